This design comes from an exercise in tuning for small area on the open sky130 flow, not from production work.
RTL that was checked went through simulation tests only; none was proved equivalent to the original.
The runs stand in the order in which they began. Some may have run side by side, so a run need not build on the results above it, and the first need not be the original design.
The series may have gaps, and a smaller design here may also do less where the tests do not look.
Function not checked in runs 2, 5, 6, 10, 11 and 15: the RTL went through the layout flow alone.
Power is estimated from default activity; no workload was simulated.

File: design/flow/run.sh
#!/bin/bash
# synth_recipe.tcl (not shown) runs the flow's synth.tcl, then flattens the netlist and writes it again
# the make line also repeats each setting of config.mk as NAME=value (left out here)
make -C /OpenROAD-flow-scripts/flow DESIGN_CONFIG=/design/flow/config.mk WORK_HOME=/design/flow/orfs CLKGATE_MAP_FILE= SYNTH_SCRIPT=/design/flow/synth_recipe.tcl finish
File: design/flow/config.mk
export PLATFORM = sky130hd
export DESIGN_NAME = systolic_array
export DESIGN_NICKNAME = systolic_array
export VERILOG_FILES = /design/flow/design.v
export SDC_FILE = /design/flow/constraint.sdc
export NUM_CORES = 4
export LEC_CHECK = 0
export CAP_MARGIN = 20
export CORE_MARGIN = 2
export CORE_UTILIZATION = 40
export SLEW_MARGIN = 20
File: design/flow/constraint.sdc
create_clock -name core_clock -period 6.5 [get_ports {clk}]
set_input_delay 1.3000 -clock core_clock [delete_from_list [all_inputs] [get_ports {clk}]]
set_output_delay 1.3000 -clock core_clock [all_outputs]
set_load 0.01 [all_outputs]
File: design/flow/design.v
module processing_element #(parameter DATA_WIDTH = 8) (
    input clk,
    input rst,
    input signed [DATA_WIDTH-1:0] a_in, b_in,
    input signed [2*DATA_WIDTH-1:0] accum_in,
    output reg signed [2*DATA_WIDTH-1:0] accum_out,
    output reg signed [DATA_WIDTH-1:0] a_out, b_out
);
always @(posedge clk or posedge rst) begin
    if (rst) begin
        accum_out <= 0;
        a_out <= 0;
        b_out <= 0;
    end else begin
        accum_out <= accum_in + a_in * b_in;
        a_out <= a_in;
        b_out <= b_in;
    end
end
endmodule
module systolic_array #(parameter DATA_WIDTH = 8, SIZE = 4) (
    input clk,
    input rst,
    input signed [DATA_WIDTH*SIZE*SIZE-1:0] a_in,   
    input signed [DATA_WIDTH*SIZE*SIZE-1:0] b_in,   
    output signed [2*DATA_WIDTH*SIZE*SIZE-1:0] result   
);
wire signed [DATA_WIDTH-1:0] a [0:SIZE-1][0:SIZE-1];
wire signed [DATA_WIDTH-1:0] b [0:SIZE-1][0:SIZE-1];
wire signed [2*DATA_WIDTH-1:0] accum [0:SIZE-1][0:SIZE-1];
generate
    genvar i, j;
    for (i = 0; i < SIZE; i = i + 1) begin
        for (j = 0; j < SIZE; j = j + 1) begin
            assign a[i][j] = a_in[(i * SIZE + j) * DATA_WIDTH +: DATA_WIDTH];
            assign b[i][j] = b_in[(i * SIZE + j) * DATA_WIDTH +: DATA_WIDTH];
        end
    end
endgenerate
generate
    for (i = 0; i < SIZE; i = i + 1) begin
        for (j = 0; j < SIZE; j = j + 1) begin
            if (i == 0) begin
                processing_element #(.DATA_WIDTH(DATA_WIDTH)) pe (
                    .clk(clk), .rst(rst),
                    .a_in(a[i][j]), .b_in(b[i][j]),
                    .accum_in(0),   
                    .accum_out(accum[i][j])
                );
            end else begin
                processing_element #(.DATA_WIDTH(DATA_WIDTH)) pe (
                    .clk(clk), .rst(rst),
                    .a_in(a[i][j]), .b_in(b[i][j]),
                    .accum_in(accum[i-1][j]),   
                    .accum_out(accum[i][j])
                );
            end
        end
    end
endgenerate
generate
    for (i = 0; i < SIZE; i = i + 1) begin
        for (j = 0; j < SIZE; j = j + 1) begin
            assign result[(i * SIZE + j) * 2 * DATA_WIDTH +: 2 * DATA_WIDTH] = accum[i][j];
        end
    end
endgenerate
endmodule
==> results of run 1 <==
## layer usage
layer | vias to the layer above | routed length, um | GRT usage [%]
met4 | 6 | 3964 | 6.117
met3 | 149 | 5277 | 2.701
met5 | - | 41 | 0
met1 | 17160 | 54220 | 26.79
met2 | 579 | 58180 | 32.51
li1 | 15870 | - | -
## worst max-delay path: stages
cell and delay [ns]:
clkdlybuf4s50_1 0.62, and2_1 0.45, fa_1 0.52, fa_1 0.49, fa_1 0.57, fa_1 0.42, ha_1 0.29, ha_1 0.34
a2111oi_0 0.44, o21ai_0 0.16, nand2_1 0.13, o21a_1 0.16, o21ai_0 0.12, xnor2_1 0.14
## metrics by stage
stage               util, %  cell area, sq um  hold slack [ns]
global placement      46.17             57830           0.4955
floorplan                 -             50290           0.5453
detailed placement    46.17             57830           0.5144
global route          47.31             59260           0.5415
CTS                   47.29             59230           0.5268
finish                47.32             59270           0.5212
## kinds of logic after synthesis
kind of cell / synth area share [%]
fa+ha+maj: 56.62
simple gates: 12.34
buf+inv: 8.503
xor+xnor: 5.348
flops: 12.74
compound gates: 4.452
## cell type report
cell class / instances / area (sq um)
Multi-Input combinational cell: 3483 / 39600
Clock inverter: 22 / 315.3
Inverter: 1132 / 4253
Tap cell: 1650 / 2064
Antenna cell: 14 / 35.03
Clock buffer: 49 / 1085
Sequential cell: 256 / 6406
Fill cell: 11900 / 65980
Timing Repair Buffer: 561 / 5508
## path summary, 6_finish.rpt
kind | startpoint | endpoint | cells after the start
min | genblk2[2].genblk1[1].genblk1.pe.accum_out[0]$_DFF_PP0_ | genblk2[3].genblk1[1].genblk1.pe.accum_out[0]$_DFF_PP0_ | 1
max in group asynchronous | rst | genblk2[0].genblk1[0].genblk1.pe.accum_out[12]$_DFF_PP0_ | 4
min in group asynchronous | rst | genblk2[2].genblk1[2].genblk1.pe.accum_out[12]$_DFF_PP0_ | 3
max | b_in[113] | genblk2[3].genblk1[2].genblk1.pe.accum_out[15]$_DFF_PP0_ | 14
min reg2reg | genblk2[2].genblk1[1].genblk1.pe.accum_out[0]$_DFF_PP0_ | genblk2[3].genblk1[1].genblk1.pe.accum_out[0]$_DFF_PP0_ | 1
max reg2reg | genblk2[1].genblk1[0].genblk1.pe.accum_out[4]$_DFF_PP0_ | genblk2[2].genblk1[0].genblk1.pe.accum_out[14]$_DFF_PP0_ | 17
## synth_stat cells, types with 25 or more instances
library cell and number:
nor3_1 25, ha_1 560, xnor2_1 267, a21oi_1 82, o21bai_1 26, nand2_1 381, o21a_1 28, inv_1 1121
a211oi_1 25, fa_1 1072, a21o_1 29, nand2b_1 38, nor2_1 177, and2_1 549, xor2_1 40, dfrtp_1 256
o21ai_0 55
==> impl_metrics.json, run 1 <==
{
  "grt_use_total_pct": 19.64,
  "dieArea_sq_mm": 0.1286,
  "cp_data_arrival_time_ns": 6.15,
  "drt_iter0_drc": 1379,
  "finalNetCount": 7363,
  "fin_crit_sh_pct": 87.56,
  "min_path_type": "flop to flop",
  "first_pass_iters": 7,
  "netlist_area_sq_mm": 0.05028,
  "grt_pass1_vias": 36580,
  "grt_pass1_wl_um": 197800,
  "hold_violations": 0,
  "cp_max_fo": 8,
  "cts_sinks": 256,
  "synth_top_area_share_pct": 42.68,
  "path_class": "input pin to flop",
  "postCtsSetupBuffers": 0,
  "syn_inst": 4878,
  "dp_hpwl_um": 108600,
  "clk_pin_slew_ns": 0.06,
  "clk_latency_ns": 0.59,
  "largest_reg_flops": 256,
  "io-pin-count": 514,
  "cts-resized-gates": 0,
  "tritoncts": "done",
  "slew_violations": 0,
  "yosysTopAreaCell": "fa_1",
  "start_util_pct": 40.15,
  "htreeDepth": 2,
  "syn_to_final_growth_pct": 17.87,
  "synth_top_flop_cell": "dfrtp_1",
  "synth_edf_count": 0,
  "tns_ns": 0,
  "routed_wl_um": 121700,
  "dpl_worst_slack_ns": 0.2057,
  "grt_max_degree": 98,
  "drive_above_1_share_pct": 2.689,
  "core_sq_mm": 0.1252,
  "gr-total-overflow": 0,
  "cts_buffers": 39,
  "relSlewSlack_pct": 39.91,
  "outcome": "timing/DRC/antenna clean",
  "die_y_um": 358.6,
  "die_w_um": 358.6,
  "start_kind": "input pin",
  "async_flop_share_pct": 100.0,
  "finClkSkew_ns": 0.02372,
  "drcViolationCount": 0,
  "top_regs": "genblk2.genblk1.genblk1.pe.accum_out x256",
  "fmax_mhz": 175.7,
  "ant_nets": 0,
  "cts_buffer_depth": 3,
  "worstMarginPinSlew_ns": 0.9013,
  "vias": 33760,
  "row_count": 130,
  "ys_types": 56,
  "cp.required_ns": 6.96,
  "regMostFlops": "genblk2.genblk1.genblk1.pe.accum_out",
  "finalSetupViolations": 0,
  "synth_seq_area_share_pct": 12.74,
  "yosysWarnings": 2,
  "routedWlPerCell_um": 16.98,
  "fin_crit_ns": 5.691,
  "synth_seq_cells": 256,
  "rsz0062_at_grt": "no",
  "final_common_cell": "inv_1",
  "globalplace.congestion": 0.8905,
  "final_cell_mix": "inv_1, fa_1, ha_1",
  "hold_buffers": 0,
  "fin_cells": 7167,
  "maxCapViolations": 0,
  "dp_cells": 7082,
  "fin_ws_ns": 0.8087,
  "port_buffers": 513,
  "synth_nets": 6768,
  "ff2ff_setup_slack_ns": 1.80,
  "ctsRootBufferMaster": "clkbuf_16",
  "yosys-top-cells-area": "fa_1, ha_1, dfrtp_1",
  "antenna_found_initial": 15,
  "drt-vias-per-instance": 4.710,
  "syn_area_per_cell_sq_um": 10.31,
  "worstSetupEndpointType": "flop"
}
Power of run 1 is not shown: the default activity estimate is doubtful for this run.
==> inputs of run 2 (changes only) <==
==> design/flow/design.v (replaced) <==
module pe_first (
    input clk,
    input rst,
    input [7:0] a_in,
    input [7:0] b_in,
    output reg [15:0] accum_out
);
  wire na1;
  wire nb3;
  wire na5;
  wire nb7;
  wire na9;
  wire nb11;
  wire na13;
  wire nb15;
  wire na17;
  wire nb19;
  wire na21;
  wire nb23;
  wire na25;
  wire nb27;
  wire pp0_0_29;
  wire pp0_1_31;
  wire pp0_2_33;
  wire pp0_3_35;
  wire pp0_4_37;
  wire pp0_5_39;
  wire pp0_6_41;
  wire pp0_7_43;
  wire pp1_0_45;
  wire pp1_1_47;
  wire pp1_2_49;
  wire pp1_3_51;
  wire pp1_4_53;
  wire pp1_5_55;
  wire pp1_6_57;
  wire pp1_7_59;
  wire pp2_0_61;
  wire pp2_1_63;
  wire pp2_2_65;
  wire pp2_3_67;
  wire pp2_4_69;
  wire pp2_5_71;
  wire pp2_6_73;
  wire pp2_7_75;
  wire pp3_0_77;
  wire pp3_1_79;
  wire pp3_2_81;
  wire pp3_3_83;
  wire pp3_4_85;
  wire pp3_5_87;
  wire pp3_6_89;
  wire pp3_7_91;
  wire pp4_0_93;
  wire pp4_1_95;
  wire pp4_2_97;
  wire pp4_3_99;
  wire pp4_4_101;
  wire pp4_5_103;
  wire pp4_6_105;
  wire pp4_7_107;
  wire pp5_0_109;
  wire pp5_1_111;
  wire pp5_2_113;
  wire pp5_3_115;
  wire pp5_4_117;
  wire pp5_5_119;
  wire pp5_6_121;
  wire pp5_7_123;
  wire pp6_0_125;
  wire pp6_1_127;
  wire pp6_2_129;
  wire pp6_3_131;
  wire pp6_4_133;
  wire pp6_5_135;
  wire pp6_6_137;
  wire pp6_7_139;
  wire pp7_0_141;
  wire pp7_1_143;
  wire pp7_2_145;
  wire pp7_3_147;
  wire pp7_4_149;
  wire pp7_5_151;
  wire pp7_6_153;
  wire pp7_7_155;
  wire s157;
  wire c158;
  wire s160;
  wire c161;
  wire s163;
  wire c164;
  wire s166;
  wire c167;
  wire s169;
  wire c170;
  wire s172;
  wire c173;
  wire s175;
  wire c176;
  wire s178;
  wire c179;
  wire s181;
  wire c182;
  wire s184;
  wire c185;
  wire s187;
  wire c188;
  wire s190;
  wire c191;
  wire s193;
  wire c194;
  wire s196;
  wire c197;
  wire s199;
  wire c200;
  wire s202;
  wire c203;
  wire s205;
  wire c206;
  wire s208;
  wire c209;
  wire s211;
  wire c212;
  wire s214;
  wire c215;
  wire s217;
  wire c218;
  wire s220;
  wire c221;
  wire s223;
  wire c224;
  wire s226;
  wire c227;
  wire s229;
  wire c230;
  wire s232;
  wire c233;
  wire s235;
  wire c236;
  wire s238;
  wire c239;
  wire s241;
  wire c242;
  wire s244;
  wire c245;
  wire s247;
  wire c248;
  wire s250;
  wire c251;
  wire s253;
  wire c254;
  wire s256;
  wire c257;
  wire s259;
  wire c260;
  wire s263;
  wire c264;
  wire s266;
  wire c267;
  wire s269;
  wire c270;
  wire s272;
  wire c273;
  wire s275;
  wire c276;
  wire s278;
  wire c279;
  wire s281;
  wire c282;
  wire s284;
  wire c285;
  wire s287;
  wire c288;
  wire s290;
  wire c291;
  wire s293;
  wire c294;
  wire s296;
  wire c297;
  wire s299;
  wire c300;
  wire s302;
  wire c303;
  wire s305;
  wire c306;
  wire s308;
  wire c309;
  wire s311;
  wire c312;
  wire s314;
  wire c315;
  wire s317;
  wire c318;
  wire s320;
  wire c321;
  wire s323;
  wire c324;
  wire x326;
  c_inv g2 (.a(a_in[0]), .y(na1));
  c_inv g4 (.a(b_in[0]), .y(nb3));
  c_inv g6 (.a(a_in[1]), .y(na5));
  c_inv g8 (.a(b_in[1]), .y(nb7));
  c_inv g10 (.a(a_in[2]), .y(na9));
  c_inv g12 (.a(b_in[2]), .y(nb11));
  c_inv g14 (.a(a_in[3]), .y(na13));
  c_inv g16 (.a(b_in[3]), .y(nb15));
  c_inv g18 (.a(a_in[4]), .y(na17));
  c_inv g20 (.a(b_in[4]), .y(nb19));
  c_inv g22 (.a(a_in[5]), .y(na21));
  c_inv g24 (.a(b_in[5]), .y(nb23));
  c_inv g26 (.a(a_in[6]), .y(na25));
  c_inv g28 (.a(b_in[6]), .y(nb27));
  c_nor2 g30 (.a(na1), .b(nb3), .y(pp0_0_29));
  c_nor2 g32 (.a(na1), .b(nb7), .y(pp0_1_31));
  c_nor2 g34 (.a(na1), .b(nb11), .y(pp0_2_33));
  c_nor2 g36 (.a(na1), .b(nb15), .y(pp0_3_35));
  c_nor2 g38 (.a(na1), .b(nb19), .y(pp0_4_37));
  c_nor2 g40 (.a(na1), .b(nb23), .y(pp0_5_39));
  c_nor2 g42 (.a(na1), .b(nb27), .y(pp0_6_41));
  c_nand2 g44 (.a(a_in[0]), .b(b_in[7]), .y(pp0_7_43));
  c_nor2 g46 (.a(na5), .b(nb3), .y(pp1_0_45));
  c_nor2 g48 (.a(na5), .b(nb7), .y(pp1_1_47));
  c_nor2 g50 (.a(na5), .b(nb11), .y(pp1_2_49));
  c_nor2 g52 (.a(na5), .b(nb15), .y(pp1_3_51));
  c_nor2 g54 (.a(na5), .b(nb19), .y(pp1_4_53));
  c_nor2 g56 (.a(na5), .b(nb23), .y(pp1_5_55));
  c_nor2 g58 (.a(na5), .b(nb27), .y(pp1_6_57));
  c_nand2 g60 (.a(a_in[1]), .b(b_in[7]), .y(pp1_7_59));
  c_nor2 g62 (.a(na9), .b(nb3), .y(pp2_0_61));
  c_nor2 g64 (.a(na9), .b(nb7), .y(pp2_1_63));
  c_nor2 g66 (.a(na9), .b(nb11), .y(pp2_2_65));
  c_nor2 g68 (.a(na9), .b(nb15), .y(pp2_3_67));
  c_nor2 g70 (.a(na9), .b(nb19), .y(pp2_4_69));
  c_nor2 g72 (.a(na9), .b(nb23), .y(pp2_5_71));
  c_nor2 g74 (.a(na9), .b(nb27), .y(pp2_6_73));
  c_nand2 g76 (.a(a_in[2]), .b(b_in[7]), .y(pp2_7_75));
  c_nor2 g78 (.a(na13), .b(nb3), .y(pp3_0_77));
  c_nor2 g80 (.a(na13), .b(nb7), .y(pp3_1_79));
  c_nor2 g82 (.a(na13), .b(nb11), .y(pp3_2_81));
  c_nor2 g84 (.a(na13), .b(nb15), .y(pp3_3_83));
  c_nor2 g86 (.a(na13), .b(nb19), .y(pp3_4_85));
  c_nor2 g88 (.a(na13), .b(nb23), .y(pp3_5_87));
  c_nor2 g90 (.a(na13), .b(nb27), .y(pp3_6_89));
  c_nand2 g92 (.a(a_in[3]), .b(b_in[7]), .y(pp3_7_91));
  c_nor2 g94 (.a(na17), .b(nb3), .y(pp4_0_93));
  c_nor2 g96 (.a(na17), .b(nb7), .y(pp4_1_95));
  c_nor2 g98 (.a(na17), .b(nb11), .y(pp4_2_97));
  c_nor2 g100 (.a(na17), .b(nb15), .y(pp4_3_99));
  c_nor2 g102 (.a(na17), .b(nb19), .y(pp4_4_101));
  c_nor2 g104 (.a(na17), .b(nb23), .y(pp4_5_103));
  c_nor2 g106 (.a(na17), .b(nb27), .y(pp4_6_105));
  c_nand2 g108 (.a(a_in[4]), .b(b_in[7]), .y(pp4_7_107));
  c_nor2 g110 (.a(na21), .b(nb3), .y(pp5_0_109));
  c_nor2 g112 (.a(na21), .b(nb7), .y(pp5_1_111));
  c_nor2 g114 (.a(na21), .b(nb11), .y(pp5_2_113));
  c_nor2 g116 (.a(na21), .b(nb15), .y(pp5_3_115));
  c_nor2 g118 (.a(na21), .b(nb19), .y(pp5_4_117));
  c_nor2 g120 (.a(na21), .b(nb23), .y(pp5_5_119));
  c_nor2 g122 (.a(na21), .b(nb27), .y(pp5_6_121));
  c_nand2 g124 (.a(a_in[5]), .b(b_in[7]), .y(pp5_7_123));
  c_nor2 g126 (.a(na25), .b(nb3), .y(pp6_0_125));
  c_nor2 g128 (.a(na25), .b(nb7), .y(pp6_1_127));
  c_nor2 g130 (.a(na25), .b(nb11), .y(pp6_2_129));
  c_nor2 g132 (.a(na25), .b(nb15), .y(pp6_3_131));
  c_nor2 g134 (.a(na25), .b(nb19), .y(pp6_4_133));
  c_nor2 g136 (.a(na25), .b(nb23), .y(pp6_5_135));
  c_nor2 g138 (.a(na25), .b(nb27), .y(pp6_6_137));
  c_nand2 g140 (.a(a_in[6]), .b(b_in[7]), .y(pp6_7_139));
  c_nand2 g142 (.a(a_in[7]), .b(b_in[0]), .y(pp7_0_141));
  c_nand2 g144 (.a(a_in[7]), .b(b_in[1]), .y(pp7_1_143));
  c_nand2 g146 (.a(a_in[7]), .b(b_in[2]), .y(pp7_2_145));
  c_nand2 g148 (.a(a_in[7]), .b(b_in[3]), .y(pp7_3_147));
  c_nand2 g150 (.a(a_in[7]), .b(b_in[4]), .y(pp7_4_149));
  c_nand2 g152 (.a(a_in[7]), .b(b_in[5]), .y(pp7_5_151));
  c_nand2 g154 (.a(a_in[7]), .b(b_in[6]), .y(pp7_6_153));
  c_and2 g156 (.a(a_in[7]), .b(b_in[7]), .y(pp7_7_155));
  c_ha g159 (.a(pp0_1_31), .b(pp1_0_45), .s(s157), .c(c158));
  c_fa g162 (.a(pp0_2_33), .b(pp1_1_47), .ci(pp2_0_61), .s(s160), .c(c161));
  c_ha g165 (.a(c158), .b(s160), .s(s163), .c(c164));
  c_fa g168 (.a(pp0_3_35), .b(pp1_2_49), .ci(pp2_1_63), .s(s166), .c(c167));
  c_fa g171 (.a(pp3_0_77), .b(c161), .ci(s166), .s(s169), .c(c170));
  c_ha g174 (.a(c164), .b(s169), .s(s172), .c(c173));
  c_fa g177 (.a(pp0_4_37), .b(pp1_3_51), .ci(pp2_2_65), .s(s175), .c(c176));
  c_fa g180 (.a(pp3_1_79), .b(pp4_0_93), .ci(c167), .s(s178), .c(c179));
  c_fa g183 (.a(s175), .b(c170), .ci(s178), .s(s181), .c(c182));
  c_ha g186 (.a(c173), .b(s181), .s(s184), .c(c185));
  c_fa g189 (.a(pp0_5_39), .b(pp1_4_53), .ci(pp2_3_67), .s(s187), .c(c188));
  c_fa g192 (.a(pp3_2_81), .b(pp4_1_95), .ci(pp5_0_109), .s(s190), .c(c191));
  c_fa g195 (.a(c176), .b(s187), .ci(s190), .s(s193), .c(c194));
  c_fa g198 (.a(c179), .b(s193), .ci(c182), .s(s196), .c(c197));
  c_ha g201 (.a(c185), .b(s196), .s(s199), .c(c200));
  c_fa g204 (.a(pp0_6_41), .b(pp1_5_55), .ci(pp2_4_69), .s(s202), .c(c203));
  c_fa g207 (.a(pp3_3_83), .b(pp4_2_97), .ci(pp5_1_111), .s(s205), .c(c206));
  c_fa g210 (.a(pp6_0_125), .b(c188), .ci(c191), .s(s208), .c(c209));
  c_fa g213 (.a(s202), .b(s205), .ci(c194), .s(s211), .c(c212));
  c_fa g216 (.a(s208), .b(s211), .ci(c197), .s(s214), .c(c215));
  c_ha g219 (.a(c200), .b(s214), .s(s217), .c(c218));
  c_fa g222 (.a(pp0_7_43), .b(pp7_0_141), .ci(pp1_6_57), .s(s220), .c(c221));
  c_fa g225 (.a(pp2_5_71), .b(pp3_4_85), .ci(pp4_3_99), .s(s223), .c(c224));
  c_fa g228 (.a(pp5_2_113), .b(pp6_1_127), .ci(c203), .s(s226), .c(c227));
  c_fa g231 (.a(c206), .b(s220), .ci(s223), .s(s229), .c(c230));
  c_fa g234 (.a(c209), .b(s226), .ci(s229), .s(s232), .c(c233));
  c_fa g237 (.a(c212), .b(s232), .ci(c215), .s(s235), .c(c236));
  c_ha g240 (.a(c218), .b(s235), .s(s238), .c(c239));
  c_fa g243 (.a(pp1_7_59), .b(pp7_1_143), .ci(pp2_6_73), .s(s241), .c(c242));
  c_fa g246 (.a(pp3_5_87), .b(pp4_4_101), .ci(pp5_3_115), .s(s244), .c(c245));
  c_fa g249 (.a(pp6_2_129), .b(c221), .ci(c224), .s(s247), .c(c248));
  c_fa g252 (.a(s241), .b(s244), .ci(c227), .s(s250), .c(c251));
  c_fa g255 (.a(c230), .b(s247), .ci(s250), .s(s253), .c(c254));
  c_fa g258 (.a(c233), .b(s253), .ci(c236), .s(s256), .c(c257));
  c_xnor2 g261 (.a(c239), .b(s256), .y(s259));
  c_or2 g262 (.a(c239), .b(s256), .y(c260));
  c_fa g265 (.a(pp2_7_75), .b(pp7_2_145), .ci(pp3_6_89), .s(s263), .c(c264));
  c_fa g268 (.a(pp4_5_103), .b(pp5_4_117), .ci(pp6_3_131), .s(s266), .c(c267));
  c_fa g271 (.a(c242), .b(c245), .ci(s263), .s(s269), .c(c270));
  c_fa g274 (.a(s266), .b(c248), .ci(s269), .s(s272), .c(c273));
  c_fa g277 (.a(c251), .b(s272), .ci(c254), .s(s275), .c(c276));
  c_fa g280 (.a(s275), .b(c257), .ci(c260), .s(s278), .c(c279));
  c_fa g283 (.a(pp3_7_91), .b(pp7_3_147), .ci(pp4_6_105), .s(s281), .c(c282));
  c_fa g286 (.a(pp5_5_119), .b(pp6_4_133), .ci(c264), .s(s284), .c(c285));
  c_fa g289 (.a(c267), .b(s281), .ci(c270), .s(s287), .c(c288));
  c_fa g292 (.a(s284), .b(c273), .ci(s287), .s(s290), .c(c291));
  c_fa g295 (.a(s290), .b(c276), .ci(c279), .s(s293), .c(c294));
  c_fa g298 (.a(pp4_7_107), .b(pp7_4_149), .ci(pp5_6_121), .s(s296), .c(c297));
  c_fa g301 (.a(pp6_5_135), .b(c282), .ci(s296), .s(s299), .c(c300));
  c_fa g304 (.a(c285), .b(s299), .ci(c288), .s(s302), .c(c303));
  c_fa g307 (.a(c291), .b(s302), .ci(c294), .s(s305), .c(c306));
  c_fa g310 (.a(pp5_7_123), .b(pp7_5_151), .ci(pp6_6_137), .s(s308), .c(c309));
  c_fa g313 (.a(c297), .b(s308), .ci(c300), .s(s311), .c(c312));
  c_fa g316 (.a(s311), .b(c303), .ci(c306), .s(s314), .c(c315));
  c_fa g319 (.a(pp6_7_139), .b(pp7_6_153), .ci(c309), .s(s317), .c(c318));
  c_fa g322 (.a(s317), .b(c312), .ci(c315), .s(s320), .c(c321));
  c_fa g325 (.a(pp7_7_155), .b(c318), .ci(c321), .s(s323), .c(c324));
  c_inv g327 (.a(c324), .y(x326));
  wire [15:0] sum = {x326, s323, s320, s314, s305, s293, s278, s259, s238, s217, s199, s184, s172, s163, s157, pp0_0_29};
  always @(posedge clk or posedge rst) begin
    if (rst)
      accum_out <= 16'd0;
    else
      accum_out <= sum;
  end
endmodule
module pe_acc (
    input clk,
    input rst,
    input [7:0] a_in,
    input [7:0] b_in,
    input [15:0] accum_in,
    output reg [15:0] accum_out
);
  wire na1;
  wire nb3;
  wire na5;
  wire nb7;
  wire na9;
  wire nb11;
  wire na13;
  wire nb15;
  wire na17;
  wire nb19;
  wire na21;
  wire nb23;
  wire na25;
  wire nb27;
  wire pp0_0_29;
  wire pp0_1_31;
  wire pp0_2_33;
  wire pp0_3_35;
  wire pp0_4_37;
  wire pp0_5_39;
  wire pp0_6_41;
  wire pp0_7_43;
  wire pp1_0_45;
  wire pp1_1_47;
  wire pp1_2_49;
  wire pp1_3_51;
  wire pp1_4_53;
  wire pp1_5_55;
  wire pp1_6_57;
  wire pp1_7_59;
  wire pp2_0_61;
  wire pp2_1_63;
  wire pp2_2_65;
  wire pp2_3_67;
  wire pp2_4_69;
  wire pp2_5_71;
  wire pp2_6_73;
  wire pp2_7_75;
  wire pp3_0_77;
  wire pp3_1_79;
  wire pp3_2_81;
  wire pp3_3_83;
  wire pp3_4_85;
  wire pp3_5_87;
  wire pp3_6_89;
  wire pp3_7_91;
  wire pp4_0_93;
  wire pp4_1_95;
  wire pp4_2_97;
  wire pp4_3_99;
  wire pp4_4_101;
  wire pp4_5_103;
  wire pp4_6_105;
  wire pp4_7_107;
  wire pp5_0_109;
  wire pp5_1_111;
  wire pp5_2_113;
  wire pp5_3_115;
  wire pp5_4_117;
  wire pp5_5_119;
  wire pp5_6_121;
  wire pp5_7_123;
  wire pp6_0_125;
  wire pp6_1_127;
  wire pp6_2_129;
  wire pp6_3_131;
  wire pp6_4_133;
  wire pp6_5_135;
  wire pp6_6_137;
  wire pp6_7_139;
  wire pp7_0_141;
  wire pp7_1_143;
  wire pp7_2_145;
  wire pp7_3_147;
  wire pp7_4_149;
  wire pp7_5_151;
  wire pp7_6_153;
  wire pp7_7_155;
  wire s157;
  wire c158;
  wire s160;
  wire c161;
  wire s163;
  wire c164;
  wire s166;
  wire c167;
  wire s169;
  wire c170;
  wire s172;
  wire c173;
  wire s175;
  wire c176;
  wire s178;
  wire c179;
  wire s181;
  wire c182;
  wire s184;
  wire c185;
  wire s187;
  wire c188;
  wire s190;
  wire c191;
  wire s193;
  wire c194;
  wire s196;
  wire c197;
  wire s199;
  wire c200;
  wire s202;
  wire c203;
  wire s205;
  wire c206;
  wire s208;
  wire c209;
  wire s211;
  wire c212;
  wire s214;
  wire c215;
  wire s217;
  wire c218;
  wire s220;
  wire c221;
  wire s223;
  wire c224;
  wire s226;
  wire c227;
  wire s229;
  wire c230;
  wire s232;
  wire c233;
  wire s235;
  wire c236;
  wire s238;
  wire c239;
  wire s241;
  wire c242;
  wire s244;
  wire c245;
  wire s247;
  wire c248;
  wire s250;
  wire c251;
  wire s253;
  wire c254;
  wire s256;
  wire c257;
  wire s259;
  wire c260;
  wire s262;
  wire c263;
  wire s265;
  wire c266;
  wire s268;
  wire c269;
  wire s271;
  wire c272;
  wire s274;
  wire c275;
  wire s277;
  wire c278;
  wire s280;
  wire c281;
  wire s283;
  wire c284;
  wire s286;
  wire c287;
  wire s290;
  wire c291;
  wire s293;
  wire c294;
  wire s296;
  wire c297;
  wire s299;
  wire c300;
  wire s302;
  wire c303;
  wire s305;
  wire c306;
  wire s308;
  wire c309;
  wire s311;
  wire c312;
  wire s314;
  wire c315;
  wire s317;
  wire c318;
  wire s320;
  wire c321;
  wire s323;
  wire c324;
  wire s326;
  wire c327;
  wire s329;
  wire c330;
  wire s332;
  wire c333;
  wire s335;
  wire c336;
  wire s338;
  wire c339;
  wire s341;
  wire c342;
  wire s344;
  wire c345;
  wire s347;
  wire c348;
  wire s350;
  wire c351;
  wire s353;
  wire c354;
  wire s356;
  wire c357;
  wire s359;
  wire c360;
  wire s362;
  wire c363;
  wire s365;
  wire c366;
  wire s368;
  wire c369;
  wire x371;
  wire x373;
  c_inv g2 (.a(a_in[0]), .y(na1));
  c_inv g4 (.a(b_in[0]), .y(nb3));
  c_inv g6 (.a(a_in[1]), .y(na5));
  c_inv g8 (.a(b_in[1]), .y(nb7));
  c_inv g10 (.a(a_in[2]), .y(na9));
  c_inv g12 (.a(b_in[2]), .y(nb11));
  c_inv g14 (.a(a_in[3]), .y(na13));
  c_inv g16 (.a(b_in[3]), .y(nb15));
  c_inv g18 (.a(a_in[4]), .y(na17));
  c_inv g20 (.a(b_in[4]), .y(nb19));
  c_inv g22 (.a(a_in[5]), .y(na21));
  c_inv g24 (.a(b_in[5]), .y(nb23));
  c_inv g26 (.a(a_in[6]), .y(na25));
  c_inv g28 (.a(b_in[6]), .y(nb27));
  c_nor2 g30 (.a(na1), .b(nb3), .y(pp0_0_29));
  c_nor2 g32 (.a(na1), .b(nb7), .y(pp0_1_31));
  c_nor2 g34 (.a(na1), .b(nb11), .y(pp0_2_33));
  c_nor2 g36 (.a(na1), .b(nb15), .y(pp0_3_35));
  c_nor2 g38 (.a(na1), .b(nb19), .y(pp0_4_37));
  c_nor2 g40 (.a(na1), .b(nb23), .y(pp0_5_39));
  c_nor2 g42 (.a(na1), .b(nb27), .y(pp0_6_41));
  c_nand2 g44 (.a(a_in[0]), .b(b_in[7]), .y(pp0_7_43));
  c_nor2 g46 (.a(na5), .b(nb3), .y(pp1_0_45));
  c_nor2 g48 (.a(na5), .b(nb7), .y(pp1_1_47));
  c_nor2 g50 (.a(na5), .b(nb11), .y(pp1_2_49));
  c_nor2 g52 (.a(na5), .b(nb15), .y(pp1_3_51));
  c_nor2 g54 (.a(na5), .b(nb19), .y(pp1_4_53));
  c_nor2 g56 (.a(na5), .b(nb23), .y(pp1_5_55));
  c_nor2 g58 (.a(na5), .b(nb27), .y(pp1_6_57));
  c_nand2 g60 (.a(a_in[1]), .b(b_in[7]), .y(pp1_7_59));
  c_nor2 g62 (.a(na9), .b(nb3), .y(pp2_0_61));
  c_nor2 g64 (.a(na9), .b(nb7), .y(pp2_1_63));
  c_nor2 g66 (.a(na9), .b(nb11), .y(pp2_2_65));
  c_nor2 g68 (.a(na9), .b(nb15), .y(pp2_3_67));
  c_nor2 g70 (.a(na9), .b(nb19), .y(pp2_4_69));
  c_nor2 g72 (.a(na9), .b(nb23), .y(pp2_5_71));
  c_nor2 g74 (.a(na9), .b(nb27), .y(pp2_6_73));
  c_nand2 g76 (.a(a_in[2]), .b(b_in[7]), .y(pp2_7_75));
  c_nor2 g78 (.a(na13), .b(nb3), .y(pp3_0_77));
  c_nor2 g80 (.a(na13), .b(nb7), .y(pp3_1_79));
  c_nor2 g82 (.a(na13), .b(nb11), .y(pp3_2_81));
  c_nor2 g84 (.a(na13), .b(nb15), .y(pp3_3_83));
  c_nor2 g86 (.a(na13), .b(nb19), .y(pp3_4_85));
  c_nor2 g88 (.a(na13), .b(nb23), .y(pp3_5_87));
  c_nor2 g90 (.a(na13), .b(nb27), .y(pp3_6_89));
  c_nand2 g92 (.a(a_in[3]), .b(b_in[7]), .y(pp3_7_91));
  c_nor2 g94 (.a(na17), .b(nb3), .y(pp4_0_93));
  c_nor2 g96 (.a(na17), .b(nb7), .y(pp4_1_95));
  c_nor2 g98 (.a(na17), .b(nb11), .y(pp4_2_97));
  c_nor2 g100 (.a(na17), .b(nb15), .y(pp4_3_99));
  c_nor2 g102 (.a(na17), .b(nb19), .y(pp4_4_101));
  c_nor2 g104 (.a(na17), .b(nb23), .y(pp4_5_103));
  c_nor2 g106 (.a(na17), .b(nb27), .y(pp4_6_105));
  c_nand2 g108 (.a(a_in[4]), .b(b_in[7]), .y(pp4_7_107));
  c_nor2 g110 (.a(na21), .b(nb3), .y(pp5_0_109));
  c_nor2 g112 (.a(na21), .b(nb7), .y(pp5_1_111));
  c_nor2 g114 (.a(na21), .b(nb11), .y(pp5_2_113));
  c_nor2 g116 (.a(na21), .b(nb15), .y(pp5_3_115));
  c_nor2 g118 (.a(na21), .b(nb19), .y(pp5_4_117));
  c_nor2 g120 (.a(na21), .b(nb23), .y(pp5_5_119));
  c_nor2 g122 (.a(na21), .b(nb27), .y(pp5_6_121));
  c_nand2 g124 (.a(a_in[5]), .b(b_in[7]), .y(pp5_7_123));
  c_nor2 g126 (.a(na25), .b(nb3), .y(pp6_0_125));
  c_nor2 g128 (.a(na25), .b(nb7), .y(pp6_1_127));
  c_nor2 g130 (.a(na25), .b(nb11), .y(pp6_2_129));
  c_nor2 g132 (.a(na25), .b(nb15), .y(pp6_3_131));
  c_nor2 g134 (.a(na25), .b(nb19), .y(pp6_4_133));
  c_nor2 g136 (.a(na25), .b(nb23), .y(pp6_5_135));
  c_nor2 g138 (.a(na25), .b(nb27), .y(pp6_6_137));
  c_nand2 g140 (.a(a_in[6]), .b(b_in[7]), .y(pp6_7_139));
  c_nand2 g142 (.a(a_in[7]), .b(b_in[0]), .y(pp7_0_141));
  c_nand2 g144 (.a(a_in[7]), .b(b_in[1]), .y(pp7_1_143));
  c_nand2 g146 (.a(a_in[7]), .b(b_in[2]), .y(pp7_2_145));
  c_nand2 g148 (.a(a_in[7]), .b(b_in[3]), .y(pp7_3_147));
  c_nand2 g150 (.a(a_in[7]), .b(b_in[4]), .y(pp7_4_149));
  c_nand2 g152 (.a(a_in[7]), .b(b_in[5]), .y(pp7_5_151));
  c_nand2 g154 (.a(a_in[7]), .b(b_in[6]), .y(pp7_6_153));
  c_and2 g156 (.a(a_in[7]), .b(b_in[7]), .y(pp7_7_155));
  c_ha g159 (.a(accum_in[0]), .b(pp0_0_29), .s(s157), .c(c158));
  c_fa g162 (.a(accum_in[1]), .b(pp0_1_31), .ci(pp1_0_45), .s(s160), .c(c161));
  c_ha g165 (.a(c158), .b(s160), .s(s163), .c(c164));
  c_fa g168 (.a(accum_in[2]), .b(pp0_2_33), .ci(pp1_1_47), .s(s166), .c(c167));
  c_fa g171 (.a(pp2_0_61), .b(c161), .ci(s166), .s(s169), .c(c170));
  c_ha g174 (.a(c164), .b(s169), .s(s172), .c(c173));
  c_fa g177 (.a(accum_in[3]), .b(pp0_3_35), .ci(pp1_2_49), .s(s175), .c(c176));
  c_fa g180 (.a(pp2_1_63), .b(pp3_0_77), .ci(c167), .s(s178), .c(c179));
  c_fa g183 (.a(s175), .b(c170), .ci(s178), .s(s181), .c(c182));
  c_ha g186 (.a(c173), .b(s181), .s(s184), .c(c185));
  c_fa g189 (.a(accum_in[4]), .b(pp0_4_37), .ci(pp1_3_51), .s(s187), .c(c188));
  c_fa g192 (.a(pp2_2_65), .b(pp3_1_79), .ci(pp4_0_93), .s(s190), .c(c191));
  c_fa g195 (.a(c176), .b(s187), .ci(s190), .s(s193), .c(c194));
  c_fa g198 (.a(c179), .b(s193), .ci(c182), .s(s196), .c(c197));
  c_ha g201 (.a(c185), .b(s196), .s(s199), .c(c200));
  c_fa g204 (.a(accum_in[5]), .b(pp0_5_39), .ci(pp1_4_53), .s(s202), .c(c203));
  c_fa g207 (.a(pp2_3_67), .b(pp3_2_81), .ci(pp4_1_95), .s(s205), .c(c206));
  c_fa g210 (.a(pp5_0_109), .b(c188), .ci(c191), .s(s208), .c(c209));
  c_fa g213 (.a(s202), .b(s205), .ci(c194), .s(s211), .c(c212));
  c_fa g216 (.a(s208), .b(s211), .ci(c197), .s(s214), .c(c215));
  c_ha g219 (.a(c200), .b(s214), .s(s217), .c(c218));
  c_fa g222 (.a(accum_in[6]), .b(pp0_6_41), .ci(pp1_5_55), .s(s220), .c(c221));
  c_fa g225 (.a(pp2_4_69), .b(pp3_3_83), .ci(pp4_2_97), .s(s223), .c(c224));
  c_fa g228 (.a(pp5_1_111), .b(pp6_0_125), .ci(c203), .s(s226), .c(c227));
  c_fa g231 (.a(c206), .b(s220), .ci(s223), .s(s229), .c(c230));
  c_fa g234 (.a(c209), .b(s226), .ci(s229), .s(s232), .c(c233));
  c_fa g237 (.a(c212), .b(s232), .ci(c215), .s(s235), .c(c236));
  c_ha g240 (.a(c218), .b(s235), .s(s238), .c(c239));
  c_fa g243 (.a(accum_in[7]), .b(pp0_7_43), .ci(pp7_0_141), .s(s241), .c(c242));
  c_fa g246 (.a(pp1_6_57), .b(pp2_5_71), .ci(pp3_4_85), .s(s244), .c(c245));
  c_fa g249 (.a(pp4_3_99), .b(pp5_2_113), .ci(pp6_1_127), .s(s247), .c(c248));
  c_fa g252 (.a(s241), .b(c221), .ci(c224), .s(s250), .c(c251));
  c_fa g255 (.a(s244), .b(s247), .ci(c227), .s(s253), .c(c254));
  c_fa g258 (.a(c230), .b(s250), .ci(s253), .s(s256), .c(c257));
  c_fa g261 (.a(c233), .b(s256), .ci(c236), .s(s259), .c(c260));
  c_ha g264 (.a(c239), .b(s259), .s(s262), .c(c263));
  c_fa g267 (.a(accum_in[8]), .b(pp1_7_59), .ci(pp7_1_143), .s(s265), .c(c266));
  c_fa g270 (.a(pp2_6_73), .b(pp3_5_87), .ci(pp4_4_101), .s(s268), .c(c269));
  c_fa g273 (.a(pp5_3_115), .b(pp6_2_129), .ci(c242), .s(s271), .c(c272));
  c_fa g276 (.a(s265), .b(c245), .ci(c248), .s(s274), .c(c275));
  c_fa g279 (.a(s268), .b(s271), .ci(c251), .s(s277), .c(c278));
  c_fa g282 (.a(s274), .b(c254), .ci(s277), .s(s280), .c(c281));
  c_fa g285 (.a(c257), .b(s280), .ci(c260), .s(s283), .c(c284));
  c_xnor2 g288 (.a(c263), .b(s283), .y(s286));
  c_or2 g289 (.a(c263), .b(s283), .y(c287));
  c_fa g292 (.a(accum_in[9]), .b(pp2_7_75), .ci(pp7_2_145), .s(s290), .c(c291));
  c_fa g295 (.a(pp3_6_89), .b(pp4_5_103), .ci(pp5_4_117), .s(s293), .c(c294));
  c_fa g298 (.a(pp6_3_131), .b(c266), .ci(s290), .s(s296), .c(c297));
  c_fa g301 (.a(c269), .b(s293), .ci(c272), .s(s299), .c(c300));
  c_fa g304 (.a(c275), .b(s296), .ci(s299), .s(s302), .c(c303));
  c_fa g307 (.a(c278), .b(s302), .ci(c281), .s(s305), .c(c306));
  c_fa g310 (.a(s305), .b(c284), .ci(c287), .s(s308), .c(c309));
  c_fa g313 (.a(accum_in[10]), .b(pp3_7_91), .ci(pp7_3_147), .s(s311), .c(c312));
  c_fa g316 (.a(pp4_6_105), .b(pp5_5_119), .ci(pp6_4_133), .s(s314), .c(c315));
  c_fa g319 (.a(c291), .b(s311), .ci(c294), .s(s317), .c(c318));
  c_fa g322 (.a(s314), .b(c297), .ci(s317), .s(s320), .c(c321));
  c_fa g325 (.a(c300), .b(s320), .ci(c303), .s(s323), .c(c324));
  c_fa g328 (.a(s323), .b(c306), .ci(c309), .s(s326), .c(c327));
  c_fa g331 (.a(accum_in[11]), .b(pp4_7_107), .ci(pp7_4_149), .s(s329), .c(c330));
  c_fa g334 (.a(pp5_6_121), .b(pp6_5_135), .ci(c312), .s(s332), .c(c333));
  c_fa g337 (.a(s329), .b(c315), .ci(s332), .s(s335), .c(c336));
  c_fa g340 (.a(c318), .b(s335), .ci(c321), .s(s338), .c(c339));
  c_fa g343 (.a(s338), .b(c324), .ci(c327), .s(s341), .c(c342));
  c_fa g346 (.a(accum_in[12]), .b(pp5_7_123), .ci(pp7_5_151), .s(s344), .c(c345));
  c_fa g349 (.a(pp6_6_137), .b(c330), .ci(s344), .s(s347), .c(c348));
  c_fa g352 (.a(c333), .b(s347), .ci(c336), .s(s350), .c(c351));
  c_fa g355 (.a(s350), .b(c339), .ci(c342), .s(s353), .c(c354));
  c_fa g358 (.a(accum_in[13]), .b(pp6_7_139), .ci(pp7_6_153), .s(s356), .c(c357));
  c_fa g361 (.a(c345), .b(s356), .ci(c348), .s(s359), .c(c360));
  c_fa g364 (.a(s359), .b(c351), .ci(c354), .s(s362), .c(c363));
  c_fa g367 (.a(accum_in[14]), .b(pp7_7_155), .ci(c357), .s(s365), .c(c366));
  c_fa g370 (.a(s365), .b(c360), .ci(c363), .s(s368), .c(c369));
  c_xnor2 g372 (.a(accum_in[15]), .b(c366), .y(x371));
  c_xor2 g374 (.a(x371), .b(c369), .y(x373));
  wire [15:0] sum = {x373, s368, s362, s353, s341, s326, s308, s286, s262, s238, s217, s199, s184, s172, s163, s157};
  always @(posedge clk or posedge rst) begin
    if (rst)
      accum_out <= 16'd0;
    else
      accum_out <= sum;
  end
endmodule
module c_inv (input a, output y);
  assign y = ~a;
endmodule
module c_and2 (input a, input b, output y);
  assign y = a & b;
endmodule
module c_nand2 (input a, input b, output y);
  assign y = ~(a & b);
endmodule
module c_nor2 (input a, input b, output y);
  assign y = ~(a | b);
endmodule
module c_or2 (input a, input b, output y);
  assign y = a | b;
endmodule
module c_xor2 (input a, input b, output y);
  assign y = a ^ b;
endmodule
module c_xnor2 (input a, input b, output y);
  assign y = ~(a ^ b);
endmodule
module c_ha (input a, input b, output s, output c);
  assign s = a ^ b;
  assign c = a & b;
endmodule
module c_fa (input a, input b, input ci, output s, output c);
  assign s = a ^ b ^ ci;
  assign c = (a & b) | (a & ci) | (b & ci);
endmodule
module systolic_array #(parameter DATA_WIDTH = 8, SIZE = 4) (
    input clk,
    input rst,
    input [DATA_WIDTH*SIZE*SIZE-1:0] a_in,
    input [DATA_WIDTH*SIZE*SIZE-1:0] b_in,
    output [2*DATA_WIDTH*SIZE*SIZE-1:0] result
);
wire [2*DATA_WIDTH-1:0] accum [0:SIZE-1][0:SIZE-1];
generate
    genvar i, j;
    for (i = 0; i < SIZE; i = i + 1) begin : row
        for (j = 0; j < SIZE; j = j + 1) begin : col
            if (i == 0) begin : first
                pe_first pe (
                    .clk(clk), .rst(rst),
                    .a_in(a_in[(i * SIZE + j) * DATA_WIDTH +: DATA_WIDTH]),
                    .b_in(b_in[(i * SIZE + j) * DATA_WIDTH +: DATA_WIDTH]),
                    .accum_out(accum[i][j])
                );
            end else begin : rest
                pe_acc pe (
                    .clk(clk), .rst(rst),
                    .a_in(a_in[(i * SIZE + j) * DATA_WIDTH +: DATA_WIDTH]),
                    .b_in(b_in[(i * SIZE + j) * DATA_WIDTH +: DATA_WIDTH]),
                    .accum_in(accum[i-1][j]),
                    .accum_out(accum[i][j])
                );
            end
            assign result[(i * SIZE + j) * 2 * DATA_WIDTH +: 2 * DATA_WIDTH] = accum[i][j];
        end
    end
endgenerate
endmodule
--- a/design/flow/config.mk
+++ b/design/flow/config.mk
@@ -9,3 +9,4 @@
 export CORE_MARGIN = 2
 export CORE_UTILIZATION = 40
 export SLEW_MARGIN = 20
+export SYNTH_HIERARCHICAL = 1
==> run 2 against run 1 <==
Now fails the layout checks on negative setup slack. Synthesized area down 36%. Register-to-register slack got worse by 1.6 ns. Core utilization grew 9.6 points. Fmax shrank 16%. Count of clock-buffer cells in the layout is 4 lower. Via count down 32%. Cell count shrank 34%. Worst setup slack got worse by 1.1 ns. Critical path type unchanged. First-iteration DRC count down 14%. Die area is 36% lower. Sequential share of layout area up 3.4 points.
==> impl_metrics.json, run 2 <==
{
  "p_sw_share_pct": 42.61,
  "dp_hpwl_um": 87500,
  "tritoncts": "done",
  "async_flop_share_pct": 100.0,
  "cts_sinks": 256,
  "path_class": "input pin to flop",
  "io-pin-count": 514,
  "ant_nets": 0,
  "fin_crit_sh_pct": 103.9,
  "synth_top_flop_cell": "dfrtp_1",
  "slew_violations": 0,
  "cp_max_fo": 2,
  "die_w_um": 286.6,
  "globalplace.congestion": 0.9655,
  "maxCapViolations": 0,
  "antenna_found_initial": 27,
  "final_common_cell": "fa_1",
  "regMostFlops": "row.col.rest.pe.accum_out",
  "ctsRootBufferMaster": "clkbuf_16",
  "finalNetCount": 4998,
  "dieArea_sq_mm": 0.08214,
  "grt_max_degree": 17,
  "synth_seq_cells": 256,
  "combPwrFrac_pct": 75.4,
  "p_per_area_mw_per_mm2": 528.1,
  "fmax_mhz": 148.1,
  "dpl_worst_slack_ns": -1.470,
  "syn_to_final_growth_pct": 40.83,
  "final_area_sq_mm": 0.04499,
  "fin_ws_ns": -0.2526,
  "cp_data_arrival_time_ns": 7.17,
  "violations": "negative setup slack",
  "dpl_cell_area_sq_mm": 0.04239,
  "top_regs": "row.col.rest.pe.accum_out x192, row.col.first.pe.accum_out x64",
  "hold_buffers": 0,
  "rsz0062_at_grt": "yes",
  "start_kind": "input pin",
  "htreeDepth": 2,
  "clk_latency_ns": 0.56,
  "yosys-top-cells-area": "fa_1, dfrtp_1, nor2_1",
  "routed_wl_um": 98190,
  "cts_buffer_depth": 3,
  "drt-vias-per-instance": 4.783,
  "syn_area_per_cell_sq_um": 12.10,
  "ys_types": 10,
  "gr-total-overflow": 0,
  "power_mw": 23.76,
  "vias": 22790,
  "netlist_area_sq_mm": 0.03195,
  "first_pass_iters": 5,
  "sequentialPowerShare_pct": 15.6,
  "intPower_mw": 13.63,
  "switchingPower_mw": 10.12,
  "synth_common_cells": "fa_1, nor2_1, dfrtp_1, inv_1, nand2_1",
  "largest_reg_flops": 192,
  "clk_pin_slew_ns": 0.06,
  "start_util_pct": 40.44,
  "cts_buffers": 36,
  "worstMarginPinSlew_ns": 0.7506,
  "min_path_type": "flop to flop",
  "final_cell_mix": "fa_1, nor2_1, buf_4",
  "hold_violations": 0,
  "drt_iter0_drc": 1185,
  "yosysWarnings": 9,
  "cp.required_ns": 6.92,
  "grt_pass1_wl_um": 153100,
  "core_sq_mm": 0.07900,
  "synth_seq_area_share_pct": 20.05,
  "syn_inst": 2640,
  "finalSetupViolations": 25,
  "peakVddDrop_mv": 0.3622,
  "grt_use_total_pct": 24.56,
  "worstSetupEndpointType": "flop",
  "row_count": 103,
  "drive_above_1_share_pct": 32.49,
  "cellLeakagePower_nw": 20.00,
  "synth.most_common_cell": "fa_1",
  "synth_top_area_share_pct": 58.66,
  "yosysTopAreaCell": "fa_1",
  "outcome": "failed layout checks",
  "relSlewSlack_pct": 49.91,
  "fin_crit_ns": 6.753,
  "port_buffers": 513,
  "synth_nets": 3958,
  "drcViolationCount": 0,
  "clock_power_share_pct": 9.0,
  "finClkSkew_ns": 0.01955,
  "die_y_um": 286.6,
  "routedWlPerCell_um": 20.61,
  "synth_edf_count": 0,
  "grt_pass1_vias": 26900
}
[run 2: worst paths after layout]
| path | endpoint | depth (start not counted) | from | slack (ns) |
|---|---|---|---|---|
| max reg2reg | row[1].col[3].rest.pe.accum_out[15]$_DFF_PP0_ | 16 | row[0].col[3].first.pe.accum_out[2]$_DFF_PP0_ | 0.25 |
| min reg2reg | row[1].col[1].rest.pe.accum_out[0]$_DFF_PP0_ | 1 | row[0].col[1].first.pe.accum_out[0]$_DFF_PP0_ | 0.54 |
| max | row[3].col[0].rest.pe.accum_out[15]$_DFF_PP0_ | 19 | a_in[96] | -0.25 |
| min | row[1].col[1].rest.pe.accum_out[0]$_DFF_PP0_ | 1 | row[0].col[1].first.pe.accum_out[0]$_DFF_PP0_ | 0.54 |
| min in group asynchronous | row[2].col[1].rest.pe.accum_out[12]$_DFF_PP0_ | 3 | rst | 1.43 |
| max in group asynchronous | row[3].col[1].rest.pe.accum_out[2]$_DFF_PP0_ | 3 | rst | 4.49 |
[run 2: kinds of logic (layout without fill, tap and decap cells)]
kind of cell,Yosys count,after routing,synth area share (%)
adder cells (fa/ha/maj),1060,1060,63.51
flip-flops,256,256,20.05
other,0,12,0
XOR/XNOR,40,40,1.097
AND/OR/NAND/NOR,1040,1040,12.47
buffers and inverters,244,1307,2.867
[run 2: cell type report]
type                    count  area, sq um
clock inverters            16        256.5
diodes                     12        30.03
repair buffers           1002         8897
inverters                 244         1136
clock buffers              45         1026
well taps                1050         1314
fillers                  6628        34010
multi-input cells        2140        25920
flip-flops and latches    256         6406
[run 2: power groups by stage]
| stage | Clock [mW] | Combinational (mW) | Sequential [mW] |
|---|---|---|---|
| 2_1_floorplan | 0 | 10.7 | 3.76 |
| 4_1_cts | 2.22 | 18.4 | 3.73 |
| 5_1_grt | 2.28 | 20.5 | 3.80 |
| 6_report | 2.14 | 17.9 | 3.71 |
| 3_3_place_gp | 0 | 17.4 | 3.74 |
| 3_5_place_dp | 0 | 18.0 | 3.75 |
[run 2: what timing repair did]
action	in CTS	in global routing
setup buffers	38	19
cloned	0	0
pin swaps	152	86
gates resized for setup	719	170
setup endpoints to repair	54	34
[run 2: metrics by stage]
stage	hold WS (ns)	utilization, %	TNS (ns)	instances
finish	0.5438	56.95	-4.511	4765
global route	0.5697	56.95	-7.456	4765
CTS	0.5364	56.43	-4.604	4734
detailed placement	0.5233	53.65	-64.20	4635
global placement	0.5165	53.65	-60.49	4635
floorplan	0.5453	-	-16.88	2640
[run 2: critical path, cell delays in order]
cell        delay, ns
buf_8            0.08
clkinvlp_4       0.09
nor2_4           0.12
fa_2             0.47
fa_2             0.36
fa_2             0.35
fa_2             0.35
fa_2             0.36
fa_2             0.37
fa_2             0.35
fa_1             0.46
or2_1            0.25
fa_2             0.34
fa_2             0.37
fa_2             0.36
fa_2             0.35
fa_2             0.34
fa_2             0.34
xor2_1           0.16
[run 2: per-module statistics from Yosys (local to each module, per instance), excerpt]
module    copies in the design  flip-flops and latches
c_and2                      16                       0
c_or2                       16                       0
c_nand2                    224                       0
pe_acc                      12                      16
c_xor2                      12                       0
pe_first                     4                      16
c_ha                       124                       0
c_xnor2                     28                       0
c_inv                      228                       0
c_nor2                     784                       0
c_fa                       936                       0
[run 2: routing by layer]
| metal | vias to the layer above | share of wire, % | GRT usage [%] |
|---|---|---|---|
| met5 | - | 0.11 | 0 |
| met4 | 18 | 3.1 | 7.120 |
| met3 | 157 | 5.2 | 4.141 |
| met2 | 689 | 51 | 41.94 |
| met1 | 11970 | 41 | 32.36 |
| li1 | 9959 | - | - |
==> inputs of run 3 (changes only) <==
--- a/design/flow/design.v
+++ b/design/flow/design.v
@@ -174,28 +174,37 @@
   wire s290;
   wire c291;
   wire s293;
-  wire c294;
-  wire s296;
-  wire c297;
-  wire s299;
-  wire c300;
-  wire s302;
-  wire c303;
-  wire s305;
-  wire c306;
-  wire s308;
-  wire c309;
-  wire s311;
-  wire c312;
-  wire s314;
-  wire c315;
+  wire k294;
+  wire p295;
+  wire g296;
+  wire s300;
+  wire c301;
+  wire s303;
+  wire c304;
+  wire s306;
+  wire c307;
+  wire s309;
+  wire k310;
+  wire pn311;
+  wire gn312;
   wire s317;
   wire c318;
   wire s320;
   wire c321;
   wire s323;
-  wire c324;
-  wire x326;
+  wire k324;
+  wire p325;
+  wire g326;
+  wire s330;
+  wire c331;
+  wire s333;
+  wire k334;
+  wire pn335;
+  wire gn336;
+  wire s341;
+  wire k342;
+  wire p343;
+  wire g344;
   c_inv g2 (.a(a_in[0]), .y(na1));
   c_inv g4 (.a(b_in[0]), .y(nb3));
   c_inv g6 (.a(a_in[1]), .y(na5));
@@ -320,19 +329,30 @@
   c_fa g286 (.a(pp5_5_119), .b(pp6_4_133), .ci(c264), .s(s284), .c(c285));
   c_fa g289 (.a(c267), .b(s281), .ci(c270), .s(s287), .c(c288));
   c_fa g292 (.a(s284), .b(c273), .ci(s287), .s(s290), .c(c291));
-  c_fa g295 (.a(s290), .b(c276), .ci(c279), .s(s293), .c(c294));
-  c_fa g298 (.a(pp4_7_107), .b(pp7_4_149), .ci(pp5_6_121), .s(s296), .c(c297));
-  c_fa g301 (.a(pp6_5_135), .b(c282), .ci(s296), .s(s299), .c(c300));
-  c_fa g304 (.a(c285), .b(s299), .ci(c288), .s(s302), .c(c303));
-  c_fa g307 (.a(c291), .b(s302), .ci(c294), .s(s305), .c(c306));
-  c_fa g310 (.a(pp5_7_123), .b(pp7_5_151), .ci(pp6_6_137), .s(s308), .c(c309));
-  c_fa g313 (.a(c297), .b(s308), .ci(c300), .s(s311), .c(c312));
-  c_fa g316 (.a(s311), .b(c303), .ci(c306), .s(s314), .c(c315));
-  c_fa g319 (.a(pp6_7_139), .b(pp7_6_153), .ci(c309), .s(s317), .c(c318));
-  c_fa g322 (.a(s317), .b(c312), .ci(c315), .s(s320), .c(c321));
-  c_fa g325 (.a(pp7_7_155), .b(c318), .ci(c321), .s(s323), .c(c324));
-  c_inv g327 (.a(c324), .y(x326));
-  wire [15:0] sum = {x326, s323, s320, s314, s305, s293, s278, s259, s238, s217, s199, s184, s172, s163, s157, pp0_0_29};
+  c_ha g297 (.a(s290), .b(c276), .s(p295), .c(g296));
+  c_xor2 g298 (.a(p295), .b(c279), .y(s293));
+  c_a21oi g299 (.a1(p295), .a2(c279), .b1(g296), .y(k294));
+  c_fa g302 (.a(pp4_7_107), .b(pp7_4_149), .ci(pp5_6_121), .s(s300), .c(c301));
+  c_fa g305 (.a(pp6_5_135), .b(c282), .ci(s300), .s(s303), .c(c304));
+  c_fa g308 (.a(c285), .b(s303), .ci(c288), .s(s306), .c(c307));
+  c_xnor2 g313 (.a(c291), .b(s306), .y(pn311));
+  c_nand2 g314 (.a(c291), .b(s306), .y(gn312));
+  c_xor2 g315 (.a(pn311), .b(k294), .y(s309));
+  c_o21ai g316 (.a1(pn311), .a2(k294), .b1(gn312), .y(k310));
+  c_fa g319 (.a(pp5_7_123), .b(pp7_5_151), .ci(pp6_6_137), .s(s317), .c(c318));
+  c_fa g322 (.a(c301), .b(s317), .ci(c304), .s(s320), .c(c321));
+  c_ha g327 (.a(s320), .b(c307), .s(p325), .c(g326));
+  c_xor2 g328 (.a(p325), .b(k310), .y(s323));
+  c_a21oi g329 (.a1(p325), .a2(k310), .b1(g326), .y(k324));
+  c_fa g332 (.a(pp6_7_139), .b(pp7_6_153), .ci(c318), .s(s330), .c(c331));
+  c_xnor2 g337 (.a(s330), .b(c321), .y(pn335));
+  c_nand2 g338 (.a(s330), .b(c321), .y(gn336));
+  c_xor2 g339 (.a(pn335), .b(k324), .y(s333));
+  c_o21ai g340 (.a1(pn335), .a2(k324), .b1(gn336), .y(k334));
+  c_ha g345 (.a(pp7_7_155), .b(c331), .s(p343), .c(g344));
+  c_xor2 g346 (.a(p343), .b(k334), .y(s341));
+  c_a21oi g347 (.a1(p343), .a2(k334), .b1(g344), .y(k342));
+  wire [15:0] sum = {k342, s341, s333, s323, s309, s293, s278, s259, s238, s217, s199, s184, s172, s163, s157, pp0_0_29};
   always @(posedge clk or posedge rst) begin
     if (rst)
       accum_out <= 16'd0;
@@ -512,28 +532,26 @@
   wire c281;
   wire s283;
   wire c284;
-  wire s286;
-  wire c287;
-  wire s290;
-  wire c291;
-  wire s293;
-  wire c294;
-  wire s296;
-  wire c297;
-  wire s299;
-  wire c300;
-  wire s302;
-  wire c303;
-  wire s305;
-  wire c306;
-  wire s308;
-  wire c309;
-  wire s311;
-  wire c312;
-  wire s314;
-  wire c315;
-  wire s317;
-  wire c318;
+  wire s287;
+  wire k288;
+  wire p289;
+  wire g290;
+  wire s294;
+  wire c295;
+  wire s297;
+  wire c298;
+  wire s300;
+  wire c301;
+  wire s303;
+  wire c304;
+  wire s306;
+  wire c307;
+  wire s309;
+  wire c310;
+  wire s312;
+  wire k313;
+  wire pn314;
+  wire gn315;
   wire s320;
   wire c321;
   wire s323;
@@ -545,31 +563,47 @@
   wire s332;
   wire c333;
   wire s335;
-  wire c336;
-  wire s338;
-  wire c339;
-  wire s341;
-  wire c342;
-  wire s344;
-  wire c345;
-  wire s347;
-  wire c348;
-  wire s350;
-  wire c351;
-  wire s353;
-  wire c354;
-  wire s356;
-  wire c357;
-  wire s359;
-  wire c360;
+  wire k336;
+  wire p337;
+  wire g338;
+  wire s342;
+  wire c343;
+  wire s345;
+  wire c346;
+  wire s348;
+  wire c349;
+  wire s351;
+  wire c352;
+  wire s354;
+  wire k355;
+  wire pn356;
+  wire gn357;
   wire s362;
   wire c363;
   wire s365;
   wire c366;
   wire s368;
   wire c369;
-  wire x371;
-  wire x373;
+  wire s371;
+  wire k372;
+  wire p373;
+  wire g374;
+  wire s378;
+  wire c379;
+  wire s381;
+  wire c382;
+  wire s384;
+  wire k385;
+  wire pn386;
+  wire gn387;
+  wire s392;
+  wire c393;
+  wire s395;
+  wire k396;
+  wire p397;
+  wire g398;
+  wire x402;
+  wire x404;
   c_inv g2 (.a(a_in[0]), .y(na1));
   c_inv g4 (.a(b_in[0]), .y(nb3));
   c_inv g6 (.a(a_in[1]), .y(na5));
@@ -690,39 +724,56 @@
   c_fa g276 (.a(s265), .b(c245), .ci(c248), .s(s274), .c(c275));
   c_fa g279 (.a(s268), .b(s271), .ci(c251), .s(s277), .c(c278));
   c_fa g282 (.a(s274), .b(c254), .ci(s277), .s(s280), .c(c281));
-  c_fa g285 (.a(c257), .b(s280), .ci(c260), .s(s283), .c(c284));
-  c_xnor2 g288 (.a(c263), .b(s283), .y(s286));
-  c_or2 g289 (.a(c263), .b(s283), .y(c287));
-  c_fa g292 (.a(accum_in[9]), .b(pp2_7_75), .ci(pp7_2_145), .s(s290), .c(c291));
-  c_fa g295 (.a(pp3_6_89), .b(pp4_5_103), .ci(pp5_4_117), .s(s293), .c(c294));
-  c_fa g298 (.a(pp6_3_131), .b(c266), .ci(s290), .s(s296), .c(c297));
-  c_fa g301 (.a(c269), .b(s293), .ci(c272), .s(s299), .c(c300));
-  c_fa g304 (.a(c275), .b(s296), .ci(s299), .s(s302), .c(c303));
-  c_fa g307 (.a(c278), .b(s302), .ci(c281), .s(s305), .c(c306));
-  c_fa g310 (.a(s305), .b(c284), .ci(c287), .s(s308), .c(c309));
-  c_fa g313 (.a(accum_in[10]), .b(pp3_7_91), .ci(pp7_3_147), .s(s311), .c(c312));
-  c_fa g316 (.a(pp4_6_105), .b(pp5_5_119), .ci(pp6_4_133), .s(s314), .c(c315));
-  c_fa g319 (.a(c291), .b(s311), .ci(c294), .s(s317), .c(c318));
-  c_fa g322 (.a(s314), .b(c297), .ci(s317), .s(s320), .c(c321));
-  c_fa g325 (.a(c300), .b(s320), .ci(c303), .s(s323), .c(c324));
-  c_fa g328 (.a(s323), .b(c306), .ci(c309), .s(s326), .c(c327));
-  c_fa g331 (.a(accum_in[11]), .b(pp4_7_107), .ci(pp7_4_149), .s(s329), .c(c330));
-  c_fa g334 (.a(pp5_6_121), .b(pp6_5_135), .ci(c312), .s(s332), .c(c333));
-  c_fa g337 (.a(s329), .b(c315), .ci(s332), .s(s335), .c(c336));
-  c_fa g340 (.a(c318), .b(s335), .ci(c321), .s(s338), .c(c339));
-  c_fa g343 (.a(s338), .b(c324), .ci(c327), .s(s341), .c(c342));
-  c_fa g346 (.a(accum_in[12]), .b(pp5_7_123), .ci(pp7_5_151), .s(s344), .c(c345));
-  c_fa g349 (.a(pp6_6_137), .b(c330), .ci(s344), .s(s347), .c(c348));
-  c_fa g352 (.a(c333), .b(s347), .ci(c336), .s(s350), .c(c351));
-  c_fa g355 (.a(s350), .b(c339), .ci(c342), .s(s353), .c(c354));
-  c_fa g358 (.a(accum_in[13]), .b(pp6_7_139), .ci(pp7_6_153), .s(s356), .c(c357));
-  c_fa g361 (.a(c345), .b(s356), .ci(c348), .s(s359), .c(c360));
-  c_fa g364 (.a(s359), .b(c351), .ci(c354), .s(s362), .c(c363));
-  c_fa g367 (.a(accum_in[14]), .b(pp7_7_155), .ci(c357), .s(s365), .c(c366));
-  c_fa g370 (.a(s365), .b(c360), .ci(c363), .s(s368), .c(c369));
-  c_xnor2 g372 (.a(accum_in[15]), .b(c366), .y(x371));
-  c_xor2 g374 (.a(x371), .b(c369), .y(x373));
-  wire [15:0] sum = {x373, s368, s362, s353, s341, s326, s308, s286, s262, s238, s217, s199, s184, s172, s163, s157};
+  c_xnor2 g285 (.a(c257), .b(s280), .y(s283));
+  c_or2 g286 (.a(c257), .b(s280), .y(c284));
+  c_ha g291 (.a(s283), .b(c260), .s(p289), .c(g290));
+  c_xor2 g292 (.a(p289), .b(c263), .y(s287));
+  c_a21oi g293 (.a1(p289), .a2(c263), .b1(g290), .y(k288));
+  c_fa g296 (.a(accum_in[9]), .b(pp2_7_75), .ci(pp7_2_145), .s(s294), .c(c295));
+  c_fa g299 (.a(pp3_6_89), .b(pp4_5_103), .ci(pp5_4_117), .s(s297), .c(c298));
+  c_fa g302 (.a(pp6_3_131), .b(c266), .ci(s294), .s(s300), .c(c301));
+  c_fa g305 (.a(c269), .b(s297), .ci(c272), .s(s303), .c(c304));
+  c_fa g308 (.a(c275), .b(s300), .ci(s303), .s(s306), .c(c307));
+  c_fa g311 (.a(c278), .b(s306), .ci(c281), .s(s309), .c(c310));
+  c_xnor2 g316 (.a(c284), .b(s309), .y(pn314));
+  c_nand2 g317 (.a(c284), .b(s309), .y(gn315));
+  c_xor2 g318 (.a(pn314), .b(k288), .y(s312));
+  c_o21ai g319 (.a1(pn314), .a2(k288), .b1(gn315), .y(k313));
+  c_fa g322 (.a(accum_in[10]), .b(pp3_7_91), .ci(pp7_3_147), .s(s320), .c(c321));
+  c_fa g325 (.a(pp4_6_105), .b(pp5_5_119), .ci(pp6_4_133), .s(s323), .c(c324));
+  c_fa g328 (.a(c295), .b(s320), .ci(c298), .s(s326), .c(c327));
+  c_fa g331 (.a(s323), .b(c301), .ci(s326), .s(s329), .c(c330));
+  c_fa g334 (.a(c304), .b(s329), .ci(c307), .s(s332), .c(c333));
+  c_ha g339 (.a(s332), .b(c310), .s(p337), .c(g338));
+  c_xor2 g340 (.a(p337), .b(k313), .y(s335));
+  c_a21oi g341 (.a1(p337), .a2(k313), .b1(g338), .y(k336));
+  c_fa g344 (.a(accum_in[11]), .b(pp4_7_107), .ci(pp7_4_149), .s(s342), .c(c343));
+  c_fa g347 (.a(pp5_6_121), .b(pp6_5_135), .ci(c321), .s(s345), .c(c346));
+  c_fa g350 (.a(s342), .b(c324), .ci(s345), .s(s348), .c(c349));
+  c_fa g353 (.a(c327), .b(s348), .ci(c330), .s(s351), .c(c352));
+  c_xnor2 g358 (.a(s351), .b(c333), .y(pn356));
+  c_nand2 g359 (.a(s351), .b(c333), .y(gn357));
+  c_xor2 g360 (.a(pn356), .b(k336), .y(s354));
+  c_o21ai g361 (.a1(pn356), .a2(k336), .b1(gn357), .y(k355));
+  c_fa g364 (.a(accum_in[12]), .b(pp5_7_123), .ci(pp7_5_151), .s(s362), .c(c363));
+  c_fa g367 (.a(pp6_6_137), .b(c343), .ci(s362), .s(s365), .c(c366));
+  c_fa g370 (.a(c346), .b(s365), .ci(c349), .s(s368), .c(c369));
+  c_ha g375 (.a(s368), .b(c352), .s(p373), .c(g374));
+  c_xor2 g376 (.a(p373), .b(k355), .y(s371));
+  c_a21oi g377 (.a1(p373), .a2(k355), .b1(g374), .y(k372));
+  c_fa g380 (.a(accum_in[13]), .b(pp6_7_139), .ci(pp7_6_153), .s(s378), .c(c379));
+  c_fa g383 (.a(c363), .b(s378), .ci(c366), .s(s381), .c(c382));
+  c_xnor2 g388 (.a(s381), .b(c369), .y(pn386));
+  c_nand2 g389 (.a(s381), .b(c369), .y(gn387));
+  c_xor2 g390 (.a(pn386), .b(k372), .y(s384));
+  c_o21ai g391 (.a1(pn386), .a2(k372), .b1(gn387), .y(k385));
+  c_fa g394 (.a(accum_in[14]), .b(pp7_7_155), .ci(c379), .s(s392), .c(c393));
+  c_ha g399 (.a(s392), .b(c382), .s(p397), .c(g398));
+  c_xor2 g400 (.a(p397), .b(k385), .y(s395));
+  c_a21oi g401 (.a1(p397), .a2(k385), .b1(g398), .y(k396));
+  c_xor2 g403 (.a(accum_in[15]), .b(c393), .y(x402));
+  c_xor2 g405 (.a(x402), .b(k396), .y(x404));
+  wire [15:0] sum = {x404, s395, s384, s371, s354, s335, s312, s287, s262, s238, s217, s199, s184, s172, s163, s157};
   always @(posedge clk or posedge rst) begin
     if (rst)
       accum_out <= 16'd0;
@@ -751,6 +802,12 @@
 module c_xnor2 (input a, input b, output y);
   assign y = ~(a ^ b);
 endmodule
+module c_a21oi (input a1, input a2, input b1, output y);
+  assign y = ~((a1 & a2) | b1);
+endmodule
+module c_o21ai (input a1, input a2, input b1, output y);
+  assign y = ~((a1 | a2) & b1);
+endmodule
 module c_ha (input a, input b, output s, output c);
   assign s = a ^ b;
   assign c = a & b;
==> design/flow/flow/run.sh (new file) <==
#!/bin/bash
# Layout flow: the standard ORFS flow (standard.sh), with
#  - the port buffers made from the smallest buffer cell (buf_1) instead of
#    the default delay buffer, and
#  - clock tree synthesis using small clock buffers and no dummy loads.
# Each tool's full output is in the ORFS logs under orfs/logs/; the make output
# is in standard.log.
set -euo pipefail
export BUFFER_PORTS_ARGS="-buffer_cell sky130_fd_sc_hd__buf_1"
export CTS_ARGS="-sink_clustering_enable -repair_clock_nets -dont_use_dummy_load -buf_list {sky130_fd_sc_hd__clkbuf_4 sky130_fd_sc_hd__clkbuf_8}"
bash standard.sh > standard.log 2>&1
==> design/flow/standard.sh (new file) <==
#!/bin/bash
# synth_recipe.tcl (not shown) runs the flow's synth.tcl, then flattens the netlist and writes it again
# the make line also repeats each setting of config.mk as NAME=value (left out here)
make -C /OpenROAD-flow-scripts/flow DESIGN_CONFIG=/design/flow/config.mk WORK_HOME=/design/flow/orfs CLKGATE_MAP_FILE= SYNTH_SCRIPT=/design/flow/synth_recipe.tcl "${@:-finish}"
removed: design/flow/run.sh
==> run 3 against run 2 <==
The run now finishes clean. Critical endpoint is now row[3].col[1].rest.pe.accum_out[15]$_DFF_PP0_. Clock skew grew 0.044 ns. First-iteration DRC count is 13% lower. Count of clock-buffer cells in the layout increased by 8.
==> impl_metrics.json, run 3 <==
{
  "yosys-top-cells-area": "fa_1, dfrtp_1, nor2_1",
  "synth_edf_count": 0,
  "netlist_area_sq_mm": 0.03281,
  "hold_buffers": 0,
  "worstSetupEndpointType": "flop",
  "routed_wl_um": 88780,
  "syn_area_per_cell_sq_um": 11.36,
  "antenna_found_initial": 22,
  "fmax_mhz": 174.3,
  "start_util_pct": 40.21,
  "cts-resized-gates": 0,
  "htreeDepth": 2,
  "yosysWarnings": 9,
  "cts_sinks": 256,
  "cp_max_fo": 7,
  "synth_seq_area_share_pct": 19.53,
  "grt_use_total_pct": 21.66,
  "synth_seq_cells": 256,
  "core_sq_mm": 0.08158,
  "cp_data_arrival_time_ns": 6.23,
  "fin_crit_ns": 5.738,
  "regMostFlops": "row.col.rest.pe.accum_out",
  "vias": 22530,
  "nFillCells": 7738,
  "postCtsSetupBuffers": 0,
  "cp.required_ns": 6.99,
  "relSlewSlack_pct": 40.36,
  "grt_pass1_wl_um": 141800,
  "final_cell_mix": "fa_1, nor2_1, buf_1",
  "die_y_um": 290.4,
  "port_buffers": 513,
  "ant_nets": 0,
  "synth_common_cells": "fa_1, nor2_1, nand2_1, dfrtp_1, inv_1",
  "worstMarginPinSlew_ns": 0.8946,
  "drcViolationCount": 0,
  "fin_crit_sh_pct": 88.28,
  "largest_reg_flops": 192,
  "finalSetupViolations": 0,
  "cts_buffer_depth": 3,
  "finalNetCount": 4809,
  "synth.most_common_cell": "fa_1",
  "finClkSkew_ns": 0.06374,
  "yosysTopAreaCell": "fa_1",
  "min_path_type": "flop to flop",
  "cts_buffers": 53,
  "synth_top_area_share_pct": 50.77,
  "ctsRootBufferMaster": "clkbuf_8",
  "drt-vias-per-instance": 4.881,
  "drt_iter0_drc": 1030,
  "row_count": 105,
  "path_class": "input pin to flop",
  "dpl_worst_slack_ns": 0.1125,
  "fin_ws_ns": 0.7617,
  "outcome": "timing/DRC/antenna clean",
  "final_core_util_pct": 45.88,
  "dieArea_sq_mm": 0.08432,
  "final_common_cell": "fa_1",
  "ys_types": 12,
  "start_kind": "input pin",
  "routedWlPerCell_um": 19.23,
  "top_regs": "row.col.rest.pe.accum_out x192, row.col.first.pe.accum_out x64",
  "syn_inst": 2888,
  "dp_hpwl_um": 78080,
  "rsz0062_at_grt": "no",
  "maxCapViolations": 0,
  "tritoncts": "done",
  "grt_pass1_vias": 25240,
  "gr-total-overflow": 0,
  "async_flop_share_pct": 100.0,
  "slew_violations": 0,
  "clk_pin_slew_ns": 0.06,
  "hold_violations": 0,
  "grt_max_degree": 17,
  "tns_ns": 0,
  "syn_to_final_growth_pct": 14.08,
  "first_pass_iters": 5,
  "synth_top_flop_cell": "dfrtp_1",
  "drive_above_1_share_pct": 5.463,
  "synth_nets": 4162,
  "clk_latency_ns": 0.64,
  "globalplace.congestion": 0.9364,
  "io-pin-count": 514,
  "die_w_um": 290.4
}
## run 3: cell count changes after synthesis
cell     change
o21ai_1     +44
ha_1        +60
a21oi_2     +60
nand2_1     +44
xor2_1     +116
inv_1        -4
fa_1       -104
xnor2_1     +32
## run 3: metal layers
metal | vias to the layer above | track usage, % | wire, um
met3 | 165 | 4.206 | 5457
li1 | 10050 | - | -
met1 | 11580 | 29.66 | 38610
met4 | 18 | 8.067 | 3286
met5 | - | 0 | 126
met2 | 727 | 34.42 | 41300
## run 3: path summary, 6_finish.rpt
| kind | startpoint | endpoint | slack (ns) | cells past startpoint |
|---|---|---|---|---|
| min in group asynchronous | rst | row[1].col[1].rest.pe.accum_out[14]$_DFF_PP0_ | 1.37 | 2 |
| worst min register to register | row[0].col[2].first.pe.accum_out[0]$_DFF_PP0_ | row[1].col[2].rest.pe.accum_out[0]$_DFF_PP0_ | 0.52 | 1 |
| worst min-delay path | row[0].col[2].first.pe.accum_out[0]$_DFF_PP0_ | row[1].col[2].rest.pe.accum_out[0]$_DFF_PP0_ | 0.52 | 1 |
| max in group asynchronous | rst | row[3].col[3].rest.pe.accum_out[1]$_DFF_PP0_ | 4.51 | 2 |
| worst max register to register | row[2].col[1].rest.pe.accum_out[2]$_DFF_PP0_ | row[3].col[1].rest.pe.accum_out[15]$_DFF_PP0_ | 1.34 | 16 |
| worst max-delay path | a_in[104] | row[3].col[1].rest.pe.accum_out[15]$_DFF_PP0_ | 0.76 | 19 |
## run 3: logic make-up (layout without fill, tap and decap cells)
family | count (synthesis) | count (layout) | share of synthesized area [%]
AOI/OAI and AO/OA | 104 | 104 | 2.273
xor gates and xnor gates | 188 | 188 | 5.019
adders and majority gates | 1016 | 1016 | 57.79
buffers and inverters | 240 | 885 | 2.746
DFF | 256 | 256 | 19.53
other | 0 | 13 | 0
and+or+nand+nor | 1084 | 1084 | 12.65
## run 3: worst max-delay path, cell delays in order
cell and delay (ns):
buf_1 0.11, inv_1 0.12, nor2_1 0.15, fa_1 0.45, fa_1 0.40, fa_1 0.44
fa_1 0.40, fa_1 0.39, fa_1 0.39, fa_1 0.37, ha_1 0.33, a21oi_2 0.08
o21ai_1 0.26, a21oi_2 0.11, o21ai_1 0.27, a21oi_2 0.11, o21ai_1 0.27, a21oi_2 0.09
xor2_1 0.16
## run 3: final cells by class
cell class	count	area (sq um)	area share, %
inverter	240	900.9	2.407
sequential	256	6406	17.12
tap	1070	1339	3.577
clock buffer	53	729.5	1.949
antenna	13	32.53	0.08692
timing repair buffer	592	2520	6.733
multi-input combinational	2392	25500	68.13
## run 3: metrics by stage
stage               std cells  instance area (sq um)  hold slack, ns
floorplan                2888                  32810          0.5453
global placement         4550                  36670          0.4924
detailed placement       4550                  36670          0.5171
CTS                      4603                  37390          0.5355
global route             4616                  37430          0.5466
finish                   4616                  37430          0.5184
## run 3: modules after synthesis (local to each module, per instance), a selection
module | copies in the design | area [sq um] | flip-flops and latches
pe_acc | 12 | 404.1 | 16
pe_first | 4 | 404.1 | 16
c_fa | 832 | 20.02 | 0
c_ha | 184 | 12.51 | 0
c_xnor2 | 60 | 8.758 | 0
c_and2 | 16 | 6.256 | 0
c_o21ai | 44 | 5.005 | 0
c_nor2 | 784 | 3.754 | 0
c_nand2 | 268 | 3.754 | 0
c_inv | 224 | 3.754 | 0
Power of run 3 is not shown: the default activity estimate is doubtful for this run.
==> inputs of run 4 (changes only) <==
--- a/design/flow/config.mk
+++ b/design/flow/config.mk
@@ -8,5 +8,6 @@
 export CAP_MARGIN = 20
 export CORE_MARGIN = 2
 export CORE_UTILIZATION = 40
+export GPL_TIMING_DRIVEN = 0
 export SLEW_MARGIN = 20
 export SYNTH_HIERARCHICAL = 1
==> run 4 against run 3 <==
Die area unchanged. Fmax decreased by 3.0%. Global-route usage decreased by 0.46 points. Via count decreased by 0.97%. Wire length decreased by 2.5%. Final area decreased by 1.6%. Critical path depth unchanged. Sequential share of layout area increased by 0.27 points. Register-to-register slack got worse by 0.08 ns. Synthesized cell count unchanged. Synthesized area unchanged. Critical path type unchanged. Highest routed layer unchanged.
==> impl_metrics.json, run 4 <==
{
  "synth_top_flop_cell": "dfrtp_1",
  "final_cell_mix": "fa_1, nor2_1, buf_1",
  "slew_violations": 0,
  "drcViolationCount": 0,
  "fin_crit_sh_pct": 90.98,
  "hold_buffers": 0,
  "tns_ns": 0,
  "clk_pin_slew_ns": 0.05,
  "drive_above_1_share_pct": 3.273,
  "synth.most_common_cell": "fa_1",
  "antenna_found_initial": 25,
  "cts-resized-gates": 0,
  "relSlewSlack_pct": 52.83,
  "dpl_cell_area_sq_mm": 0.03610,
  "fmax_mhz": 169.1,
  "grt_max_degree": 17,
  "synth_edf_count": 0,
  "globalplace.congestion": 0.9310,
  "min_path_type": "flop to flop",
  "cp_data_arrival_time_ns": 6.39,
  "routedWlPerCell_um": 19.08,
  "grt_pass1_wl_um": 140500,
  "largest_reg_flops": 192,
  "row_count": 105,
  "path_buf_inv": 2,
  "fin_cells": 4538,
  "worstMarginPinSlew_ns": 0.7067,
  "synth_compound_gate_area_share_pct": 2.273,
  "first_pass_iters": 6,
  "synth_seq_area_share_pct": 19.53,
  "clk_latency_ns": 0.62,
  "netlist_area_sq_mm": 0.03281,
  "hold_violations": 0,
  "yosysTopAreaCell": "fa_1",
  "port_buffers": 513,
  "cts_buffers": 51,
  "postCtsSetupBuffers": 0,
  "ant_nets": 0,
  "hold_ws_ns": 0.5543,
  "drt-vias-per-instance": 4.917,
  "final_common_cell": "fa_1",
  "finalSetupViolations": 0,
  "synthMuxAreaShare_pct": 0,
  "dieArea_sq_mm": 0.08432,
  "drt_iter0_drc": 1003,
  "ys_types": 12,
  "synth_common_cells": "fa_1, nor2_1, nand2_1, dfrtp_1, inv_1",
  "final_area_sq_mm": 0.03684,
  "grt_use_total_pct": 21.20,
  "io-pin-count": 514,
  "die_w_um": 290.4,
  "finClkSkew_ns": 0.04337,
  "htreeDepth": 2,
  "yosysWarnings": 9,
  "grt_pass1_vias": 25420,
  "syn_to_final_growth_pct": 12.29,
  "synth-simple-area-share_pct": 12.65,
  "yosys-top-cells-area": "fa_1, dfrtp_1, nor2_1",
  "synthXorXnorAreaFrac_pct": 5.019,
  "cp_slowest_cell": "fa_1",
  "regMostFlops": "row.col.rest.pe.accum_out",
  "start_kind": "input pin",
  "outcome": "timing/DRC/antenna clean",
  "gr-total-overflow": 0,
  "routed_wl_um": 86580,
  "syn_area_per_cell_sq_um": 11.36,
  "cpPeakStageDelay_ns": 0.45,
  "core_sq_mm": 0.08158,
  "path_class": "input pin to flop",
  "rsz0062_at_grt": "no",
  "synth_nets": 4162,
  "async_flop_share_pct": 100.0,
  "synth_top_family_by_area": "adder cells",
  "syn_inst": 2888,
  "synth_fa_ha_area_share_pct": 57.79,
  "crit_top_cell": "fa_1",
  "dp_hpwl_um": 76130,
  "cts_sinks": 256,
  "cp.required_ns": 6.98,
  "dp_cells": 4472,
  "ctsRootBufferMaster": "clkbuf_8",
  "cts_buffer_depth": 3,
  "worstSetupEndpointType": "flop",
  "synth_seq_cells": 256,
  "crit_chain": "buf_1 > inv_1 > nor2_1 > fa_1 > fa_1 > fa_1 > fa_1 > fa_1 > fa_1 > fa_1 > ha_1 > a21oi_2 > o21ai_1 > a21oi_2 > o21ai_1 > a21oi_2 > o21ai_1 > a21oi_2 > xor2_1",
  "vias": 22310,
  "fin_crit_ns": 5.913,
  "tritoncts": "done",
  "cp_max_fo": 7,
  "synth_top_area_share_pct": 50.77,
  "nFillCells": 7721,
  "finalNetCount": 4729,
  "die_y_um": 290.4,
  "maxCapViolations": 0,
  "start_util_pct": 40.21,
  "path_delay_family": "adder cells",
  "top_regs": "row.col.rest.pe.accum_out x192, row.col.first.pe.accum_out x64"
}
[run 4: cell counts after synthesis]
Identical to the previous run, type by type.
[run 4: layer usage]
| layer | share of wire, % | up-vias | GRT usage, % |
|---|---|---|---|
| met3 | 5.7 | 175 | 3.969 |
| met1 | 43 | 11540 | 29.03 |
| met5 | 0.17 | - | 0 |
| li1 | - | 9883 | - |
| met4 | 3.8 | 20 | 7.851 |
| met2 | 47 | 699 | 33.83 |
[run 4: cell type report]
cell class              count  area (sq um)  share of cell area (%)
flip-flops and latches    256          6406                   17.39
multi-input cells        2392         25500                   69.22
clock buffers              51         701.9                   1.905
diodes                     15         37.54                  0.1019
repair buffers            514          1954                   5.305
inverters                 240         900.9                   2.445
well taps                1070          1339                   3.634
[run 4: worst paths after layout]
kind,from,endpoint,slack [ns],cells after the start
min in group asynchronous,rst,row[1].col[1].rest.pe.accum_out[12]$_DFF_PP0_,0.92,2
worst min-delay path,row[0].col[2].first.pe.accum_out[0]$_DFF_PP0_,row[1].col[2].rest.pe.accum_out[0]$_DFF_PP0_,0.55,1
worst max register to register,row[1].col[1].rest.pe.accum_out[2]$_DFF_PP0_,row[2].col[1].rest.pe.accum_out[15]$_DFF_PP0_,1.26,16
worst max-delay path,b_in[81],row[2].col[2].rest.pe.accum_out[15]$_DFF_PP0_,0.59,19
max in group asynchronous,rst,row[3].col[3].rest.pe.accum_out[2]$_DFF_PP0_,4.87,3
worst min register to register,row[0].col[2].first.pe.accum_out[0]$_DFF_PP0_,row[1].col[2].rest.pe.accum_out[0]$_DFF_PP0_,0.55,1
[run 4: kinds of logic after synthesis]
family / after synthesis
buf+inv: 240
compound gates: 104
simple gates: 1084
xor+xnor: 188
fa+ha+maj: 1016
flops: 256
[run 4: metrics by stage]
stage	setup WS, ns	utilization, %
after global routing	0.3392	45.15
final	0.5865	45.15
after CTS	0.6290	45.11
after detailed placement	-0.01730	44.25
after floorplan	0.6128	-
after global placement	0.004518	44.21
[run 4: modules after synthesis, one instance, submodules excluded, a selection]
module,flip-flops and latches,cells inside,area [sq um],copies in the design
c_xor2,0,1,8.758,128
c_or2,0,1,6.256,16
c_fa,0,1,20.02,832
pe_first,16,17,404.1,4
c_nor2,0,1,3.754,784
pe_acc,16,17,404.1,12
c_xnor2,0,1,8.758,60
c_nand2,0,1,3.754,268
c_inv,0,1,3.754,224
c_and2,0,1,6.256,16
c_a21oi,0,1,8.758,60
Power of run 4 is not shown: the default activity estimate is doubtful for this run.
==> inputs of run 5 (changes only) <==
==> design/flow/design.v (replaced) <==
module systolic_array #(parameter DATA_WIDTH = 8, SIZE = 4) (
    input clk,
    input rst,
    input [DATA_WIDTH*SIZE*SIZE-1:0] a_in,
    input [DATA_WIDTH*SIZE*SIZE-1:0] b_in,
    output [2*DATA_WIDTH*SIZE*SIZE-1:0] result
);
wire [2*DATA_WIDTH-1:0] accum [0:SIZE-1][0:SIZE-1];
generate
    genvar i, j;
    for (i = 0; i < SIZE; i = i + 1) begin : row
        for (j = 0; j < SIZE; j = j + 1) begin : col
            if (i == 0) begin : first
                pe_first pe (
                    .clk(clk), .rst(rst),
                    .a_in(a_in[(i * SIZE + j) * DATA_WIDTH +: DATA_WIDTH]),
                    .b_in(b_in[(i * SIZE + j) * DATA_WIDTH +: DATA_WIDTH]),
                    .accum_out(accum[i][j])
                );
            end else begin : rest
                pe_acc pe (
                    .clk(clk), .rst(rst),
                    .a_in(a_in[(i * SIZE + j) * DATA_WIDTH +: DATA_WIDTH]),
                    .b_in(b_in[(i * SIZE + j) * DATA_WIDTH +: DATA_WIDTH]),
                    .accum_in(accum[i-1][j]),
                    .accum_out(accum[i][j])
                );
            end
            assign result[(i * SIZE + j) * 2 * DATA_WIDTH +: 2 * DATA_WIDTH] = accum[i][j];
        end
    end
endgenerate
endmodule
==> design/flow/flow/run.sh (replaced) <==
#!/bin/bash
# Layout flow: the standard ORFS flow (standard.sh), with
#  - the AOI21 gates that synthesis sized to drive strength 2 set back to
#    drive strength 1 (same function; timing repair may upsize them again),
#  - the port buffers made from the smallest buffer cell (buf_1) instead of
#    the default delay buffer, and
#  - clock tree synthesis with smaller clusters of clkbuf_8 and no dummy loads.
# Each tool's full output is in the ORFS logs under orfs/logs/; the make
# output is in synth.log and standard.log.
set -euo pipefail
export BUFFER_PORTS_ARGS="-buffer_cell sky130_fd_sc_hd__buf_1"
export CTS_ARGS="-sink_clustering_enable -repair_clock_nets -dont_use_dummy_load -sink_clustering_size 14 -sink_clustering_max_diameter 80 -buf_list {sky130_fd_sc_hd__clkbuf_4 sky130_fd_sc_hd__clkbuf_8}"
RES=orfs/results/sky130hd/systolic_array/base
bash standard.sh synth > synth.log 2>&1
sed -i 's/sky130_fd_sc_hd__a21oi_2 /sky130_fd_sc_hd__a21oi_1 /' $RES/1_2_yosys.v
rm -f $RES/1_synth.odb $RES/1_synth.sdc
bash standard.sh > standard.log 2>&1
==> run 5 against run 4 <==
The flow now stops in Yosys front end (1_1_yosys_canonicalize).
==> impl_metrics.json, run 5 <==
{
  "outcome": "aborted with a tool error",
  "stop_stage": "Yosys front end (1_1_yosys_canonicalize)",
  "error_line": "ERROR: Module `\\pe_acc' referenced in module `\\systolic_array' in cell `\\row[3].col[3].rest.pe' is not part of the design.",
  "yosysWarnings": 0
}
==> inputs of run 6 (changes only) <==
--- a/design/flow/design.v
+++ b/design/flow/design.v
@@ -1,3 +1,823 @@
+module pe_first (
+    input clk,
+    input rst,
+    input [7:0] a_in,
+    input [7:0] b_in,
+    output reg [15:0] accum_out
+);
+  wire na1;
+  wire nb3;
+  wire na5;
+  wire nb7;
+  wire na9;
+  wire nb11;
+  wire na13;
+  wire nb15;
+  wire na17;
+  wire nb19;
+  wire na21;
+  wire nb23;
+  wire na25;
+  wire nb27;
+  wire pp0_0_29;
+  wire pp0_1_31;
+  wire pp0_2_33;
+  wire pp0_3_35;
+  wire pp0_4_37;
+  wire pp0_5_39;
+  wire pp0_6_41;
+  wire pp0_7_43;
+  wire pp1_0_45;
+  wire pp1_1_47;
+  wire pp1_2_49;
+  wire pp1_3_51;
+  wire pp1_4_53;
+  wire pp1_5_55;
+  wire pp1_6_57;
+  wire pp1_7_59;
+  wire pp2_0_61;
+  wire pp2_1_63;
+  wire pp2_2_65;
+  wire pp2_3_67;
+  wire pp2_4_69;
+  wire pp2_5_71;
+  wire pp2_6_73;
+  wire pp2_7_75;
+  wire pp3_0_77;
+  wire pp3_1_79;
+  wire pp3_2_81;
+  wire pp3_3_83;
+  wire pp3_4_85;
+  wire pp3_5_87;
+  wire pp3_6_89;
+  wire pp3_7_91;
+  wire pp4_0_93;
+  wire pp4_1_95;
+  wire pp4_2_97;
+  wire pp4_3_99;
+  wire pp4_4_101;
+  wire pp4_5_103;
+  wire pp4_6_105;
+  wire pp4_7_107;
+  wire pp5_0_109;
+  wire pp5_1_111;
+  wire pp5_2_113;
+  wire pp5_3_115;
+  wire pp5_4_117;
+  wire pp5_5_119;
+  wire pp5_6_121;
+  wire pp5_7_123;
+  wire pp6_0_125;
+  wire pp6_1_127;
+  wire pp6_2_129;
+  wire pp6_3_131;
+  wire pp6_4_133;
+  wire pp6_5_135;
+  wire pp6_6_137;
+  wire pp6_7_139;
+  wire pp7_0_141;
+  wire pp7_1_143;
+  wire pp7_2_145;
+  wire pp7_3_147;
+  wire pp7_4_149;
+  wire pp7_5_151;
+  wire pp7_6_153;
+  wire pp7_7_155;
+  wire s157;
+  wire c158;
+  wire s160;
+  wire c161;
+  wire s163;
+  wire c164;
+  wire s166;
+  wire c167;
+  wire s169;
+  wire c170;
+  wire s172;
+  wire c173;
+  wire s175;
+  wire c176;
+  wire s178;
+  wire c179;
+  wire s181;
+  wire c182;
+  wire s184;
+  wire c185;
+  wire s187;
+  wire c188;
+  wire s190;
+  wire c191;
+  wire s193;
+  wire c194;
+  wire s196;
+  wire c197;
+  wire s199;
+  wire c200;
+  wire s202;
+  wire c203;
+  wire s205;
+  wire c206;
+  wire s208;
+  wire c209;
+  wire s211;
+  wire c212;
+  wire s214;
+  wire c215;
+  wire s217;
+  wire c218;
+  wire s220;
+  wire c221;
+  wire s223;
+  wire c224;
+  wire s226;
+  wire c227;
+  wire s229;
+  wire c230;
+  wire s232;
+  wire c233;
+  wire s235;
+  wire c236;
+  wire s238;
+  wire c239;
+  wire s241;
+  wire c242;
+  wire s244;
+  wire c245;
+  wire s247;
+  wire c248;
+  wire s250;
+  wire c251;
+  wire s253;
+  wire c254;
+  wire s256;
+  wire c257;
+  wire s259;
+  wire c260;
+  wire s263;
+  wire c264;
+  wire s266;
+  wire c267;
+  wire s269;
+  wire c270;
+  wire s272;
+  wire c273;
+  wire s275;
+  wire c276;
+  wire s278;
+  wire c279;
+  wire s281;
+  wire c282;
+  wire s284;
+  wire c285;
+  wire s287;
+  wire c288;
+  wire s290;
+  wire c291;
+  wire s293;
+  wire k294;
+  wire p295;
+  wire g296;
+  wire s300;
+  wire c301;
+  wire s303;
+  wire c304;
+  wire s306;
+  wire c307;
+  wire s309;
+  wire k310;
+  wire pn311;
+  wire gn312;
+  wire s317;
+  wire c318;
+  wire s320;
+  wire c321;
+  wire s323;
+  wire k324;
+  wire p325;
+  wire g326;
+  wire s330;
+  wire c331;
+  wire s333;
+  wire k334;
+  wire pn335;
+  wire gn336;
+  wire s341;
+  wire k342;
+  wire p343;
+  wire g344;
+  c_inv g2 (.a(a_in[0]), .y(na1));
+  c_inv g4 (.a(b_in[0]), .y(nb3));
+  c_inv g6 (.a(a_in[1]), .y(na5));
+  c_inv g8 (.a(b_in[1]), .y(nb7));
+  c_inv g10 (.a(a_in[2]), .y(na9));
+  c_inv g12 (.a(b_in[2]), .y(nb11));
+  c_inv g14 (.a(a_in[3]), .y(na13));
+  c_inv g16 (.a(b_in[3]), .y(nb15));
+  c_inv g18 (.a(a_in[4]), .y(na17));
+  c_inv g20 (.a(b_in[4]), .y(nb19));
+  c_inv g22 (.a(a_in[5]), .y(na21));
+  c_inv g24 (.a(b_in[5]), .y(nb23));
+  c_inv g26 (.a(a_in[6]), .y(na25));
+  c_inv g28 (.a(b_in[6]), .y(nb27));
+  c_nor2 g30 (.a(na1), .b(nb3), .y(pp0_0_29));
+  c_nor2 g32 (.a(na1), .b(nb7), .y(pp0_1_31));
+  c_nor2 g34 (.a(na1), .b(nb11), .y(pp0_2_33));
+  c_nor2 g36 (.a(na1), .b(nb15), .y(pp0_3_35));
+  c_nor2 g38 (.a(na1), .b(nb19), .y(pp0_4_37));
+  c_nor2 g40 (.a(na1), .b(nb23), .y(pp0_5_39));
+  c_nor2 g42 (.a(na1), .b(nb27), .y(pp0_6_41));
+  c_nand2 g44 (.a(a_in[0]), .b(b_in[7]), .y(pp0_7_43));
+  c_nor2 g46 (.a(na5), .b(nb3), .y(pp1_0_45));
+  c_nor2 g48 (.a(na5), .b(nb7), .y(pp1_1_47));
+  c_nor2 g50 (.a(na5), .b(nb11), .y(pp1_2_49));
+  c_nor2 g52 (.a(na5), .b(nb15), .y(pp1_3_51));
+  c_nor2 g54 (.a(na5), .b(nb19), .y(pp1_4_53));
+  c_nor2 g56 (.a(na5), .b(nb23), .y(pp1_5_55));
+  c_nor2 g58 (.a(na5), .b(nb27), .y(pp1_6_57));
+  c_nand2 g60 (.a(a_in[1]), .b(b_in[7]), .y(pp1_7_59));
+  c_nor2 g62 (.a(na9), .b(nb3), .y(pp2_0_61));
+  c_nor2 g64 (.a(na9), .b(nb7), .y(pp2_1_63));
+  c_nor2 g66 (.a(na9), .b(nb11), .y(pp2_2_65));
+  c_nor2 g68 (.a(na9), .b(nb15), .y(pp2_3_67));
+  c_nor2 g70 (.a(na9), .b(nb19), .y(pp2_4_69));
+  c_nor2 g72 (.a(na9), .b(nb23), .y(pp2_5_71));
+  c_nor2 g74 (.a(na9), .b(nb27), .y(pp2_6_73));
+  c_nand2 g76 (.a(a_in[2]), .b(b_in[7]), .y(pp2_7_75));
+  c_nor2 g78 (.a(na13), .b(nb3), .y(pp3_0_77));
+  c_nor2 g80 (.a(na13), .b(nb7), .y(pp3_1_79));
+  c_nor2 g82 (.a(na13), .b(nb11), .y(pp3_2_81));
+  c_nor2 g84 (.a(na13), .b(nb15), .y(pp3_3_83));
+  c_nor2 g86 (.a(na13), .b(nb19), .y(pp3_4_85));
+  c_nor2 g88 (.a(na13), .b(nb23), .y(pp3_5_87));
+  c_nor2 g90 (.a(na13), .b(nb27), .y(pp3_6_89));
+  c_nand2 g92 (.a(a_in[3]), .b(b_in[7]), .y(pp3_7_91));
+  c_nor2 g94 (.a(na17), .b(nb3), .y(pp4_0_93));
+  c_nor2 g96 (.a(na17), .b(nb7), .y(pp4_1_95));
+  c_nor2 g98 (.a(na17), .b(nb11), .y(pp4_2_97));
+  c_nor2 g100 (.a(na17), .b(nb15), .y(pp4_3_99));
+  c_nor2 g102 (.a(na17), .b(nb19), .y(pp4_4_101));
+  c_nor2 g104 (.a(na17), .b(nb23), .y(pp4_5_103));
+  c_nor2 g106 (.a(na17), .b(nb27), .y(pp4_6_105));
+  c_nand2 g108 (.a(a_in[4]), .b(b_in[7]), .y(pp4_7_107));
+  c_nor2 g110 (.a(na21), .b(nb3), .y(pp5_0_109));
+  c_nor2 g112 (.a(na21), .b(nb7), .y(pp5_1_111));
+  c_nor2 g114 (.a(na21), .b(nb11), .y(pp5_2_113));
+  c_nor2 g116 (.a(na21), .b(nb15), .y(pp5_3_115));
+  c_nor2 g118 (.a(na21), .b(nb19), .y(pp5_4_117));
+  c_nor2 g120 (.a(na21), .b(nb23), .y(pp5_5_119));
+  c_nor2 g122 (.a(na21), .b(nb27), .y(pp5_6_121));
+  c_nand2 g124 (.a(a_in[5]), .b(b_in[7]), .y(pp5_7_123));
+  c_nor2 g126 (.a(na25), .b(nb3), .y(pp6_0_125));
+  c_nor2 g128 (.a(na25), .b(nb7), .y(pp6_1_127));
+  c_nor2 g130 (.a(na25), .b(nb11), .y(pp6_2_129));
+  c_nor2 g132 (.a(na25), .b(nb15), .y(pp6_3_131));
+  c_nor2 g134 (.a(na25), .b(nb19), .y(pp6_4_133));
+  c_nor2 g136 (.a(na25), .b(nb23), .y(pp6_5_135));
+  c_nor2 g138 (.a(na25), .b(nb27), .y(pp6_6_137));
+  c_nand2 g140 (.a(a_in[6]), .b(b_in[7]), .y(pp6_7_139));
+  c_nand2 g142 (.a(a_in[7]), .b(b_in[0]), .y(pp7_0_141));
+  c_nand2 g144 (.a(a_in[7]), .b(b_in[1]), .y(pp7_1_143));
+  c_nand2 g146 (.a(a_in[7]), .b(b_in[2]), .y(pp7_2_145));
+  c_nand2 g148 (.a(a_in[7]), .b(b_in[3]), .y(pp7_3_147));
+  c_nand2 g150 (.a(a_in[7]), .b(b_in[4]), .y(pp7_4_149));
+  c_nand2 g152 (.a(a_in[7]), .b(b_in[5]), .y(pp7_5_151));
+  c_nand2 g154 (.a(a_in[7]), .b(b_in[6]), .y(pp7_6_153));
+  c_and2 g156 (.a(a_in[7]), .b(b_in[7]), .y(pp7_7_155));
+  c_ha g159 (.a(pp0_1_31), .b(pp1_0_45), .s(s157), .c(c158));
+  c_fa g162 (.a(pp0_2_33), .b(pp1_1_47), .ci(pp2_0_61), .s(s160), .c(c161));
+  c_ha g165 (.a(c158), .b(s160), .s(s163), .c(c164));
+  c_fa g168 (.a(pp0_3_35), .b(pp1_2_49), .ci(pp2_1_63), .s(s166), .c(c167));
+  c_fa g171 (.a(pp3_0_77), .b(c161), .ci(s166), .s(s169), .c(c170));
+  c_ha g174 (.a(c164), .b(s169), .s(s172), .c(c173));
+  c_fa g177 (.a(pp0_4_37), .b(pp1_3_51), .ci(pp2_2_65), .s(s175), .c(c176));
+  c_fa g180 (.a(pp3_1_79), .b(pp4_0_93), .ci(c167), .s(s178), .c(c179));
+  c_fa g183 (.a(s175), .b(c170), .ci(s178), .s(s181), .c(c182));
+  c_ha g186 (.a(c173), .b(s181), .s(s184), .c(c185));
+  c_fa g189 (.a(pp0_5_39), .b(pp1_4_53), .ci(pp2_3_67), .s(s187), .c(c188));
+  c_fa g192 (.a(pp3_2_81), .b(pp4_1_95), .ci(pp5_0_109), .s(s190), .c(c191));
+  c_fa g195 (.a(c176), .b(s187), .ci(s190), .s(s193), .c(c194));
+  c_fa g198 (.a(c179), .b(s193), .ci(c182), .s(s196), .c(c197));
+  c_ha g201 (.a(c185), .b(s196), .s(s199), .c(c200));
+  c_fa g204 (.a(pp0_6_41), .b(pp1_5_55), .ci(pp2_4_69), .s(s202), .c(c203));
+  c_fa g207 (.a(pp3_3_83), .b(pp4_2_97), .ci(pp5_1_111), .s(s205), .c(c206));
+  c_fa g210 (.a(pp6_0_125), .b(c188), .ci(c191), .s(s208), .c(c209));
+  c_fa g213 (.a(s202), .b(s205), .ci(c194), .s(s211), .c(c212));
+  c_fa g216 (.a(s208), .b(s211), .ci(c197), .s(s214), .c(c215));
+  c_ha g219 (.a(c200), .b(s214), .s(s217), .c(c218));
+  c_fa g222 (.a(pp0_7_43), .b(pp7_0_141), .ci(pp1_6_57), .s(s220), .c(c221));
+  c_fa g225 (.a(pp2_5_71), .b(pp3_4_85), .ci(pp4_3_99), .s(s223), .c(c224));
+  c_fa g228 (.a(pp5_2_113), .b(pp6_1_127), .ci(c203), .s(s226), .c(c227));
+  c_fa g231 (.a(c206), .b(s220), .ci(s223), .s(s229), .c(c230));
+  c_fa g234 (.a(c209), .b(s226), .ci(s229), .s(s232), .c(c233));
+  c_fa g237 (.a(c212), .b(s232), .ci(c215), .s(s235), .c(c236));
+  c_ha g240 (.a(c218), .b(s235), .s(s238), .c(c239));
+  c_fa g243 (.a(pp1_7_59), .b(pp7_1_143), .ci(pp2_6_73), .s(s241), .c(c242));
+  c_fa g246 (.a(pp3_5_87), .b(pp4_4_101), .ci(pp5_3_115), .s(s244), .c(c245));
+  c_fa g249 (.a(pp6_2_129), .b(c221), .ci(c224), .s(s247), .c(c248));
+  c_fa g252 (.a(s241), .b(s244), .ci(c227), .s(s250), .c(c251));
+  c_fa g255 (.a(c230), .b(s247), .ci(s250), .s(s253), .c(c254));
+  c_fa g258 (.a(c233), .b(s253), .ci(c236), .s(s256), .c(c257));
+  c_xnor2 g261 (.a(c239), .b(s256), .y(s259));
+  c_or2 g262 (.a(c239), .b(s256), .y(c260));
+  c_fa g265 (.a(pp2_7_75), .b(pp7_2_145), .ci(pp3_6_89), .s(s263), .c(c264));
+  c_fa g268 (.a(pp4_5_103), .b(pp5_4_117), .ci(pp6_3_131), .s(s266), .c(c267));
+  c_fa g271 (.a(c242), .b(c245), .ci(s263), .s(s269), .c(c270));
+  c_fa g274 (.a(s266), .b(c248), .ci(s269), .s(s272), .c(c273));
+  c_fa g277 (.a(c251), .b(s272), .ci(c254), .s(s275), .c(c276));
+  c_fa g280 (.a(s275), .b(c257), .ci(c260), .s(s278), .c(c279));
+  c_fa g283 (.a(pp3_7_91), .b(pp7_3_147), .ci(pp4_6_105), .s(s281), .c(c282));
+  c_fa g286 (.a(pp5_5_119), .b(pp6_4_133), .ci(c264), .s(s284), .c(c285));
+  c_fa g289 (.a(c267), .b(s281), .ci(c270), .s(s287), .c(c288));
+  c_fa g292 (.a(s284), .b(c273), .ci(s287), .s(s290), .c(c291));
+  c_ha g297 (.a(s290), .b(c276), .s(p295), .c(g296));
+  c_xor2 g298 (.a(p295), .b(c279), .y(s293));
+  c_a21oi g299 (.a1(p295), .a2(c279), .b1(g296), .y(k294));
+  c_fa g302 (.a(pp4_7_107), .b(pp7_4_149), .ci(pp5_6_121), .s(s300), .c(c301));
+  c_fa g305 (.a(pp6_5_135), .b(c282), .ci(s300), .s(s303), .c(c304));
+  c_fa g308 (.a(c285), .b(s303), .ci(c288), .s(s306), .c(c307));
+  c_xnor2 g313 (.a(c291), .b(s306), .y(pn311));
+  c_nand2 g314 (.a(c291), .b(s306), .y(gn312));
+  c_xor2 g315 (.a(pn311), .b(k294), .y(s309));
+  c_o21ai g316 (.a1(pn311), .a2(k294), .b1(gn312), .y(k310));
+  c_fa g319 (.a(pp5_7_123), .b(pp7_5_151), .ci(pp6_6_137), .s(s317), .c(c318));
+  c_fa g322 (.a(c301), .b(s317), .ci(c304), .s(s320), .c(c321));
+  c_ha g327 (.a(s320), .b(c307), .s(p325), .c(g326));
+  c_xor2 g328 (.a(p325), .b(k310), .y(s323));
+  c_a21oi g329 (.a1(p325), .a2(k310), .b1(g326), .y(k324));
+  c_fa g332 (.a(pp6_7_139), .b(pp7_6_153), .ci(c318), .s(s330), .c(c331));
+  c_xnor2 g337 (.a(s330), .b(c321), .y(pn335));
+  c_nand2 g338 (.a(s330), .b(c321), .y(gn336));
+  c_xor2 g339 (.a(pn335), .b(k324), .y(s333));
+  c_o21ai g340 (.a1(pn335), .a2(k324), .b1(gn336), .y(k334));
+  c_ha g345 (.a(pp7_7_155), .b(c331), .s(p343), .c(g344));
+  c_xor2 g346 (.a(p343), .b(k334), .y(s341));
+  c_a21oi g347 (.a1(p343), .a2(k334), .b1(g344), .y(k342));
+  wire [15:0] sum = {k342, s341, s333, s323, s309, s293, s278, s259, s238, s217, s199, s184, s172, s163, s157, pp0_0_29};
+  always @(posedge clk or posedge rst) begin
+    if (rst)
+      accum_out <= 16'd0;
+    else
+      accum_out <= sum;
+  end
+endmodule
+module pe_acc (
+    input clk,
+    input rst,
+    input [7:0] a_in,
+    input [7:0] b_in,
+    input [15:0] accum_in,
+    output reg [15:0] accum_out
+);
+  wire na1;
+  wire nb3;
+  wire na5;
+  wire nb7;
+  wire na9;
+  wire nb11;
+  wire na13;
+  wire nb15;
+  wire na17;
+  wire nb19;
+  wire na21;
+  wire nb23;
+  wire na25;
+  wire nb27;
+  wire pp0_0_29;
+  wire pp0_1_31;
+  wire pp0_2_33;
+  wire pp0_3_35;
+  wire pp0_4_37;
+  wire pp0_5_39;
+  wire pp0_6_41;
+  wire pp0_7_43;
+  wire pp1_0_45;
+  wire pp1_1_47;
+  wire pp1_2_49;
+  wire pp1_3_51;
+  wire pp1_4_53;
+  wire pp1_5_55;
+  wire pp1_6_57;
+  wire pp1_7_59;
+  wire pp2_0_61;
+  wire pp2_1_63;
+  wire pp2_2_65;
+  wire pp2_3_67;
+  wire pp2_4_69;
+  wire pp2_5_71;
+  wire pp2_6_73;
+  wire pp2_7_75;
+  wire pp3_0_77;
+  wire pp3_1_79;
+  wire pp3_2_81;
+  wire pp3_3_83;
+  wire pp3_4_85;
+  wire pp3_5_87;
+  wire pp3_6_89;
+  wire pp3_7_91;
+  wire pp4_0_93;
+  wire pp4_1_95;
+  wire pp4_2_97;
+  wire pp4_3_99;
+  wire pp4_4_101;
+  wire pp4_5_103;
+  wire pp4_6_105;
+  wire pp4_7_107;
+  wire pp5_0_109;
+  wire pp5_1_111;
+  wire pp5_2_113;
+  wire pp5_3_115;
+  wire pp5_4_117;
+  wire pp5_5_119;
+  wire pp5_6_121;
+  wire pp5_7_123;
+  wire pp6_0_125;
+  wire pp6_1_127;
+  wire pp6_2_129;
+  wire pp6_3_131;
+  wire pp6_4_133;
+  wire pp6_5_135;
+  wire pp6_6_137;
+  wire pp6_7_139;
+  wire pp7_0_141;
+  wire pp7_1_143;
+  wire pp7_2_145;
+  wire pp7_3_147;
+  wire pp7_4_149;
+  wire pp7_5_151;
+  wire pp7_6_153;
+  wire pp7_7_155;
+  wire s157;
+  wire c158;
+  wire s160;
+  wire c161;
+  wire s163;
+  wire c164;
+  wire s166;
+  wire c167;
+  wire s169;
+  wire c170;
+  wire s172;
+  wire c173;
+  wire s175;
+  wire c176;
+  wire s178;
+  wire c179;
+  wire s181;
+  wire c182;
+  wire s184;
+  wire c185;
+  wire s187;
+  wire c188;
+  wire s190;
+  wire c191;
+  wire s193;
+  wire c194;
+  wire s196;
+  wire c197;
+  wire s199;
+  wire c200;
+  wire s202;
+  wire c203;
+  wire s205;
+  wire c206;
+  wire s208;
+  wire c209;
+  wire s211;
+  wire c212;
+  wire s214;
+  wire c215;
+  wire s217;
+  wire c218;
+  wire s220;
+  wire c221;
+  wire s223;
+  wire c224;
+  wire s226;
+  wire c227;
+  wire s229;
+  wire c230;
+  wire s232;
+  wire c233;
+  wire s235;
+  wire c236;
+  wire s238;
+  wire c239;
+  wire s241;
+  wire c242;
+  wire s244;
+  wire c245;
+  wire s247;
+  wire c248;
+  wire s250;
+  wire c251;
+  wire s253;
+  wire c254;
+  wire s256;
+  wire c257;
+  wire s259;
+  wire c260;
+  wire s262;
+  wire k263;
+  wire s266;
+  wire c267;
+  wire s269;
+  wire c270;
+  wire s272;
+  wire c273;
+  wire s275;
+  wire c276;
+  wire s278;
+  wire c279;
+  wire s281;
+  wire c282;
+  wire s284;
+  wire c285;
+  wire s288;
+  wire k289;
+  wire pn290;
+  wire gn291;
+  wire s296;
+  wire c297;
+  wire s299;
+  wire c300;
+  wire s302;
+  wire c303;
+  wire s305;
+  wire c306;
+  wire s308;
+  wire c309;
+  wire s311;
+  wire c312;
+  wire s314;
+  wire k315;
+  wire p316;
+  wire g317;
+  wire s321;
+  wire c322;
+  wire s324;
+  wire c325;
+  wire s327;
+  wire c328;
+  wire s330;
+  wire c331;
+  wire s333;
+  wire c334;
+  wire s336;
+  wire k337;
+  wire pn338;
+  wire gn339;
+  wire s344;
+  wire c345;
+  wire s347;
+  wire c348;
+  wire s350;
+  wire c351;
+  wire s353;
+  wire c354;
+  wire s356;
+  wire k357;
+  wire p358;
+  wire g359;
+  wire s363;
+  wire c364;
+  wire s366;
+  wire c367;
+  wire s369;
+  wire c370;
+  wire s372;
+  wire k373;
+  wire pn374;
+  wire gn375;
+  wire s380;
+  wire c381;
+  wire s383;
+  wire c384;
+  wire s386;
+  wire k387;
+  wire p388;
+  wire g389;
+  wire s393;
+  wire c394;
+  wire s396;
+  wire k397;
+  wire pn398;
+  wire gn399;
+  wire x404;
+  wire x406;
+  c_inv g2 (.a(a_in[0]), .y(na1));
+  c_inv g4 (.a(b_in[0]), .y(nb3));
+  c_inv g6 (.a(a_in[1]), .y(na5));
+  c_inv g8 (.a(b_in[1]), .y(nb7));
+  c_inv g10 (.a(a_in[2]), .y(na9));
+  c_inv g12 (.a(b_in[2]), .y(nb11));
+  c_inv g14 (.a(a_in[3]), .y(na13));
+  c_inv g16 (.a(b_in[3]), .y(nb15));
+  c_inv g18 (.a(a_in[4]), .y(na17));
+  c_inv g20 (.a(b_in[4]), .y(nb19));
+  c_inv g22 (.a(a_in[5]), .y(na21));
+  c_inv g24 (.a(b_in[5]), .y(nb23));
+  c_inv g26 (.a(a_in[6]), .y(na25));
+  c_inv g28 (.a(b_in[6]), .y(nb27));
+  c_nor2 g30 (.a(na1), .b(nb3), .y(pp0_0_29));
+  c_nor2 g32 (.a(na1), .b(nb7), .y(pp0_1_31));
+  c_nor2 g34 (.a(na1), .b(nb11), .y(pp0_2_33));
+  c_nor2 g36 (.a(na1), .b(nb15), .y(pp0_3_35));
+  c_nor2 g38 (.a(na1), .b(nb19), .y(pp0_4_37));
+  c_nor2 g40 (.a(na1), .b(nb23), .y(pp0_5_39));
+  c_nor2 g42 (.a(na1), .b(nb27), .y(pp0_6_41));
+  c_nand2 g44 (.a(a_in[0]), .b(b_in[7]), .y(pp0_7_43));
+  c_nor2 g46 (.a(na5), .b(nb3), .y(pp1_0_45));
+  c_nor2 g48 (.a(na5), .b(nb7), .y(pp1_1_47));
+  c_nor2 g50 (.a(na5), .b(nb11), .y(pp1_2_49));
+  c_nor2 g52 (.a(na5), .b(nb15), .y(pp1_3_51));
+  c_nor2 g54 (.a(na5), .b(nb19), .y(pp1_4_53));
+  c_nor2 g56 (.a(na5), .b(nb23), .y(pp1_5_55));
+  c_nor2 g58 (.a(na5), .b(nb27), .y(pp1_6_57));
+  c_nand2 g60 (.a(a_in[1]), .b(b_in[7]), .y(pp1_7_59));
+  c_nor2 g62 (.a(na9), .b(nb3), .y(pp2_0_61));
+  c_nor2 g64 (.a(na9), .b(nb7), .y(pp2_1_63));
+  c_nor2 g66 (.a(na9), .b(nb11), .y(pp2_2_65));
+  c_nor2 g68 (.a(na9), .b(nb15), .y(pp2_3_67));
+  c_nor2 g70 (.a(na9), .b(nb19), .y(pp2_4_69));
+  c_nor2 g72 (.a(na9), .b(nb23), .y(pp2_5_71));
+  c_nor2 g74 (.a(na9), .b(nb27), .y(pp2_6_73));
+  c_nand2 g76 (.a(a_in[2]), .b(b_in[7]), .y(pp2_7_75));
+  c_nor2 g78 (.a(na13), .b(nb3), .y(pp3_0_77));
+  c_nor2 g80 (.a(na13), .b(nb7), .y(pp3_1_79));
+  c_nor2 g82 (.a(na13), .b(nb11), .y(pp3_2_81));
+  c_nor2 g84 (.a(na13), .b(nb15), .y(pp3_3_83));
+  c_nor2 g86 (.a(na13), .b(nb19), .y(pp3_4_85));
+  c_nor2 g88 (.a(na13), .b(nb23), .y(pp3_5_87));
+  c_nor2 g90 (.a(na13), .b(nb27), .y(pp3_6_89));
+  c_nand2 g92 (.a(a_in[3]), .b(b_in[7]), .y(pp3_7_91));
+  c_nor2 g94 (.a(na17), .b(nb3), .y(pp4_0_93));
+  c_nor2 g96 (.a(na17), .b(nb7), .y(pp4_1_95));
+  c_nor2 g98 (.a(na17), .b(nb11), .y(pp4_2_97));
+  c_nor2 g100 (.a(na17), .b(nb15), .y(pp4_3_99));
+  c_nor2 g102 (.a(na17), .b(nb19), .y(pp4_4_101));
+  c_nor2 g104 (.a(na17), .b(nb23), .y(pp4_5_103));
+  c_nor2 g106 (.a(na17), .b(nb27), .y(pp4_6_105));
+  c_nand2 g108 (.a(a_in[4]), .b(b_in[7]), .y(pp4_7_107));
+  c_nor2 g110 (.a(na21), .b(nb3), .y(pp5_0_109));
+  c_nor2 g112 (.a(na21), .b(nb7), .y(pp5_1_111));
+  c_nor2 g114 (.a(na21), .b(nb11), .y(pp5_2_113));
+  c_nor2 g116 (.a(na21), .b(nb15), .y(pp5_3_115));
+  c_nor2 g118 (.a(na21), .b(nb19), .y(pp5_4_117));
+  c_nor2 g120 (.a(na21), .b(nb23), .y(pp5_5_119));
+  c_nor2 g122 (.a(na21), .b(nb27), .y(pp5_6_121));
+  c_nand2 g124 (.a(a_in[5]), .b(b_in[7]), .y(pp5_7_123));
+  c_nor2 g126 (.a(na25), .b(nb3), .y(pp6_0_125));
+  c_nor2 g128 (.a(na25), .b(nb7), .y(pp6_1_127));
+  c_nor2 g130 (.a(na25), .b(nb11), .y(pp6_2_129));
+  c_nor2 g132 (.a(na25), .b(nb15), .y(pp6_3_131));
+  c_nor2 g134 (.a(na25), .b(nb19), .y(pp6_4_133));
+  c_nor2 g136 (.a(na25), .b(nb23), .y(pp6_5_135));
+  c_nor2 g138 (.a(na25), .b(nb27), .y(pp6_6_137));
+  c_nand2 g140 (.a(a_in[6]), .b(b_in[7]), .y(pp6_7_139));
+  c_nand2 g142 (.a(a_in[7]), .b(b_in[0]), .y(pp7_0_141));
+  c_nand2 g144 (.a(a_in[7]), .b(b_in[1]), .y(pp7_1_143));
+  c_nand2 g146 (.a(a_in[7]), .b(b_in[2]), .y(pp7_2_145));
+  c_nand2 g148 (.a(a_in[7]), .b(b_in[3]), .y(pp7_3_147));
+  c_nand2 g150 (.a(a_in[7]), .b(b_in[4]), .y(pp7_4_149));
+  c_nand2 g152 (.a(a_in[7]), .b(b_in[5]), .y(pp7_5_151));
+  c_nand2 g154 (.a(a_in[7]), .b(b_in[6]), .y(pp7_6_153));
+  c_and2 g156 (.a(a_in[7]), .b(b_in[7]), .y(pp7_7_155));
+  c_ha g159 (.a(accum_in[0]), .b(pp0_0_29), .s(s157), .c(c158));
+  c_fa g162 (.a(accum_in[1]), .b(pp0_1_31), .ci(pp1_0_45), .s(s160), .c(c161));
+  c_ha g165 (.a(c158), .b(s160), .s(s163), .c(c164));
+  c_fa g168 (.a(accum_in[2]), .b(pp0_2_33), .ci(pp1_1_47), .s(s166), .c(c167));
+  c_fa g171 (.a(pp2_0_61), .b(c161), .ci(s166), .s(s169), .c(c170));
+  c_ha g174 (.a(c164), .b(s169), .s(s172), .c(c173));
+  c_fa g177 (.a(accum_in[3]), .b(pp0_3_35), .ci(pp1_2_49), .s(s175), .c(c176));
+  c_fa g180 (.a(pp2_1_63), .b(pp3_0_77), .ci(c167), .s(s178), .c(c179));
+  c_fa g183 (.a(s175), .b(c170), .ci(s178), .s(s181), .c(c182));
+  c_ha g186 (.a(c173), .b(s181), .s(s184), .c(c185));
+  c_fa g189 (.a(accum_in[4]), .b(pp0_4_37), .ci(pp1_3_51), .s(s187), .c(c188));
+  c_fa g192 (.a(pp2_2_65), .b(pp3_1_79), .ci(pp4_0_93), .s(s190), .c(c191));
+  c_fa g195 (.a(c176), .b(s187), .ci(s190), .s(s193), .c(c194));
+  c_fa g198 (.a(c179), .b(s193), .ci(c182), .s(s196), .c(c197));
+  c_ha g201 (.a(c185), .b(s196), .s(s199), .c(c200));
+  c_fa g204 (.a(accum_in[5]), .b(pp0_5_39), .ci(pp1_4_53), .s(s202), .c(c203));
+  c_fa g207 (.a(pp2_3_67), .b(pp3_2_81), .ci(pp4_1_95), .s(s205), .c(c206));
+  c_fa g210 (.a(pp5_0_109), .b(c188), .ci(c191), .s(s208), .c(c209));
+  c_fa g213 (.a(s202), .b(s205), .ci(c194), .s(s211), .c(c212));
+  c_fa g216 (.a(s208), .b(s211), .ci(c197), .s(s214), .c(c215));
+  c_ha g219 (.a(c200), .b(s214), .s(s217), .c(c218));
+  c_fa g222 (.a(accum_in[6]), .b(pp0_6_41), .ci(pp1_5_55), .s(s220), .c(c221));
+  c_fa g225 (.a(pp2_4_69), .b(pp3_3_83), .ci(pp4_2_97), .s(s223), .c(c224));
+  c_fa g228 (.a(pp5_1_111), .b(pp6_0_125), .ci(c203), .s(s226), .c(c227));
+  c_fa g231 (.a(c206), .b(s220), .ci(s223), .s(s229), .c(c230));
+  c_fa g234 (.a(c209), .b(s226), .ci(s229), .s(s232), .c(c233));
+  c_fa g237 (.a(c212), .b(s232), .ci(c215), .s(s235), .c(c236));
+  c_ha g240 (.a(c218), .b(s235), .s(s238), .c(c239));
+  c_fa g243 (.a(accum_in[7]), .b(pp0_7_43), .ci(pp7_0_141), .s(s241), .c(c242));
+  c_fa g246 (.a(pp1_6_57), .b(pp2_5_71), .ci(pp3_4_85), .s(s244), .c(c245));
+  c_fa g249 (.a(pp4_3_99), .b(pp5_2_113), .ci(pp6_1_127), .s(s247), .c(c248));
+  c_fa g252 (.a(s241), .b(c221), .ci(c224), .s(s250), .c(c251));
+  c_fa g255 (.a(s244), .b(s247), .ci(c227), .s(s253), .c(c254));
+  c_fa g258 (.a(c230), .b(s250), .ci(s253), .s(s256), .c(c257));
+  c_fa g261 (.a(c233), .b(s256), .ci(c236), .s(s259), .c(c260));
+  c_xor2 g264 (.a(s259), .b(c239), .y(s262));
+  c_nand2 g265 (.a(s259), .b(c239), .y(k263));
+  c_fa g268 (.a(accum_in[8]), .b(pp1_7_59), .ci(pp7_1_143), .s(s266), .c(c267));
+  c_fa g271 (.a(pp2_6_73), .b(pp3_5_87), .ci(pp4_4_101), .s(s269), .c(c270));
+  c_fa g274 (.a(pp5_3_115), .b(pp6_2_129), .ci(c242), .s(s272), .c(c273));
+  c_fa g277 (.a(s266), .b(c245), .ci(c248), .s(s275), .c(c276));
+  c_fa g280 (.a(s269), .b(s272), .ci(c251), .s(s278), .c(c279));
+  c_fa g283 (.a(s275), .b(c254), .ci(s278), .s(s281), .c(c282));
+  c_xnor2 g286 (.a(c257), .b(s281), .y(s284));
+  c_or2 g287 (.a(c257), .b(s281), .y(c285));
+  c_xnor2 g292 (.a(s284), .b(c260), .y(pn290));
+  c_nand2 g293 (.a(s284), .b(c260), .y(gn291));
+  c_xor2 g294 (.a(pn290), .b(k263), .y(s288));
+  c_o21ai g295 (.a1(pn290), .a2(k263), .b1(gn291), .y(k289));
+  c_fa g298 (.a(accum_in[9]), .b(pp2_7_75), .ci(pp7_2_145), .s(s296), .c(c297));
+  c_fa g301 (.a(pp3_6_89), .b(pp4_5_103), .ci(pp5_4_117), .s(s299), .c(c300));
+  c_fa g304 (.a(pp6_3_131), .b(c267), .ci(s296), .s(s302), .c(c303));
+  c_fa g307 (.a(c270), .b(s299), .ci(c273), .s(s305), .c(c306));
+  c_fa g310 (.a(c276), .b(s302), .ci(s305), .s(s308), .c(c309));
+  c_fa g313 (.a(c279), .b(s308), .ci(c282), .s(s311), .c(c312));
+  c_ha g318 (.a(c285), .b(s311), .s(p316), .c(g317));
+  c_xor2 g319 (.a(p316), .b(k289), .y(s314));
+  c_a21oi g320 (.a1(p316), .a2(k289), .b1(g317), .y(k315));
+  c_fa g323 (.a(accum_in[10]), .b(pp3_7_91), .ci(pp7_3_147), .s(s321), .c(c322));
+  c_fa g326 (.a(pp4_6_105), .b(pp5_5_119), .ci(pp6_4_133), .s(s324), .c(c325));
+  c_fa g329 (.a(c297), .b(s321), .ci(c300), .s(s327), .c(c328));
+  c_fa g332 (.a(s324), .b(c303), .ci(s327), .s(s330), .c(c331));
+  c_fa g335 (.a(c306), .b(s330), .ci(c309), .s(s333), .c(c334));
+  c_xnor2 g340 (.a(s333), .b(c312), .y(pn338));
+  c_nand2 g341 (.a(s333), .b(c312), .y(gn339));
+  c_xor2 g342 (.a(pn338), .b(k315), .y(s336));
+  c_o21ai g343 (.a1(pn338), .a2(k315), .b1(gn339), .y(k337));
+  c_fa g346 (.a(accum_in[11]), .b(pp4_7_107), .ci(pp7_4_149), .s(s344), .c(c345));
+  c_fa g349 (.a(pp5_6_121), .b(pp6_5_135), .ci(c322), .s(s347), .c(c348));
+  c_fa g352 (.a(s344), .b(c325), .ci(s347), .s(s350), .c(c351));
+  c_fa g355 (.a(c328), .b(s350), .ci(c331), .s(s353), .c(c354));
+  c_ha g360 (.a(s353), .b(c334), .s(p358), .c(g359));
+  c_xor2 g361 (.a(p358), .b(k337), .y(s356));
+  c_a21oi g362 (.a1(p358), .a2(k337), .b1(g359), .y(k357));
+  c_fa g365 (.a(accum_in[12]), .b(pp5_7_123), .ci(pp7_5_151), .s(s363), .c(c364));
+  c_fa g368 (.a(pp6_6_137), .b(c345), .ci(s363), .s(s366), .c(c367));
+  c_fa g371 (.a(c348), .b(s366), .ci(c351), .s(s369), .c(c370));
+  c_xnor2 g376 (.a(s369), .b(c354), .y(pn374));
+  c_nand2 g377 (.a(s369), .b(c354), .y(gn375));
+  c_xor2 g378 (.a(pn374), .b(k357), .y(s372));
+  c_o21ai g379 (.a1(pn374), .a2(k357), .b1(gn375), .y(k373));
+  c_fa g382 (.a(accum_in[13]), .b(pp6_7_139), .ci(pp7_6_153), .s(s380), .c(c381));
+  c_fa g385 (.a(c364), .b(s380), .ci(c367), .s(s383), .c(c384));
+  c_ha g390 (.a(s383), .b(c370), .s(p388), .c(g389));
+  c_xor2 g391 (.a(p388), .b(k373), .y(s386));
+  c_a21oi g392 (.a1(p388), .a2(k373), .b1(g389), .y(k387));
+  c_fa g395 (.a(accum_in[14]), .b(pp7_7_155), .ci(c381), .s(s393), .c(c394));
+  c_xnor2 g400 (.a(s393), .b(c384), .y(pn398));
+  c_nand2 g401 (.a(s393), .b(c384), .y(gn399));
+  c_xor2 g402 (.a(pn398), .b(k387), .y(s396));
+  c_o21ai g403 (.a1(pn398), .a2(k387), .b1(gn399), .y(k397));
+  c_xnor2 g405 (.a(accum_in[15]), .b(c394), .y(x404));
+  c_xor2 g407 (.a(x404), .b(k397), .y(x406));
+  wire [15:0] sum = {x406, s396, s386, s372, s356, s336, s314, s288, s262, s238, s217, s199, s184, s172, s163, s157};
+  always @(posedge clk or posedge rst) begin
+    if (rst)
+      accum_out <= 16'd0;
+    else
+      accum_out <= sum;
+  end
+endmodule
+module c_inv (input a, output y);
+  assign y = ~a;
+endmodule
+module c_and2 (input a, input b, output y);
+  assign y = a & b;
+endmodule
+module c_nand2 (input a, input b, output y);
+  assign y = ~(a & b);
+endmodule
+module c_nor2 (input a, input b, output y);
+  assign y = ~(a | b);
+endmodule
+module c_or2 (input a, input b, output y);
+  assign y = a | b;
+endmodule
+module c_xor2 (input a, input b, output y);
+  assign y = a ^ b;
+endmodule
+module c_xnor2 (input a, input b, output y);
+  assign y = ~(a ^ b);
+endmodule
+module c_a21oi (input a1, input a2, input b1, output y);
+  assign y = ~((a1 & a2) | b1);
+endmodule
+module c_o21ai (input a1, input a2, input b1, output y);
+  assign y = ~((a1 | a2) & b1);
+endmodule
+module c_ha (input a, input b, output s, output c);
+  assign s = a ^ b;
+  assign c = a & b;
+endmodule
+module c_fa (input a, input b, input ci, output s, output c);
+  assign s = a ^ b ^ ci;
+  assign c = (a & b) | (a & ci) | (b & ci);
+endmodule
 module systolic_array #(parameter DATA_WIDTH = 8, SIZE = 4) (
     input clk,
     input rst,
==> run 6 against run 5 <==
The run now finishes clean.
==> impl_metrics.json, run 6 <==
{
  "r2r_start": "row[2].col[2].rest.pe.accum_out[2]$_DFF_PP0_",
  "yosysWarnings": 9,
  "clk_latency_ns": 0.67,
  "synth_nets": 4162,
  "drt_iter0_drc": 1222,
  "fmax_mhz": 168.6,
  "first_pass_iters": 5,
  "syn_to_final_growth_pct": 11.34,
  "ys_types": 12,
  "worstMarginPinSlew_ns": 0.7413,
  "regMostFlops": "row.col.rest.pe.accum_out",
  "routedWlPerCell_um": 19.03,
  "netlist_area_sq_mm": 0.03258,
  "drive_above_1_share_pct": 0.8973,
  "dp_hpwl_um": 76060,
  "finalNetCount": 4707,
  "synth_top_area_share_pct": 50.84,
  "rsz0062_at_grt": "no",
  "cp_max_fo": 7,
  "largest_reg_flops": 192,
  "top_regs": "row.col.rest.pe.accum_out x192, row.col.first.pe.accum_out x64",
  "drcViolationCount": 0,
  "async_flop_share_pct": 100.0,
  "outcome": "timing/DRC/antenna clean",
  "postCtsSetupBuffers": 0,
  "die_w_um": 289.4,
  "drt-vias-per-instance": 4.928,
  "synth_edf_count": 0,
  "hold_violations": 0,
  "htreeDepth": 1,
  "port_buffers": 513,
  "cts_buffer_depth": 3,
  "hp-start": "row[0].col[1].first.pe.accum_out[0]$_DFF_PP0_",
  "critPathLaunch": "b_in[73]",
  "min_path_type": "flop to flop",
  "grt_max_degree": 17,
  "tritoncts": "done",
  "cts_sinks": 256,
  "synth-simple-area-share_pct": 12.94,
  "ys_chip_area_sq_mm": 0.03276,
  "fin_crit_sh_pct": 91.25,
  "synth_seq_area_share_pct": 19.55,
  "start_kind": "input pin",
  "final_cell_mix": "fa_1, nor2_1, buf_1",
  "grt_use_total_pct": 20.68,
  "path_class": "input pin to flop",
  "antenna_found_initial": 18,
  "globalplace.congestion": 0.9067,
  "yosysTopAreaCell": "fa_1",
  "io-pin-count": 514,
  "cts_buffers": 29,
  "synthMuxAreaShare_pct": 0,
  "hold_buffers": 0,
  "slew_violations": 0,
  "routed_wl_um": 86050,
  "synthXorXnorAreaFrac_pct": 5.668,
  "relSlewSlack_pct": 50.52,
  "die_y_um": 289.4,
  "maxCapViolations": 0,
  "synth.most_common_cell": "fa_1",
  "gr-total-overflow": 0,
  "final_common_cell": "fa_1",
  "worstSetupEndpointType": "flop",
  "dieArea_sq_mm": 0.08375,
  "fin_crit_ns": 5.931,
  "row_count": 104,
  "start_util_pct": 40.45,
  "grt_pass1_wl_um": 135000,
  "synth_top_flop_cell": "dfrtp_1",
  "synth_compound_gate_area_share_pct": 2.139,
  "finClkSkew_ns": 0.07504,
  "yosys-top-cells-area": "fa_1, dfrtp_1, nor2_1",
  "ctsRootBufferMaster": "clkbuf_8",
  "grt_pass1_vias": 24440,
  "ant_nets": 0,
  "cp_data_arrival_time_ns": 6.44,
  "synth_seq_cells": 256,
  "synth_top_family_by_area": "adder cells",
  "clk_pin_slew_ns": 0.07,
  "syn_area_per_cell_sq_um": 11.19,
  "syn_inst": 2912,
  "core_sq_mm": 0.08055,
  "final_core_util_pct": 45.04,
  "finalSetupViolations": 0,
  "cts-resized-gates": 0,
  "synth_fa_ha_area_share_pct": 56.95,
  "cp.required_ns": 7.01,
  "synth_common_cells": "fa_1, nor2_1, nand2_1, dfrtp_1, inv_1",
  "vias": 22280
}
-- run 6: layout make-up --
class / count / area [sq um]
well taps: 1060 / 1326
flip-flops and latches: 256 / 6406
multi-input cells: 2416 / 25270
fillers: 7650 / 44270
diodes: 6 / 15.01
clock buffers: 29 / 399.1
inverters: 240 / 900.9
repair buffers: 514 / 1954
-- run 6: cells by family (layout without fill, tap and decap cells) --
family | Yosys count | count (layout)
AO/OA/AOI/OAI | 104 | 104
other | 0 | 6
adder cells (fa/ha/maj) | 992 | 992
flip-flops | 256 | 256
AND/OR/NAND/NOR | 1108 | 1108
XOR/XNOR | 212 | 212
buffers and inverters | 240 | 783
-- run 6: worst paths after layout --
check	cells after the start	slack, ns	end
max reg2reg	16	1.19	row[3].col[2].rest.pe.accum_out[15]$_DFF_PP0_
max in group asynchronous	3	4.90	row[3].col[2].rest.pe.accum_out[5]$_DFF_PP0_
min	1	0.52	row[1].col[1].rest.pe.accum_out[0]$_DFF_PP0_
min reg2reg	1	0.52	row[1].col[1].rest.pe.accum_out[0]$_DFF_PP0_
min in group asynchronous	2	0.89	row[0].col[2].first.pe.accum_out[3]$_DFF_PP0_
max	19	0.57	row[2].col[1].rest.pe.accum_out[15]$_DFF_PP0_
-- run 6: per-stage QoR --
| stage | hold slack [ns] | cells | setup TNS (ns) | setup WS [ns] | area, sq um |
|---|---|---|---|---|---|
| finish | 0.5161 | 4521 | 0 | 0.5689 | 36280 |
| global route | 0.5235 | 4519 | 0 | 0.1745 | 36270 |
| CTS | 0.5106 | 4515 | 0 | 0.5016 | 36260 |
| detailed placement | 0.5227 | 4486 | -0.3786 | -0.1680 | 35860 |
| global placement | 0.5100 | 4485 | -0.2659 | -0.1467 | 35830 |
| floorplan | 0.5453 | 2912 | 0 | 0.5623 | 32580 |
-- run 6: layer usage --
metal / part of all wire, % / wire (um) / GRT usage [%]
met2: 47 / 40260 / 32.88
met3: 6.1 / 5280 / 3.764
met5: 0.15 / 129 / 0
met1: 44 / 37840 / 28.94
met4: 2.9 / 2529 / 6.443
-- run 6: modules after synthesis (local to each module, per instance), a selection --
| module | cell area [sq um] | flip-flops and latches | cells | copies in the design |
|---|---|---|---|---|
| c_fa | 20.02 | 0 | 1 | 832 |
| c_and2 | 6.256 | 0 | 1 | 16 |
| c_xor2 | 8.758 | 0 | 1 | 128 |
| c_nor2 | 3.754 | 0 | 1 | 784 |
| pe_first | 404.1 | 16 | 17 | 4 |
| c_inv | 3.754 | 0 | 1 | 224 |
| c_a21oi | 8.758 | 0 | 1 | 48 |
| c_or2 | 6.256 | 0 | 1 | 16 |
| c_ha | 12.51 | 0 | 1 | 160 |
| pe_acc | 404.1 | 16 | 17 | 12 |
| c_o21ai | 5.005 | 0 | 1 | 56 |
| c_nand2 | 3.754 | 0 | 1 | 292 |
| c_xnor2 | 8.758 | 0 | 1 | 84 |
-- run 6: critical path, stage by stage --
cell     delay (ns)
buf_1          0.16
inv_1          0.16
nor2_1         0.16
fa_1           0.44
fa_1           0.40
fa_1           0.42
fa_1           0.40
fa_1           0.39
fa_1           0.39
fa_1           0.41
xnor2_1        0.27
o21ai_1        0.14
a21oi_1        0.26
o21ai_1        0.15
a21oi_1        0.24
o21ai_1        0.15
a21oi_1        0.22
o21ai_1        0.11
xor2_1         0.26
Power of run 6 is not shown: the default activity estimate is doubtful for this run.
==> inputs of run 7 (changes only) <==
==> design/flow/design.v (replaced) <==
module pe_first (
    input clk,
    input rst,
    input [7:0] a_in,
    input [7:0] b_in,
    output reg [15:0] accum_out
);
  wire two1;
  wire n2;
  wire m0_0_5;
  wire p0_0_7;
  wire m0_1_9;
  wire p0_1_11;
  wire m0_2_13;
  wire p0_2_15;
  wire m0_3_17;
  wire p0_3_19;
  wire m0_4_21;
  wire p0_4_23;
  wire m0_5_25;
  wire p0_5_27;
  wire m0_6_29;
  wire p0_6_31;
  wire m0_7_33;
  wire p0_7_35;
  wire m0_8_37;
  wire p0_8_39;
  wire one41;
  wire eq43;
  wire two45;
  wire m1_0_47;
  wire p1_0_49;
  wire m1_1_51;
  wire p1_1_53;
  wire m1_2_55;
  wire p1_2_57;
  wire m1_3_59;
  wire p1_3_61;
  wire m1_4_63;
  wire p1_4_65;
  wire m1_5_67;
  wire p1_5_69;
  wire m1_6_71;
  wire p1_6_73;
  wire m1_7_75;
  wire p1_7_77;
  wire m1_8_79;
  wire p1_8_81;
  wire one83;
  wire eq85;
  wire two87;
  wire m2_0_89;
  wire p2_0_91;
  wire m2_1_93;
  wire p2_1_95;
  wire m2_2_97;
  wire p2_2_99;
  wire m2_3_101;
  wire p2_3_103;
  wire m2_4_105;
  wire p2_4_107;
  wire m2_5_109;
  wire p2_5_111;
  wire m2_6_113;
  wire p2_6_115;
  wire m2_7_117;
  wire p2_7_119;
  wire m2_8_121;
  wire p2_8_123;
  wire one125;
  wire eq127;
  wire two129;
  wire m3_0_131;
  wire p3_0_133;
  wire m3_1_135;
  wire p3_1_137;
  wire m3_2_139;
  wire p3_2_141;
  wire m3_3_143;
  wire p3_3_145;
  wire m3_4_147;
  wire p3_4_149;
  wire m3_5_151;
  wire p3_5_153;
  wire m3_6_155;
  wire p3_6_157;
  wire m3_7_159;
  wire p3_7_161;
  wire m3_8_163;
  wire p3_8_165;
  wire s167;
  wire c168;
  wire s170;
  wire c171;
  wire s173;
  wire c174;
  wire s176;
  wire c177;
  wire s179;
  wire c180;
  wire s182;
  wire c183;
  wire s185;
  wire c186;
  wire s188;
  wire c189;
  wire s191;
  wire c192;
  wire s194;
  wire c195;
  wire s197;
  wire c198;
  wire s200;
  wire k201;
  wire s204;
  wire c205;
  wire s207;
  wire c208;
  wire s210;
  wire c211;
  wire s213;
  wire k214;
  wire pn215;
  wire gn216;
  wire s221;
  wire c222;
  wire s224;
  wire c225;
  wire s227;
  wire c228;
  wire s230;
  wire k231;
  wire s234;
  wire c235;
  wire s237;
  wire c238;
  wire s240;
  wire c241;
  wire s244;
  wire k245;
  wire pn246;
  wire gn247;
  wire s252;
  wire c253;
  wire s255;
  wire c256;
  wire s258;
  wire c259;
  wire s262;
  wire k263;
  wire s266;
  wire c267;
  wire s269;
  wire c270;
  wire s272;
  wire k273;
  wire pn274;
  wire gn275;
  wire s280;
  wire c281;
  wire s283;
  wire c284;
  wire s287;
  wire k288;
  wire s291;
  wire c292;
  wire s294;
  wire k295;
  wire pn296;
  wire gn297;
  wire s302;
  wire c303;
  wire s306;
  wire k307;
  wire s310;
  wire k311;
  wire pn312;
  wire gn313;
  wire x318;
  c_inv g3 (.a(b_in[1]), .y(n2));
  c_nor2 g4 (.a(b_in[0]), .b(n2), .y(two1));
  c_nand2 g6 (.a(b_in[0]), .b(a_in[0]), .y(m0_0_5));
  c_xnor2 g8 (.a(m0_0_5), .b(b_in[1]), .y(p0_0_7));
  c_a22oi g10 (.a1(b_in[0]), .a2(a_in[1]), .b1(two1), .b2(a_in[0]), .y(m0_1_9));
  c_xnor2 g12 (.a(m0_1_9), .b(b_in[1]), .y(p0_1_11));
  c_a22oi g14 (.a1(b_in[0]), .a2(a_in[2]), .b1(two1), .b2(a_in[1]), .y(m0_2_13));
  c_xnor2 g16 (.a(m0_2_13), .b(b_in[1]), .y(p0_2_15));
  c_a22oi g18 (.a1(b_in[0]), .a2(a_in[3]), .b1(two1), .b2(a_in[2]), .y(m0_3_17));
  c_xnor2 g20 (.a(m0_3_17), .b(b_in[1]), .y(p0_3_19));
  c_a22oi g22 (.a1(b_in[0]), .a2(a_in[4]), .b1(two1), .b2(a_in[3]), .y(m0_4_21));
  c_xnor2 g24 (.a(m0_4_21), .b(b_in[1]), .y(p0_4_23));
  c_a22oi g26 (.a1(b_in[0]), .a2(a_in[5]), .b1(two1), .b2(a_in[4]), .y(m0_5_25));
  c_xnor2 g28 (.a(m0_5_25), .b(b_in[1]), .y(p0_5_27));
  c_a22oi g30 (.a1(b_in[0]), .a2(a_in[6]), .b1(two1), .b2(a_in[5]), .y(m0_6_29));
  c_xnor2 g32 (.a(m0_6_29), .b(b_in[1]), .y(p0_6_31));
  c_a22oi g34 (.a1(b_in[0]), .a2(a_in[7]), .b1(two1), .b2(a_in[6]), .y(m0_7_33));
  c_xnor2 g36 (.a(m0_7_33), .b(b_in[1]), .y(p0_7_35));
  c_a22oi g38 (.a1(b_in[0]), .a2(a_in[7]), .b1(two1), .b2(a_in[7]), .y(m0_8_37));
  c_xor2 g40 (.a(m0_8_37), .b(b_in[1]), .y(p0_8_39));
  c_xor2 g42 (.a(b_in[2]), .b(b_in[1]), .y(one41));
  c_xnor2 g44 (.a(b_in[3]), .b(b_in[2]), .y(eq43));
  c_nor2 g46 (.a(one41), .b(eq43), .y(two45));
  c_nand2 g48 (.a(one41), .b(a_in[0]), .y(m1_0_47));
  c_xnor2 g50 (.a(m1_0_47), .b(b_in[3]), .y(p1_0_49));
  c_a22oi g52 (.a1(one41), .a2(a_in[1]), .b1(two45), .b2(a_in[0]), .y(m1_1_51));
  c_xnor2 g54 (.a(m1_1_51), .b(b_in[3]), .y(p1_1_53));
  c_a22oi g56 (.a1(one41), .a2(a_in[2]), .b1(two45), .b2(a_in[1]), .y(m1_2_55));
  c_xnor2 g58 (.a(m1_2_55), .b(b_in[3]), .y(p1_2_57));
  c_a22oi g60 (.a1(one41), .a2(a_in[3]), .b1(two45), .b2(a_in[2]), .y(m1_3_59));
  c_xnor2 g62 (.a(m1_3_59), .b(b_in[3]), .y(p1_3_61));
  c_a22oi g64 (.a1(one41), .a2(a_in[4]), .b1(two45), .b2(a_in[3]), .y(m1_4_63));
  c_xnor2 g66 (.a(m1_4_63), .b(b_in[3]), .y(p1_4_65));
  c_a22oi g68 (.a1(one41), .a2(a_in[5]), .b1(two45), .b2(a_in[4]), .y(m1_5_67));
  c_xnor2 g70 (.a(m1_5_67), .b(b_in[3]), .y(p1_5_69));
  c_a22oi g72 (.a1(one41), .a2(a_in[6]), .b1(two45), .b2(a_in[5]), .y(m1_6_71));
  c_xnor2 g74 (.a(m1_6_71), .b(b_in[3]), .y(p1_6_73));
  c_a22oi g76 (.a1(one41), .a2(a_in[7]), .b1(two45), .b2(a_in[6]), .y(m1_7_75));
  c_xnor2 g78 (.a(m1_7_75), .b(b_in[3]), .y(p1_7_77));
  c_a22oi g80 (.a1(one41), .a2(a_in[7]), .b1(two45), .b2(a_in[7]), .y(m1_8_79));
  c_xor2 g82 (.a(m1_8_79), .b(b_in[3]), .y(p1_8_81));
  c_xor2 g84 (.a(b_in[4]), .b(b_in[3]), .y(one83));
  c_xnor2 g86 (.a(b_in[5]), .b(b_in[4]), .y(eq85));
  c_nor2 g88 (.a(one83), .b(eq85), .y(two87));
  c_nand2 g90 (.a(one83), .b(a_in[0]), .y(m2_0_89));
  c_xnor2 g92 (.a(m2_0_89), .b(b_in[5]), .y(p2_0_91));
  c_a22oi g94 (.a1(one83), .a2(a_in[1]), .b1(two87), .b2(a_in[0]), .y(m2_1_93));
  c_xnor2 g96 (.a(m2_1_93), .b(b_in[5]), .y(p2_1_95));
  c_a22oi g98 (.a1(one83), .a2(a_in[2]), .b1(two87), .b2(a_in[1]), .y(m2_2_97));
  c_xnor2 g100 (.a(m2_2_97), .b(b_in[5]), .y(p2_2_99));
  c_a22oi g102 (.a1(one83), .a2(a_in[3]), .b1(two87), .b2(a_in[2]), .y(m2_3_101));
  c_xnor2 g104 (.a(m2_3_101), .b(b_in[5]), .y(p2_3_103));
  c_a22oi g106 (.a1(one83), .a2(a_in[4]), .b1(two87), .b2(a_in[3]), .y(m2_4_105));
  c_xnor2 g108 (.a(m2_4_105), .b(b_in[5]), .y(p2_4_107));
  c_a22oi g110 (.a1(one83), .a2(a_in[5]), .b1(two87), .b2(a_in[4]), .y(m2_5_109));
  c_xnor2 g112 (.a(m2_5_109), .b(b_in[5]), .y(p2_5_111));
  c_a22oi g114 (.a1(one83), .a2(a_in[6]), .b1(two87), .b2(a_in[5]), .y(m2_6_113));
  c_xnor2 g116 (.a(m2_6_113), .b(b_in[5]), .y(p2_6_115));
  c_a22oi g118 (.a1(one83), .a2(a_in[7]), .b1(two87), .b2(a_in[6]), .y(m2_7_117));
  c_xnor2 g120 (.a(m2_7_117), .b(b_in[5]), .y(p2_7_119));
  c_a22oi g122 (.a1(one83), .a2(a_in[7]), .b1(two87), .b2(a_in[7]), .y(m2_8_121));
  c_xor2 g124 (.a(m2_8_121), .b(b_in[5]), .y(p2_8_123));
  c_xor2 g126 (.a(b_in[6]), .b(b_in[5]), .y(one125));
  c_xnor2 g128 (.a(b_in[7]), .b(b_in[6]), .y(eq127));
  c_nor2 g130 (.a(one125), .b(eq127), .y(two129));
  c_nand2 g132 (.a(one125), .b(a_in[0]), .y(m3_0_131));
  c_xnor2 g134 (.a(m3_0_131), .b(b_in[7]), .y(p3_0_133));
  c_a22oi g136 (.a1(one125), .a2(a_in[1]), .b1(two129), .b2(a_in[0]), .y(m3_1_135));
  c_xnor2 g138 (.a(m3_1_135), .b(b_in[7]), .y(p3_1_137));
  c_a22oi g140 (.a1(one125), .a2(a_in[2]), .b1(two129), .b2(a_in[1]), .y(m3_2_139));
  c_xnor2 g142 (.a(m3_2_139), .b(b_in[7]), .y(p3_2_141));
  c_a22oi g144 (.a1(one125), .a2(a_in[3]), .b1(two129), .b2(a_in[2]), .y(m3_3_143));
  c_xnor2 g146 (.a(m3_3_143), .b(b_in[7]), .y(p3_3_145));
  c_a22oi g148 (.a1(one125), .a2(a_in[4]), .b1(two129), .b2(a_in[3]), .y(m3_4_147));
  c_xnor2 g150 (.a(m3_4_147), .b(b_in[7]), .y(p3_4_149));
  c_a22oi g152 (.a1(one125), .a2(a_in[5]), .b1(two129), .b2(a_in[4]), .y(m3_5_151));
  c_xnor2 g154 (.a(m3_5_151), .b(b_in[7]), .y(p3_5_153));
  c_a22oi g156 (.a1(one125), .a2(a_in[6]), .b1(two129), .b2(a_in[5]), .y(m3_6_155));
  c_xnor2 g158 (.a(m3_6_155), .b(b_in[7]), .y(p3_6_157));
  c_a22oi g160 (.a1(one125), .a2(a_in[7]), .b1(two129), .b2(a_in[6]), .y(m3_7_159));
  c_xnor2 g162 (.a(m3_7_159), .b(b_in[7]), .y(p3_7_161));
  c_a22oi g164 (.a1(one125), .a2(a_in[7]), .b1(two129), .b2(a_in[7]), .y(m3_8_163));
  c_xor2 g166 (.a(m3_8_163), .b(b_in[7]), .y(p3_8_165));
  c_ha g169 (.a(b_in[1]), .b(p0_0_7), .s(s167), .c(c168));
  c_ha g172 (.a(c168), .b(p0_1_11), .s(s170), .c(c171));
  c_fa g175 (.a(b_in[3]), .b(p1_0_49), .ci(p0_2_15), .s(s173), .c(c174));
  c_ha g178 (.a(c171), .b(s173), .s(s176), .c(c177));
  c_fa g181 (.a(p0_3_19), .b(p1_1_53), .ci(c174), .s(s179), .c(c180));
  c_ha g184 (.a(c177), .b(s179), .s(s182), .c(c183));
  c_fa g187 (.a(b_in[5]), .b(p2_0_91), .ci(p0_4_23), .s(s185), .c(c186));
  c_fa g190 (.a(p1_2_57), .b(s185), .ci(c180), .s(s188), .c(c189));
  c_ha g193 (.a(c183), .b(s188), .s(s191), .c(c192));
  c_fa g196 (.a(p0_5_27), .b(p1_3_61), .ci(p2_1_95), .s(s194), .c(c195));
  c_fa g199 (.a(c186), .b(s194), .ci(c189), .s(s197), .c(c198));
  c_xor2 g202 (.a(s197), .b(c192), .y(s200));
  c_nand2 g203 (.a(s197), .b(c192), .y(k201));
  c_ha g206 (.a(b_in[7]), .b(p3_0_133), .s(s204), .c(c205));
  c_fa g209 (.a(p0_6_31), .b(s204), .ci(p1_4_65), .s(s207), .c(c208));
  c_fa g212 (.a(p2_2_99), .b(c195), .ci(s207), .s(s210), .c(c211));
  c_xnor2 g217 (.a(s210), .b(c198), .y(pn215));
  c_nand2 g218 (.a(s210), .b(c198), .y(gn216));
  c_xor2 g219 (.a(pn215), .b(k201), .y(s213));
  c_o21ai g220 (.a1(pn215), .a2(k201), .b1(gn216), .y(k214));
  c_fa g223 (.a(c205), .b(p0_7_35), .ci(p1_5_69), .s(s221), .c(c222));
  c_fa g226 (.a(p2_3_103), .b(p3_1_137), .ci(c208), .s(s224), .c(c225));
  c_fa g229 (.a(s221), .b(c211), .ci(s224), .s(s227), .c(c228));
  c_xor2 g232 (.a(s227), .b(k214), .y(s230));
  c_nand2 g233 (.a(s227), .b(k214), .y(k231));
  c_fa g236 (.a(p0_8_39), .b(p1_6_73), .ci(p2_4_107), .s(s234), .c(c235));
  c_fa g239 (.a(p3_2_141), .b(c222), .ci(s234), .s(s237), .c(c238));
  c_xnor2 g242 (.a(c225), .b(s237), .y(s240));
  c_or2 g243 (.a(c225), .b(s237), .y(c241));
  c_xnor2 g248 (.a(s240), .b(c228), .y(pn246));
  c_nand2 g249 (.a(s240), .b(c228), .y(gn247));
  c_xor2 g250 (.a(pn246), .b(k231), .y(s244));
  c_o21ai g251 (.a1(pn246), .a2(k231), .b1(gn247), .y(k245));
  c_fa g254 (.a(p1_7_77), .b(p2_5_111), .ci(p3_3_145), .s(s252), .c(c253));
  c_fa g257 (.a(c235), .b(s252), .ci(c238), .s(s255), .c(c256));
  c_xnor2 g260 (.a(c241), .b(s255), .y(s258));
  c_or2 g261 (.a(c241), .b(s255), .y(c259));
  c_xor2 g264 (.a(s258), .b(k245), .y(s262));
  c_nand2 g265 (.a(s258), .b(k245), .y(k263));
  c_fa g268 (.a(p1_8_81), .b(p2_6_115), .ci(p3_4_149), .s(s266), .c(c267));
  c_fa g271 (.a(c253), .b(s266), .ci(c256), .s(s269), .c(c270));
  c_xnor2 g276 (.a(c259), .b(s269), .y(pn274));
  c_nand2 g277 (.a(c259), .b(s269), .y(gn275));
  c_xor2 g278 (.a(pn274), .b(k263), .y(s272));
  c_o21ai g279 (.a1(pn274), .a2(k263), .b1(gn275), .y(k273));
  c_fa g282 (.a(p2_7_119), .b(p3_5_153), .ci(c267), .s(s280), .c(c281));
  c_xnor2 g285 (.a(s280), .b(c270), .y(s283));
  c_or2 g286 (.a(s280), .b(c270), .y(c284));
  c_xor2 g289 (.a(s283), .b(k273), .y(s287));
  c_nand2 g290 (.a(s283), .b(k273), .y(k288));
  c_fa g293 (.a(p2_8_123), .b(p3_6_157), .ci(c281), .s(s291), .c(c292));
  c_xnor2 g298 (.a(s291), .b(c284), .y(pn296));
  c_nand2 g299 (.a(s291), .b(c284), .y(gn297));
  c_xor2 g300 (.a(pn296), .b(k288), .y(s294));
  c_o21ai g301 (.a1(pn296), .a2(k288), .b1(gn297), .y(k295));
  c_xnor2 g304 (.a(p3_7_161), .b(c292), .y(s302));
  c_or2 g305 (.a(p3_7_161), .b(c292), .y(c303));
  c_xor2 g308 (.a(s302), .b(k295), .y(s306));
  c_nand2 g309 (.a(s302), .b(k295), .y(k307));
  c_xnor2 g314 (.a(p3_8_165), .b(c303), .y(pn312));
  c_nand2 g315 (.a(p3_8_165), .b(c303), .y(gn313));
  c_xor2 g316 (.a(pn312), .b(k307), .y(s310));
  c_o21ai g317 (.a1(pn312), .a2(k307), .b1(gn313), .y(k311));
  c_inv g319 (.a(k311), .y(x318));
  wire [15:0] sum = {x318, s310, s306, s294, s287, s272, s262, s244, s230, s213, s200, s191, s182, s176, s170, s167};
  always @(posedge clk or posedge rst) begin
    if (rst)
      accum_out <= 16'd0;
    else
      accum_out <= sum;
  end
endmodule
module pe_acc (
    input clk,
    input rst,
    input [7:0] a_in,
    input [7:0] b_in,
    input [15:0] accum_in,
    output reg [15:0] accum_out
);
  wire two1;
  wire n2;
  wire m0_0_5;
  wire p0_0_7;
  wire m0_1_9;
  wire p0_1_11;
  wire m0_2_13;
  wire p0_2_15;
  wire m0_3_17;
  wire p0_3_19;
  wire m0_4_21;
  wire p0_4_23;
  wire m0_5_25;
  wire p0_5_27;
  wire m0_6_29;
  wire p0_6_31;
  wire m0_7_33;
  wire p0_7_35;
  wire m0_8_37;
  wire p0_8_39;
  wire one41;
  wire eq43;
  wire two45;
  wire m1_0_47;
  wire p1_0_49;
  wire m1_1_51;
  wire p1_1_53;
  wire m1_2_55;
  wire p1_2_57;
  wire m1_3_59;
  wire p1_3_61;
  wire m1_4_63;
  wire p1_4_65;
  wire m1_5_67;
  wire p1_5_69;
  wire m1_6_71;
  wire p1_6_73;
  wire m1_7_75;
  wire p1_7_77;
  wire m1_8_79;
  wire p1_8_81;
  wire one83;
  wire eq85;
  wire two87;
  wire m2_0_89;
  wire p2_0_91;
  wire m2_1_93;
  wire p2_1_95;
  wire m2_2_97;
  wire p2_2_99;
  wire m2_3_101;
  wire p2_3_103;
  wire m2_4_105;
  wire p2_4_107;
  wire m2_5_109;
  wire p2_5_111;
  wire m2_6_113;
  wire p2_6_115;
  wire m2_7_117;
  wire p2_7_119;
  wire m2_8_121;
  wire p2_8_123;
  wire one125;
  wire eq127;
  wire two129;
  wire m3_0_131;
  wire p3_0_133;
  wire m3_1_135;
  wire p3_1_137;
  wire m3_2_139;
  wire p3_2_141;
  wire m3_3_143;
  wire p3_3_145;
  wire m3_4_147;
  wire p3_4_149;
  wire m3_5_151;
  wire p3_5_153;
  wire m3_6_155;
  wire p3_6_157;
  wire m3_7_159;
  wire p3_7_161;
  wire m3_8_163;
  wire p3_8_165;
  wire s167;
  wire c168;
  wire s170;
  wire c171;
  wire s173;
  wire c174;
  wire s176;
  wire c177;
  wire s179;
  wire c180;
  wire s182;
  wire c183;
  wire s185;
  wire c186;
  wire s188;
  wire c189;
  wire s191;
  wire c192;
  wire s194;
  wire c195;
  wire s197;
  wire c198;
  wire s200;
  wire c201;
  wire s203;
  wire c204;
  wire s206;
  wire c207;
  wire s209;
  wire c210;
  wire s212;
  wire k213;
  wire p214;
  wire g215;
  wire s219;
  wire c220;
  wire s222;
  wire c223;
  wire s225;
  wire c226;
  wire s228;
  wire k229;
  wire pn230;
  wire gn231;
  wire s236;
  wire c237;
  wire s239;
  wire c240;
  wire s242;
  wire c243;
  wire s245;
  wire c246;
  wire s249;
  wire k250;
  wire s253;
  wire c254;
  wire s256;
  wire c257;
  wire s259;
  wire c260;
  wire s262;
  wire s264;
  wire k265;
  wire pn266;
  wire gn267;
  wire s272;
  wire c273;
  wire s275;
  wire c276;
  wire s278;
  wire c279;
  wire s281;
  wire k282;
  wire p283;
  wire g284;
  wire s288;
  wire c289;
  wire s291;
  wire c292;
  wire s294;
  wire s296;
  wire k297;
  wire pn298;
  wire gn299;
  wire s304;
  wire c305;
  wire s307;
  wire c308;
  wire s310;
  wire k311;
  wire p312;
  wire g313;
  wire s317;
  wire c318;
  wire s320;
  wire c321;
  wire s324;
  wire k325;
  wire nx327;
  wire s330;
  wire c331;
  wire s333;
  wire k334;
  wire p335;
  wire g336;
  wire x340;
  wire x342;
  c_inv g3 (.a(b_in[1]), .y(n2));
  c_nor2 g4 (.a(b_in[0]), .b(n2), .y(two1));
  c_nand2 g6 (.a(b_in[0]), .b(a_in[0]), .y(m0_0_5));
  c_xnor2 g8 (.a(m0_0_5), .b(b_in[1]), .y(p0_0_7));
  c_a22oi g10 (.a1(b_in[0]), .a2(a_in[1]), .b1(two1), .b2(a_in[0]), .y(m0_1_9));
  c_xnor2 g12 (.a(m0_1_9), .b(b_in[1]), .y(p0_1_11));
  c_a22oi g14 (.a1(b_in[0]), .a2(a_in[2]), .b1(two1), .b2(a_in[1]), .y(m0_2_13));
  c_xnor2 g16 (.a(m0_2_13), .b(b_in[1]), .y(p0_2_15));
  c_a22oi g18 (.a1(b_in[0]), .a2(a_in[3]), .b1(two1), .b2(a_in[2]), .y(m0_3_17));
  c_xnor2 g20 (.a(m0_3_17), .b(b_in[1]), .y(p0_3_19));
  c_a22oi g22 (.a1(b_in[0]), .a2(a_in[4]), .b1(two1), .b2(a_in[3]), .y(m0_4_21));
  c_xnor2 g24 (.a(m0_4_21), .b(b_in[1]), .y(p0_4_23));
  c_a22oi g26 (.a1(b_in[0]), .a2(a_in[5]), .b1(two1), .b2(a_in[4]), .y(m0_5_25));
  c_xnor2 g28 (.a(m0_5_25), .b(b_in[1]), .y(p0_5_27));
  c_a22oi g30 (.a1(b_in[0]), .a2(a_in[6]), .b1(two1), .b2(a_in[5]), .y(m0_6_29));
  c_xnor2 g32 (.a(m0_6_29), .b(b_in[1]), .y(p0_6_31));
  c_a22oi g34 (.a1(b_in[0]), .a2(a_in[7]), .b1(two1), .b2(a_in[6]), .y(m0_7_33));
  c_xnor2 g36 (.a(m0_7_33), .b(b_in[1]), .y(p0_7_35));
  c_a22oi g38 (.a1(b_in[0]), .a2(a_in[7]), .b1(two1), .b2(a_in[7]), .y(m0_8_37));
  c_xor2 g40 (.a(m0_8_37), .b(b_in[1]), .y(p0_8_39));
  c_xor2 g42 (.a(b_in[2]), .b(b_in[1]), .y(one41));
  c_xnor2 g44 (.a(b_in[3]), .b(b_in[2]), .y(eq43));
  c_nor2 g46 (.a(one41), .b(eq43), .y(two45));
  c_nand2 g48 (.a(one41), .b(a_in[0]), .y(m1_0_47));
  c_xnor2 g50 (.a(m1_0_47), .b(b_in[3]), .y(p1_0_49));
  c_a22oi g52 (.a1(one41), .a2(a_in[1]), .b1(two45), .b2(a_in[0]), .y(m1_1_51));
  c_xnor2 g54 (.a(m1_1_51), .b(b_in[3]), .y(p1_1_53));
  c_a22oi g56 (.a1(one41), .a2(a_in[2]), .b1(two45), .b2(a_in[1]), .y(m1_2_55));
  c_xnor2 g58 (.a(m1_2_55), .b(b_in[3]), .y(p1_2_57));
  c_a22oi g60 (.a1(one41), .a2(a_in[3]), .b1(two45), .b2(a_in[2]), .y(m1_3_59));
  c_xnor2 g62 (.a(m1_3_59), .b(b_in[3]), .y(p1_3_61));
  c_a22oi g64 (.a1(one41), .a2(a_in[4]), .b1(two45), .b2(a_in[3]), .y(m1_4_63));
  c_xnor2 g66 (.a(m1_4_63), .b(b_in[3]), .y(p1_4_65));
  c_a22oi g68 (.a1(one41), .a2(a_in[5]), .b1(two45), .b2(a_in[4]), .y(m1_5_67));
  c_xnor2 g70 (.a(m1_5_67), .b(b_in[3]), .y(p1_5_69));
  c_a22oi g72 (.a1(one41), .a2(a_in[6]), .b1(two45), .b2(a_in[5]), .y(m1_6_71));
  c_xnor2 g74 (.a(m1_6_71), .b(b_in[3]), .y(p1_6_73));
  c_a22oi g76 (.a1(one41), .a2(a_in[7]), .b1(two45), .b2(a_in[6]), .y(m1_7_75));
  c_xnor2 g78 (.a(m1_7_75), .b(b_in[3]), .y(p1_7_77));
  c_a22oi g80 (.a1(one41), .a2(a_in[7]), .b1(two45), .b2(a_in[7]), .y(m1_8_79));
  c_xor2 g82 (.a(m1_8_79), .b(b_in[3]), .y(p1_8_81));
  c_xor2 g84 (.a(b_in[4]), .b(b_in[3]), .y(one83));
  c_xnor2 g86 (.a(b_in[5]), .b(b_in[4]), .y(eq85));
  c_nor2 g88 (.a(one83), .b(eq85), .y(two87));
  c_nand2 g90 (.a(one83), .b(a_in[0]), .y(m2_0_89));
  c_xnor2 g92 (.a(m2_0_89), .b(b_in[5]), .y(p2_0_91));
  c_a22oi g94 (.a1(one83), .a2(a_in[1]), .b1(two87), .b2(a_in[0]), .y(m2_1_93));
  c_xnor2 g96 (.a(m2_1_93), .b(b_in[5]), .y(p2_1_95));
  c_a22oi g98 (.a1(one83), .a2(a_in[2]), .b1(two87), .b2(a_in[1]), .y(m2_2_97));
  c_xnor2 g100 (.a(m2_2_97), .b(b_in[5]), .y(p2_2_99));
  c_a22oi g102 (.a1(one83), .a2(a_in[3]), .b1(two87), .b2(a_in[2]), .y(m2_3_101));
  c_xnor2 g104 (.a(m2_3_101), .b(b_in[5]), .y(p2_3_103));
  c_a22oi g106 (.a1(one83), .a2(a_in[4]), .b1(two87), .b2(a_in[3]), .y(m2_4_105));
  c_xnor2 g108 (.a(m2_4_105), .b(b_in[5]), .y(p2_4_107));
  c_a22oi g110 (.a1(one83), .a2(a_in[5]), .b1(two87), .b2(a_in[4]), .y(m2_5_109));
  c_xnor2 g112 (.a(m2_5_109), .b(b_in[5]), .y(p2_5_111));
  c_a22oi g114 (.a1(one83), .a2(a_in[6]), .b1(two87), .b2(a_in[5]), .y(m2_6_113));
  c_xnor2 g116 (.a(m2_6_113), .b(b_in[5]), .y(p2_6_115));
  c_a22oi g118 (.a1(one83), .a2(a_in[7]), .b1(two87), .b2(a_in[6]), .y(m2_7_117));
  c_xnor2 g120 (.a(m2_7_117), .b(b_in[5]), .y(p2_7_119));
  c_a22oi g122 (.a1(one83), .a2(a_in[7]), .b1(two87), .b2(a_in[7]), .y(m2_8_121));
  c_xor2 g124 (.a(m2_8_121), .b(b_in[5]), .y(p2_8_123));
  c_xor2 g126 (.a(b_in[6]), .b(b_in[5]), .y(one125));
  c_xnor2 g128 (.a(b_in[7]), .b(b_in[6]), .y(eq127));
  c_nor2 g130 (.a(one125), .b(eq127), .y(two129));
  c_nand2 g132 (.a(one125), .b(a_in[0]), .y(m3_0_131));
  c_xnor2 g134 (.a(m3_0_131), .b(b_in[7]), .y(p3_0_133));
  c_a22oi g136 (.a1(one125), .a2(a_in[1]), .b1(two129), .b2(a_in[0]), .y(m3_1_135));
  c_xnor2 g138 (.a(m3_1_135), .b(b_in[7]), .y(p3_1_137));
  c_a22oi g140 (.a1(one125), .a2(a_in[2]), .b1(two129), .b2(a_in[1]), .y(m3_2_139));
  c_xnor2 g142 (.a(m3_2_139), .b(b_in[7]), .y(p3_2_141));
  c_a22oi g144 (.a1(one125), .a2(a_in[3]), .b1(two129), .b2(a_in[2]), .y(m3_3_143));
  c_xnor2 g146 (.a(m3_3_143), .b(b_in[7]), .y(p3_3_145));
  c_a22oi g148 (.a1(one125), .a2(a_in[4]), .b1(two129), .b2(a_in[3]), .y(m3_4_147));
  c_xnor2 g150 (.a(m3_4_147), .b(b_in[7]), .y(p3_4_149));
  c_a22oi g152 (.a1(one125), .a2(a_in[5]), .b1(two129), .b2(a_in[4]), .y(m3_5_151));
  c_xnor2 g154 (.a(m3_5_151), .b(b_in[7]), .y(p3_5_153));
  c_a22oi g156 (.a1(one125), .a2(a_in[6]), .b1(two129), .b2(a_in[5]), .y(m3_6_155));
  c_xnor2 g158 (.a(m3_6_155), .b(b_in[7]), .y(p3_6_157));
  c_a22oi g160 (.a1(one125), .a2(a_in[7]), .b1(two129), .b2(a_in[6]), .y(m3_7_159));
  c_xnor2 g162 (.a(m3_7_159), .b(b_in[7]), .y(p3_7_161));
  c_a22oi g164 (.a1(one125), .a2(a_in[7]), .b1(two129), .b2(a_in[7]), .y(m3_8_163));
  c_xor2 g166 (.a(m3_8_163), .b(b_in[7]), .y(p3_8_165));
  c_fa g169 (.a(accum_in[0]), .b(b_in[1]), .ci(p0_0_7), .s(s167), .c(c168));
  c_fa g172 (.a(accum_in[1]), .b(c168), .ci(p0_1_11), .s(s170), .c(c171));
  c_fa g175 (.a(accum_in[2]), .b(b_in[3]), .ci(p1_0_49), .s(s173), .c(c174));
  c_fa g178 (.a(p0_2_15), .b(s173), .ci(c171), .s(s176), .c(c177));
  c_fa g181 (.a(accum_in[3]), .b(p0_3_19), .ci(c174), .s(s179), .c(c180));
  c_fa g184 (.a(p1_1_53), .b(s179), .ci(c177), .s(s182), .c(c183));
  c_fa g187 (.a(accum_in[4]), .b(b_in[5]), .ci(p2_0_91), .s(s185), .c(c186));
  c_fa g190 (.a(p0_4_23), .b(s185), .ci(p1_2_57), .s(s188), .c(c189));
  c_fa g193 (.a(c180), .b(s188), .ci(c183), .s(s191), .c(c192));
  c_fa g196 (.a(accum_in[5]), .b(p0_5_27), .ci(c186), .s(s194), .c(c195));
  c_fa g199 (.a(p1_3_61), .b(p2_1_95), .ci(s194), .s(s197), .c(c198));
  c_fa g202 (.a(c189), .b(s197), .ci(c192), .s(s200), .c(c201));
  c_fa g205 (.a(accum_in[6]), .b(b_in[7]), .ci(p3_0_133), .s(s203), .c(c204));
  c_fa g208 (.a(p0_6_31), .b(s203), .ci(p1_4_65), .s(s206), .c(c207));
  c_fa g211 (.a(p2_2_99), .b(c195), .ci(s206), .s(s209), .c(c210));
  c_ha g216 (.a(c198), .b(s209), .s(p214), .c(g215));
  c_xor2 g217 (.a(p214), .b(c201), .y(s212));
  c_a21oi g218 (.a1(p214), .a2(c201), .b1(g215), .y(k213));
  c_fa g221 (.a(accum_in[7]), .b(p0_7_35), .ci(c204), .s(s219), .c(c220));
  c_fa g224 (.a(p1_5_69), .b(p2_3_103), .ci(p3_1_137), .s(s222), .c(c223));
  c_fa g227 (.a(s219), .b(c207), .ci(s222), .s(s225), .c(c226));
  c_xnor2 g232 (.a(c210), .b(s225), .y(pn230));
  c_nand2 g233 (.a(c210), .b(s225), .y(gn231));
  c_xor2 g234 (.a(pn230), .b(k213), .y(s228));
  c_o21ai g235 (.a1(pn230), .a2(k213), .b1(gn231), .y(k229));
  c_fa g238 (.a(accum_in[8]), .b(p0_8_39), .ci(p1_6_73), .s(s236), .c(c237));
  c_fa g241 (.a(p2_4_107), .b(p3_2_141), .ci(c220), .s(s239), .c(c240));
  c_fa g244 (.a(c223), .b(s236), .ci(s239), .s(s242), .c(c243));
  c_xnor2 g247 (.a(c226), .b(s242), .y(s245));
  c_or2 g248 (.a(c226), .b(s242), .y(c246));
  c_xor2 g251 (.a(s245), .b(k229), .y(s249));
  c_nand2 g252 (.a(s245), .b(k229), .y(k250));
  c_fa g255 (.a(accum_in[9]), .b(p1_7_77), .ci(p2_5_111), .s(s253), .c(c254));
  c_fa g258 (.a(p3_3_145), .b(c237), .ci(s253), .s(s256), .c(c257));
  c_fa g261 (.a(c240), .b(s256), .ci(c243), .s(s259), .c(c260));
  c_inv g263 (.a(s259), .y(s262));
  c_xnor2 g268 (.a(c246), .b(s262), .y(pn266));
  c_nand2 g269 (.a(c246), .b(s262), .y(gn267));
  c_xor2 g270 (.a(pn266), .b(k250), .y(s264));
  c_o21ai g271 (.a1(pn266), .a2(k250), .b1(gn267), .y(k265));
  c_fa g274 (.a(accum_in[10]), .b(p1_8_81), .ci(p2_6_115), .s(s272), .c(c273));
  c_fa g277 (.a(p3_4_149), .b(c254), .ci(s272), .s(s275), .c(c276));
  c_fa g280 (.a(c257), .b(s275), .ci(c260), .s(s278), .c(c279));
  c_ha g285 (.a(s259), .b(s278), .s(p283), .c(g284));
  c_xor2 g286 (.a(p283), .b(k265), .y(s281));
  c_a21oi g287 (.a1(p283), .a2(k265), .b1(g284), .y(k282));
  c_fa g290 (.a(accum_in[11]), .b(p2_7_119), .ci(p3_5_153), .s(s288), .c(c289));
  c_fa g293 (.a(c273), .b(s288), .ci(c276), .s(s291), .c(c292));
  c_inv g295 (.a(s291), .y(s294));
  c_xnor2 g300 (.a(s294), .b(c279), .y(pn298));
  c_nand2 g301 (.a(s294), .b(c279), .y(gn299));
  c_xor2 g302 (.a(pn298), .b(k282), .y(s296));
  c_o21ai g303 (.a1(pn298), .a2(k282), .b1(gn299), .y(k297));
  c_fa g306 (.a(accum_in[12]), .b(p2_8_123), .ci(p3_6_157), .s(s304), .c(c305));
  c_fa g309 (.a(c289), .b(s304), .ci(c292), .s(s307), .c(c308));
  c_ha g314 (.a(s291), .b(s307), .s(p312), .c(g313));
  c_xor2 g315 (.a(p312), .b(k297), .y(s310));
  c_a21oi g316 (.a1(p312), .a2(k297), .b1(g313), .y(k311));
  c_fa g319 (.a(accum_in[13]), .b(p3_7_161), .ci(c305), .s(s317), .c(c318));
  c_xnor2 g322 (.a(s317), .b(c308), .y(s320));
  c_or2 g323 (.a(s317), .b(c308), .y(c321));
  c_xnor2 g326 (.a(s320), .b(k311), .y(s324));
  c_inv g328 (.a(s320), .y(nx327));
  c_nor2 g329 (.a(nx327), .b(k311), .y(k325));
  c_fa g332 (.a(accum_in[14]), .b(p3_8_165), .ci(c318), .s(s330), .c(c331));
  c_ha g337 (.a(s330), .b(c321), .s(p335), .c(g336));
  c_xor2 g338 (.a(p335), .b(k325), .y(s333));
  c_a21oi g339 (.a1(p335), .a2(k325), .b1(g336), .y(k334));
  c_xor2 g341 (.a(accum_in[15]), .b(c331), .y(x340));
  c_xor2 g343 (.a(x340), .b(k334), .y(x342));
  wire [15:0] sum = {x342, s333, s324, s310, s296, s281, s264, s249, s228, s212, s200, s191, s182, s176, s170, s167};
  always @(posedge clk or posedge rst) begin
    if (rst)
      accum_out <= 16'd0;
    else
      accum_out <= sum;
  end
endmodule
module c_inv (input a, output y);
  assign y = ~a;
endmodule
module c_and2 (input a, input b, output y);
  assign y = a & b;
endmodule
module c_nand2 (input a, input b, output y);
  assign y = ~(a & b);
endmodule
module c_nor2 (input a, input b, output y);
  assign y = ~(a | b);
endmodule
module c_or2 (input a, input b, output y);
  assign y = a | b;
endmodule
module c_xor2 (input a, input b, output y);
  assign y = a ^ b;
endmodule
module c_xnor2 (input a, input b, output y);
  assign y = ~(a ^ b);
endmodule
module c_a21oi (input a1, input a2, input b1, output y);
  assign y = ~((a1 & a2) | b1);
endmodule
module c_o21ai (input a1, input a2, input b1, output y);
  assign y = ~((a1 | a2) & b1);
endmodule
module c_a22oi (input a1, input a2, input b1, input b2, output y);
  assign y = ~((a1 & a2) | (b1 & b2));
endmodule
module c_ha (input a, input b, output s, output c);
  assign s = a ^ b;
  assign c = a & b;
endmodule
module c_fa (input a, input b, input ci, output s, output c);
  assign s = a ^ b ^ ci;
  assign c = (a & b) | (a & ci) | (b & ci);
endmodule
module systolic_array #(parameter DATA_WIDTH = 8, SIZE = 4) (
    input clk,
    input rst,
    input [DATA_WIDTH*SIZE*SIZE-1:0] a_in,
    input [DATA_WIDTH*SIZE*SIZE-1:0] b_in,
    output [2*DATA_WIDTH*SIZE*SIZE-1:0] result
);
wire [2*DATA_WIDTH-1:0] accum [0:SIZE-1][0:SIZE-1];
generate
    genvar i, j;
    for (i = 0; i < SIZE; i = i + 1) begin : row
        for (j = 0; j < SIZE; j = j + 1) begin : col
            if (i == 0) begin : first
                pe_first pe (
                    .clk(clk), .rst(rst),
                    .a_in(a_in[(i * SIZE + j) * DATA_WIDTH +: DATA_WIDTH]),
                    .b_in(b_in[(i * SIZE + j) * DATA_WIDTH +: DATA_WIDTH]),
                    .accum_out(accum[i][j])
                );
            end else begin : rest
                pe_acc pe (
                    .clk(clk), .rst(rst),
                    .a_in(a_in[(i * SIZE + j) * DATA_WIDTH +: DATA_WIDTH]),
                    .b_in(b_in[(i * SIZE + j) * DATA_WIDTH +: DATA_WIDTH]),
                    .accum_in(accum[i-1][j]),
                    .accum_out(accum[i][j])
                );
            end
            assign result[(i * SIZE + j) * 2 * DATA_WIDTH +: 2 * DATA_WIDTH] = accum[i][j];
        end
    end
endgenerate
endmodule
--- a/design/flow/flow/run.sh
+++ b/design/flow/flow/run.sh
@@ -1,6 +1,6 @@
 #!/bin/bash
 # Layout flow: the standard ORFS flow (standard.sh), with
-#  - the AOI21 gates that synthesis sized to drive strength 2 set back to
+#  - the AOI21 and AOI22 gates that synthesis sized to drive strength 2 set back to
 #    drive strength 1 (same function; timing repair may upsize them again),
 #  - the port buffers made from the smallest buffer cell (buf_1) instead of
 #    the default delay buffer, and
@@ -12,6 +12,6 @@
 export CTS_ARGS="-sink_clustering_enable -repair_clock_nets -dont_use_dummy_load -sink_clustering_size 14 -sink_clustering_max_diameter 80 -buf_list {sky130_fd_sc_hd__clkbuf_4 sky130_fd_sc_hd__clkbuf_8}"
 RES=orfs/results/sky130hd/systolic_array/base
 bash standard.sh synth > synth.log 2>&1
-sed -i 's/sky130_fd_sc_hd__a21oi_2 /sky130_fd_sc_hd__a21oi_1 /' $RES/1_2_yosys.v
+sed -i -e "s/sky130_fd_sc_hd__a21oi_2 /sky130_fd_sc_hd__a21oi_1 /" -e "s/sky130_fd_sc_hd__a22oi_2 /sky130_fd_sc_hd__a22oi_1 /" $RES/1_2_yosys.v
 rm -f $RES/1_synth.odb $RES/1_synth.sdc
 bash standard.sh > standard.log 2>&1
==> run 7 against run 6 <==
Final area shrank 4.8%. Core utilization grew 0.41 points. Wire length shrank 6.4%. Non-clock buffer count is the same. Critical endpoint is now row[3].col[2].rest.pe.accum_out[15]$_DFF_PP0_.
==> impl_metrics.json, run 7 <==
{
  "syn_area_per_cell_sq_um": 11.40,
  "clk_latency_ns": 0.62,
  "dieArea_sq_mm": 0.07906,
  "outcome": "timing/DRC/antenna clean",
  "final_common_cell": "xnor2_1",
  "fin_crit_sh_pct": 96.69,
  "row_count": 101,
  "fin_ws_ns": 0.2151,
  "regMostFlops": "row.col.rest.pe.accum_out",
  "syn_to_final_growth_pct": 12.33,
  "min_path_type": "flop to flop",
  "yosysWarnings": 9,
  "dp_hpwl_um": 67140,
  "grt_max_degree": 17,
  "globalplace.congestion": 0.8892,
  "routedWlPerCell_um": 18.83,
  "worstMarginPinSlew_ns": 0.9396,
  "cts_buffers": 28,
  "r2r_start": "row[0].col[3].first.pe.accum_out[0]$_DFF_PP0_",
  "cp.required_ns": 7.05,
  "cpPeakStageDelay_ns": 0.72,
  "crit_chain": "buf_1 > xor2_1 > nand2_1 > xnor2_1 > fa_1 > fa_1 > fa_1 > fa_1 > fa_1 > a21oi_1 > o21ai_1 > nand2_1 > o21ai_1 > a21oi_1 > o21ai_1 > a21oi_1 > nor2_1 > a21oi_1 > xor2_1",
  "finalNetCount": 4042,
  "core_sq_mm": 0.07595,
  "finClkSkew_ns": 0.04282,
  "ant_nets": 0,
  "largest_reg_flops": 192,
  "crit_top_cell": "fa_1",
  "syn_inst": 2696,
  "critPathLaunch": "b_in[113]",
  "rsz0062_at_grt": "no",
  "routed_wl_um": 80580,
  "tritoncts": "done",
  "cts-resized-gates": 0,
  "dpl_worst_slack_ns": -0.4554,
  "hold_violations": 0,
  "netlist_area_sq_mm": 0.03073,
  "fmax_mhz": 159.1,
  "worstSetupEndpointType": "flop",
  "final_area_sq_mm": 0.03452,
  "clk_pin_slew_ns": 0.09,
  "cp_slowest_cell": "xor2_1",
  "antenna_found_initial": 11,
  "top_regs": "row.col.rest.pe.accum_out x192, row.col.first.pe.accum_out x64",
  "cp-endpoint": "row[3].col[2].rest.pe.accum_out[15]$_DFF_PP0_",
  "cp_max_fo": 12,
  "reg2reg_to": "row[1].col[3].rest.pe.accum_out[15]$_DFF_PP0_",
  "die_w_um": 281.2,
  "postCtsSetupBuffers": 0,
  "ff2ff_setup_slack_ns": 1.80,
  "io-pin-count": 514,
  "die_y_um": 281.2,
  "drive_above_1_share_pct": 1.297,
  "finalSetupViolations": 0,
  "cts_sinks": 256,
  "grt_pass1_vias": 21580,
  "fin_crit_ns": 6.285,
  "grt_use_total_pct": 19.94,
  "first_pass_iters": 6,
  "cts_buffer_depth": 3,
  "vias": 21900,
  "grt_pass1_wl_um": 123900,
  "gr-total-overflow": 0,
  "drt-vias-per-instance": 5.117,
  "maxCapViolations": 0,
  "path_class": "input pin to flop",
  "hold_buffers": 0,
  "cp_data_arrival_time_ns": 6.84,
  "final_core_util_pct": 45.45,
  "slew_violations": 0,
  "final_cell_mix": "xnor2_1, a22oi_1, buf_1",
  "drcViolationCount": 0,
  "start_kind": "input pin",
  "synth_nets": 3498,
  "drt_iter0_drc": 1316,
  "reg2reg_depth": 16,
  "ctsRootBufferMaster": "clkbuf_8",
  "start_util_pct": 40.46,
  "htreeDepth": 1,
  "port_buffers": 513,
  "tns_ns": 0,
  "relSlewSlack_pct": 37.36,
  "dpl_cell_area_sq_mm": 0.03397
}
run 7: cell count changes in the layout (fill, tap and decap cells not counted), moves of 12 or more:
cell,before,now
inv_1,240,72
xor2_2,0,12
xnor2_1,84,668
ha_1,160,72
or2_1,16,40
a22oi_1,0,512
and2_1,16,0
xor2_1,128,260
nor2_1,784,76
fa_1,832,472
nand2_1,292,152
run 7: metal layers:
metal  wire length, um  vias up  share of wire [%]  GRT usage [%]
met5                 0        -                  0              0
met4              2522        0                3.1          6.499
met3              4197      106                5.2          2.386
met1             36340    10800                 45          28.53
met2             37520      654                 47          31.45
li1                  -    10340                  -              -
run 7: how the worst min path moves through the flow:
| stage | from | to | slack [ns] | cells after the start |
|---|---|---|---|---|
| floorplan | row[0].col[0].first.pe.accum_out[0]$_DFF_PP0_ | row[1].col[0].rest.pe.accum_out[0]$_DFF_PP0_ | 0.60 | 1 |
| global placement | row[2].col[2].rest.pe.accum_out[0]$_DFF_PP0_ | row[3].col[2].rest.pe.accum_out[0]$_DFF_PP0_ | 0.55 | 1 |
| detailed placement | row[2].col[2].rest.pe.accum_out[0]$_DFF_PP0_ | row[3].col[2].rest.pe.accum_out[0]$_DFF_PP0_ | 0.57 | 1 |
| CTS | row[2].col[1].rest.pe.accum_out[0]$_DFF_PP0_ | row[3].col[1].rest.pe.accum_out[0]$_DFF_PP0_ | 0.58 | 1 |
| global route | row[1].col[3].rest.pe.accum_out[1]$_DFF_PP0_ | row[2].col[3].rest.pe.accum_out[1]$_DFF_PP0_ | 0.60 | 1 |
| finish | row[2].col[2].rest.pe.accum_out[0]$_DFF_PP0_ | row[3].col[2].rest.pe.accum_out[0]$_DFF_PP0_ | 0.58 | 1 |
run 7: per-stage QoR:
stage	instances	hold slack, ns
global route	4278	0.5951
global placement	4239	0.5549
detailed placement	4240	0.5654
finish	4279	0.5799
CTS	4268	0.5840
floorplan	2696	0.6037
run 7: cell type report:
class,instances,area (sq um)
Clock buffer,28,385.4
Sequential cell,256,6406
Tap cell,1030,1289
Multi-Input combinational cell,2368,24140
Fill cell,7398,41430
Inverter,72,270.3
Timing Repair Buffer,514,1998
Antenna cell,11,27.53
run 7: critical path: cells and delay by family:
kind / cells / cell delay (ns)
AOI/OAI and AO/OA: 7 / 1.25
xor gates and xnor gates: 3 / 1.13
adders and majority gates: 5 / 2.17
buffers and inverters: 1 / 0.60
and+or+nand+nor: 3 / 0.38
Power of run 7 is not shown: the default activity estimate is doubtful for this run.
==> inputs of run 8 (changes only) <==
--- a/design/flow/design.v
+++ b/design/flow/design.v
@@ -262,25 +262,25 @@
   c_xor2 g166 (.a(m3_8_163), .b(b_in[7]), .y(p3_8_165));
   c_ha g169 (.a(b_in[1]), .b(p0_0_7), .s(s167), .c(c168));
   c_ha g172 (.a(c168), .b(p0_1_11), .s(s170), .c(c171));
-  c_fa g175 (.a(b_in[3]), .b(p1_0_49), .ci(p0_2_15), .s(s173), .c(c174));
+  c_fa g175 (.a(b_in[3]), .b(p0_2_15), .ci(p1_0_49), .s(s173), .c(c174));
   c_ha g178 (.a(c171), .b(s173), .s(s176), .c(c177));
-  c_fa g181 (.a(p0_3_19), .b(p1_1_53), .ci(c174), .s(s179), .c(c180));
+  c_fa g181 (.a(p0_3_19), .b(c174), .ci(p1_1_53), .s(s179), .c(c180));
   c_ha g184 (.a(c177), .b(s179), .s(s182), .c(c183));
-  c_fa g187 (.a(b_in[5]), .b(p2_0_91), .ci(p0_4_23), .s(s185), .c(c186));
-  c_fa g190 (.a(p1_2_57), .b(s185), .ci(c180), .s(s188), .c(c189));
+  c_fa g187 (.a(b_in[5]), .b(p0_4_23), .ci(p2_0_91), .s(s185), .c(c186));
+  c_fa g190 (.a(s185), .b(p1_2_57), .ci(c180), .s(s188), .c(c189));
   c_ha g193 (.a(c183), .b(s188), .s(s191), .c(c192));
-  c_fa g196 (.a(p0_5_27), .b(p1_3_61), .ci(p2_1_95), .s(s194), .c(c195));
-  c_fa g199 (.a(c186), .b(s194), .ci(c189), .s(s197), .c(c198));
+  c_fa g196 (.a(p0_5_27), .b(c186), .ci(p1_3_61), .s(s194), .c(c195));
+  c_fa g199 (.a(p2_1_95), .b(s194), .ci(c189), .s(s197), .c(c198));
   c_xor2 g202 (.a(s197), .b(c192), .y(s200));
   c_nand2 g203 (.a(s197), .b(c192), .y(k201));
-  c_ha g206 (.a(b_in[7]), .b(p3_0_133), .s(s204), .c(c205));
-  c_fa g209 (.a(p0_6_31), .b(s204), .ci(p1_4_65), .s(s207), .c(c208));
+  c_ha g206 (.a(b_in[7]), .b(p0_6_31), .s(s204), .c(c205));
+  c_fa g209 (.a(p3_0_133), .b(s204), .ci(p1_4_65), .s(s207), .c(c208));
   c_fa g212 (.a(p2_2_99), .b(c195), .ci(s207), .s(s210), .c(c211));
   c_xnor2 g217 (.a(s210), .b(c198), .y(pn215));
   c_nand2 g218 (.a(s210), .b(c198), .y(gn216));
   c_xor2 g219 (.a(pn215), .b(k201), .y(s213));
   c_o21ai g220 (.a1(pn215), .a2(k201), .b1(gn216), .y(k214));
-  c_fa g223 (.a(c205), .b(p0_7_35), .ci(p1_5_69), .s(s221), .c(c222));
+  c_fa g223 (.a(p0_7_35), .b(c205), .ci(p1_5_69), .s(s221), .c(c222));
   c_fa g226 (.a(p2_3_103), .b(p3_1_137), .ci(c208), .s(s224), .c(c225));
   c_fa g229 (.a(s221), .b(c211), .ci(s224), .s(s227), .c(c228));
   c_xor2 g232 (.a(s227), .b(k214), .y(s230));
@@ -446,90 +446,90 @@
   wire s197;
   wire c198;
   wire s200;
-  wire c201;
-  wire s203;
-  wire c204;
-  wire s206;
-  wire c207;
-  wire s209;
-  wire c210;
-  wire s212;
-  wire k213;
-  wire p214;
-  wire g215;
-  wire s219;
-  wire c220;
-  wire s222;
-  wire c223;
-  wire s225;
-  wire c226;
-  wire s228;
-  wire k229;
-  wire pn230;
-  wire gn231;
-  wire s236;
-  wire c237;
-  wire s239;
-  wire c240;
-  wire s242;
-  wire c243;
-  wire s245;
-  wire c246;
+  wire k201;
+  wire p202;
+  wire g203;
+  wire s207;
+  wire c208;
+  wire s210;
+  wire c211;
+  wire s213;
+  wire c214;
+  wire s216;
+  wire k217;
+  wire pn218;
+  wire gn219;
+  wire s224;
+  wire c225;
+  wire s227;
+  wire c228;
+  wire s230;
+  wire c231;
+  wire s233;
+  wire k234;
+  wire p235;
+  wire g236;
+  wire s240;
+  wire c241;
+  wire s243;
+  wire c244;
+  wire s246;
+  wire c247;
   wire s249;
-  wire k250;
-  wire s253;
-  wire c254;
-  wire s256;
-  wire c257;
+  wire s251;
+  wire k252;
+  wire pn253;
+  wire gn254;
   wire s259;
   wire c260;
   wire s262;
-  wire s264;
-  wire k265;
-  wire pn266;
-  wire gn267;
+  wire c263;
+  wire s265;
+  wire c266;
+  wire s268;
+  wire c269;
   wire s272;
-  wire c273;
-  wire s275;
-  wire c276;
-  wire s278;
-  wire c279;
-  wire s281;
-  wire k282;
-  wire p283;
-  wire g284;
-  wire s288;
-  wire c289;
-  wire s291;
-  wire c292;
-  wire s294;
+  wire k273;
+  wire s276;
+  wire c277;
+  wire s279;
+  wire c280;
+  wire s282;
+  wire c283;
+  wire s285;
+  wire k286;
+  wire pn287;
+  wire gn288;
+  wire s293;
+  wire c294;
   wire s296;
-  wire k297;
-  wire pn298;
-  wire gn299;
-  wire s304;
-  wire c305;
+  wire c297;
+  wire s299;
+  wire c300;
+  wire s303;
+  wire k304;
   wire s307;
   wire c308;
   wire s310;
-  wire k311;
-  wire p312;
-  wire g313;
-  wire s317;
-  wire c318;
-  wire s320;
-  wire c321;
+  wire c311;
+  wire s313;
+  wire k314;
+  wire pn315;
+  wire gn316;
+  wire s321;
+  wire c322;
   wire s324;
-  wire k325;
-  wire nx327;
-  wire s330;
-  wire c331;
-  wire s333;
-  wire k334;
-  wire p335;
-  wire g336;
-  wire x340;
-  wire x342;
+  wire c325;
+  wire s328;
+  wire k329;
+  wire s332;
+  wire c333;
+  wire s335;
+  wire k336;
+  wire pn337;
+  wire gn338;
+  wire x343;
+  wire x345;
   c_inv g3 (.a(b_in[1]), .y(n2));
   c_nor2 g4 (.a(b_in[0]), .b(n2), .y(two1));
   c_nand2 g6 (.a(b_in[0]), .b(a_in[0]), .y(m0_0_5));
@@ -615,75 +615,78 @@
   c_xor2 g166 (.a(m3_8_163), .b(b_in[7]), .y(p3_8_165));
   c_fa g169 (.a(accum_in[0]), .b(b_in[1]), .ci(p0_0_7), .s(s167), .c(c168));
   c_fa g172 (.a(accum_in[1]), .b(c168), .ci(p0_1_11), .s(s170), .c(c171));
-  c_fa g175 (.a(accum_in[2]), .b(b_in[3]), .ci(p1_0_49), .s(s173), .c(c174));
-  c_fa g178 (.a(p0_2_15), .b(s173), .ci(c171), .s(s176), .c(c177));
+  c_fa g175 (.a(accum_in[2]), .b(b_in[3]), .ci(p0_2_15), .s(s173), .c(c174));
+  c_fa g178 (.a(p1_0_49), .b(c171), .ci(s173), .s(s176), .c(c177));
   c_fa g181 (.a(accum_in[3]), .b(p0_3_19), .ci(c174), .s(s179), .c(c180));
-  c_fa g184 (.a(p1_1_53), .b(s179), .ci(c177), .s(s182), .c(c183));
-  c_fa g187 (.a(accum_in[4]), .b(b_in[5]), .ci(p2_0_91), .s(s185), .c(c186));
-  c_fa g190 (.a(p0_4_23), .b(s185), .ci(p1_2_57), .s(s188), .c(c189));
+  c_fa g184 (.a(p1_1_53), .b(c177), .ci(s179), .s(s182), .c(c183));
+  c_fa g187 (.a(accum_in[4]), .b(b_in[5]), .ci(p0_4_23), .s(s185), .c(c186));
+  c_fa g190 (.a(p2_0_91), .b(s185), .ci(p1_2_57), .s(s188), .c(c189));
   c_fa g193 (.a(c180), .b(s188), .ci(c183), .s(s191), .c(c192));
   c_fa g196 (.a(accum_in[5]), .b(p0_5_27), .ci(c186), .s(s194), .c(c195));
   c_fa g199 (.a(p1_3_61), .b(p2_1_95), .ci(s194), .s(s197), .c(c198));
-  c_fa g202 (.a(c189), .b(s197), .ci(c192), .s(s200), .c(c201));
-  c_fa g205 (.a(accum_in[6]), .b(b_in[7]), .ci(p3_0_133), .s(s203), .c(c204));
-  c_fa g208 (.a(p0_6_31), .b(s203), .ci(p1_4_65), .s(s206), .c(c207));
-  c_fa g211 (.a(p2_2_99), .b(c195), .ci(s206), .s(s209), .c(c210));
-  c_ha g216 (.a(c198), .b(s209), .s(p214), .c(g215));
-  c_xor2 g217 (.a(p214), .b(c201), .y(s212));
-  c_a21oi g218 (.a1(p214), .a2(c201), .b1(g215), .y(k213));
-  c_fa g221 (.a(accum_in[7]), .b(p0_7_35), .ci(c204), .s(s219), .c(c220));
-  c_fa g224 (.a(p1_5_69), .b(p2_3_103), .ci(p3_1_137), .s(s222), .c(c223));
-  c_fa g227 (.a(s219), .b(c207), .ci(s222), .s(s225), .c(c226));
-  c_xnor2 g232 (.a(c210), .b(s225), .y(pn230));
-  c_nand2 g233 (.a(c210), .b(s225), .y(gn231));
-  c_xor2 g234 (.a(pn230), .b(k213), .y(s228));
-  c_o21ai g235 (.a1(pn230), .a2(k213), .b1(gn231), .y(k229));
-  c_fa g238 (.a(accum_in[8]), .b(p0_8_39), .ci(p1_6_73), .s(s236), .c(c237));
-  c_fa g241 (.a(p2_4_107), .b(p3_2_141), .ci(c220), .s(s239), .c(c240));
-  c_fa g244 (.a(c223), .b(s236), .ci(s239), .s(s242), .c(c243));
-  c_xnor2 g247 (.a(c226), .b(s242), .y(s245));
-  c_or2 g248 (.a(c226), .b(s242), .y(c246));
-  c_xor2 g251 (.a(s245), .b(k229), .y(s249));
-  c_nand2 g252 (.a(s245), .b(k229), .y(k250));
-  c_fa g255 (.a(accum_in[9]), .b(p1_7_77), .ci(p2_5_111), .s(s253), .c(c254));
-  c_fa g258 (.a(p3_3_145), .b(c237), .ci(s253), .s(s256), .c(c257));
-  c_fa g261 (.a(c240), .b(s256), .ci(c243), .s(s259), .c(c260));
-  c_inv g263 (.a(s259), .y(s262));
-  c_xnor2 g268 (.a(c246), .b(s262), .y(pn266));
-  c_nand2 g269 (.a(c246), .b(s262), .y(gn267));
-  c_xor2 g270 (.a(pn266), .b(k250), .y(s264));
-  c_o21ai g271 (.a1(pn266), .a2(k250), .b1(gn267), .y(k265));
-  c_fa g274 (.a(accum_in[10]), .b(p1_8_81), .ci(p2_6_115), .s(s272), .c(c273));
-  c_fa g277 (.a(p3_4_149), .b(c254), .ci(s272), .s(s275), .c(c276));
-  c_fa g280 (.a(c257), .b(s275), .ci(c260), .s(s278), .c(c279));
-  c_ha g285 (.a(s259), .b(s278), .s(p283), .c(g284));
-  c_xor2 g286 (.a(p283), .b(k265), .y(s281));
-  c_a21oi g287 (.a1(p283), .a2(k265), .b1(g284), .y(k282));
-  c_fa g290 (.a(accum_in[11]), .b(p2_7_119), .ci(p3_5_153), .s(s288), .c(c289));
-  c_fa g293 (.a(c273), .b(s288), .ci(c276), .s(s291), .c(c292));
-  c_inv g295 (.a(s291), .y(s294));
-  c_xnor2 g300 (.a(s294), .b(c279), .y(pn298));
-  c_nand2 g301 (.a(s294), .b(c279), .y(gn299));
-  c_xor2 g302 (.a(pn298), .b(k282), .y(s296));
-  c_o21ai g303 (.a1(pn298), .a2(k282), .b1(gn299), .y(k297));
-  c_fa g306 (.a(accum_in[12]), .b(p2_8_123), .ci(p3_6_157), .s(s304), .c(c305));
-  c_fa g309 (.a(c289), .b(s304), .ci(c292), .s(s307), .c(c308));
-  c_ha g314 (.a(s291), .b(s307), .s(p312), .c(g313));
-  c_xor2 g315 (.a(p312), .b(k297), .y(s310));
-  c_a21oi g316 (.a1(p312), .a2(k297), .b1(g313), .y(k311));
-  c_fa g319 (.a(accum_in[13]), .b(p3_7_161), .ci(c305), .s(s317), .c(c318));
-  c_xnor2 g322 (.a(s317), .b(c308), .y(s320));
-  c_or2 g323 (.a(s317), .b(c308), .y(c321));
-  c_xnor2 g326 (.a(s320), .b(k311), .y(s324));
-  c_inv g328 (.a(s320), .y(nx327));
-  c_nor2 g329 (.a(nx327), .b(k311), .y(k325));
-  c_fa g332 (.a(accum_in[14]), .b(p3_8_165), .ci(c318), .s(s330), .c(c331));
-  c_ha g337 (.a(s330), .b(c321), .s(p335), .c(g336));
-  c_xor2 g338 (.a(p335), .b(k325), .y(s333));
-  c_a21oi g339 (.a1(p335), .a2(k325), .b1(g336), .y(k334));
-  c_xor2 g341 (.a(accum_in[15]), .b(c331), .y(x340));
-  c_xor2 g343 (.a(x340), .b(k334), .y(x342));
-  wire [15:0] sum = {x342, s333, s324, s310, s296, s281, s264, s249, s228, s212, s200, s191, s182, s176, s170, s167};
+  c_ha g204 (.a(c189), .b(s197), .s(p202), .c(g203));
+  c_xor2 g205 (.a(p202), .b(c192), .y(s200));
+  c_a21oi g206 (.a1(p202), .a2(c192), .b1(g203), .y(k201));
+  c_fa g209 (.a(accum_in[6]), .b(b_in[7]), .ci(p0_6_31), .s(s207), .c(c208));
+  c_fa g212 (.a(p3_0_133), .b(s207), .ci(p1_4_65), .s(s210), .c(c211));
+  c_fa g215 (.a(p2_2_99), .b(c195), .ci(s210), .s(s213), .c(c214));
+  c_xnor2 g220 (.a(c198), .b(s213), .y(pn218));
+  c_nand2 g221 (.a(c198), .b(s213), .y(gn219));
+  c_xor2 g222 (.a(pn218), .b(k201), .y(s216));
+  c_o21ai g223 (.a1(pn218), .a2(k201), .b1(gn219), .y(k217));
+  c_fa g226 (.a(accum_in[7]), .b(p0_7_35), .ci(c208), .s(s224), .c(c225));
+  c_fa g229 (.a(p1_5_69), .b(p2_3_103), .ci(p3_1_137), .s(s227), .c(c228));
+  c_fa g232 (.a(s224), .b(c211), .ci(s227), .s(s230), .c(c231));
+  c_ha g237 (.a(c214), .b(s230), .s(p235), .c(g236));
+  c_xor2 g238 (.a(p235), .b(k217), .y(s233));
+  c_a21oi g239 (.a1(p235), .a2(k217), .b1(g236), .y(k234));
+  c_fa g242 (.a(accum_in[8]), .b(p0_8_39), .ci(p1_6_73), .s(s240), .c(c241));
+  c_fa g245 (.a(p2_4_107), .b(p3_2_141), .ci(c225), .s(s243), .c(c244));
+  c_fa g248 (.a(c228), .b(s240), .ci(s243), .s(s246), .c(c247));
+  c_inv g250 (.a(s246), .y(s249));
+  c_xnor2 g255 (.a(c231), .b(s249), .y(pn253));
+  c_nand2 g256 (.a(c231), .b(s249), .y(gn254));
+  c_xor2 g257 (.a(pn253), .b(k234), .y(s251));
+  c_o21ai g258 (.a1(pn253), .a2(k234), .b1(gn254), .y(k252));
+  c_fa g261 (.a(accum_in[9]), .b(p1_7_77), .ci(p2_5_111), .s(s259), .c(c260));
+  c_fa g264 (.a(p3_3_145), .b(c241), .ci(s259), .s(s262), .c(c263));
+  c_fa g267 (.a(c244), .b(s262), .ci(c247), .s(s265), .c(c266));
+  c_xnor2 g270 (.a(s246), .b(s265), .y(s268));
+  c_or2 g271 (.a(s246), .b(s265), .y(c269));
+  c_xor2 g274 (.a(s268), .b(k252), .y(s272));
+  c_nand2 g275 (.a(s268), .b(k252), .y(k273));
+  c_fa g278 (.a(accum_in[10]), .b(p1_8_81), .ci(p2_6_115), .s(s276), .c(c277));
+  c_fa g281 (.a(p3_4_149), .b(c260), .ci(s276), .s(s279), .c(c280));
+  c_fa g284 (.a(c263), .b(s279), .ci(c266), .s(s282), .c(c283));
+  c_xnor2 g289 (.a(c269), .b(s282), .y(pn287));
+  c_nand2 g290 (.a(c269), .b(s282), .y(gn288));
+  c_xor2 g291 (.a(pn287), .b(k273), .y(s285));
+  c_o21ai g292 (.a1(pn287), .a2(k273), .b1(gn288), .y(k286));
+  c_fa g295 (.a(accum_in[11]), .b(p2_7_119), .ci(p3_5_153), .s(s293), .c(c294));
+  c_fa g298 (.a(c277), .b(s293), .ci(c280), .s(s296), .c(c297));
+  c_xnor2 g301 (.a(s296), .b(c283), .y(s299));
+  c_or2 g302 (.a(s296), .b(c283), .y(c300));
+  c_xor2 g305 (.a(s299), .b(k286), .y(s303));
+  c_nand2 g306 (.a(s299), .b(k286), .y(k304));
+  c_fa g309 (.a(accum_in[12]), .b(p2_8_123), .ci(p3_6_157), .s(s307), .c(c308));
+  c_fa g312 (.a(c294), .b(s307), .ci(c297), .s(s310), .c(c311));
+  c_xnor2 g317 (.a(s310), .b(c300), .y(pn315));
+  c_nand2 g318 (.a(s310), .b(c300), .y(gn316));
+  c_xor2 g319 (.a(pn315), .b(k304), .y(s313));
+  c_o21ai g320 (.a1(pn315), .a2(k304), .b1(gn316), .y(k314));
+  c_fa g323 (.a(accum_in[13]), .b(p3_7_161), .ci(c308), .s(s321), .c(c322));
+  c_xnor2 g326 (.a(s321), .b(c311), .y(s324));
+  c_or2 g327 (.a(s321), .b(c311), .y(c325));
+  c_xor2 g330 (.a(s324), .b(k314), .y(s328));
+  c_nand2 g331 (.a(s324), .b(k314), .y(k329));
+  c_fa g334 (.a(accum_in[14]), .b(p3_8_165), .ci(c322), .s(s332), .c(c333));
+  c_xnor2 g339 (.a(s332), .b(c325), .y(pn337));
+  c_nand2 g340 (.a(s332), .b(c325), .y(gn338));
+  c_xor2 g341 (.a(pn337), .b(k329), .y(s335));
+  c_o21ai g342 (.a1(pn337), .a2(k329), .b1(gn338), .y(k336));
+  c_xnor2 g344 (.a(accum_in[15]), .b(c333), .y(x343));
+  c_xor2 g346 (.a(x343), .b(k336), .y(x345));
+  wire [15:0] sum = {x345, s335, s328, s313, s303, s285, s272, s251, s233, s216, s200, s191, s182, s176, s170, s167};
   always @(posedge clk or posedge rst) begin
     if (rst)
       accum_out <= 16'd0;
==> run 8 against run 7 <==
Critical path type unchanged. Critical path depth is 1 lower. Die area unchanged. Cell count grew 1.0%. Clock skew rose by 0.016 ns. Register-to-register slack better by 0.32 ns. Sequential share of layout area rose by 0.053 points. Fmax rose by 2.0%. Sequential cell count unchanged.
==> impl_metrics.json, run 8 <==
{
  "outcome": "timing/DRC/antenna clean",
  "path_class": "input pin to flop",
  "htreeDepth": 1,
  "gr-total-overflow": 0,
  "crit_chain": "buf_1 > inv_1 > nor2_1 > a22oi_1 > xnor2_1 > fa_1 > fa_1 > fa_1 > fa_1 > fa_1 > fa_1 > xnor2_1 > o21ai_1 > nand2_1 > o21ai_1 > nand2_1 > o21ai_1 > xor2_1",
  "finClkSkew_ns": 0.05866,
  "grt_pass1_vias": 22200,
  "finalNetCount": 4044,
  "drt-vias-per-instance": 5.136,
  "ff2ff_setup_slack_ns": 2.12,
  "rsz0062_at_grt": "no",
  "drive_above_1_share_pct": 0.9768,
  "cts_buffers": 30,
  "dieArea_sq_mm": 0.07906,
  "yosysWarnings": 9,
  "cts_buffer_depth": 3,
  "slew_violations": 0,
  "dp_hpwl_um": 67330,
  "crit_top_cell": "fa_1",
  "ant_nets": 0,
  "nFillCells": 7322,
  "cp_max_fo": 12,
  "maxCapViolations": 0,
  "die_w_um": 281.2,
  "relSlewSlack_pct": 37.63,
  "tritoncts": "done",
  "cp_slowest_cell": "buf_1",
  "routed_wl_um": 80820,
  "row_count": 101,
  "cpPeakStageDelay_ns": 0.62,
  "netlist_area_sq_mm": 0.03073,
  "start_kind": "input pin",
  "worstSetupEndpointType": "flop",
  "top_regs": "row.col.rest.pe.accum_out x192, row.col.first.pe.accum_out x64",
  "synth_nets": 3498,
  "grt_use_total_pct": 19.98,
  "min_path_cells": 1,
  "drcViolationCount": 0,
  "clk_pin_slew_ns": 0.10,
  "final_cell_mix": "xnor2_1, a22oi_1, buf_1",
  "first_pass_iters": 6,
  "vias": 22210,
  "critPathLaunch": "b_in[81]",
  "grt_max_degree": 17,
  "cts_sinks": 256,
  "die_y_um": 281.2,
  "min_path_type": "flop to flop",
  "worst_hold_path.endpoint": "row[3].col[0].rest.pe.accum_out[1]$_DFF_PP0_",
  "r2r_start": "row[2].col[0].rest.pe.accum_out[6]$_DFF_PP0_",
  "tns_ns": 0,
  "final_common_cell": "xnor2_1",
  "hold_buffers": 0,
  "start_util_pct": 40.46,
  "routedWlPerCell_um": 18.70,
  "postCtsSetupBuffers": 0,
  "fin_crit_sh_pct": 94.75,
  "hold_violations": 0,
  "worstMarginPinSlew_ns": 0.9325,
  "regMostFlops": "row.col.rest.pe.accum_out",
  "cts-resized-gates": 0,
  "core_sq_mm": 0.07595,
  "fmax_mhz": 162.4,
  "drt_iter0_drc": 1534,
  "cp_data_arrival_time_ns": 6.74,
  "clk_latency_ns": 0.65,
  "syn_to_final_growth_pct": 12.01,
  "grt_pass1_wl_um": 124800,
  "cp.required_ns": 7.09,
  "hp-start": "row[2].col[0].rest.pe.accum_out[1]$_DFF_PP0_",
  "syn_inst": 2732,
  "io-pin-count": 514,
  "ctsRootBufferMaster": "clkbuf_8",
  "syn_area_per_cell_sq_um": 11.25,
  "antenna_found_initial": 18,
  "fin_crit_ns": 6.159,
  "largest_reg_flops": 192,
  "port_buffers": 513,
  "finalSetupViolations": 0,
  "reg2reg_depth": 13,
  "reg2reg_to": "row[3].col[0].rest.pe.accum_out[15]$_DFF_PP0_",
  "globalplace.congestion": 0.9249
}
run 8: layout make-up:
type	count	area [sq um]	area share, %
multi-input cells	2428	24140	70.14
flip-flops and latches	256	6406	18.61
repair buffers	514	1947	5.656
well taps	1030	1289	3.744
clock buffers	30	412.9	1.200
inverters	48	180.2	0.5234
diodes	17	42.54	0.1236
run 8: per-stage QoR:
| step | std cells | cell area (sq um) | hold WS [ns] | utilization, % | setup WS (ns) |
|---|---|---|---|---|---|
| after global routing | 4320 | 34410 | 0.5368 | 45.31 | 0.1336 |
| final | 4323 | 34420 | 0.5176 | 45.32 | 0.3413 |
| after global placement | 4275 | 33940 | 0.5541 | 44.69 | -0.09773 |
| after detailed placement | 4276 | 33970 | 0.5721 | 44.72 | -0.2580 |
| after floorplan | 2732 | 30730 | 0.6037 | - | 1.073 |
| after CTS | 4306 | 34380 | 0.5163 | 45.26 | 0.4836 |
run 8: metal layers:
| metal | up-vias | global-route usage (%) | wire length, um |
|---|---|---|---|
| met3 | 128 | 1.987 | 3392 |
| met2 | 579 | 31.81 | 37490 |
| met5 | - | 0 | 37 |
| li1 | 10490 | - | - |
| met1 | 11000 | 28.35 | 37090 |
| met4 | 6 | 7.103 | 2810 |
run 8: how the worst max path moves through the flow:
stage                                                    end  slack, ns  cells after the start
2_1_floorplan  row[1].col[0].rest.pe.accum_out[15]$_DFF_PP0_       1.07                     17
3_3_place_gp   row[2].col[2].rest.pe.accum_out[15]$_DFF_PP0_       -0.1                     18
3_5_place_dp   row[2].col[2].rest.pe.accum_out[15]$_DFF_PP0_      -0.26                     18
4_1_cts        row[2].col[2].rest.pe.accum_out[15]$_DFF_PP0_       0.48                     18
5_1_grt        row[2].col[2].rest.pe.accum_out[15]$_DFF_PP0_       0.13                     18
6_report       row[2].col[2].rest.pe.accum_out[15]$_DFF_PP0_       0.34                     18
run 8: critical path, delay by kind of cell:
family / cells / cell delay, ns
simple gates: 3 / 0.75
fa+ha+maj: 6 / 2.62
compound gates: 4 / 0.80
xor+xnor: 3 / 0.56
buf+inv: 2 / 0.71
Power of run 8 is not shown: the default activity estimate is doubtful for this run.
==> inputs of run 9 (changes only) <==
==> design/flow/flow/run.sh (replaced) <==
#!/bin/bash
# Layout flow: the standard ORFS flow (standard.sh), with
#  - the AOI21 and AOI22 gates that synthesis sized to drive strength 2 set back to
#    drive strength 1 (same function; timing repair may upsize them again),
#  - the port buffers made from the smallest buffer cell (buf_1) instead of
#    the default delay buffer, and
#  - clock tree synthesis with small clusters of clkbuf_4 and no dummy loads.
# Each tool's full output is in the ORFS logs under orfs/logs/; the make
# output is in synth.log and standard.log.
set -euo pipefail
export BUFFER_PORTS_ARGS="-buffer_cell sky130_fd_sc_hd__buf_1"
export CTS_ARGS="-sink_clustering_enable -repair_clock_nets -dont_use_dummy_load -sink_clustering_size 10 -sink_clustering_max_diameter 60 -buf_list {sky130_fd_sc_hd__clkbuf_4}"
RES=orfs/results/sky130hd/systolic_array/base
bash standard.sh synth > synth.log 2>&1
sed -i -e "s/sky130_fd_sc_hd__a21oi_2 /sky130_fd_sc_hd__a21oi_1 /" -e "s/sky130_fd_sc_hd__a22oi_2 /sky130_fd_sc_hd__a22oi_1 /" $RES/1_2_yosys.v
rm -f $RES/1_synth.odb $RES/1_synth.sdc
bash standard.sh > standard.log 2>&1
==> run 9 against run 8 <==
Count of clock-buffer cells in the layout increased by 10. Non-clock buffer count did not move. Register-to-register slack gained 0.03 ns. Sequential share of layout area is 0.060 points higher. Synthesized area stayed put. Via count is essentially flat. Clock skew up 0.015 ns. Sequential cell count unchanged.
==> impl_metrics.json, run 9 <==
{
  "outcome": "timing/DRC/antenna clean",
  "min_path_type": "flop to flop",
  "largest_reg_flops": 192,
  "slew_violations": 0,
  "reg2reg_to": "row[3].col[0].rest.pe.accum_out[15]$_DFF_PP0_",
  "syn_area_per_cell_sq_um": 11.25,
  "die_y_um": 281.2,
  "postCtsSetupBuffers": 0,
  "top_regs": "row.col.rest.pe.accum_out x192, row.col.first.pe.accum_out x64",
  "die_w_um": 281.2,
  "cts_buffers": 40,
  "routedWlPerCell_um": 18.61,
  "dp_cells": 4276,
  "finalSetupViolations": 0,
  "core_sq_mm": 0.07595,
  "clk_pin_slew_ns": 0.11,
  "path_class": "input pin to flop",
  "clk_latency_ns": 0.75,
  "regArea_sq_mm": 0.006406,
  "relSlewSlack_pct": 37.31,
  "drt-vias-per-instance": 5.120,
  "fin_cells": 4334,
  "worst_hold_path.endpoint": "row[1].col[0].rest.pe.accum_out[0]$_DFF_PP0_",
  "ctsRootBufferMaster": "clkbuf_4",
  "cts_buffer_depth": 3,
  "cp_data_arrival_time_ns": 6.74,
  "netlist_area_sq_mm": 0.03073,
  "port_buffers": 513,
  "start_util_pct": 40.46,
  "grt_pass1_vias": 22210,
  "syn_to_final_growth_pct": 11.65,
  "worstSetupEndpointType": "flop",
  "worstMarginPinSlew_ns": 0.9371,
  "tritoncts": "done",
  "drcViolationCount": 0,
  "nFillCells": 7348,
  "min_path_cells": 1,
  "final_core_util_pct": 45.18,
  "dpl_worst_slack_ns": -0.2580,
  "cts-resized-gates": 0,
  "fin_crit_sh_pct": 93.18,
  "io-pin-count": 514,
  "final_common_cell": "xnor2_1",
  "globalplace.congestion": 0.9249,
  "final_cell_mix": "xnor2_1, a22oi_1, buf_1",
  "regMostFlops": "row.col.rest.pe.accum_out",
  "hp-start": "row[0].col[0].first.pe.accum_out[0]$_DFF_PP0_",
  "start_kind": "input pin",
  "yosysWarnings": 9,
  "finalNetCount": 4054,
  "ff2ff_setup_slack_ns": 2.15,
  "rsz0062_at_grt": "no",
  "dieArea_sq_mm": 0.07906,
  "hold_violations": 0,
  "first_pass_iters": 6,
  "fmax_mhz": 165.1,
  "grt_max_degree": 17,
  "syn_inst": 2732,
  "drt_iter0_drc": 1404,
  "maxCapViolations": 0,
  "synth_nets": 3498,
  "ant_nets": 0,
  "reg2reg_depth": 13,
  "row_count": 101,
  "cts_sinks": 256,
  "cp_max_fo": 12,
  "cp.required_ns": 7.19,
  "gr-total-overflow": 0,
  "grt_use_total_pct": 20.05,
  "htreeDepth": 2,
  "grt_pass1_wl_um": 124600,
  "fin_crit_ns": 6.057,
  "drive_above_1_share_pct": 1.278,
  "multi_input_area_sq_mm": 0.02414,
  "antenna_found_initial": 20,
  "r2r_start": "row[2].col[0].rest.pe.accum_out[6]$_DFF_PP0_",
  "vias": 22190,
  "hold_buffers": 0,
  "dp_hpwl_um": 67330,
  "fin_ws_ns": 0.4434,
  "routed_wl_um": 80650,
  "finClkSkew_ns": 0.07383
}
[run 9: metal layers]
metal | global-route usage [%] | part of all wire, % | routed length, um | up-vias
met4 | 7.500 | 3.7 | 2948 | 8
met2 | 31.72 | 46 | 37420 | 542
met5 | 0 | 0.056 | 45 | -
met3 | 2.336 | 4.2 | 3352 | 121
met1 | 28.25 | 46 | 36890 | 10990
li1 | - | - | - | 10530
[run 9: critical path: stages]
cell,delay (ns)
buf_1,0.61
inv_1,0.10
nor2_1,0.51
a22oi_1,0.21
xnor2_1,0.18
fa_1,0.42
fa_1,0.45
fa_1,0.47
fa_1,0.39
fa_1,0.39
fa_1,0.50
xnor2_1,0.18
o21ai_1,0.20
nand2_1,0.12
o21ai_1,0.23
nand2_1,0.12
o21ai_1,0.17
xor2_1,0.19
[run 9: stage by stage]
| step | hold WS [ns] | setup TNS, ns | instance area [sq um] |
|---|---|---|---|
| floorplan | 0.6037 | 0 | 30730 |
| global placement | 0.5541 | -0.3310 | 33940 |
| detailed placement | 0.5721 | -0.7805 | 33970 |
| CTS | 0.5146 | 0 | 34270 |
| global route | 0.5953 | 0 | 34300 |
| finish | 0.5803 | 0 | 34310 |
[run 9: worst max-delay path by stage]
stage               depth (start not counted)  slack, ns  startpoint                                             to
floorplan                                  17       1.07    b_in[33]  row[1].col[0].rest.pe.accum_out[15]$_DFF_PP0_
global placement                           18       -0.1    b_in[81]  row[2].col[2].rest.pe.accum_out[15]$_DFF_PP0_
detailed placement                         18      -0.26    b_in[81]  row[2].col[2].rest.pe.accum_out[15]$_DFF_PP0_
CTS                                        18       0.62    b_in[81]  row[2].col[2].rest.pe.accum_out[15]$_DFF_PP0_
global route                               18       0.26    b_in[81]  row[2].col[2].rest.pe.accum_out[15]$_DFF_PP0_
finish                                     18       0.44    b_in[81]  row[2].col[2].rest.pe.accum_out[15]$_DFF_PP0_
[run 9: layout make-up]
type	instances	area share, %
Clock buffer	40	0.8752
Timing Repair Buffer	514	5.674
Tap cell	1030	3.756
Multi-Input combinational cell	2428	70.37
Sequential cell	256	18.67
Antenna cell	18	0.1313
Inverter	48	0.5251
Power of run 9 is not shown: the default activity estimate is doubtful for this run.
==> inputs of run 10 (changes only) <==
--- a/design/flow/design.v
+++ b/design/flow/design.v
@@ -446,90 +446,86 @@
   wire s197;
   wire c198;
   wire s200;
-  wire k201;
-  wire p202;
-  wire g203;
-  wire s207;
-  wire c208;
-  wire s210;
-  wire c211;
-  wire s213;
-  wire c214;
-  wire s216;
-  wire k217;
-  wire pn218;
-  wire gn219;
+  wire c201;
+  wire s203;
+  wire c204;
+  wire s206;
+  wire c207;
+  wire s209;
+  wire c210;
+  wire s212;
+  wire c213;
+  wire s215;
+  wire c216;
+  wire s218;
+  wire c219;
+  wire s221;
+  wire c222;
   wire s224;
-  wire c225;
-  wire s227;
-  wire c228;
-  wire s230;
-  wire c231;
-  wire s233;
-  wire k234;
-  wire p235;
-  wire g236;
+  wire k225;
+  wire p226;
+  wire g227;
+  wire s231;
+  wire c232;
+  wire s234;
+  wire c235;
+  wire s237;
+  wire c238;
   wire s240;
-  wire c241;
-  wire s243;
-  wire c244;
-  wire s246;
-  wire c247;
-  wire s249;
-  wire s251;
-  wire k252;
-  wire pn253;
-  wire gn254;
+  wire s242;
+  wire k243;
+  wire pn244;
+  wire gn245;
+  wire s250;
+  wire c251;
+  wire s253;
+  wire c254;
+  wire s256;
+  wire c257;
   wire s259;
   wire c260;
-  wire s262;
-  wire c263;
-  wire s265;
-  wire c266;
-  wire s268;
-  wire c269;
-  wire s272;
-  wire k273;
+  wire s263;
+  wire k264;
+  wire s267;
+  wire c268;
+  wire s270;
+  wire c271;
+  wire s273;
+  wire c274;
   wire s276;
-  wire c277;
-  wire s279;
-  wire c280;
-  wire s282;
-  wire c283;
-  wire s285;
-  wire k286;
-  wire pn287;
-  wire gn288;
-  wire s293;
-  wire c294;
-  wire s296;
-  wire c297;
-  wire s299;
-  wire c300;
-  wire s303;
-  wire k304;
-  wire s307;
-  wire c308;
-  wire s310;
-  wire c311;
-  wire s313;
-  wire k314;
-  wire pn315;
-  wire gn316;
-  wire s321;
-  wire c322;
-  wire s324;
-  wire c325;
-  wire s328;
-  wire k329;
-  wire s332;
-  wire c333;
-  wire s335;
-  wire k336;
-  wire pn337;
-  wire gn338;
-  wire x343;
-  wire x345;
+  wire k277;
+  wire pn278;
+  wire gn279;
+  wire s284;
+  wire c285;
+  wire s287;
+  wire c288;
+  wire s290;
+  wire c291;
+  wire s294;
+  wire k295;
+  wire s298;
+  wire c299;
+  wire s301;
+  wire c302;
+  wire s304;
+  wire k305;
+  wire pn306;
+  wire gn307;
+  wire s312;
+  wire c313;
+  wire s315;
+  wire c316;
+  wire s319;
+  wire k320;
+  wire s323;
+  wire c324;
+  wire s326;
+  wire k327;
+  wire pn328;
+  wire gn329;
+  wire x334;
+  wire x336;
   c_inv g3 (.a(b_in[1]), .y(n2));
   c_nor2 g4 (.a(b_in[0]), .b(n2), .y(two1));
   c_nand2 g6 (.a(b_in[0]), .b(a_in[0]), .y(m0_0_5));
@@ -624,69 +620,64 @@
   c_fa g193 (.a(c180), .b(s188), .ci(c183), .s(s191), .c(c192));
   c_fa g196 (.a(accum_in[5]), .b(p0_5_27), .ci(c186), .s(s194), .c(c195));
   c_fa g199 (.a(p1_3_61), .b(p2_1_95), .ci(s194), .s(s197), .c(c198));
-  c_ha g204 (.a(c189), .b(s197), .s(p202), .c(g203));
-  c_xor2 g205 (.a(p202), .b(c192), .y(s200));
-  c_a21oi g206 (.a1(p202), .a2(c192), .b1(g203), .y(k201));
-  c_fa g209 (.a(accum_in[6]), .b(b_in[7]), .ci(p0_6_31), .s(s207), .c(c208));
-  c_fa g212 (.a(p3_0_133), .b(s207), .ci(p1_4_65), .s(s210), .c(c211));
-  c_fa g215 (.a(p2_2_99), .b(c195), .ci(s210), .s(s213), .c(c214));
-  c_xnor2 g220 (.a(c198), .b(s213), .y(pn218));
-  c_nand2 g221 (.a(c198), .b(s213), .y(gn219));
-  c_xor2 g222 (.a(pn218), .b(k201), .y(s216));
-  c_o21ai g223 (.a1(pn218), .a2(k201), .b1(gn219), .y(k217));
-  c_fa g226 (.a(accum_in[7]), .b(p0_7_35), .ci(c208), .s(s224), .c(c225));
-  c_fa g229 (.a(p1_5_69), .b(p2_3_103), .ci(p3_1_137), .s(s227), .c(c228));
-  c_fa g232 (.a(s224), .b(c211), .ci(s227), .s(s230), .c(c231));
-  c_ha g237 (.a(c214), .b(s230), .s(p235), .c(g236));
-  c_xor2 g238 (.a(p235), .b(k217), .y(s233));
-  c_a21oi g239 (.a1(p235), .a2(k217), .b1(g236), .y(k234));
-  c_fa g242 (.a(accum_in[8]), .b(p0_8_39), .ci(p1_6_73), .s(s240), .c(c241));
-  c_fa g245 (.a(p2_4_107), .b(p3_2_141), .ci(c225), .s(s243), .c(c244));
-  c_fa g248 (.a(c228), .b(s240), .ci(s243), .s(s246), .c(c247));
-  c_inv g250 (.a(s246), .y(s249));
-  c_xnor2 g255 (.a(c231), .b(s249), .y(pn253));
-  c_nand2 g256 (.a(c231), .b(s249), .y(gn254));
-  c_xor2 g257 (.a(pn253), .b(k234), .y(s251));
-  c_o21ai g258 (.a1(pn253), .a2(k234), .b1(gn254), .y(k252));
-  c_fa g261 (.a(accum_in[9]), .b(p1_7_77), .ci(p2_5_111), .s(s259), .c(c260));
-  c_fa g264 (.a(p3_3_145), .b(c241), .ci(s259), .s(s262), .c(c263));
-  c_fa g267 (.a(c244), .b(s262), .ci(c247), .s(s265), .c(c266));
-  c_xnor2 g270 (.a(s246), .b(s265), .y(s268));
-  c_or2 g271 (.a(s246), .b(s265), .y(c269));
-  c_xor2 g274 (.a(s268), .b(k252), .y(s272));
-  c_nand2 g275 (.a(s268), .b(k252), .y(k273));
-  c_fa g278 (.a(accum_in[10]), .b(p1_8_81), .ci(p2_6_115), .s(s276), .c(c277));
-  c_fa g281 (.a(p3_4_149), .b(c260), .ci(s276), .s(s279), .c(c280));
-  c_fa g284 (.a(c263), .b(s279), .ci(c266), .s(s282), .c(c283));
-  c_xnor2 g289 (.a(c269), .b(s282), .y(pn287));
-  c_nand2 g290 (.a(c269), .b(s282), .y(gn288));
-  c_xor2 g291 (.a(pn287), .b(k273), .y(s285));
-  c_o21ai g292 (.a1(pn287), .a2(k273), .b1(gn288), .y(k286));
-  c_fa g295 (.a(accum_in[11]), .b(p2_7_119), .ci(p3_5_153), .s(s293), .c(c294));
-  c_fa g298 (.a(c277), .b(s293), .ci(c280), .s(s296), .c(c297));
-  c_xnor2 g301 (.a(s296), .b(c283), .y(s299));
-  c_or2 g302 (.a(s296), .b(c283), .y(c300));
-  c_xor2 g305 (.a(s299), .b(k286), .y(s303));
-  c_nand2 g306 (.a(s299), .b(k286), .y(k304));
-  c_fa g309 (.a(accum_in[12]), .b(p2_8_123), .ci(p3_6_157), .s(s307), .c(c308));
-  c_fa g312 (.a(c294), .b(s307), .ci(c297), .s(s310), .c(c311));
-  c_xnor2 g317 (.a(s310), .b(c300), .y(pn315));
-  c_nand2 g318 (.a(s310), .b(c300), .y(gn316));
-  c_xor2 g319 (.a(pn315), .b(k304), .y(s313));
-  c_o21ai g320 (.a1(pn315), .a2(k304), .b1(gn316), .y(k314));
-  c_fa g323 (.a(accum_in[13]), .b(p3_7_161), .ci(c308), .s(s321), .c(c322));
-  c_xnor2 g326 (.a(s321), .b(c311), .y(s324));
-  c_or2 g327 (.a(s321), .b(c311), .y(c325));
-  c_xor2 g330 (.a(s324), .b(k314), .y(s328));
-  c_nand2 g331 (.a(s324), .b(k314), .y(k329));
-  c_fa g334 (.a(accum_in[14]), .b(p3_8_165), .ci(c322), .s(s332), .c(c333));
-  c_xnor2 g339 (.a(s332), .b(c325), .y(pn337));
-  c_nand2 g340 (.a(s332), .b(c325), .y(gn338));
-  c_xor2 g341 (.a(pn337), .b(k329), .y(s335));
-  c_o21ai g342 (.a1(pn337), .a2(k329), .b1(gn338), .y(k336));
-  c_xnor2 g344 (.a(accum_in[15]), .b(c333), .y(x343));
-  c_xor2 g346 (.a(x343), .b(k336), .y(x345));
-  wire [15:0] sum = {x345, s335, s328, s313, s303, s285, s272, s251, s233, s216, s200, s191, s182, s176, s170, s167};
+  c_fa g202 (.a(c189), .b(s197), .ci(c192), .s(s200), .c(c201));
+  c_fa g205 (.a(accum_in[6]), .b(b_in[7]), .ci(p0_6_31), .s(s203), .c(c204));
+  c_fa g208 (.a(p3_0_133), .b(s203), .ci(p1_4_65), .s(s206), .c(c207));
+  c_fa g211 (.a(p2_2_99), .b(c195), .ci(s206), .s(s209), .c(c210));
+  c_fa g214 (.a(c198), .b(s209), .ci(c201), .s(s212), .c(c213));
+  c_fa g217 (.a(accum_in[7]), .b(p0_7_35), .ci(c204), .s(s215), .c(c216));
+  c_fa g220 (.a(p1_5_69), .b(p2_3_103), .ci(p3_1_137), .s(s218), .c(c219));
+  c_fa g223 (.a(s215), .b(c207), .ci(s218), .s(s221), .c(c222));
+  c_ha g228 (.a(c210), .b(s221), .s(p226), .c(g227));
+  c_xor2 g229 (.a(p226), .b(c213), .y(s224));
+  c_a21oi g230 (.a1(p226), .a2(c213), .b1(g227), .y(k225));
+  c_fa g233 (.a(accum_in[8]), .b(p0_8_39), .ci(p1_6_73), .s(s231), .c(c232));
+  c_fa g236 (.a(p2_4_107), .b(p3_2_141), .ci(c216), .s(s234), .c(c235));
+  c_fa g239 (.a(c219), .b(s231), .ci(s234), .s(s237), .c(c238));
+  c_inv g241 (.a(s237), .y(s240));
+  c_xnor2 g246 (.a(c222), .b(s240), .y(pn244));
+  c_nand2 g247 (.a(c222), .b(s240), .y(gn245));
+  c_xor2 g248 (.a(pn244), .b(k225), .y(s242));
+  c_o21ai g249 (.a1(pn244), .a2(k225), .b1(gn245), .y(k243));
+  c_fa g252 (.a(accum_in[9]), .b(p1_7_77), .ci(p2_5_111), .s(s250), .c(c251));
+  c_fa g255 (.a(p3_3_145), .b(c232), .ci(s250), .s(s253), .c(c254));
+  c_fa g258 (.a(c235), .b(s253), .ci(c238), .s(s256), .c(c257));
+  c_xnor2 g261 (.a(s237), .b(s256), .y(s259));
+  c_or2 g262 (.a(s237), .b(s256), .y(c260));
+  c_xor2 g265 (.a(s259), .b(k243), .y(s263));
+  c_nand2 g266 (.a(s259), .b(k243), .y(k264));
+  c_fa g269 (.a(accum_in[10]), .b(p1_8_81), .ci(p2_6_115), .s(s267), .c(c268));
+  c_fa g272 (.a(p3_4_149), .b(c251), .ci(s267), .s(s270), .c(c271));
+  c_fa g275 (.a(c254), .b(s270), .ci(c257), .s(s273), .c(c274));
+  c_xnor2 g280 (.a(c260), .b(s273), .y(pn278));
+  c_nand2 g281 (.a(c260), .b(s273), .y(gn279));
+  c_xor2 g282 (.a(pn278), .b(k264), .y(s276));
+  c_o21ai g283 (.a1(pn278), .a2(k264), .b1(gn279), .y(k277));
+  c_fa g286 (.a(accum_in[11]), .b(p2_7_119), .ci(p3_5_153), .s(s284), .c(c285));
+  c_fa g289 (.a(c268), .b(s284), .ci(c271), .s(s287), .c(c288));
+  c_xnor2 g292 (.a(s287), .b(c274), .y(s290));
+  c_or2 g293 (.a(s287), .b(c274), .y(c291));
+  c_xor2 g296 (.a(s290), .b(k277), .y(s294));
+  c_nand2 g297 (.a(s290), .b(k277), .y(k295));
+  c_fa g300 (.a(accum_in[12]), .b(p2_8_123), .ci(p3_6_157), .s(s298), .c(c299));
+  c_fa g303 (.a(c285), .b(s298), .ci(c288), .s(s301), .c(c302));
+  c_xnor2 g308 (.a(s301), .b(c291), .y(pn306));
+  c_nand2 g309 (.a(s301), .b(c291), .y(gn307));
+  c_xor2 g310 (.a(pn306), .b(k295), .y(s304));
+  c_o21ai g311 (.a1(pn306), .a2(k295), .b1(gn307), .y(k305));
+  c_fa g314 (.a(accum_in[13]), .b(p3_7_161), .ci(c299), .s(s312), .c(c313));
+  c_xnor2 g317 (.a(s312), .b(c302), .y(s315));
+  c_or2 g318 (.a(s312), .b(c302), .y(c316));
+  c_xor2 g321 (.a(s315), .b(k305), .y(s319));
+  c_nand2 g322 (.a(s315), .b(k305), .y(k320));
+  c_fa g325 (.a(accum_in[14]), .b(p3_8_165), .ci(c313), .s(s323), .c(c324));
+  c_xnor2 g330 (.a(s323), .b(c316), .y(pn328));
+  c_nand2 g331 (.a(s323), .b(c316), .y(gn329));
+  c_xor2 g332 (.a(pn328), .b(k320), .y(s326));
+  c_o21ai g333 (.a1(pn328), .a2(k320), .b1(gn329), .y(k327));
+  c_xnor2 g335 (.a(accum_in[15]), .b(c324), .y(x334));
+  c_xor2 g337 (.a(x334), .b(k327), .y(x336));
+  wire [15:0] sum = {x336, s326, s319, s304, s294, s276, s263, s242, s224, s212, s200, s191, s182, s176, s170, s167};
   always @(posedge clk or posedge rst) begin
     if (rst)
       accum_out <= 16'd0;
==> run 10 against run 9 <==
Count of clock-buffer cells in the layout unchanged. Die area decreased by 0.48%. Final area decreased by 0.68%. Synthesized cell count decreased by 2.2%. Synthesized area decreased by 0.49%. First-iteration DRC count decreased by 4.9%. Critical endpoint is now row[3].col[3].rest.pe.accum_out[15]$_DFF_PP0_. Worst setup slack improved by 0.027 ns. Clock skew decreased by 0.019 ns. Global-route usage increased by 0.15 points. Cell count decreased by 2.7%. Sequential share of layout area increased by 0.13 points. Critical path depth increased by 2.
==> impl_metrics.json, run 10 <==
{
  "outcome": "timing/DRC/antenna clean",
  "min_path_type": "flop to flop",
  "netlist_area_sq_mm": 0.03058,
  "yosysWarnings": 9,
  "slew_violations": 0,
  "regMostFlops": "row.col.rest.pe.accum_out",
  "die_y_um": 280.5,
  "drt-vias-per-instance": 5.190,
  "syn_area_per_cell_sq_um": 11.44,
  "io-pin-count": 514,
  "die_w_um": 280.5,
  "grt_max_degree": 17,
  "hp-start": "row[2].col[0].rest.pe.accum_out[1]$_DFF_PP0_",
  "worstMarginPinSlew_ns": 0.9233,
  "finalSetupViolations": 0,
  "cts_sinks": 256,
  "ant_nets": 0,
  "wl_met1_um": 36170,
  "row_count": 101,
  "path_class": "input pin to flop",
  "postCtsSetupBuffers": 0,
  "clk_pin_slew_ns": 0.11,
  "finalNetCount": 4006,
  "synth_nets": 3450,
  "globalplace.congestion": 0.9081,
  "clk_latency_ns": 0.75,
  "dieArea_sq_mm": 0.07867,
  "vias": 21880,
  "port_buffers": 513,
  "ctsRootBufferMaster": "clkbuf_4",
  "syn_inst": 2672,
  "gr-total-overflow": 0,
  "fin_crit_ns": 6.030,
  "relSlewSlack_pct": 38.45,
  "antenna_found_initial": 17,
  "grt_pass1_vias": 21670,
  "syn_to_final_growth_pct": 11.44,
  "hold_buffers": 0,
  "wl_met2_um": 37720,
  "dp_hpwl_um": 66980,
  "wl_met3_um": 3945,
  "routed_wl_um": 80230,
  "cts-resized-gates": 0,
  "routedWlPerCell_um": 19.03,
  "critPathLaunch": "b_in[121]",
  "final_area_sq_mm": 0.03408,
  "core_sq_mm": 0.07582,
  "htreeDepth": 2,
  "cts_buffers": 40,
  "drcViolationCount": 0,
  "top_regs": "row.col.rest.pe.accum_out x192, row.col.first.pe.accum_out x64",
  "final_core_util_pct": 44.94,
  "cts_buffer_depth": 3,
  "hold_violations": 0,
  "drt_iter0_drc": 1335,
  "dpl_cell_area_sq_mm": 0.03375,
  "cp_data_arrival_time_ns": 6.65,
  "fmax_mhz": 165.8,
  "drive_above_1_share_pct": 1.302,
  "cp_max_fo": 12,
  "maxCapViolations": 0,
  "start_kind": "input pin",
  "top_layer": "met5",
  "nFillCells": 7368,
  "rsz0062_at_grt": "no",
  "dpl_worst_slack_ns": -0.2114,
  "start_util_pct": 40.33,
  "largest_reg_flops": 192,
  "worstSetupEndpointType": "flop",
  "r2r_start": "row[1].col[0].rest.pe.accum_out[0]$_DFF_PP0_",
  "cp.required_ns": 7.12,
  "tritoncts": "done",
  "first_pass_iters": 7,
  "fin_ws_ns": 0.4700,
  "fin_crit_sh_pct": 92.77,
  "grt_use_total_pct": 20.20,
  "final_common_cell": "xnor2_1",
  "final_cell_mix": "xnor2_1, a22oi_1, buf_1",
  "grt_pass1_wl_um": 124400,
  "finClkSkew_ns": 0.05449
}
## run 10: worst paths after layout
kind	endpoint	slack, ns	cells after the start
min in group asynchronous	row[1].col[0].rest.pe.accum_out[0]$_DFF_PP0_	0.81	3
hold / removal	row[3].col[0].rest.pe.accum_out[1]$_DFF_PP0_	0.58	1
max in group asynchronous	row[3].col[1].rest.pe.accum_out[1]$_DFF_PP0_	5.10	3
hold reg to reg	row[3].col[0].rest.pe.accum_out[1]$_DFF_PP0_	0.58	1
setup / recovery	row[3].col[3].rest.pe.accum_out[15]$_DFF_PP0_	0.47	20
setup reg to reg	row[2].col[0].rest.pe.accum_out[15]$_DFF_PP0_	1.71	16
## run 10: area by class of cell
cell class	count	area, sq um	area share (%)
diodes	11	27.53	0.08078
clock buffers	40	300.3	0.8812
inverters	48	180.2	0.5287
multi-input cells	2368	23990	70.41
flip-flops and latches	256	6406	18.80
well taps	978	1224	3.591
repair buffers	514	1947	5.713
## run 10: critical path, stage by stage
cell and delay (ns):
buf_1 0.60, inv_1 0.10, nor2_1 0.45, a22oi_1 0.17, xnor2_1 0.23, fa_1 0.48
fa_1 0.40, fa_1 0.46, fa_1 0.41, fa_1 0.41, fa_1 0.41, a21oi_1 0.23
o21ai_1 0.14, nand2_1 0.12, o21ai_1 0.12, nand2_1 0.12, o21ai_1 0.11, nand2_1 0.10
o21ai_1 0.10, xor2_1 0.17
## run 10: per-stage QoR
stage,setup TNS [ns],instances,hold slack (ns)
after floorplan,0,2672,0.6037
after global placement,-0.5586,4163,0.5545
after detailed placement,-1.138,4164,0.5704
after CTS,0,4204,0.5857
after global routing,0,4214,0.6103
final,0,4215,0.5804
## run 10: metal layers
metal / GRT usage, % / up-vias
met5: 0 / -
met4: 6.664 / 12
met3: 2.889 / 115
met2: 31.92 / 608
met1: 28.57 / 10840
li1: - / 10300
Power of run 10 is not shown: the default activity estimate is doubtful for this run.
==> inputs of run 11 (changes only) <==
==> design/flow/design.v (replaced) <==
module pe_first (
    input clk,
    input rst,
    input [7:0] a_in,
    input [7:0] b_in,
    output reg [15:0] accum_out
);
  wire n1;
  wire ntwo3;
  wire ny0_0_5;
  wire ny0_1_7;
  wire ny0_2_9;
  wire ny0_3_11;
  wire ny0_4_13;
  wire ny0_5_15;
  wire ny0_6_17;
  wire ny0_7_19;
  wire n21;
  wire p0_0_23;
  wire p0_1_25;
  wire p0_2_27;
  wire p0_3_29;
  wire p0_4_31;
  wire p0_5_33;
  wire p0_6_35;
  wire p0_7_37;
  wire p0_8_39;
  wire none41;
  wire neq43;
  wire ntwo45;
  wire negc47;
  wire ny1_0_49;
  wire ny1_1_51;
  wire ny1_2_53;
  wire ny1_3_55;
  wire ny1_4_57;
  wire ny1_5_59;
  wire ny1_6_61;
  wire ny1_7_63;
  wire n65;
  wire p1_0_67;
  wire p1_1_69;
  wire p1_2_71;
  wire p1_3_73;
  wire p1_4_75;
  wire p1_5_77;
  wire p1_6_79;
  wire p1_7_81;
  wire p1_8_83;
  wire none85;
  wire neq87;
  wire ntwo89;
  wire negc91;
  wire ny2_0_93;
  wire ny2_1_95;
  wire ny2_2_97;
  wire ny2_3_99;
  wire ny2_4_101;
  wire ny2_5_103;
  wire ny2_6_105;
  wire ny2_7_107;
  wire n109;
  wire p2_0_111;
  wire p2_1_113;
  wire p2_2_115;
  wire p2_3_117;
  wire p2_4_119;
  wire p2_5_121;
  wire p2_6_123;
  wire p2_7_125;
  wire p2_8_127;
  wire none129;
  wire neq131;
  wire ntwo133;
  wire negc135;
  wire ny3_0_137;
  wire ny3_1_139;
  wire ny3_2_141;
  wire ny3_3_143;
  wire ny3_4_145;
  wire ny3_5_147;
  wire ny3_6_149;
  wire ny3_7_151;
  wire n153;
  wire p3_0_155;
  wire p3_1_157;
  wire p3_2_159;
  wire p3_3_161;
  wire p3_4_163;
  wire p3_5_165;
  wire p3_6_167;
  wire p3_7_169;
  wire p3_8_171;
  wire s173;
  wire c174;
  wire s176;
  wire c177;
  wire s179;
  wire c180;
  wire s182;
  wire c183;
  wire s185;
  wire c186;
  wire s188;
  wire c189;
  wire s191;
  wire c192;
  wire s194;
  wire c195;
  wire s197;
  wire c198;
  wire s200;
  wire c201;
  wire s203;
  wire c204;
  wire s206;
  wire k207;
  wire s210;
  wire c211;
  wire s213;
  wire c214;
  wire s216;
  wire c217;
  wire s219;
  wire k220;
  wire pn221;
  wire gn222;
  wire s227;
  wire c228;
  wire s230;
  wire c231;
  wire s233;
  wire c234;
  wire s236;
  wire k237;
  wire s240;
  wire c241;
  wire s243;
  wire c244;
  wire s246;
  wire c247;
  wire s250;
  wire k251;
  wire pn252;
  wire gn253;
  wire s258;
  wire c259;
  wire s261;
  wire c262;
  wire s264;
  wire c265;
  wire s268;
  wire k269;
  wire s272;
  wire c273;
  wire s275;
  wire c276;
  wire s278;
  wire k279;
  wire pn280;
  wire gn281;
  wire s286;
  wire c287;
  wire s289;
  wire c290;
  wire s293;
  wire k294;
  wire s297;
  wire c298;
  wire s300;
  wire k301;
  wire pn302;
  wire gn303;
  wire s308;
  wire c309;
  wire s312;
  wire k313;
  wire s316;
  wire k317;
  wire pn318;
  wire gn319;
  wire x324;
  c_inv g2 (.a(b_in[0]), .y(n1));
  c_nand2 g4 (.a(b_in[1]), .b(n1), .y(ntwo3));
  c_xnor2 g6 (.a(a_in[0]), .b(b_in[1]), .y(ny0_0_5));
  c_xnor2 g8 (.a(a_in[1]), .b(b_in[1]), .y(ny0_1_7));
  c_xnor2 g10 (.a(a_in[2]), .b(b_in[1]), .y(ny0_2_9));
  c_xnor2 g12 (.a(a_in[3]), .b(b_in[1]), .y(ny0_3_11));
  c_xnor2 g14 (.a(a_in[4]), .b(b_in[1]), .y(ny0_4_13));
  c_xnor2 g16 (.a(a_in[5]), .b(b_in[1]), .y(ny0_5_15));
  c_xnor2 g18 (.a(a_in[6]), .b(b_in[1]), .y(ny0_6_17));
  c_xnor2 g20 (.a(a_in[7]), .b(b_in[1]), .y(ny0_7_19));
  c_inv g22 (.a(b_in[1]), .y(n21));
  c_o22ai g24 (.a1(n1), .a2(ny0_0_5), .b1(ntwo3), .b2(n21), .y(p0_0_23));
  c_o22ai g26 (.a1(n1), .a2(ny0_1_7), .b1(ntwo3), .b2(ny0_0_5), .y(p0_1_25));
  c_o22ai g28 (.a1(n1), .a2(ny0_2_9), .b1(ntwo3), .b2(ny0_1_7), .y(p0_2_27));
  c_o22ai g30 (.a1(n1), .a2(ny0_3_11), .b1(ntwo3), .b2(ny0_2_9), .y(p0_3_29));
  c_o22ai g32 (.a1(n1), .a2(ny0_4_13), .b1(ntwo3), .b2(ny0_3_11), .y(p0_4_31));
  c_o22ai g34 (.a1(n1), .a2(ny0_5_15), .b1(ntwo3), .b2(ny0_4_13), .y(p0_5_33));
  c_o22ai g36 (.a1(n1), .a2(ny0_6_17), .b1(ntwo3), .b2(ny0_5_15), .y(p0_6_35));
  c_o22ai g38 (.a1(n1), .a2(ny0_7_19), .b1(ntwo3), .b2(ny0_6_17), .y(p0_7_37));
  c_a21o g40 (.a1(n1), .a2(ntwo3), .b1(ny0_7_19), .x(p0_8_39));
  c_xnor2 g42 (.a(b_in[2]), .b(b_in[1]), .y(none41));
  c_xor2 g44 (.a(b_in[3]), .b(b_in[2]), .y(neq43));
  c_nand2 g46 (.a(none41), .b(neq43), .y(ntwo45));
  c_a21boi g48 (.a1(b_in[2]), .a2(b_in[1]), .b1_n(b_in[3]), .y(negc47));
  c_xnor2 g50 (.a(a_in[0]), .b(b_in[3]), .y(ny1_0_49));
  c_xnor2 g52 (.a(a_in[1]), .b(b_in[3]), .y(ny1_1_51));
  c_xnor2 g54 (.a(a_in[2]), .b(b_in[3]), .y(ny1_2_53));
  c_xnor2 g56 (.a(a_in[3]), .b(b_in[3]), .y(ny1_3_55));
  c_xnor2 g58 (.a(a_in[4]), .b(b_in[3]), .y(ny1_4_57));
  c_xnor2 g60 (.a(a_in[5]), .b(b_in[3]), .y(ny1_5_59));
  c_xnor2 g62 (.a(a_in[6]), .b(b_in[3]), .y(ny1_6_61));
  c_xnor2 g64 (.a(a_in[7]), .b(b_in[3]), .y(ny1_7_63));
  c_inv g66 (.a(b_in[3]), .y(n65));
  c_o22ai g68 (.a1(none41), .a2(ny1_0_49), .b1(ntwo45), .b2(n65), .y(p1_0_67));
  c_o22ai g70 (.a1(none41), .a2(ny1_1_51), .b1(ntwo45), .b2(ny1_0_49), .y(p1_1_69));
  c_o22ai g72 (.a1(none41), .a2(ny1_2_53), .b1(ntwo45), .b2(ny1_1_51), .y(p1_2_71));
  c_o22ai g74 (.a1(none41), .a2(ny1_3_55), .b1(ntwo45), .b2(ny1_2_53), .y(p1_3_73));
  c_o22ai g76 (.a1(none41), .a2(ny1_4_57), .b1(ntwo45), .b2(ny1_3_55), .y(p1_4_75));
  c_o22ai g78 (.a1(none41), .a2(ny1_5_59), .b1(ntwo45), .b2(ny1_4_57), .y(p1_5_77));
  c_o22ai g80 (.a1(none41), .a2(ny1_6_61), .b1(ntwo45), .b2(ny1_5_59), .y(p1_6_79));
  c_o22ai g82 (.a1(none41), .a2(ny1_7_63), .b1(ntwo45), .b2(ny1_6_61), .y(p1_7_81));
  c_a21o g84 (.a1(none41), .a2(ntwo45), .b1(ny1_7_63), .x(p1_8_83));
  c_xnor2 g86 (.a(b_in[4]), .b(b_in[3]), .y(none85));
  c_xor2 g88 (.a(b_in[5]), .b(b_in[4]), .y(neq87));
  c_nand2 g90 (.a(none85), .b(neq87), .y(ntwo89));
  c_a21boi g92 (.a1(b_in[4]), .a2(b_in[3]), .b1_n(b_in[5]), .y(negc91));
  c_xnor2 g94 (.a(a_in[0]), .b(b_in[5]), .y(ny2_0_93));
  c_xnor2 g96 (.a(a_in[1]), .b(b_in[5]), .y(ny2_1_95));
  c_xnor2 g98 (.a(a_in[2]), .b(b_in[5]), .y(ny2_2_97));
  c_xnor2 g100 (.a(a_in[3]), .b(b_in[5]), .y(ny2_3_99));
  c_xnor2 g102 (.a(a_in[4]), .b(b_in[5]), .y(ny2_4_101));
  c_xnor2 g104 (.a(a_in[5]), .b(b_in[5]), .y(ny2_5_103));
  c_xnor2 g106 (.a(a_in[6]), .b(b_in[5]), .y(ny2_6_105));
  c_xnor2 g108 (.a(a_in[7]), .b(b_in[5]), .y(ny2_7_107));
  c_inv g110 (.a(b_in[5]), .y(n109));
  c_o22ai g112 (.a1(none85), .a2(ny2_0_93), .b1(ntwo89), .b2(n109), .y(p2_0_111));
  c_o22ai g114 (.a1(none85), .a2(ny2_1_95), .b1(ntwo89), .b2(ny2_0_93), .y(p2_1_113));
  c_o22ai g116 (.a1(none85), .a2(ny2_2_97), .b1(ntwo89), .b2(ny2_1_95), .y(p2_2_115));
  c_o22ai g118 (.a1(none85), .a2(ny2_3_99), .b1(ntwo89), .b2(ny2_2_97), .y(p2_3_117));
  c_o22ai g120 (.a1(none85), .a2(ny2_4_101), .b1(ntwo89), .b2(ny2_3_99), .y(p2_4_119));
  c_o22ai g122 (.a1(none85), .a2(ny2_5_103), .b1(ntwo89), .b2(ny2_4_101), .y(p2_5_121));
  c_o22ai g124 (.a1(none85), .a2(ny2_6_105), .b1(ntwo89), .b2(ny2_5_103), .y(p2_6_123));
  c_o22ai g126 (.a1(none85), .a2(ny2_7_107), .b1(ntwo89), .b2(ny2_6_105), .y(p2_7_125));
  c_a21o g128 (.a1(none85), .a2(ntwo89), .b1(ny2_7_107), .x(p2_8_127));
  c_xnor2 g130 (.a(b_in[6]), .b(b_in[5]), .y(none129));
  c_xor2 g132 (.a(b_in[7]), .b(b_in[6]), .y(neq131));
  c_nand2 g134 (.a(none129), .b(neq131), .y(ntwo133));
  c_a21boi g136 (.a1(b_in[6]), .a2(b_in[5]), .b1_n(b_in[7]), .y(negc135));
  c_xnor2 g138 (.a(a_in[0]), .b(b_in[7]), .y(ny3_0_137));
  c_xnor2 g140 (.a(a_in[1]), .b(b_in[7]), .y(ny3_1_139));
  c_xnor2 g142 (.a(a_in[2]), .b(b_in[7]), .y(ny3_2_141));
  c_xnor2 g144 (.a(a_in[3]), .b(b_in[7]), .y(ny3_3_143));
  c_xnor2 g146 (.a(a_in[4]), .b(b_in[7]), .y(ny3_4_145));
  c_xnor2 g148 (.a(a_in[5]), .b(b_in[7]), .y(ny3_5_147));
  c_xnor2 g150 (.a(a_in[6]), .b(b_in[7]), .y(ny3_6_149));
  c_xnor2 g152 (.a(a_in[7]), .b(b_in[7]), .y(ny3_7_151));
  c_inv g154 (.a(b_in[7]), .y(n153));
  c_o22ai g156 (.a1(none129), .a2(ny3_0_137), .b1(ntwo133), .b2(n153), .y(p3_0_155));
  c_o22ai g158 (.a1(none129), .a2(ny3_1_139), .b1(ntwo133), .b2(ny3_0_137), .y(p3_1_157));
  c_o22ai g160 (.a1(none129), .a2(ny3_2_141), .b1(ntwo133), .b2(ny3_1_139), .y(p3_2_159));
  c_o22ai g162 (.a1(none129), .a2(ny3_3_143), .b1(ntwo133), .b2(ny3_2_141), .y(p3_3_161));
  c_o22ai g164 (.a1(none129), .a2(ny3_4_145), .b1(ntwo133), .b2(ny3_3_143), .y(p3_4_163));
  c_o22ai g166 (.a1(none129), .a2(ny3_5_147), .b1(ntwo133), .b2(ny3_4_145), .y(p3_5_165));
  c_o22ai g168 (.a1(none129), .a2(ny3_6_149), .b1(ntwo133), .b2(ny3_5_147), .y(p3_6_167));
  c_o22ai g170 (.a1(none129), .a2(ny3_7_151), .b1(ntwo133), .b2(ny3_6_149), .y(p3_7_169));
  c_a21o g172 (.a1(none129), .a2(ntwo133), .b1(ny3_7_151), .x(p3_8_171));
  c_ha g175 (.a(b_in[1]), .b(p0_0_23), .s(s173), .c(c174));
  c_ha g178 (.a(p0_1_25), .b(c174), .s(s176), .c(c177));
  c_fa g181 (.a(negc47), .b(p0_2_27), .ci(p1_0_67), .s(s179), .c(c180));
  c_ha g184 (.a(c177), .b(s179), .s(s182), .c(c183));
  c_fa g187 (.a(p0_3_29), .b(p1_1_69), .ci(c180), .s(s185), .c(c186));
  c_ha g190 (.a(c183), .b(s185), .s(s188), .c(c189));
  c_fa g193 (.a(negc91), .b(p0_4_31), .ci(p1_2_71), .s(s191), .c(c192));
  c_fa g196 (.a(p2_0_111), .b(s191), .ci(c186), .s(s194), .c(c195));
  c_ha g199 (.a(c189), .b(s194), .s(s197), .c(c198));
  c_fa g202 (.a(p0_5_33), .b(p1_3_73), .ci(p2_1_113), .s(s200), .c(c201));
  c_fa g205 (.a(c192), .b(s200), .ci(c195), .s(s203), .c(c204));
  c_xor2 g208 (.a(s203), .b(c198), .y(s206));
  c_nand2 g209 (.a(s203), .b(c198), .y(k207));
  c_ha g212 (.a(negc135), .b(p0_6_35), .s(s210), .c(c211));
  c_fa g215 (.a(p1_4_75), .b(p2_2_115), .ci(p3_0_155), .s(s213), .c(c214));
  c_fa g218 (.a(s210), .b(c201), .ci(s213), .s(s216), .c(c217));
  c_xnor2 g223 (.a(s216), .b(c204), .y(pn221));
  c_nand2 g224 (.a(s216), .b(c204), .y(gn222));
  c_xor2 g225 (.a(pn221), .b(k207), .y(s219));
  c_o21ai g226 (.a1(pn221), .a2(k207), .b1(gn222), .y(k220));
  c_fa g229 (.a(p0_7_37), .b(c211), .ci(p1_5_77), .s(s227), .c(c228));
  c_fa g232 (.a(p2_3_117), .b(p3_1_157), .ci(c214), .s(s230), .c(c231));
  c_fa g235 (.a(s227), .b(c217), .ci(s230), .s(s233), .c(c234));
  c_xor2 g238 (.a(s233), .b(k220), .y(s236));
  c_nand2 g239 (.a(s233), .b(k220), .y(k237));
  c_fa g242 (.a(p0_8_39), .b(p1_6_79), .ci(p2_4_119), .s(s240), .c(c241));
  c_fa g245 (.a(p3_2_159), .b(c228), .ci(s240), .s(s243), .c(c244));
  c_xnor2 g248 (.a(c231), .b(s243), .y(s246));
  c_or2 g249 (.a(c231), .b(s243), .y(c247));
  c_xnor2 g254 (.a(s246), .b(c234), .y(pn252));
  c_nand2 g255 (.a(s246), .b(c234), .y(gn253));
  c_xor2 g256 (.a(pn252), .b(k237), .y(s250));
  c_o21ai g257 (.a1(pn252), .a2(k237), .b1(gn253), .y(k251));
  c_fa g260 (.a(p1_7_81), .b(p2_5_121), .ci(p3_3_161), .s(s258), .c(c259));
  c_fa g263 (.a(c241), .b(s258), .ci(c244), .s(s261), .c(c262));
  c_xnor2 g266 (.a(c247), .b(s261), .y(s264));
  c_or2 g267 (.a(c247), .b(s261), .y(c265));
  c_xor2 g270 (.a(s264), .b(k251), .y(s268));
  c_nand2 g271 (.a(s264), .b(k251), .y(k269));
  c_fa g274 (.a(p1_8_83), .b(p2_6_123), .ci(p3_4_163), .s(s272), .c(c273));
  c_fa g277 (.a(c259), .b(s272), .ci(c262), .s(s275), .c(c276));
  c_xnor2 g282 (.a(c265), .b(s275), .y(pn280));
  c_nand2 g283 (.a(c265), .b(s275), .y(gn281));
  c_xor2 g284 (.a(pn280), .b(k269), .y(s278));
  c_o21ai g285 (.a1(pn280), .a2(k269), .b1(gn281), .y(k279));
  c_fa g288 (.a(p2_7_125), .b(p3_5_165), .ci(c273), .s(s286), .c(c287));
  c_xnor2 g291 (.a(s286), .b(c276), .y(s289));
  c_or2 g292 (.a(s286), .b(c276), .y(c290));
  c_xor2 g295 (.a(s289), .b(k279), .y(s293));
  c_nand2 g296 (.a(s289), .b(k279), .y(k294));
  c_fa g299 (.a(p2_8_127), .b(p3_6_167), .ci(c287), .s(s297), .c(c298));
  c_xnor2 g304 (.a(s297), .b(c290), .y(pn302));
  c_nand2 g305 (.a(s297), .b(c290), .y(gn303));
  c_xor2 g306 (.a(pn302), .b(k294), .y(s300));
  c_o21ai g307 (.a1(pn302), .a2(k294), .b1(gn303), .y(k301));
  c_xnor2 g310 (.a(p3_7_169), .b(c298), .y(s308));
  c_or2 g311 (.a(p3_7_169), .b(c298), .y(c309));
  c_xor2 g314 (.a(s308), .b(k301), .y(s312));
  c_nand2 g315 (.a(s308), .b(k301), .y(k313));
  c_xnor2 g320 (.a(p3_8_171), .b(c309), .y(pn318));
  c_nand2 g321 (.a(p3_8_171), .b(c309), .y(gn319));
  c_xor2 g322 (.a(pn318), .b(k313), .y(s316));
  c_o21ai g323 (.a1(pn318), .a2(k313), .b1(gn319), .y(k317));
  c_inv g325 (.a(k317), .y(x324));
  wire [15:0] sum = {x324, s316, s312, s300, s293, s278, s268, s250, s236, s219, s206, s197, s188, s182, s176, s173};
  always @(posedge clk or posedge rst) begin
    if (rst)
      accum_out <= 16'd0;
    else
      accum_out <= sum;
  end
endmodule
module pe_acc (
    input clk,
    input rst,
    input [7:0] a_in,
    input [7:0] b_in,
    input [15:0] accum_in,
    output reg [15:0] accum_out
);
  wire n1;
  wire ntwo3;
  wire ny0_0_5;
  wire ny0_1_7;
  wire ny0_2_9;
  wire ny0_3_11;
  wire ny0_4_13;
  wire ny0_5_15;
  wire ny0_6_17;
  wire ny0_7_19;
  wire n21;
  wire p0_0_23;
  wire p0_1_25;
  wire p0_2_27;
  wire p0_3_29;
  wire p0_4_31;
  wire p0_5_33;
  wire p0_6_35;
  wire p0_7_37;
  wire p0_8_39;
  wire none41;
  wire neq43;
  wire ntwo45;
  wire negc47;
  wire ny1_0_49;
  wire ny1_1_51;
  wire ny1_2_53;
  wire ny1_3_55;
  wire ny1_4_57;
  wire ny1_5_59;
  wire ny1_6_61;
  wire ny1_7_63;
  wire n65;
  wire p1_0_67;
  wire p1_1_69;
  wire p1_2_71;
  wire p1_3_73;
  wire p1_4_75;
  wire p1_5_77;
  wire p1_6_79;
  wire p1_7_81;
  wire p1_8_83;
  wire none85;
  wire neq87;
  wire ntwo89;
  wire negc91;
  wire ny2_0_93;
  wire ny2_1_95;
  wire ny2_2_97;
  wire ny2_3_99;
  wire ny2_4_101;
  wire ny2_5_103;
  wire ny2_6_105;
  wire ny2_7_107;
  wire n109;
  wire p2_0_111;
  wire p2_1_113;
  wire p2_2_115;
  wire p2_3_117;
  wire p2_4_119;
  wire p2_5_121;
  wire p2_6_123;
  wire p2_7_125;
  wire p2_8_127;
  wire none129;
  wire neq131;
  wire ntwo133;
  wire negc135;
  wire ny3_0_137;
  wire ny3_1_139;
  wire ny3_2_141;
  wire ny3_3_143;
  wire ny3_4_145;
  wire ny3_5_147;
  wire ny3_6_149;
  wire ny3_7_151;
  wire n153;
  wire p3_0_155;
  wire p3_1_157;
  wire p3_2_159;
  wire p3_3_161;
  wire p3_4_163;
  wire p3_5_165;
  wire p3_6_167;
  wire p3_7_169;
  wire p3_8_171;
  wire s173;
  wire c174;
  wire s176;
  wire c177;
  wire s179;
  wire c180;
  wire s182;
  wire c183;
  wire s185;
  wire c186;
  wire s188;
  wire c189;
  wire s191;
  wire c192;
  wire s194;
  wire c195;
  wire s197;
  wire c198;
  wire s200;
  wire c201;
  wire s203;
  wire c204;
  wire s206;
  wire k207;
  wire p208;
  wire g209;
  wire s213;
  wire c214;
  wire s216;
  wire c217;
  wire s219;
  wire c220;
  wire s222;
  wire k223;
  wire pn224;
  wire gn225;
  wire s230;
  wire c231;
  wire s233;
  wire c234;
  wire s236;
  wire c237;
  wire s239;
  wire k240;
  wire p241;
  wire g242;
  wire s246;
  wire c247;
  wire s249;
  wire c250;
  wire s252;
  wire c253;
  wire s255;
  wire s257;
  wire k258;
  wire pn259;
  wire gn260;
  wire s265;
  wire c266;
  wire s268;
  wire c269;
  wire s271;
  wire c272;
  wire s274;
  wire c275;
  wire s278;
  wire k279;
  wire s282;
  wire c283;
  wire s285;
  wire c286;
  wire s288;
  wire c289;
  wire s291;
  wire k292;
  wire pn293;
  wire gn294;
  wire s299;
  wire c300;
  wire s302;
  wire c303;
  wire s305;
  wire c306;
  wire s309;
  wire k310;
  wire s313;
  wire c314;
  wire s316;
  wire c317;
  wire s319;
  wire k320;
  wire pn321;
  wire gn322;
  wire s327;
  wire c328;
  wire s330;
  wire c331;
  wire s334;
  wire k335;
  wire s338;
  wire c339;
  wire s341;
  wire k342;
  wire pn343;
  wire gn344;
  wire x349;
  wire x351;
  c_inv g2 (.a(b_in[0]), .y(n1));
  c_nand2 g4 (.a(b_in[1]), .b(n1), .y(ntwo3));
  c_xnor2 g6 (.a(a_in[0]), .b(b_in[1]), .y(ny0_0_5));
  c_xnor2 g8 (.a(a_in[1]), .b(b_in[1]), .y(ny0_1_7));
  c_xnor2 g10 (.a(a_in[2]), .b(b_in[1]), .y(ny0_2_9));
  c_xnor2 g12 (.a(a_in[3]), .b(b_in[1]), .y(ny0_3_11));
  c_xnor2 g14 (.a(a_in[4]), .b(b_in[1]), .y(ny0_4_13));
  c_xnor2 g16 (.a(a_in[5]), .b(b_in[1]), .y(ny0_5_15));
  c_xnor2 g18 (.a(a_in[6]), .b(b_in[1]), .y(ny0_6_17));
  c_xnor2 g20 (.a(a_in[7]), .b(b_in[1]), .y(ny0_7_19));
  c_inv g22 (.a(b_in[1]), .y(n21));
  c_o22ai g24 (.a1(n1), .a2(ny0_0_5), .b1(ntwo3), .b2(n21), .y(p0_0_23));
  c_o22ai g26 (.a1(n1), .a2(ny0_1_7), .b1(ntwo3), .b2(ny0_0_5), .y(p0_1_25));
  c_o22ai g28 (.a1(n1), .a2(ny0_2_9), .b1(ntwo3), .b2(ny0_1_7), .y(p0_2_27));
  c_o22ai g30 (.a1(n1), .a2(ny0_3_11), .b1(ntwo3), .b2(ny0_2_9), .y(p0_3_29));
  c_o22ai g32 (.a1(n1), .a2(ny0_4_13), .b1(ntwo3), .b2(ny0_3_11), .y(p0_4_31));
  c_o22ai g34 (.a1(n1), .a2(ny0_5_15), .b1(ntwo3), .b2(ny0_4_13), .y(p0_5_33));
  c_o22ai g36 (.a1(n1), .a2(ny0_6_17), .b1(ntwo3), .b2(ny0_5_15), .y(p0_6_35));
  c_o22ai g38 (.a1(n1), .a2(ny0_7_19), .b1(ntwo3), .b2(ny0_6_17), .y(p0_7_37));
  c_a21o g40 (.a1(n1), .a2(ntwo3), .b1(ny0_7_19), .x(p0_8_39));
  c_xnor2 g42 (.a(b_in[2]), .b(b_in[1]), .y(none41));
  c_xor2 g44 (.a(b_in[3]), .b(b_in[2]), .y(neq43));
  c_nand2 g46 (.a(none41), .b(neq43), .y(ntwo45));
  c_a21boi g48 (.a1(b_in[2]), .a2(b_in[1]), .b1_n(b_in[3]), .y(negc47));
  c_xnor2 g50 (.a(a_in[0]), .b(b_in[3]), .y(ny1_0_49));
  c_xnor2 g52 (.a(a_in[1]), .b(b_in[3]), .y(ny1_1_51));
  c_xnor2 g54 (.a(a_in[2]), .b(b_in[3]), .y(ny1_2_53));
  c_xnor2 g56 (.a(a_in[3]), .b(b_in[3]), .y(ny1_3_55));
  c_xnor2 g58 (.a(a_in[4]), .b(b_in[3]), .y(ny1_4_57));
  c_xnor2 g60 (.a(a_in[5]), .b(b_in[3]), .y(ny1_5_59));
  c_xnor2 g62 (.a(a_in[6]), .b(b_in[3]), .y(ny1_6_61));
  c_xnor2 g64 (.a(a_in[7]), .b(b_in[3]), .y(ny1_7_63));
  c_inv g66 (.a(b_in[3]), .y(n65));
  c_o22ai g68 (.a1(none41), .a2(ny1_0_49), .b1(ntwo45), .b2(n65), .y(p1_0_67));
  c_o22ai g70 (.a1(none41), .a2(ny1_1_51), .b1(ntwo45), .b2(ny1_0_49), .y(p1_1_69));
  c_o22ai g72 (.a1(none41), .a2(ny1_2_53), .b1(ntwo45), .b2(ny1_1_51), .y(p1_2_71));
  c_o22ai g74 (.a1(none41), .a2(ny1_3_55), .b1(ntwo45), .b2(ny1_2_53), .y(p1_3_73));
  c_o22ai g76 (.a1(none41), .a2(ny1_4_57), .b1(ntwo45), .b2(ny1_3_55), .y(p1_4_75));
  c_o22ai g78 (.a1(none41), .a2(ny1_5_59), .b1(ntwo45), .b2(ny1_4_57), .y(p1_5_77));
  c_o22ai g80 (.a1(none41), .a2(ny1_6_61), .b1(ntwo45), .b2(ny1_5_59), .y(p1_6_79));
  c_o22ai g82 (.a1(none41), .a2(ny1_7_63), .b1(ntwo45), .b2(ny1_6_61), .y(p1_7_81));
  c_a21o g84 (.a1(none41), .a2(ntwo45), .b1(ny1_7_63), .x(p1_8_83));
  c_xnor2 g86 (.a(b_in[4]), .b(b_in[3]), .y(none85));
  c_xor2 g88 (.a(b_in[5]), .b(b_in[4]), .y(neq87));
  c_nand2 g90 (.a(none85), .b(neq87), .y(ntwo89));
  c_a21boi g92 (.a1(b_in[4]), .a2(b_in[3]), .b1_n(b_in[5]), .y(negc91));
  c_xnor2 g94 (.a(a_in[0]), .b(b_in[5]), .y(ny2_0_93));
  c_xnor2 g96 (.a(a_in[1]), .b(b_in[5]), .y(ny2_1_95));
  c_xnor2 g98 (.a(a_in[2]), .b(b_in[5]), .y(ny2_2_97));
  c_xnor2 g100 (.a(a_in[3]), .b(b_in[5]), .y(ny2_3_99));
  c_xnor2 g102 (.a(a_in[4]), .b(b_in[5]), .y(ny2_4_101));
  c_xnor2 g104 (.a(a_in[5]), .b(b_in[5]), .y(ny2_5_103));
  c_xnor2 g106 (.a(a_in[6]), .b(b_in[5]), .y(ny2_6_105));
  c_xnor2 g108 (.a(a_in[7]), .b(b_in[5]), .y(ny2_7_107));
  c_inv g110 (.a(b_in[5]), .y(n109));
  c_o22ai g112 (.a1(none85), .a2(ny2_0_93), .b1(ntwo89), .b2(n109), .y(p2_0_111));
  c_o22ai g114 (.a1(none85), .a2(ny2_1_95), .b1(ntwo89), .b2(ny2_0_93), .y(p2_1_113));
  c_o22ai g116 (.a1(none85), .a2(ny2_2_97), .b1(ntwo89), .b2(ny2_1_95), .y(p2_2_115));
  c_o22ai g118 (.a1(none85), .a2(ny2_3_99), .b1(ntwo89), .b2(ny2_2_97), .y(p2_3_117));
  c_o22ai g120 (.a1(none85), .a2(ny2_4_101), .b1(ntwo89), .b2(ny2_3_99), .y(p2_4_119));
  c_o22ai g122 (.a1(none85), .a2(ny2_5_103), .b1(ntwo89), .b2(ny2_4_101), .y(p2_5_121));
  c_o22ai g124 (.a1(none85), .a2(ny2_6_105), .b1(ntwo89), .b2(ny2_5_103), .y(p2_6_123));
  c_o22ai g126 (.a1(none85), .a2(ny2_7_107), .b1(ntwo89), .b2(ny2_6_105), .y(p2_7_125));
  c_a21o g128 (.a1(none85), .a2(ntwo89), .b1(ny2_7_107), .x(p2_8_127));
  c_xnor2 g130 (.a(b_in[6]), .b(b_in[5]), .y(none129));
  c_xor2 g132 (.a(b_in[7]), .b(b_in[6]), .y(neq131));
  c_nand2 g134 (.a(none129), .b(neq131), .y(ntwo133));
  c_a21boi g136 (.a1(b_in[6]), .a2(b_in[5]), .b1_n(b_in[7]), .y(negc135));
  c_xnor2 g138 (.a(a_in[0]), .b(b_in[7]), .y(ny3_0_137));
  c_xnor2 g140 (.a(a_in[1]), .b(b_in[7]), .y(ny3_1_139));
  c_xnor2 g142 (.a(a_in[2]), .b(b_in[7]), .y(ny3_2_141));
  c_xnor2 g144 (.a(a_in[3]), .b(b_in[7]), .y(ny3_3_143));
  c_xnor2 g146 (.a(a_in[4]), .b(b_in[7]), .y(ny3_4_145));
  c_xnor2 g148 (.a(a_in[5]), .b(b_in[7]), .y(ny3_5_147));
  c_xnor2 g150 (.a(a_in[6]), .b(b_in[7]), .y(ny3_6_149));
  c_xnor2 g152 (.a(a_in[7]), .b(b_in[7]), .y(ny3_7_151));
  c_inv g154 (.a(b_in[7]), .y(n153));
  c_o22ai g156 (.a1(none129), .a2(ny3_0_137), .b1(ntwo133), .b2(n153), .y(p3_0_155));
  c_o22ai g158 (.a1(none129), .a2(ny3_1_139), .b1(ntwo133), .b2(ny3_0_137), .y(p3_1_157));
  c_o22ai g160 (.a1(none129), .a2(ny3_2_141), .b1(ntwo133), .b2(ny3_1_139), .y(p3_2_159));
  c_o22ai g162 (.a1(none129), .a2(ny3_3_143), .b1(ntwo133), .b2(ny3_2_141), .y(p3_3_161));
  c_o22ai g164 (.a1(none129), .a2(ny3_4_145), .b1(ntwo133), .b2(ny3_3_143), .y(p3_4_163));
  c_o22ai g166 (.a1(none129), .a2(ny3_5_147), .b1(ntwo133), .b2(ny3_4_145), .y(p3_5_165));
  c_o22ai g168 (.a1(none129), .a2(ny3_6_149), .b1(ntwo133), .b2(ny3_5_147), .y(p3_6_167));
  c_o22ai g170 (.a1(none129), .a2(ny3_7_151), .b1(ntwo133), .b2(ny3_6_149), .y(p3_7_169));
  c_a21o g172 (.a1(none129), .a2(ntwo133), .b1(ny3_7_151), .x(p3_8_171));
  c_fa g175 (.a(accum_in[0]), .b(b_in[1]), .ci(p0_0_23), .s(s173), .c(c174));
  c_fa g178 (.a(accum_in[1]), .b(p0_1_25), .ci(c174), .s(s176), .c(c177));
  c_fa g181 (.a(accum_in[2]), .b(negc47), .ci(p0_2_27), .s(s179), .c(c180));
  c_fa g184 (.a(p1_0_67), .b(s179), .ci(c177), .s(s182), .c(c183));
  c_fa g187 (.a(accum_in[3]), .b(p0_3_29), .ci(p1_1_69), .s(s185), .c(c186));
  c_fa g190 (.a(c180), .b(s185), .ci(c183), .s(s188), .c(c189));
  c_fa g193 (.a(accum_in[4]), .b(negc91), .ci(p0_4_31), .s(s191), .c(c192));
  c_fa g196 (.a(p1_2_71), .b(p2_0_111), .ci(s191), .s(s194), .c(c195));
  c_fa g199 (.a(c186), .b(s194), .ci(c189), .s(s197), .c(c198));
  c_fa g202 (.a(accum_in[5]), .b(p0_5_33), .ci(p1_3_73), .s(s200), .c(c201));
  c_fa g205 (.a(p2_1_113), .b(c192), .ci(s200), .s(s203), .c(c204));
  c_ha g210 (.a(c195), .b(s203), .s(p208), .c(g209));
  c_xor2 g211 (.a(p208), .b(c198), .y(s206));
  c_a21oi g212 (.a1(p208), .a2(c198), .b1(g209), .y(k207));
  c_fa g215 (.a(accum_in[6]), .b(negc135), .ci(p0_6_35), .s(s213), .c(c214));
  c_fa g218 (.a(p1_4_75), .b(p2_2_115), .ci(p3_0_155), .s(s216), .c(c217));
  c_fa g221 (.a(s213), .b(c201), .ci(s216), .s(s219), .c(c220));
  c_xnor2 g226 (.a(c204), .b(s219), .y(pn224));
  c_nand2 g227 (.a(c204), .b(s219), .y(gn225));
  c_xor2 g228 (.a(pn224), .b(k207), .y(s222));
  c_o21ai g229 (.a1(pn224), .a2(k207), .b1(gn225), .y(k223));
  c_fa g232 (.a(accum_in[7]), .b(p0_7_37), .ci(p1_5_77), .s(s230), .c(c231));
  c_fa g235 (.a(p2_3_117), .b(p3_1_157), .ci(c214), .s(s233), .c(c234));
  c_fa g238 (.a(c217), .b(s230), .ci(s233), .s(s236), .c(c237));
  c_ha g243 (.a(c220), .b(s236), .s(p241), .c(g242));
  c_xor2 g244 (.a(p241), .b(k223), .y(s239));
  c_a21oi g245 (.a1(p241), .a2(k223), .b1(g242), .y(k240));
  c_fa g248 (.a(accum_in[8]), .b(p0_8_39), .ci(p1_6_79), .s(s246), .c(c247));
  c_fa g251 (.a(p2_4_119), .b(p3_2_159), .ci(c231), .s(s249), .c(c250));
  c_fa g254 (.a(s246), .b(c234), .ci(s249), .s(s252), .c(c253));
  c_inv g256 (.a(s252), .y(s255));
  c_xnor2 g261 (.a(c237), .b(s255), .y(pn259));
  c_nand2 g262 (.a(c237), .b(s255), .y(gn260));
  c_xor2 g263 (.a(pn259), .b(k240), .y(s257));
  c_o21ai g264 (.a1(pn259), .a2(k240), .b1(gn260), .y(k258));
  c_fa g267 (.a(accum_in[9]), .b(p1_7_81), .ci(p2_5_121), .s(s265), .c(c266));
  c_fa g270 (.a(p3_3_161), .b(c247), .ci(s265), .s(s268), .c(c269));
  c_fa g273 (.a(c250), .b(s268), .ci(c253), .s(s271), .c(c272));
  c_xnor2 g276 (.a(s252), .b(s271), .y(s274));
  c_or2 g277 (.a(s252), .b(s271), .y(c275));
  c_xor2 g280 (.a(s274), .b(k258), .y(s278));
  c_nand2 g281 (.a(s274), .b(k258), .y(k279));
  c_fa g284 (.a(accum_in[10]), .b(p1_8_83), .ci(p2_6_123), .s(s282), .c(c283));
  c_fa g287 (.a(p3_4_163), .b(c266), .ci(s282), .s(s285), .c(c286));
  c_fa g290 (.a(c269), .b(s285), .ci(c272), .s(s288), .c(c289));
  c_xnor2 g295 (.a(c275), .b(s288), .y(pn293));
  c_nand2 g296 (.a(c275), .b(s288), .y(gn294));
  c_xor2 g297 (.a(pn293), .b(k279), .y(s291));
  c_o21ai g298 (.a1(pn293), .a2(k279), .b1(gn294), .y(k292));
  c_fa g301 (.a(accum_in[11]), .b(p2_7_125), .ci(p3_5_165), .s(s299), .c(c300));
  c_fa g304 (.a(c283), .b(s299), .ci(c286), .s(s302), .c(c303));
  c_xnor2 g307 (.a(s302), .b(c289), .y(s305));
  c_or2 g308 (.a(s302), .b(c289), .y(c306));
  c_xor2 g311 (.a(s305), .b(k292), .y(s309));
  c_nand2 g312 (.a(s305), .b(k292), .y(k310));
  c_fa g315 (.a(accum_in[12]), .b(p2_8_127), .ci(p3_6_167), .s(s313), .c(c314));
  c_fa g318 (.a(c300), .b(s313), .ci(c303), .s(s316), .c(c317));
  c_xnor2 g323 (.a(s316), .b(c306), .y(pn321));
  c_nand2 g324 (.a(s316), .b(c306), .y(gn322));
  c_xor2 g325 (.a(pn321), .b(k310), .y(s319));
  c_o21ai g326 (.a1(pn321), .a2(k310), .b1(gn322), .y(k320));
  c_fa g329 (.a(accum_in[13]), .b(p3_7_169), .ci(c314), .s(s327), .c(c328));
  c_xnor2 g332 (.a(s327), .b(c317), .y(s330));
  c_or2 g333 (.a(s327), .b(c317), .y(c331));
  c_xor2 g336 (.a(s330), .b(k320), .y(s334));
  c_nand2 g337 (.a(s330), .b(k320), .y(k335));
  c_fa g340 (.a(accum_in[14]), .b(p3_8_171), .ci(c328), .s(s338), .c(c339));
  c_xnor2 g345 (.a(s338), .b(c331), .y(pn343));
  c_nand2 g346 (.a(s338), .b(c331), .y(gn344));
  c_xor2 g347 (.a(pn343), .b(k335), .y(s341));
  c_o21ai g348 (.a1(pn343), .a2(k335), .b1(gn344), .y(k342));
  c_xnor2 g350 (.a(accum_in[15]), .b(c339), .y(x349));
  c_xor2 g352 (.a(x349), .b(k342), .y(x351));
  wire [15:0] sum = {x351, s341, s334, s319, s309, s291, s278, s257, s239, s222, s206, s197, s188, s182, s176, s173};
  always @(posedge clk or posedge rst) begin
    if (rst)
      accum_out <= 16'd0;
    else
      accum_out <= sum;
  end
endmodule
module c_inv (input a, output y);
  assign y = ~a;
endmodule
module c_and2 (input a, input b, output y);
  assign y = a & b;
endmodule
module c_nand2 (input a, input b, output y);
  assign y = ~(a & b);
endmodule
module c_nor2 (input a, input b, output y);
  assign y = ~(a | b);
endmodule
module c_or2 (input a, input b, output y);
  assign y = a | b;
endmodule
module c_xor2 (input a, input b, output y);
  assign y = a ^ b;
endmodule
module c_xnor2 (input a, input b, output y);
  assign y = ~(a ^ b);
endmodule
module c_a21oi (input a1, input a2, input b1, output y);
  assign y = ~((a1 & a2) | b1);
endmodule
module c_o21ai (input a1, input a2, input b1, output y);
  assign y = ~((a1 | a2) & b1);
endmodule
module c_a22oi (input a1, input a2, input b1, input b2, output y);
  assign y = ~((a1 & a2) | (b1 & b2));
endmodule
module c_o22ai (input a1, input a2, input b1, input b2, output y);
  assign y = ~((a1 | a2) & (b1 | b2));
endmodule
module c_a21o (input a1, input a2, input b1, output x);
  assign x = (a1 & a2) | b1;
endmodule
module c_a21boi (input a1, input a2, input b1_n, output y);
  assign y = ~((a1 & a2) | ~b1_n);
endmodule
module c_ha (input a, input b, output s, output c);
  assign s = a ^ b;
  assign c = a & b;
endmodule
module c_fa (input a, input b, input ci, output s, output c);
  assign s = a ^ b ^ ci;
  assign c = (a & b) | (a & ci) | (b & ci);
endmodule
module systolic_array #(parameter DATA_WIDTH = 8, SIZE = 4) (
    input clk,
    input rst,
    input [DATA_WIDTH*SIZE*SIZE-1:0] a_in,
    input [DATA_WIDTH*SIZE*SIZE-1:0] b_in,
    output [2*DATA_WIDTH*SIZE*SIZE-1:0] result
);
wire [2*DATA_WIDTH-1:0] accum [0:SIZE-1][0:SIZE-1];
generate
    genvar i, j;
    for (i = 0; i < SIZE; i = i + 1) begin : row
        for (j = 0; j < SIZE; j = j + 1) begin : col
            if (i == 0) begin : first
                pe_first pe (
                    .clk(clk), .rst(rst),
                    .a_in(a_in[(i * SIZE + j) * DATA_WIDTH +: DATA_WIDTH]),
                    .b_in(b_in[(i * SIZE + j) * DATA_WIDTH +: DATA_WIDTH]),
                    .accum_out(accum[i][j])
                );
            end else begin : rest
                pe_acc pe (
                    .clk(clk), .rst(rst),
                    .a_in(a_in[(i * SIZE + j) * DATA_WIDTH +: DATA_WIDTH]),
                    .b_in(b_in[(i * SIZE + j) * DATA_WIDTH +: DATA_WIDTH]),
                    .accum_in(accum[i-1][j]),
                    .accum_out(accum[i][j])
                );
            end
            assign result[(i * SIZE + j) * 2 * DATA_WIDTH +: 2 * DATA_WIDTH] = accum[i][j];
        end
    end
endgenerate
endmodule
==> design/flow/flow/run.sh (replaced) <==
#!/bin/bash
# Layout flow: the standard ORFS flow (standard.sh), with
#  - the AOI21, AOI22 and AOI21B gates that synthesis sized to drive strength 2 set back to
#    the smallest drive strength (same function; timing repair may upsize them again),
#  - the port buffers made from the smallest buffer cell (buf_1) instead of
#    the default delay buffer, and
#  - clock tree synthesis with small clusters of clkbuf_4 and no dummy loads.
# Each tool's full output is in the ORFS logs under orfs/logs/; the make
# output is in synth.log and standard.log.
set -euo pipefail
export BUFFER_PORTS_ARGS="-buffer_cell sky130_fd_sc_hd__buf_1"
export CTS_ARGS="-sink_clustering_enable -repair_clock_nets -dont_use_dummy_load -sink_clustering_size 10 -sink_clustering_max_diameter 60 -buf_list {sky130_fd_sc_hd__clkbuf_4}"
RES=orfs/results/sky130hd/systolic_array/base
bash standard.sh synth > synth.log 2>&1
sed -i -e "s/sky130_fd_sc_hd__a21oi_2 /sky130_fd_sc_hd__a21oi_1 /" -e "s/sky130_fd_sc_hd__a22oi_2 /sky130_fd_sc_hd__a22oi_1 /" -e "s/sky130_fd_sc_hd__a21boi_2 /sky130_fd_sc_hd__a21boi_0 /" $RES/1_2_yosys.v
rm -f $RES/1_synth.odb $RES/1_synth.sdc
bash standard.sh > standard.log 2>&1
==> run 11 against run 10 <==
Count of clock-buffer cells in the layout down 2. Wire length increased by 0.66%. Final area fell by 0.59%.
==> impl_metrics.json, run 11 <==
{
  "slew_violations": 0,
  "grt_pass1_wl_um": 125200,
  "grt_use_total_pct": 20.39,
  "cts_buffers": 38,
  "cp_max_fo": 13,
  "synth_common_cells": "xnor2_1, o22ai_1, fa_1, dfrtp_1, xor2_1",
  "path_class": "input pin to flop",
  "rsz0062_at_grt": "no",
  "syn_inst": 2780,
  "synth_top_flop_cell": "dfrtp_1",
  "start_kind": "input pin",
  "cts-resized-gates": 0,
  "grt-busiest-layer": "met2",
  "drt-vias-per-instance": 5.183,
  "postCtsSetupBuffers": 0,
  "largest_reg_flops": 192,
  "worstSetupEndpointType": "flop",
  "synth_seq_cells": 256,
  "cts_sinks": 256,
  "reg2reg_depth": 16,
  "yosysTopAreaCell": "fa_1",
  "finClkSkew_ns": 0.05716,
  "synth.most_common_cell": "xnor2_1",
  "cpPeakStageDelay_ns": 0.87,
  "relSlewSlack_pct": 34.45,
  "fin_crit_sh_pct": 87.86,
  "maxCapViolations": 0,
  "fmax_mhz": 175.1,
  "cp_slowest_cell": "xnor2_1",
  "dpl_worst_slack_ns": 0.1625,
  "clk_latency_ns": 0.73,
  "min_path_cells": 1,
  "gr-usage-met2_pct": 32.16,
  "antenna_found_initial": 19,
  "min_path_type": "flop to flop",
  "globalplace.congestion": 0.9389,
  "synth_edf_count": 0,
  "fin_crit_ns": 5.711,
  "core_sq_mm": 0.07557,
  "synth_top_area_share_pct": 30.06,
  "grtUsageMet1_pct": 28.36,
  "crit_top_cell": "fa_1",
  "grt_max_degree": 17,
  "io-pin-count": 514,
  "regMostFlops": "row.col.rest.pe.accum_out",
  "synth_seq_area_share_pct": 20.91,
  "r2r_start": "row[2].col[2].rest.pe.accum_out[0]$_DFF_PP0_",
  "critPathLaunch": "b_in[73]",
  "htreeDepth": 2,
  "top_regs": "row.col.rest.pe.accum_out x192, row.col.first.pe.accum_out x64",
  "drcViolationCount": 0,
  "syn_area_per_cell_sq_um": 10.92,
  "gr-total-overflow": 0,
  "grt_pass1_vias": 22540,
  "hp-start": "row[0].col[0].first.pe.accum_out[1]$_DFF_PP0_",
  "synth_nets": 3546,
  "finalSetupViolations": 0,
  "port_buffers": 513,
  "ys_types": 13,
  "vias": 22430,
  "netlist_area_sq_mm": 0.03037,
  "die_w_um": 279.5,
  "reg2reg_to": "row[3].col[2].rest.pe.accum_out[15]$_DFF_PP0_",
  "hold_buffers": 0,
  "yosysWarnings": 9,
  "syn_to_final_growth_pct": 11.55,
  "yosys-top-cells-area": "fa_1, dfrtp_1, xnor2_1",
  "start_util_pct": 40.19,
  "row_count": 101,
  "hold_ws_ns": 0.5822,
  "tritoncts": "done",
  "hold_violations": 0,
  "cp_data_arrival_time_ns": 6.34,
  "async_flop_share_pct": 100.0,
  "dp_hpwl_um": 69650,
  "first_pass_iters": 5,
  "crit_chain": "buf_1 > xnor2_1 > nand2_1 > o22ai_1 > fa_1 > fa_1 > fa_1 > fa_1 > fa_1 > xnor2_1 > o21ai_1 > nand2_1 > o21ai_1 > nand2_1 > o21ai_1 > xor2_1",
  "worstMarginPinSlew_ns": 0.9762,
  "grtUsageMet3_pct": 2.902,
  "drt_iter0_drc": 1208,
  "outcome": "timing/DRC/antenna clean",
  "ff2ff_setup_slack_ns": 2.22,
  "finalNetCount": 4100,
  "clk_pin_slew_ns": 0.10,
  "drive_above_1_share_pct": 1.200,
  "worst_hold_path.endpoint": "row[1].col[0].rest.pe.accum_out[1]$_DFF_PP0_",
  "ys_chip_area_sq_mm": 0.03064,
  "final_cell_mix": "xnor2_1, o22ai_1, buf_1",
  "cts_buffer_depth": 3,
  "ant_nets": 0,
  "tns_ns": 0,
  "die_y_um": 279.5,
  "ctsRootBufferMaster": "clkbuf_4",
  "dieArea_sq_mm": 0.07814,
  "routedWlPerCell_um": 18.66,
  "final_common_cell": "xnor2_1",
  "routed_wl_um": 80760,
  "cp.required_ns": 7.13,
  "fin_ws_ns": 0.7892
}
## run 11: metal layers
layer  up-vias  share of wire [%]  wire length [um]
met3       130                4.6              3722
met4         6                3.8              3038
met5         -              0.052                42
li1      10800                  -                 -
met2       626                 46             36810
met1     10870                 46             37140
## run 11: worst max path at each step
stage / to / slack, ns / cells after the start
2_1_floorplan: row[1].col[0].rest.pe.accum_out[15]$_DFF_PP0_ / 1.33 / 15
3_3_place_gp: row[2].col[2].rest.pe.accum_out[15]$_DFF_PP0_ / 0.22 / 16
3_5_place_dp: row[3].col[2].rest.pe.accum_out[15]$_DFF_PP0_ / 0.16 / 16
4_1_cts: row[2].col[1].rest.pe.accum_out[15]$_DFF_PP0_ / 0.98 / 16
5_1_grt: row[1].col[0].rest.pe.accum_out[15]$_DFF_PP0_ / 0.43 / 15
6_report: row[2].col[1].rest.pe.accum_out[15]$_DFF_PP0_ / 0.79 / 16
## run 11: logic make-up (layout without fill, tap and decap cells)
group / after synthesis / after routing / share of synthesized area (%)
AOI/OAI and AO/OA: 728 / 728 / 15.78
xor gates and xnor gates: 924 / 924 / 26.41
adders and majority gates: 508 / 508 / 32.02
buffers and inverters: 112 / 664 / 1.372
DFF: 256 / 256 / 20.91
other: 0 / 18 / 0
and+or+nand+nor: 252 / 252 / 3.512
## run 11: layout make-up
type                            instances  area (sq um)
Antenna cell                           18         45.04
Clock buffer                           38         285.3
Fill cell                            7370         41690
Inverter                              112         420.4
Multi-Input combinational cell       2412         23540
Sequential cell                       256          6406
Tap cell                              978          1224
Timing Repair Buffer                  514          1954
## run 11: Yosys stat by module (local to each module, per instance), excerpt
module | cells inside | cell area, sq um | times used | flip-flops and latches
c_a21boi | 1 | 11.26 | 48 | 0
c_a21o | 1 | 7.507 | 64 | 0
c_a21oi | 1 | 8.758 | 24 | 0
c_fa | 1 | 20.02 | 460 | 0
c_ha | 1 | 12.51 | 48 | 0
c_inv | 1 | 3.754 | 96 | 0
c_nand2 | 1 | 3.754 | 200 | 0
c_o21ai | 1 | 5.005 | 80 | 0
c_o22ai | 1 | 6.256 | 512 | 0
c_or2 | 1 | 6.256 | 52 | 0
c_xnor2 | 1 | 8.758 | 704 | 0
c_xor2 | 1 | 8.758 | 220 | 0
pe_acc | 17 | 404.1 | 12 | 16
pe_first | 17 | 404.1 | 4 | 16
## run 11: per-stage QoR
step / instance area, sq um / std cells / utilization, %
4_1_cts: 33830 / 4310 / 44.77
3_5_place_dp: 33550 / 4272 / 44.39
3_3_place_gp: 33520 / 4271 / 44.35
2_1_floorplan: 30370 / 2780 / -
5_1_grt: 33880 / 4327 / 44.83
6_report: 33880 / 4328 / 44.83
## run 11: critical path, delay by kind of cell
family | cells | cell delay [ns]
adders and majority gates | 5 | 1.96
AOI/OAI and AO/OA | 4 | 0.83
buffers and inverters | 1 | 0.33
xor gates and xnor gates | 3 | 1.23
and+or+nand+nor | 3 | 0.68
Power of run 11 is not shown: the default activity estimate is doubtful for this run.
==> inputs of run 12 (changes only) <==
==> design/flow/design.v (replaced) <==
module pe_first (
    input clk,
    input rst,
    input [7:0] a_in,
    input [7:0] b_in,
    output reg [15:0] accum_out
);
  wire n1;
  wire ntwo3;
  wire ny0_0_5;
  wire ny0_1_7;
  wire ny0_2_9;
  wire ny0_3_11;
  wire ny0_4_13;
  wire ny0_5_15;
  wire ny0_6_17;
  wire ny0_7_19;
  wire p0_0_21;
  wire p0_1_23;
  wire p0_2_25;
  wire p0_3_27;
  wire p0_4_29;
  wire p0_5_31;
  wire p0_6_33;
  wire p0_7_35;
  wire p0_8_37;
  wire none39;
  wire neq41;
  wire ntwo43;
  wire negc45;
  wire ny1_0_47;
  wire ny1_1_49;
  wire ny1_2_51;
  wire ny1_3_53;
  wire ny1_4_55;
  wire ny1_5_57;
  wire ny1_6_59;
  wire ny1_7_61;
  wire p1_0_63;
  wire p1_1_65;
  wire p1_2_67;
  wire p1_3_69;
  wire p1_4_71;
  wire p1_5_73;
  wire p1_6_75;
  wire p1_7_77;
  wire p1_8_79;
  wire none81;
  wire neq83;
  wire ntwo85;
  wire negc87;
  wire ny2_0_89;
  wire ny2_1_91;
  wire ny2_2_93;
  wire ny2_3_95;
  wire ny2_4_97;
  wire ny2_5_99;
  wire ny2_6_101;
  wire ny2_7_103;
  wire p2_0_105;
  wire p2_1_107;
  wire p2_2_109;
  wire p2_3_111;
  wire p2_4_113;
  wire p2_5_115;
  wire p2_6_117;
  wire p2_7_119;
  wire p2_8_121;
  wire none123;
  wire neq125;
  wire ntwo127;
  wire negc129;
  wire ny3_0_131;
  wire ny3_1_133;
  wire ny3_2_135;
  wire ny3_3_137;
  wire ny3_4_139;
  wire ny3_5_141;
  wire ny3_6_143;
  wire ny3_7_145;
  wire p3_0_147;
  wire p3_1_149;
  wire p3_2_151;
  wire p3_3_153;
  wire p3_4_155;
  wire p3_5_157;
  wire p3_6_159;
  wire p3_7_161;
  wire p3_8_163;
  wire s165;
  wire c166;
  wire s168;
  wire c169;
  wire s171;
  wire c172;
  wire s174;
  wire c175;
  wire s177;
  wire c178;
  wire s180;
  wire c181;
  wire s183;
  wire c184;
  wire s186;
  wire c187;
  wire s189;
  wire c190;
  wire s192;
  wire c193;
  wire s195;
  wire c196;
  wire s198;
  wire c199;
  wire s201;
  wire c202;
  wire s204;
  wire c205;
  wire s207;
  wire c208;
  wire s210;
  wire c211;
  wire s213;
  wire c214;
  wire s216;
  wire c217;
  wire s219;
  wire c220;
  wire s222;
  wire k223;
  wire s226;
  wire c227;
  wire s229;
  wire c230;
  wire s232;
  wire c233;
  wire s236;
  wire k237;
  wire pn238;
  wire gn239;
  wire s244;
  wire c245;
  wire s247;
  wire c248;
  wire s250;
  wire c251;
  wire s254;
  wire k255;
  wire s258;
  wire c259;
  wire s261;
  wire c262;
  wire s264;
  wire k265;
  wire pn266;
  wire gn267;
  wire s272;
  wire c273;
  wire s275;
  wire c276;
  wire s279;
  wire k280;
  wire s283;
  wire c284;
  wire s286;
  wire k287;
  wire pn288;
  wire gn289;
  wire s294;
  wire c295;
  wire s298;
  wire k299;
  wire s302;
  wire k303;
  wire pn304;
  wire gn305;
  wire x310;
  c_inv g2 (.a(b_in[0]), .y(n1));
  c_nand2 g4 (.a(b_in[1]), .b(n1), .y(ntwo3));
  c_xnor2 g6 (.a(a_in[0]), .b(b_in[1]), .y(ny0_0_5));
  c_xnor2 g8 (.a(a_in[1]), .b(b_in[1]), .y(ny0_1_7));
  c_xnor2 g10 (.a(a_in[2]), .b(b_in[1]), .y(ny0_2_9));
  c_xnor2 g12 (.a(a_in[3]), .b(b_in[1]), .y(ny0_3_11));
  c_xnor2 g14 (.a(a_in[4]), .b(b_in[1]), .y(ny0_4_13));
  c_xnor2 g16 (.a(a_in[5]), .b(b_in[1]), .y(ny0_5_15));
  c_xnor2 g18 (.a(a_in[6]), .b(b_in[1]), .y(ny0_6_17));
  c_xnor2 g20 (.a(a_in[7]), .b(b_in[1]), .y(ny0_7_19));
  c_o22ai g22 (.a1(n1), .a2(ny0_0_5), .b1(ntwo3), .b2(b_in[0]), .y(p0_0_21));
  c_o22ai g24 (.a1(n1), .a2(ny0_1_7), .b1(ntwo3), .b2(ny0_0_5), .y(p0_1_23));
  c_o22ai g26 (.a1(n1), .a2(ny0_2_9), .b1(ntwo3), .b2(ny0_1_7), .y(p0_2_25));
  c_o22ai g28 (.a1(n1), .a2(ny0_3_11), .b1(ntwo3), .b2(ny0_2_9), .y(p0_3_27));
  c_o22ai g30 (.a1(n1), .a2(ny0_4_13), .b1(ntwo3), .b2(ny0_3_11), .y(p0_4_29));
  c_o22ai g32 (.a1(n1), .a2(ny0_5_15), .b1(ntwo3), .b2(ny0_4_13), .y(p0_5_31));
  c_o22ai g34 (.a1(n1), .a2(ny0_6_17), .b1(ntwo3), .b2(ny0_5_15), .y(p0_6_33));
  c_o22ai g36 (.a1(n1), .a2(ny0_7_19), .b1(ntwo3), .b2(ny0_6_17), .y(p0_7_35));
  c_a21o g38 (.a1(n1), .a2(ntwo3), .b1(ny0_7_19), .x(p0_8_37));
  c_xnor2 g40 (.a(b_in[2]), .b(b_in[1]), .y(none39));
  c_xor2 g42 (.a(b_in[3]), .b(b_in[2]), .y(neq41));
  c_nand2 g44 (.a(none39), .b(neq41), .y(ntwo43));
  c_a21boi g46 (.a1(b_in[2]), .a2(b_in[1]), .b1_n(b_in[3]), .y(negc45));
  c_xnor2 g48 (.a(a_in[0]), .b(b_in[3]), .y(ny1_0_47));
  c_xnor2 g50 (.a(a_in[1]), .b(b_in[3]), .y(ny1_1_49));
  c_xnor2 g52 (.a(a_in[2]), .b(b_in[3]), .y(ny1_2_51));
  c_xnor2 g54 (.a(a_in[3]), .b(b_in[3]), .y(ny1_3_53));
  c_xnor2 g56 (.a(a_in[4]), .b(b_in[3]), .y(ny1_4_55));
  c_xnor2 g58 (.a(a_in[5]), .b(b_in[3]), .y(ny1_5_57));
  c_xnor2 g60 (.a(a_in[6]), .b(b_in[3]), .y(ny1_6_59));
  c_xnor2 g62 (.a(a_in[7]), .b(b_in[3]), .y(ny1_7_61));
  c_o22ai g64 (.a1(none39), .a2(ny1_0_47), .b1(ntwo43), .b2(b_in[2]), .y(p1_0_63));
  c_o22ai g66 (.a1(none39), .a2(ny1_1_49), .b1(ntwo43), .b2(ny1_0_47), .y(p1_1_65));
  c_o22ai g68 (.a1(none39), .a2(ny1_2_51), .b1(ntwo43), .b2(ny1_1_49), .y(p1_2_67));
  c_o22ai g70 (.a1(none39), .a2(ny1_3_53), .b1(ntwo43), .b2(ny1_2_51), .y(p1_3_69));
  c_o22ai g72 (.a1(none39), .a2(ny1_4_55), .b1(ntwo43), .b2(ny1_3_53), .y(p1_4_71));
  c_o22ai g74 (.a1(none39), .a2(ny1_5_57), .b1(ntwo43), .b2(ny1_4_55), .y(p1_5_73));
  c_o22ai g76 (.a1(none39), .a2(ny1_6_59), .b1(ntwo43), .b2(ny1_5_57), .y(p1_6_75));
  c_o22ai g78 (.a1(none39), .a2(ny1_7_61), .b1(ntwo43), .b2(ny1_6_59), .y(p1_7_77));
  c_a21o g80 (.a1(none39), .a2(ntwo43), .b1(ny1_7_61), .x(p1_8_79));
  c_xnor2 g82 (.a(b_in[4]), .b(b_in[3]), .y(none81));
  c_xor2 g84 (.a(b_in[5]), .b(b_in[4]), .y(neq83));
  c_nand2 g86 (.a(none81), .b(neq83), .y(ntwo85));
  c_a21boi g88 (.a1(b_in[4]), .a2(b_in[3]), .b1_n(b_in[5]), .y(negc87));
  c_xnor2 g90 (.a(a_in[0]), .b(b_in[5]), .y(ny2_0_89));
  c_xnor2 g92 (.a(a_in[1]), .b(b_in[5]), .y(ny2_1_91));
  c_xnor2 g94 (.a(a_in[2]), .b(b_in[5]), .y(ny2_2_93));
  c_xnor2 g96 (.a(a_in[3]), .b(b_in[5]), .y(ny2_3_95));
  c_xnor2 g98 (.a(a_in[4]), .b(b_in[5]), .y(ny2_4_97));
  c_xnor2 g100 (.a(a_in[5]), .b(b_in[5]), .y(ny2_5_99));
  c_xnor2 g102 (.a(a_in[6]), .b(b_in[5]), .y(ny2_6_101));
  c_xnor2 g104 (.a(a_in[7]), .b(b_in[5]), .y(ny2_7_103));
  c_o22ai g106 (.a1(none81), .a2(ny2_0_89), .b1(ntwo85), .b2(b_in[4]), .y(p2_0_105));
  c_o22ai g108 (.a1(none81), .a2(ny2_1_91), .b1(ntwo85), .b2(ny2_0_89), .y(p2_1_107));
  c_o22ai g110 (.a1(none81), .a2(ny2_2_93), .b1(ntwo85), .b2(ny2_1_91), .y(p2_2_109));
  c_o22ai g112 (.a1(none81), .a2(ny2_3_95), .b1(ntwo85), .b2(ny2_2_93), .y(p2_3_111));
  c_o22ai g114 (.a1(none81), .a2(ny2_4_97), .b1(ntwo85), .b2(ny2_3_95), .y(p2_4_113));
  c_o22ai g116 (.a1(none81), .a2(ny2_5_99), .b1(ntwo85), .b2(ny2_4_97), .y(p2_5_115));
  c_o22ai g118 (.a1(none81), .a2(ny2_6_101), .b1(ntwo85), .b2(ny2_5_99), .y(p2_6_117));
  c_o22ai g120 (.a1(none81), .a2(ny2_7_103), .b1(ntwo85), .b2(ny2_6_101), .y(p2_7_119));
  c_a21o g122 (.a1(none81), .a2(ntwo85), .b1(ny2_7_103), .x(p2_8_121));
  c_xnor2 g124 (.a(b_in[6]), .b(b_in[5]), .y(none123));
  c_xor2 g126 (.a(b_in[7]), .b(b_in[6]), .y(neq125));
  c_nand2 g128 (.a(none123), .b(neq125), .y(ntwo127));
  c_a21boi g130 (.a1(b_in[6]), .a2(b_in[5]), .b1_n(b_in[7]), .y(negc129));
  c_xnor2 g132 (.a(a_in[0]), .b(b_in[7]), .y(ny3_0_131));
  c_xnor2 g134 (.a(a_in[1]), .b(b_in[7]), .y(ny3_1_133));
  c_xnor2 g136 (.a(a_in[2]), .b(b_in[7]), .y(ny3_2_135));
  c_xnor2 g138 (.a(a_in[3]), .b(b_in[7]), .y(ny3_3_137));
  c_xnor2 g140 (.a(a_in[4]), .b(b_in[7]), .y(ny3_4_139));
  c_xnor2 g142 (.a(a_in[5]), .b(b_in[7]), .y(ny3_5_141));
  c_xnor2 g144 (.a(a_in[6]), .b(b_in[7]), .y(ny3_6_143));
  c_xnor2 g146 (.a(a_in[7]), .b(b_in[7]), .y(ny3_7_145));
  c_o22ai g148 (.a1(none123), .a2(ny3_0_131), .b1(ntwo127), .b2(b_in[6]), .y(p3_0_147));
  c_o22ai g150 (.a1(none123), .a2(ny3_1_133), .b1(ntwo127), .b2(ny3_0_131), .y(p3_1_149));
  c_o22ai g152 (.a1(none123), .a2(ny3_2_135), .b1(ntwo127), .b2(ny3_1_133), .y(p3_2_151));
  c_o22ai g154 (.a1(none123), .a2(ny3_3_137), .b1(ntwo127), .b2(ny3_2_135), .y(p3_3_153));
  c_o22ai g156 (.a1(none123), .a2(ny3_4_139), .b1(ntwo127), .b2(ny3_3_137), .y(p3_4_155));
  c_o22ai g158 (.a1(none123), .a2(ny3_5_141), .b1(ntwo127), .b2(ny3_4_139), .y(p3_5_157));
  c_o22ai g160 (.a1(none123), .a2(ny3_6_143), .b1(ntwo127), .b2(ny3_5_141), .y(p3_6_159));
  c_o22ai g162 (.a1(none123), .a2(ny3_7_145), .b1(ntwo127), .b2(ny3_6_143), .y(p3_7_161));
  c_a21o g164 (.a1(none123), .a2(ntwo127), .b1(ny3_7_145), .x(p3_8_163));
  c_ha g167 (.a(b_in[1]), .b(p0_0_21), .s(s165), .c(c166));
  c_ha g170 (.a(p0_1_23), .b(c166), .s(s168), .c(c169));
  c_fa g173 (.a(negc45), .b(p0_2_25), .ci(p1_0_63), .s(s171), .c(c172));
  c_ha g176 (.a(c169), .b(s171), .s(s174), .c(c175));
  c_fa g179 (.a(p0_3_27), .b(p1_1_65), .ci(c172), .s(s177), .c(c178));
  c_ha g182 (.a(c175), .b(s177), .s(s180), .c(c181));
  c_fa g185 (.a(negc87), .b(p0_4_29), .ci(p1_2_67), .s(s183), .c(c184));
  c_fa g188 (.a(p2_0_105), .b(s183), .ci(c178), .s(s186), .c(c187));
  c_ha g191 (.a(c181), .b(s186), .s(s189), .c(c190));
  c_fa g194 (.a(p0_5_31), .b(p1_3_69), .ci(p2_1_107), .s(s192), .c(c193));
  c_fa g197 (.a(c184), .b(s192), .ci(c187), .s(s195), .c(c196));
  c_ha g200 (.a(c190), .b(s195), .s(s198), .c(c199));
  c_fa g203 (.a(negc129), .b(p0_6_33), .ci(p1_4_71), .s(s201), .c(c202));
  c_fa g206 (.a(p2_2_109), .b(p3_0_147), .ci(c193), .s(s204), .c(c205));
  c_fa g209 (.a(s201), .b(s204), .ci(c196), .s(s207), .c(c208));
  c_ha g212 (.a(c199), .b(s207), .s(s210), .c(c211));
  c_fa g215 (.a(p0_7_35), .b(p1_5_73), .ci(p2_3_111), .s(s213), .c(c214));
  c_fa g218 (.a(p3_1_149), .b(c202), .ci(s213), .s(s216), .c(c217));
  c_fa g221 (.a(c205), .b(s216), .ci(c208), .s(s219), .c(c220));
  c_xor2 g224 (.a(s219), .b(c211), .y(s222));
  c_nand2 g225 (.a(s219), .b(c211), .y(k223));
  c_fa g228 (.a(p0_8_37), .b(p1_6_75), .ci(p2_4_113), .s(s226), .c(c227));
  c_fa g231 (.a(p3_2_151), .b(c214), .ci(s226), .s(s229), .c(c230));
  c_xnor2 g234 (.a(c217), .b(s229), .y(s232));
  c_or2 g235 (.a(c217), .b(s229), .y(c233));
  c_xnor2 g240 (.a(s232), .b(c220), .y(pn238));
  c_nand2 g241 (.a(s232), .b(c220), .y(gn239));
  c_xor2 g242 (.a(pn238), .b(k223), .y(s236));
  c_o21ai g243 (.a1(pn238), .a2(k223), .b1(gn239), .y(k237));
  c_fa g246 (.a(p1_7_77), .b(p2_5_115), .ci(p3_3_153), .s(s244), .c(c245));
  c_fa g249 (.a(c227), .b(s244), .ci(c230), .s(s247), .c(c248));
  c_xnor2 g252 (.a(c233), .b(s247), .y(s250));
  c_or2 g253 (.a(c233), .b(s247), .y(c251));
  c_xor2 g256 (.a(s250), .b(k237), .y(s254));
  c_nand2 g257 (.a(s250), .b(k237), .y(k255));
  c_fa g260 (.a(p1_8_79), .b(p2_6_117), .ci(p3_4_155), .s(s258), .c(c259));
  c_fa g263 (.a(c245), .b(s258), .ci(c248), .s(s261), .c(c262));
  c_xnor2 g268 (.a(c251), .b(s261), .y(pn266));
  c_nand2 g269 (.a(c251), .b(s261), .y(gn267));
  c_xor2 g270 (.a(pn266), .b(k255), .y(s264));
  c_o21ai g271 (.a1(pn266), .a2(k255), .b1(gn267), .y(k265));
  c_fa g274 (.a(p2_7_119), .b(p3_5_157), .ci(c259), .s(s272), .c(c273));
  c_xnor2 g277 (.a(s272), .b(c262), .y(s275));
  c_or2 g278 (.a(s272), .b(c262), .y(c276));
  c_xor2 g281 (.a(s275), .b(k265), .y(s279));
  c_nand2 g282 (.a(s275), .b(k265), .y(k280));
  c_fa g285 (.a(p2_8_121), .b(p3_6_159), .ci(c273), .s(s283), .c(c284));
  c_xnor2 g290 (.a(s283), .b(c276), .y(pn288));
  c_nand2 g291 (.a(s283), .b(c276), .y(gn289));
  c_xor2 g292 (.a(pn288), .b(k280), .y(s286));
  c_o21ai g293 (.a1(pn288), .a2(k280), .b1(gn289), .y(k287));
  c_xnor2 g296 (.a(p3_7_161), .b(c284), .y(s294));
  c_or2 g297 (.a(p3_7_161), .b(c284), .y(c295));
  c_xor2 g300 (.a(s294), .b(k287), .y(s298));
  c_nand2 g301 (.a(s294), .b(k287), .y(k299));
  c_xnor2 g306 (.a(p3_8_163), .b(c295), .y(pn304));
  c_nand2 g307 (.a(p3_8_163), .b(c295), .y(gn305));
  c_xor2 g308 (.a(pn304), .b(k299), .y(s302));
  c_o21ai g309 (.a1(pn304), .a2(k299), .b1(gn305), .y(k303));
  c_inv g311 (.a(k303), .y(x310));
  wire [15:0] sum = {x310, s302, s298, s286, s279, s264, s254, s236, s222, s210, s198, s189, s180, s174, s168, s165};
  always @(posedge clk or posedge rst) begin
    if (rst)
      accum_out <= 16'd0;
    else
      accum_out <= sum;
  end
endmodule
module pe_acc (
    input clk,
    input rst,
    input [7:0] a_in,
    input [7:0] b_in,
    input [15:0] accum_in,
    output reg [15:0] accum_out
);
  wire n1;
  wire ntwo3;
  wire ny0_0_5;
  wire ny0_1_7;
  wire ny0_2_9;
  wire ny0_3_11;
  wire ny0_4_13;
  wire ny0_5_15;
  wire ny0_6_17;
  wire ny0_7_19;
  wire p0_0_21;
  wire p0_1_23;
  wire p0_2_25;
  wire p0_3_27;
  wire p0_4_29;
  wire p0_5_31;
  wire p0_6_33;
  wire p0_7_35;
  wire p0_8_37;
  wire none39;
  wire neq41;
  wire ntwo43;
  wire negc45;
  wire ny1_0_47;
  wire ny1_1_49;
  wire ny1_2_51;
  wire ny1_3_53;
  wire ny1_4_55;
  wire ny1_5_57;
  wire ny1_6_59;
  wire ny1_7_61;
  wire p1_0_63;
  wire p1_1_65;
  wire p1_2_67;
  wire p1_3_69;
  wire p1_4_71;
  wire p1_5_73;
  wire p1_6_75;
  wire p1_7_77;
  wire p1_8_79;
  wire none81;
  wire neq83;
  wire ntwo85;
  wire negc87;
  wire ny2_0_89;
  wire ny2_1_91;
  wire ny2_2_93;
  wire ny2_3_95;
  wire ny2_4_97;
  wire ny2_5_99;
  wire ny2_6_101;
  wire ny2_7_103;
  wire p2_0_105;
  wire p2_1_107;
  wire p2_2_109;
  wire p2_3_111;
  wire p2_4_113;
  wire p2_5_115;
  wire p2_6_117;
  wire p2_7_119;
  wire p2_8_121;
  wire none123;
  wire neq125;
  wire ntwo127;
  wire negc129;
  wire ny3_0_131;
  wire ny3_1_133;
  wire ny3_2_135;
  wire ny3_3_137;
  wire ny3_4_139;
  wire ny3_5_141;
  wire ny3_6_143;
  wire ny3_7_145;
  wire p3_0_147;
  wire p3_1_149;
  wire p3_2_151;
  wire p3_3_153;
  wire p3_4_155;
  wire p3_5_157;
  wire p3_6_159;
  wire p3_7_161;
  wire p3_8_163;
  wire s165;
  wire c166;
  wire s168;
  wire c169;
  wire s171;
  wire c172;
  wire s174;
  wire c175;
  wire s177;
  wire c178;
  wire s180;
  wire c181;
  wire s183;
  wire c184;
  wire s186;
  wire c187;
  wire s189;
  wire c190;
  wire s192;
  wire c193;
  wire s195;
  wire c196;
  wire s198;
  wire c199;
  wire s201;
  wire c202;
  wire s204;
  wire c205;
  wire s207;
  wire c208;
  wire s210;
  wire c211;
  wire s213;
  wire c214;
  wire s216;
  wire c217;
  wire s219;
  wire c220;
  wire s222;
  wire k223;
  wire p224;
  wire g225;
  wire s229;
  wire c230;
  wire s232;
  wire c233;
  wire s235;
  wire c236;
  wire s238;
  wire c239;
  wire s242;
  wire k243;
  wire nx245;
  wire s248;
  wire c249;
  wire s251;
  wire c252;
  wire s254;
  wire c255;
  wire s257;
  wire c258;
  wire s261;
  wire k262;
  wire s265;
  wire c266;
  wire s268;
  wire c269;
  wire s271;
  wire c272;
  wire s274;
  wire k275;
  wire pn276;
  wire gn277;
  wire s282;
  wire c283;
  wire s285;
  wire c286;
  wire s288;
  wire c289;
  wire s292;
  wire k293;
  wire s296;
  wire c297;
  wire s299;
  wire c300;
  wire s302;
  wire k303;
  wire pn304;
  wire gn305;
  wire s310;
  wire c311;
  wire s313;
  wire c314;
  wire s317;
  wire k318;
  wire s321;
  wire c322;
  wire s324;
  wire k325;
  wire pn326;
  wire gn327;
  wire x332;
  wire x334;
  c_inv g2 (.a(b_in[0]), .y(n1));
  c_nand2 g4 (.a(b_in[1]), .b(n1), .y(ntwo3));
  c_xnor2 g6 (.a(a_in[0]), .b(b_in[1]), .y(ny0_0_5));
  c_xnor2 g8 (.a(a_in[1]), .b(b_in[1]), .y(ny0_1_7));
  c_xnor2 g10 (.a(a_in[2]), .b(b_in[1]), .y(ny0_2_9));
  c_xnor2 g12 (.a(a_in[3]), .b(b_in[1]), .y(ny0_3_11));
  c_xnor2 g14 (.a(a_in[4]), .b(b_in[1]), .y(ny0_4_13));
  c_xnor2 g16 (.a(a_in[5]), .b(b_in[1]), .y(ny0_5_15));
  c_xnor2 g18 (.a(a_in[6]), .b(b_in[1]), .y(ny0_6_17));
  c_xnor2 g20 (.a(a_in[7]), .b(b_in[1]), .y(ny0_7_19));
  c_o22ai g22 (.a1(n1), .a2(ny0_0_5), .b1(ntwo3), .b2(b_in[0]), .y(p0_0_21));
  c_o22ai g24 (.a1(n1), .a2(ny0_1_7), .b1(ntwo3), .b2(ny0_0_5), .y(p0_1_23));
  c_o22ai g26 (.a1(n1), .a2(ny0_2_9), .b1(ntwo3), .b2(ny0_1_7), .y(p0_2_25));
  c_o22ai g28 (.a1(n1), .a2(ny0_3_11), .b1(ntwo3), .b2(ny0_2_9), .y(p0_3_27));
  c_o22ai g30 (.a1(n1), .a2(ny0_4_13), .b1(ntwo3), .b2(ny0_3_11), .y(p0_4_29));
  c_o22ai g32 (.a1(n1), .a2(ny0_5_15), .b1(ntwo3), .b2(ny0_4_13), .y(p0_5_31));
  c_o22ai g34 (.a1(n1), .a2(ny0_6_17), .b1(ntwo3), .b2(ny0_5_15), .y(p0_6_33));
  c_o22ai g36 (.a1(n1), .a2(ny0_7_19), .b1(ntwo3), .b2(ny0_6_17), .y(p0_7_35));
  c_a21o g38 (.a1(n1), .a2(ntwo3), .b1(ny0_7_19), .x(p0_8_37));
  c_xnor2 g40 (.a(b_in[2]), .b(b_in[1]), .y(none39));
  c_xor2 g42 (.a(b_in[3]), .b(b_in[2]), .y(neq41));
  c_nand2 g44 (.a(none39), .b(neq41), .y(ntwo43));
  c_a21boi g46 (.a1(b_in[2]), .a2(b_in[1]), .b1_n(b_in[3]), .y(negc45));
  c_xnor2 g48 (.a(a_in[0]), .b(b_in[3]), .y(ny1_0_47));
  c_xnor2 g50 (.a(a_in[1]), .b(b_in[3]), .y(ny1_1_49));
  c_xnor2 g52 (.a(a_in[2]), .b(b_in[3]), .y(ny1_2_51));
  c_xnor2 g54 (.a(a_in[3]), .b(b_in[3]), .y(ny1_3_53));
  c_xnor2 g56 (.a(a_in[4]), .b(b_in[3]), .y(ny1_4_55));
  c_xnor2 g58 (.a(a_in[5]), .b(b_in[3]), .y(ny1_5_57));
  c_xnor2 g60 (.a(a_in[6]), .b(b_in[3]), .y(ny1_6_59));
  c_xnor2 g62 (.a(a_in[7]), .b(b_in[3]), .y(ny1_7_61));
  c_o22ai g64 (.a1(none39), .a2(ny1_0_47), .b1(ntwo43), .b2(b_in[2]), .y(p1_0_63));
  c_o22ai g66 (.a1(none39), .a2(ny1_1_49), .b1(ntwo43), .b2(ny1_0_47), .y(p1_1_65));
  c_o22ai g68 (.a1(none39), .a2(ny1_2_51), .b1(ntwo43), .b2(ny1_1_49), .y(p1_2_67));
  c_o22ai g70 (.a1(none39), .a2(ny1_3_53), .b1(ntwo43), .b2(ny1_2_51), .y(p1_3_69));
  c_o22ai g72 (.a1(none39), .a2(ny1_4_55), .b1(ntwo43), .b2(ny1_3_53), .y(p1_4_71));
  c_o22ai g74 (.a1(none39), .a2(ny1_5_57), .b1(ntwo43), .b2(ny1_4_55), .y(p1_5_73));
  c_o22ai g76 (.a1(none39), .a2(ny1_6_59), .b1(ntwo43), .b2(ny1_5_57), .y(p1_6_75));
  c_o22ai g78 (.a1(none39), .a2(ny1_7_61), .b1(ntwo43), .b2(ny1_6_59), .y(p1_7_77));
  c_a21o g80 (.a1(none39), .a2(ntwo43), .b1(ny1_7_61), .x(p1_8_79));
  c_xnor2 g82 (.a(b_in[4]), .b(b_in[3]), .y(none81));
  c_xor2 g84 (.a(b_in[5]), .b(b_in[4]), .y(neq83));
  c_nand2 g86 (.a(none81), .b(neq83), .y(ntwo85));
  c_a21boi g88 (.a1(b_in[4]), .a2(b_in[3]), .b1_n(b_in[5]), .y(negc87));
  c_xnor2 g90 (.a(a_in[0]), .b(b_in[5]), .y(ny2_0_89));
  c_xnor2 g92 (.a(a_in[1]), .b(b_in[5]), .y(ny2_1_91));
  c_xnor2 g94 (.a(a_in[2]), .b(b_in[5]), .y(ny2_2_93));
  c_xnor2 g96 (.a(a_in[3]), .b(b_in[5]), .y(ny2_3_95));
  c_xnor2 g98 (.a(a_in[4]), .b(b_in[5]), .y(ny2_4_97));
  c_xnor2 g100 (.a(a_in[5]), .b(b_in[5]), .y(ny2_5_99));
  c_xnor2 g102 (.a(a_in[6]), .b(b_in[5]), .y(ny2_6_101));
  c_xnor2 g104 (.a(a_in[7]), .b(b_in[5]), .y(ny2_7_103));
  c_o22ai g106 (.a1(none81), .a2(ny2_0_89), .b1(ntwo85), .b2(b_in[4]), .y(p2_0_105));
  c_o22ai g108 (.a1(none81), .a2(ny2_1_91), .b1(ntwo85), .b2(ny2_0_89), .y(p2_1_107));
  c_o22ai g110 (.a1(none81), .a2(ny2_2_93), .b1(ntwo85), .b2(ny2_1_91), .y(p2_2_109));
  c_o22ai g112 (.a1(none81), .a2(ny2_3_95), .b1(ntwo85), .b2(ny2_2_93), .y(p2_3_111));
  c_o22ai g114 (.a1(none81), .a2(ny2_4_97), .b1(ntwo85), .b2(ny2_3_95), .y(p2_4_113));
  c_o22ai g116 (.a1(none81), .a2(ny2_5_99), .b1(ntwo85), .b2(ny2_4_97), .y(p2_5_115));
  c_o22ai g118 (.a1(none81), .a2(ny2_6_101), .b1(ntwo85), .b2(ny2_5_99), .y(p2_6_117));
  c_o22ai g120 (.a1(none81), .a2(ny2_7_103), .b1(ntwo85), .b2(ny2_6_101), .y(p2_7_119));
  c_a21o g122 (.a1(none81), .a2(ntwo85), .b1(ny2_7_103), .x(p2_8_121));
  c_xnor2 g124 (.a(b_in[6]), .b(b_in[5]), .y(none123));
  c_xor2 g126 (.a(b_in[7]), .b(b_in[6]), .y(neq125));
  c_nand2 g128 (.a(none123), .b(neq125), .y(ntwo127));
  c_a21boi g130 (.a1(b_in[6]), .a2(b_in[5]), .b1_n(b_in[7]), .y(negc129));
  c_xnor2 g132 (.a(a_in[0]), .b(b_in[7]), .y(ny3_0_131));
  c_xnor2 g134 (.a(a_in[1]), .b(b_in[7]), .y(ny3_1_133));
  c_xnor2 g136 (.a(a_in[2]), .b(b_in[7]), .y(ny3_2_135));
  c_xnor2 g138 (.a(a_in[3]), .b(b_in[7]), .y(ny3_3_137));
  c_xnor2 g140 (.a(a_in[4]), .b(b_in[7]), .y(ny3_4_139));
  c_xnor2 g142 (.a(a_in[5]), .b(b_in[7]), .y(ny3_5_141));
  c_xnor2 g144 (.a(a_in[6]), .b(b_in[7]), .y(ny3_6_143));
  c_xnor2 g146 (.a(a_in[7]), .b(b_in[7]), .y(ny3_7_145));
  c_o22ai g148 (.a1(none123), .a2(ny3_0_131), .b1(ntwo127), .b2(b_in[6]), .y(p3_0_147));
  c_o22ai g150 (.a1(none123), .a2(ny3_1_133), .b1(ntwo127), .b2(ny3_0_131), .y(p3_1_149));
  c_o22ai g152 (.a1(none123), .a2(ny3_2_135), .b1(ntwo127), .b2(ny3_1_133), .y(p3_2_151));
  c_o22ai g154 (.a1(none123), .a2(ny3_3_137), .b1(ntwo127), .b2(ny3_2_135), .y(p3_3_153));
  c_o22ai g156 (.a1(none123), .a2(ny3_4_139), .b1(ntwo127), .b2(ny3_3_137), .y(p3_4_155));
  c_o22ai g158 (.a1(none123), .a2(ny3_5_141), .b1(ntwo127), .b2(ny3_4_139), .y(p3_5_157));
  c_o22ai g160 (.a1(none123), .a2(ny3_6_143), .b1(ntwo127), .b2(ny3_5_141), .y(p3_6_159));
  c_o22ai g162 (.a1(none123), .a2(ny3_7_145), .b1(ntwo127), .b2(ny3_6_143), .y(p3_7_161));
  c_a21o g164 (.a1(none123), .a2(ntwo127), .b1(ny3_7_145), .x(p3_8_163));
  c_fa g167 (.a(accum_in[0]), .b(b_in[1]), .ci(p0_0_21), .s(s165), .c(c166));
  c_fa g170 (.a(accum_in[1]), .b(p0_1_23), .ci(c166), .s(s168), .c(c169));
  c_fa g173 (.a(accum_in[2]), .b(negc45), .ci(p0_2_25), .s(s171), .c(c172));
  c_fa g176 (.a(p1_0_63), .b(s171), .ci(c169), .s(s174), .c(c175));
  c_fa g179 (.a(accum_in[3]), .b(p0_3_27), .ci(p1_1_65), .s(s177), .c(c178));
  c_fa g182 (.a(c172), .b(s177), .ci(c175), .s(s180), .c(c181));
  c_fa g185 (.a(accum_in[4]), .b(negc87), .ci(p0_4_29), .s(s183), .c(c184));
  c_fa g188 (.a(p1_2_67), .b(p2_0_105), .ci(s183), .s(s186), .c(c187));
  c_fa g191 (.a(c178), .b(s186), .ci(c181), .s(s189), .c(c190));
  c_fa g194 (.a(accum_in[5]), .b(p0_5_31), .ci(p1_3_69), .s(s192), .c(c193));
  c_fa g197 (.a(p2_1_107), .b(c184), .ci(s192), .s(s195), .c(c196));
  c_fa g200 (.a(c187), .b(s195), .ci(c190), .s(s198), .c(c199));
  c_fa g203 (.a(accum_in[6]), .b(negc129), .ci(p0_6_33), .s(s201), .c(c202));
  c_fa g206 (.a(p1_4_71), .b(p2_2_109), .ci(p3_0_147), .s(s204), .c(c205));
  c_fa g209 (.a(s201), .b(c193), .ci(s204), .s(s207), .c(c208));
  c_fa g212 (.a(c196), .b(s207), .ci(c199), .s(s210), .c(c211));
  c_fa g215 (.a(accum_in[7]), .b(p0_7_35), .ci(p1_5_73), .s(s213), .c(c214));
  c_fa g218 (.a(p2_3_111), .b(p3_1_149), .ci(c202), .s(s216), .c(c217));
  c_fa g221 (.a(c205), .b(s213), .ci(s216), .s(s219), .c(c220));
  c_ha g226 (.a(c208), .b(s219), .s(p224), .c(g225));
  c_xor2 g227 (.a(p224), .b(c211), .y(s222));
  c_a21oi g228 (.a1(p224), .a2(c211), .b1(g225), .y(k223));
  c_fa g231 (.a(accum_in[8]), .b(p0_8_37), .ci(p1_6_75), .s(s229), .c(c230));
  c_fa g234 (.a(p2_4_113), .b(p3_2_151), .ci(c214), .s(s232), .c(c233));
  c_fa g237 (.a(s229), .b(c217), .ci(s232), .s(s235), .c(c236));
  c_xnor2 g240 (.a(c220), .b(s235), .y(s238));
  c_or2 g241 (.a(c220), .b(s235), .y(c239));
  c_xnor2 g244 (.a(s238), .b(k223), .y(s242));
  c_inv g246 (.a(s238), .y(nx245));
  c_nor2 g247 (.a(nx245), .b(k223), .y(k243));
  c_fa g250 (.a(accum_in[9]), .b(p1_7_77), .ci(p2_5_115), .s(s248), .c(c249));
  c_fa g253 (.a(p3_3_153), .b(c230), .ci(s248), .s(s251), .c(c252));
  c_fa g256 (.a(c233), .b(s251), .ci(c236), .s(s254), .c(c255));
  c_xnor2 g259 (.a(c239), .b(s254), .y(s257));
  c_or2 g260 (.a(c239), .b(s254), .y(c258));
  c_xor2 g263 (.a(s257), .b(k243), .y(s261));
  c_nand2 g264 (.a(s257), .b(k243), .y(k262));
  c_fa g267 (.a(accum_in[10]), .b(p1_8_79), .ci(p2_6_117), .s(s265), .c(c266));
  c_fa g270 (.a(p3_4_155), .b(c249), .ci(s265), .s(s268), .c(c269));
  c_fa g273 (.a(c252), .b(s268), .ci(c255), .s(s271), .c(c272));
  c_xnor2 g278 (.a(c258), .b(s271), .y(pn276));
  c_nand2 g279 (.a(c258), .b(s271), .y(gn277));
  c_xor2 g280 (.a(pn276), .b(k262), .y(s274));
  c_o21ai g281 (.a1(pn276), .a2(k262), .b1(gn277), .y(k275));
  c_fa g284 (.a(accum_in[11]), .b(p2_7_119), .ci(p3_5_157), .s(s282), .c(c283));
  c_fa g287 (.a(c266), .b(s282), .ci(c269), .s(s285), .c(c286));
  c_xnor2 g290 (.a(s285), .b(c272), .y(s288));
  c_or2 g291 (.a(s285), .b(c272), .y(c289));
  c_xor2 g294 (.a(s288), .b(k275), .y(s292));
  c_nand2 g295 (.a(s288), .b(k275), .y(k293));
  c_fa g298 (.a(accum_in[12]), .b(p2_8_121), .ci(p3_6_159), .s(s296), .c(c297));
  c_fa g301 (.a(c283), .b(s296), .ci(c286), .s(s299), .c(c300));
  c_xnor2 g306 (.a(s299), .b(c289), .y(pn304));
  c_nand2 g307 (.a(s299), .b(c289), .y(gn305));
  c_xor2 g308 (.a(pn304), .b(k293), .y(s302));
  c_o21ai g309 (.a1(pn304), .a2(k293), .b1(gn305), .y(k303));
  c_fa g312 (.a(accum_in[13]), .b(p3_7_161), .ci(c297), .s(s310), .c(c311));
  c_xnor2 g315 (.a(s310), .b(c300), .y(s313));
  c_or2 g316 (.a(s310), .b(c300), .y(c314));
  c_xor2 g319 (.a(s313), .b(k303), .y(s317));
  c_nand2 g320 (.a(s313), .b(k303), .y(k318));
  c_fa g323 (.a(accum_in[14]), .b(p3_8_163), .ci(c311), .s(s321), .c(c322));
  c_xnor2 g328 (.a(s321), .b(c314), .y(pn326));
  c_nand2 g329 (.a(s321), .b(c314), .y(gn327));
  c_xor2 g330 (.a(pn326), .b(k318), .y(s324));
  c_o21ai g331 (.a1(pn326), .a2(k318), .b1(gn327), .y(k325));
  c_xnor2 g333 (.a(accum_in[15]), .b(c322), .y(x332));
  c_xor2 g335 (.a(x332), .b(k325), .y(x334));
  wire [15:0] sum = {x334, s324, s317, s302, s292, s274, s261, s242, s222, s210, s198, s189, s180, s174, s168, s165};
  always @(posedge clk or posedge rst) begin
    if (rst)
      accum_out <= 16'd0;
    else
      accum_out <= sum;
  end
endmodule
module c_inv (input a, output y);
  assign y = ~a;
endmodule
module c_and2 (input a, input b, output y);
  assign y = a & b;
endmodule
module c_nand2 (input a, input b, output y);
  assign y = ~(a & b);
endmodule
module c_nor2 (input a, input b, output y);
  assign y = ~(a | b);
endmodule
module c_or2 (input a, input b, output y);
  assign y = a | b;
endmodule
module c_xor2 (input a, input b, output y);
  assign y = a ^ b;
endmodule
module c_xnor2 (input a, input b, output y);
  assign y = ~(a ^ b);
endmodule
module c_a21oi (input a1, input a2, input b1, output y);
  assign y = ~((a1 & a2) | b1);
endmodule
module c_o21ai (input a1, input a2, input b1, output y);
  assign y = ~((a1 | a2) & b1);
endmodule
module c_a22oi (input a1, input a2, input b1, input b2, output y);
  assign y = ~((a1 & a2) | (b1 & b2));
endmodule
module c_o22ai (input a1, input a2, input b1, input b2, output y);
  assign y = ~((a1 | a2) & (b1 | b2));
endmodule
module c_a21o (input a1, input a2, input b1, output x);
  assign x = (a1 & a2) | b1;
endmodule
module c_a21boi (input a1, input a2, input b1_n, output y);
  assign y = ~((a1 & a2) | ~b1_n);
endmodule
module c_ha (input a, input b, output s, output c);
  assign s = a ^ b;
  assign c = a & b;
endmodule
module c_fa (input a, input b, input ci, output s, output c);
  assign s = a ^ b ^ ci;
  assign c = (a & b) | (a & ci) | (b & ci);
endmodule
module systolic_array #(parameter DATA_WIDTH = 8, SIZE = 4) (
    input clk,
    input rst,
    input [DATA_WIDTH*SIZE*SIZE-1:0] a_in,
    input [DATA_WIDTH*SIZE*SIZE-1:0] b_in,
    output [2*DATA_WIDTH*SIZE*SIZE-1:0] result
);
wire [2*DATA_WIDTH-1:0] accum [0:SIZE-1][0:SIZE-1];
generate
    genvar i, j;
    for (i = 0; i < SIZE; i = i + 1) begin : row
        for (j = 0; j < SIZE; j = j + 1) begin : col
            if (i == 0) begin : first
                pe_first pe (
                    .clk(clk), .rst(rst),
                    .a_in(a_in[(i * SIZE + j) * DATA_WIDTH +: DATA_WIDTH]),
                    .b_in(b_in[(i * SIZE + j) * DATA_WIDTH +: DATA_WIDTH]),
                    .accum_out(accum[i][j])
                );
            end else begin : rest
                pe_acc pe (
                    .clk(clk), .rst(rst),
                    .a_in(a_in[(i * SIZE + j) * DATA_WIDTH +: DATA_WIDTH]),
                    .b_in(b_in[(i * SIZE + j) * DATA_WIDTH +: DATA_WIDTH]),
                    .accum_in(accum[i-1][j]),
                    .accum_out(accum[i][j])
                );
            end
            assign result[(i * SIZE + j) * 2 * DATA_WIDTH +: 2 * DATA_WIDTH] = accum[i][j];
        end
    end
endgenerate
endmodule
==> run 12 against run 11 <==
Core utilization increased by 0.17 points. Sequential cell count did not move. Clock skew grew 0.015 ns. Still clean on timing, DRC and antenna. Cell count down 3.5%. Via count down 1.5%. Register-to-register slack lost 0.36 ns. Fmax decreased by 4.7%. Critical endpoint is now row[0].col[1].first.pe.accum_out[14]$_DFF_PP0_. Synthesized cell count fell by 5.0%. Final area is 1.3% lower.
==> impl_metrics.json, run 12 <==
{
  "outcome": "timing/DRC/antenna clean",
  "largest_reg_flops": 192,
  "path_class": "input pin to flop",
  "top_layer": "met5",
  "min_path_type": "flop to flop",
  "final_core_util_pct": 45.00,
  "fin_crit_sh_pct": 92.16,
  "synth_top_flop_cell": "dfrtp_1",
  "wl_met3_um": 4475,
  "finalNetCount": 3982,
  "cts_buffers": 41,
  "tritoncts": "done",
  "yosysTopAreaCell": "fa_1",
  "r2r_start": "row[1].col[3].rest.pe.accum_out[0]$_DFF_PP0_",
  "worstMarginPinSlew_ns": 0.8575,
  "wl_met1_um": 36280,
  "dieArea_sq_mm": 0.07713,
  "start_util_pct": 40.32,
  "synth_top_area_share_pct": 32.36,
  "grt_pass1_wl_um": 126700,
  "cts_buffer_depth": 3,
  "final_common_cell": "xnor2_1",
  "multi_input_area_sq_mm": 0.02338,
  "finClkSkew_ns": 0.07211,
  "netlist_area_sq_mm": 0.02997,
  "cpPeakStageDelay_ns": 0.56,
  "crit_chain": "buf_1 > xnor2_1 > nand2_1 > o22ai_1 > fa_1 > fa_1 > fa_1 > fa_1 > fa_1 > fa_1 > nand2_1 > o21ai_1 > nand2_1 > o21ai_1 > nand2_1 > o21ai_1 > nand2_1 > xor2_1",
  "syn_area_per_cell_sq_um": 11.35,
  "cp_max_fo": 12,
  "maxCapViolations": 0,
  "routed_wl_um": 80610,
  "clk_pin_slew_ns": 0.11,
  "syn_inst": 2640,
  "core_sq_mm": 0.07432,
  "ctsRootBufferMaster": "clkbuf_4",
  "hold_buffers": 0,
  "rsz0062_at_grt": "no",
  "antenna_found_initial": 15,
  "synth_seq_cells": 256,
  "dp_hpwl_um": 69370,
  "final_area_sq_mm": 0.03345,
  "yosys-top-cells-area": "fa_1, dfrtp_1, xnor2_1",
  "drive_above_1_share_pct": 1.315,
  "synth_edf_count": 0,
  "cts-resized-gates": 0,
  "cts_sinks": 256,
  "gr-total-overflow": 0,
  "globalplace.congestion": 0.9285,
  "synth_common_cells": "xnor2_1, o22ai_1, fa_1, dfrtp_1, xor2_1",
  "slew_violations": 0,
  "ant_nets": 0,
  "routedWlPerCell_um": 19.31,
  "first_pass_iters": 5,
  "dpl_cell_area_sq_mm": 0.03311,
  "start_kind": "input pin",
  "ys_types": 14,
  "wl_met2_um": 37360,
  "htreeDepth": 2,
  "fmax_mhz": 166.9,
  "syn_to_final_growth_pct": 11.60,
  "grt_max_degree": 17,
  "critPathLaunch": "b_in[9]",
  "grt_use_total_pct": 20.81,
  "drt_iter0_drc": 1298,
  "async_flop_share_pct": 100.0,
  "clk_latency_ns": 0.79,
  "final_cell_mix": "xnor2_1, o22ai_1, buf_1",
  "port_buffers": 513,
  "relSlewSlack_pct": 42.42,
  "postCtsSetupBuffers": 0,
  "regMostFlops": "row.col.rest.pe.accum_out",
  "hp-start": "row[2].col[0].rest.pe.accum_out[1]$_DFF_PP0_",
  "synth_nets": 3426,
  "yosysWarnings": 9,
  "worstSetupEndpointType": "flop",
  "drcViolationCount": 0,
  "synth.most_common_cell": "xnor2_1",
  "drt-vias-per-instance": 5.294,
  "die_w_um": 277.7,
  "die_y_um": 277.7,
  "cp_slowest_cell": "buf_1",
  "fin_crit_ns": 5.991,
  "nFillCells": 7202,
  "cp.required_ns": 7.11,
  "hold_violations": 0,
  "ys_chip_area_sq_mm": 0.03019,
  "regArea_sq_mm": 0.006406,
  "crit_top_cell": "fa_1",
  "cp_data_arrival_time_ns": 6.60,
  "top_regs": "row.col.rest.pe.accum_out x192, row.col.first.pe.accum_out x64",
  "finalSetupViolations": 0,
  "vias": 22100,
  "row_count": 100,
  "io-pin-count": 514,
  "synth_seq_area_share_pct": 21.22,
  "grt_pass1_vias": 22410
}
==> run 12: changes by cell type in the layout (fill, tap and decap cells not counted), moves of 8 or more <==
cell	before	now
a21oi_1	24	12
ha_1	48	40
or2_1	52	64
inv_1	112	48
nand2_1	200	168
o21ai_1	80	52
nor2_1	0	12
xor2_1	220	176
fa_1	460	488
==> run 12: per-stage QoR <==
step           instances  setup TNS (ns)  worst slack [ns]  hold slack, ns
6_report            4175               0            0.5093          0.5704
5_1_grt             4173               0            0.1123          0.5957
4_1_cts             4163               0            0.6728          0.5744
3_5_place_dp        4122         -0.9366           -0.2017          0.5700
3_3_place_gp        4122         -0.6781           -0.1693          0.5581
2_1_floorplan       2640               0            0.9091          0.6037
==> run 12: metal layers <==
layer / global-route usage [%] / vias to the layer above
met1: 29.21 / 10860
met5: 0 / -
met3: 3.428 / 132
li1: - / 10390
met2: 32.87 / 716
met4: 6.833 / 8
==> run 12: cell type report <==
type / count / share of cell area [%]
multi-input combinational: 2336 / 69.91
clock buffer: 41 / 0.9203
timing repair buffer: 513 / 5.761
sequential: 256 / 19.15
inverter: 48 / 0.5387
antenna: 12 / 0.08978
tap: 969 / 3.625
==> run 12: per-module statistics from Yosys, one instance, submodules excluded, excerpt <==
module    copies in the design  flops+latches
c_a21oi                     12              0
c_nor2                      12              0
c_a21boi                    48              0
c_ha                        40              0
c_xnor2                    700              0
c_fa                       488              0
c_xor2                     176              0
==> run 12: cell families (layout without fill, tap and decap cells) <==
logic type,count (synthesis),after routing,share of synthesized area (%)
xor+xnor,876,876,25.41
compound gates,688,688,15.20
fa+ha+maj,528,528,34.01
flops,256,256,21.22
simple gates,244,244,3.564
buf+inv,48,602,0.5967
other cells,0,12,0
==> run 12: critical path: cells and delay by family <==
kind	cells	cell delay, ns
adder cells (fa/ha/maj)	6	2.58
AO/OA/AOI/OAI	4	0.76
XOR/XNOR	2	0.60
buffers and inverters	1	0.56
AND/OR/NAND/NOR	5	0.78
==> run 12: path summary, 6_finish.rpt <==
| check | slack (ns) | cells after the start | end |
|---|---|---|---|
| min in group asynchronous | 0.91 | 2 | row[0].col[0].first.pe.accum_out[2]$_DFF_PP0_ |
| max | 0.51 | 18 | row[0].col[1].first.pe.accum_out[14]$_DFF_PP0_ |
| max in group asynchronous | 5.01 | 2 | row[3].col[0].rest.pe.accum_out[3]$_DFF_PP0_ |
| min reg2reg | 0.57 | 1 | row[3].col[0].rest.pe.accum_out[1]$_DFF_PP0_ |
| max reg2reg | 1.86 | 16 | row[2].col[3].rest.pe.accum_out[15]$_DFF_PP0_ |
| min | 0.57 | 1 | row[3].col[0].rest.pe.accum_out[1]$_DFF_PP0_ |
Power of run 12 is not shown: the default activity estimate is doubtful for this run.
==> inputs of run 13 (changes only) <==
--- a/design/flow/design.v
+++ b/design/flow/design.v
@@ -110,70 +110,72 @@
   wire s195;
   wire c196;
   wire s198;
-  wire c199;
-  wire s201;
-  wire c202;
-  wire s204;
-  wire c205;
-  wire s207;
-  wire c208;
-  wire s210;
-  wire c211;
-  wire s213;
-  wire c214;
-  wire s216;
-  wire c217;
+  wire k199;
+  wire s202;
+  wire c203;
+  wire s205;
+  wire c206;
+  wire s208;
+  wire c209;
+  wire s211;
+  wire k212;
+  wire pn213;
+  wire gn214;
   wire s219;
   wire c220;
   wire s222;
-  wire k223;
-  wire s226;
-  wire c227;
-  wire s229;
-  wire c230;
+  wire c223;
+  wire s225;
+  wire c226;
+  wire s228;
+  wire k229;
   wire s232;
   wire c233;
-  wire s236;
-  wire k237;
-  wire pn238;
-  wire gn239;
-  wire s244;
-  wire c245;
-  wire s247;
-  wire c248;
+  wire s235;
+  wire c236;
+  wire s238;
+  wire c239;
+  wire s242;
+  wire k243;
+  wire pn244;
+  wire gn245;
   wire s250;
   wire c251;
-  wire s254;
-  wire k255;
-  wire s258;
-  wire c259;
-  wire s261;
-  wire c262;
+  wire s253;
+  wire c254;
+  wire s256;
+  wire c257;
+  wire s260;
+  wire k261;
   wire s264;
-  wire k265;
-  wire pn266;
-  wire gn267;
-  wire s272;
-  wire c273;
-  wire s275;
-  wire c276;
-  wire s279;
-  wire k280;
-  wire s283;
-  wire c284;
-  wire s286;
-  wire k287;
-  wire pn288;
-  wire gn289;
-  wire s294;
-  wire c295;
-  wire s298;
-  wire k299;
-  wire s302;
-  wire k303;
-  wire pn304;
-  wire gn305;
-  wire x310;
+  wire c265;
+  wire s267;
+  wire c268;
+  wire s270;
+  wire k271;
+  wire pn272;
+  wire gn273;
+  wire s278;
+  wire c279;
+  wire s281;
+  wire c282;
+  wire s285;
+  wire k286;
+  wire s289;
+  wire c290;
+  wire s292;
+  wire k293;
+  wire pn294;
+  wire gn295;
+  wire s300;
+  wire c301;
+  wire s304;
+  wire k305;
+  wire s308;
+  wire k309;
+  wire pn310;
+  wire gn311;
+  wire x316;
   c_inv g2 (.a(b_in[0]), .y(n1));
   c_nand2 g4 (.a(b_in[1]), .b(n1), .y(ntwo3));
   c_xnor2 g6 (.a(a_in[0]), .b(b_in[1]), .y(ny0_0_5));
@@ -267,56 +269,60 @@
   c_ha g191 (.a(c181), .b(s186), .s(s189), .c(c190));
   c_fa g194 (.a(p0_5_31), .b(p1_3_69), .ci(p2_1_107), .s(s192), .c(c193));
   c_fa g197 (.a(c184), .b(s192), .ci(c187), .s(s195), .c(c196));
-  c_ha g200 (.a(c190), .b(s195), .s(s198), .c(c199));
-  c_fa g203 (.a(negc129), .b(p0_6_33), .ci(p1_4_71), .s(s201), .c(c202));
-  c_fa g206 (.a(p2_2_109), .b(p3_0_147), .ci(c193), .s(s204), .c(c205));
-  c_fa g209 (.a(s201), .b(s204), .ci(c196), .s(s207), .c(c208));
-  c_ha g212 (.a(c199), .b(s207), .s(s210), .c(c211));
-  c_fa g215 (.a(p0_7_35), .b(p1_5_73), .ci(p2_3_111), .s(s213), .c(c214));
-  c_fa g218 (.a(p3_1_149), .b(c202), .ci(s213), .s(s216), .c(c217));
-  c_fa g221 (.a(c205), .b(s216), .ci(c208), .s(s219), .c(c220));
-  c_xor2 g224 (.a(s219), .b(c211), .y(s222));
-  c_nand2 g225 (.a(s219), .b(c211), .y(k223));
-  c_fa g228 (.a(p0_8_37), .b(p1_6_75), .ci(p2_4_113), .s(s226), .c(c227));
-  c_fa g231 (.a(p3_2_151), .b(c214), .ci(s226), .s(s229), .c(c230));
-  c_xnor2 g234 (.a(c217), .b(s229), .y(s232));
-  c_or2 g235 (.a(c217), .b(s229), .y(c233));
-  c_xnor2 g240 (.a(s232), .b(c220), .y(pn238));
-  c_nand2 g241 (.a(s232), .b(c220), .y(gn239));
-  c_xor2 g242 (.a(pn238), .b(k223), .y(s236));
-  c_o21ai g243 (.a1(pn238), .a2(k223), .b1(gn239), .y(k237));
-  c_fa g246 (.a(p1_7_77), .b(p2_5_115), .ci(p3_3_153), .s(s244), .c(c245));
-  c_fa g249 (.a(c227), .b(s244), .ci(c230), .s(s247), .c(c248));
-  c_xnor2 g252 (.a(c233), .b(s247), .y(s250));
-  c_or2 g253 (.a(c233), .b(s247), .y(c251));
-  c_xor2 g256 (.a(s250), .b(k237), .y(s254));
-  c_nand2 g257 (.a(s250), .b(k237), .y(k255));
-  c_fa g260 (.a(p1_8_79), .b(p2_6_117), .ci(p3_4_155), .s(s258), .c(c259));
-  c_fa g263 (.a(c245), .b(s258), .ci(c248), .s(s261), .c(c262));
-  c_xnor2 g268 (.a(c251), .b(s261), .y(pn266));
-  c_nand2 g269 (.a(c251), .b(s261), .y(gn267));
-  c_xor2 g270 (.a(pn266), .b(k255), .y(s264));
-  c_o21ai g271 (.a1(pn266), .a2(k255), .b1(gn267), .y(k265));
-  c_fa g274 (.a(p2_7_119), .b(p3_5_157), .ci(c259), .s(s272), .c(c273));
-  c_xnor2 g277 (.a(s272), .b(c262), .y(s275));
-  c_or2 g278 (.a(s272), .b(c262), .y(c276));
-  c_xor2 g281 (.a(s275), .b(k265), .y(s279));
-  c_nand2 g282 (.a(s275), .b(k265), .y(k280));
-  c_fa g285 (.a(p2_8_121), .b(p3_6_159), .ci(c273), .s(s283), .c(c284));
-  c_xnor2 g290 (.a(s283), .b(c276), .y(pn288));
-  c_nand2 g291 (.a(s283), .b(c276), .y(gn289));
-  c_xor2 g292 (.a(pn288), .b(k280), .y(s286));
-  c_o21ai g293 (.a1(pn288), .a2(k280), .b1(gn289), .y(k287));
-  c_xnor2 g296 (.a(p3_7_161), .b(c284), .y(s294));
-  c_or2 g297 (.a(p3_7_161), .b(c284), .y(c295));
-  c_xor2 g300 (.a(s294), .b(k287), .y(s298));
-  c_nand2 g301 (.a(s294), .b(k287), .y(k299));
-  c_xnor2 g306 (.a(p3_8_163), .b(c295), .y(pn304));
-  c_nand2 g307 (.a(p3_8_163), .b(c295), .y(gn305));
-  c_xor2 g308 (.a(pn304), .b(k299), .y(s302));
-  c_o21ai g309 (.a1(pn304), .a2(k299), .b1(gn305), .y(k303));
-  c_inv g311 (.a(k303), .y(x310));
-  wire [15:0] sum = {x310, s302, s298, s286, s279, s264, s254, s236, s222, s210, s198, s189, s180, s174, s168, s165};
+  c_xor2 g200 (.a(s195), .b(c190), .y(s198));
+  c_nand2 g201 (.a(s195), .b(c190), .y(k199));
+  c_ha g204 (.a(negc129), .b(p0_6_33), .s(s202), .c(c203));
+  c_fa g207 (.a(p1_4_71), .b(p2_2_109), .ci(p3_0_147), .s(s205), .c(c206));
+  c_fa g210 (.a(s202), .b(c193), .ci(s205), .s(s208), .c(c209));
+  c_xnor2 g215 (.a(s208), .b(c196), .y(pn213));
+  c_nand2 g216 (.a(s208), .b(c196), .y(gn214));
+  c_xor2 g217 (.a(pn213), .b(k199), .y(s211));
+  c_o21ai g218 (.a1(pn213), .a2(k199), .b1(gn214), .y(k212));
+  c_fa g221 (.a(p0_7_35), .b(c203), .ci(p1_5_73), .s(s219), .c(c220));
+  c_fa g224 (.a(p2_3_111), .b(p3_1_149), .ci(c206), .s(s222), .c(c223));
+  c_fa g227 (.a(s219), .b(c209), .ci(s222), .s(s225), .c(c226));
+  c_xor2 g230 (.a(s225), .b(k212), .y(s228));
+  c_nand2 g231 (.a(s225), .b(k212), .y(k229));
+  c_fa g234 (.a(p0_8_37), .b(p1_6_75), .ci(p2_4_113), .s(s232), .c(c233));
+  c_fa g237 (.a(p3_2_151), .b(c220), .ci(s232), .s(s235), .c(c236));
+  c_xnor2 g240 (.a(c223), .b(s235), .y(s238));
+  c_or2 g241 (.a(c223), .b(s235), .y(c239));
+  c_xnor2 g246 (.a(s238), .b(c226), .y(pn244));
+  c_nand2 g247 (.a(s238), .b(c226), .y(gn245));
+  c_xor2 g248 (.a(pn244), .b(k229), .y(s242));
+  c_o21ai g249 (.a1(pn244), .a2(k229), .b1(gn245), .y(k243));
+  c_fa g252 (.a(p1_7_77), .b(p2_5_115), .ci(p3_3_153), .s(s250), .c(c251));
+  c_fa g255 (.a(c233), .b(s250), .ci(c236), .s(s253), .c(c254));
+  c_xnor2 g258 (.a(c239), .b(s253), .y(s256));
+  c_or2 g259 (.a(c239), .b(s253), .y(c257));
+  c_xor2 g262 (.a(s256), .b(k243), .y(s260));
+  c_nand2 g263 (.a(s256), .b(k243), .y(k261));
+  c_fa g266 (.a(p1_8_79), .b(p2_6_117), .ci(p3_4_155), .s(s264), .c(c265));
+  c_fa g269 (.a(c251), .b(s264), .ci(c254), .s(s267), .c(c268));
+  c_xnor2 g274 (.a(c257), .b(s267), .y(pn272));
+  c_nand2 g275 (.a(c257), .b(s267), .y(gn273));
+  c_xor2 g276 (.a(pn272), .b(k261), .y(s270));
+  c_o21ai g277 (.a1(pn272), .a2(k261), .b1(gn273), .y(k271));
+  c_fa g280 (.a(p2_7_119), .b(p3_5_157), .ci(c265), .s(s278), .c(c279));
+  c_xnor2 g283 (.a(s278), .b(c268), .y(s281));
+  c_or2 g284 (.a(s278), .b(c268), .y(c282));
+  c_xor2 g287 (.a(s281), .b(k271), .y(s285));
+  c_nand2 g288 (.a(s281), .b(k271), .y(k286));
+  c_fa g291 (.a(p2_8_121), .b(p3_6_159), .ci(c279), .s(s289), .c(c290));
+  c_xnor2 g296 (.a(s289), .b(c282), .y(pn294));
+  c_nand2 g297 (.a(s289), .b(c282), .y(gn295));
+  c_xor2 g298 (.a(pn294), .b(k286), .y(s292));
+  c_o21ai g299 (.a1(pn294), .a2(k286), .b1(gn295), .y(k293));
+  c_xnor2 g302 (.a(p3_7_161), .b(c290), .y(s300));
+  c_or2 g303 (.a(p3_7_161), .b(c290), .y(c301));
+  c_xor2 g306 (.a(s300), .b(k293), .y(s304));
+  c_nand2 g307 (.a(s300), .b(k293), .y(k305));
+  c_xnor2 g312 (.a(p3_8_163), .b(c301), .y(pn310));
+  c_nand2 g313 (.a(p3_8_163), .b(c301), .y(gn311));
+  c_xor2 g314 (.a(pn310), .b(k305), .y(s308));
+  c_o21ai g315 (.a1(pn310), .a2(k305), .b1(gn311), .y(k309));
+  c_inv g317 (.a(k309), .y(x316));
+  wire [15:0] sum = {x316, s308, s304, s292, s285, s270, s260, s242, s228, s211, s198, s189, s180, s174, s168, s165};
   always @(posedge clk or posedge rst) begin
     if (rst)
       accum_out <= 16'd0;
@@ -437,86 +443,90 @@
   wire s195;
   wire c196;
   wire s198;
-  wire c199;
-  wire s201;
-  wire c202;
-  wire s204;
-  wire c205;
-  wire s207;
-  wire c208;
-  wire s210;
-  wire c211;
-  wire s213;
-  wire c214;
-  wire s216;
-  wire c217;
-  wire s219;
-  wire c220;
+  wire k199;
+  wire p200;
+  wire g201;
+  wire s205;
+  wire c206;
+  wire s208;
+  wire c209;
+  wire s211;
+  wire c212;
+  wire s214;
+  wire k215;
+  wire pn216;
+  wire gn217;
   wire s222;
-  wire k223;
-  wire p224;
-  wire g225;
-  wire s229;
-  wire c230;
-  wire s232;
-  wire c233;
-  wire s235;
-  wire c236;
+  wire c223;
+  wire s225;
+  wire c226;
+  wire s228;
+  wire c229;
+  wire s231;
+  wire k232;
+  wire p233;
+  wire g234;
   wire s238;
   wire c239;
-  wire s242;
-  wire k243;
-  wire nx245;
-  wire s248;
-  wire c249;
-  wire s251;
-  wire c252;
-  wire s254;
-  wire c255;
+  wire s241;
+  wire c242;
+  wire s244;
+  wire c245;
+  wire s247;
+  wire s249;
+  wire k250;
+  wire pn251;
+  wire gn252;
   wire s257;
   wire c258;
-  wire s261;
-  wire k262;
-  wire s265;
-  wire c266;
-  wire s268;
-  wire c269;
-  wire s271;
-  wire c272;
+  wire s260;
+  wire c261;
+  wire s263;
+  wire c264;
+  wire s266;
+  wire c267;
+  wire s270;
+  wire k271;
   wire s274;
-  wire k275;
-  wire pn276;
-  wire gn277;
-  wire s282;
-  wire c283;
-  wire s285;
-  wire c286;
-  wire s288;
-  wire c289;
-  wire s292;
-  wire k293;
-  wire s296;
-  wire c297;
-  wire s299;
-  wire c300;
-  wire s302;
-  wire k303;
-  wire pn304;
-  wire gn305;
-  wire s310;
-  wire c311;
-  wire s313;
-  wire c314;
-  wire s317;
-  wire k318;
-  wire s321;
-  wire c322;
-  wire s324;
-  wire k325;
-  wire pn326;
-  wire gn327;
-  wire x332;
-  wire x334;
+  wire c275;
+  wire s277;
+  wire c278;
+  wire s280;
+  wire c281;
+  wire s283;
+  wire k284;
+  wire pn285;
+  wire gn286;
+  wire s291;
+  wire c292;
+  wire s294;
+  wire c295;
+  wire s297;
+  wire c298;
+  wire s301;
+  wire k302;
+  wire s305;
+  wire c306;
+  wire s308;
+  wire c309;
+  wire s311;
+  wire k312;
+  wire pn313;
+  wire gn314;
+  wire s319;
+  wire c320;
+  wire s322;
+  wire c323;
+  wire s326;
+  wire k327;
+  wire s330;
+  wire c331;
+  wire s333;
+  wire k334;
+  wire pn335;
+  wire gn336;
+  wire x341;
+  wire x343;
   c_inv g2 (.a(b_in[0]), .y(n1));
   c_nand2 g4 (.a(b_in[1]), .b(n1), .y(ntwo3));
   c_xnor2 g6 (.a(a_in[0]), .b(b_in[1]), .y(ny0_0_5));
@@ -610,64 +620,69 @@
   c_fa g191 (.a(c178), .b(s186), .ci(c181), .s(s189), .c(c190));
   c_fa g194 (.a(accum_in[5]), .b(p0_5_31), .ci(p1_3_69), .s(s192), .c(c193));
   c_fa g197 (.a(p2_1_107), .b(c184), .ci(s192), .s(s195), .c(c196));
-  c_fa g200 (.a(c187), .b(s195), .ci(c190), .s(s198), .c(c199));
-  c_fa g203 (.a(accum_in[6]), .b(negc129), .ci(p0_6_33), .s(s201), .c(c202));
-  c_fa g206 (.a(p1_4_71), .b(p2_2_109), .ci(p3_0_147), .s(s204), .c(c205));
-  c_fa g209 (.a(s201), .b(c193), .ci(s204), .s(s207), .c(c208));
-  c_fa g212 (.a(c196), .b(s207), .ci(c199), .s(s210), .c(c211));
-  c_fa g215 (.a(accum_in[7]), .b(p0_7_35), .ci(p1_5_73), .s(s213), .c(c214));
-  c_fa g218 (.a(p2_3_111), .b(p3_1_149), .ci(c202), .s(s216), .c(c217));
-  c_fa g221 (.a(c205), .b(s213), .ci(s216), .s(s219), .c(c220));
-  c_ha g226 (.a(c208), .b(s219), .s(p224), .c(g225));
-  c_xor2 g227 (.a(p224), .b(c211), .y(s222));
-  c_a21oi g228 (.a1(p224), .a2(c211), .b1(g225), .y(k223));
-  c_fa g231 (.a(accum_in[8]), .b(p0_8_37), .ci(p1_6_75), .s(s229), .c(c230));
-  c_fa g234 (.a(p2_4_113), .b(p3_2_151), .ci(c214), .s(s232), .c(c233));
-  c_fa g237 (.a(s229), .b(c217), .ci(s232), .s(s235), .c(c236));
-  c_xnor2 g240 (.a(c220), .b(s235), .y(s238));
-  c_or2 g241 (.a(c220), .b(s235), .y(c239));
-  c_xnor2 g244 (.a(s238), .b(k223), .y(s242));
-  c_inv g246 (.a(s238), .y(nx245));
-  c_nor2 g247 (.a(nx245), .b(k223), .y(k243));
-  c_fa g250 (.a(accum_in[9]), .b(p1_7_77), .ci(p2_5_115), .s(s248), .c(c249));
-  c_fa g253 (.a(p3_3_153), .b(c230), .ci(s248), .s(s251), .c(c252));
-  c_fa g256 (.a(c233), .b(s251), .ci(c236), .s(s254), .c(c255));
-  c_xnor2 g259 (.a(c239), .b(s254), .y(s257));
-  c_or2 g260 (.a(c239), .b(s254), .y(c258));
-  c_xor2 g263 (.a(s257), .b(k243), .y(s261));
-  c_nand2 g264 (.a(s257), .b(k243), .y(k262));
-  c_fa g267 (.a(accum_in[10]), .b(p1_8_79), .ci(p2_6_117), .s(s265), .c(c266));
-  c_fa g270 (.a(p3_4_155), .b(c249), .ci(s265), .s(s268), .c(c269));
-  c_fa g273 (.a(c252), .b(s268), .ci(c255), .s(s271), .c(c272));
-  c_xnor2 g278 (.a(c258), .b(s271), .y(pn276));
-  c_nand2 g279 (.a(c258), .b(s271), .y(gn277));
-  c_xor2 g280 (.a(pn276), .b(k262), .y(s274));
-  c_o21ai g281 (.a1(pn276), .a2(k262), .b1(gn277), .y(k275));
-  c_fa g284 (.a(accum_in[11]), .b(p2_7_119), .ci(p3_5_157), .s(s282), .c(c283));
-  c_fa g287 (.a(c266), .b(s282), .ci(c269), .s(s285), .c(c286));
-  c_xnor2 g290 (.a(s285), .b(c272), .y(s288));
-  c_or2 g291 (.a(s285), .b(c272), .y(c289));
-  c_xor2 g294 (.a(s288), .b(k275), .y(s292));
-  c_nand2 g295 (.a(s288), .b(k275), .y(k293));
-  c_fa g298 (.a(accum_in[12]), .b(p2_8_121), .ci(p3_6_159), .s(s296), .c(c297));
-  c_fa g301 (.a(c283), .b(s296), .ci(c286), .s(s299), .c(c300));
-  c_xnor2 g306 (.a(s299), .b(c289), .y(pn304));
-  c_nand2 g307 (.a(s299), .b(c289), .y(gn305));
-  c_xor2 g308 (.a(pn304), .b(k293), .y(s302));
-  c_o21ai g309 (.a1(pn304), .a2(k293), .b1(gn305), .y(k303));
-  c_fa g312 (.a(accum_in[13]), .b(p3_7_161), .ci(c297), .s(s310), .c(c311));
-  c_xnor2 g315 (.a(s310), .b(c300), .y(s313));
-  c_or2 g316 (.a(s310), .b(c300), .y(c314));
-  c_xor2 g319 (.a(s313), .b(k303), .y(s317));
-  c_nand2 g320 (.a(s313), .b(k303), .y(k318));
-  c_fa g323 (.a(accum_in[14]), .b(p3_8_163), .ci(c311), .s(s321), .c(c322));
-  c_xnor2 g328 (.a(s321), .b(c314), .y(pn326));
-  c_nand2 g329 (.a(s321), .b(c314), .y(gn327));
-  c_xor2 g330 (.a(pn326), .b(k318), .y(s324));
-  c_o21ai g331 (.a1(pn326), .a2(k318), .b1(gn327), .y(k325));
-  c_xnor2 g333 (.a(accum_in[15]), .b(c322), .y(x332));
-  c_xor2 g335 (.a(x332), .b(k325), .y(x334));
-  wire [15:0] sum = {x334, s324, s317, s302, s292, s274, s261, s242, s222, s210, s198, s189, s180, s174, s168, s165};
+  c_ha g202 (.a(c187), .b(s195), .s(p200), .c(g201));
+  c_xor2 g203 (.a(p200), .b(c190), .y(s198));
+  c_a21oi g204 (.a1(p200), .a2(c190), .b1(g201), .y(k199));
+  c_fa g207 (.a(accum_in[6]), .b(negc129), .ci(p0_6_33), .s(s205), .c(c206));
+  c_fa g210 (.a(p1_4_71), .b(p2_2_109), .ci(p3_0_147), .s(s208), .c(c209));
+  c_fa g213 (.a(s205), .b(c193), .ci(s208), .s(s211), .c(c212));
+  c_xnor2 g218 (.a(c196), .b(s211), .y(pn216));
+  c_nand2 g219 (.a(c196), .b(s211), .y(gn217));
+  c_xor2 g220 (.a(pn216), .b(k199), .y(s214));
+  c_o21ai g221 (.a1(pn216), .a2(k199), .b1(gn217), .y(k215));
+  c_fa g224 (.a(accum_in[7]), .b(p0_7_35), .ci(p1_5_73), .s(s222), .c(c223));
+  c_fa g227 (.a(p2_3_111), .b(p3_1_149), .ci(c206), .s(s225), .c(c226));
+  c_fa g230 (.a(c209), .b(s222), .ci(s225), .s(s228), .c(c229));
+  c_ha g235 (.a(c212), .b(s228), .s(p233), .c(g234));
+  c_xor2 g236 (.a(p233), .b(k215), .y(s231));
+  c_a21oi g237 (.a1(p233), .a2(k215), .b1(g234), .y(k232));
+  c_fa g240 (.a(accum_in[8]), .b(p0_8_37), .ci(p1_6_75), .s(s238), .c(c239));
+  c_fa g243 (.a(p2_4_113), .b(p3_2_151), .ci(c223), .s(s241), .c(c242));
+  c_fa g246 (.a(s238), .b(c226), .ci(s241), .s(s244), .c(c245));
+  c_inv g248 (.a(s244), .y(s247));
+  c_xnor2 g253 (.a(c229), .b(s247), .y(pn251));
+  c_nand2 g254 (.a(c229), .b(s247), .y(gn252));
+  c_xor2 g255 (.a(pn251), .b(k232), .y(s249));
+  c_o21ai g256 (.a1(pn251), .a2(k232), .b1(gn252), .y(k250));
+  c_fa g259 (.a(accum_in[9]), .b(p1_7_77), .ci(p2_5_115), .s(s257), .c(c258));
+  c_fa g262 (.a(p3_3_153), .b(c239), .ci(s257), .s(s260), .c(c261));
+  c_fa g265 (.a(c242), .b(s260), .ci(c245), .s(s263), .c(c264));
+  c_xnor2 g268 (.a(s244), .b(s263), .y(s266));
+  c_or2 g269 (.a(s244), .b(s263), .y(c267));
+  c_xor2 g272 (.a(s266), .b(k250), .y(s270));
+  c_nand2 g273 (.a(s266), .b(k250), .y(k271));
+  c_fa g276 (.a(accum_in[10]), .b(p1_8_79), .ci(p2_6_117), .s(s274), .c(c275));
+  c_fa g279 (.a(p3_4_155), .b(c258), .ci(s274), .s(s277), .c(c278));
+  c_fa g282 (.a(c261), .b(s277), .ci(c264), .s(s280), .c(c281));
+  c_xnor2 g287 (.a(c267), .b(s280), .y(pn285));
+  c_nand2 g288 (.a(c267), .b(s280), .y(gn286));
+  c_xor2 g289 (.a(pn285), .b(k271), .y(s283));
+  c_o21ai g290 (.a1(pn285), .a2(k271), .b1(gn286), .y(k284));
+  c_fa g293 (.a(accum_in[11]), .b(p2_7_119), .ci(p3_5_157), .s(s291), .c(c292));
+  c_fa g296 (.a(c275), .b(s291), .ci(c278), .s(s294), .c(c295));
+  c_xnor2 g299 (.a(s294), .b(c281), .y(s297));
+  c_or2 g300 (.a(s294), .b(c281), .y(c298));
+  c_xor2 g303 (.a(s297), .b(k284), .y(s301));
+  c_nand2 g304 (.a(s297), .b(k284), .y(k302));
+  c_fa g307 (.a(accum_in[12]), .b(p2_8_121), .ci(p3_6_159), .s(s305), .c(c306));
+  c_fa g310 (.a(c292), .b(s305), .ci(c295), .s(s308), .c(c309));
+  c_xnor2 g315 (.a(s308), .b(c298), .y(pn313));
+  c_nand2 g316 (.a(s308), .b(c298), .y(gn314));
+  c_xor2 g317 (.a(pn313), .b(k302), .y(s311));
+  c_o21ai g318 (.a1(pn313), .a2(k302), .b1(gn314), .y(k312));
+  c_fa g321 (.a(accum_in[13]), .b(p3_7_161), .ci(c306), .s(s319), .c(c320));
+  c_xnor2 g324 (.a(s319), .b(c309), .y(s322));
+  c_or2 g325 (.a(s319), .b(c309), .y(c323));
+  c_xor2 g328 (.a(s322), .b(k312), .y(s326));
+  c_nand2 g329 (.a(s322), .b(k312), .y(k327));
+  c_fa g332 (.a(accum_in[14]), .b(p3_8_163), .ci(c320), .s(s330), .c(c331));
+  c_xnor2 g337 (.a(s330), .b(c323), .y(pn335));
+  c_nand2 g338 (.a(s330), .b(c323), .y(gn336));
+  c_xor2 g339 (.a(pn335), .b(k327), .y(s333));
+  c_o21ai g340 (.a1(pn335), .a2(k327), .b1(gn336), .y(k334));
+  c_xnor2 g342 (.a(accum_in[15]), .b(c331), .y(x341));
+  c_xor2 g344 (.a(x341), .b(k334), .y(x343));
+  wire [15:0] sum = {x343, s333, s326, s311, s301, s283, s270, s249, s231, s214, s198, s189, s180, s174, s168, s165};
   always @(posedge clk or posedge rst) begin
     if (rst)
       accum_out <= 16'd0;
==> run 13 against run 12 <==
Still clean on timing, DRC and antenna. Sequential cell count is the same. Clock skew grew 0.015 ns. Core utilization grew 0.16 points. Global-route usage shrank 0.098 points. Final area up 0.53%. Critical endpoint is now row[3].col[3].rest.pe.accum_out[15]$_DFF_PP0_.
==> impl_metrics.json, run 13 <==
{
  "drive_above_1_share_pct": 1.315,
  "syn_inst": 2716,
  "clk_latency_ns": 0.76,
  "regArea_sq_mm": 0.006406,
  "dieArea_sq_mm": 0.07753,
  "synth_common_cells": "xnor2_1, o22ai_1, fa_1, dfrtp_1, xor2_1",
  "die_y_um": 278.5,
  "dp_hpwl_um": 70210,
  "hold_violations": 0,
  "relSlewSlack_pct": 40.93,
  "start_util_pct": 40.47,
  "worstSetupEndpointType": "flop",
  "dpl_worst_slack_ns": 0.1995,
  "syn_to_final_growth_pct": 11.60,
  "worst_hold_path.endpoint": "row[3].col[1].rest.pe.accum_out[15]$_DFF_PP0_",
  "gr-total-overflow": 0,
  "synth.most_common_cell": "xnor2_1",
  "hold_ws_ns": 0.5773,
  "grt_pass1_wl_um": 126600,
  "finalSetupViolations": 0,
  "nFillCells": 7200,
  "ant_nets": 0,
  "fin_ws_ns": 0.8735,
  "first_pass_iters": 7,
  "cts_sinks": 256,
  "yosys-top-cells-area": "fa_1, dfrtp_1, xnor2_1",
  "synth_top_flop_cell": "dfrtp_1",
  "slew_violations": 0,
  "maxCapViolations": 0,
  "drt_iter0_drc": 1221,
  "cp_max_fo": 12,
  "finalNetCount": 4039,
  "clk_pin_slew_ns": 0.11,
  "synth_edf_count": 0,
  "io-pin-count": 514,
  "largest_reg_flops": 192,
  "cp_data_arrival_time_ns": 6.33,
  "hold_buffers": 0,
  "grt_use_total_pct": 20.71,
  "core_sq_mm": 0.07445,
  "synth_seq_cells": 256,
  "fin_crit_ns": 5.627,
  "drcViolationCount": 0,
  "postCtsSetupBuffers": 0,
  "final_cell_mix": "xnor2_1, o22ai_1, buf_1",
  "finClkSkew_ns": 0.08684,
  "async_flop_share_pct": 100.0,
  "reg2reg_to": "row[3].col[2].rest.pe.accum_out[15]$_DFF_PP0_",
  "port_buffers": 513,
  "routed_wl_um": 80860,
  "globalplace.congestion": 0.9367,
  "synth_seq_area_share_pct": 21.07,
  "synth_nets": 3482,
  "grt_max_degree": 17,
  "fmax_mhz": 177.7,
  "rsz0062_at_grt": "no",
  "htreeDepth": 2,
  "grt_pass1_vias": 22340,
  "die_w_um": 278.5,
  "min_path_type": "flop to flop",
  "final_common_cell": "xnor2_1",
  "antenna_found_initial": 16,
  "tritoncts": "done",
  "ctsRootBufferMaster": "clkbuf_4",
  "worstMarginPinSlew_ns": 0.8797,
  "cts-resized-gates": 0,
  "reg2reg_depth": 16,
  "min_path_cells": 2,
  "syn_area_per_cell_sq_um": 11.09,
  "tns_ns": 0,
  "synth_top_area_share_pct": 30.29,
  "top_regs": "row.col.rest.pe.accum_out x192, row.col.first.pe.accum_out x64",
  "ys_chip_area_sq_mm": 0.03040,
  "vias": 22200,
  "cp.required_ns": 7.20,
  "multi_input_area_sq_mm": 0.02354,
  "start_kind": "input pin",
  "ys_types": 13,
  "netlist_area_sq_mm": 0.03013,
  "routedWlPerCell_um": 19.02,
  "hp-start": "row[2].col[1].rest.pe.accum_out[15]$_DFF_PP0_",
  "row_count": 100,
  "cts_buffer_depth": 3,
  "fin_crit_sh_pct": 86.56,
  "yosysTopAreaCell": "fa_1",
  "ff2ff_setup_slack_ns": 2.29,
  "outcome": "timing/DRC/antenna clean",
  "path_class": "input pin to flop",
  "r2r_start": "row[2].col[2].rest.pe.accum_out[0]$_DFF_PP0_",
  "regMostFlops": "row.col.rest.pe.accum_out",
  "cts_buffers": 41,
  "yosysWarnings": 9,
  "drt-vias-per-instance": 5.222
}
[run 13: cell count changes in the layout (fill, tap and decap cells not counted), moves of 8 or more]
cell / change
a21oi_1: +12
fa_1: -28
o21ai_1: +28
or2_1: -12
nand2_1: +32
nor2_1: -12
xor2_1: +44
ha_1: +8
[run 13: per-layer routing]
| layer | vias to the layer above | track usage [%] | part of all wire, % |
|---|---|---|---|
| met1 | 10810 | 29.49 | 46 |
| li1 | 10680 | - | - |
| met3 | 102 | 3.173 | 5.2 |
| met4 | 10 | 6.245 | 2.6 |
| met2 | 598 | 32.67 | 46 |
| met5 | - | 0 | 0.084 |
[run 13: final cells by class]
class,count,share of cell area [%]
Multi-Input combinational cell,2412,70.02
Sequential cell,256,19.05
Inverter,48,0.5359
Antenna cell,11,0.08187
Tap cell,969,3.606
Clock buffer,41,0.9154
Timing Repair Buffer,514,5.790
[run 13: cells by family after synthesis]
family,count (synthesis),share of synthesized area [%]
xor gates and xnor gates,924,26.62
buffers and inverters,48,0.5927
adders and majority gates,508,32.27
DFF,256,21.07
AOI/OAI and AO/OA,728,15.90
and+or+nand+nor,252,3.540
[run 13: per-module statistics from Yosys (local to each module, per instance), a selection]
| module | copies in the design | cells |
|---|---|---|
| c_xnor2 | 704 | 1 |
| c_inv | 32 | 1 |
| c_o22ai | 512 | 1 |
| c_xor2 | 220 | 1 |
| c_ha | 48 | 1 |
| c_o21ai | 80 | 1 |
| c_a21oi | 24 | 1 |
| pe_first | 4 | 17 |
| c_a21o | 64 | 1 |
| c_a21boi | 48 | 1 |
| c_fa | 460 | 1 |
| pe_acc | 12 | 17 |
[run 13: worst max-delay path, cell delays in order]
cell	delay, ns
buf_1	0.32
xnor2_1	0.83
nand2_1	0.43
o22ai_1	0.25
fa_1	0.26
fa_1	0.44
fa_1	0.39
fa_1	0.39
fa_1	0.47
xnor2_1	0.17
o21ai_1	0.20
nand2_1	0.11
o21ai_1	0.28
nand2_1	0.13
o21ai_1	0.18
xor2_1	0.15
[run 13: metrics by stage]
stage / instances / instance area, sq um / utilization [%]
2_1_floorplan: 2716 / 30130 / -
3_3_place_gp: 4198 / 33270 / 44.69
3_5_place_dp: 4199 / 33290 / 44.71
4_1_cts: 4240 / 33600 / 45.13
5_1_grt: 4251 / 33620 / 45.16
6_report: 4251 / 33620 / 45.16
[run 13: worst max path at each step]
stage / end / cells after the start / from
after floorplan: row[1].col[0].rest.pe.accum_out[15]$_DFF_PP0_ / 15 / b_in[33]
after detailed placement: row[3].col[3].rest.pe.accum_out[15]$_DFF_PP0_ / 16 / b_in[121]
after CTS: row[3].col[3].rest.pe.accum_out[15]$_DFF_PP0_ / 16 / b_in[121]
final: row[3].col[3].rest.pe.accum_out[15]$_DFF_PP0_ / 16 / b_in[121]
after global routing: row[2].col[3].rest.pe.accum_out[15]$_DFF_PP0_ / 16 / b_in[89]
after global placement: row[3].col[3].rest.pe.accum_out[15]$_DFF_PP0_ / 16 / b_in[121]
Power of run 13 is not shown: the default activity estimate is doubtful for this run.
==> inputs of run 14 (changes only) <==
==> design/flow/design.v: back to that of run 12 <==
--- a/design/flow/flow/run.sh
+++ b/design/flow/flow/run.sh
@@ -9,7 +9,7 @@
 # output is in synth.log and standard.log.
 set -euo pipefail
 export BUFFER_PORTS_ARGS="-buffer_cell sky130_fd_sc_hd__buf_1"
-export CTS_ARGS="-sink_clustering_enable -repair_clock_nets -dont_use_dummy_load -sink_clustering_size 10 -sink_clustering_max_diameter 60 -buf_list {sky130_fd_sc_hd__clkbuf_4}"
+export CTS_ARGS="-sink_clustering_enable -repair_clock_nets -dont_use_dummy_load -sink_clustering_size 8 -sink_clustering_max_diameter 50 -buf_list {sky130_fd_sc_hd__clkbuf_4}"
 RES=orfs/results/sky130hd/systolic_array/base
 bash standard.sh synth > synth.log 2>&1
 sed -i -e "s/sky130_fd_sc_hd__a21oi_2 /sky130_fd_sc_hd__a21oi_1 /" -e "s/sky130_fd_sc_hd__a22oi_2 /sky130_fd_sc_hd__a22oi_1 /" -e "s/sky130_fd_sc_hd__a21boi_2 /sky130_fd_sc_hd__a21boi_0 /" $RES/1_2_yosys.v
==> run 14 against run 13 <==
Count of clock-buffer cells in the layout rose by 7. Fmax fell by 6.7%. Core utilization fell by 0.086 points. Worst hold slack got worse by 0.011 ns. Critical path depth rose by 2. Clock skew fell by 0.031 ns. First-iteration DRC count rose by 17%. Global-route usage rose by 0.062 points. Via count fell by 0.23%. Sequential share of layout area rose by 0.068 points. Largest cell class unchanged.
==> impl_metrics.json, run 14 <==
{
  "io-pin-count": 514,
  "rsz0062_at_grt": "no",
  "yosysWarnings": 9,
  "reg2reg_to": "row[3].col[0].rest.pe.accum_out[15]$_DFF_PP0_",
  "hold_violations": 0,
  "core_sq_mm": 0.07432,
  "synth_top_area_share_pct": 32.36,
  "routedWlPerCell_um": 19.21,
  "htreeDepth": 2,
  "globalplace.congestion": 0.9285,
  "row_count": 100,
  "path_class": "input pin to flop",
  "clk_latency_ns": 0.74,
  "fmax_mhz": 165.8,
  "clk_pin_slew_ns": 0.09,
  "ys_types": 14,
  "synth_seq_area_share_pct": 21.22,
  "port_buffers": 513,
  "dp_hpwl_um": 69370,
  "hold_buffers": 0,
  "cp_max_fo": 12,
  "regMostFlops": "row.col.rest.pe.accum_out",
  "drt_iter0_drc": 1432,
  "relSlewSlack_pct": 40.16,
  "worstSetupEndpointType": "flop",
  "first_pass_iters": 5,
  "fin_crit_ns": 6.031,
  "crit_top_cell": "fa_1",
  "syn_area_per_cell_sq_um": 11.35,
  "synth_common_cells": "xnor2_1, o22ai_1, fa_1, dfrtp_1, xor2_1",
  "nFillCells": 7213,
  "synth_top_flop_cell": "dfrtp_1",
  "cts_buffers": 48,
  "min_path_cells": 1,
  "final_common_cell": "xnor2_1",
  "netlist_area_sq_mm": 0.02997,
  "r2r_start": "row[2].col[0].rest.pe.accum_out[0]$_DFF_PP0_",
  "ff2ff_setup_slack_ns": 1.86,
  "final_cell_mix": "xnor2_1, o22ai_1, buf_1",
  "grt_pass1_vias": 22510,
  "crit_chain": "buf_1 > xnor2_1 > nand2_1 > o22ai_1 > fa_1 > fa_1 > fa_1 > fa_1 > fa_1 > fa_1 > nand2_1 > o21ai_1 > nand2_1 > o21ai_1 > nand2_1 > o21ai_1 > nand2_1 > xor2_1",
  "synth_nets": 3426,
  "grt_max_degree": 17,
  "ys_chip_area_sq_mm": 0.03019,
  "cp_slowest_cell": "buf_1",
  "finClkSkew_ns": 0.05627,
  "outcome": "timing/DRC/antenna clean",
  "fin_crit_sh_pct": 92.78,
  "worstMarginPinSlew_ns": 0.8911,
  "async_flop_share_pct": 100.0,
  "cpPeakStageDelay_ns": 0.56,
  "yosysTopAreaCell": "fa_1",
  "finalSetupViolations": 0,
  "hp-start": "row[2].col[3].rest.pe.accum_out[1]$_DFF_PP0_",
  "worst_hold_path.endpoint": "row[3].col[3].rest.pe.accum_out[1]$_DFF_PP0_",
  "die_w_um": 277.7,
  "die_y_um": 277.7,
  "maxCapViolations": 0,
  "postCtsSetupBuffers": 0,
  "regArea_sq_mm": 0.006406,
  "slew_violations": 0,
  "critPathLaunch": "b_in[9]",
  "synth_edf_count": 0,
  "routed_wl_um": 80360,
  "drt-vias-per-instance": 5.294,
  "vias": 22150,
  "gr-total-overflow": 0,
  "grt_use_total_pct": 20.77,
  "cts_sinks": 256,
  "final_core_util_pct": 45.08,
  "drive_above_1_share_pct": 1.531,
  "ctsRootBufferMaster": "clkbuf_4",
  "grt_pass1_wl_um": 126500,
  "antenna_found_initial": 16,
  "largest_reg_flops": 192,
  "drcViolationCount": 0,
  "cp_data_arrival_time_ns": 6.59,
  "cts-resized-gates": 0,
  "cts_buffer_depth": 3,
  "reg2reg_depth": 16,
  "syn_to_final_growth_pct": 11.79,
  "fin_cells": 4184,
  "finalNetCount": 3989,
  "cp.required_ns": 7.06,
  "synth_seq_cells": 256,
  "yosys-top-cells-area": "fa_1, dfrtp_1, xnor2_1",
  "syn_inst": 2640,
  "start_util_pct": 40.32,
  "ant_nets": 0,
  "dp_cells": 4122,
  "min_path_type": "flop to flop",
  "start_kind": "input pin",
  "top_regs": "row.col.rest.pe.accum_out x192, row.col.first.pe.accum_out x64",
  "multi_input_area_sq_mm": 0.02338,
  "synth.most_common_cell": "xnor2_1",
  "tritoncts": "done",
  "dieArea_sq_mm": 0.07713
}
## run 14: modules after synthesis, one instance, submodules excluded, a selection
| module | cells inside | area [sq um] |
|---|---|---|
| pe_first | 17 | 404.1 |
| c_ha | 1 | 12.51 |
| c_o22ai | 1 | 6.256 |
| c_or2 | 1 | 6.256 |
| c_nor2 | 1 | 3.754 |
| c_nand2 | 1 | 3.754 |
## run 14: critical path, delay by kind of cell
| family | cells | cell delay (ns) |
|---|---|---|
| adders and majority gates | 6 | 2.57 |
| and+or+nand+nor | 5 | 0.78 |
| AOI/OAI and AO/OA | 4 | 0.76 |
| xor gates and xnor gates | 2 | 0.60 |
| buffers and inverters | 1 | 0.56 |
## run 14: stage by stage
stage	hold slack [ns]	cell area [sq um]	setup WS [ns]	setup TNS [ns]
floorplan	0.6037	29970	0.9091	0
global placement	0.5581	33110	-0.1693	-0.6781
detailed placement	0.5700	33110	-0.2017	-0.9366
CTS	0.5738	33470	0.6322	0
global route	0.5963	33500	0.08350	0
finish	0.5659	33500	0.4694	0
## run 14: cell families after synthesis
group	synth area share [%]
DFF	21.22
xor gates and xnor gates	25.41
and+or+nand+nor	3.564
buffers and inverters	0.5967
adders and majority gates	34.01
AOI/OAI and AO/OA	15.20
## run 14: cell type report
type	instances	area share [%]
inverter	48	0.5378
antenna	14	0.1046
timing repair buffer	513	5.751
clock buffer	48	1.076
multi-input combinational	2336	69.79
sequential	256	19.12
tap	969	3.619
## run 14: worst max-delay path by stage
stage,end,slack (ns),depth (start not counted)
2_1_floorplan,row[0].col[0].first.pe.accum_out[14]$_DFF_PP0_,0.91,16
3_3_place_gp,row[0].col[1].first.pe.accum_out[14]$_DFF_PP0_,-0.17,18
3_5_place_dp,row[0].col[1].first.pe.accum_out[14]$_DFF_PP0_,-0.20,18
4_1_cts,row[0].col[1].first.pe.accum_out[14]$_DFF_PP0_,0.63,18
5_1_grt,row[0].col[1].first.pe.accum_out[15]$_DFF_PP0_,0.08,19
6_report,row[0].col[1].first.pe.accum_out[14]$_DFF_PP0_,0.47,18
## run 14: metal layers
layer,global-route usage [%],share of wire (%)
met3,3.462,5.6
met4,6.958,3.0
met2,32.78,46
met1,29.11,45
met5,0,0.041
Power of run 14 is not shown: the default activity estimate is doubtful for this run.
==> inputs of run 15 (changes only) <==
--- a/design/flow/design.v
+++ b/design/flow/design.v
@@ -126,54 +126,52 @@
   wire s219;
   wire c220;
   wire s222;
-  wire k223;
-  wire s226;
-  wire c227;
-  wire s229;
-  wire c230;
-  wire s232;
-  wire c233;
-  wire s236;
-  wire k237;
-  wire pn238;
-  wire gn239;
+  wire c223;
+  wire s225;
+  wire c226;
+  wire s228;
+  wire c229;
+  wire s231;
+  wire c232;
+  wire s234;
+  wire c235;
+  wire s238;
+  wire c239;
+  wire s241;
+  wire c242;
   wire s244;
   wire c245;
-  wire s247;
-  wire c248;
-  wire s250;
-  wire c251;
-  wire s254;
-  wire k255;
+  wire s248;
+  wire k249;
+  wire s252;
+  wire c253;
+  wire s255;
+  wire c256;
   wire s258;
-  wire c259;
-  wire s261;
-  wire c262;
-  wire s264;
-  wire k265;
-  wire pn266;
-  wire gn267;
-  wire s272;
-  wire c273;
-  wire s275;
-  wire c276;
-  wire s279;
-  wire k280;
-  wire s283;
-  wire c284;
-  wire s286;
-  wire k287;
-  wire pn288;
-  wire gn289;
-  wire s294;
-  wire c295;
-  wire s298;
-  wire k299;
-  wire s302;
-  wire k303;
-  wire pn304;
-  wire gn305;
-  wire x310;
+  wire k259;
+  wire pn260;
+  wire gn261;
+  wire s266;
+  wire c267;
+  wire s269;
+  wire c270;
+  wire s273;
+  wire k274;
+  wire s277;
+  wire c278;
+  wire s280;
+  wire k281;
+  wire pn282;
+  wire gn283;
+  wire s288;
+  wire c289;
+  wire s292;
+  wire k293;
+  wire s296;
+  wire k297;
+  wire pn298;
+  wire gn299;
+  wire x304;
   c_inv g2 (.a(b_in[0]), .y(n1));
   c_nand2 g4 (.a(b_in[1]), .b(n1), .y(ntwo3));
   c_xnor2 g6 (.a(a_in[0]), .b(b_in[1]), .y(ny0_0_5));
@@ -275,48 +273,44 @@
   c_fa g215 (.a(p0_7_35), .b(p1_5_73), .ci(p2_3_111), .s(s213), .c(c214));
   c_fa g218 (.a(p3_1_149), .b(c202), .ci(s213), .s(s216), .c(c217));
   c_fa g221 (.a(c205), .b(s216), .ci(c208), .s(s219), .c(c220));
-  c_xor2 g224 (.a(s219), .b(c211), .y(s222));
-  c_nand2 g225 (.a(s219), .b(c211), .y(k223));
-  c_fa g228 (.a(p0_8_37), .b(p1_6_75), .ci(p2_4_113), .s(s226), .c(c227));
-  c_fa g231 (.a(p3_2_151), .b(c214), .ci(s226), .s(s229), .c(c230));
-  c_xnor2 g234 (.a(c217), .b(s229), .y(s232));
-  c_or2 g235 (.a(c217), .b(s229), .y(c233));
-  c_xnor2 g240 (.a(s232), .b(c220), .y(pn238));
-  c_nand2 g241 (.a(s232), .b(c220), .y(gn239));
-  c_xor2 g242 (.a(pn238), .b(k223), .y(s236));
-  c_o21ai g243 (.a1(pn238), .a2(k223), .b1(gn239), .y(k237));
-  c_fa g246 (.a(p1_7_77), .b(p2_5_115), .ci(p3_3_153), .s(s244), .c(c245));
-  c_fa g249 (.a(c227), .b(s244), .ci(c230), .s(s247), .c(c248));
-  c_xnor2 g252 (.a(c233), .b(s247), .y(s250));
-  c_or2 g253 (.a(c233), .b(s247), .y(c251));
-  c_xor2 g256 (.a(s250), .b(k237), .y(s254));
-  c_nand2 g257 (.a(s250), .b(k237), .y(k255));
-  c_fa g260 (.a(p1_8_79), .b(p2_6_117), .ci(p3_4_155), .s(s258), .c(c259));
-  c_fa g263 (.a(c245), .b(s258), .ci(c248), .s(s261), .c(c262));
-  c_xnor2 g268 (.a(c251), .b(s261), .y(pn266));
-  c_nand2 g269 (.a(c251), .b(s261), .y(gn267));
-  c_xor2 g270 (.a(pn266), .b(k255), .y(s264));
-  c_o21ai g271 (.a1(pn266), .a2(k255), .b1(gn267), .y(k265));
-  c_fa g274 (.a(p2_7_119), .b(p3_5_157), .ci(c259), .s(s272), .c(c273));
-  c_xnor2 g277 (.a(s272), .b(c262), .y(s275));
-  c_or2 g278 (.a(s272), .b(c262), .y(c276));
-  c_xor2 g281 (.a(s275), .b(k265), .y(s279));
-  c_nand2 g282 (.a(s275), .b(k265), .y(k280));
-  c_fa g285 (.a(p2_8_121), .b(p3_6_159), .ci(c273), .s(s283), .c(c284));
-  c_xnor2 g290 (.a(s283), .b(c276), .y(pn288));
-  c_nand2 g291 (.a(s283), .b(c276), .y(gn289));
-  c_xor2 g292 (.a(pn288), .b(k280), .y(s286));
-  c_o21ai g293 (.a1(pn288), .a2(k280), .b1(gn289), .y(k287));
-  c_xnor2 g296 (.a(p3_7_161), .b(c284), .y(s294));
-  c_or2 g297 (.a(p3_7_161), .b(c284), .y(c295));
-  c_xor2 g300 (.a(s294), .b(k287), .y(s298));
-  c_nand2 g301 (.a(s294), .b(k287), .y(k299));
-  c_xnor2 g306 (.a(p3_8_163), .b(c295), .y(pn304));
-  c_nand2 g307 (.a(p3_8_163), .b(c295), .y(gn305));
-  c_xor2 g308 (.a(pn304), .b(k299), .y(s302));
-  c_o21ai g309 (.a1(pn304), .a2(k299), .b1(gn305), .y(k303));
-  c_inv g311 (.a(k303), .y(x310));
-  wire [15:0] sum = {x310, s302, s298, s286, s279, s264, s254, s236, s222, s210, s198, s189, s180, s174, s168, s165};
+  c_ha g224 (.a(c211), .b(s219), .s(s222), .c(c223));
+  c_fa g227 (.a(p0_8_37), .b(p1_6_75), .ci(p2_4_113), .s(s225), .c(c226));
+  c_fa g230 (.a(p3_2_151), .b(c214), .ci(s225), .s(s228), .c(c229));
+  c_fa g233 (.a(c217), .b(s228), .ci(c220), .s(s231), .c(c232));
+  c_xnor2 g236 (.a(c223), .b(s231), .y(s234));
+  c_or2 g237 (.a(c223), .b(s231), .y(c235));
+  c_fa g240 (.a(p1_7_77), .b(p2_5_115), .ci(p3_3_153), .s(s238), .c(c239));
+  c_fa g243 (.a(c226), .b(s238), .ci(c229), .s(s241), .c(c242));
+  c_xnor2 g246 (.a(s241), .b(c232), .y(s244));
+  c_or2 g247 (.a(s241), .b(c232), .y(c245));
+  c_xor2 g250 (.a(s244), .b(c235), .y(s248));
+  c_nand2 g251 (.a(s244), .b(c235), .y(k249));
+  c_fa g254 (.a(p1_8_79), .b(p2_6_117), .ci(p3_4_155), .s(s252), .c(c253));
+  c_fa g257 (.a(c239), .b(s252), .ci(c242), .s(s255), .c(c256));
+  c_xnor2 g262 (.a(s255), .b(c245), .y(pn260));
+  c_nand2 g263 (.a(s255), .b(c245), .y(gn261));
+  c_xor2 g264 (.a(pn260), .b(k249), .y(s258));
+  c_o21ai g265 (.a1(pn260), .a2(k249), .b1(gn261), .y(k259));
+  c_fa g268 (.a(p2_7_119), .b(p3_5_157), .ci(c253), .s(s266), .c(c267));
+  c_xnor2 g271 (.a(s266), .b(c256), .y(s269));
+  c_or2 g272 (.a(s266), .b(c256), .y(c270));
+  c_xor2 g275 (.a(s269), .b(k259), .y(s273));
+  c_nand2 g276 (.a(s269), .b(k259), .y(k274));
+  c_fa g279 (.a(p2_8_121), .b(p3_6_159), .ci(c267), .s(s277), .c(c278));
+  c_xnor2 g284 (.a(s277), .b(c270), .y(pn282));
+  c_nand2 g285 (.a(s277), .b(c270), .y(gn283));
+  c_xor2 g286 (.a(pn282), .b(k274), .y(s280));
+  c_o21ai g287 (.a1(pn282), .a2(k274), .b1(gn283), .y(k281));
+  c_xnor2 g290 (.a(p3_7_161), .b(c278), .y(s288));
+  c_or2 g291 (.a(p3_7_161), .b(c278), .y(c289));
+  c_xor2 g294 (.a(s288), .b(k281), .y(s292));
+  c_nand2 g295 (.a(s288), .b(k281), .y(k293));
+  c_xnor2 g300 (.a(p3_8_163), .b(c289), .y(pn298));
+  c_nand2 g301 (.a(p3_8_163), .b(c289), .y(gn299));
+  c_xor2 g302 (.a(pn298), .b(k293), .y(s296));
+  c_o21ai g303 (.a1(pn298), .a2(k293), .b1(gn299), .y(k297));
+  c_inv g305 (.a(k297), .y(x304));
+  wire [15:0] sum = {x304, s296, s292, s280, s273, s258, s248, s234, s222, s210, s198, s189, s180, s174, s168, s165};
   always @(posedge clk or posedge rst) begin
     if (rst)
       accum_out <= 16'd0;
@@ -453,70 +447,70 @@
   wire s219;
   wire c220;
   wire s222;
-  wire k223;
-  wire p224;
-  wire g225;
-  wire s229;
-  wire c230;
-  wire s232;
-  wire c233;
-  wire s235;
-  wire c236;
+  wire c223;
+  wire s225;
+  wire c226;
+  wire s228;
+  wire c229;
+  wire s231;
+  wire c232;
+  wire s234;
+  wire c235;
   wire s238;
-  wire c239;
+  wire k239;
   wire s242;
-  wire k243;
-  wire nx245;
+  wire c243;
+  wire s245;
+  wire c246;
   wire s248;
   wire c249;
   wire s251;
-  wire c252;
-  wire s254;
-  wire c255;
-  wire s257;
-  wire c258;
+  wire s253;
+  wire k254;
+  wire pn255;
+  wire gn256;
   wire s261;
-  wire k262;
-  wire s265;
-  wire c266;
-  wire s268;
-  wire c269;
-  wire s271;
-  wire c272;
-  wire s274;
-  wire k275;
-  wire pn276;
-  wire gn277;
-  wire s282;
-  wire c283;
+  wire c262;
+  wire s264;
+  wire c265;
+  wire s267;
+  wire c268;
+  wire s270;
+  wire k271;
+  wire p272;
+  wire g273;
+  wire s277;
+  wire c278;
+  wire s280;
+  wire c281;
+  wire s283;
   wire s285;
-  wire c286;
-  wire s288;
-  wire c289;
-  wire s292;
-  wire k293;
+  wire k286;
+  wire pn287;
+  wire gn288;
+  wire s293;
+  wire c294;
   wire s296;
   wire c297;
   wire s299;
-  wire c300;
-  wire s302;
-  wire k303;
-  wire pn304;
-  wire gn305;
-  wire s310;
-  wire c311;
-  wire s313;
-  wire c314;
-  wire s317;
-  wire k318;
-  wire s321;
-  wire c322;
-  wire s324;
-  wire k325;
-  wire pn326;
-  wire gn327;
-  wire x332;
-  wire x334;
+  wire k300;
+  wire p301;
+  wire g302;
+  wire s306;
+  wire c307;
+  wire s309;
+  wire s311;
+  wire k312;
+  wire pn313;
+  wire gn314;
+  wire s319;
+  wire c320;
+  wire s322;
+  wire k323;
+  wire p324;
+  wire g325;
+  wire x329;
+  wire x331;
   c_inv g2 (.a(b_in[0]), .y(n1));
   c_nand2 g4 (.a(b_in[1]), .b(n1), .y(ntwo3));
   c_xnor2 g6 (.a(a_in[0]), .b(b_in[1]), .y(ny0_0_5));
@@ -618,56 +612,53 @@
   c_fa g215 (.a(accum_in[7]), .b(p0_7_35), .ci(p1_5_73), .s(s213), .c(c214));
   c_fa g218 (.a(p2_3_111), .b(p3_1_149), .ci(c202), .s(s216), .c(c217));
   c_fa g221 (.a(c205), .b(s213), .ci(s216), .s(s219), .c(c220));
-  c_ha g226 (.a(c208), .b(s219), .s(p224), .c(g225));
-  c_xor2 g227 (.a(p224), .b(c211), .y(s222));
-  c_a21oi g228 (.a1(p224), .a2(c211), .b1(g225), .y(k223));
-  c_fa g231 (.a(accum_in[8]), .b(p0_8_37), .ci(p1_6_75), .s(s229), .c(c230));
-  c_fa g234 (.a(p2_4_113), .b(p3_2_151), .ci(c214), .s(s232), .c(c233));
-  c_fa g237 (.a(s229), .b(c217), .ci(s232), .s(s235), .c(c236));
-  c_xnor2 g240 (.a(c220), .b(s235), .y(s238));
-  c_or2 g241 (.a(c220), .b(s235), .y(c239));
-  c_xnor2 g244 (.a(s238), .b(k223), .y(s242));
-  c_inv g246 (.a(s238), .y(nx245));
-  c_nor2 g247 (.a(nx245), .b(k223), .y(k243));
-  c_fa g250 (.a(accum_in[9]), .b(p1_7_77), .ci(p2_5_115), .s(s248), .c(c249));
-  c_fa g253 (.a(p3_3_153), .b(c230), .ci(s248), .s(s251), .c(c252));
-  c_fa g256 (.a(c233), .b(s251), .ci(c236), .s(s254), .c(c255));
-  c_xnor2 g259 (.a(c239), .b(s254), .y(s257));
-  c_or2 g260 (.a(c239), .b(s254), .y(c258));
-  c_xor2 g263 (.a(s257), .b(k243), .y(s261));
-  c_nand2 g264 (.a(s257), .b(k243), .y(k262));
-  c_fa g267 (.a(accum_in[10]), .b(p1_8_79), .ci(p2_6_117), .s(s265), .c(c266));
-  c_fa g270 (.a(p3_4_155), .b(c249), .ci(s265), .s(s268), .c(c269));
-  c_fa g273 (.a(c252), .b(s268), .ci(c255), .s(s271), .c(c272));
-  c_xnor2 g278 (.a(c258), .b(s271), .y(pn276));
-  c_nand2 g279 (.a(c258), .b(s271), .y(gn277));
-  c_xor2 g280 (.a(pn276), .b(k262), .y(s274));
-  c_o21ai g281 (.a1(pn276), .a2(k262), .b1(gn277), .y(k275));
-  c_fa g284 (.a(accum_in[11]), .b(p2_7_119), .ci(p3_5_157), .s(s282), .c(c283));
-  c_fa g287 (.a(c266), .b(s282), .ci(c269), .s(s285), .c(c286));
-  c_xnor2 g290 (.a(s285), .b(c272), .y(s288));
-  c_or2 g291 (.a(s285), .b(c272), .y(c289));
-  c_xor2 g294 (.a(s288), .b(k275), .y(s292));
-  c_nand2 g295 (.a(s288), .b(k275), .y(k293));
-  c_fa g298 (.a(accum_in[12]), .b(p2_8_121), .ci(p3_6_159), .s(s296), .c(c297));
-  c_fa g301 (.a(c283), .b(s296), .ci(c286), .s(s299), .c(c300));
-  c_xnor2 g306 (.a(s299), .b(c289), .y(pn304));
-  c_nand2 g307 (.a(s299), .b(c289), .y(gn305));
-  c_xor2 g308 (.a(pn304), .b(k293), .y(s302));
-  c_o21ai g309 (.a1(pn304), .a2(k293), .b1(gn305), .y(k303));
-  c_fa g312 (.a(accum_in[13]), .b(p3_7_161), .ci(c297), .s(s310), .c(c311));
-  c_xnor2 g315 (.a(s310), .b(c300), .y(s313));
-  c_or2 g316 (.a(s310), .b(c300), .y(c314));
-  c_xor2 g319 (.a(s313), .b(k303), .y(s317));
-  c_nand2 g320 (.a(s313), .b(k303), .y(k318));
-  c_fa g323 (.a(accum_in[14]), .b(p3_8_163), .ci(c311), .s(s321), .c(c322));
-  c_xnor2 g328 (.a(s321), .b(c314), .y(pn326));
-  c_nand2 g329 (.a(s321), .b(c314), .y(gn327));
-  c_xor2 g330 (.a(pn326), .b(k318), .y(s324));
-  c_o21ai g331 (.a1(pn326), .a2(k318), .b1(gn327), .y(k325));
-  c_xnor2 g333 (.a(accum_in[15]), .b(c322), .y(x332));
-  c_xor2 g335 (.a(x332), .b(k325), .y(x334));
-  wire [15:0] sum = {x334, s324, s317, s302, s292, s274, s261, s242, s222, s210, s198, s189, s180, s174, s168, s165};
+  c_fa g224 (.a(c208), .b(s219), .ci(c211), .s(s222), .c(c223));
+  c_fa g227 (.a(accum_in[8]), .b(p0_8_37), .ci(p1_6_75), .s(s225), .c(c226));
+  c_fa g230 (.a(p2_4_113), .b(p3_2_151), .ci(c214), .s(s228), .c(c229));
+  c_fa g233 (.a(s225), .b(c217), .ci(s228), .s(s231), .c(c232));
+  c_xnor2 g236 (.a(c220), .b(s231), .y(s234));
+  c_or2 g237 (.a(c220), .b(s231), .y(c235));
+  c_xor2 g240 (.a(s234), .b(c223), .y(s238));
+  c_nand2 g241 (.a(s234), .b(c223), .y(k239));
+  c_fa g244 (.a(accum_in[9]), .b(p1_7_77), .ci(p2_5_115), .s(s242), .c(c243));
+  c_fa g247 (.a(p3_3_153), .b(c226), .ci(s242), .s(s245), .c(c246));
+  c_fa g250 (.a(c229), .b(s245), .ci(c232), .s(s248), .c(c249));
+  c_inv g252 (.a(s248), .y(s251));
+  c_xnor2 g257 (.a(c235), .b(s251), .y(pn255));
+  c_nand2 g258 (.a(c235), .b(s251), .y(gn256));
+  c_xor2 g259 (.a(pn255), .b(k239), .y(s253));
+  c_o21ai g260 (.a1(pn255), .a2(k239), .b1(gn256), .y(k254));
+  c_fa g263 (.a(accum_in[10]), .b(p1_8_79), .ci(p2_6_117), .s(s261), .c(c262));
+  c_fa g266 (.a(p3_4_155), .b(c243), .ci(s261), .s(s264), .c(c265));
+  c_fa g269 (.a(c246), .b(s264), .ci(c249), .s(s267), .c(c268));
+  c_ha g274 (.a(s248), .b(s267), .s(p272), .c(g273));
+  c_xor2 g275 (.a(p272), .b(k254), .y(s270));
+  c_a21oi g276 (.a1(p272), .a2(k254), .b1(g273), .y(k271));
+  c_fa g279 (.a(accum_in[11]), .b(p2_7_119), .ci(p3_5_157), .s(s277), .c(c278));
+  c_fa g282 (.a(c262), .b(s277), .ci(c265), .s(s280), .c(c281));
+  c_inv g284 (.a(s280), .y(s283));
+  c_xnor2 g289 (.a(s283), .b(c268), .y(pn287));
+  c_nand2 g290 (.a(s283), .b(c268), .y(gn288));
+  c_xor2 g291 (.a(pn287), .b(k271), .y(s285));
+  c_o21ai g292 (.a1(pn287), .a2(k271), .b1(gn288), .y(k286));
+  c_fa g295 (.a(accum_in[12]), .b(p2_8_121), .ci(p3_6_159), .s(s293), .c(c294));
+  c_fa g298 (.a(c278), .b(s293), .ci(c281), .s(s296), .c(c297));
+  c_ha g303 (.a(s280), .b(s296), .s(p301), .c(g302));
+  c_xor2 g304 (.a(p301), .b(k286), .y(s299));
+  c_a21oi g305 (.a1(p301), .a2(k286), .b1(g302), .y(k300));
+  c_fa g308 (.a(accum_in[13]), .b(p3_7_161), .ci(c294), .s(s306), .c(c307));
+  c_inv g310 (.a(s306), .y(s309));
+  c_xnor2 g315 (.a(s309), .b(c297), .y(pn313));
+  c_nand2 g316 (.a(s309), .b(c297), .y(gn314));
+  c_xor2 g317 (.a(pn313), .b(k300), .y(s311));
+  c_o21ai g318 (.a1(pn313), .a2(k300), .b1(gn314), .y(k312));
+  c_fa g321 (.a(accum_in[14]), .b(p3_8_163), .ci(c307), .s(s319), .c(c320));
+  c_ha g326 (.a(s306), .b(s319), .s(p324), .c(g325));
+  c_xor2 g327 (.a(p324), .b(k312), .y(s322));
+  c_a21oi g328 (.a1(p324), .a2(k312), .b1(g325), .y(k323));
+  c_xor2 g330 (.a(accum_in[15]), .b(c320), .y(x329));
+  c_xor2 g332 (.a(x329), .b(k323), .y(x331));
+  wire [15:0] sum = {x331, s322, s311, s299, s285, s270, s253, s238, s222, s210, s198, s189, s180, s174, s168, s165};
   always @(posedge clk or posedge rst) begin
     if (rst)
       accum_out <= 16'd0;
==> run 15 against run 14 <==
Cell count down 1.3%. Wire length fell by 0.38%. Sequential share of layout area hardly changed. Register-to-register slack got worse by 0.65 ns. Worst setup slack got worse by 0.28 ns. Die area fell by 0.18%.
==> impl_metrics.json, run 15 <==
{
  "final_common_cell": "xnor2_1",
  "top_regs": "row.col.rest.pe.accum_out x192, row.col.first.pe.accum_out x64",
  "start_kind": "input pin",
  "core_sq_mm": 0.07420,
  "worstSetupEndpointType": "flop",
  "hold_violations": 0,
  "fin_crit_sh_pct": 97.05,
  "routed_wl_um": 80060,
  "final_cell_mix": "xnor2_1, o22ai_1, buf_1",
  "cts_sinks": 256,
  "nFillCells": 7270,
  "syn_to_final_growth_pct": 12.03,
  "finalSetupViolations": 0,
  "final_core_util_pct": 45.17,
  "netlist_area_sq_mm": 0.02991,
  "grt_use_total_pct": 20.60,
  "ctsRootBufferMaster": "clkbuf_4",
  "die_y_um": 277.5,
  "tritoncts": "done",
  "cts_buffer_depth": 3,
  "cp.required_ns": 7.18,
  "syn_area_per_cell_sq_um": 11.56,
  "cp_max_fo": 12,
  "io-pin-count": 514,
  "clk_pin_slew_ns": 0.08,
  "row_count": 100,
  "finalNetCount": 3986,
  "postCtsSetupBuffers": 0,
  "dp_hpwl_um": 69040,
  "finClkSkew_ns": 0.1078,
  "path_class": "input pin to flop",
  "fin_crit_ns": 6.308,
  "dieArea_sq_mm": 0.07699,
  "vias": 21880,
  "drcViolationCount": 0,
  "syn_inst": 2588,
  "first_pass_iters": 5,
  "slew_violations": 0,
  "synth_nets": 3418,
  "die_w_um": 277.5,
  "maxCapViolations": 0,
  "ff2ff_setup_slack_ns": 1.21,
  "tns_ns": 0,
  "htreeDepth": 2,
  "globalplace.congestion": 0.9193,
  "grt_pass1_vias": 22410,
  "ant_nets": 0,
  "grt_max_degree": 17,
  "routedWlPerCell_um": 19.39,
  "drt_iter0_drc": 1445,
  "relSlewSlack_pct": 41.71,
  "worstMarginPinSlew_ns": 0.8680,
  "grt_pass1_wl_um": 125100,
  "hold_buffers": 0,
  "cts_buffers": 53,
  "port_buffers": 513,
  "outcome": "timing/DRC/antenna clean",
  "cp_data_arrival_time_ns": 6.99,
  "largest_reg_flops": 192,
  "clk_latency_ns": 0.80,
  "antenna_found_initial": 10,
  "start_util_pct": 40.32,
  "regMostFlops": "row.col.rest.pe.accum_out",
  "drive_above_1_share_pct": 1.934,
  "gr-total-overflow": 0,
  "drt-vias-per-instance": 5.300,
  "min_path_type": "flop to flop",
  "yosysWarnings": 9,
  "fmax_mhz": 158.5
}
[run 15: metrics by stage]
| stage | instances | hold slack (ns) | setup WS [ns] | cell area (sq um) |
|---|---|---|---|---|
| 2_1_floorplan | 2588 | 0.6037 | 0.5582 | 29910 |
| 3_3_place_gp | 4070 | 0.5564 | -0.4479 | 33050 |
| 3_5_place_dp | 4070 | 0.5723 | -0.5175 | 33050 |
| 4_1_cts | 4123 | 0.5840 | 0.3497 | 33450 |
| 5_1_grt | 4128 | 0.6000 | -0.01296 | 33510 |
| 6_report | 4129 | 0.5621 | 0.1920 | 33510 |
[run 15: final cells by class]
cell class              count  area [sq um]  share of cell area (%)
clock buffers              53         397.9                   1.187
well taps                 969          1212                   3.618
multi-input cells        2260         23280                   69.47
inverters                  72         270.3                  0.8065
flip-flops and latches    256          6406                   19.12
diodes                      6         15.01                 0.04480
repair buffers            513          1928                   5.753
[run 15: timing repair]
action | CTS | global route
resized for setup | 0 | 7
setup endpoints to repair | 0 | 8
endpoints found under the hold margin | 0 | 0
[run 15: path summary, 6_finish.rpt]
kind	end	cells past startpoint	from
hold / removal	row[3].col[0].rest.pe.accum_out[0]$_DFF_PP0_	1	row[2].col[0].rest.pe.accum_out[0]$_DFF_PP0_
min in group asynchronous	row[0].col[0].first.pe.accum_out[0]$_DFF_PP0_	2	rst
max in group asynchronous	row[3].col[2].rest.pe.accum_out[15]$_DFF_PP0_	2	rst
hold reg to reg	row[3].col[0].rest.pe.accum_out[0]$_DFF_PP0_	1	row[2].col[0].rest.pe.accum_out[0]$_DFF_PP0_
setup / recovery	row[1].col[1].rest.pe.accum_out[15]$_DFF_PP0_	19	b_in[41]
setup reg to reg	row[1].col[1].rest.pe.accum_out[15]$_DFF_PP0_	16	row[0].col[1].first.pe.accum_out[0]$_DFF_PP0_
[run 15: critical path, cell delays in order]
cell     delay, ns
buf_1         0.59
xnor2_1       0.22
o22ai_1       0.16
fa_1          0.40
fa_1          0.39
fa_1          0.42
fa_1          0.40
fa_1          0.39
fa_1          0.39
fa_1          0.39
fa_1          0.41
nand2_1       0.11
o21ai_1       0.12
a21oi_1       0.26
o21ai_1       0.16
a21oi_1       0.24
o21ai_1       0.15
a21oi_1       0.17
xor2_1        0.30
[run 15: metal layers]
metal / vias to the layer above / share of wire (%) / global-route usage [%]
met4: 10 / 2.4 / 5.783
met5: - / 0.082 / 0
met3: 105 / 5.6 / 3.546
met1: 10860 / 46 / 28.83
met2: 605 / 46 / 32.98
li1: 10300 / - / -
Power of run 15 is not shown: the default activity estimate is doubtful for this run.

==> static timing again, ports no longer ideal <==
The flow's constraints put no driver on any port. The routed layouts listed below were extracted and timed again, unchanged, in two steps. Step 1 assumes that a clkbuf_16 drives the clock port and a buf_2 every other input. Step 2 times the ports against the registers' clock, not the clock port: input delays grow and output delays shrink by t, the midpoint of the rising clock arrivals with the driver on. Three values: ideal, step 1, step 2; two values: the first two.
| run | t (ns) | slack for setup (ns) | slew at the worst register clock pin (ns) | worst slew at a driven data input, ns |
|---|---|---|---|---|
| run 1 | 0.646 | 0.809 / 0.762 / 0.116 | 0.06 / 0.06 | 0.15 |
| run 2 | 0.597 | -0.253 / -0.282 / -0.879 | 0.07 / 0.07 | 0.12 |
| run 3 | 0.668 | 0.762 / 0.786 / 0.118 | 0.06 / 0.06 | 0.11 |
| run 4 | 0.667 | 0.587 / 0.569 / -0.098 | 0.06 / 0.06 | 0.11 |
| run 6 | 0.677 | 0.569 / 0.539 / -0.138 | 0.10 / 0.10 | 0.11 |
| run 7 | 0.673 | 0.215 / 0.241 / -0.432 | 0.10 / 0.10 | 0.10 |
| run 8 | 0.678 | 0.341 / 0.360 / -0.318 | 0.10 / 0.10 | 0.10 |
| run 9 | 0.764 | 0.443 / 0.459 / -0.305 | 0.11 / 0.11 | 0.10 |
| run 10 | 0.773 | 0.470 / 0.492 / -0.281 | 0.11 / 0.11 | 0.11 |
| run 11 | 0.764 | 0.789 / 0.789 / 0.025 | 0.11 / 0.11 | 0.11 |
| run 12 | 0.789 | 0.509 / 0.539 / -0.250 | 0.12 / 0.12 | 0.10 |
| run 13 | 0.774 | 0.873 / 0.905 / 0.130 | 0.11 / 0.11 | 0.12 |
| run 14 | 0.785 | 0.469 / 0.497 / -0.288 | 0.10 / 0.10 | 0.10 |
| run 15 | 0.807 | 0.192 / 0.218 / -0.589 | 0.10 / 0.10 | 0.09 |
Met with ideal ports but missed after step 2: setup timing in 9 of these runs. The setup slack of run 15, which loses most, moves by +0.026 ns with the drivers and by -0.781 ns with both steps.
